Background: an optimization exercise with open tools, aiming at small area, a short achievable clock period and few clock cycles per item. Do not read the settings as production practice.
Where RTL was checked, it was by simulation tests only, not by an equivalence proof against the original.
Order is by start time. A run may have started before the one above it ended, and the first run may already hold edits.
The series may have gaps, and a smaller design here may also do less where the tests do not look.
For runs 14, 23, 24, 28, 30 and 35, only the layout was checked, not whether the RTL still works.
Power and IR drop assume default switching activity.

[flow/config.mk]
export PLATFORM = sky130hd
export DESIGN_NAME = xtea_cores
export DESIGN_NICKNAME = xtea_cores
export VERILOG_FILES = /design/flow/design.v
export SDC_FILE = /design/flow/constraint.sdc
export NUM_CORES = 4
export LEC_CHECK = 0
export CAP_MARGIN = 20
export CORE_MARGIN = 2
export CORE_UTILIZATION = 40
export SLEW_MARGIN = 20
[flow/constraint.sdc]
create_clock -name core_clock -period 7.0 [get_ports {clk}]
set_input_delay 1.4000 -clock core_clock [delete_from_list [all_inputs] [get_ports {clk}]]
set_output_delay 1.4000 -clock core_clock [all_outputs]
set_load 0.01 [all_outputs]
[flow/design.v]
`default_nettype none
module xtea (
    input  wire         clk,         
    input  wire         rst_i,       
    input  wire         valid_i,     
    input  wire         en_i,        
    input  wire [ 63:0] data_i,      
    input  wire [127:0] key,         
    input  wire         decrypt_i,   
    output reg  [ 63:0] result_o,    
    output reg          valid_o,     
    output reg          busy_o       
);
  localparam reg [2:0] IDLE = 3'b000;
  localparam reg [2:0] ENC_Y = 3'b001;
  localparam reg [2:0] ENC_S = 3'b010;
  localparam reg [2:0] ENC_Z = 3'b011;
  localparam reg [2:0] DENC_Z = 3'b100;
  localparam reg [2:0] DENC_S = 3'b101;
  localparam reg [2:0] DENC_Y = 3'b110;
  localparam reg [2:0] DONE = 3'b111;
  reg [2:0] state;
  reg [31:0] k[4];
  reg [31:0] y, z, limit, sum;
  reg [31:0] delta;
  always @(posedge clk or posedge rst_i) begin : xtea
    if (rst_i) begin : reset_block
      state <= IDLE;
      valid_o <= 0;
      busy_o <= 0;
      result_o <= 0;
      delta <= 32'h9e3779b9;   
      sum <= 0;
    end else begin : xtea_core
      case (state)
        IDLE: begin
          busy_o  <= 0;
          valid_o <= 0;
          if (valid_i & en_i) begin
            k[0] <= key[127:96];   
            k[1] <= key[95:64];   
            k[2] <= key[63:32];   
            k[3] <= key[31:0];   
            y <= data_i[63:32];   
            z <= data_i[31:0];   
            busy_o <= 1;
            if (decrypt_i) begin : Encryption
              state <= DENC_Z;
              sum   <= 32'hc6ef3720;   
            end else begin : Decryption
              limit <= 32'hc6ef3720;   
              state <= ENC_Y;
              sum   <= 0;
            end
          end
        end
        ENC_Y: begin
          y <= y + ((((z << 4) ^ (z >> 5)) + z) ^ (sum + k[sum&3]));
          state <= ENC_S;
        end
        ENC_S: begin
          sum   <= sum + delta;
          state <= ENC_Z;
        end
        ENC_Z: begin
          z <= z + ((((y << 4) ^ (y >> 5)) + y) ^ (sum + k[(sum>>11)&3]));
          if (sum != limit) begin
            state <= ENC_Y;
          end else begin
            state <= DONE;
          end
        end
        DENC_Z: begin
          z <= z - ((((y << 4) ^ (y >> 5)) + y) ^ (sum + k[(sum>>11)&3]));
          state <= DENC_S;
        end
        DENC_S: begin
          sum   <= sum - delta;
          state <= DENC_Y;
        end
        DENC_Y: begin
          y <= y - ((((z << 4) ^ (z >> 5)) + z) ^ (sum + k[sum&3]));
          if (sum != 0) begin
            state <= DENC_Z;
          end else begin
            state <= DONE;
          end
        end
        DONE: begin
          valid_o <= 1;
          result_o <= {y, z};
          state <= IDLE;
        end
        default: begin
          state <= IDLE;
        end
      endcase
    end
  end
endmodule
`default_nettype none
module xtea_cores (
    input wire clk,
    input wire rst_i,
    input wire valid_i,
    input wire en_i,
    input wire [63:0] data_a_i,
    input wire [63:0] data_b_i,
    input wire [127:0] key,
    input wire decrypt_i,
    output reg [63:0] result_a_o,
    output reg [63:0] result_b_o,
    output reg valid_o,
    output reg busy_o
);
  wire [63:0] result_a_o_w, result_b_o_w;
  wire valid_o_a_w, valid_o_b_w;
  wire busy_o_a_w, busy_o_b_w;
  xtea core_1 (
      .clk(clk),
      .rst_i(rst_i),
      .valid_i(valid_i),
      .en_i(en_i),
      .data_i(data_a_i),
      .key(key),
      .decrypt_i(decrypt_i),
      .result_o(result_a_o_w),
      .valid_o(valid_o_a_w),
      .busy_o(busy_o_a_w)
  );
  xtea core_2 (
      .clk(clk),
      .rst_i(rst_i),
      .valid_i(valid_i),
      .en_i(en_i),
      .data_i(data_b_i),
      .key(key),
      .decrypt_i(decrypt_i),
      .result_o(result_b_o_w),
      .valid_o(valid_o_b_w),
      .busy_o(busy_o_b_w)
  );
  always @(busy_o_a_w or busy_o_b_w or valid_o_a_w or valid_o_b_w) begin
    valid_o <= valid_o_a_w & valid_o_b_w;
    busy_o  <= busy_o_a_w & busy_o_b_w;
  end
  always @(result_a_o_w or result_b_o_w) begin
    result_a_o <= result_a_o_w;
    result_b_o <= result_b_o_w;
  end
endmodule
[flow/run.sh]
#!/bin/bash
# synth_recipe.tcl (not shown) runs the flow's synth.tcl, then flattens the netlist and writes it again
# the make line also repeats each setting of config.mk as NAME=value (left out here)
make -C /OpenROAD-flow-scripts/flow DESIGN_CONFIG=/design/flow/config.mk WORK_HOME=/design/flow/orfs CLKGATE_MAP_FILE= SYNTH_SCRIPT=/design/flow/synth_recipe.tcl finish
==> run summary, run 1 <==
max-cap violations 0; GPL Wtd Cong 0.964; hold path startpoint core_1.result_o[0]$_DFFE_PP0P_; Worst Slack Setup Final 241 ps; Final min period 6760 ps; area grow syn2layout 21.7%; status complete, no violations; setup_tns 0 ps; number of antenna violations at the first check in global routing 8; Worst-path clk slew 60 ps; dpl ws -213 ps; unrepaired setup endpoints after global routing true; post-synthesis register bit count 586; CP max-delay cell or4_1; Die W 353 um; DRC errors left 0; vias in the first global route 39600; Final Slew Violations 0; Worst Setup SP core_1.sum[12]$_DFFE_PP0P_; DR WL/cell 24.1 um; GRT Total Usage 26.7%; H-tree levels 3; Yosys top cell by area edfxtp_1; startpoint types register; CTS tree done; CP top delay family compound AO/OA/AOI/OAI gates; WP data required 7350 ps; Routed Antenna Nets 0; Yosys warnings 3; synthesized instance count 4822; worst hold path type reg2reg; Final Routed Wirelength 171000 um; Die Area 125000 um^2; crit end category register; synth cell count leaders 452 x ha_1, 431 x a21oi_1, 417 x xnor2_1; Starting Density 40.5%; TritonCTS Sinks 586; CP max FO 6; hpwl dp 137000 um; Final Hold Vio Count 0; Worst R2R Setup Slack 240 ps; CP Class reg2reg; Top FF cell, synth edfxtp_1; Register Area 16600 um^2; CTS Buf Count 69; Overflow after GRT 0; hold depth 2; root cell of the clock tree clkbuf_16; Max Fclk 0.148 GHz; TritonRoute pass-1 iters 6; Least-Margin Pin Slew 1100 ps; Worst R2R Start core_1.sum[12]$_DFFE_PP0P_; Via density 5.85; Synth Net Count 5549; Hold Path Sink core_1.result_o[0]$_DFFE_PP0P_; sequential area share after synthesis 34.1%; most frequent cell after synthesis ha_1; top-level port count 391; worst reg2reg path depth 26; Clock Tree Buf Depth 3; synth top area cells edfxtp_1 24%, ha_1 12%, dfrtp_1 10%; layout cells sized above 1 14.7%; worst r2r dst core_1.z[31]$_DFFE_PP_; first-iteration detailed-routing DRC count 3985; Filler cells 11200; largest net degree at the start of global routing 129; Yosys top cell area share 23.7%; Post-synth ARST share 34.5%; Final setup viols 0; most used cell, CP buf_4; CP arrival 7110 ps; Die Y 353 um; Setup Skew 28.9 ps; first-pass GRT wire length 254000 um; Mapped Area 48700 um^2; I/O Buffers 390; # rows 127; Slowest Stage Delay on Critical Path 550 ps; Via Count 41700; Final Cycle Share 96.6%; clk latency of the worst-skew pair 640 ps; number of synthesized flops with an enable pin 384; area of the multi-input gates 31600 um^2; Inst Count DP 6970; Worst Path Buf+Inv 3; slew margin rel. 26.3%; Mean Syn Cell Area 10.1 um^2; fin util 49.2%; synth unique cells 110; Final nets 6179; Non-Filler Instances 7122; core area 120000 um^2
## layer usage
layer  wire (um)  share of wire [%]  up-vias  GRT usage [%]
met5           0                  0        -              0
met4        3210                1.9        0           5.46
met3       15100                8.8      157           4.54
met2       72100                 42     1674           39.2
met1       81100                 47    20400           40.8
li1            -                  -    19400              -
## worst max-delay path by stage
stage / end / slack, ps / depth (start not counted)
5_1_grt: core_2.y[31]$_DFFE_PP_ / -60 / 32
3_3_place_gp: core_2.y[31]$_DFFE_PP_ / -230 / 28
3_5_place_dp: core_2.y[31]$_DFFE_PP_ / -210 / 28
6_report: core_1.z[31]$_DFFE_PP_ / 240 / 26
4_1_cts: core_2.y[30]$_DFFE_PP_ / 4 / 30
2_1_floorplan: core_2.y[31]$_DFFE_PP_ / 70 / 28
## through the flow
step,hold slack [ps],area [um^2]
6_report,483,59200
4_1_cts,484,58700
5_1_grt,515,59200
2_1_floorplan,442,48700
3_3_place_gp,471,56400
3_5_place_dp,471,56400
## worst reg2reg max path: stages (launching register included)
cell       delay [ps]
dfrtp_4           480
buf_4             220
mux4_2            530
ha_1              430
nand3_1           120
a2bb2oi_2         170
a21oi_2           240
a31oi_4           120
buf_4             180
o41ai_4           460
and2_2            290
o22ai_1           150
nor4bb_1          180
or4_1             550
xor2_1            190
buf_4             190
a31oi_1           220
xnor2_1           120
ha_1              320
o21ai_0           100
nand2b_1          130
a21boi_0          340
a31oi_2           100
o21ai_0           290
xnor2_1           120
o311ai_1          120
o311ai_1          130
## final cells by class
class / instances / area share, %
multi-input combinational: 3989 / 53.4
sequential: 586 / 28.0
timing repair buffer: 690 / 10.6
tap: 1612 / 3.40
clock buffer: 95 / 3.22
inverter: 116 / 0.748
clock inverter: 32 / 0.547
antenna: 2 / 0.00845
## logic make-up (layout without fill, tap and decap cells)
group / count (synthesis) / count (layout) / share of synthesized area, %
multiplexers: 256 / 256 / 8.88
XOR/XNOR: 731 / 731 / 13.4
other: 0 / 2 / 0
adder cells (fa/ha/maj): 466 / 466 / 12.2
AND/OR/NAND/NOR: 1136 / 1136 / 11.3
AO/OA/AOI/OAI: 1400 / 1400 / 18.3
buffers and inverters: 247 / 933 / 1.91
flip-flops: 586 / 586 / 34.1
## what timing repair did
action / CTS / global route
buffers inserted: 2 / 20
setup endpoints to repair: 4 / 22
pin swaps: 1 / 16
gates resized for setup: 7 / 72
hold buffers: 0 / 0
## flip-flops by register name (all words and copies together) (netlist names)
register / flops
core_1.k: 128
core_2.k: 128
core_1.result_o: 64
core_2.result_o: 64
core_1.sum: 32
core_1.y: 32
core_1.z: 32
core_2.sum: 32
core_2.y: 32
core_2.z: 32
core_1.state: 3
core_2.state: 3
core_1.busy_o: 1
core_1.valid_o: 1
core_2.busy_o: 1
core_2.valid_o: 1
## cells in the final DEF, fill, tap and decap left out, drive strengths merged, types with 95 or more instances in the layout
master	n
ha	452
a21oi	437
xnor2	419
clkdlybuf4s50	390
edfxtp	384
nand2	357
o21ai	338
xor2	306
buf	300
nor2	273
dfrtp	202
a21o	187
mux4	128
mux2	126
inv	121
nand3	95
clkbuf	95
Testbench counts, summed over its fixed seeds: cycles 37,632, items 768.
Power of run 1 is left out: the tool's default activity adds up to more than one toggle a clock period on the data nets, which glitch-free logic cannot reach.
==> run 2, diff against run 1 <==
==> flow/design.v (replaced) <==
`default_nettype none
module xtea (
    input  wire [31:0] a,
    input  wire [31:0] b,
    input  wire [31:0] k,
    input  wire        g,
    input  wire        cin,
    output wire [31:0] y
);
  wire [31:0] bg = b & {32{g}};
  wire [31:0] f = ((bg << 4) ^ (bg >> 5)) + bg;
  wire [32:0] s = {a, cin} + {f ^ k, cin};
  assign y = s[32:1];
endmodule
`default_nettype none
module xtea_cores (
    input wire clk,
    input wire rst_i,
    input wire valid_i,
    input wire en_i,
    input wire [63:0] data_a_i,
    input wire [63:0] data_b_i,
    input wire [127:0] key,
    input wire decrypt_i,
    output wire [63:0] result_a_o,
    output wire [63:0] result_b_o,
    output reg valid_o,
    output reg busy_o
);
  localparam [31:0] DELTA = 32'h9e3779b9;
  localparam [31:0] SUM32 = 32'hc6ef3720;
  reg [6:0] cnt;
  reg dec;
  reg g;
  reg [31:0] k0, k1, k2, k3;
  reg [31:0] aa, ba, ab, bb;
  reg [31:0] kr, t;
  wire acc = (~busy_o | valid_o) & valid_i & en_i;
  wire last = dec ? (cnt == 7'd65) : (cnt == 7'd63);
  always @(posedge clk or posedge rst_i) begin
    if (rst_i) begin
      busy_o <= 1'b0;
      valid_o <= 1'b0;
      cnt <= 7'd0;
      dec <= 1'b0;
      g <= 1'b0;
    end else begin
      if (acc) begin
        busy_o <= 1'b1;
        valid_o <= 1'b0;
        cnt <= 7'd0;
        dec <= decrypt_i;
        g <= ~decrypt_i;
      end else begin
        if (valid_o) begin
          busy_o <= 1'b0;
          valid_o <= 1'b0;
        end else if (busy_o) begin
          valid_o <= last;
        end
        cnt <= cnt + 7'd1;
        g <= ~(dec & (cnt == 7'd64));
      end
    end
  end
  always @(posedge clk) begin
    if (acc) begin
      k0 <= key[127:96];
      k1 <= key[95:64];
      k2 <= key[63:32];
      k3 <= key[31:0];
    end
  end
  wire p = cnt[0] ^ dec;   
  wire [1:0] sel = cnt[0] ? t[1:0] : t[12:11];
  reg [31:0] ksel;
  always @(*) begin
    case (sel)
      2'd0: ksel = k0;
      2'd1: ksel = k1;
      2'd2: ksel = k2;
      default: ksel = k3;
    endcase
  end
  wire [31:0] sk = t + ksel;
  wire swap_next = dec & (cnt == 7'd64);
  always @(posedge clk) begin
    if (acc) begin
      kr <= decrypt_i ? 32'hffffffff : key[127:96];
      t  <= decrypt_i ? SUM32 : DELTA;
    end else begin
      kr <= swap_next ? 32'hffffffff : (sk ^ {32{dec}});
      if (p) t <= dec ? t - DELTA : t + DELTA;
    end
  end
  wire [31:0] na, nb;
  xtea step_a (.a(aa), .b(ba), .k(kr), .g(g), .cin(dec), .y(na));
  xtea step_b (.a(ab), .b(bb), .k(kr), .g(g), .cin(dec), .y(nb));
  always @(posedge clk) begin
    if (acc) begin
      aa <= data_a_i[63:32];
      ba <= data_a_i[31:0];
      ab <= data_b_i[63:32];
      bb <= data_b_i[31:0];
    end else begin
      aa <= ba;
      ba <= na;
      ab <= bb;
      bb <= nb;
    end
  end
  assign result_a_o = {aa, ba};
  assign result_b_o = {ab, bb};
endmodule
==> run 2 against run 1 <==
Via count is 54% lower. First-iteration DRC count is 71% lower. Clock-buffer cell count is 39 lower. Critical path type unchanged. Worst setup slack better by 850 ps. Core utilization is 2.3 points higher. Area after synthesis is 54% lower. Wire length is 58% lower. Cell area is 52% lower. Global-route usage is 2.4 points lower. Die area is 54% lower.
==> run summary, run 2 <==
Max Fclk 0.169 GHz (was 0.148 GHz); met3 routed WL 3550 um (was 15100 um); core area 55200 um^2 (was 120000 um^2); area grow syn2layout 27.1% (was 21.7%); Yosys warnings 1 (was 3); hpwl dp 55400 um (was 137000 um); commonest non-fill, non-tap cell in the layout clkdlybuf4s50_1 (was ha_1); H-tree levels 2 (was 3); Post-synth ARST share 3.32% (was 34.5%); met2 WL 33200 um (was 72100 um); most frequent cells in the layout 390 x clkdlybuf4s50_1, 331 x nand2_1, 224 x xnor2_1, 197 x a21oi_1, 195 x ha_1 (was 448 x ha_1, 419 x a21oi_1, 409 x xnor2_1, 390 x clkdlybuf4s50_1, 384 x edfxtp_1); max-cap violations 0 (unchanged); CTS tree done (unchanged); Die Y 241 um (was 353 um); Final Hold Vio Count 0 (unchanged); CP max-delay cell o41ai_1 (was or4_1); CP Class reg2reg (unchanged); Worst Path Buf+Inv 0 (was 3); post-synthesis register bit count 331 (was 586); CTS Buf Count 39 (was 69); Final Routed Wirelength 71300 um (was 171000 um); Yosys top cell area share 21.5% (was 23.7%); I/O Buffers 390 (unchanged); CP max FO 17 (was 6); cts hold-fix bufs 0 (unchanged); status complete, no violations (unchanged); Top FF cell, synth edfxtp_1 (unchanged); TritonCTS Sinks 331 (was 586); GPL Wtd Cong 0.906 (was 0.964); Die Area 57900 um^2 (was 125000 um^2); Overflow after GRT 0 (unchanged); most used cell, CP a21o_1 (was buf_4); Starting Density 40.5% (about the same); largest net degree at the start of global routing 120 (was 129); Final nets 3208 (was 6179); synth cell count leaders 332 x nand2_1, 224 x xnor2_1, 198 x a21oi_1 (was 452 x ha_1, 431 x a21oi_1, 417 x xnor2_1); Setup Skew 19.1 ps (was 28.9 ps); DRC errors left 0 (unchanged); CP top delay family compound AO/OA/AOI/OAI gates (unchanged); vias in the first global route 19100 (was 39600); worst hold path type reg2reg (unchanged); number of synthesized flops with an enable pin 160 (was 384); Least-Margin Pin Slew 901 ps (was 1100 ps); Clock Tree Buf Depth 3 (unchanged); Worst-path clk slew 70 ps (was 60 ps); slew margin rel. 39.7% (was 26.3%); root cell of the clock tree clkbuf_16 (unchanged); # rows 86 (was 127); Final Cycle Share 84.5% (was 96.6%); top-level port count 391 (unchanged); Via Count 19100 (was 41700); Design Area, Final 28400 um^2 (was 59200 um^2); Mean Syn Cell Area 9.39 um^2 (was 10.1 um^2); WP data required 7490 ps (was 7350 ps); Setup Buffers After CTS 0 (was 2); number of antenna violations at the first check in global routing 2 (was 8); Mapped Area 22400 um^2 (was 48700 um^2); Final min period 5910 ps (was 6760 ps); sequential area share after synthesis 37.0% (was 34.1%); Cell Chain, Critical Path and2_1 > ha_1 > ha_1 > a31o_2 > a21o_1 > a21oi_1 > o21ai_1 > a21oi_1 > o21ai_1 > a31o_2 > a21o_1 > a21oi_1 > xnor2_1 > ha_1 > a21o_1 > a21o_1 > a221o_1 > o41ai_1 > a31oi_1 > a21o_1 > a21oi_1 > xnor3_1 > o21ai_1; synth top area cells edfxtp_1 21%, dfxtp_1 14%, ha_1 11% (was edfxtp_1 24%, ha_1 12%, dfrtp_1 10%); synth unique cells 79 (was 110); Via density 5.41 (was 5.85); Final Slew Violations 0 (unchanged); DRT met1 WL 32300 um (was 81100 um); TritonRoute pass-1 iters 7 (was 6); post-CTS sizing 0 (was 7); first-iteration detailed-routing DRC count 1147 (was 3985); clk latency of the worst-skew pair 570 ps (was 640 ps); Die W 241 um (was 353 um); startpoint types register (unchanged); crit end category register (unchanged); Yosys top cell by area edfxtp_1 (unchanged); layout cells sized above 1 5.07% (was 14.7%); Worst R2R Setup Slack 1090 ps (was 240 ps); placed cell area 27100 um^2 (was 56400 um^2); Final setup viols 0 (unchanged); most frequent cell after synthesis nand2_1 (was ha_1); highest metal used met5 (was met4); Synth Net Count 2843 (was 5549); CP arrival 6410 ps (was 7110 ps); synthesized instance count 2383 (was 4822); GRT Total Usage 24.3% (was 26.7%); Slowest Stage Delay on Critical Path 510 ps (was 550 ps); first-pass GRT wire length 108000 um (was 254000 um); unrepaired setup endpoints after global routing false (was true); setup_tns 0 ps (unchanged); DR WL/cell 20.2 um (was 24.1 um); Routed Antenna Nets 0 (unchanged)
-- run 2: final cells by class --
cell class / instances / area [um^2]
multi-input cells: 1924 / 13600
clock buffers: 56 / 1120
well taps: 748 / 936
diodes: 1 / 2.50
flip-flops and latches: 331 / 8290
fillers: 5137 / 26800
repair buffers: 405 / 4060
clock inverters: 16 / 226
inverters: 47 / 184
-- run 2: through the flow --
stage	hold slack, ps	std cells	setup slack (ps)	utilization [%]
floorplan	497	2383	848	-
global placement	488	3454	1310	49.0
detailed placement	495	3454	1110	49.0
CTS	503	3526	1090	51.5
global route	533	3528	551	51.5
finish	500	3528	1090	51.5
-- run 2: per-layer routing --
metal | GRT usage, % | up-vias
met5 | 0 | -
li1 | - | 9288
met2 | 40.4 | 558
met1 | 33.0 | 9111
met4 | 7.57 | 2
met3 | 3.09 | 129
-- run 2: final timing paths --
kind | startpoint | to | cells past startpoint
setup / recovery | g$_DFF_PP0_ | ba[31]$_DFF_P_ | 23
hold reg to reg | ba[0]$_DFF_P_ | aa[0]$_DFF_P_ | 2
hold / removal | ba[0]$_DFF_P_ | aa[0]$_DFF_P_ | 2
setup reg to reg | g$_DFF_PP0_ | ba[31]$_DFF_P_ | 23
min in group asynchronous | rst_i | g$_DFF_PP0_ | 2
max in group asynchronous | rst_i | dec$_DFFE_PP0P_ | 2
-- run 2: logic make-up after synthesis --
group	count (synthesis)	synth area share, %
AO/OA/AOI/OAI	610	17.5
XOR/XNOR	328	13.2
adder cells (fa/ha/maj)	201	11.3
buffers and inverters	128	2.33
flip-flops	331	37.0
multiplexers	38	3.49
AND/OR/NAND/NOR	747	15.1
-- run 2: worst min-delay path, cell delays in order, from the launching register on --
cell	delay, ps
dfxtp_1	340
nand2_1	70
nand2_1	40
Testbench counts for the RTL of run 2, summed over its fixed seeds: cycles 25,346, items 768.
Power of run 2 is not shown: the default activity estimate is doubtful for this run.
==> run 3, diff against run 2 <==
--- a/flow/config.mk
+++ b/flow/config.mk
@@ -6,4 +6,5 @@
 export NUM_CORES = 4
 export LEC_CHECK = 0
+export ABC_CLOCK_PERIOD_IN_PS = 4000
 export CAP_MARGIN = 20
 export CORE_MARGIN = 2
==> run 3 against run 2 <==
Wire length unchanged. Area after synthesis unchanged. Clock skew unchanged. Worst setup slack unchanged. Die area unchanged. Synthesized cell count unchanged. Cell count unchanged. Non-clock buffer count unchanged.
==> run summary, run 3 <==
number of synthesized flops with an enable pin 160 (unchanged); most frequent cell after synthesis nand2_1 (unchanged); TritonCTS Sinks 331 (unchanged); synth unique cells 79 (unchanged); worst reg2reg path depth 23 (unchanged); Yosys top cell by area edfxtp_1 (unchanged); hold depth 2 (unchanged); area grow syn2layout 27.1% (unchanged); Setup Skew 19.1 ps (unchanged); # rows 86 (unchanged); worst hold path type reg2reg (unchanged); TritonRoute pass-1 iters 7 (unchanged); CP arrival 6410 ps (about the same); slew margin rel. 39.7% (unchanged); dpl ws 1110 ps (unchanged); cts hold-fix bufs 0 (unchanged); startpoint types register (unchanged); worst r2r dst ba[31]$_DFF_P_ (unchanged); commonest non-fill, non-tap cell in the layout clkdlybuf4s50_1 (unchanged); Final nets 3208 (unchanged); GRT Total Usage 24.3% (unchanged); Final Hold Vio Count 0 (unchanged); number of antenna violations at the first check in global routing 2 (unchanged); Yosys warnings 1 (unchanged); Setup Buffers After CTS 0 (unchanged); CP Class reg2reg (unchanged); Filler cells 5137 (unchanged); layout cells sized above 1 5.07% (unchanged); largest net degree at the start of global routing 120 (unchanged); most frequent cells in the layout 390 x clkdlybuf4s50_1, 331 x nand2_1, 224 x xnor2_1, 197 x a21oi_1, 195 x ha_1 (unchanged); CP max FO 17 (unchanged); most used cell, CP a21o_1 (unchanged); first-pass GRT wire length 108000 um (unchanged); Starting Density 40.5% (unchanged); Clock Tree Buf Depth 3 (unchanged); status complete, no violations (unchanged); DRC errors left 0 (unchanged); post-CTS sizing 0 (unchanged); H-tree levels 2 (unchanged); core area 55200 um^2 (unchanged); hold path startpoint ba[0]$_DFF_P_ (unchanged); Routed Antenna Nets 0 (unchanged); Top FF cell, synth edfxtp_1 (unchanged); Final Cycle Share 84.5% (unchanged); WP data required 7490 ps (about the same); top-level port count 391 (unchanged); CTS tree done (unchanged); Mean Syn Cell Area 9.39 um^2 (unchanged); Yosys top cell area share 21.5% (unchanged); CP max-delay cell o41ai_1 (unchanged); Final min period 5910 ps (unchanged); Die W 241 um (unchanged); Synth Net Count 2843 (unchanged); synthesized instance count 2383 (unchanged); Die Area 57900 um^2 (unchanged); GPL Wtd Cong 0.906 (unchanged); Mapped Area 22400 um^2 (unchanged); Worst-path clk slew 70 ps (about the same); Via Count 19100 (unchanged); Slowest Stage Delay on Critical Path 510 ps (about the same); I/O Buffers 390 (unchanged); sequential area share after synthesis 37.0% (unchanged); Final Routed Wirelength 71300 um (unchanged); Final Slew Violations 0 (unchanged); clk latency of the worst-skew pair 570 ps (about the same); post-synthesis register bit count 331 (unchanged); Worst R2R Start g$_DFF_PP0_ (unchanged); Cell Chain, Critical Path and2_1 > ha_1 > ha_1 > a31o_2 > a21o_1 > a21oi_1 > o21ai_1 > a21oi_1 > o21ai_1 > a31o_2 > a21o_1 > a21oi_1 > xnor2_1 > ha_1 > a21o_1 > a21o_1 > a221o_1 > o41ai_1 > a31oi_1 > a21o_1 > a21oi_1 > xnor3_1 > o21ai_1 (unchanged); Max Fclk 0.169 GHz (unchanged); setup_tns 0 ps (unchanged); Post-synth ARST share 3.32% (unchanged); CTS Buf Count 39 (unchanged); Via density 5.41 (unchanged); Hold Path Sink aa[0]$_DFF_P_ (unchanged); max-cap violations 0 (unchanged); Worst Slack Setup Final 1090 ps (unchanged); first-iteration detailed-routing DRC count 1147 (unchanged); synth cell count leaders 332 x nand2_1, 224 x xnor2_1, 198 x a21oi_1 (unchanged); crit end category register (unchanged); Inst Count DP 3454 (unchanged); synth top area cells edfxtp_1 21%, dfxtp_1 14%, ha_1 11% (unchanged); DR WL/cell 20.2 um (unchanged); unrepaired setup endpoints after global routing false (unchanged); Final setup viols 0 (unchanged); root cell of the clock tree clkbuf_16 (unchanged); Hold WS 500 ps (unchanged); Least-Margin Pin Slew 901 ps (unchanged); vias in the first global route 19100 (unchanged); Worst R2R Setup Slack 1090 ps (about the same); Overflow after GRT 0 (unchanged); Non-Filler Instances 3528 (unchanged); hpwl dp 55400 um (unchanged); Die Y 241 um (unchanged)
==> run 3: worst max-delay path, delay by kind of cell, from the launching register on <==
family / cells / cell delay, ps
AOI/OAI and AO/OA: 17 / 4000
xor gates and xnor gates: 2 / 370
adders and majority gates: 3 / 750
DFF: 1 / 500
and+or+nand+nor: 1 / 210
==> run 3: cell families (layout without fill, tap and decap cells) <==
family	count (synthesis)	after routing	synth area share, %
AOI/OAI and AO/OA	610	610	17.5
xor gates and xnor gates	328	328	13.2
adders and majority gates	201	201	11.3
buffers and inverters	128	524	2.33
DFF	331	331	37.0
muxes	38	38	3.49
other	0	1	0
and+or+nand+nor	747	747	15.1
==> run 3: cell type report <==
cell class | count | area [um^2] | area share, %
multi-input cells | 1924 | 13600 | 47.9
flip-flops and latches | 331 | 8290 | 29.1
repair buffers | 405 | 4060 | 14.3
clock buffers | 56 | 1120 | 3.94
well taps | 748 | 936 | 3.29
clock inverters | 16 | 226 | 0.796
inverters | 47 | 184 | 0.647
diodes | 1 | 2.50 | 0.00880
==> run 3: through the flow <==
stage | instance area [um^2] | utilization [%]
2_1_floorplan | 22400 | -
3_3_place_gp | 27100 | 49.0
3_5_place_dp | 27100 | 49.0
4_1_cts | 28400 | 51.5
5_1_grt | 28400 | 51.5
6_report | 28400 | 51.5
==> run 3: how the worst max path moves through the flow <==
stage	startpoint	to	slack [ps]
finish	g$_DFF_PP0_	ba[31]$_DFF_P_	1090
global route	g$_DFF_PP0_	bb[31]$_DFF_P_	550
CTS	g$_DFF_PP0_	bb[31]$_DFF_P_	1090
detailed placement	g$_DFF_PP0_	bb[31]$_DFF_P_	1110
global placement	g$_DFF_PP0_	ba[31]$_DFF_P_	1310
floorplan	en_i	k0[0]$_DFFE_PP_	850
==> run 3: layer usage <==
layer  up-vias  GRT usage (%)  share of wire (%)
met5         -              0              0.017
met4         2           7.57                3.0
met3       129           3.09                5.0
met2       558           40.4                 47
met1      9111           33.0                 45
li1       9288              -                  -
Power of run 3 is not shown: the default activity estimate is doubtful for this run.
==> run 4, diff against run 3 <==
--- a/flow/config.mk
+++ b/flow/config.mk
@@ -6,5 +6,5 @@
 export NUM_CORES = 4
 export LEC_CHECK = 0
-export ABC_CLOCK_PERIOD_IN_PS = 4000
+export ABC_CLOCK_PERIOD_IN_PS = 2500
 export CAP_MARGIN = 20
 export CORE_MARGIN = 2
==> run 4 against run 3 <==
Still clean. Die area unchanged. Sequential cell count stayed put. Critical path depth stayed put. Non-clock buffer count is the same. First-iteration DRC count unchanged. Cell area unchanged. Area after synthesis stayed put. Worst setup slack did not move. Synthesized cell count is the same. Clock-buffer cell count is the same. Largest cell class unchanged. Highest routed layer unchanged.
==> run summary, run 4 <==
synthesized instance count 2383 (unchanged); Starting Density 40.5% (unchanged); Top FF cell, synth edfxtp_1 (unchanged); GPL Wtd Cong 0.906 (unchanged); Filler cells 5137 (unchanged); post-CTS sizing 0 (unchanged); Post-synth ARST share 3.32% (unchanged); root cell of the clock tree clkbuf_16 (unchanged); hpwl dp 55400 um (unchanged); worst hold path type reg2reg (unchanged); Register Area 8290 um^2 (unchanged); Setup Skew 19.1 ps (unchanged); CTS tree done (unchanged); crit end category register (unchanged); CP max FO 17 (unchanged); startpoint types register (unchanged); synth cell count leaders 332 x nand2_1, 224 x xnor2_1, 198 x a21oi_1 (unchanged); post-synthesis register bit count 331 (unchanged); WP data required 7490 ps (about the same); Yosys top cell area share 21.5% (unchanged); core area 55200 um^2 (unchanged); Synth Net Count 2843 (unchanged); worst reg2reg path depth 23 (unchanged); Clock Tree Buf Depth 3 (unchanged); first-pass GRT wire length 108000 um (unchanged); synth top area cells edfxtp_1 21%, dfxtp_1 14%, ha_1 11% (unchanged); Final Hold Vio Count 0 (unchanged); Die W 241 um (unchanged); status complete, no violations (unchanged); TritonCTS Sinks 331 (unchanged); cts hold-fix bufs 0 (unchanged); Worst Slack Setup Final 1090 ps (unchanged); Via Count 19100 (unchanged); # rows 86 (unchanged); number of antenna violations at the first check in global routing 2 (unchanged); Die Area 57900 um^2 (unchanged); hold depth 2 (unchanged); first-iteration detailed-routing DRC count 1147 (unchanged); most frequent cell after synthesis nand2_1 (unchanged); Setup Buffers After CTS 0 (unchanged); I/O Buffers 390 (unchanged); CP Class reg2reg (unchanged); max-cap violations 0 (unchanged); clk latency of the worst-skew pair 570 ps (about the same); Mean Syn Cell Area 9.39 um^2 (unchanged); sequential area share after synthesis 37.0% (unchanged); CTS Buf Count 39 (unchanged); Worst-path clk slew 70 ps (about the same); Max Fclk 0.169 GHz (unchanged); Yosys warnings 1 (unchanged); Mapped Area 22400 um^2 (unchanged); Least-Margin Pin Slew 901 ps (unchanged); number of synthesized flops with an enable pin 160 (unchanged); DRC errors left 0 (unchanged); Die Y 241 um (unchanged); vias in the first global route 19100 (unchanged); fin util 51.5% (unchanged); DR WL/cell 20.2 um (unchanged); Design Area, Final 28400 um^2 (unchanged); unrepaired setup endpoints after global routing false (unchanged); GRT Total Usage 24.3% (unchanged); largest net degree at the start of global routing 120 (unchanged); CP arrival 6410 ps (about the same); Overflow after GRT 0 (unchanged); placed cell area 27100 um^2 (unchanged); Final nets 3208 (unchanged); Final Routed Wirelength 71300 um (unchanged); most frequent cells in the layout 390 x clkdlybuf4s50_1, 331 x nand2_1, 224 x xnor2_1, 197 x a21oi_1, 195 x ha_1 (unchanged); slew margin rel. 39.7% (unchanged); commonest non-fill, non-tap cell in the layout clkdlybuf4s50_1 (unchanged); area grow syn2layout 27.1% (unchanged); Yosys top cell by area edfxtp_1 (unchanged); top-level port count 391 (unchanged); Routed Antenna Nets 0 (unchanged); Final min period 5910 ps (unchanged); Final Cycle Share 84.5% (unchanged); Final Slew Violations 0 (unchanged); layout cells sized above 1 5.07% (unchanged); area of the multi-input gates 13600 um^2 (unchanged); H-tree levels 2 (unchanged); TritonRoute pass-1 iters 7 (unchanged); Via density 5.41 (unchanged); setup_tns 0 ps (unchanged); Final setup viols 0 (unchanged); synth unique cells 79 (unchanged); dpl ws 1110 ps (unchanged)
## run 4: cell counts in the layout (fill, tap and decap cells not counted)
No cell type changed its count.
## run 4: logic make-up after synthesis
logic type | Yosys count | share of synthesized area (%)
adders and majority gates | 201 | 11.3
buffers and inverters | 128 | 2.33
AOI/OAI and AO/OA | 610 | 17.5
and+or+nand+nor | 747 | 15.1
muxes | 38 | 3.49
DFF | 331 | 37.0
xor gates and xnor gates | 328 | 13.2
## run 4: per-stage QoR
stage	hold WS, ps	instances
2_1_floorplan	497	2383
3_3_place_gp	488	3454
3_5_place_dp	495	3454
4_1_cts	503	3526
5_1_grt	533	3528
6_report	500	3528
## run 4: layout make-up
class | count | share of cell area, %
inverters | 47 | 0.647
clock buffers | 56 | 3.94
repair buffers | 405 | 14.3
clock inverters | 16 | 0.796
flip-flops and latches | 331 | 29.1
multi-input cells | 1924 | 47.9
well taps | 748 | 3.29
diodes | 1 | 0.00880
## run 4: layer usage
layer  wire length, um  vias up  global-route usage (%)
met4              2130        2                    7.57
met2             33200      558                    40.4
met3              3550      129                    3.09
li1                  -     9288                       -
met1             32300     9111                    33.0
met5                12        -                       0
## run 4: final timing paths
kind	startpoint	end	slack [ps]
setup / recovery	g$_DFF_PP0_	ba[31]$_DFF_P_	1090
hold / removal	ba[0]$_DFF_P_	aa[0]$_DFF_P_	500
setup reg to reg	g$_DFF_PP0_	ba[31]$_DFF_P_	1090
hold reg to reg	ba[0]$_DFF_P_	aa[0]$_DFF_P_	500
max in group asynchronous	rst_i	dec$_DFFE_PP0P_	5340
min in group asynchronous	rst_i	g$_DFF_PP0_	1220
## run 4: critical path: stages (launching register included)
cell and delay (ps):
dfrtp_2 500, and2_1 210, ha_1 220, ha_1 200
a31o_2 230, a21o_1 180, a21oi_1 250, o21ai_1 190
a21oi_1 330, o21ai_1 210, a31o_2 300, a21o_1 170
a21oi_1 160, xnor2_1 140, ha_1 330, a21o_1 220
a21o_1 180, a221o_1 340, o41ai_1 510, a31oi_1 240
a21o_1 230, a21oi_1 150, xnor3_1 230, o21ai_1 110
Power of run 4 is not shown: the default activity estimate is doubtful for this run.
==> run 5, diff against run 4 <==
--- a/flow/config.mk
+++ b/flow/config.mk
@@ -6,7 +6,7 @@
 export NUM_CORES = 4
 export LEC_CHECK = 0
-export ABC_CLOCK_PERIOD_IN_PS = 2500
 export CAP_MARGIN = 20
 export CORE_MARGIN = 2
 export CORE_UTILIZATION = 40
+export SETUP_SLACK_MARGIN = 1.5
 export SLEW_MARGIN = 20
==> run 5 against run 4 <==
Still clean. Global-route usage about the same. Synthesized cell count did not move. Wire length up 1.1%. Worst hold slack improved by 5.3 ps. Cell count grew 0.40%. Fmax increased by 12%. Worst setup slack improved by 610 ps. Sequential cell count unchanged. Critical path type unchanged.
==> run summary, run 5 <==
status complete, no violations (unchanged); Final Hold Vio Count 0 (unchanged); Post-synth ARST share 3.32% (unchanged); Final min period 5300 ps (was 5910 ps); Final nets 3226 (was 3208); synth unique cells 79 (unchanged); Via Count 19100 (about the same); CP max-delay cell dfrtp_4 (was o41ai_1); sequential area share after synthesis 37.0% (unchanged); hpwl dp 56200 um (was 55400 um); number of synthesized flops with an enable pin 160 (unchanged); CP arrival 5730 ps (was 6410 ps); synth cell count leaders 332 x nand2_1, 224 x xnor2_1, 198 x a21oi_1 (unchanged); number of antenna violations at the first check in global routing 2 (unchanged); Crit path depth 22 (was 23); Final setup viols 0 (unchanged); top-level port count 391 (unchanged); Worst-path clk slew 60 ps (was 70 ps); first-pass GRT wire length 108000 um (about the same); vias in the first global route 19000 (was 19100); CP top delay family compound AO/OA/AOI/OAI gates (unchanged); Final Cycle Share 75.8% (was 84.5%); TritonRoute pass-1 iters 5 (was 7); Die Y 241 um (unchanged); most frequent cells in the layout 390 x clkdlybuf4s50_1, 331 x nand2_1, 224 x xnor2_1, 194 x ha_1, 190 x a21oi_1 (was 390 x clkdlybuf4s50_1, 331 x nand2_1, 224 x xnor2_1, 197 x a21oi_1, 195 x ha_1); Die Area 57900 um^2 (unchanged); Overflow after GRT 0 (unchanged); Setup crit end bb[24]$_DFF_P_ (was ba[31]$_DFF_P_); most frequent cell after synthesis nand2_1 (unchanged); I/O Buffers 390 (unchanged); Yosys top cell area share 21.5% (unchanged); Antenna Diode Count 0 (was 1); Slowest Stage Delay on Critical Path 530 ps (was 510 ps); most used cell, CP a21oi_1 (was a21o_1); unrepaired setup endpoints after global routing true (was false); CTS tree done (unchanged); CP Class reg2reg (unchanged); area grow syn2layout 27.4% (was 27.1%); synthesized instance count 2383 (unchanged); Mapped Area 22400 um^2 (unchanged); post-synthesis register bit count 331 (unchanged); crit end category register (unchanged); GPL Wtd Cong 0.913 (was 0.906); Die W 241 um (unchanged); worst reg2reg path depth 22 (was 23); WP data required 7430 ps (was 7490 ps); Worst Path Buf+Inv 2 (was 0); Final Slew Violations 0 (unchanged); GRT Total Usage 24.3% (about the same); Setup Skew 18.2 ps (was 19.1 ps); placed cell area 27100 um^2 (about the same); TritonCTS Sinks 331 (unchanged); Worst R2R Start g$_DFF_PP0_ (unchanged); Synth Net Count 2843 (unchanged); Via density 5.39 (was 5.41); core area 55200 um^2 (unchanged); Clock Tree Buf Depth 3 (unchanged); Yosys warnings 1 (unchanged); synth top area cells edfxtp_1 21%, dfxtp_1 14%, ha_1 11% (unchanged); Mean Syn Cell Area 9.39 um^2 (unchanged); setup_tns 0 ps (unchanged); commonest non-fill, non-tap cell in the layout clkdlybuf4s50_1 (unchanged); worst hold path type reg2reg (unchanged); H-tree levels 2 (unchanged); first-iteration detailed-routing DRC count 941 (was 1147); clk latency of the worst-skew pair 580 ps (was 570 ps); max-cap violations 0 (unchanged); # rows 86 (unchanged); DR WL/cell 20.3 um (was 20.2 um); Design Area, Final 28500 um^2 (was 28400 um^2); largest net degree at the start of global routing 94 (was 120); Final Routed Wirelength 72000 um (was 71300 um); DRC errors left 0 (unchanged); Top FF cell, synth edfxtp_1 (unchanged); CP max FO 40 (was 17); Least-Margin Pin Slew 963 ps (was 901 ps); Cell Chain, Critical Path buf_2 > buf_8 > and2_1 > ha_1 > or3_1 > o22ai_2 > o21ai_1 > a31oi_2 > o21bai_1 > a21oi_1 > xnor2_1 > ha_1 > nand2_1 > a211oi_1 > o311ai_0 > o21ba_2 > o211ai_1 > o211a_1 > o21ai_0 > a21oi_1 > xnor2_1 > a21oi_1 (was and2_1 > ha_1 > ha_1 > a31o_2 > a21o_1 > a21oi_1 > o21ai_1 > a21oi_1 > o21ai_1 > a31o_2 > a21o_1 > a21oi_1 > xnor2_1 > ha_1 > a21o_1 > a21o_1 > a221o_1 > o41ai_1 > a31oi_1 > a21o_1 > a21oi_1 > xnor3_1 > o21ai_1); Yosys top cell by area edfxtp_1 (unchanged); worst r2r dst bb[24]$_DFF_P_ (was ba[31]$_DFF_P_); CTS Buf Count 38 (was 39); Worst Setup SP g$_DFF_PP0_ (unchanged); Worst R2R Setup Slack 1700 ps (was 1090 ps); slew margin rel. 35.8% (was 39.7%); layout cells sized above 1 6.34% (was 5.07%); Starting Density 40.5% (unchanged); cts hold-fix bufs 0 (unchanged); startpoint types register (unchanged); Routed Antenna Nets 0 (unchanged); root cell of the clock tree clkbuf_16 (unchanged); Max Fclk 0.189 GHz (was 0.169 GHz)
==> run 5: timing repair <==
| action | in CTS | in global routing |
|---|---|---|
| setup endpoints to repair | 8 | 13 |
| resized for setup | 9 | 22 |
| buffers inserted | 4 | 13 |
| pin swaps | 3 | 12 |
| hold endpoints to repair | 0 | 0 |
==> run 5: area by class of cell <==
cell class              count  area, um^2
fillers                  5088       26700
multi-input cells        1924       13700
flip-flops and latches    331        8290
repair buffers            424        4180
clock buffers              50        1030
well taps                 748         936
inverters                  47         188
clock inverters            18         139
==> run 5: kinds of logic after synthesis <==
kind of cell	after synthesis	synth area share (%)
muxes	38	3.49
AOI/OAI and AO/OA	610	17.5
buffers and inverters	128	2.33
and+or+nand+nor	747	15.1
xor gates and xnor gates	328	13.2
adders and majority gates	201	11.3
DFF	331	37.0
==> run 5: worst min-delay path by stage <==
stage	cells after the start	from	endpoint	slack, ps
5_1_grt	2	ba[30]$_DFF_P_	aa[30]$_DFF_P_	530
4_1_cts	2	ba[3]$_DFF_P_	aa[3]$_DFF_P_	510
3_5_place_dp	2	ba[3]$_DFF_P_	aa[3]$_DFF_P_	510
3_3_place_gp	2	ba[30]$_DFF_P_	aa[30]$_DFF_P_	500
6_report	2	ba[3]$_DFF_P_	aa[3]$_DFF_P_	510
2_1_floorplan	2	ba[3]$_DFF_P_	aa[3]$_DFF_P_	500
==> run 5: stage by stage <==
step	hold slack (ps)	worst slack, ps	utilization, %	cells
floorplan	497	1540	-	2383
CTS	511	1500	51.3	3529
finish	506	1700	51.6	3542
detailed placement	509	1240	49.0	3457
global placement	502	1350	49.0	3457
global route	534	1400	51.6	3542
==> run 5: routing by layer <==
| layer | part of all wire, % | routed length, um | GRT usage [%] |
|---|---|---|---|
| met1 | 45 | 32700 | 32.4 |
| met5 | 0.018 | 13 | 0 |
| met4 | 2.1 | 1480 | 5.87 |
| met2 | 48 | 34300 | 41.9 |
| met3 | 5.0 | 3610 | 3.03 |
==> run 5: tightest hold or removal path: cells and delay by family (launching register included) <==
kind / cells / cell delay (ps)
DFF: 1 / 350
and+or+nand+nor: 2 / 110
Power of run 5 is not shown: the default activity estimate is doubtful for this run.
==> run 6, diff against run 5 <==
--- a/flow/config.mk
+++ b/flow/config.mk
@@ -9,4 +9,4 @@
 export CORE_MARGIN = 2
 export CORE_UTILIZATION = 40
-export SETUP_SLACK_MARGIN = 1.5
+export SETUP_SLACK_MARGIN = 3
 export SLEW_MARGIN = 20
==> run 6 against run 5 <==
Worst setup slack improved by 290 ps. Global-route usage increased by 0.47 points. Sequential cell count unchanged. Highest routed layer is now met4. Synthesized cell count unchanged. Area after synthesis unchanged. First-iteration DRC count increased by 14%.
==> run summary, run 6 <==
Die Area 57900 um^2 (unchanged); Final nets 3375 (was 3226); CP Class reg2reg (unchanged); Via Count 19800 (was 19100); synthesized instance count 2383 (unchanged); CP max-delay cell dfrtp_2 (was dfrtp_4); post-synthesis register bit count 331 (unchanged); commonest non-fill, non-tap cell in the layout clkdlybuf4s50_1 (unchanged); dpl ws 1370 ps (was 1240 ps); sequential area share after synthesis 37.0% (unchanged); Clock Tree Buf Depth 3 (unchanged); Worst R2R Setup Slack 1990 ps (was 1700 ps); number of synthesized flops with an enable pin 160 (unchanged); Final setup viols 0 (unchanged); CP max FO 5 (was 40); layout cells sized above 1 17.8% (was 6.34%); first-pass GRT wire length 111000 um (was 108000 um); area grow syn2layout 40.1% (was 27.4%); Antenna Diode Count 0 (unchanged); Slowest Stage Delay on Critical Path 460 ps (was 530 ps); DR WL/cell 20.3 um (about the same); setup_tns 0 ps (unchanged); Yosys top cell area share 21.5% (unchanged); Mean Syn Cell Area 9.39 um^2 (unchanged); GRT Total Usage 24.8% (was 24.3%); DRC errors left 0 (unchanged); Setup Skew 20.1 ps (was 18.2 ps); root cell of the clock tree clkbuf_16 (unchanged); placed cell area 27300 um^2 (was 27100 um^2); worst hold path type reg2reg (unchanged); Via density 5.37 (was 5.39); # rows 86 (unchanged); Final Routed Wirelength 74900 um (was 72000 um); WP data required 7510 ps (was 7430 ps); core area 55200 um^2 (unchanged); Mapped Area 22400 um^2 (unchanged); CTS tree done (unchanged); CTS Buf Count 40 (was 38); Overflow after GRT 0 (unchanged); synth cell count leaders 332 x nand2_1, 224 x xnor2_1, 198 x a21oi_1 (unchanged); vias in the first global route 19500 (was 19000); Synth Net Count 2843 (unchanged); max-cap violations 0 (unchanged); Die Y 241 um (unchanged); number of antenna violations at the first check in global routing 0 (was 2); Yosys warnings 1 (unchanged); Hold WS 510 ps (was 506 ps); CP arrival 5530 ps (was 5730 ps); most frequent cells in the layout 390 x clkdlybuf4s50_1, 326 x nand2_1, 206 x xnor2_1, 165 x ha_1, 162 x nor2_1 (was 390 x clkdlybuf4s50_1, 331 x nand2_1, 224 x xnor2_1, 194 x ha_1, 190 x a21oi_1); synth unique cells 79 (unchanged); top-level port count 391 (unchanged); I/O Buffers 390 (unchanged); most used cell, CP a21o_1 (was a21oi_1); synth top area cells edfxtp_1 21%, dfxtp_1 14%, ha_1 11% (unchanged); Design Area, Final 31400 um^2 (was 28500 um^2); Max Fclk 0.200 GHz (was 0.189 GHz); Routed Antenna Nets 0 (unchanged); Yosys top cell by area edfxtp_1 (unchanged); Least-Margin Pin Slew 930 ps (was 963 ps); Final min period 5010 ps (was 5300 ps); TritonCTS Sinks 331 (unchanged); status complete, no violations (unchanged); Top FF cell, synth edfxtp_1 (unchanged); most frequent cell after synthesis nand2_1 (unchanged); Filler cells 4817 (was 5088); GPL Wtd Cong 0.885 (was 0.913); slew margin rel. 37.8% (was 35.8%); CP top delay family compound AO/OA/AOI/OAI gates (unchanged); Final Slew Violations 0 (unchanged); startpoint types register (unchanged); Post-synth ARST share 3.32% (unchanged); unrepaired setup endpoints after global routing true (unchanged); Starting Density 40.5% (unchanged); first-iteration detailed-routing DRC count 1076 (was 941); Final Cycle Share 71.6% (was 75.8%); clk latency of the worst-skew pair 580 ps (about the same); Final Hold Vio Count 0 (unchanged); hpwl dp 55000 um (was 56200 um); Cell Chain, Critical Path buf_12 > and2_4 > ha_4 > ha_4 > a31o_4 > a21o_1 > a21oi_2 > o21ai_2 > a21oi_2 > o21ai_2 > a31o_2 > a21o_1 > a21oi_2 > xnor2_1 > ha_1 > a21o_1 > a21o_1 > a221o_1 > o41ai_4 > a31oi_2 > a21o_1 > a21oi_2 > xnor3_1 > o21ai_1 (was buf_2 > buf_8 > and2_1 > ha_1 > or3_1 > o22ai_2 > o21ai_1 > a31oi_2 > o21bai_1 > a21oi_1 > xnor2_1 > ha_1 > nand2_1 > a211oi_1 > o311ai_0 > o21ba_2 > o211ai_1 > o211a_1 > o21ai_0 > a21oi_1 > xnor2_1 > a21oi_1); H-tree levels 2 (unchanged); Worst Slack Setup Final 1990 ps (was 1700 ps); Worst-path clk slew 70 ps (was 60 ps); Worst Path Buf+Inv 1 (was 2); cts hold-fix bufs 0 (unchanged); TritonRoute pass-1 iters 6 (was 5); largest net degree at the start of global routing 109 (was 94); crit end category register (unchanged); Die W 241 um (unchanged)
run 6: path summary, 6_finish.rpt:
check                                   end     startpoint  cells past startpoint
max                          ba[31]$_DFF_P_    g$_DFF_PP0_                     24
min                           aa[0]$_DFF_P_  ba[0]$_DFF_P_                      2
max reg2reg                  ba[31]$_DFF_P_    g$_DFF_PP0_                     24
min reg2reg                   aa[0]$_DFF_P_  ba[0]$_DFF_P_                      2
max in group asynchronous   dec$_DFFE_PP0P_          rst_i                      2
min in group asynchronous  cnt[6]$_DFF_PP0_          rst_i                      2
run 6: per-layer routing:
metal	vias to the layer above	global-route usage, %	share of wire (%)
li1	9633	-	-
met4	0	6.15	2.1
met2	569	42.4	48
met1	9535	33.2	45
met3	92	3.08	5.0
met5	-	0	0
run 6: worst register-to-register path: cells and delay by family, from the launching register on:
family	cells	cell delay, ps
buf+inv	1	160
simple gates	1	170
fa+ha+maj	3	610
compound gates	17	3170
flops	1	460
xor+xnor	2	360
run 6: cell families after synthesis:
logic type / synth area share, %
buffers and inverters: 2.33
multiplexers: 3.49
AND/OR/NAND/NOR: 15.1
XOR/XNOR: 13.2
AO/OA/AOI/OAI: 17.5
flip-flops: 37.0
adder cells (fa/ha/maj): 11.3
run 6: layout make-up:
type	instances	area (um^2)	area share, %
clock buffer	57	1110	3.56
sequential	331	8290	26.4
inverter	47	191	0.610
multi-input combinational	1924	15100	48.1
clock inverter	16	230	0.734
timing repair inverter	3	17.5	0.0559
tap	748	936	2.98
timing repair buffer	568	5490	17.5
run 6: stage by stage:
stage	utilization (%)	instances
6_report	56.8	3694
5_1_grt	56.8	3694
4_1_cts	55.1	3649
2_1_floorplan	-	2383
3_3_place_gp	49.4	3455
3_5_place_dp	49.4	3455
run 6: repair_timing:
item,CTS,global route
pin swaps,117,97
cloned,6,2
setup buffers,115,43
resized for setup,158,125
endpoints found under the setup margin,85,61
Power of run 6 is not shown: the default activity estimate is doubtful for this run.
==> run 7, diff against run 6 <==
--- a/flow/design.v
+++ b/flow/design.v
@@ -4,10 +4,8 @@
     input  wire [31:0] b,
     input  wire [31:0] k,
-    input  wire        g,
     input  wire        cin,
     output wire [31:0] y
 );
-  wire [31:0] bg = b & {32{g}};
-  wire [31:0] f = ((bg << 4) ^ (bg >> 5)) + bg;
+  wire [31:0] f = ((b << 4) ^ (b >> 5)) + b;
   wire [32:0] s = {a, cin} + {f ^ k, cin};
   assign y = s[32:1];
@@ -32,5 +30,5 @@
   reg [6:0] cnt;
   reg dec;
-  reg g;
+  reg swp;
   reg [31:0] k0, k1, k2, k3;
   reg [31:0] aa, ba, ab, bb;
@@ -44,5 +42,5 @@
       cnt <= 7'd0;
       dec <= 1'b0;
-      g <= 1'b0;
+      swp <= 1'b0;
     end else begin
       if (acc) begin
@@ -51,5 +49,5 @@
         cnt <= 7'd0;
         dec <= decrypt_i;
-        g <= ~decrypt_i;
+        swp <= decrypt_i;
       end else begin
         if (valid_o) begin
@@ -60,5 +58,5 @@
         end
         cnt <= cnt + 7'd1;
-        g <= ~(dec & (cnt == 7'd64));
+        swp <= dec & (cnt == 7'd64);
       end
     end
@@ -84,17 +82,16 @@
   end
   wire [31:0] sk = t + ksel;
-  wire swap_next = dec & (cnt == 7'd64);
   always @(posedge clk) begin
     if (acc) begin
-      kr <= decrypt_i ? 32'hffffffff : key[127:96];
+      kr <= key[127:96];
       t  <= decrypt_i ? SUM32 : DELTA;
     end else begin
-      kr <= swap_next ? 32'hffffffff : (sk ^ {32{dec}});
+      kr <= sk ^ {32{dec}};
       if (p) t <= dec ? t - DELTA : t + DELTA;
     end
   end
   wire [31:0] na, nb;
-  xtea step_a (.a(aa), .b(ba), .k(kr), .g(g), .cin(dec), .y(na));
-  xtea step_b (.a(ab), .b(bb), .k(kr), .g(g), .cin(dec), .y(nb));
+  xtea step_a (.a(aa), .b(ba), .k(kr), .cin(dec), .y(na));
+  xtea step_b (.a(ab), .b(bb), .k(kr), .cin(dec), .y(nb));
   always @(posedge clk) begin
     if (acc) begin
@@ -105,7 +102,7 @@
     end else begin
       aa <= ba;
-      ba <= na;
+      ba <= swp ? aa : na;
       ab <= bb;
-      bb <= nb;
+      bb <= swp ? ab : nb;
     end
   end
==> run 7 against run 6 <==
Still clean on timing, DRC and antenna. Worst hold slack got worse by 0.72 ps. Clock skew rose by 9.4 ps. Non-clock buffer count down 39. Die area decreased by 0.96%. Core utilization decreased by 0.45 points. Wire length is 1.6% lower.
==> run summary, run 7 <==
status complete, no violations (unchanged); DRT met1 WL 32200 um (was 33500 um); root cell of the clock tree clkbuf_16 (unchanged); Worst R2R Start ba[17]$_DFF_P_ (was g$_DFF_PP0_); Final Hold Vio Count 0 (unchanged); Yosys warnings 1 (unchanged); setup_tns 0 ps (unchanged); Worst R2R Setup Slack 2320 ps (was 1990 ps); most frequent cells in the layout 390 x clkdlybuf4s50_1, 304 x nand2_1, 214 x a21oi_1, 191 x nor2_1, 163 x xnor2_1 (was 390 x clkdlybuf4s50_1, 326 x nand2_1, 206 x xnor2_1, 165 x ha_1, 162 x nor2_1); clk latency of the worst-skew pair 580 ps (about the same); WP data required 7490 ps (was 7510 ps); post-synthesis register bit count 331 (unchanged); Die W 239 um (was 241 um); Synth Net Count 2845 (was 2843); Hold Path Sink aa[0]$_DFF_P_ (unchanged); most frequent cell after synthesis nand2_1 (unchanged); DR WL/cell 20.2 um (was 20.3 um); Final Routed Wirelength 73700 um (was 74900 um); largest net degree at the start of global routing 135 (was 109); first-pass GRT wire length 109000 um (was 111000 um); top-level port count 391 (unchanged); Overflow after GRT 0 (unchanged); Least-Margin Pin Slew 878 ps (was 930 ps); highest metal used met5 (was met4); met2 WL 35800 um (was 36100 um); Final setup viols 0 (unchanged); Worst-path clk slew 60 ps (was 70 ps); worst reg2reg path depth 19 (was 24); Yosys top cell area share 21.7% (was 21.5%); startpoint types register (unchanged); core area 55000 um^2 (was 55200 um^2); met3 routed WL 3550 um (was 3770 um); Max Fclk 0.214 GHz (was 0.200 GHz); GPL Wtd Cong 0.943 (was 0.885); Final nets 3347 (was 3375); Clock Tree Buf Depth 3 (unchanged); first-iteration detailed-routing DRC count 1175 (was 1076); area grow syn2layout 39.8% (was 40.1%); Die Y 239 um (was 241 um); Yosys top cell by area edfxtp_1 (unchanged); worst r2r dst ba[31]$_DFF_P_ (unchanged); commonest non-fill, non-tap cell in the layout clkdlybuf4s50_1 (unchanged); synthesized instance count 2377 (was 2383); number of antenna violations at the first check in global routing 1 (was 0); mux share of post-synthesis cell area 4.09% (was 3.49%); CP arrival 5170 ps (was 5530 ps); Via Count 19700 (was 19800); Final min period 4680 ps (was 5010 ps); combinational family with the most area after synthesis compound AO/OA/AOI/OAI gates (unchanged); XOR/XNOR share of the synthesized area 12.3% (was 13.2%); hold depth 2 (unchanged); Routed Antenna Nets 0 (unchanged); GRT Total Usage 24.5% (was 24.8%); Setup Skew 29.5 ps (was 20.1 ps); area fraction in compound gates after synthesis 18.0% (was 17.5%); TritonRoute pass-1 iters 5 (was 6); Final Slew Violations 0 (unchanged); worst hold path type reg2reg (unchanged); slew margin rel. 41.3% (was 37.8%); hold path startpoint ba[0]$_DFF_P_ (unchanged); Final Cycle Share 66.9% (was 71.6%); CP max FO 6 (was 5); synth cell count leaders 309 x nand2_1, 265 x a21oi_1, 203 x nor2_1 (was 332 x nand2_1, 224 x xnor2_1, 198 x a21oi_1); Top FF cell, synth edfxtp_1 (unchanged); cts hold-fix bufs 0 (unchanged); Mean Syn Cell Area 9.32 um^2 (was 9.39 um^2); Post-Synth Adder-Cell Area 11.9% (was 11.3%); CTS tree done (unchanged); TritonCTS Sinks 331 (unchanged); Starting Density 40.3% (was 40.5%); max-cap violations 0 (unchanged); layout cells sized above 1 18.5% (was 17.8%); hpwl dp 54500 um (was 55000 um); Antenna Diode Count 0 (unchanged); Post-synth ARST share 3.32% (unchanged); Via density 5.39 (was 5.37); synth top area cells edfxtp_1 22%, dfxtp_1 14%, ha_1 11% (was edfxtp_1 21%, dfxtp_1 14%, ha_1 11%); unrepaired setup endpoints after global routing true (unchanged); vias in the first global route 19300 (was 19500); CTS Buf Count 40 (unchanged); Die Area 57300 um^2 (was 57900 um^2); # rows 86 (unchanged); H-tree levels 2 (unchanged); number of synthesized flops with an enable pin 160 (unchanged); CP Class reg2reg (unchanged); sequential area share after synthesis 37.4% (was 37.0%); Mapped Area 22200 um^2 (was 22400 um^2); DRC errors left 0 (unchanged); I/O Buffers 390 (unchanged); crit end category register (unchanged); Simple-Gate Fraction of Synth Area 14.4% (was 15.1%); synth unique cells 81 (was 79)
-- run 7: how the worst max path moves through the flow --
stage / cells past startpoint / startpoint / to / slack [ps]
after floorplan: 20 / ba[7]$_DFF_P_ / ba[31]$_DFF_P_ / 2500
after global placement: 15 / cnt[0]$_DFF_PP0_ / kr[31]$_DFF_P_ / 2090
after detailed placement: 15 / cnt[0]$_DFF_PP0_ / kr[31]$_DFF_P_ / 1980
after CTS: 20 / ba[7]$_DFF_P_ / ba[31]$_DFF_P_ / 2340
after global routing: 22 / bb[0]$_DFF_P_ / bb[31]$_DFF_P_ / 2160
final: 19 / ba[17]$_DFF_P_ / ba[31]$_DFF_P_ / 2320
-- run 7: kinds of logic (layout without fill, tap and decap cells) --
kind of cell	Yosys count	after routing
AO/OA/AOI/OAI	644	644
XOR/XNOR	311	311
adder cells (fa/ha/maj)	207	207
buffers and inverters	116	648
flip-flops	331	331
multiplexers	50	50
AND/OR/NAND/NOR	718	718
-- run 7: per-stage QoR --
| stage | cell area [um^2] | instances | worst slack (ps) | util, % | hold slack, ps |
|---|---|---|---|---|---|
| after detailed placement | 27100 | 3455 | 1980 | 49.3 | 490 |
| final | 31000 | 3657 | 2320 | 56.4 | 509 |
| after global routing | 31000 | 3657 | 2160 | 56.4 | 524 |
| after floorplan | 22500 | 2377 | 2500 | - | 476 |
| after global placement | 27100 | 3455 | 2090 | 49.3 | 484 |
| after CTS | 29800 | 3604 | 2340 | 54.1 | 498 |
-- run 7: routing by layer --
metal  vias to the layer above  global-route usage [%]
li1                       9545                       -
met1                      9501                    32.0
met2                       554                    42.5
met3                       124                    3.43
met4                         2                    6.59
met5                         -                       0
-- run 7: repair_timing --
action,4_1_cts,5_1_grt
pin swaps,123,133
buffers inserted,76,52
gates resized for setup,168,172
gates cloned,1,1
setup endpoints to repair,68,63
-- run 7: final cells by class --
class / count / area, um^2
fillers: 4808 / 24000
multi-input cells: 1930 / 15000
flip-flops and latches: 331 / 8390
repair buffers: 529 / 5100
clock buffers: 48 / 1070
well taps: 748 / 936
clock inverters: 24 / 313
inverters: 46 / 189
repair inverters: 1 / 7.51
-- run 7: critical path, stage by stage (launching register included) --
cell	delay (ps)
dfxtp_2	450
xor2_1	190
ha_2	340
a21o_1	170
a211o_1	320
a21oi_4	190
buf_6	140
xnor2_2	80
ha_1	320
a21o_1	170
a21oi_2	170
or2b_1	310
nor4b_4	420
o21ai_4	120
a21oi_4	210
nor2_2	60
a211oi_2	260
a21oi_2	60
or4_1	460
a31oi_1	160
Testbench counts for the RTL of run 7, summed over its fixed seeds: cycles 25,346, items 768.
Power of run 7 is left out: the tool's default activity adds up to more than one toggle a clock period on the data nets, which glitch-free logic cannot reach.
==> run 8, diff against run 7 <==
==> flow/flow/run.sh (new file) <==
#!/bin/bash
# Standard ORFS layout, but the port buffers are the smallest buffer cell.
set -euo pipefail
export BUFFER_PORTS_ARGS="-buffer_cell sky130_fd_sc_hd__buf_1"
bash standard.sh > standard_make.log 2>&1
==> flow/standard.sh (new file) <==
#!/bin/bash
# synth_recipe.tcl (not shown) runs the flow's synth.tcl, then flattens the netlist and writes it again
# the make line also repeats each setting of config.mk as NAME=value (left out here)
make -C /OpenROAD-flow-scripts/flow DESIGN_CONFIG=/design/flow/config.mk WORK_HOME=/design/flow/orfs CLKGATE_MAP_FILE= SYNTH_SCRIPT=/design/flow/synth_recipe.tcl "${@:-finish}"
--- a/flow/config.mk
+++ b/flow/config.mk
@@ -9,4 +9,4 @@
 export CORE_MARGIN = 2
 export CORE_UTILIZATION = 40
-export SETUP_SLACK_MARGIN = 3
+export SETUP_SLACK_MARGIN = 1.5
 export SLEW_MARGIN = 20
removed: flow/run.sh
==> run 8 against run 7 <==
Still clean on timing, DRC and antenna. Non-clock buffer count fell by 127. Register-to-register slack got worse by 590 ps. Via count fell by 2.9%. Worst setup slack got worse by 590 ps. Critical path depth rose by 2. Sequential cell count did not move. Synthesized cell count did not move. Worst hold slack got worse by 5.6 ps. Wire length fell by 7.1%. Global-route usage fell by 1.2 points. Area after synthesis did not move.
==> run summary, run 8 <==
Max Fclk 0.190 GHz (was 0.214 GHz); status complete, no violations (unchanged); most frequent cells in the layout 390 x buf_1, 308 x nand2_1, 262 x a21oi_1, 203 x nor2_1, 200 x ha_1 (was 390 x clkdlybuf4s50_1, 304 x nand2_1, 214 x a21oi_1, 191 x nor2_1, 163 x xnor2_1); Via density 5.43 (was 5.39); TritonRoute pass-1 iters 7 (was 5); max-cap violations 0 (unchanged); largest net degree at the start of global routing 134 (was 135); CTS Buf Count 40 (unchanged); met3 Resource Use GR 3.49% (was 3.43%); CTS tree done (unchanged); # rows 86 (unchanged); Mapped Area 22200 um^2 (unchanged); Final min period 5270 ps (was 4680 ps); commonest non-fill, non-tap cell in the layout buf_1 (was clkdlybuf4s50_1); root cell of the clock tree clkbuf_16 (unchanged); clk latency of the worst-skew pair 580 ps (about the same); first-iteration detailed-routing DRC count 1170 (was 1175); Final nets 3219 (was 3347); layout cells sized above 1 6.14% (was 18.5%); vias in the first global route 19000 (was 19300); Antenna Diode Count 0 (unchanged); CP max FO 6 (unchanged); Top FF cell, synth edfxtp_1 (unchanged); Routed Antenna Nets 0 (unchanged); I/O Buffers 390 (unchanged); post-synthesis register bit count 331 (unchanged); Die Area 57300 um^2 (unchanged); synth cell count leaders 309 x nand2_1, 265 x a21oi_1, 203 x nor2_1 (unchanged); Yosys warnings 1 (unchanged); synth unique cells 81 (unchanged); sequential area share after synthesis 37.4% (unchanged); Die Y 239 um (unchanged); Overflow after GRT 0 (unchanged); Least-Margin Pin Slew 915 ps (was 878 ps); slew margin rel. 39.0% (was 41.3%); Die W 239 um (unchanged); Final setup viols 0 (unchanged); Mean Syn Cell Area 9.32 um^2 (unchanged); DR WL/cell 19.4 um (was 20.2 um); DRC errors left 0 (unchanged); Yosys top cell area share 21.7% (unchanged); GPL Wtd Cong 0.955 (was 0.943); Final Cycle Share 75.2% (was 66.9%); Worst R2R Setup Slack 1730 ps (was 2320 ps); CP arrival 5760 ps (was 5170 ps); WP data required 7500 ps (was 7490 ps); hpwl dp 53100 um (was 54500 um); area grow syn2layout 17.1% (was 39.8%); worst hold path type reg2reg (unchanged); TritonCTS Sinks 331 (unchanged); startpoint types register (unchanged); first-pass GRT wire length 104000 um (was 109000 um); Worst-path clk slew 60 ps (about the same); met2 usage 39.9% (was 42.5%); Yosys top cell by area edfxtp_1 (unchanged); Clock Tree Buf Depth 3 (unchanged); Final Slew Violations 0 (unchanged); CP Class reg2reg (unchanged); crit end category register (unchanged); Synth Net Count 2845 (unchanged); Final Routed Wirelength 68500 um (was 73700 um); global routing usage on met1 29.6% (was 32.0%); Post-synth ARST share 3.32% (unchanged); Via Count 19200 (was 19700); Setup Skew 15.2 ps (was 29.5 ps); number of antenna violations at the first check in global routing 1 (unchanged); setup_tns 0 ps (unchanged); Register Area 8290 um^2 (was 8390 um^2); GRT Total Usage 23.3% (was 24.5%); top-level port count 391 (unchanged); Final Hold Vio Count 0 (unchanged); synthesized instance count 2377 (unchanged); unrepaired setup endpoints after global routing true (unchanged); area of the multi-input gates 13500 um^2 (was 15000 um^2); number of synthesized flops with an enable pin 160 (unchanged); gr busiest metal met2 (unchanged); H-tree levels 2 (unchanged); Filler cells 5218 (was 4808); Starting Density 40.3% (unchanged); synth top area cells edfxtp_1 22%, dfxtp_1 14%, ha_1 11% (unchanged); most frequent cell after synthesis nand2_1 (unchanged); core area 55000 um^2 (unchanged)
==> run 8: cell counts after synthesis <==
Identical to the previous run, type by type.
==> run 8: layout make-up <==
cell class	instances	share of cell area, %
clock buffers	48	4.17
multi-input cells	1930	52.1
inverters	46	0.694
well taps	748	3.61
clock inverters	26	1.45
repair buffers	402	6.00
flip-flops and latches	331	31.9
==> run 8: stage by stage <==
step           hold slack, ps  std cells  setup slack [ps]  cell area [um^2]  util (%)
6_report                  504       3531              1730             26000      47.2
5_1_grt                   519       3531              1360             26000      47.2
4_1_cts                   510       3531              1520             25900      47.1
3_5_place_dp              501       3457              1500             24400      44.4
3_3_place_gp              504       3457              1580             24400      44.4
2_1_floorplan             505       2377              2040             22200         -
==> run 8: worst max-delay path, cell delays in order, from the launching register on <==
cell	delay, ps
dfxtp_1	470
ha_1	270
fa_1	230
a21o_1	150
a21oi_2	80
o31ai_2	390
a21oi_2	160
o31ai_1	220
buf_4	170
a41oi_1	150
a211oi_1	360
a211o_1	220
xnor2_1	130
ha_1	310
a21o_1	180
a21o_1	180
or2_2	280
o311ai_0	360
a211oi_2	90
and3_2	230
or4_1	390
a31oi_1	160
==> run 8: repair_timing <==
| action | in CTS | in global routing |
|---|---|---|
| endpoints found under the setup margin | 1 | 13 |
| hold buffers | 0 | 0 |
| pin swaps | 0 | 1 |
| resized for setup | 1 | 18 |
| buffers inserted | 0 | 0 |
==> run 8: metal layers <==
layer,wire [um],vias to the layer above
met2,32600,666
met5,13,-
met4,2580,2
met3,3790,159
met1,29500,9028
li1,-,9303
==> run 8: path summary, 6_finish.rpt <==
check | endpoint | startpoint | cells after the start
min in group asynchronous | cnt[4]$_DFF_PP0_ | rst_i | 2
max in group asynchronous | swp$_DFF_PP0_ | rst_i | 2
max | ba[31]$_DFF_P_ | ba[5]$_DFF_P_ | 21
min | ba[31]$_DFF_P_ | aa[31]$_DFF_P_ | 2
max reg2reg | ba[31]$_DFF_P_ | ba[5]$_DFF_P_ | 21
min reg2reg | ba[31]$_DFF_P_ | aa[31]$_DFF_P_ | 2
==> run 8: kinds of logic (layout without fill, tap and decap cells) <==
| logic type | Yosys count | after routing | synth area share [%] |
|---|---|---|---|
| AND/OR/NAND/NOR | 718 | 718 | 14.4 |
| AO/OA/AOI/OAI | 644 | 644 | 18.0 |
| flip-flops | 331 | 331 | 37.4 |
| XOR/XNOR | 311 | 311 | 12.3 |
| adder cells (fa/ha/maj) | 207 | 207 | 11.9 |
| buffers and inverters | 116 | 522 | 1.97 |
| multiplexers | 50 | 50 | 4.09 |
Power of run 8 is left out for the same reason.
==> run 9, diff against run 8 <==
==> flow/flow/run.sh (replaced) <==
#!/bin/bash
# Standard ORFS layout, but the port buffers are the smallest buffer cell and
# CTS uses smaller buffers and no dummy loads.
set -euo pipefail
export BUFFER_PORTS_ARGS="-buffer_cell sky130_fd_sc_hd__buf_1"
export CTS_ARGS="-sink_clustering_enable -repair_clock_nets -dont_use_dummy_load -buf_list {sky130_fd_sc_hd__clkbuf_4 sky130_fd_sc_hd__clkbuf_8}"
export RECOVER_POWER=100
bash standard.sh > standard_make.log 2>&1
==> run 9 against run 8 <==
Sequential cell count stayed put. Via count up 0.13%. Core utilization down 1.3 points. Largest cell class unchanged. Now fails the layout checks on max-capacitance violations, max-slew violations. Clock-buffer cell count rose by 12. Worst setup slack worse by 860 ps. Non-clock buffer count unchanged. Global-route usage hardly changed.
==> run summary, run 9 <==
hpwl dp 53100 um (unchanged); vias in the first global route 19100 (was 19000); Max Fclk 0.163 GHz (was 0.190 GHz); Clock Tree Buf Depth 3 (unchanged); clk latency of the worst-skew pair 670 ps (was 580 ps); Synth Net Count 2845 (unchanged); slew margin rel. -48.4% (was 39.0%); TritonRoute pass-1 iters 5 (was 7); setup_tns 0 ps (unchanged); first-pass GRT wire length 104000 um (about the same); CP max FO 6 (unchanged); Die Y 239 um (unchanged); number of synthesized flops with an enable pin 160 (unchanged); area grow syn2layout 13.8% (was 17.1%); crit end category register (unchanged); worst hold path type reg2reg (unchanged); Starting Density 40.3% (unchanged); top-level port count 391 (unchanged); synth cell count leaders 309 x nand2_1, 265 x a21oi_1, 203 x nor2_1 (unchanged); Antenna Diode Count 0 (unchanged); Yosys warnings 1 (unchanged); Least-Margin Pin Slew 2220 ps (was 915 ps); post-synthesis register bit count 331 (unchanged); CTS Buf Count 60 (was 40); Final setup viols 0 (unchanged); Routed Antenna Nets 0 (unchanged); DRC errors left 0 (unchanged); # rows 86 (unchanged); synth top area cells edfxtp_1 22%, dfxtp_1 14%, ha_1 11% (unchanged); Setup Buffers After CTS 0 (unchanged); first-iteration detailed-routing DRC count 1070 (was 1170); largest net degree at the start of global routing 134 (unchanged); root cell of the clock tree clkbuf_8 (was clkbuf_16); Worst-path clk slew 60 ps (about the same); Post-synth ARST share 3.32% (unchanged); GRT Total Usage 23.3% (about the same); core area 55000 um^2 (unchanged); Top FF cell, synth edfxtp_1 (unchanged); Setup Skew 71.5 ps (was 15.2 ps); Via Count 19200 (about the same); H-tree levels 2 (unchanged); CTS tree done (unchanged); Mapped Area 22200 um^2 (unchanged); WP data required 7550 ps (was 7500 ps); commonest non-fill, non-tap cell in the layout buf_1 (unchanged); most frequent cells in the layout 388 x buf_1, 309 x nand2_1, 262 x a21oi_1, 203 x nor2_1, 200 x ha_1 (was 390 x buf_1, 308 x nand2_1, 262 x a21oi_1, 203 x nor2_1, 200 x ha_1); TritonCTS Sinks 331 (unchanged); Die W 239 um (unchanged); unrepaired setup endpoints after global routing true (unchanged); synthesized instance count 2377 (unchanged); sequential area share after synthesis 37.4% (unchanged); max-cap violations 5 (was 0); Final min period 6130 ps (was 5270 ps); CP arrival 6680 ps (was 5760 ps); Mean Syn Cell Area 9.32 um^2 (unchanged); Final Cycle Share 87.5% (was 75.2%); Filler cells 5290 (was 5218); CP Class reg2reg (unchanged); number of antenna violations at the first check in global routing 1 (unchanged); I/O Buffers 390 (unchanged); status finished with violations (was complete, no violations); Final nets 3239 (was 3219); Yosys top cell by area edfxtp_1 (unchanged); synth unique cells 81 (unchanged); Die Area 57300 um^2 (unchanged); startpoint types register (unchanged); Via density 5.45 (was 5.43); Yosys top cell area share 21.7% (unchanged); Final Hold Vio Count 0 (unchanged); Final Routed Wirelength 68500 um (about the same); most frequent cell after synthesis nand2_1 (unchanged); GPL Wtd Cong 0.955 (unchanged); Failing Checks max-capacitance violations, max-slew violations; layout cells sized above 1 5.16% (was 6.14%); DR WL/cell 19.5 um (was 19.4 um); Final Slew Violations 223 (was 0); Overflow after GRT 0 (unchanged)
run 9: cell counts after synthesis:
No cell type changed its count.
run 9: layout make-up:
type	count	area, um^2	share of cell area (%)
Sequential cell	331	8290	32.9
Inverter	46	180	0.714
Clock buffer	60	826	3.27
Timing Repair Buffer	402	1550	6.13
Multi-Input combinational cell	1930	13500	53.3
Tap cell	748	936	3.71
run 9: final timing paths:
| check | start | slack, ps | cells after the start | end |
|---|---|---|---|---|
| setup / recovery | ba[6]$_DFF_P_ | 870 | 20 | ba[31]$_DFF_P_ |
| hold / removal | aa[31]$_DFF_P_ | 500 | 2 | ba[31]$_DFF_P_ |
| setup reg to reg | ba[6]$_DFF_P_ | 870 | 20 | ba[31]$_DFF_P_ |
| hold reg to reg | aa[31]$_DFF_P_ | 500 | 2 | ba[31]$_DFF_P_ |
| max in group asynchronous | rst_i | 5940 | 2 | swp$_DFF_PP0_ |
| min in group asynchronous | rst_i | 720 | 2 | busy_o$_DFFE_PP0P_ |
run 9: repair_timing:
action | 4_1_cts | 5_1_grt
gates resized for setup | 0 | 18
hold buffers | 0 | 0
endpoints found under the setup margin | 0 | 12
run 9: kinds of logic after synthesis:
family	synth area share [%]
buf+inv	1.97
mux	4.09
fa+ha+maj	11.9
flops	37.4
compound gates	18.0
simple gates	14.4
xor+xnor	12.3
run 9: worst max-delay path, cell delays in order (launching register included):
cell and delay (ps):
dfxtp_1 490, ha_1 310, a211oi_1 210, o21bai_1 150, o41ai_1 630, nand2_1 220, a21o_1 230, a21oi_1 170
xnor2_1 120, ha_1 220, a21o_1 190, a21oi_1 320, or2b_1 270, nor4b_1 830, o21ai_0 440, a21oi_4 310
nor2_2 70, a211oi_2 170, a21oi_1 80, or4_1 460, a31oi_1 160
run 9: through the flow:
stage | worst slack (ps) | hold WS, ps | instances | instance area (um^2) | utilization (%)
floorplan | 2040 | 505 | 2377 | 22200 | -
global placement | 1580 | 504 | 3457 | 24400 | 44.4
detailed placement | 1500 | 501 | 3457 | 24400 | 44.4
CTS | 1510 | 499 | 3517 | 25300 | 45.9
global route | 702 | 514 | 3517 | 25200 | 45.9
finish | 873 | 496 | 3517 | 25200 | 45.9
run 9: layer usage:
layer | vias to the layer above | track usage (%) | routed length, um
met4 | 2 | 9.72 | 2660
li1 | 9297 | - | -
met1 | 9073 | 29.3 | 29400
met5 | - | 0 | 13
met2 | 648 | 39.8 | 32500
met3 | 163 | 3.54 | 3890
Power of run 9 is left out for the same reason.
==> run 10, diff against run 9 <==
--- a/flow/flow/run.sh
+++ b/flow/flow/run.sh
@@ -5,4 +5,3 @@
 export BUFFER_PORTS_ARGS="-buffer_cell sky130_fd_sc_hd__buf_1"
 export CTS_ARGS="-sink_clustering_enable -repair_clock_nets -dont_use_dummy_load -buf_list {sky130_fd_sc_hd__clkbuf_4 sky130_fd_sc_hd__clkbuf_8}"
-export RECOVER_POWER=100
 bash standard.sh > standard_make.log 2>&1
==> run 10 against run 9 <==
The run now finishes clean. Critical path depth up 2. Global-route usage unchanged. Sequential share of layout area decreased by 0.11 points. Via count grew 0.23%. Clock-buffer cell count stayed put. Synthesized cell count is the same.
==> run summary, run 10 <==
Overflow after GRT 0 (unchanged); XOR/XNOR share of the synthesized area 12.3% (unchanged); Mean Syn Cell Area 9.32 um^2 (unchanged); DR WL/cell 19.4 um (was 19.5 um); Final setup viols 0 (unchanged); CTS Buf Count 60 (unchanged); worst hold path type reg2reg (unchanged); clk latency of the worst-skew pair 670 ps (about the same); setup_tns 0 ps (unchanged); Worst-path clk slew 60 ps (about the same); CP max FO 6 (unchanged); combinational family with the most area after synthesis compound AO/OA/AOI/OAI gates (unchanged); layout cells sized above 1 5.81% (was 5.16%); post-synthesis register bit count 331 (unchanged); Synth Net Count 2845 (unchanged); Max Fclk 0.190 GHz (was 0.163 GHz); Hold WS 496 ps (about the same); core area 55000 um^2 (unchanged); vias in the first global route 19100 (unchanged); number of antenna violations at the first check in global routing 1 (unchanged); area fraction in compound gates after synthesis 18.0% (unchanged); DRC errors left 0 (unchanged); startpoint types register (unchanged); synth top area cells edfxtp_1 22%, dfxtp_1 14%, ha_1 11% (unchanged); global routing usage on met1 29.3% (unchanged); mux share of post-synthesis cell area 4.09% (unchanged); CP arrival 5820 ps (was 6680 ps); synth cell count leaders 309 x nand2_1, 265 x a21oi_1, 203 x nor2_1 (unchanged); Setup Skew 72.0 ps (was 71.5 ps); most frequent cell after synthesis nand2_1 (unchanged); unrepaired setup endpoints after global routing true (unchanged); TritonCTS Sinks 331 (unchanged); GPL Wtd Cong 0.955 (unchanged); Clock Tree Buf Depth 3 (unchanged); GRT Total Usage 23.3% (unchanged); Post-synth ARST share 3.32% (unchanged); top-level port count 391 (unchanged); sequential area share after synthesis 37.4% (unchanged); Final nets 3239 (unchanged); area grow syn2layout 14.3% (was 13.8%); Die Area 57300 um^2 (unchanged); I/O Buffers 390 (unchanged); Final Slew Violations 0 (was 223); Starting Density 40.3% (unchanged); met2 usage 39.8% (unchanged); met3 Resource Use GR 3.54% (unchanged); Yosys top cell by area edfxtp_1 (unchanged); most frequent cells in the layout 390 x buf_1, 308 x nand2_1, 262 x a21oi_1, 203 x nor2_1, 200 x ha_1 (was 388 x buf_1, 309 x nand2_1, 262 x a21oi_1, 203 x nor2_1, 200 x ha_1); Routed Antenna Nets 0 (unchanged); Via Count 19200 (about the same); Simple-Gate Fraction of Synth Area 14.4% (unchanged); Final Hold Vio Count 0 (unchanged); TritonRoute pass-1 iters 7 (was 5); # rows 86 (unchanged); Post-Synth Adder-Cell Area 11.9% (unchanged); gr busiest metal met2 (unchanged); WP data required 7550 ps (about the same); first-iteration detailed-routing DRC count 1071 (was 1070); Mapped Area 22200 um^2 (unchanged); Die Y 239 um (unchanged); root cell of the clock tree clkbuf_8 (unchanged); status complete, no violations (was finished with violations); Final min period 5270 ps (was 6130 ps); synthesized instance count 2377 (unchanged); Yosys warnings 1 (unchanged); fin util 46.1% (was 45.9%); Least-Margin Pin Slew 917 ps (was 2220 ps); Antenna Diode Count 0 (unchanged); crit end category register (unchanged); CP Class reg2reg (unchanged); cts hold-fix bufs 0 (unchanged); CTS tree done (unchanged); Yosys top cell area share 21.7% (unchanged); max-cap violations 0 (was 5); synth unique cells 81 (unchanged); number of synthesized flops with an enable pin 160 (unchanged); Via density 5.47 (was 5.45); commonest non-fill, non-tap cell in the layout buf_1 (unchanged); slew margin rel. 38.8% (was -48.4%); Final Routed Wirelength 68300 um (was 68500 um); H-tree levels 2 (unchanged); largest net degree at the start of global routing 134 (unchanged); Final Cycle Share 75.2% (was 87.5%); Die W 239 um (unchanged); Filler cells 5272 (was 5290); first-pass GRT wire length 104000 um (unchanged); hpwl dp 53100 um (unchanged); Top FF cell, synth edfxtp_1 (unchanged)
run 10: cells by family after synthesis:
logic type,count (synthesis)
compound gates,644
xor+xnor,311
fa+ha+maj,207
buf+inv,116
flops,331
mux,50
simple gates,718
run 10: layout make-up:
class / instances / area [um^2] / area share [%]
inverters: 46 / 180 / 0.711
repair buffers: 402 / 1560 / 6.15
clock buffers: 60 / 826 / 3.26
well taps: 748 / 936 / 3.70
multi-input cells: 1930 / 13500 / 53.4
flip-flops and latches: 331 / 8290 / 32.7
run 10: final timing paths:
check / start / to / slack [ps] / cells after the start
max in group asynchronous: rst_i / swp$_DFF_PP0_ / 5940 / 2
hold reg to reg: aa[31]$_DFF_P_ / ba[31]$_DFF_P_ / 500 / 2
setup / recovery: bb[5]$_DFF_P_ / bb[31]$_DFF_P_ / 1730 / 22
min in group asynchronous: rst_i / busy_o$_DFFE_PP0P_ / 720 / 2
hold / removal: aa[31]$_DFF_P_ / ba[31]$_DFF_P_ / 500 / 2
setup reg to reg: bb[5]$_DFF_P_ / bb[31]$_DFF_P_ / 1730 / 22
run 10: timing repair:
action	CTS	global route
buffers inserted	0	0
resized for setup	0	18
setup endpoints to repair	0	12
run 10: metrics by stage:
stage          setup WS [ps]  instance area (um^2)  instances
6_report                1730                 25300       3517
5_1_grt                 1380                 25300       3517
2_1_floorplan           2040                 22200       2377
3_5_place_dp            1500                 24400       3457
4_1_cts                 1510                 25300       3517
3_3_place_gp            1580                 24400       3457
run 10: worst max-delay path: stages, from the launching register on:
cell and delay, ps:
dfxtp_1 380, ha_1 250, fa_1 420, a21o_1 180
a21oi_1 270, o21ai_2 140, a221oi_2 370, o211a_1 240
nor2_1 90, a21o_1 180, a21oi_1 160, xnor2_1 100
ha_1 250, a2111oi_2 330, a211oi_1 150, a22o_1 220
a311o_1 390, and3_1 190, nor3_1 200, nor3_1 90
xnor2_1 130, or3_1 310, a31oi_1 160
run 10: metal layers:
metal | up-vias | part of all wire [%]
met4 | 2 | 4.0
met3 | 175 | 5.8
li1 | 9309 | -
met2 | 664 | 47
met5 | - | 0.019
met1 | 9078 | 43
Power of run 10 is left out for the same reason.
==> run 11, diff against run 10 <==
--- a/flow/config.mk
+++ b/flow/config.mk
@@ -9,4 +9,4 @@
 export CORE_MARGIN = 2
 export CORE_UTILIZATION = 40
-export SETUP_SLACK_MARGIN = 1.5
+export SETUP_SLACK_MARGIN = 2.6
 export SLEW_MARGIN = 20
==> run 11 against run 10 <==
Highest routed layer is now met4. Area after synthesis unchanged. Die area is the same. Critical endpoint unchanged. Cell area rose by 6.5%. Largest cell class unchanged. Still clean on timing, DRC and antenna. Non-clock buffer count increased by 91.
==> run summary, run 11 <==
status complete, no violations (unchanged); max-cap violations 0 (unchanged); post-synthesis register bit count 331 (unchanged); Synth Net Count 2845 (unchanged); crit end category register (unchanged); Top FF cell, synth edfxtp_1 (unchanged); Final Cycle Share 68.3% (was 75.2%); CTS tree done (unchanged); mux share of post-synthesis cell area 4.09% (unchanged); DR WL/cell 19.5 um (was 19.4 um); root cell of the clock tree clkbuf_8 (unchanged); CP Class reg2reg (unchanged); synth unique cells 81 (unchanged); Clock Tree Buf Depth 3 (unchanged); Mean Syn Cell Area 9.32 um^2 (unchanged); startpoint types register (unchanged); TritonRoute pass-1 iters 5 (was 7); Yosys top cell by area edfxtp_1 (unchanged); Cell Chain, Critical Path ha_4 > fa_2 > a21o_1 > a21oi_2 > o21ai_2 > a221oi_2 > o211a_1 > nor2_4 > and3_4 > nor2_4 > xnor2_2 > ha_1 > buf_4 > and2_1 > a22o_1 > a311o_1 > and3_4 > nor3_4 > nor3_2 > xnor2_1 > or3_1 > a31oi_1 (was ha_1 > fa_1 > a21o_1 > a21oi_1 > o21ai_2 > a221oi_2 > o211a_1 > nor2_1 > a21o_1 > a21oi_1 > xnor2_1 > ha_1 > a2111oi_2 > a211oi_1 > a22o_1 > a311o_1 > and3_1 > nor3_1 > nor3_1 > xnor2_1 > or3_1 > a31oi_1); first-iteration detailed-routing DRC count 1113 (was 1071); Mapped Area 22200 um^2 (unchanged); Final min period 4780 ps (was 5270 ps); Final Hold Vio Count 0 (unchanged); unrepaired setup endpoints after global routing true (unchanged); cts hold-fix bufs 0 (unchanged); DRC errors left 0 (unchanged); TritonCTS Sinks 331 (unchanged); GPL Wtd Cong 0.921 (was 0.955); Die Y 239 um (unchanged); Yosys warnings 1 (unchanged); GRT Total Usage 23.8% (was 23.3%); synthesized instance count 2377 (unchanged); # rows 86 (unchanged); Via Count 19600 (was 19200); Yosys top cell area share 21.7% (unchanged); Least-Margin Pin Slew 965 ps (was 917 ps); I/O Buffers 390 (unchanged); Max Fclk 0.209 GHz (was 0.190 GHz); area fraction in compound gates after synthesis 18.0% (unchanged); Filler cells 5144 (was 5272); slew margin rel. 35.6% (was 38.8%); layout cells sized above 1 14.5% (was 5.81%); WP data required 7540 ps (was 7550 ps); CTS Buf Count 60 (unchanged); Via density 5.43 (was 5.47); Post-synth ARST share 3.32% (unchanged); Final Slew Violations 0 (unchanged); Worst-path clk slew 60 ps (about the same); Final Routed Wirelength 70400 um (was 68300 um); top-level port count 391 (unchanged); H-tree levels 2 (unchanged); CP arrival 5320 ps (was 5820 ps); XOR/XNOR share of the synthesized area 12.3% (unchanged); area grow syn2layout 21.8% (was 14.3%); first-pass GRT wire length 106000 um (was 104000 um); Worst R2R Setup Slack 2220 ps (was 1730 ps); Post-Synth Adder-Cell Area 11.9% (unchanged); combinational family with the most area after synthesis compound AO/OA/AOI/OAI gates (unchanged); synth top area cells edfxtp_1 22%, dfxtp_1 14%, ha_1 11% (unchanged); Final setup viols 0 (unchanged); worst hold path type reg2reg (unchanged); hpwl dp 53200 um (was 53100 um); Final nets 3330 (was 3239); Overflow after GRT 0 (unchanged); Routed Antenna Nets 0 (unchanged); largest net degree at the start of global routing 91 (was 134); sequential area share after synthesis 37.4% (unchanged); most frequent cells in the layout 390 x buf_1, 304 x nand2_1, 234 x a21oi_1, 195 x nor2_1, 184 x ha_1 (was 390 x buf_1, 308 x nand2_1, 262 x a21oi_1, 203 x nor2_1, 200 x ha_1); clk latency of the worst-skew pair 660 ps (was 670 ps); setup_tns 0 ps (unchanged); synth cell count leaders 309 x nand2_1, 265 x a21oi_1, 203 x nor2_1 (unchanged); core area 55000 um^2 (unchanged); Die Area 57300 um^2 (unchanged); Slowest Stage Delay on Critical Path 380 ps (was 420 ps); Setup Skew 58.9 ps (was 72.0 ps); vias in the first global route 19300 (was 19100); commonest non-fill, non-tap cell in the layout buf_1 (unchanged); most frequent cell after synthesis nand2_1 (unchanged); number of synthesized flops with an enable pin 160 (unchanged); Starting Density 40.3% (unchanged); CP max FO 4 (was 6); number of antenna violations at the first check in global routing 1 (unchanged); CP max-delay cell fa_2 (was fa_1); Die W 239 um (unchanged); Simple-Gate Fraction of Synth Area 14.4% (unchanged)
[run 11: changes by cell type in the layout (fill, tap and decap cells not counted), moves of 10 or more]
cell     change
a21oi_1     -28
a21oi_2     +24
buf_4       +82
dfxtp_1     -36
dfxtp_2     +22
dfxtp_4     +14
ha_1        -16
ha_2        +10
o21ai_0     -16
o21ai_2     +10
[run 11: worst paths after layout]
path | from | to | depth (start not counted)
worst max-delay path | bb[0]$_DFF_P_ | bb[31]$_DFF_P_ | 22
worst min-delay path | ba[3]$_DFF_P_ | aa[3]$_DFF_P_ | 2
worst max register to register | bb[0]$_DFF_P_ | bb[31]$_DFF_P_ | 22
worst min register to register | ba[3]$_DFF_P_ | aa[3]$_DFF_P_ | 2
max in group asynchronous | rst_i | swp$_DFF_PP0_ | 2
min in group asynchronous | rst_i | busy_o$_DFFE_PP0P_ | 2
[run 11: logic make-up (layout without fill, tap and decap cells)]
group,count (synthesis),count (layout)
AND/OR/NAND/NOR,718,718
AO/OA/AOI/OAI,644,644
flip-flops,331,331
XOR/XNOR,311,311
adder cells (fa/ha/maj),207,207
buffers and inverters,116,599
multiplexers,50,50
other,0,1
[run 11: worst max-delay path, delay by kind of cell (launching register included)]
kind / cells / cell delay, ps
buf+inv: 1 / 160
simple gates: 8 / 1300
xor+xnor: 2 / 250
flops: 1 / 360
fa+ha+maj: 3 / 830
compound gates: 8 / 1760
[run 11: what timing repair did]
item                                   CTS  global route
gates resized for setup                138            89
endpoints found under the hold margin    0             0
setup buffers                           59            32
setup endpoints to repair               44            41
pin swaps                               78            88
[run 11: cell type report]
| type | instances | area, um^2 | area share [%] |
|---|---|---|---|
| Antenna cell | 1 | 2.50 | 0.00927 |
| Clock buffer | 60 | 826 | 3.06 |
| Inverter | 46 | 180 | 0.668 |
| Multi-Input combinational cell | 1930 | 14400 | 53.2 |
| Sequential cell | 331 | 8380 | 31.0 |
| Tap cell | 748 | 936 | 3.47 |
| Timing Repair Buffer | 493 | 2300 | 8.53 |
[run 11: stage by stage]
step	cells	area, um^2	hold WS, ps	utilization (%)	setup WS (ps)
2_1_floorplan	2377	22300	492	-	2500
6_report	3609	27000	499	49.1	2220
5_1_grt	3609	27000	508	49.1	2040
3_5_place_dp	3457	24600	493	44.7	1690
4_1_cts	3576	26400	498	48.0	2380
3_3_place_gp	3457	24600	496	44.7	1700
[run 11: routing by layer]
layer,vias up,part of all wire [%],global-route usage [%]
li1,9495,-,-
met1,9325,44,30.9
met2,612,48,40.5
met3,149,5.2,3.31
met4,0,3.5,8.37
met5,-,0,0
Power of run 11 is left out for the same reason.
==> run 12, diff against run 11 <==
--- a/flow/config.mk
+++ b/flow/config.mk
@@ -8,5 +8,6 @@
 export CAP_MARGIN = 20
 export CORE_MARGIN = 2
-export CORE_UTILIZATION = 40
-export SETUP_SLACK_MARGIN = 2.6
+export CORE_UTILIZATION = 55
+export PLACE_DENSITY = 0.72
+export SETUP_SLACK_MARGIN = 2.2
 export SLEW_MARGIN = 20
==> run 12 against run 11 <==
First-iteration DRC count is 25% higher. Wire length is 6.3% lower. Via count is 0.41% lower. Sequential share of layout area is 1.0 points higher. Still clean. Register-to-register slack hardly changed. Core utilization is 17 points higher. Sequential cell count stayed put. Cell count is 7.4% lower. Clock skew is 6.7 ps higher.
==> run summary, run 12 <==
status complete, no violations (unchanged); Setup Skew 65.6 ps (was 58.9 ps); unrepaired setup endpoints after global routing true (unchanged); met2 usage 50.7% (was 40.5%); Final Cycle Share 68.3% (about the same); worst hold path type reg2reg (unchanged); Via density 5.83 (was 5.43); layout cells sized above 1 12.1% (was 14.5%); global routing usage on met1 39.5% (was 30.9%); CP max FO 6 (was 4); Yosys top cell by area edfxtp_1 (unchanged); Final min period 4780 ps (about the same); Final Hold Vio Count 0 (unchanged); Final nets 3288 (was 3330); synthesized instance count 2377 (unchanged); hpwl dp 49900 um (was 53200 um); Mean Syn Cell Area 9.32 um^2 (unchanged); Synth Net Count 2845 (unchanged); synth cell count leaders 309 x nand2_1, 265 x a21oi_1, 203 x nor2_1 (unchanged); Routed Antenna Nets 0 (unchanged); WP data required 7520 ps (was 7540 ps); # rows 73 (was 86); number of antenna violations at the first check in global routing 0 (was 1); area grow syn2layout 18.0% (was 21.8%); largest net degree at the start of global routing 145 (was 91); sequential area share after synthesis 37.4% (unchanged); Least-Margin Pin Slew 934 ps (was 965 ps); CTS Buf Count 55 (was 60); Non-Filler Instances 3343 (was 3609); top-level port count 391 (unchanged); DRC errors left 0 (unchanged); Overflow after GRT 0 (unchanged); Worst Path Buf+Inv 0 (was 1); crit end category register (unchanged); Slowest Stage Delay on Critical Path 410 ps (was 380 ps); Inst Count DP 3231 (was 3457); Starting Density 55.8% (was 40.3%); CP max-delay cell or4_4 (was fa_2); most frequent cell after synthesis nand2_1 (unchanged); Die Y 205 um (was 239 um); core area 39700 um^2 (was 55000 um^2); Yosys top cell area share 21.7% (unchanged); Die Area 41900 um^2 (was 57300 um^2); H-tree levels 2 (unchanged); Design Area, Final 26100 um^2 (was 27000 um^2); DR WL/cell 19.7 um (was 19.5 um); CP arrival 5300 ps (was 5320 ps); met3 Resource Use GR 4.26% (was 3.31%); root cell of the clock tree clkbuf_8 (unchanged); Final setup viols 0 (unchanged); Final Routed Wirelength 66000 um (was 70400 um); Mapped Area 22200 um^2 (unchanged); vias in the first global route 18800 (was 19300); gr busiest metal met2 (unchanged); Post-synth ARST share 3.32% (unchanged); setup_tns 0 ps (unchanged); clk latency of the worst-skew pair 650 ps (was 660 ps); Clock Tree Buf Depth 3 (unchanged); fin util 65.8% (was 49.1%); CP top delay family compound AO/OA/AOI/OAI gates (unchanged); post-synthesis register bit count 331 (unchanged); Yosys warnings 1 (unchanged); Antenna Diode Count 0 (was 1); first-iteration detailed-routing DRC count 1388 (was 1113); first-pass GRT wire length 99500 um (was 106000 um); TritonRoute pass-1 iters 6 (was 5); slew margin rel. 37.7% (was 35.6%); Die W 205 um (was 239 um); Final Slew Violations 0 (unchanged); TritonCTS Sinks 331 (unchanged); CP Class reg2reg (unchanged); placed cell area 24200 um^2 (was 24600 um^2); GPL Wtd Cong 0.959 (was 0.921); Cell Chain, Critical Path xor2_4 > ha_4 > a21o_1 > a21o_1 > a211o_1 > a21oi_4 > o31ai_4 > a41oi_2 > a211oi_2 > a211o_1 > xnor2_2 > ha_1 > a21o_1 > a21o_1 > or2_4 > o311ai_4 > a211oi_2 > and3_4 > or4_4 > a31oi_1 (was ha_4 > fa_2 > a21o_1 > a21oi_2 > o21ai_2 > a221oi_2 > o211a_1 > nor2_4 > and3_4 > nor2_4 > xnor2_2 > ha_1 > buf_4 > and2_1 > a22o_1 > a311o_1 > and3_4 > nor3_4 > nor3_2 > xnor2_1 > or3_1 > a31oi_1); commonest non-fill, non-tap cell in the layout buf_1 (unchanged); Top FF cell, synth edfxtp_1 (unchanged); number of synthesized flops with an enable pin 160 (unchanged); most frequent cells in the layout 390 x buf_1, 305 x nand2_1, 241 x a21oi_1, 199 x nor2_1, 181 x ha_1 (was 390 x buf_1, 304 x nand2_1, 234 x a21oi_1, 195 x nor2_1, 184 x ha_1); Max Fclk 0.209 GHz (about the same); GRT Total Usage 30.3% (was 23.8%); synth unique cells 81 (unchanged); I/O Buffers 390 (unchanged); synth top area cells edfxtp_1 22%, dfxtp_1 14%, ha_1 11% (unchanged); most used cell, CP a21o_1; Via Count 19500 (was 19600); startpoint types register (unchanged); CTS tree done (unchanged); Worst-path clk slew 60 ps (about the same); max-cap violations 0 (unchanged)
==> run 12: changes by cell type in the layout (fill, tap and decap cells not counted), moves of 4 or more <==
cell      before  now
buf_4         93   64
o21ai_0       96  107
a21oi_2       27   19
o21ai_2       12    4
a21oi_1      234  241
buf_6          7    1
clkbuf_8      60   55
nor2_1       195  199
==> run 12: timing repair <==
item	CTS	global route
buffers inserted	15	42
hold endpoints to repair	0	0
endpoints found under the setup margin	29	29
hold buffers	0	0
resized for setup	68	130
pin swaps	24	89
==> run 12: path summary, 6_finish.rpt <==
check                          startpoint                end  slack (ps)  depth (start not counted)
max                         ba[7]$_DFF_P_     ba[31]$_DFF_P_        2220                         20
min                        aa[31]$_DFF_P_     ba[31]$_DFF_P_         500                          2
max reg2reg                 ba[7]$_DFF_P_     ba[31]$_DFF_P_        2220                         20
min reg2reg                aa[31]$_DFF_P_     ba[31]$_DFF_P_         500                          2
max in group asynchronous           rst_i      swp$_DFF_PP0_        5930                          2
min in group asynchronous           rst_i  valid_o$_DFF_PP0_         720                          2
==> run 12: worst reg2reg max path: stages, from the launching register on <==
cell      delay [ps]
dfxtp_4          380
xor2_4           200
ha_4             270
a21o_1           160
a21o_1           160
a211o_1          290
a21oi_4          180
o31ai_4          110
a41oi_2          280
a211oi_2         120
a211o_1          360
xnor2_2          150
ha_1             320
a21o_1           160
a21o_1           160
or2_4            260
o311ai_4         300
a211oi_2          80
and3_4           160
or4_4            410
a31oi_1          160
==> run 12: cell type report <==
| type | instances | area [um^2] |
|---|---|---|
| clock buffer | 55 | 757 |
| timing repair buffer | 456 | 1980 |
| tap | 525 | 657 |
| inverter | 46 | 180 |
| sequential | 331 | 8380 |
| fill | 3279 | 13600 |
| multi-input combinational | 1930 | 14200 |
==> run 12: kinds of logic after synthesis <==
kind of cell	count (synthesis)	share of synthesized area [%]
AND/OR/NAND/NOR	718	14.4
multiplexers	50	4.09
XOR/XNOR	311	12.3
adder cells (fa/ha/maj)	207	11.9
AO/OA/AOI/OAI	644	18.0
buffers and inverters	116	1.97
flip-flops	331	37.4
==> run 12: metrics by stage <==
stage / hold WS [ps] / setup WS (ps)
2_1_floorplan: 505 / 2210
3_3_place_gp: 490 / 1830
3_5_place_dp: 506 / 1710
4_1_cts: 493 / 2170
5_1_grt: 518 / 2050
6_report: 505 / 2220
==> run 12: metal layers <==
metal / vias up / wire (um)
li1: 9398 / -
met5: - / 0
met3: 150 / 4370
met4: 0 / 2590
met1: 9228 / 27800
met2: 725 / 31200
Power of run 12 is left out for the same reason.
==> run 13, diff against run 12 <==
--- a/flow/config.mk
+++ b/flow/config.mk
@@ -8,6 +8,5 @@
 export CAP_MARGIN = 20
 export CORE_MARGIN = 2
-export CORE_UTILIZATION = 55
-export PLACE_DENSITY = 0.72
+export CORE_UTILIZATION = 40
 export SETUP_SLACK_MARGIN = 2.2
 export SLEW_MARGIN = 20
==> run 13 against run 12 <==
Still clean. Sequential share of layout area shrank 0.48 points. Synthesized cell count is the same. Clock skew grew 27 ps. Worst setup slack gained 16 ps. First-iteration DRC count shrank 16%. Highest routed layer is now met5. Sequential cell count is the same. Largest cell class unchanged. Via count shrank 0.68%.
==> run summary, run 13 <==
worst hold path type reg2reg (unchanged); max-cap violations 0 (unchanged); number of antenna violations at the first check in global routing 2 (was 0); Final setup viols 0 (unchanged); Die Y 239 um (was 205 um); sequential area share after synthesis 37.4% (unchanged); synthesized instance count 2377 (unchanged); CP Class reg2reg (unchanged); Max Fclk 0.210 GHz (was 0.209 GHz); CP top delay family compound AO/OA/AOI/OAI gates (unchanged); Cell Chain, Critical Path ha_4 > fa_2 > a21o_1 > a21oi_2 > o21ai_2 > a221oi_2 > o211a_1 > nor2_2 > a21o_1 > a21oi_2 > xnor2_1 > ha_2 > nor2_4 > a211oi_2 > a22o_1 > a311o_1 > and3_4 > nor3_4 > nor3_2 > xnor2_1 > or3_1 > a31oi_1 (was xor2_4 > ha_4 > a21o_1 > a21o_1 > a211o_1 > a21oi_4 > o31ai_4 > a41oi_2 > a211oi_2 > a211o_1 > xnor2_2 > ha_1 > a21o_1 > a21o_1 > or2_4 > o311ai_4 > a211oi_2 > and3_4 > or4_4 > a31oi_1); Filler cells 5129 (was 3279); largest net degree at the start of global routing 146 (was 145); crit end category register (unchanged); area grow syn2layout 19.4% (was 18.0%); I/O Buffers 390 (unchanged); top-level port count 391 (unchanged); WP data required 7540 ps (was 7520 ps); vias in the first global route 18900 (was 18800); Mean Syn Cell Area 9.32 um^2 (unchanged); CP arrival 5300 ps (about the same); root cell of the clock tree clkbuf_8 (unchanged); core area 55000 um^2 (was 39700 um^2); slew margin rel. 36.3% (was 37.7%); post-synthesis register bit count 331 (unchanged); Final nets 3300 (was 3288); Clock Tree Buf Depth 3 (unchanged); most frequent cells in the layout 390 x buf_1, 306 x nand2_1, 245 x a21oi_1, 198 x nor2_1, 186 x ha_1 (was 390 x buf_1, 305 x nand2_1, 241 x a21oi_1, 199 x nor2_1, 181 x ha_1); synth cell count leaders 309 x nand2_1, 265 x a21oi_1, 203 x nor2_1 (unchanged); Mapped Area 22200 um^2 (unchanged); Design Area, Final 26500 um^2 (was 26100 um^2); CTS Buf Count 60 (was 55); Worst Path Buf+Inv 0 (unchanged); Die Area 57300 um^2 (was 41900 um^2); status complete, no violations (unchanged); layout cells sized above 1 11.8% (was 12.1%); Via density 5.41 (was 5.83); synth top area cells edfxtp_1 22%, dfxtp_1 14%, ha_1 11% (unchanged); Post-synth ARST share 3.32% (unchanged); Overflow after GRT 0 (unchanged); H-tree levels 2 (unchanged); number of synthesized flops with an enable pin 160 (unchanged); Worst Slack Setup Final 2230 ps (was 2220 ps); TritonCTS Sinks 331 (unchanged); Via Count 19400 (was 19500); Worst-path clk slew 60 ps (about the same); placed cell area 24500 um^2 (was 24200 um^2); Antenna Diode Count 0 (unchanged); Final Routed Wirelength 69300 um (was 66000 um); Non-Filler Instances 3578 (was 3343); clk latency of the worst-skew pair 690 ps (was 650 ps); Final Hold Vio Count 0 (unchanged); unrepaired setup endpoints after global routing true (unchanged); setup_tns 0 ps (unchanged); # rows 86 (was 73); hpwl dp 52900 um (was 49900 um); cts hold-fix bufs 0 (unchanged); Yosys warnings 1 (unchanged); Final Cycle Share 68.1% (was 68.3%); CP max FO 6 (unchanged); synth unique cells 81 (unchanged); Die W 239 um (was 205 um); GPL Wtd Cong 0.989 (was 0.959); commonest non-fill, non-tap cell in the layout buf_1 (unchanged); Routed Antenna Nets 0 (unchanged); first-pass GRT wire length 104000 um (was 99500 um); Slowest Stage Delay on Critical Path 400 ps (was 410 ps); Yosys top cell area share 21.7% (unchanged); dpl ws 1670 ps (was 1710 ps); GRT Total Usage 23.4% (was 30.3%); DRC errors left 0 (unchanged); TritonRoute pass-1 iters 5 (was 6); Least-Margin Pin Slew 955 ps (was 934 ps); Synth Net Count 2845 (unchanged); Starting Density 40.3% (was 55.8%); Yosys top cell by area edfxtp_1 (unchanged); Setup Skew 92.2 ps (was 65.6 ps); first-iteration detailed-routing DRC count 1162 (was 1388); Inst Count DP 3456 (was 3231); Top FF cell, synth edfxtp_1 (unchanged); Final min period 4770 ps (was 4780 ps); Final Slew Violations 0 (unchanged); CTS tree done (unchanged); startpoint types register (unchanged); DR WL/cell 19.4 um (was 19.7 um); most frequent cell after synthesis nand2_1 (unchanged); CP max-delay cell a311o_1 (was or4_4)
run 13: what timing repair did:
item / 4_1_cts / 5_1_grt
gates resized for setup: 74 / 105
gates cloned: 0 / 0
setup buffers: 17 / 45
endpoints found under the setup margin: 28 / 25
pin swaps: 27 / 69
run 13: layer usage:
layer | part of all wire (%) | GRT usage, % | vias to the layer above | routed length, um
met5 | 0.033 | 0 | - | 23
met4 | 3.5 | 8.48 | 4 | 2420
met3 | 5.4 | 3.18 | 157 | 3750
met2 | 48 | 40.2 | 619 | 33200
met1 | 43 | 30.0 | 9164 | 30000
li1 | - | - | 9425 | -
run 13: final cells by class:
| class | instances | area, um^2 | area share [%] |
|---|---|---|---|
| clock buffers | 60 | 826 | 3.12 |
| repair buffers | 463 | 2040 | 7.70 |
| multi-input cells | 1930 | 14100 | 53.4 |
| well taps | 748 | 936 | 3.54 |
| inverters | 46 | 180 | 0.681 |
| flip-flops and latches | 331 | 8360 | 31.6 |
run 13: stage by stage:
stage          hold WS (ps)  util [%]
2_1_floorplan           505         -
3_3_place_gp            494      44.5
3_5_place_dp            496      44.5
4_1_cts                 495      46.7
5_1_grt                 511      48.1
6_report                486      48.1
run 13: cells by family (layout without fill, tap and decap cells):
group	Yosys count	after routing	share of synthesized area [%]
DFF	331	331	37.4
xor gates and xnor gates	311	311	12.3
adders and majority gates	207	207	11.9
muxes	50	50	4.09
buffers and inverters	116	569	1.97
AOI/OAI and AO/OA	644	644	18.0
and+or+nand+nor	718	718	14.4
run 13: worst paths after layout:
kind | start | to | slack (ps) | cells past startpoint
min in group asynchronous | rst_i | cnt[5]$_DFF_PP0_ | 690 | 2
worst min register to register | ba[2]$_DFF_P_ | aa[2]$_DFF_P_ | 490 | 2
max in group asynchronous | rst_i | swp$_DFF_PP0_ | 5960 | 2
worst max-delay path | bb[0]$_DFF_P_ | bb[31]$_DFF_P_ | 2230 | 22
worst max register to register | bb[0]$_DFF_P_ | bb[31]$_DFF_P_ | 2230 | 22
worst min-delay path | ba[2]$_DFF_P_ | aa[2]$_DFF_P_ | 490 | 2
run 13: worst min-delay path, cell delays in order (launching register included):
cell and delay (ps):
dfxtp_2 340, nand2_1 60, nand2_1 40
Power of run 13 is left out for the same reason.
==> run 14, diff against run 13 <==
--- a/flow/design.v
+++ b/flow/design.v
@@ -7,7 +7,30 @@
     output wire [31:0] y
 );
-  wire [31:0] f = ((b << 4) ^ (b >> 5)) + b;
-  wire [32:0] s = {a, cin} + {f ^ k, cin};
-  assign y = s[32:1];
+  wire [31:0] s = (b << 4) ^ (b >> 5);
+  wire [31:0] c1;
+  xtea_prefix pf1 (.g(s & b), .p(s ^ b), .cin(1'b0), .c(c1));
+  wire [31:0] f = s ^ b ^ c1;
+  wire [31:0] gk = f ^ k;
+  wire [31:0] c2;
+  xtea_prefix pf2 (.g(a & gk), .p(a ^ gk), .cin(cin), .c(c2));
+  assign y = a ^ gk ^ c2;
+endmodule
+module xtea_prefix (
+    input  wire [31:0] g,
+    input  wire [31:0] p,
+    input  wire        cin,
+    output wire [31:0] c
+);
+  wire [31:0] g0 = {g[31:1], g[0] | (p[0] & cin)};
+  wire [31:0] g1 = g0 | (p & (g0 << 1));
+  wire [31:0] p1 = p & {p[30:0], 1'b1};
+  wire [31:0] g2 = g1 | (p1 & (g1 << 2));
+  wire [31:0] p2 = p1 & {p1[29:0], 2'b11};
+  wire [31:0] g3 = g2 | (p2 & (g2 << 4));
+  wire [31:0] p3 = p2 & {p2[27:0], 4'hf};
+  wire [31:0] g4 = g3 | (p3 & (g3 << 8));
+  wire [31:0] p4 = p3 & {p3[23:0], 8'hff};
+  wire [31:0] g5 = g4 | (p4 & (g4 << 16));
+  assign c = {g5[30:0], cin};
 endmodule
 `default_nettype none
==> run 14 against run 13 <==
Critical path type unchanged. Cell count rose by 0.67%. Global-route usage is 1.5 points higher. Cell area up 1.6%. Highest routed layer is now met4. Clock skew fell by 22 ps. Fmax shrank 6.9%. Sequential share of layout area decreased by 0.40 points. Sequential cell count unchanged. Die area rose by 1.3%. Clock-buffer cell count is 1 higher. Via count up 2.7%. Area after synthesis rose by 1.3%.
==> run summary, run 14 <==
Via density 5.52 (was 5.41); Final setup viols 0 (unchanged); Overflow after GRT 0 (unchanged); Synth Net Count 2874 (was 2845); synth cell count leaders 293 x nand2_1, 255 x a21oi_1, 199 x ha_1 (was 309 x nand2_1, 265 x a21oi_1, 203 x nor2_1); first-iteration detailed-routing DRC count 1192 (was 1162); worst hold path type reg2reg (unchanged); GPL Wtd Cong 0.939 (was 0.989); layout cells sized above 1 12.4% (was 11.8%); # rows 86 (unchanged); Non-Filler Instances 3602 (was 3578); DR WL/cell 20.6 um (was 19.4 um); crit end category register (unchanged); CTS tree done (unchanged); slew margin rel. 33.5% (was 36.3%); Worst-path clk slew 60 ps (about the same); Inst Count DP 3479 (was 3456); Antenna Diode Count 0 (unchanged); top-level port count 391 (unchanged); post-synthesis register bit count 331 (unchanged); CTS Buf Count 61 (was 60); DRC errors left 0 (unchanged); synth top area cells edfxtp_1 21%, dfxtp_1 14%, ha_1 11% (was edfxtp_1 22%, dfxtp_1 14%, ha_1 11%); root cell of the clock tree clkbuf_8 (unchanged); CP Class reg2reg (unchanged); Filler cells 5336 (was 5129); startpoint types register (unchanged); synth unique cells 72 (was 81); Setup Skew 70.6 ps (was 92.2 ps); CP arrival 5650 ps (was 5300 ps); Final Routed Wirelength 74200 um (was 69300 um); Die Y 241 um (was 239 um); Final Slew Violations 0 (unchanged); hpwl dp 57200 um (was 52900 um); Clock Tree Buf Depth 3 (unchanged); Least-Margin Pin Slew 998 ps (was 955 ps); status complete, no violations (unchanged); Worst Slack Setup Final 1880 ps (was 2230 ps); unrepaired setup endpoints after global routing true (unchanged); Die W 241 um (was 239 um); Final nets 3324 (was 3300); Starting Density 40.6% (was 40.3%); commonest non-fill, non-tap cell in the layout buf_1 (unchanged); Post-synth ARST share 3.32% (unchanged); dpl ws 1330 ps (was 1670 ps); Yosys top cell by area edfxtp_1 (unchanged); Final Hold Vio Count 0 (unchanged); area grow syn2layout 19.7% (was 19.4%); CP max FO 5 (was 6); most frequent cell after synthesis nand2_1 (unchanged); Top FF cell, synth edfxtp_1 (unchanged); cts hold-fix bufs 0 (unchanged); Yosys warnings 1 (unchanged); sequential area share after synthesis 36.9% (was 37.4%); WP data required 7530 ps (was 7540 ps); Via Count 19900 (was 19400); Routed Antenna Nets 0 (unchanged); most frequent cells in the layout 390 x buf_1, 287 x nand2_1, 234 x a21oi_1, 192 x nor2_1, 179 x ha_1 (was 390 x buf_1, 306 x nand2_1, 245 x a21oi_1, 198 x nor2_1, 186 x ha_1); fin util 48.6% (was 48.1%); number of synthesized flops with an enable pin 160 (unchanged); number of antenna violations at the first check in global routing 0 (was 2); I/O Buffers 390 (unchanged); clk latency of the worst-skew pair 690 ps (about the same); Die Area 58000 um^2 (was 57300 um^2); Max Fclk 0.195 GHz (was 0.210 GHz); first-pass GRT wire length 111000 um (was 104000 um); setup_tns 0 ps (unchanged); Mean Syn Cell Area 9.33 um^2 (was 9.32 um^2); vias in the first global route 19500 (was 18900); Yosys top cell area share 21.4% (was 21.7%); TritonRoute pass-1 iters 5 (unchanged); H-tree levels 2 (unchanged); GRT Total Usage 24.9% (was 23.4%); Final Cycle Share 73.1% (was 68.1%); core area 55300 um^2 (was 55000 um^2); Mapped Area 22500 um^2 (was 22200 um^2); TritonCTS Sinks 331 (unchanged); synthesized instance count 2406 (was 2377); max-cap violations 0 (unchanged); largest net degree at the start of global routing 99 (was 146); Final min period 5120 ps (was 4770 ps)
## run 14: cell types whose count changed in the layout (fill, tap and decap cells not counted), sizes merged, moves of 8 or more
| cell | change |
|---|---|
| a211oi | +10 |
| a21oi | -11 |
| nand2 | -16 |
| nor2 | -8 |
| o211ai | +8 |
| o21ai | -20 |
| xnor2 | +8 |
| xor2 | -18 |
## run 14: area by class of cell
| cell class | instances | area, um^2 | share of cell area, % |
|---|---|---|---|
| tap | 748 | 936 | 3.48 |
| sequential | 331 | 8380 | 31.2 |
| timing repair buffer | 466 | 2090 | 7.77 |
| inverter | 51 | 199 | 0.740 |
| clock buffer | 61 | 840 | 3.12 |
| multi-input combinational | 1945 | 14400 | 53.7 |
## run 14: path summary, 6_finish.rpt
check | startpoint | to | slack [ps] | depth (start not counted)
setup / recovery | bb[13]$_DFF_P_ | bb[31]$_DFF_P_ | 1880 | 22
min in group asynchronous | rst_i | valid_o$_DFF_PP0_ | 690 | 2
setup reg to reg | bb[13]$_DFF_P_ | bb[31]$_DFF_P_ | 1880 | 22
max in group asynchronous | rst_i | swp$_DFF_PP0_ | 5900 | 2
hold reg to reg | ba[29]$_DFF_P_ | aa[29]$_DFF_P_ | 490 | 2
hold / removal | ba[29]$_DFF_P_ | aa[29]$_DFF_P_ | 490 | 2
## run 14: what timing repair did
action	in CTS	in global routing
setup buffers	35	27
pin swaps	63	85
setup endpoints to repair	31	32
gates resized for setup	119	94
## run 14: cell families after synthesis
| group | synth area share [%] |
|---|---|
| compound gates | 19.2 |
| xor+xnor | 11.7 |
| fa+ha+maj | 11.8 |
| buf+inv | 2.18 |
| flops | 36.9 |
| mux | 4.02 |
| simple gates | 14.2 |
## run 14: metal layers
layer	track usage (%)	share of wire (%)
met5	0	0
met1	32.1	43
met4	9.11	3.4
met2	42.1	48
met3	3.89	5.8
## run 14: per-stage QoR
stage,area [um^2],hold WS (ps)
6_report,26900,487
5_1_grt,26900,486
4_1_cts,26300,455
3_5_place_dp,24700,503
3_3_place_gp,24700,490
2_1_floorplan,22500,484
## run 14: critical path, cell delays in order (launching register included)
cell,delay (ps)
dfxtp_4,370
xor2_1,180
ha_1,340
a211oi_2,210
o21ai_1,100
a221o_1,290
a31o_1,250
a41o_1,280
a211o_1,290
a21o_1,190
a21oi_2,160
xnor2_2,90
ha_1,320
nand2_2,90
nor4_4,370
nand2_2,130
o221ai_4,280
o41ai_4,110
nand4b_1,190
nand4_1,190
nor4b_1,330
a2111oi_2,80
o211a_1,140
Power of run 14 is left out for the same reason.
==> run 15, diff against run 14 <==
--- a/flow/design.v
+++ b/flow/design.v
@@ -7,30 +7,7 @@
     output wire [31:0] y
 );
-  wire [31:0] s = (b << 4) ^ (b >> 5);
-  wire [31:0] c1;
-  xtea_prefix pf1 (.g(s & b), .p(s ^ b), .cin(1'b0), .c(c1));
-  wire [31:0] f = s ^ b ^ c1;
-  wire [31:0] gk = f ^ k;
-  wire [31:0] c2;
-  xtea_prefix pf2 (.g(a & gk), .p(a ^ gk), .cin(cin), .c(c2));
-  assign y = a ^ gk ^ c2;
-endmodule
-module xtea_prefix (
-    input  wire [31:0] g,
-    input  wire [31:0] p,
-    input  wire        cin,
-    output wire [31:0] c
-);
-  wire [31:0] g0 = {g[31:1], g[0] | (p[0] & cin)};
-  wire [31:0] g1 = g0 | (p & (g0 << 1));
-  wire [31:0] p1 = p & {p[30:0], 1'b1};
-  wire [31:0] g2 = g1 | (p1 & (g1 << 2));
-  wire [31:0] p2 = p1 & {p1[29:0], 2'b11};
-  wire [31:0] g3 = g2 | (p2 & (g2 << 4));
-  wire [31:0] p3 = p2 & {p2[27:0], 4'hf};
-  wire [31:0] g4 = g3 | (p3 & (g3 << 8));
-  wire [31:0] p4 = p3 & {p3[23:0], 8'hff};
-  wire [31:0] g5 = g4 | (p4 & (g4 << 16));
-  assign c = {g5[30:0], cin};
+  wire [31:0] f = ((b << 4) ^ (b >> 5)) + b;
+  wire [32:0] s = {a, cin} + {f ^ k, cin};
+  assign y = s[32:1];
 endmodule
 `default_nettype none
==> flow/flow/run.sh (replaced) <==
#!/bin/bash
# Standard ORFS layout, but the port buffers are the smallest buffer cell and
# CTS uses smaller buffers and no dummy loads.
set -euo pipefail
export BUFFER_PORTS_ARGS="-buffer_cell sky130_fd_sc_hd__buf_1"
export CTS_ARGS="-sink_clustering_enable -repair_clock_nets -dont_use_dummy_load -buf_list {sky130_fd_sc_hd__clkbuf_4} -sink_clustering_size 16"
bash standard.sh > standard_make.log 2>&1
==> run 15 against run 14 <==
Clock-buffer cell count is 34 higher. Clock skew is 1.9 ps lower. Area after synthesis is 1.3% lower. Cell area is 1.9% lower. Register-to-register slack better by 320 ps. Largest cell class unchanged. Still clean. Synthesized cell count is 1.2% lower.
==> run summary, run 15 <==
status complete, no violations (unchanged); Die Area 57300 um^2 (was 58000 um^2); number of antenna violations at the first check in global routing 2 (was 0); Clock Tree Buf Depth 3 (unchanged); hpwl dp 52900 um (was 57200 um); Yosys warnings 1 (unchanged); most frequent cells in the layout 390 x buf_1, 306 x nand2_1, 245 x a21oi_1, 199 x nor2_1, 181 x ha_1 (was 390 x buf_1, 287 x nand2_1, 234 x a21oi_1, 192 x nor2_1, 179 x ha_1); root cell of the clock tree clkbuf_4 (was clkbuf_8); CTS Buf Count 95 (was 61); Yosys top cell area share 21.7% (was 21.4%); synth top area cells edfxtp_1 22%, dfxtp_1 14%, ha_1 11% (was edfxtp_1 21%, dfxtp_1 14%, ha_1 11%); GPL Wtd Cong 0.989 (was 0.939); slew margin rel. 36.8% (was 33.5%); Die Y 239 um (was 241 um); Yosys top cell by area edfxtp_1 (unchanged); Hold WS 491 ps (was 487 ps); commonest non-fill, non-tap cell in the layout buf_1 (unchanged); number of synthesized flops with an enable pin 160 (unchanged); most frequent cell after synthesis nand2_1 (unchanged); CTS tree done (unchanged); synthesized instance count 2377 (was 2406); Via density 5.44 (was 5.52); Final Cycle Share 68.6% (was 73.1%); Mean Syn Cell Area 9.32 um^2 (was 9.33 um^2); Worst-path clk slew 60 ps (about the same); worst hold path type reg2reg (unchanged); unrepaired setup endpoints after global routing true (unchanged); cts hold-fix bufs 0 (unchanged); WP data required 7740 ps (was 7530 ps); TritonRoute pass-1 iters 7 (was 5); Hold Path Sink aa[2]$_DFF_P_ (was aa[29]$_DFF_P_); area grow syn2layout 19.0% (was 19.7%); Max Fclk 0.208 GHz (was 0.195 GHz); Routed Antenna Nets 0 (unchanged); Final Slew Violations 0 (unchanged); CP Class reg2reg (unchanged); first-iteration detailed-routing DRC count 1241 (was 1192); Worst R2R Start ba[3]$_DFF_P_ (was bb[13]$_DFF_P_); H-tree levels 3 (was 2); max-cap violations 0 (unchanged); Final setup viols 0 (unchanged); worst r2r dst ba[31]$_DFF_P_ (was bb[31]$_DFF_P_); largest net degree at the start of global routing 146 (was 99); Final nets 3336 (was 3324); Filler cells 5170 (was 5336); Top FF cell, synth edfxtp_1 (unchanged); CP arrival 5540 ps (was 5650 ps); hold path startpoint ba[2]$_DFF_P_ (was ba[29]$_DFF_P_); I/O Buffers 390 (unchanged); top-level port count 391 (unchanged); TritonCTS Sinks 331 (unchanged); Overflow after GRT 0 (unchanged); Final Hold Vio Count 0 (unchanged); CP max FO 4 (was 5); Final min period 4800 ps (was 5120 ps); startpoint types register (unchanged); Synth Net Count 2845 (was 2874); Post-synth ARST share 3.32% (unchanged); Register Area 8380 um^2 (about the same); area of the multi-input gates 14100 um^2 (was 14400 um^2); hold depth 2 (unchanged); worst reg2reg path depth 21 (was 22); synth unique cells 81 (was 72); Worst R2R Setup Slack 2200 ps (was 1880 ps); crit end category register (unchanged); synth cell count leaders 309 x nand2_1, 265 x a21oi_1, 203 x nor2_1 (was 293 x nand2_1, 255 x a21oi_1, 199 x ha_1); Mapped Area 22200 um^2 (was 22500 um^2); first-pass GRT wire length 104000 um (was 111000 um); setup_tns 0 ps (unchanged); GRT Total Usage 23.6% (was 24.9%); Die W 239 um (was 241 um); Setup Skew 68.7 ps (was 70.6 ps); # rows 86 (unchanged); DRC errors left 0 (unchanged); Least-Margin Pin Slew 947 ps (was 998 ps); Starting Density 40.3% (was 40.6%); core area 55000 um^2 (was 55300 um^2); post-synthesis register bit count 331 (unchanged); layout cells sized above 1 13.1% (was 12.4%); clk latency of the worst-skew pair 840 ps (was 690 ps); Final Routed Wirelength 69700 um (was 74200 um); DR WL/cell 19.3 um (was 20.6 um); Via Count 19700 (was 19900); sequential area share after synthesis 37.4% (was 36.9%); vias in the first global route 19100 (was 19500)
==> run 15: worst max-delay path: stages, from the launching register on <==
cell      delay (ps)
dfxtp_2          360
xor2_2           160
ha_1             370
buf_4            130
nand4_1          120
a21oi_1          270
o41ai_4          150
nand2_2          120
nor2_1            50
a21oi_1          220
xnor2_1          180
ha_1             340
a21oi_4          180
or2b_1           280
nor4b_4          410
o21ai_2          150
a21oi_4          230
nor2_2            60
a211oi_2         260
a21oi_2           60
or4_1            470
a31oi_1          160
==> run 15: timing repair <==
| item | 4_1_cts | 5_1_grt |
|---|---|---|
| buffers inserted | 9 | 54 |
| endpoints found under the hold margin | 0 | 0 |
| pin swaps | 19 | 64 |
| gates resized for setup | 53 | 132 |
| setup endpoints to repair | 28 | 29 |
| gates cloned | 0 | 0 |
==> run 15: final cells by class <==
type | instances | area share (%)
clock buffers | 95 | 2.70
repair buffers | 464 | 7.77
well taps | 748 | 3.55
inverters | 46 | 0.683
multi-input cells | 1930 | 53.5
flip-flops and latches | 331 | 31.8
diodes | 1 | 0.00949
==> run 15: worst max-delay path by stage <==
stage                        from              to  slack [ps]  cells past startpoint
floorplan           ba[5]$_DFF_P_  ba[31]$_DFF_P_        2210                     20
global placement    bb[5]$_DFF_P_  bb[31]$_DFF_P_        1740                     22
detailed placement  ba[5]$_DFF_P_  ba[31]$_DFF_P_        1670                     20
CTS                 ba[5]$_DFF_P_  ba[31]$_DFF_P_        2110                     20
global route        ba[3]$_DFF_P_  ba[31]$_DFF_P_        1950                     21
finish              ba[3]$_DFF_P_  ba[31]$_DFF_P_        2200                     21
==> run 15: per-layer routing <==
layer  track usage (%)  vias up  wire length (um)
li1                  -     9540                 -
met1              29.9     9276             29900
met2              40.2      696             33500
met3              4.16      139              4230
met4              8.56        2              2120
met5                 0        -                10
==> run 15: through the flow <==
step	utilization [%]	instances	instance area [um^2]	setup WS, ps
3_5_place_dp	44.5	3456	24500	1670
6_report	48.0	3615	26400	2200
2_1_floorplan	-	2377	22200	2210
4_1_cts	46.2	3560	25400	2110
5_1_grt	48.0	3615	26400	1950
3_3_place_gp	44.5	3456	24500	1740
==> run 15: kinds of logic after synthesis <==
| logic type | share of synthesized area [%] |
|---|---|
| DFF | 37.4 |
| adders and majority gates | 11.9 |
| buffers and inverters | 1.97 |
| AOI/OAI and AO/OA | 18.0 |
| xor gates and xnor gates | 12.3 |
| and+or+nand+nor | 14.4 |
| muxes | 4.09 |
Testbench counts for the RTL of run 15, summed over its fixed seeds: cycles 25,346, items 768.
Power of run 15 is left out for the same reason.
==> run 16, diff against run 15 <==
==> flow/flow/run.sh (replaced) <==
#!/bin/bash
# Standard ORFS layout, but the port buffers are the smallest buffer cell and
# CTS uses smaller buffers and no dummy loads.
set -euo pipefail
export BUFFER_PORTS_ARGS="-buffer_cell sky130_fd_sc_hd__buf_1"
export CTS_ARGS="-sink_clustering_enable -repair_clock_nets -dont_use_dummy_load -buf_list {sky130_fd_sc_hd__clkbuf_4 sky130_fd_sc_hd__clkbuf_8}"
bash standard.sh > standard_make.log 2>&1
--- a/flow/config.mk
+++ b/flow/config.mk
@@ -6,4 +6,5 @@
 export NUM_CORES = 4
 export LEC_CHECK = 0
+export ABC_AREA = 1
 export CAP_MARGIN = 20
 export CORE_MARGIN = 2
==> run 16 against run 15 <==
Still clean on timing, DRC and antenna. Clock-buffer cell count shrank 37. First-iteration DRC count is 37% higher. Area after synthesis grew 11%. Critical path depth up 3. Cell count increased by 26%. Clock skew up 22 ps. Via count is 20% higher. Global-route usage up 2.8 points. Synthesized cell count rose by 43%. Critical endpoint is now bb[31]$_DFF_P_. Highest routed layer is now met4.
==> run summary, run 16 <==
Die Y 252 um (was 239 um); Setup Skew 90.8 ps (was 68.7 ps); hpwl dp 68900 um (was 52900 um); Yosys top cell area share 19.6% (was 21.7%); Least-Margin Pin Slew 1060 ps (was 947 ps); synth cell count leaders 973 x nand2_1, 342 x inv_1, 291 x nor2_1 (was 309 x nand2_1, 265 x a21oi_1, 203 x nor2_1); Worst R2R Start bb[10]$_DFF_P_ (was ba[3]$_DFF_P_); root cell of the clock tree clkbuf_8 (was clkbuf_4); GPL Wtd Cong 0.958 (was 0.989); top-level port count 391 (unchanged); Final Routed Wirelength 85500 um (was 69700 um); Yosys warnings 1 (unchanged); Final min period 4270 ps (was 4800 ps); slew margin rel. 29.3% (was 36.8%); post-synthesis register bit count 331 (unchanged); H-tree levels 2 (was 3); DR WL/cell 18.8 um (was 19.3 um); largest net degree at the start of global routing 149 (was 146); sequential area share after synthesis 33.8% (was 37.4%); Synth Net Count 3858 (was 2845); Starting Density 40.5% (was 40.3%); max-cap violations 0 (unchanged); Die Area 63300 um^2 (was 57300 um^2); Via density 5.18 (was 5.44); Final Cycle Share 61.0% (was 68.6%); number of antenna violations at the first check in global routing 0 (was 2); # rows 90 (was 86); most frequent cells in the layout 973 x nand2_1, 390 x buf_1, 341 x inv_1, 291 x nor2_1, 257 x a21oi_1 (was 390 x buf_1, 306 x nand2_1, 245 x a21oi_1, 199 x nor2_1, 181 x ha_1); Mean Syn Cell Area 7.23 um^2 (was 9.32 um^2); layout cells sized above 1 3.18% (was 13.1%); Final Slew Violations 0 (unchanged); first-pass GRT wire length 129000 um (was 104000 um); CP Class reg2reg (unchanged); Top FF cell, synth edfxtp_1 (unchanged); CTS Buf Count 58 (was 95); setup_tns 0 ps (unchanged); TritonRoute pass-1 iters 5 (was 7); Overflow after GRT 0 (unchanged); vias in the first global route 22800 (was 19100); first-iteration detailed-routing DRC count 1700 (was 1241); number of synthesized flops with an enable pin 160 (unchanged); Worst Setup SP bb[10]$_DFF_P_ (was ba[3]$_DFF_P_); worst hold path type reg2reg (unchanged); synth top area cells edfxtp_1 20%, nand2_1 15%, dfxtp_1 13% (was edfxtp_1 22%, dfxtp_1 14%, ha_1 11%); Final Hold Vio Count 0 (unchanged); WP data required 7490 ps (was 7740 ps); Post-synth ARST share 3.32% (unchanged); status complete, no violations (unchanged); Hold WS 491 ps (about the same); Mapped Area 24500 um^2 (was 22200 um^2); Worst R2R Setup Slack 2730 ps (was 2200 ps); area grow syn2layout 12.6% (was 19.0%); TritonCTS Sinks 331 (unchanged); Final nets 4245 (was 3336); commonest non-fill, non-tap cell in the layout nand2_1 (was buf_1); Antenna Diode Count 0 (was 1); clk latency of the worst-skew pair 680 ps (was 840 ps); Die W 252 um (was 239 um); synthesized instance count 3390 (was 2377); most frequent cell after synthesis nand2_1 (unchanged); startpoint types register (unchanged); worst reg2reg path depth 24 (was 21); worst r2r dst bb[31]$_DFF_P_ (was ba[31]$_DFF_P_); Via Count 23600 (was 19700); synth unique cells 51 (was 81); unrepaired setup endpoints after global routing false (was true); I/O Buffers 390 (unchanged); Worst-path clk slew 60 ps (about the same); Setup crit end bb[31]$_DFF_P_ (was ba[31]$_DFF_P_); Yosys top cell by area edfxtp_1 (unchanged); Routed Antenna Nets 0 (unchanged); CP max FO 5 (was 4); crit end category register (unchanged); cts hold-fix bufs 0 (unchanged); Final setup viols 0 (unchanged); GRT Total Usage 26.4% (was 23.6%); CTS tree done (unchanged); CP arrival 4770 ps (was 5540 ps); DRC errors left 0 (unchanged); core area 60500 um^2 (was 55000 um^2); Clock Tree Buf Depth 3 (unchanged); Max Fclk 0.234 GHz (was 0.208 GHz)
run 16: changes by cell type after synthesis, sizes merged, moves of 87 or more:
cell,before,now
nor2,204,291
nand3,37,154
inv,46,347
o21ai,117,269
xnor2,177,57
nand2,309,975
run 16: worst max-delay path, stage by stage, from the launching register on:
cell and delay, ps:
dfxtp_1 590, xor2_1 260, ha_1 280, nand2_1 90, inv_1 40, a21oi_1 120, nand2_1 160, a21oi_2 270
o21ai_2 110, a21oi_2 170, o21ai_1 90, nand2_1 60, inv_1 40, nor2_1 290, ha_1 340, nand2_1 140
inv_1 50, a21oi_1 200, nand2_1 150, a21oi_1 160, nand2_1 110, nand3_1 120, nand4_1 100, nand3_1 160
nand2_1 60
run 16: final cells by class:
cell class	count	area, um^2
clock buffer	58	798
tap	782	978
sequential	331	8280
inverter	348	1320
multi-input combinational	2638	14600
fill	6398	32900
timing repair buffer	400	1570
run 16: routing by layer:
layer  track usage (%)  vias to the layer above  routed length [um]
met4              8.88                        0                2760
met2              44.0                      674               39500
met5                 0                        -                   0
met1              35.3                    10800               38800
li1                  -                    12000                   -
met3              3.24                      137                4430
run 16: cells by family after synthesis:
family                     synth area share, %
and+or+nand+nor                           25.6
AOI/OAI and AO/OA                         14.8
xor gates and xnor gates                  8.54
buffers and inverters                     6.53
adders and majority gates                 10.7
DFF                                       33.8
run 16: timing repair:
item                                    CTS  global route
buffers inserted                          0             0
endpoints found under the setup margin    0             2
resized for setup                         0             1
run 16: how the worst min path moves through the flow:
stage	start	cells past startpoint	endpoint
2_1_floorplan	ba[28]$_DFF_P_	2	aa[28]$_DFF_P_
3_3_place_gp	ba[31]$_DFF_P_	2	aa[31]$_DFF_P_
3_5_place_dp	ba[31]$_DFF_P_	2	aa[31]$_DFF_P_
4_1_cts	bb[2]$_DFF_P_	2	ab[2]$_DFF_P_
5_1_grt	bb[2]$_DFF_P_	2	ab[2]$_DFF_P_
6_report	bb[2]$_DFF_P_	2	ab[2]$_DFF_P_
run 16: stage by stage:
stage	setup slack, ps	std cells	utilization (%)	area, um^2
6_report	2730	4557	45.6	27600
5_1_grt	2360	4557	45.6	27600
4_1_cts	2290	4556	45.6	27600
3_5_place_dp	2280	4498	44.3	26800
3_3_place_gp	2480	4498	44.3	26800
2_1_floorplan	2810	3390	-	24500
Power of run 16 is not shown: the default activity estimate is doubtful for this run.
==> run 17, diff against run 16 <==
--- a/flow/config.mk
+++ b/flow/config.mk
@@ -10,4 +10,4 @@
 export CORE_MARGIN = 2
 export CORE_UTILIZATION = 40
-export SETUP_SLACK_MARGIN = 2.2
+export SETUP_SLACK_MARGIN = 3.5
 export SLEW_MARGIN = 20
==> run 17 against run 16 <==
Still clean. Clock skew grew 18 ps. Sequential share of layout area shrank 4.0 points. Worst hold slack lost 61 ps. Critical path type unchanged. Largest cell class unchanged. Highest routed layer is now met5.
==> run summary, run 17 <==
crit end category register (unchanged); Via density 5.37 (was 5.18); Final nets 4399 (was 4245); synth unique cells 51 (unchanged); commonest non-fill, non-tap cell in the layout nand2_1 (unchanged); Least-Margin Pin Slew 985 ps (was 1060 ps); CP Class reg2reg (unchanged); Die Area 63300 um^2 (unchanged); post-synthesis register bit count 331 (unchanged); core area 60500 um^2 (unchanged); synth cell count leaders 973 x nand2_1, 342 x inv_1, 291 x nor2_1 (unchanged); Mean Syn Cell Area 7.23 um^2 (unchanged); top-level port count 391 (unchanged); Post-synth ARST share 3.32% (unchanged); Overflow after GRT 0 (unchanged); Final Slew Violations 0 (unchanged); Routed Antenna Nets 0 (unchanged); area grow syn2layout 32.7% (was 12.6%); XOR/XNOR share of the synthesized area 8.54% (unchanged); status complete, no violations (unchanged); sequential area share after synthesis 33.8% (unchanged); most frequent cells in the layout 846 x nand2_1, 390 x buf_1, 305 x inv_1, 231 x nor2_1, 160 x edfxtp_1 (was 973 x nand2_1, 390 x buf_1, 341 x inv_1, 291 x nor2_1, 257 x a21oi_1); TritonRoute pass-1 iters 5 (unchanged); DRC errors left 0 (unchanged); Final Cycle Share 53.5% (was 61.0%); area fraction in compound gates after synthesis 14.8% (unchanged); combinational family with the most area after synthesis simple AND/OR/NAND/NOR gates (unchanged); cts hold-fix bufs 0 (unchanged); Setup Skew 109 ps (was 90.8 ps); worst hold path type reg2reg (unchanged); Clock Tree Buf Depth 3 (unchanged); Starting Density 40.5% (unchanged); mux share of post-synthesis cell area 0% (unchanged); Top FF cell, synth edfxtp_1 (unchanged); setup_tns 0 ps (unchanged); most frequent cell after synthesis nand2_1 (unchanged); Synth Net Count 3858 (unchanged); Die W 252 um (unchanged); max-cap violations 0 (unchanged); Final min period 3740 ps (was 4270 ps); Mapped Area 24500 um^2 (unchanged); # rows 90 (unchanged); hpwl dp 68300 um (was 68900 um); startpoint types register (unchanged); slew margin rel. 34.3% (was 29.3%); synth top area cells edfxtp_1 20%, nand2_1 15%, dfxtp_1 13% (unchanged); Yosys top cell by area edfxtp_1 (unchanged); first-iteration detailed-routing DRC count 1980 (was 1700); GPL Wtd Cong 0.974 (was 0.958); GRT Total Usage 27.7% (was 26.4%); Final Routed Wirelength 93700 um (was 85500 um); CTS tree done (unchanged); H-tree levels 2 (unchanged); DR WL/cell 19.9 um (was 18.8 um); I/O Buffers 390 (unchanged); first-pass GRT wire length 136000 um (was 129000 um); Max Fclk 0.267 GHz (was 0.234 GHz); Yosys warnings 1 (unchanged); Simple-Gate Fraction of Synth Area 25.6% (unchanged); WP data required 7480 ps (was 7490 ps); Worst-path clk slew 50 ps (was 60 ps); number of antenna violations at the first check in global routing 2 (was 0); Die Y 252 um (unchanged); root cell of the clock tree clkbuf_8 (unchanged); CP arrival 4230 ps (was 4770 ps); unrepaired setup endpoints after global routing true (was false); clk latency of the worst-skew pair 700 ps (was 680 ps); number of synthesized flops with an enable pin 160 (unchanged); Final setup viols 0 (unchanged); Final Hold Vio Count 0 (unchanged); largest net degree at the start of global routing 120 (was 149); Post-Synth Adder-Cell Area 10.7% (unchanged); Via Count 25300 (was 23600); vias in the first global route 23900 (was 22800); layout cells sized above 1 22.8% (was 3.18%); Yosys top cell area share 19.6% (unchanged); CP max FO 5 (unchanged); synthesized instance count 3390 (unchanged); CTS Buf Count 58 (unchanged); TritonCTS Sinks 331 (unchanged)
## run 17: worst max-delay path, stage by stage, from the launching register on
cell and delay (ps):
dfxtp_2 480, xor2_1 180, ha_1 310, nand2_1 190, nor2_1 80, nor2_1 140
inv_1 100, o21ai_0 190, o211ai_1 140, xor2_1 330, inv_2 100, buf_6 130
ha_4 270, nand2_4 60, nor2_4 130, inv_2 70, nor3_4 140, nand4_1 210
nand3_1 130, nand3_1 100, nand2_1 110, nand2_1 40
## run 17: worst paths after layout
| path | startpoint | to | cells past startpoint | slack (ps) |
|---|---|---|---|---|
| setup / recovery | bb[12]$_DFF_P_ | bb[27]$_DFF_P_ | 21 | 3260 |
| hold / removal | bb[2]$_DFF_P_ | ab[2]$_DFF_P_ | 2 | 430 |
| setup reg to reg | bb[12]$_DFF_P_ | bb[27]$_DFF_P_ | 21 | 3260 |
| hold reg to reg | bb[2]$_DFF_P_ | ab[2]$_DFF_P_ | 2 | 430 |
| max in group asynchronous | rst_i | dec$_DFFE_PP0P_ | 2 | 5940 |
| min in group asynchronous | rst_i | cnt[1]$_DFF_PP0_ | 2 | 710 |
## run 17: logic make-up (layout without fill, tap and decap cells)
group	Yosys count	in the layout
compound gates	650	650
fa+ha+maj	207	207
buf+inv	421	960
simple gates	1542	1542
other cells	0	2
xor+xnor	239	239
flops	331	331
## run 17: routing by layer
layer / wire length, um / track usage, % / up-vias
met2: 44400 / 47.3 / 977
met5: 11 / 0 / -
li1: - / - / 12300
met1: 39400 / 36.0 / 11800
met4: 4000 / 10.0 / 2
met3: 5850 / 3.17 / 238
## run 17: repair_timing
item / in CTS / in global routing
setup endpoints to repair: 68 / 66
gates resized for setup: 370 / 561
buffers inserted: 63 / 84
gates cloned: 5 / 0
pin swaps: 87 / 246
hold endpoints to repair: 0 / 0
## run 17: layout make-up
class | instances | area (um^2)
clock buffer | 58 | 798
sequential | 331 | 8460
fill | 5709 | 27900
timing repair buffer | 553 | 2960
timing repair inverter | 1 | 8.76
inverter | 348 | 1340
tap | 782 | 978
multi-input combinational | 2638 | 18000
antenna | 2 | 5.00
## run 17: per-stage QoR
stage	std cells	hold slack [ps]	instance area, um^2	util (%)	worst slack, ps
6_report	4713	430	32500	53.8	3260
5_1_grt	4713	450	32500	53.8	3060
4_1_cts	4627	418	29600	48.9	3380
3_5_place_dp	4501	517	26800	44.3	2740
3_3_place_gp	4501	509	26800	44.3	2690
2_1_floorplan	3390	515	24500	-	3570
Power of run 17 is not shown: the default activity estimate is doubtful for this run.
==> run 18, diff against run 17 <==
--- a/flow/config.mk
+++ b/flow/config.mk
@@ -10,4 +10,4 @@
 export CORE_MARGIN = 2
 export CORE_UTILIZATION = 40
-export SETUP_SLACK_MARGIN = 3.5
+export SETUP_SLACK_MARGIN = 4
 export SLEW_MARGIN = 20
==> run 18 against run 17 <==
Still clean. Die area is the same. First-iteration DRC count is 5.6% higher. Global-route usage rose by 1.0 points. Core utilization rose by 3.0 points. Wire length grew 2.9%. Area after synthesis unchanged. Via count increased by 1.5%. Cell count rose by 2.1%. Sequential share of layout area decreased by 1.4 points. Non-clock buffer count up 95. Critical path type unchanged.
==> run summary, run 18 <==
I/O Buffers 390 (unchanged); # rows 90 (unchanged); layout cells sized above 1 28.3% (was 22.8%); most frequent cells in the layout 805 x nand2_1, 390 x buf_1, 277 x inv_1, 218 x nor2_1, 195 x buf_4 (was 846 x nand2_1, 390 x buf_1, 305 x inv_1, 231 x nor2_1, 160 x edfxtp_1); TritonCTS Sinks 331 (unchanged); slew margin rel. 33.7% (was 34.3%); synth cell count leaders 973 x nand2_1, 342 x inv_1, 291 x nor2_1 (unchanged); clk latency of the worst-skew pair 700 ps (about the same); Yosys top cell by area edfxtp_1 (unchanged); Crit path depth 23 (was 21); Setup crit end ba[24]$_DFF_P_ (was bb[27]$_DFF_P_); synthesized instance count 3390 (unchanged); DRC errors left 0 (unchanged); Final Hold Vio Count 0 (unchanged); most used cell, CP nand2_1 (unchanged); Worst Path Buf+Inv 3 (was 4); CP max-delay cell fa_2 (was dfxtp_2); TritonRoute pass-1 iters 7 (was 5); Worst R2R Setup Slack 3260 ps (about the same); Mean Syn Cell Area 7.23 um^2 (unchanged); CP arrival 4260 ps (was 4230 ps); Final nets 4496 (was 4399); Die W 252 um (unchanged); Via Count 25700 (was 25300); root cell of the clock tree clkbuf_8 (unchanged); first-iteration detailed-routing DRC count 2091 (was 1980); worst r2r dst ba[24]$_DFF_P_ (was bb[27]$_DFF_P_); sequential area share after synthesis 33.8% (unchanged); post-synthesis register bit count 331 (unchanged); Slowest Stage Delay on Critical Path 410 ps (was 480 ps); Synth Net Count 3858 (unchanged); largest net degree at the start of global routing 133 (was 120); Worst-path clk slew 60 ps (was 50 ps); synth top area cells edfxtp_1 20%, nand2_1 15%, dfxtp_1 13% (unchanged); Hold WS 477 ps (was 430 ps); Mapped Area 24500 um^2 (unchanged); Setup Skew 97.5 ps (was 109 ps); CP max FO 4 (was 5); crit end category register (unchanged); CP top delay family adder cells (was simple AND/OR/NAND/NOR gates); Final min period 3740 ps (about the same); Max Fclk 0.267 GHz (about the same); CTS tree done (unchanged); Overflow after GRT 0 (unchanged); Die Y 252 um (unchanged); number of antenna violations at the first check in global routing 1 (was 2); Final Cycle Share 53.4% (was 53.5%); first-pass GRT wire length 141000 um (was 136000 um); unrepaired setup endpoints after global routing true (unchanged); Yosys warnings 1 (unchanged); Worst Setup SP ba[5]$_DFF_P_ (was bb[12]$_DFF_P_); Final Routed Wirelength 96400 um (was 93700 um); core area 60500 um^2 (unchanged); Worst R2R Start ba[5]$_DFF_P_ (was bb[12]$_DFF_P_); status complete, no violations (unchanged); most frequent cell after synthesis nand2_1 (unchanged); cts hold-fix bufs 0 (unchanged); Final setup viols 0 (unchanged); WP data required 7520 ps (was 7480 ps); CP Class reg2reg (unchanged); Post-synth ARST share 3.32% (unchanged); Cell Chain, Critical Path ha_4 > fa_2 > nand3_2 > nand2_4 > a21oi_4 > buf_4 > o21bai_4 > a21oi_4 > buf_4 > o21ai_1 > xor2_1 > ha_4 > buf_12 > nand2_1 > o21ai_0 > a21oi_2 > nand3_2 > nand2_1 > nand2_2 > nand2_1 > nand2_1 > nor2_1 > o21ai_1 (was xor2_1 > ha_1 > nand2_1 > nor2_1 > nor2_1 > inv_1 > o21ai_0 > o211ai_1 > xor2_1 > inv_2 > buf_6 > ha_4 > nand2_4 > nor2_4 > inv_2 > nor3_4 > nand4_1 > nand3_1 > nand3_1 > nand2_1 > nand2_1); GRT Total Usage 28.7% (was 27.7%); area grow syn2layout 40.1% (was 32.7%); Via density 5.34 (was 5.37); hpwl dp 68800 um (was 68300 um); Top FF cell, synth edfxtp_1 (unchanged); Die Area 63300 um^2 (unchanged); GPL Wtd Cong 0.960 (was 0.974); worst reg2reg path depth 23 (was 21); Clock Tree Buf Depth 3 (unchanged); Starting Density 40.5% (unchanged); worst hold path type reg2reg (unchanged); Yosys top cell area share 19.6% (unchanged); Least-Margin Pin Slew 995 ps (was 985 ps); vias in the first global route 24700 (was 23900); setup_tns 0 ps (unchanged); CTS Buf Count 58 (unchanged); startpoint types register (unchanged); number of synthesized flops with an enable pin 160 (unchanged); Routed Antenna Nets 0 (unchanged); commonest non-fill, non-tap cell in the layout nand2_1 (unchanged); top-level port count 391 (unchanged); Final Slew Violations 0 (unchanged); synth unique cells 51 (unchanged); H-tree levels 2 (unchanged); max-cap violations 0 (unchanged); DR WL/cell 20.0 um (was 19.9 um)
-- run 18: cell counts after synthesis --
Identical to the previous run, type by type.
-- run 18: metal layers --
layer	GRT usage, %	wire (um)	up-vias
met2	48.8	46200	891
met1	37.6	41100	12100
met3	3.23	5320	214
met5	0	0	-
li1	-	-	12500
met4	10.5	3740	0
-- run 18: kinds of logic (layout without fill, tap and decap cells) --
kind of cell	Yosys count	count (layout)	synth area share (%)
simple gates	1542	1543	25.6
compound gates	650	650	14.8
buf+inv	421	1056	6.53
flops	331	331	33.8
xor+xnor	239	239	8.54
fa+ha+maj	207	207	10.7
other cells	0	2	0
-- run 18: worst min-delay path: cells and delay by family (launching register included) --
kind,cells,cell delay (ps)
flip-flops,1,350
AND/OR/NAND/NOR,2,110
-- run 18: final cells by class --
| class | instances | area (um^2) |
|---|---|---|
| diodes | 2 | 5.00 |
| clock buffers | 58 | 798 |
| fillers | 5597 | 26100 |
| inverters | 348 | 1370 |
| multi-input cells | 2639 | 18900 |
| flip-flops and latches | 331 | 8460 |
| well taps | 782 | 978 |
| repair buffers | 648 | 3850 |
| repair inverters | 2 | 16.3 |
-- run 18: how the worst min path moves through the flow --
stage | from | to | slack [ps] | cells after the start
global route | bb[4]$_DFF_P_ | ab[4]$_DFF_P_ | 490 | 2
floorplan | ba[2]$_DFF_P_ | aa[2]$_DFF_P_ | 490 | 2
CTS | bb[4]$_DFF_P_ | ab[4]$_DFF_P_ | 480 | 2
detailed placement | bb[3]$_DFF_P_ | ab[3]$_DFF_P_ | 500 | 2
finish | bb[4]$_DFF_P_ | ab[4]$_DFF_P_ | 480 | 2
global placement | bb[0]$_DFF_P_ | ab[0]$_DFF_P_ | 500 | 2
-- run 18: metrics by stage --
stage          area [um^2]  utilization, %  worst slack [ps]  instances
6_report             34300            56.8              3260       4810
5_1_grt              34300            56.8              3140       4810
4_1_cts              31900            52.8              3410       4716
3_5_place_dp         27100            44.8              1900       4499
3_3_place_gp         27100            44.8              2080       4498
2_1_floorplan        24900               -              3830       3390
-- run 18: repair_timing --
item,4_1_cts,5_1_grt
setup endpoints to repair,106,204
gates resized for setup,650,442
pin swaps,236,269
buffers inserted,152,91
gates cloned,7,1
Power of run 18 is not shown: the default activity estimate is doubtful for this run.
==> run 19, diff against run 18 <==
--- a/flow/flow/run.sh
+++ b/flow/flow/run.sh
@@ -4,4 +4,5 @@
 set -euo pipefail
 export BUFFER_PORTS_ARGS="-buffer_cell sky130_fd_sc_hd__buf_1"
+export ADDER_MAP_FILE=
 export CTS_ARGS="-sink_clustering_enable -repair_clock_nets -dont_use_dummy_load -buf_list {sky130_fd_sc_hd__clkbuf_4 sky130_fd_sc_hd__clkbuf_8}"
 bash standard.sh > standard_make.log 2>&1
--- a/flow/config.mk
+++ b/flow/config.mk
@@ -10,4 +10,4 @@
 export CORE_MARGIN = 2
 export CORE_UTILIZATION = 40
-export SETUP_SLACK_MARGIN = 4
+export SETUP_SLACK_MARGIN = 3.8
 export SLEW_MARGIN = 20
==> run 19 against run 18 <==
Critical path depth down 2. Sequential cell count unchanged. Highest routed layer unchanged. Wire length rose by 25%. Largest cell class unchanged. Cell count increased by 24%. Area after synthesis increased by 12%. Sequential share of layout area down 0.42 points.
==> run summary, run 19 <==
Max Fclk 0.318 GHz (was 0.267 GHz); CTS Buf Count 58 (unchanged); Yosys top cell by area nand2_1 (was edfxtp_1); setup_tns 0 ps (unchanged); number of antenna violations at the first check in global routing 3 (was 1); root cell of the clock tree clkbuf_8 (unchanged); CTS tree done (unchanged); number of synthesized flops with an enable pin 160 (unchanged); max-cap violations 0 (unchanged); Starting Density 40.3% (was 40.5%); Mean Syn Cell Area 6.06 um^2 (was 7.23 um^2); Via Count 31800 (was 25700); TritonRoute pass-1 iters 8 (was 7); Worst Setup SP dec$_DFFE_PP0P_ (was ba[5]$_DFF_P_); synth unique cells 58 (was 51); WP data required 7410 ps (was 7520 ps); met2 WL 55900 um (was 46200 um); DRT met1 WL 49200 um (was 41100 um); crit end category register (unchanged); most frequent cell after synthesis nand2_1 (unchanged); I/O Buffers 390 (unchanged); cts hold-fix bufs 0 (unchanged); clk latency of the worst-skew pair 710 ps (was 700 ps); Post-synth ARST share 3.32% (unchanged); Final Slew Violations 0 (unchanged); GRT Total Usage 32.0% (was 28.7%); post-synthesis register bit count 331 (unchanged); core area 68300 um^2 (was 60500 um^2); Mapped Area 27500 um^2 (was 24500 um^2); Final Hold Vio Count 0 (unchanged); Final Routed Wirelength 121000 um (was 96400 um); vias in the first global route 29200 (was 24700); TritonCTS Sinks 331 (unchanged); DRC errors left 0 (unchanged); Worst-path clk slew 60 ps (about the same); layout cells sized above 1 22.8% (was 28.3%); slew margin rel. 37.7% (was 33.7%); Clock Tree Buf Depth 3 (unchanged); status complete, no violations (unchanged); Via density 5.33 (was 5.34); CP arrival 3550 ps (was 4260 ps); Filler cells 7150 (was 5597); unrepaired setup endpoints after global routing true (unchanged); largest net degree at the start of global routing 185 (was 133); Final min period 3150 ps (was 3740 ps); Final nets 5349 (was 4496); Worst R2R Start dec$_DFFE_PP0P_ (was ba[5]$_DFF_P_); Setup Skew 68.0 ps (was 97.5 ps); area of the multi-input gates 19000 um^2 (was 18900 um^2); highest metal used met4 (unchanged); hold path startpoint bb[31]$_DFF_P_ (was bb[4]$_DFF_P_); synth cell count leaders 1719 x nand2_1, 529 x inv_1, 423 x nand3_1 (was 973 x nand2_1, 342 x inv_1, 291 x nor2_1); CP Class reg2reg (unchanged); GPL Wtd Cong 1.01 (was 0.960); worst hold path type reg2reg (unchanged); top-level port count 391 (unchanged); commonest non-fill, non-tap cell in the layout nand2_1 (unchanged); Top FF cell, synth edfxtp_1 (unchanged); sequential area share after synthesis 30.1% (was 33.8%); # rows 96 (was 90); synthesized instance count 4538 (was 3390); H-tree levels 2 (unchanged); Final setup viols 0 (unchanged); Overflow after GRT 0 (unchanged); hpwl dp 93000 um (was 68800 um); met3 routed WL 9080 um (was 5320 um); Synth Net Count 4799 (was 3858); DR WL/cell 20.2 um (was 20.0 um); Routed Antenna Nets 0 (unchanged); Final Cycle Share 45.0% (was 53.4%); CP max FO 7 (was 4); first-iteration detailed-routing DRC count 2828 (was 2091); Yosys top cell area share 23.4% (was 19.6%); Die Area 70900 um^2 (was 63300 um^2); most frequent cells in the layout 1487 x nand2_1, 496 x inv_1, 390 x buf_1, 340 x nand3_1, 271 x nand2_2 (was 805 x nand2_1, 390 x buf_1, 277 x inv_1, 218 x nor2_1, 195 x buf_4); first-pass GRT wire length 172000 um (was 141000 um); area grow syn2layout 27.4% (was 40.1%); Die Y 266 um (was 252 um); Least-Margin Pin Slew 935 ps (was 995 ps); Register Area 8490 um^2 (was 8460 um^2); Die W 266 um (was 252 um); startpoint types register (unchanged); Yosys warnings 1 (unchanged); synth top area cells nand2_1 23%, edfxtp_1 17%, dfxtp_1 12% (was edfxtp_1 20%, nand2_1 15%, dfxtp_1 13%)
run 19: final timing paths:
kind	depth (start not counted)	slack, ps	endpoint
worst max-delay path	21	3850	t[20]$_DFFE_PP_
worst min-delay path	2	520	ab[31]$_DFF_P_
worst max register to register	21	3850	t[20]$_DFFE_PP_
worst min register to register	2	520	ab[31]$_DFF_P_
max in group asynchronous	2	5890	dec$_DFFE_PP0P_
min in group asynchronous	2	700	dec$_DFFE_PP0P_
run 19: cell families (layout without fill, tap and decap cells):
group                  after synthesis  in the layout  share of synthesized area (%)
AO/OA/AOI/OAI                      543            543                           11.1
XOR/XNOR                           166            166                           5.28
buffers and inverters              695           1239                           9.86
flip-flops                         331            331                           30.1
other                                0              1                              0
AND/OR/NAND/NOR                   2803           2807                           43.6
run 19: final cells by class:
class                           count  area share, %
Timing Repair Buffer              565           9.07
Sequential cell                   331           24.2
Clock buffer                       58           2.28
Multi-Input combinational cell   3516           54.3
Tap cell                          882           3.15
Antenna cell                        1        0.00714
Inverter                          616           6.94
run 19: metal layers:
layer	track usage (%)	vias to the layer above
li1	-	15500
met1	40.7	14700
met2	53.5	1329
met3	5.07	312
met4	13.8	0
met5	0	-
run 19: what timing repair did:
item	in CTS	in global routing
resized for setup	182	691
setup endpoints to repair	94	78
gates cloned	6	6
buffers inserted	28	126
pin swaps	19	169
run 19: per-stage QoR:
stage | worst slack (ps) | utilization, % | hold WS [ps] | cell area (um^2) | instances
2_1_floorplan | 3950 | - | 519 | 27500 | 4538
3_3_place_gp | 2970 | 43.6 | 508 | 29800 | 5744
3_5_place_dp | 2930 | 43.6 | 507 | 29800 | 5744
4_1_cts | 3800 | 46.1 | 517 | 31500 | 5836
5_1_grt | 3680 | 51.3 | 556 | 35100 | 5969
6_report | 3850 | 51.3 | 519 | 35100 | 5969
run 19: worst max-delay path, stage by stage (launching register included):
cell and delay [ps]:
dfrtp_4 520, buf_12 160, clkinvlp_4 120, buf_12 170
buf_4 140, nor2_1 150, inv_1 100, nand3_1 90
and2_4 150, inv_2 40, nand2_1 60, nand2_2 70
nand3_2 60, nand2_2 70, a31oi_4 270, o21bai_1 130
nand2_1 90, nand2_2 70, buf_4 130, xor2_1 130
nand2_1 60, nand2_1 50
Power of run 19 is not shown: the default activity estimate is doubtful for this run.
==> run 20, diff against run 19 <==
--- a/flow/flow/run.sh
+++ b/flow/flow/run.sh
@@ -4,5 +4,4 @@
 set -euo pipefail
 export BUFFER_PORTS_ARGS="-buffer_cell sky130_fd_sc_hd__buf_1"
-export ADDER_MAP_FILE=
 export CTS_ARGS="-sink_clustering_enable -repair_clock_nets -dont_use_dummy_load -buf_list {sky130_fd_sc_hd__clkbuf_4 sky130_fd_sc_hd__clkbuf_8}"
 bash standard.sh > standard_make.log 2>&1
--- a/flow/config.mk
+++ b/flow/config.mk
@@ -10,4 +10,4 @@
 export CORE_MARGIN = 2
 export CORE_UTILIZATION = 40
-export SETUP_SLACK_MARGIN = 3.8
+export SETUP_SLACK_MARGIN = 3
 export SLEW_MARGIN = 20
==> run 20 against run 19 <==
Fmax fell by 17%. Via count down 25%. Cell area shrank 18%. Worst setup slack got worse by 630 ps. Clock skew grew 5.0 ps. Global-route usage decreased by 5.3 points. Critical endpoint is now bb[29]$_DFF_P_.
==> run summary, run 20 <==
most used cell, CP a21oi_1 (was nand2_1); Final Routed Wirelength 87600 um (was 121000 um); unrepaired setup endpoints after global routing true (unchanged); GRT Total Usage 26.7% (was 32.0%); CP max FO 6 (was 7); Worst-path clk slew 60 ps (about the same); Final setup viols 0 (unchanged); largest net degree at the start of global routing 100 (was 185); Die Area 63300 um^2 (was 70900 um^2); slew margin rel. 36.8% (was 37.7%); WP data required 7550 ps (was 7410 ps); layout cells sized above 1 8.61% (was 22.8%); CTS Buf Count 58 (unchanged); sequential area share after synthesis 33.8% (was 30.1%); Worst Path Buf+Inv 2 (was 7); synthesized instance count 3390 (was 4538); root cell of the clock tree clkbuf_8 (unchanged); area grow syn2layout 16.8% (was 27.4%); number of antenna violations at the first check in global routing 2 (was 3); post-synthesis register bit count 331 (unchanged); number of synthesized flops with an enable pin 160 (unchanged); Yosys warnings 1 (unchanged); clk latency of the worst-skew pair 690 ps (was 710 ps); DR WL/cell 19.1 um (was 20.2 um); # rows 90 (was 96); Synth Net Count 3858 (was 4799); Starting Density 40.5% (was 40.3%); GPL Wtd Cong 0.970 (was 1.01); DRC errors left 0 (unchanged); Slowest Stage Delay on Critical Path 440 ps (was 520 ps); synth unique cells 51 (was 58); top-level port count 391 (unchanged); TritonRoute pass-1 iters 6 (was 8); TritonCTS Sinks 331 (unchanged); synth cell count leaders 973 x nand2_1, 342 x inv_1, 291 x nor2_1 (was 1719 x nand2_1, 529 x inv_1, 423 x nand3_1); Post-synth ARST share 3.32% (unchanged); global routing usage on met1 36.0% (was 40.7%); CP arrival 4330 ps (was 3550 ps); H-tree levels 2 (unchanged); crit end category register (unchanged); most frequent cells in the layout 950 x nand2_1, 390 x buf_1, 340 x inv_1, 275 x nor2_1, 222 x a21oi_1 (was 1487 x nand2_1, 496 x inv_1, 390 x buf_1, 340 x nand3_1, 271 x nand2_2); Cell Chain, Critical Path xor2_1 > ha_1 > a21oi_1 > inv_1 > a31oi_2 > o21a_1 > nand3_1 > xor2_2 > inv_1 > ha_1 > a21oi_1 > a21boi_1 > o21ai_0 > a21oi_1 > nand2_1 > a21oi_1 > o21ai_0 > nand2_1 > nand2_1 (was buf_12 > clkinvlp_4 > buf_12 > buf_4 > nor2_1 > inv_1 > nand3_1 > and2_4 > inv_2 > nand2_1 > nand2_2 > nand3_2 > nand2_2 > a31oi_4 > o21bai_1 > nand2_1 > nand2_2 > buf_4 > xor2_1 > nand2_1 > nand2_1); most frequent cell after synthesis nand2_1 (unchanged); gr busiest metal met2 (unchanged); Mapped Area 24500 um^2 (was 27500 um^2); Overflow after GRT 0 (unchanged); startpoint types register (unchanged); CP top delay family compound AO/OA/AOI/OAI gates (was simple AND/OR/NAND/NOR gates); Die Y 252 um (was 266 um); core area 60500 um^2 (was 68300 um^2); status complete, no violations (unchanged); max-cap violations 0 (unchanged); I/O Buffers 390 (unchanged); vias in the first global route 22900 (was 29200); synth top area cells edfxtp_1 20%, nand2_1 15%, dfxtp_1 13% (was nand2_1 23%, edfxtp_1 17%, dfxtp_1 12%); Filler cells 6248 (was 7150); Final min period 3780 ps (was 3150 ps); Via density 5.22 (was 5.33); setup_tns 0 ps (unchanged); Max Fclk 0.264 GHz (was 0.318 GHz); met3 Resource Use GR 3.21% (was 5.07%); Final Slew Violations 0 (unchanged); Least-Margin Pin Slew 948 ps (was 935 ps); Via Count 23900 (was 31800); CP Class reg2reg (unchanged); met2 usage 45.2% (was 53.5%); Final Hold Vio Count 0 (unchanged); Clock Tree Buf Depth 3 (unchanged); first-iteration detailed-routing DRC count 1972 (was 2828); Mean Syn Cell Area 7.23 um^2 (was 6.06 um^2); Final nets 4267 (was 5349); Antenna Diode Count 0 (was 1); CP max-delay cell dfxtp_2 (was dfrtp_4); commonest non-fill, non-tap cell in the layout nand2_1 (unchanged); worst hold path type reg2reg (unchanged); Routed Antenna Nets 0 (unchanged); Top FF cell, synth edfxtp_1 (unchanged); Yosys top cell area share 19.6% (was 23.4%); hpwl dp 68900 um (was 93000 um); CTS tree done (unchanged); Setup Skew 72.9 ps (was 68.0 ps); Die W 252 um (was 266 um); Final Cycle Share 54.0% (was 45.0%); first-pass GRT wire length 131000 um (was 172000 um); Yosys top cell by area edfxtp_1 (was nand2_1)
[run 20: changes by cell type in the layout (fill, tap and decap cells not counted), moves of 47 or more]
cell / before / now
nand2_1: 1487 / 950
nand2_2: 271 / 22
nand3_1: 340 / 146
xor2_1: 123 / 172
inv_1: 496 / 340
inv_2: 83 / 3
ha_1: 0 / 177
nor2_2: 104 / 13
nor2_1: 228 / 275
buf_4: 143 / 26
a21oi_1: 135 / 222
nor2_4: 88 / 3
nand3_2: 97 / 7
[run 20: per-stage QoR]
| stage | worst slack, ps | cells | hold slack (ps) | cell area, um^2 | utilization, % |
|---|---|---|---|---|---|
| 3_5_place_dp | 2200 | 4501 | 521 | 26800 | 44.3 |
| 4_1_cts | 3000 | 4568 | 502 | 27800 | 45.9 |
| 5_1_grt | 2930 | 4579 | 485 | 28600 | 47.3 |
| 3_3_place_gp | 2280 | 4501 | 521 | 26800 | 44.3 |
| 6_report | 3220 | 4579 | 472 | 28600 | 47.3 |
| 2_1_floorplan | 3080 | 3390 | 515 | 24500 | - |
[run 20: area by class of cell]
| type | count | area (um^2) | share of cell area [%] |
|---|---|---|---|
| repair inverters | 2 | 16.3 | 0.0568 |
| repair buffers | 420 | 1730 | 6.03 |
| well taps | 782 | 978 | 3.42 |
| clock buffers | 58 | 798 | 2.79 |
| inverters | 348 | 1340 | 4.68 |
| multi-input cells | 2638 | 15400 | 53.7 |
| flip-flops and latches | 331 | 8400 | 29.3 |
[run 20: path summary, 6_finish.rpt]
path | from | end | slack [ps] | depth (start not counted)
min in group asynchronous | rst_i | busy_o$_DFFE_PP0P_ | 700 | 2
max in group asynchronous | rst_i | dec$_DFFE_PP0P_ | 5900 | 2
setup reg to reg | bb[19]$_DFF_P_ | bb[29]$_DFF_P_ | 3220 | 19
hold reg to reg | bb[2]$_DFF_P_ | ab[2]$_DFF_P_ | 470 | 2
hold / removal | bb[2]$_DFF_P_ | ab[2]$_DFF_P_ | 470 | 2
setup / recovery | bb[19]$_DFF_P_ | bb[29]$_DFF_P_ | 3220 | 19
[run 20: kinds of logic (layout without fill, tap and decap cells)]
logic type | Yosys count | after routing | synth area share [%]
AO/OA/AOI/OAI | 650 | 650 | 14.8
XOR/XNOR | 239 | 239 | 8.54
adder cells (fa/ha/maj) | 207 | 207 | 10.7
buffers and inverters | 421 | 828 | 6.53
flip-flops | 331 | 331 | 33.8
AND/OR/NAND/NOR | 1542 | 1542 | 25.6
[run 20: routing by layer]
metal / vias to the layer above / part of all wire, %
met5: - / 0
met3: 127 / 5.7
met4: 0 / 2.4
met2: 701 / 47
met1: 11100 / 45
li1: 12000 / -
[run 20: repair_timing]
action / CTS / global route
buffers inserted: 8 / 10
cloned: 1 / 1
endpoints found under the setup margin: 51 / 57
hold buffers: 0 / 0
resized for setup: 38 / 225
pin swaps: 3 / 22
[run 20: worst min-delay path, cell delays in order, from the launching register on]
cell	delay, ps
dfxtp_2	350
nand2_1	70
nand2_1	50
Power of run 20 is not shown: the default activity estimate is doubtful for this run.
==> run 21, diff against run 20 <==
--- a/flow/flow/run.sh
+++ b/flow/flow/run.sh
@@ -4,4 +4,5 @@
 set -euo pipefail
 export BUFFER_PORTS_ARGS="-buffer_cell sky130_fd_sc_hd__buf_1"
+export ADDER_MAP_FILE=
 export CTS_ARGS="-sink_clustering_enable -repair_clock_nets -dont_use_dummy_load -buf_list {sky130_fd_sc_hd__clkbuf_4 sky130_fd_sc_hd__clkbuf_8}"
 bash standard.sh > standard_make.log 2>&1
--- a/flow/config.mk
+++ b/flow/config.mk
@@ -10,4 +10,4 @@
 export CORE_MARGIN = 2
 export CORE_UTILIZATION = 40
-export SETUP_SLACK_MARGIN = 3
+export SETUP_SLACK_MARGIN = 3.0
 export SLEW_MARGIN = 20
==> run 21 against run 20 <==
Still clean on timing, DRC and antenna. Critical path depth rose by 2. Global-route usage rose by 4.4 points. Synthesized cell count rose by 34%. First-iteration DRC count rose by 31%. Die area rose by 12%. Sequential cell count did not move. Core utilization fell by 2.4 points. Worst hold slack improved by 93 ps. Worst setup slack got worse by 91 ps. Clock-buffer cell count rose by 3. Fmax fell by 2.3%. Sequential share of layout area fell by 2.3 points. Critical path type unchanged. Largest cell class unchanged.
==> run summary, run 21 <==
CP arrival 4430 ps (was 4330 ps); number of antenna violations at the first check in global routing 1 (was 2); most frequent cell after synthesis nand2_1 (unchanged); Register Area 8290 um^2 (was 8400 um^2); Yosys top cell area share 23.4% (was 19.6%); first-iteration detailed-routing DRC count 2582 (was 1972); sequential area share after synthesis 30.1% (was 33.8%); CTS Buf Count 61 (was 58); first-pass GRT wire length 167000 um (was 131000 um); Overflow after GRT 0 (unchanged); Max Fclk 0.258 GHz (was 0.264 GHz); CTS tree done (unchanged); Via Count 30500 (was 23900); unrepaired setup endpoints after global routing true (unchanged); DR WL/cell 19.7 um (was 19.1 um); number of synthesized flops with an enable pin 160 (unchanged); Die W 266 um (was 252 um); area grow syn2layout 11.6% (was 16.8%); crit end category register (unchanged); synth unique cells 58 (was 51); Die Y 266 um (was 252 um); slew margin rel. 33.9% (was 36.8%); Synth Net Count 4799 (was 3858); GPL Wtd Cong 1.03 (was 0.970); root cell of the clock tree clkbuf_8 (unchanged); Setup Skew 96.9 ps (was 72.9 ps); clk latency of the worst-skew pair 730 ps (was 690 ps); status complete, no violations (unchanged); H-tree levels 2 (unchanged); vias in the first global route 28400 (was 22900); synthesized instance count 4538 (was 3390); Die Area 70900 um^2 (was 63300 um^2); max-cap violations 0 (unchanged); GRT Total Usage 31.1% (was 26.7%); CP max FO 6 (unchanged); Post-synth ARST share 3.32% (unchanged); Routed Antenna Nets 0 (unchanged); Final Slew Violations 0 (unchanged); Mapped Area 27500 um^2 (was 24500 um^2); synth top area cells nand2_1 23%, edfxtp_1 17%, dfxtp_1 12% (was edfxtp_1 20%, nand2_1 15%, dfxtp_1 13%); Least-Margin Pin Slew 991 ps (was 948 ps); most frequent cells in the layout 1719 x nand2_1, 528 x inv_1, 422 x nand3_1, 390 x buf_1, 339 x nor2_1 (was 950 x nand2_1, 390 x buf_1, 340 x inv_1, 275 x nor2_1, 222 x a21oi_1); post-synthesis register bit count 331 (unchanged); dpl ws 2910 ps (was 2200 ps); Top FF cell, synth edfxtp_1 (unchanged); hpwl dp 92600 um (was 68900 um); TritonCTS Sinks 331 (unchanged); layout cells sized above 1 8.55% (was 8.61%); area of the multi-input gates 16600 um^2 (was 15400 um^2); setup_tns 0 ps (unchanged); Starting Density 40.3% (was 40.5%); WP data required 7550 ps (about the same); CP Class reg2reg (unchanged); top-level port count 391 (unchanged); synth cell count leaders 1719 x nand2_1, 529 x inv_1, 423 x nand3_1 (was 973 x nand2_1, 342 x inv_1, 291 x nor2_1); worst hold path type reg2reg (unchanged); Worst-path clk slew 70 ps (was 60 ps); Via density 5.25 (was 5.22); Mean Syn Cell Area 6.06 um^2 (was 7.23 um^2); core area 68300 um^2 (was 60500 um^2); startpoint types register (unchanged); Filler cells 7355 (was 6248); Final Routed Wirelength 114000 um (was 87600 um); I/O Buffers 390 (unchanged); Yosys warnings 1 (unchanged); Clock Tree Buf Depth 3 (unchanged); Final min period 3870 ps (was 3780 ps); DRC errors left 0 (unchanged); largest net degree at the start of global routing 151 (was 100); commonest non-fill, non-tap cell in the layout nand2_1 (unchanged); Final Cycle Share 55.3% (was 54.0%); # rows 96 (was 90); TritonRoute pass-1 iters 6 (unchanged); Final nets 5187 (was 4267); Final setup viols 0 (unchanged); Final Hold Vio Count 0 (unchanged); Yosys top cell by area nand2_1 (was edfxtp_1); Worst Slack Setup Final 3130 ps (was 3220 ps)
[run 21: cell count changes after synthesis, moves of 36 or more]
| cell | previous run | this run |
|---|---|---|
| nor2_1 | 291 | 339 |
| o21ai_1 | 23 | 59 |
| nor2_2 | 0 | 73 |
| a21oi_1 | 257 | 158 |
| inv_1 | 342 | 529 |
| nand3_1 | 152 | 423 |
| inv_2 | 5 | 82 |
| nand2_2 | 2 | 86 |
| xor2_1 | 182 | 123 |
| nand2_1 | 973 | 1719 |
| ha_1 | 201 | 0 |
[run 21: repair_timing]
| action | 4_1_cts | 5_1_grt |
|---|---|---|
| gates cloned | 0 | 2 |
| pin swaps | 0 | 2 |
| hold buffers | 0 | 0 |
| resized for setup | 1 | 11 |
| endpoints found under the setup margin | 17 | 36 |
| buffers inserted | 0 | 1 |
[run 21: cell type report]
type / count / area share (%)
Sequential cell: 331 / 27.0
Antenna cell: 1 / 0.00815
Tap cell: 882 / 3.59
Timing Repair Buffer: 402 / 5.16
Multi-Input combinational cell: 3514 / 53.9
Inverter: 616 / 7.58
Clock buffer: 61 / 2.73
[run 21: final timing paths]
path	start	to	slack [ps]	cells after the start
max in group asynchronous	rst_i	swp$_DFF_PP0_	5920	2
hold / removal	cnt[6]$_DFF_PP0_	cnt[6]$_DFF_PP0_	560	2
min in group asynchronous	rst_i	valid_o$_DFF_PP0_	670	2
setup reg to reg	ba[17]$_DFF_P_	ba[27]$_DFF_P_	3130	21
hold reg to reg	cnt[6]$_DFF_PP0_	cnt[6]$_DFF_PP0_	560	2
setup / recovery	ba[17]$_DFF_P_	ba[27]$_DFF_P_	3130	21
[run 21: kinds of logic (layout without fill, tap and decap cells)]
family | count (synthesis) | count (layout) | synth area share (%)
simple gates | 2803 | 2805 | 43.6
buf+inv | 695 | 1079 | 9.86
compound gates | 543 | 543 | 11.1
flops | 331 | 331 | 30.1
xor+xnor | 166 | 166 | 5.28
other cells | 0 | 1 | 0
[run 21: routing by layer]
metal / part of all wire [%] / track usage (%) / vias up / routed length (um)
met3: 7.7 / 5.08 / 255 / 8780
met4: 4.4 / 13.4 / 0 / 5040
li1: - / - / 15200 / -
met5: 0 / 0 / - / 0
met2: 47 / 52.3 / 1175 / 53100
met1: 41 / 39.2 / 13900 / 47200
[run 21: stage by stage]
stage | hold WS [ps] | util [%] | std cells | cell area, um^2
2_1_floorplan | 519 | - | 4538 | 27500
3_3_place_gp | 550 | 43.6 | 5742 | 29800
3_5_place_dp | 555 | 43.6 | 5742 | 29800
4_1_cts | 568 | 44.9 | 5803 | 30700
5_1_grt | 598 | 44.9 | 5807 | 30700
6_report | 564 | 44.9 | 5807 | 30700
[run 21: worst max-delay path, stage by stage (launching register included)]
cell and delay [ps]:
dfxtp_1 650, inv_2 190, nand2_1 130, nand2_1 60, nand2_1 100, nand2_1 140
nor2_1 200, nand2_1 160, nor2_1 210, nand3_1 160, nand4_1 180, nand2_1 70
nand2_1 110, nand2_2 110, nor2_2 200, nand2_1 150, nor2_1 200, o21ai_0 260
nand4_1 190, nand3_1 80, nand2_1 90, nand2_1 50
Power of run 21 is not shown: the default activity estimate is doubtful for this run.
==> run 22, diff against run 21 <==
--- a/flow/config.mk
+++ b/flow/config.mk
@@ -10,4 +10,4 @@
 export CORE_MARGIN = 2
 export CORE_UTILIZATION = 40
-export SETUP_SLACK_MARGIN = 3.0
+export SETUP_SLACK_MARGIN = 3.4
 export SLEW_MARGIN = 20
==> run 22 against run 21 <==
Cell count rose by 0.33%. Sequential cell count did not move. Synthesized cell count stayed put. Clock-buffer cell count is the same. Global-route usage up 0.17 points. First-iteration DRC count rose by 2.9%. Still clean. Core utilization up 0.74 points. Area after synthesis unchanged. Fmax up 12%. Register-to-register slack improved by 420 ps. Worst setup slack better by 420 ps.
==> run summary, run 22 <==
status complete, no violations (unchanged); Final Cycle Share 49.3% (was 55.3%); core area 68300 um^2 (unchanged); fin util 45.7% (was 44.9%); largest net degree at the start of global routing 151 (unchanged); GRT Total Usage 31.3% (was 31.1%); Mapped Area 27500 um^2 (unchanged); Least-Margin Pin Slew 981 ps (was 991 ps); commonest non-fill, non-tap cell in the layout nand2_1 (unchanged); CP max FO 37 (was 6); synth top area cells nand2_1 23%, edfxtp_1 17%, dfxtp_1 12% (unchanged); TritonCTS Sinks 331 (unchanged); synth cell count leaders 1719 x nand2_1, 529 x inv_1, 423 x nand3_1 (unchanged); top-level port count 391 (unchanged); # rows 96 (unchanged); Yosys top cell area share 23.4% (unchanged); first-iteration detailed-routing DRC count 2656 (was 2582); setup_tns 0 ps (unchanged); synth unique cells 58 (unchanged); GPL Wtd Cong 1.03 (unchanged); Routed Antenna Nets 0 (unchanged); H-tree levels 2 (unchanged); sequential area share after synthesis 30.1% (unchanged); synthesized instance count 4538 (unchanged); CTS Buf Count 61 (unchanged); Worst-path clk slew 60 ps (was 70 ps); Final Hold Vio Count 0 (unchanged); Yosys warnings 1 (unchanged); Setup Skew 101 ps (was 96.9 ps); TritonRoute pass-1 iters 6 (unchanged); Via Count 30700 (was 30500); number of antenna violations at the first check in global routing 2 (was 1); Die Y 266 um (unchanged); DR WL/cell 19.7 um (about the same); Final setup viols 0 (unchanged); hpwl dp 92600 um (unchanged); crit end category register (unchanged); number of synthesized flops with an enable pin 160 (unchanged); area of the multi-input gates 16700 um^2 (was 16600 um^2); Final nets 5205 (was 5187); worst hold path type reg2reg (unchanged); max-cap violations 0 (unchanged); Die W 266 um (unchanged); Starting Density 40.3% (unchanged); vias in the first global route 28500 (was 28400); Non-Filler Instances 5826 (was 5807); WP data required 7530 ps (was 7550 ps); Final Slew Violations 0 (unchanged); Mean Syn Cell Area 6.06 um^2 (unchanged); Inst Count DP 5742 (unchanged); layout cells sized above 1 10.6% (was 8.55%); Filler cells 7328 (was 7355); CP Class reg2reg (unchanged); slew margin rel. 34.6% (was 33.9%); Synth Net Count 4799 (unchanged); Top FF cell, synth edfxtp_1 (unchanged); most frequent cell after synthesis nand2_1 (unchanged); post-synthesis register bit count 331 (unchanged); Die Area 70900 um^2 (unchanged); startpoint types register (unchanged); most frequent cells in the layout 1710 x nand2_1, 525 x inv_1, 419 x nand3_1, 390 x buf_1, 324 x nor2_1 (was 1719 x nand2_1, 528 x inv_1, 422 x nand3_1, 390 x buf_1, 339 x nor2_1); Yosys top cell by area nand2_1 (unchanged); CP arrival 3980 ps (was 4430 ps); Max Fclk 0.290 GHz (was 0.258 GHz); Register Area 8380 um^2 (was 8290 um^2); unrepaired setup endpoints after global routing true (unchanged); clk latency of the worst-skew pair 730 ps (about the same); I/O Buffers 390 (unchanged); Clock Tree Buf Depth 3 (unchanged); area grow syn2layout 13.5% (was 11.6%); Overflow after GRT 0 (unchanged); first-pass GRT wire length 168000 um (was 167000 um); root cell of the clock tree clkbuf_8 (unchanged); Post-synth ARST share 3.32% (unchanged); Via density 5.27 (was 5.25); DRC errors left 0 (unchanged); Final min period 3450 ps (was 3870 ps); Final Routed Wirelength 115000 um (was 114000 um); CTS tree done (unchanged)
## run 22: cell counts after synthesis
No cell type changed its count.
## run 22: path summary, 6_finish.rpt
check | startpoint | to | slack [ps] | cells after the start
max | t[11]$_DFFE_PP_ | kr[23]$_DFF_P_ | 3550 | 22
min | cnt[6]$_DFF_PP0_ | cnt[6]$_DFF_PP0_ | 570 | 2
max reg2reg | t[11]$_DFFE_PP_ | kr[23]$_DFF_P_ | 3550 | 22
min reg2reg | cnt[6]$_DFF_PP0_ | cnt[6]$_DFF_PP0_ | 570 | 2
max in group asynchronous | rst_i | swp$_DFF_PP0_ | 5920 | 2
min in group asynchronous | rst_i | valid_o$_DFF_PP0_ | 670 | 2
## run 22: per-stage QoR
stage                     worst slack, ps  instance area, um^2  hold WS (ps)
after floorplan                      3590                27500           519
after global placement               2950                29800           550
after detailed placement             2910                29800           555
after CTS                            3400                30700           568
after global routing                 3370                31200           598
final                                3550                31200           566
## run 22: area by class of cell
cell class                 instances  area share (%)
tap                              882            3.53
multi-input combinational       3516            53.6
inverter                         616            7.52
timing repair buffer             418            5.79
antenna                            2          0.0160
clock buffer                      61            2.69
sequential                       331            26.8
## run 22: metal layers
metal,GRT usage [%],part of all wire [%],vias up
li1,-,-,15200
met1,39.4,41,13900
met2,52.6,46,1260
met3,4.97,8.0,284
met4,13.8,5.0,2
met5,0,0.010,-
## run 22: kinds of logic after synthesis
family	Yosys count	share of synthesized area (%)
compound gates	543	11.1
xor+xnor	166	5.28
buf+inv	695	9.86
flops	331	30.1
simple gates	2803	43.6
## run 22: worst max-delay path: stages (launching register included)
cell and delay (ps):
edfxtp_1 500, inv_2 120, o21ai_4 160, buf_12 240, nor2_4 70, buf_12 160
buf_4 150, nand2_1 50, nand3_1 260, o21ai_2 200, nor2_2 70, inv_1 50
nand2_1 70, nor2_2 120, inv_2 60, nor2_2 120, inv_2 70, nor2_1 220
nand3_1 170, nand2_1 120, nand2_1 60, nand3_1 80, nand2_1 60
## run 22: timing repair
action | CTS | global route
pin swaps | 2 | 11
buffers inserted | 2 | 13
resized for setup | 21 | 111
setup endpoints to repair | 47 | 68
hold buffers | 0 | 0
endpoints found under the hold margin | 0 | 0
cloned | 2 | 4
Power of run 22 is not shown: the default activity estimate is doubtful for this run.
==> run 23, diff against run 22 <==
--- a/flow/design.v
+++ b/flow/design.v
@@ -31,4 +31,5 @@
   reg dec;
   reg swp;
+  reg cin;   
   reg [31:0] k0, k1, k2, k3;
   reg [31:0] aa, ba, ab, bb;
@@ -43,4 +44,5 @@
       dec <= 1'b0;
       swp <= 1'b0;
+      cin <= 1'b0;
     end else begin
       if (acc) begin
@@ -50,4 +52,5 @@
         dec <= decrypt_i;
         swp <= decrypt_i;
+        cin <= decrypt_i;
       end else begin
         if (valid_o) begin
@@ -59,4 +62,5 @@
         cnt <= cnt + 7'd1;
         swp <= dec & (cnt == 7'd64);
+        cin <= cin & busy_o;
       end
     end
@@ -92,6 +96,6 @@
   end
   wire [31:0] na, nb;
-  xtea step_a (.a(aa), .b(ba), .k(kr), .cin(dec), .y(na));
-  xtea step_b (.a(ab), .b(bb), .k(kr), .cin(dec), .y(nb));
+  xtea step_a (.a(aa), .b(ba), .k(kr), .cin(cin), .y(na));
+  xtea step_b (.a(ab), .b(bb), .k(kr), .cin(cin), .y(nb));
   always @(posedge clk) begin
     if (acc) begin
==> run 23 against run 22 <==
Fmax up 0.89%. Worst hold slack worse by 21 ps. Critical path depth down 16. Synthesized cell count up 0.37%. Cell count up 0.12%. Largest cell class unchanged. Cell area down 0.34%. Critical endpoint is now t[28]$_DFFE_PP_.
==> run summary, run 23 <==
Die Area 70600 um^2 (was 70900 um^2); CP max FO 154 (was 37); Routed Antenna Nets 0 (unchanged); number of antenna violations at the first check in global routing 2 (unchanged); hold path startpoint cnt[6]$_DFF_PP0_ (unchanged); crit end category register (unchanged); max-cap violations 0 (unchanged); Final setup viols 0 (unchanged); root cell of the clock tree clkbuf_8 (unchanged); unrepaired setup endpoints after global routing true (unchanged); Via density 5.28 (was 5.27); Setup crit end t[28]$_DFFE_PP_ (was kr[23]$_DFF_P_); GRT Total Usage 30.9% (was 31.3%); global routing usage on met1 41.1% (was 39.4%); core area 67500 um^2 (was 68300 um^2); Mean Syn Cell Area 6.02 um^2 (was 6.06 um^2); Worst Slack Setup Final 3580 ps (was 3550 ps); power after layout 3.74 mW; sequential area share after synthesis 30.3% (was 30.1%); Final nets 5223 (was 5205); CTS Buf Count 60 (was 61); Yosys top cell area share 23.8% (was 23.4%); Setup Skew 87.1 ps (was 101 ps); Worst Setup SP en_i (was t[11]$_DFFE_PP_); Synth Net Count 4816 (was 4799); Starting Density 40.6% (was 40.3%); Via Count 30800 (was 30700); post-synthesis register bit count 332 (was 331); Final Cycle Share 48.9% (was 49.3%); Final Slew Violations 0 (unchanged); Worst R2R Setup Slack 3580 ps (was 3550 ps); worst r2r dst t[28]$_DFFE_PP_ (was kr[23]$_DFF_P_); P_leak 15.7 nW; cts hold-fix bufs 0 (unchanged); I/O Buffers 390 (unchanged); Overflow after GRT 0 (unchanged); area grow syn2layout 13.5% (about the same); worst hold path type reg2reg (unchanged); Least-Margin Pin Slew 1200 ps (was 981 ps); synth unique cells 60 (was 58); Worst R2R Start busy_o$_DFFE_PP0P_ (was t[11]$_DFFE_PP_); # rows 95 (was 96); maximum VDD drop 0.129 mV; DR WL/cell 19.5 um (was 19.7 um); Final Routed Wirelength 114000 um (was 115000 um); top-level port count 391 (unchanged); Yosys top cell by area nand2_1 (unchanged); setup_tns 0 ps (unchanged); Hold WS 545 ps (was 566 ps); met3 Resource Use GR 4.28% (was 4.97%); TritonRoute pass-1 iters 9 (was 6); startpoint types input port (was register); Max Fclk 0.292 GHz (was 0.290 GHz); CP arrival 3770 ps (was 3980 ps); most frequent cells in the layout 1728 x nand2_1, 508 x inv_1, 447 x nand3_1, 390 x buf_1, 324 x nor2_1 (was 1710 x nand2_1, 525 x inv_1, 419 x nand3_1, 390 x buf_1, 324 x nor2_1); Worst-path clk slew 50 ps (was 60 ps); GPL Wtd Cong 1.02 (was 1.03); CP Class in2reg (was reg2reg); Mapped Area 27400 um^2 (was 27500 um^2); vias in the first global route 28300 (was 28500); layout cells sized above 1 9.88% (was 10.6%); synth cell count leaders 1736 x nand2_1, 511 x inv_1, 456 x nand3_1 (was 1719 x nand2_1, 529 x inv_1, 423 x nand3_1); first-pass GRT wire length 166000 um (was 168000 um); Final min period 3420 ps (was 3450 ps); Top FF cell, synth edfxtp_1 (unchanged); gr busiest metal met2 (unchanged); status complete, no violations (unchanged); met2 usage 50.9% (was 52.6%); first-iteration detailed-routing DRC count 2957 (was 2656); DRC errors left 0 (unchanged); Die W 266 um (about the same); Yosys warnings 1 (unchanged); CTS tree done (unchanged); synthesized instance count 4555 (was 4538); pwr/cell area 120 nW/um^2; worst reg2reg path depth 8 (was 22); H-tree levels 2 (unchanged); Post-synth ARST share 3.61% (was 3.32%); Antenna Diode Count 0 (was 2); dpl ws 2870 ps (was 2910 ps); WP data required 7350 ps (was 7530 ps); Clock Tree Buf Depth 3 (unchanged); hpwl dp 91800 um (was 92600 um); commonest non-fill, non-tap cell in the layout nand2_1 (unchanged); Die Y 266 um (about the same); most frequent cell after synthesis nand2_1 (unchanged); slew margin rel. 19.9% (was 34.6%); largest net degree at the start of global routing 155 (was 151); number of synthesized flops with an enable pin 160 (unchanged); clk latency of the worst-skew pair 730 ps (about the same); Final Hold Vio Count 0 (unchanged); synth top area cells nand2_1 24%, edfxtp_1 18%, dfxtp_1 12% (was nand2_1 23%, edfxtp_1 17%, dfxtp_1 12%); TritonCTS Sinks 332 (was 331)
run 23: how the worst min path moves through the flow:
stage	cells past startpoint	slack, ps	endpoint
3_3_place_gp	2	520	cnt[6]$_DFF_PP0_
2_1_floorplan	2	500	cnt[6]$_DFF_PP0_
3_5_place_dp	2	530	cnt[6]$_DFF_PP0_
6_report	2	550	cnt[6]$_DFF_PP0_
4_1_cts	2	530	ab[1]$_DFF_P_
5_1_grt	2	570	ab[1]$_DFF_P_
run 23: what timing repair did:
item,CTS,global route
cloned,2,4
buffers inserted,0,15
gates resized for setup,16,134
pin swaps,2,12
endpoints found under the setup margin,38,64
run 23: metal layers:
metal / part of all wire (%) / vias to the layer above
li1: - / 15300
met1: 43 / 14000
met2: 45 / 1235
met3: 7.6 / 238
met4: 4.3 / 2
met5: 0.0070 / -
run 23: worst max-delay path: stages:
cell and delay, ps:
buf_1 90, nand3_2 70, buf_4 330, inv_8 750
buf_4 790, o21ai_0 210
run 23: through the flow:
stage               util (%)  area, um^2  std cells
finish                  46.1       31100       5833
global route            46.1       31100       5833
CTS                     45.3       30600       5814
detailed placement      44.0       29700       5752
global placement        44.0       29700       5752
floorplan                  -       27400       4555
run 23: layout make-up:
class / count / area (um^2)
inverters: 607 / 2310
repair buffers: 421 / 1830
multi-input cells: 3540 / 16600
fillers: 7490 / 36400
flip-flops and latches: 332 / 8410
well taps: 873 / 1090
clock buffers: 60 / 826
run 23: logic make-up after synthesis:
family / count (synthesis) / share of synthesized area [%]
simple gates: 2818 / 43.5
flops: 332 / 30.3
compound gates: 560 / 11.3
buf+inv: 685 / 9.76
xor+xnor: 160 / 5.14
run 23: power by group:
part | switching [mW] | internal [mW] | leakage [nW]
sequential | 0 | 2.05 | 3.04
combinational | 0.119 | 0.0601 | 12.2
clock | 0.772 | 0.744 | 0.431
total | 0.890 | 2.85 | 15.7
==> run 24, diff against run 23 <==
--- a/flow/config.mk
+++ b/flow/config.mk
@@ -10,4 +10,4 @@
 export CORE_MARGIN = 2
 export CORE_UTILIZATION = 40
-export SETUP_SLACK_MARGIN = 3.4
+export SETUP_SLACK_MARGIN = 3.7
 export SLEW_MARGIN = 20
==> run 24 against run 23 <==
First-iteration DRC count rose by 3.3%. Wire length rose by 6.1%. Non-clock buffer count rose by 53. Clock power is 7% higher. Power is 2.7% higher. Core utilization up 3.4 points. Sequential cell count is the same. Worst setup slack gained 220 ps. Largest power group unchanged. Combinational power is 2% higher. Synthesized cell count stayed put. Sequential power about the same. Fmax up 7.0%.
==> run summary, run 24 <==
status complete, no violations (unchanged); DRT met1 WL 50800 um (was 48700 um); Final Routed Wirelength 121000 um (was 114000 um); DR WL/cell 20.4 um (was 19.5 um); Worst Slack Setup Final 3800 ps (was 3580 ps); synth unique cells 60 (unchanged); P_leak 16.3 nW (was 15.7 nW); TritonCTS Sinks 332 (unchanged); Worst-path clk slew 50 ps (about the same); H-tree levels 3 (was 2); Yosys warnings 1 (unchanged); Final Slew Violations 0 (unchanged); Die Area 70600 um^2 (unchanged); Setup Skew 89.7 ps (was 87.1 ps); met2 WL 54800 um (was 51500 um); Synth Net Count 4816 (unchanged); core area 67500 um^2 (unchanged); CP Class reg2reg (was in2reg); top-level port count 391 (unchanged); setup_tns 0 ps (unchanged); sequential area share after synthesis 30.3% (unchanged); number of synthesized flops with an enable pin 160 (unchanged); post-synthesis register bit count 332 (unchanged); Yosys top cell by area nand2_1 (unchanged); DRC errors left 0 (unchanged); power after layout 3.84 mW (was 3.74 mW); root cell of the clock tree clkbuf_8 (unchanged); first-pass GRT wire length 174000 um (was 166000 um); Mapped Area 27400 um^2 (unchanged); max-cap violations 0 (unchanged); unrepaired setup endpoints after global routing true (unchanged); clk latency of the worst-skew pair 680 ps (was 730 ps); met3 routed WL 9140 um (was 8620 um); Max Fclk 0.313 GHz (was 0.292 GHz); Worst Path Buf+Inv 1 (was 4); Overflow after GRT 0 (unchanged); GRT Total Usage 32.5% (was 30.9%); Register Area 8520 um^2 (was 8410 um^2); cts hold-fix bufs 0 (unchanged); CP max-delay cell dfxtp_4 (was buf_4); area grow syn2layout 22.0% (was 13.5%); number of antenna violations at the first check in global routing 2 (unchanged); Post-synth ARST share 3.61% (unchanged); Final Cycle Share 45.7% (was 48.9%); synth top area cells nand2_1 24%, edfxtp_1 18%, dfxtp_1 12% (unchanged); Routed Antenna Nets 0 (unchanged); fin util 49.5% (was 46.1%); Mean Syn Cell Area 6.02 um^2 (unchanged); most frequent cells in the layout 1585 x nand2_1, 491 x inv_1, 402 x nand3_1, 390 x buf_1, 253 x nor2_1 (was 1728 x nand2_1, 508 x inv_1, 447 x nand3_1, 390 x buf_1, 324 x nor2_1); Slowest Stage Delay on Critical Path 430 ps (was 790 ps); vias in the first global route 29100 (was 28300); Cell Chain, Critical Path clkinvlp_4 > nand2_1 > nand2_1 > nand2_1 > nand2_2 > nor2_4 > nand2_1 > nor2_2 > nand3_2 > nand4_1 > nand2_1 > nand2_1 > nand2_2 > nor2_4 > nand2_2 > nor2_4 > nand3_2 > nand4_1 > nand3_1 > nand2_1 > nand2_1 (was buf_1 > nand3_2 > buf_4 > inv_8 > buf_4 > o21ai_0); CTS tree done (unchanged); Final setup viols 0 (unchanged); pwr/cell area 115 nW/um^2 (was 120 nW/um^2); commonest non-fill, non-tap cell in the layout nand2_1 (unchanged); # rows 95 (unchanged); TritonRoute pass-1 iters 8 (was 9); WP data required 7510 ps (was 7350 ps); Via Count 31900 (was 30800); Filler cells 7354 (was 7490); CP max FO 6 (was 154); Die Y 266 um (unchanged); Final nets 5285 (was 5223); Final min period 3200 ps (was 3420 ps); synthesized instance count 4555 (unchanged); most frequent cell after synthesis nand2_1 (unchanged); startpoint types register (was input port); layout cells sized above 1 17.7% (was 9.88%); first-iteration detailed-routing DRC count 3054 (was 2957); highest metal used met4 (was met5); most used cell, CP nand2_1 (was buf_4); hpwl dp 95200 um (was 91800 um); CTS Buf Count 66 (was 60); Die W 266 um (unchanged); crit end category register (unchanged); largest net degree at the start of global routing 220 (was 155); dpl ws 2580 ps (was 2870 ps); Top FF cell, synth edfxtp_1 (unchanged); Least-Margin Pin Slew 1180 ps (was 1200 ps); area of the multi-input gates 18100 um^2 (was 16600 um^2); Final Hold Vio Count 0 (unchanged); Yosys top cell area share 23.8% (unchanged); synth cell count leaders 1736 x nand2_1, 511 x inv_1, 456 x nand3_1 (unchanged); GPL Wtd Cong 0.995 (was 1.02); worst hold path type reg2reg (unchanged); CP top delay family simple AND/OR/NAND/NOR gates (was buffers and inverters); Via density 5.41 (was 5.28); I/O Buffers 390 (unchanged); CP arrival 3700 ps (was 3770 ps); maximum VDD drop 0.167 mV (was 0.129 mV); Clock Tree Buf Depth 3 (unchanged); slew margin rel. 21.6% (was 19.9%); Starting Density 40.6% (unchanged); Hold WS 550 ps (was 545 ps)
-- run 24: routing by layer --
layer  up-vias  track usage, %
met5         -               0
met4         0            13.9
met3       274            4.63
met2      1408            52.9
met1     14700            43.2
li1      15500               -
-- run 24: logic make-up after synthesis --
kind of cell              share of synthesized area (%)
and+or+nand+nor                                    43.5
DFF                                                30.3
buffers and inverters                              9.76
xor gates and xnor gates                           5.14
AOI/OAI and AO/OA                                  11.3
-- run 24: area by class of cell --
| cell class | instances | area share, % |
|---|---|---|
| antenna | 2 | 0.0150 |
| clock buffer | 66 | 2.72 |
| inverter | 607 | 7.14 |
| multi-input combinational | 3543 | 54.3 |
| sequential | 332 | 25.5 |
| tap | 873 | 3.27 |
| timing repair buffer | 474 | 7.06 |
-- run 24: final timing paths --
path	start	cells past startpoint	endpoint	slack (ps)
min in group asynchronous	rst_i	2	cnt[5]$_DFF_PP0_	920
max	ba[26]$_DFF_P_	21	ba[29]$_DFF_P_	3800
min reg2reg	cnt[2]$_DFF_PP0_	2	cnt[2]$_DFF_PP0_	550
max reg2reg	ba[26]$_DFF_P_	21	ba[29]$_DFF_P_	3800
min	cnt[2]$_DFF_PP0_	2	cnt[2]$_DFF_PP0_	550
max in group asynchronous	rst_i	2	swp$_DFF_PP0_	5690
-- run 24: worst reg2reg max path: stages (launching register included) --
cell	delay, ps
dfxtp_4	430
clkinvlp_4	180
nand2_1	110
nand2_1	60
nand2_1	110
nand2_2	120
nor2_4	140
nand2_1	130
nor2_2	190
nand3_2	160
nand4_1	150
nand2_1	60
nand2_1	100
nand2_2	130
nor2_4	170
nand2_2	140
nor2_4	170
nand3_2	160
nand4_1	130
nand3_1	90
nand2_1	100
nand2_1	50
-- run 24: report_power, final --
group	switching, mW	internal [mW]
clock network	0.804	0.826
logic	0.121	0.0615
registers	0	2.03
-- run 24: timing repair --
action,in CTS,in global routing
cloned,4,4
gates resized for setup,138,505
endpoints found under the setup margin,81,86
buffers inserted,21,50
pin swaps,10,67
hold endpoints to repair,0,0
-- run 24: through the flow --
step	area [um^2]	std cells
finish	33400	5897
detailed placement	29700	5750
global placement	29700	5750
floorplan	27400	4555
global route	33400	5896
CTS	31200	5841
==> run 25, diff against run 24 <==
--- a/flow/design.v
+++ b/flow/design.v
@@ -35,5 +35,6 @@
   reg [31:0] aa, ba, ab, bb;
   reg [31:0] kr, t;
-  wire acc = (~busy_o | valid_o) & valid_i & en_i;
+  wire rdy = ~busy_o | valid_o;
+  wire acc = rdy & valid_i & en_i;
   wire last = dec ? (cnt == 7'd65) : (cnt == 7'd63);
   always @(posedge clk or posedge rst_i) begin
@@ -41,31 +42,33 @@
       busy_o <= 1'b0;
       valid_o <= 1'b0;
+    end else if (acc) begin
+      busy_o <= 1'b1;
+      valid_o <= 1'b0;
+    end else if (valid_o) begin
+      busy_o <= 1'b0;
+      valid_o <= 1'b0;
+    end else if (busy_o) begin
+      valid_o <= last;
+    end
+  end
+  always @(posedge clk or posedge rst_i) begin
+    if (rst_i) begin
       cnt <= 7'd0;
       dec <= 1'b0;
       swp <= 1'b0;
       cin <= 1'b0;
+    end else if (rdy) begin
+      cnt <= 7'd0;
+      dec <= decrypt_i;
+      swp <= decrypt_i;
+      cin <= decrypt_i;
     end else begin
-      if (acc) begin
-        busy_o <= 1'b1;
-        valid_o <= 1'b0;
-        cnt <= 7'd0;
-        dec <= decrypt_i;
-        swp <= decrypt_i;
-        cin <= decrypt_i;
-      end else begin
-        if (valid_o) begin
-          busy_o <= 1'b0;
-          valid_o <= 1'b0;
-        end else if (busy_o) begin
-          valid_o <= last;
-        end
-        cnt <= cnt + 7'd1;
-        swp <= dec & (cnt == 7'd64);
-        cin <= cin & busy_o;
-      end
+      cnt <= cnt + 7'd1;
+      swp <= dec & (cnt == 7'd64);
+      cin <= cin & busy_o;
     end
   end
   always @(posedge clk) begin
-    if (acc) begin
+    if (rdy) begin
       k0 <= key[127:96];
       k1 <= key[95:64];
@@ -87,5 +90,5 @@
   wire [31:0] sk = t + ksel;
   always @(posedge clk) begin
-    if (acc) begin
+    if (rdy) begin
       kr <= key[127:96];
       t  <= decrypt_i ? SUM32 : DELTA;
@@ -99,5 +102,5 @@
   xtea step_b (.a(ab), .b(bb), .k(kr), .cin(cin), .y(nb));
   always @(posedge clk) begin
-    if (acc) begin
+    if (rdy) begin
       aa <= data_a_i[63:32];
       ba <= data_a_i[31:0];
--- a/flow/config.mk
+++ b/flow/config.mk
@@ -10,4 +10,4 @@
 export CORE_MARGIN = 2
 export CORE_UTILIZATION = 40
-export SETUP_SLACK_MARGIN = 3.7
+export SETUP_SLACK_MARGIN = 3.4
 export SLEW_MARGIN = 20
==> run 25 against run 24 <==
Still clean. Cell area decreased by 6.0%. Clock-buffer cell count decreased by 6. Cell count decreased by 0.61%. Sequential share of layout area increased by 1.3 points. Worst hold slack improved by 31 ps. Highest routed layer unchanged.
==> run summary, run 25 <==
Yosys warnings 1 (unchanged); setup_tns 0 ps (unchanged); GPL Wtd Cong 1.07 (was 0.995); Mapped Area 27200 um^2 (was 27400 um^2); Die Y 265 um (was 266 um); first-iteration detailed-routing DRC count 2707 (was 3054); first-pass GRT wire length 174000 um (about the same); max-cap violations 0 (unchanged); Routed Antenna Nets 0 (unchanged); TritonCTS Sinks 332 (unchanged); layout cells sized above 1 9.39% (was 17.7%); number of synthesized flops with an enable pin 160 (unchanged); # rows 95 (unchanged); Final nets 5249 (was 5285); CP Class reg2reg (unchanged); Starting Density 40.4% (was 40.6%); clk latency of the worst-skew pair 720 ps (was 680 ps); Final setup viols 0 (unchanged); CP max-delay cell dfxtp_4 (unchanged); most used cell, CP nand2_1 (unchanged); TritonRoute pass-1 iters 6 (was 8); Yosys top cell area share 24.1% (was 23.8%); Least-Margin Pin Slew 1020 ps (was 1180 ps); post-synthesis register bit count 332 (unchanged); Slowest Stage Delay on Critical Path 440 ps (was 430 ps); GRT Total Usage 32.9% (was 32.5%); slew margin rel. 32.1% (was 21.6%); largest net degree at the start of global routing 195 (was 220); Overflow after GRT 0 (unchanged); Final min period 3440 ps (was 3200 ps); commonest non-fill, non-tap cell in the layout nand2_1 (unchanged); Non-Filler Instances 5861 (was 5897); most frequent cell after synthesis nand2_1 (unchanged); H-tree levels 2 (was 3); Max Fclk 0.290 GHz (was 0.313 GHz); synthesized instance count 4561 (was 4555); startpoint types register (unchanged); area grow syn2layout 15.5% (was 22.0%); Mean Syn Cell Area 5.96 um^2 (was 6.02 um^2); Via density 5.29 (was 5.41); Final Routed Wirelength 119000 um (was 121000 um); I/O Buffers 390 (unchanged); synth unique cells 56 (was 60); Inst Count DP 5755 (was 5750); Via Count 31000 (was 31900); top-level port count 391 (unchanged); number of antenna violations at the first check in global routing 2 (unchanged); Worst-path clk slew 60 ps (was 50 ps); unrepaired setup endpoints after global routing true (unchanged); Setup Skew 82.2 ps (was 89.7 ps); Clock Tree Buf Depth 3 (unchanged); crit end category register (unchanged); CP arrival 3980 ps (was 3700 ps); synth cell count leaders 1749 x nand2_1, 589 x inv_1, 453 x nand3_1 (was 1736 x nand2_1, 511 x inv_1, 456 x nand3_1); Final Slew Violations 0 (unchanged); Die W 265 um (was 266 um); DR WL/cell 20.3 um (was 20.4 um); status complete, no violations (unchanged); most frequent cells in the layout 1717 x nand2_1, 572 x inv_1, 442 x nand3_1, 390 x buf_1, 341 x nor2_1 (was 1585 x nand2_1, 491 x inv_1, 402 x nand3_1, 390 x buf_1, 253 x nor2_1); CP max FO 7 (was 6); Final Cycle Share 49.2% (was 45.7%); hpwl dp 95700 um (was 95200 um); Synth Net Count 4822 (was 4816); root cell of the clock tree clkbuf_8 (unchanged); Post-synth ARST share 3.61% (unchanged); CTS Buf Count 60 (was 66); Die Area 70100 um^2 (was 70600 um^2); CTS tree done (unchanged); Cell Chain, Critical Path clkinvlp_4 > buf_12 > nand3_1 > nand2_2 > nor2_1 > nand2_1 > nor2_1 > inv_1 > nor2_1 > nand2_1 > nand3_1 > nand2_1 > nand3_1 > nand2_2 > nor2_2 > nand2_1 > nor2_1 > nand2_1 > nand4_1 > nand3_1 > nand2_1 > nand2_1 (was clkinvlp_4 > nand2_1 > nand2_1 > nand2_1 > nand2_2 > nor2_4 > nand2_1 > nor2_2 > nand3_2 > nand4_1 > nand2_1 > nand2_1 > nand2_2 > nor2_4 > nand2_2 > nor2_4 > nand3_2 > nand4_1 > nand3_1 > nand2_1 > nand2_1); Final Hold Vio Count 0 (unchanged); worst hold path type reg2reg (unchanged); synth top area cells nand2_1 24%, edfxtp_1 18%, dfxtp_1 12% (unchanged); DRC errors left 0 (unchanged); sequential area share after synthesis 30.5% (was 30.3%); Yosys top cell by area nand2_1 (unchanged); core area 67300 um^2 (was 67500 um^2); WP data required 7540 ps (was 7510 ps); vias in the first global route 29400 (was 29100); Top FF cell, synth edfxtp_1 (unchanged)
run 25: changes by cell type in the layout (fill, tap and decap cells not counted), sizes merged, moves of 8 or more:
| cell | change |
|---|---|
| a21oi | -9 |
| buf | -34 |
| inv | +23 |
| nand2 | -18 |
| nor2 | +17 |
| o211ai | +8 |
run 25: worst max-delay path: cells and delay by family (launching register included):
kind	cells	cell delay [ps]
DFF	1	440
buffers and inverters	3	410
and+or+nand+nor	19	2430
run 25: stage by stage:
stage / setup WS, ps / util, % / hold slack, ps / cell area (um^2)
final: 3560 / 46.7 / 581 / 31400
after global routing: 3370 / 46.7 / 607 / 31400
after CTS: 3400 / 45.5 / 576 / 30600
after detailed placement: 2660 / 43.8 / 573 / 29500
after global placement: 2670 / 43.8 / 574 / 29500
after floorplan: 3650 / - / 535 / 27200
run 25: timing repair:
item,in CTS,in global routing
hold buffers,0,0
buffers inserted,16,23
setup endpoints to repair,54,63
resized for setup,51,201
pin swaps,5,11
cloned,3,2
run 25: cell type report:
type	instances	area, um^2
multi-input cells	3523	16700
repair buffers	439	1970
inverters	631	2430
fillers	7408	35800
flip-flops and latches	332	8430
clock buffers	60	826
well taps	873	1090
repair inverters	1	5.00
diodes	2	5.00
run 25: kinds of logic (layout without fill, tap and decap cells):
| family | Yosys count | in the layout | share of synthesized area, % |
|---|---|---|---|
| simple gates | 2810 | 2811 | 43.0 |
| buf+inv | 709 | 1131 | 10.1 |
| compound gates | 550 | 552 | 11.2 |
| flops | 332 | 332 | 30.5 |
| xor+xnor | 160 | 160 | 5.15 |
| other cells | 0 | 2 | 0 |
run 25: path summary, 6_finish.rpt:
check / startpoint / to / slack (ps) / depth (start not counted)
hold / removal: cnt[6]$_DFF_PP0_ / cnt[6]$_DFF_PP0_ / 580 / 2
max in group asynchronous: rst_i / cnt[0]$_DFF_PP0_ / 5700 / 2
min in group asynchronous: rst_i / swp$_DFF_PP0_ / 780 / 2
setup reg to reg: ba[16]$_DFF_P_ / ba[30]$_DFF_P_ / 3560 / 22
setup / recovery: ba[16]$_DFF_P_ / ba[30]$_DFF_P_ / 3560 / 22
hold reg to reg: cnt[6]$_DFF_PP0_ / cnt[6]$_DFF_PP0_ / 580 / 2
run 25: layer usage:
| layer | up-vias | GRT usage [%] | share of wire [%] |
|---|---|---|---|
| met3 | 248 | 5.35 | 7.8 |
| met2 | 1243 | 54.9 | 46 |
| li1 | 15300 | - | - |
| met5 | - | 0 | 0 |
| met4 | 0 | 13.9 | 4.7 |
| met1 | 14200 | 42.1 | 41 |
Testbench counts for the RTL of run 25, summed over its fixed seeds: cycles 25,346, items 768.
Power of run 25 is not shown: the default activity estimate is doubtful for this run.
==> run 26, diff against run 25 <==
--- a/flow/config.mk
+++ b/flow/config.mk
@@ -9,5 +9,7 @@
 export CAP_MARGIN = 20
 export CORE_MARGIN = 2
-export CORE_UTILIZATION = 40
-export SETUP_SLACK_MARGIN = 3.4
+export CORE_UTILIZATION = 60
+export GPL_ROUTABILITY_DRIVEN = 0
+export PLACE_DENSITY = 0.75
+export SETUP_SLACK_MARGIN = 3.5
 export SLEW_MARGIN = 20
==> run 26 against run 25 <==
Still clean. Worst setup slack got worse by 28 ps. Non-clock buffer count fell by 13. Fmax decreased by 0.80%. Clock skew fell by 1.8 ps. Global-route usage rose by 9.0 points. Cell count down 4.9%. Via count is 1.8% higher. Synthesized cell count did not move. Sequential cell count did not move. Area after synthesis unchanged. Clock-buffer cell count fell by 4. Critical endpoint is now kr[31]$_DFF_P_. Largest cell class unchanged. Highest routed layer is now met5.
==> run summary, run 26 <==
worst hold path type reg2reg (unchanged); sequential area share after synthesis 30.5% (unchanged); Starting Density 60.3% (was 40.4%); Slowest Stage Delay on Critical Path 550 ps (was 440 ps); Top FF cell, synth edfxtp_1 (unchanged); max-cap violations 0 (unchanged); CTS Buf Count 56 (was 60); Final nets 5236 (was 5249); Non-Filler Instances 5573 (was 5861); WP data required 7600 ps (was 7540 ps); CP arrival 4080 ps (was 3980 ps); number of antenna violations at the first check in global routing 1 (was 2); Inst Count DP 5484 (was 5755); top-level port count 391 (unchanged); largest net degree at the start of global routing 183 (was 195); Die Y 217 um (was 265 um); cts hold-fix bufs 0 (unchanged); Yosys warnings 1 (unchanged); synth unique cells 56 (unchanged); setup_tns 0 ps (unchanged); DRC errors left 0 (unchanged); DR WL/cell 18.4 um (was 20.3 um); CP Class reg2reg (unchanged); status complete, no violations (unchanged); commonest non-fill, non-tap cell in the layout nand2_1 (unchanged); root cell of the clock tree clkbuf_8 (unchanged); hpwl dp 79800 um (was 95700 um); Least-Margin Pin Slew 903 ps (was 1020 ps); layout cells sized above 1 8.53% (was 9.39%); Filler cells 4371 (was 7408); Overflow after GRT 0 (unchanged); core area 45100 um^2 (was 67300 um^2); TritonRoute pass-1 iters 6 (unchanged); synthesized instance count 4561 (unchanged); slew margin rel. 39.8% (was 32.1%); clk latency of the worst-skew pair 690 ps (was 720 ps); # rows 78 (was 95); CP max FO 16 (was 7); Final Slew Violations 0 (unchanged); Worst-path clk slew 60 ps (about the same); Yosys top cell by area nand2_1 (unchanged); first-pass GRT wire length 152000 um (was 174000 um); Final setup viols 0 (unchanged); Setup Skew 80.4 ps (was 82.2 ps); Via Count 31600 (was 31000); Post-synth ARST share 3.61% (unchanged); Register Area 8420 um^2 (was 8430 um^2); synth top area cells nand2_1 24%, edfxtp_1 18%, dfxtp_1 12% (unchanged); most used cell, CP nand2_1 (unchanged); CP max-delay cell dfrtp_4 (was dfxtp_4); Yosys top cell area share 24.1% (unchanged); area of the multi-input gates 16500 um^2 (was 16700 um^2); vias in the first global route 28300 (was 29400); GRT Total Usage 41.8% (was 32.9%); CTS tree done (unchanged); Final Routed Wirelength 102000 um (was 119000 um); first-iteration detailed-routing DRC count 4140 (was 2707); area grow syn2layout 12.9% (was 15.5%); Mapped Area 27200 um^2 (unchanged); most frequent cells in the layout 1727 x nand2_1, 572 x inv_1, 446 x nand3_1, 390 x buf_1, 353 x nor2_1 (was 1717 x nand2_1, 572 x inv_1, 442 x nand3_1, 390 x buf_1, 341 x nor2_1); unrepaired setup endpoints after global routing true (unchanged); Max Fclk 0.288 GHz (was 0.290 GHz); TritonCTS Sinks 332 (unchanged); H-tree levels 2 (unchanged); Synth Net Count 4822 (unchanged); I/O Buffers 390 (unchanged); synth cell count leaders 1749 x nand2_1, 589 x inv_1, 453 x nand3_1 (unchanged); Routed Antenna Nets 0 (unchanged); Clock Tree Buf Depth 3 (unchanged); startpoint types register (unchanged); Mean Syn Cell Area 5.96 um^2 (unchanged); crit end category register (unchanged); Final Cycle Share 49.6% (was 49.2%); Via density 5.67 (was 5.29); post-synthesis register bit count 332 (unchanged); Die W 217 um (was 265 um); Die Area 47100 um^2 (was 70100 um^2); Cell Chain, Critical Path o21ai_4 > buf_4 > nand2_4 > o21ai_0 > inv_1 > or2_2 > a21boi_0 > o221ai_1 > a21oi_1 > nand2_1 > nand2_1 > nand3_1 > nand2_1 (was clkinvlp_4 > buf_12 > nand3_1 > nand2_2 > nor2_1 > nand2_1 > nor2_1 > inv_1 > nor2_1 > nand2_1 > nand3_1 > nand2_1 > nand3_1 > nand2_2 > nor2_2 > nand2_1 > nor2_1 > nand2_1 > nand4_1 > nand3_1 > nand2_1 > nand2_1); Final Hold Vio Count 0 (unchanged); Final min period 3470 ps (was 3440 ps); Antenna Diode Count 0 (was 2); number of synthesized flops with an enable pin 160 (unchanged); most frequent cell after synthesis nand2_1 (unchanged)
run 26: cell counts after synthesis:
Identical to the previous run, type by type.
run 26: critical path: cells and delay by family, from the launching register on:
kind | cells | cell delay [ps]
buffers and inverters | 2 | 310
AOI/OAI and AO/OA | 5 | 1700
DFF | 1 | 550
and+or+nand+nor | 6 | 810
run 26: repair_timing:
item | 4_1_cts | 5_1_grt
pin swaps | 3 | 13
cloned | 5 | 4
endpoints found under the setup margin | 40 | 72
endpoints found under the hold margin | 0 | 0
gates resized for setup | 19 | 182
buffers inserted | 5 | 19
run 26: per-layer routing:
layer	global-route usage, %	routed length (um)	vias to the layer above
met5	0	12	-
met4	25.9	7820	2
met3	8.93	12500	470
met2	65.8	44100	1924
met1	52.6	38100	13900
li1	-	-	15300
run 26: final cells by class:
cell class / instances / share of cell area (%)
Timing Repair Buffer: 426 / 5.93
Sequential cell: 332 / 27.4
Clock buffer: 56 / 2.51
Timing Repair inverter: 1 / 0.0163
Tap cell: 600 / 2.45
Multi-Input combinational cell: 3527 / 53.8
Inverter: 631 / 7.87
run 26: logic make-up (layout without fill, tap and decap cells):
group                  Yosys count  in the layout  synth area share (%)
buffers and inverters          709           1114                  10.1
AO/OA/AOI/OAI                  550            553                  11.2
flip-flops                     332            332                  30.5
XOR/XNOR                       160            160                  5.15
AND/OR/NAND/NOR               2810           2814                  43.0
run 26: final timing paths:
| check | startpoint | end | slack [ps] | cells after the start |
|---|---|---|---|---|
| hold / removal | ba[31]$_DFF_P_ | aa[31]$_DFF_P_ | 550 | 2 |
| setup reg to reg | cnt[0]$_DFF_PP0_ | kr[31]$_DFF_P_ | 3530 | 13 |
| min in group asynchronous | rst_i | cnt[0]$_DFF_PP0_ | 760 | 2 |
| hold reg to reg | ba[31]$_DFF_P_ | aa[31]$_DFF_P_ | 550 | 2 |
| setup / recovery | cnt[0]$_DFF_PP0_ | kr[31]$_DFF_P_ | 3530 | 13 |
| max in group asynchronous | rst_i | cnt[0]$_DFF_PP0_ | 5790 | 2 |
run 26: stage by stage:
step / setup WS, ps / util [%] / hold WS [ps] / area (um^2)
after detailed placement: 3200 / 64.7 / 538 / 29200
after global routing: 3430 / 68.1 / 611 / 30700
after global placement: 3300 / 64.7 / 546 / 29200
after CTS: 3440 / 66.7 / 552 / 30100
after floorplan: 3650 / - / 535 / 27200
final: 3530 / 68.1 / 551 / 30700
Power of run 26 is not shown: the default activity estimate is doubtful for this run.
==> run 27, diff against run 26 <==
--- a/flow/config.mk
+++ b/flow/config.mk
@@ -10,5 +10,4 @@
 export CORE_MARGIN = 2
 export CORE_UTILIZATION = 60
-export GPL_ROUTABILITY_DRIVEN = 0
 export PLACE_DENSITY = 0.75
 export SETUP_SLACK_MARGIN = 3.5
==> run 27 against run 26 <==
Sequential cell count did not move. Wire length is 5.7% higher. Cell area increased by 1.9%. Still clean on timing, DRC and antenna.
==> run summary, run 27 <==
status complete, no violations (unchanged); DR WL/cell 19.4 um (was 18.4 um); Yosys top cell area share 24.1% (unchanged); CTS tree done (unchanged); synth unique cells 56 (unchanged); synthesized instance count 4561 (unchanged); Via density 5.75 (was 5.67); setup_tns 0 ps (unchanged); number of antenna violations at the first check in global routing 2 (was 1); CP arrival 3810 ps (was 4080 ps); Die Area 47100 um^2 (unchanged); Setup Skew 70.5 ps (was 80.4 ps); post-synthesis register bit count 332 (unchanged); Least-Margin Pin Slew 1050 ps (was 903 ps); H-tree levels 2 (unchanged); Max Fclk 0.291 GHz (was 0.288 GHz); number of synthesized flops with an enable pin 160 (unchanged); slew margin rel. 30.3% (was 39.8%); Yosys top cell by area nand2_1 (unchanged); Top FF cell, synth edfxtp_1 (unchanged); crit end category register (unchanged); hpwl dp 82100 um (was 79800 um); most frequent cells in the layout 1717 x nand2_1, 573 x inv_1, 439 x nand3_1, 390 x buf_1, 325 x nor2_1 (was 1727 x nand2_1, 572 x inv_1, 446 x nand3_1, 390 x buf_1, 353 x nor2_1); Yosys warnings 1 (unchanged); startpoint types register (unchanged); max-cap violations 0 (unchanged); most frequent cell after synthesis nand2_1 (unchanged); worst reg2reg path depth 21 (was 13); worst hold path type reg2reg (unchanged); largest net degree at the start of global routing 183 (unchanged); vias in the first global route 28800 (was 28300); Final Hold Vio Count 0 (unchanged); layout cells sized above 1 10.2% (was 8.53%); Die Y 217 um (unchanged); Mapped Area 27200 um^2 (unchanged); Final nets 5259 (was 5236); Final Cycle Share 49.1% (was 49.6%); CTS Buf Count 55 (was 56); commonest non-fill, non-tap cell in the layout nand2_1 (unchanged); synth top area cells nand2_1 24%, edfxtp_1 18%, dfxtp_1 12% (unchanged); TritonRoute pass-1 iters 6 (unchanged); Synth Net Count 4822 (unchanged); Starting Density 60.3% (unchanged); TritonCTS Sinks 332 (unchanged); area grow syn2layout 15.0% (was 12.9%); Final Slew Violations 0 (unchanged); Final min period 3440 ps (was 3470 ps); DRC errors left 0 (unchanged); Mean Syn Cell Area 5.96 um^2 (unchanged); CP max FO 27 (was 16); GRT Total Usage 43.5% (was 41.8%); core area 45100 um^2 (unchanged); sequential area share after synthesis 30.5% (unchanged); WP data required 7380 ps (was 7600 ps); Final setup viols 0 (unchanged); clk latency of the worst-skew pair 690 ps (about the same); hold depth 4 (was 2); top-level port count 391 (unchanged); Final Routed Wirelength 108000 um (was 102000 um); Routed Antenna Nets 0 (unchanged); Worst-path clk slew 60 ps (about the same); first-iteration detailed-routing DRC count 4024 (was 4140); GPL Wtd Cong 1.11; root cell of the clock tree clkbuf_8 (unchanged); Design Area, Final 31300 um^2 (was 30700 um^2); first-pass GRT wire length 157000 um (was 152000 um); placed cell area 29100 um^2 (was 29200 um^2); Via Count 32200 (was 31600); # rows 78 (unchanged); synth cell count leaders 1749 x nand2_1, 589 x inv_1, 453 x nand3_1 (unchanged); CP Class reg2reg (unchanged); I/O Buffers 390 (unchanged); unrepaired setup endpoints after global routing true (unchanged); Post-synth ARST share 3.61% (unchanged); Overflow after GRT 0 (unchanged); Clock Tree Buf Depth 3 (unchanged); Die W 217 um (unchanged)
==> run 27: cell counts after synthesis <==
Identical to the previous run, type by type.
==> run 27: cell families (layout without fill, tap and decap cells) <==
kind of cell | count (synthesis) | count (layout) | synth area share, %
DFF | 332 | 332 | 30.5
buffers and inverters | 709 | 1138 | 10.1
other | 0 | 2 | 0
xor gates and xnor gates | 160 | 160 | 5.15
and+or+nand+nor | 2810 | 2813 | 43.0
AOI/OAI and AO/OA | 550 | 553 | 11.2
==> run 27: final timing paths <==
path	start	to	slack, ps
hold / removal	aa[8]$_DFF_P_	ba[8]$_DFF_P_	530
max in group asynchronous	rst_i	cnt[0]$_DFF_PP0_	5720
hold reg to reg	aa[8]$_DFF_P_	ba[8]$_DFF_P_	530
setup / recovery	dec$_DFFE_PP0N_	t[31]$_SDFFCE_PN1P_	3560
setup reg to reg	dec$_DFFE_PP0N_	t[31]$_SDFFCE_PN1P_	3560
min in group asynchronous	rst_i	cnt[1]$_DFF_PP0_	780
==> run 27: area by class of cell <==
cell class	count	area, um^2
well taps	600	751
fillers	4147	13800
multi-input cells	3526	16800
flip-flops and latches	332	8420
inverters	631	2410
repair inverters	1	5.00
diodes	2	5.00
clock buffers	55	757
repair buffers	451	2120
==> run 27: repair_timing <==
item / in CTS / in global routing
resized for setup: 25 / 266
cloned: 6 / 3
buffers inserted: 15 / 36
pin swaps: 5 / 27
endpoints found under the setup margin: 46 / 68
hold buffers: 0 / 0
==> run 27: critical path, cell delays in order, from the launching register on <==
cell	delay [ps]
dfrtp_2	490
buf_12	210
nand2_1	100
inv_1	50
nor2_1	180
nand2_1	130
o21ai_2	180
nand3_1	100
nand2_1	140
nand2_1	70
nand2_1	120
a21oi_1	140
o21ai_2	190
nand2_1	110
nand2_1	120
a21oi_1	140
o21bai_2	220
nand2_1	70
nand2_1	110
nand2_1	80
nand3_1	80
nand3_1	80
==> run 27: layer usage <==
layer	global-route usage, %	wire length (um)
met5	0	0
met4	29.6	8470
met1	54.9	40400
met3	7.49	12500
met2	68.2	47000
==> run 27: per-stage QoR <==
| step | hold slack, ps | util (%) | cells | worst slack [ps] |
|---|---|---|---|---|
| 2_1_floorplan | 535 | - | 4561 | 3650 |
| 3_3_place_gp | 558 | 64.6 | 5481 | 2850 |
| 3_5_place_dp | 557 | 64.6 | 5481 | 2790 |
| 4_1_cts | 539 | 66.9 | 5557 | 3470 |
| 5_1_grt | 601 | 69.4 | 5597 | 3360 |
| 6_report | 530 | 69.4 | 5598 | 3560 |
Power of run 27 is not shown: the default activity estimate is doubtful for this run.
==> run 28, diff against run 27 <==
--- a/flow/design.v
+++ b/flow/design.v
@@ -8,6 +8,30 @@
 );
   wire [31:0] f = ((b << 4) ^ (b >> 5)) + b;
-  wire [32:0] s = {a, cin} + {f ^ k, cin};
-  assign y = s[32:1];
+  wire [31:0] gk = f ^ k;
+  wire [31:0] p = a ^ gk;
+  wire [31:0] g = a & gk;
+  wire [31:0] g0 = {g[31:1], g[0] | (p[0] & cin)};
+  genvar l, m;
+  generate
+    for (l = 0; l < 5; l = l + 1) begin : lev
+      wire [31:0] gi, pi, gs, ps, go, po;
+      if (l == 0) begin : first
+        assign gi = g0;
+        assign pi = p;
+      end else begin : next
+        assign gi = lev[l-1].go;
+        assign pi = lev[l-1].po;
+      end
+      for (m = 0; m < 32; m = m + (2 << l)) begin : blk
+        assign gs[m+(1<<l)-1:m] = {(1 << l) {1'b0}};
+        assign ps[m+(1<<l)-1:m] = {(1 << l) {1'b1}};
+        assign gs[m+(2<<l)-1:m+(1<<l)] = {(1 << l) {gi[m+(1<<l)-1]}};
+        assign ps[m+(2<<l)-1:m+(1<<l)] = {(1 << l) {pi[m+(1<<l)-1]}};
+      end
+      assign go = gi | (pi & gs);
+      assign po = pi & ps;
+    end
+  endgenerate
+  assign y = p ^ {lev[4].go[30:0], cin};
 endmodule
 `default_nettype none
==> run 28 against run 27 <==
Cell area down 6.6%. Synthesized cell count down 8.1%. Cell count down 7.6%. Highest routed layer unchanged. Critical path depth up 3. Non-clock buffer count down 35.
==> run summary, run 28 <==
status complete, no violations (unchanged); Cell Chain, Critical Path inv_2 > nand2_1 > nand2_1 > nand2_2 > nand2_2 > nor2_2 > nand2_1 > nor2_2 > nand2_2 > nand4_1 > nand3_1 > nand2_2 > clkinv_1 > nand2_2 > nor2_1 > nor2_4 > nand3_4 > buf_4 > nand3_2 > nand3_1 > nand2_1 > nand3_1 > nand2_1 > nand2_1 (was buf_12 > nand2_1 > inv_1 > nor2_1 > nand2_1 > o21ai_2 > nand3_1 > nand2_1 > nand2_1 > nand2_1 > a21oi_1 > o21ai_2 > nand2_1 > nand2_1 > a21oi_1 > o21bai_2 > nand2_1 > nand2_1 > nand2_1 > nand3_1 > nand3_1); Worst-path clk slew 50 ps (was 60 ps); Slowest Stage Delay on Critical Path 590 ps (was 490 ps); Least-Margin Pin Slew 966 ps (was 1050 ps); Final min period 3320 ps (was 3440 ps); CTS Buf Count 56 (was 55); Register Area 8380 um^2 (was 8420 um^2); Max Fclk 0.301 GHz (was 0.291 GHz); max-cap violations 0 (unchanged); CP Class reg2reg (unchanged); startpoint types register (unchanged); first-pass GRT wire length 144000 um (was 157000 um); vias in the first global route 26900 (was 28800); crit end category register (unchanged); Mapped Area 26200 um^2 (was 27200 um^2); largest net degree at the start of global routing 182 (was 183); area grow syn2layout 11.6% (was 15.0%); # rows 76 (was 78); Filler cells 4055 (was 4147); Design Area, Final 29200 um^2 (was 31300 um^2); clk latency of the worst-skew pair 700 ps (was 690 ps); I/O Buffers 390 (unchanged); core area 43100 um^2 (was 45100 um^2); H-tree levels 2 (unchanged); CTS tree done (unchanged); slew margin rel. 35.6% (was 30.3%); setup_tns 0 ps (unchanged); most frequent cells in the layout 1525 x nand2_1, 496 x inv_1, 407 x nand3_1, 390 x buf_1, 261 x nor2_1 (was 1717 x nand2_1, 573 x inv_1, 439 x nand3_1, 390 x buf_1, 325 x nor2_1); Routed Antenna Nets 0 (unchanged); GRT Total Usage 41.5% (was 43.5%); Die W 213 um (was 217 um); Antenna Diode Count 0 (was 2); layout cells sized above 1 9.09% (was 10.2%); number of synthesized flops with an enable pin 160 (unchanged); Top FF cell, synth edfxtp_1 (unchanged); most frequent cell after synthesis nand2_1 (unchanged); root cell of the clock tree clkbuf_8 (unchanged); Final Cycle Share 47.4% (was 49.1%); synth top area cells nand2_1 22%, edfxtp_1 18%, dfxtp_1 12% (was nand2_1 24%, edfxtp_1 18%, dfxtp_1 12%); Worst Path Buf+Inv 3 (was 2); Synth Net Count 4454 (was 4822); top-level port count 391 (unchanged); TritonCTS Sinks 332 (unchanged); Via Count 29300 (was 32200); Final Hold Vio Count 0 (unchanged); placed cell area 28100 um^2 (was 29100 um^2); first-iteration detailed-routing DRC count 3064 (was 4024); sequential area share after synthesis 31.7% (was 30.5%); Yosys top cell by area nand2_1 (unchanged); most used cell, CP nand2_1 (unchanged); Post-synth ARST share 3.61% (unchanged); Mean Syn Cell Area 6.25 um^2 (was 5.96 um^2); DR WL/cell 18.6 um (was 19.4 um); Die Y 213 um (was 217 um); area of the multi-input gates 15500 um^2 (was 16800 um^2); Final Slew Violations 0 (unchanged); GPL Wtd Cong 1.03 (was 1.11); CP max-delay cell dfxtp_1 (was dfrtp_2); post-synthesis register bit count 332 (unchanged); DRC errors left 0 (unchanged); Yosys top cell area share 21.9% (was 24.1%); number of antenna violations at the first check in global routing 0 (was 2); commonest non-fill, non-tap cell in the layout nand2_1 (unchanged); Starting Density 60.8% (was 60.3%); Final nets 4852 (was 5259); Yosys warnings 1 (unchanged); CP arrival 3830 ps (was 3810 ps); synth unique cells 61 (was 56); worst hold path type reg2reg (unchanged); Setup Skew 95.1 ps (was 70.5 ps); unrepaired setup endpoints after global routing true (unchanged); Die Area 45300 um^2 (was 47100 um^2); synth cell count leaders 1526 x nand2_1, 498 x inv_1, 407 x nand3_1 (was 1749 x nand2_1, 589 x inv_1, 453 x nand3_1); Final setup viols 0 (unchanged); Clock Tree Buf Depth 3 (unchanged); TritonRoute pass-1 iters 6 (unchanged); Overflow after GRT 0 (unchanged); synthesized instance count 4193 (was 4561); Final Routed Wirelength 96200 um (was 108000 um); CP max FO 16 (was 27); WP data required 7520 ps (was 7380 ps); Via density 5.67 (was 5.75); hpwl dp 75900 um (was 82100 um); CP top delay family simple AND/OR/NAND/NOR gates (unchanged)
## run 28: cell count changes in the layout (fill, tap and decap cells not counted), sizes merged, moves of 7 or more
cell / change
inv: -58
clkinvlp: -8
nor2: -120
buf: -33
nand2: -177
xor2: +7
nand3: -21
nor3: -7
## run 28: per-layer routing
metal	global-route usage (%)	up-vias	part of all wire, %
met4	28.9	0	7.8
li1	-	14200	-
met3	6.60	422	9.2
met5	0	-	0
met2	67.3	1579	45
met1	50.8	13100	38
## run 28: tightest hold or removal path, stage by stage (launching register included)
cell      delay, ps
dfxtp_1         380
o211ai_1        100
nand2_1          50
## run 28: worst paths after layout
path | cells after the start | to | slack [ps] | startpoint
worst max register to register | 24 | bb[26]$_DFF_P_ | 3680 | bb[18]$_DFF_P_
max in group asynchronous | 2 | cin$_DFF_PP0_ | 5730 | rst_i
worst max-delay path | 24 | bb[26]$_DFF_P_ | 3680 | bb[18]$_DFF_P_
worst min register to register | 2 | bb[13]$_DFF_P_ | 550 | ab[13]$_DFF_P_
min in group asynchronous | 2 | valid_o$_DFF_PP0_ | 770 | rst_i
worst min-delay path | 2 | bb[13]$_DFF_P_ | 550 | ab[13]$_DFF_P_
## run 28: what timing repair did
item,in CTS,in global routing
setup buffers,2,13
resized for setup,6,81
pin swaps,2,6
hold buffers,0,0
setup endpoints to repair,27,66
cloned,2,0
## run 28: logic make-up (layout without fill, tap and decap cells)
family / count (synthesis) / in the layout / synth area share (%)
and+or+nand+nor: 2483 / 2485 / 41.2
buffers and inverters: 648 / 1042 / 9.58
AOI/OAI and AO/OA: 566 / 566 / 11.8
DFF: 332 / 332 / 31.7
xor gates and xnor gates: 164 / 164 / 5.65
## run 28: through the flow
step           utilization, %  hold WS, ps  std cells  setup slack (ps)
6_report                 67.9          553       5174              3680
2_1_floorplan               -          534       4193              3620
5_1_grt                  67.9          608       5174              3450
4_1_cts                  67.2          551       5161              3510
3_3_place_gp             65.3          534       5101              3330
3_5_place_dp             65.3          545       5101              3170
## run 28: area by class of cell
type | count | area share (%)
Clock buffer | 56 | 2.64
Inverter | 570 | 7.34
Multi-Input combinational cell | 3215 | 52.9
Sequential cell | 332 | 28.7
Tap cell | 585 | 2.50
Timing Repair Buffer | 416 | 5.96
Power of run 28 is not shown: the default activity estimate is doubtful for this run.
==> run 29, diff against run 28 <==
--- a/flow/design.v
+++ b/flow/design.v
@@ -7,8 +7,19 @@
     output wire [31:0] y
 );
-  wire [31:0] f = ((b << 4) ^ (b >> 5)) + b;
+  wire [31:0] s = (b << 4) ^ (b >> 5);
+  wire [31:0] c1;
+  xtea_sk pf1 (.g(s & b), .p(s ^ b), .cin(1'b0), .c(c1));
+  wire [31:0] f = s ^ b ^ c1;
   wire [31:0] gk = f ^ k;
-  wire [31:0] p = a ^ gk;
-  wire [31:0] g = a & gk;
+  wire [31:0] c2;
+  xtea_sk pf2 (.g(a & gk), .p(a ^ gk), .cin(cin), .c(c2));
+  assign y = a ^ gk ^ c2;
+endmodule
+module xtea_sk (
+    input  wire [31:0] g,
+    input  wire [31:0] p,
+    input  wire        cin,
+    output wire [31:0] c
+);
   wire [31:0] g0 = {g[31:1], g[0] | (p[0] & cin)};
   genvar l, m;
@@ -33,5 +44,5 @@
     end
   endgenerate
-  assign y = p ^ {lev[4].go[30:0], cin};
+  assign c = {lev[4].go[30:0], cin};
 endmodule
 `default_nettype none
==> run 29 against run 28 <==
Area after synthesis decreased by 8.3%. Critical path type unchanged. Still clean. Highest routed layer unchanged. Cell area decreased by 7.4%. Largest cell class unchanged. Synthesized cell count decreased by 11%.
==> run summary, run 29 <==
CTS tree done (unchanged); first-iteration detailed-routing DRC count 2188 (was 3064); Final Slew Violations 0 (unchanged); Clock Tree Buf Depth 3 (unchanged); synthesized instance count 3742 (was 4193); worst reg2reg path depth 24 (unchanged); number of synthesized flops with an enable pin 160 (unchanged); Worst Slack Setup Final 3720 ps (was 3680 ps); number of antenna violations at the first check in global routing 0 (unchanged); Least-Margin Pin Slew 1030 ps (was 966 ps); synth top area cells nand2_1 21%, edfxtp_1 20%, dfxtp_1 13% (was nand2_1 22%, edfxtp_1 18%, dfxtp_1 12%); Via Count 25000 (was 29300); Antenna Diode Count 0 (unchanged); vias in the first global route 22500 (was 26900); setup_tns 0 ps (unchanged); post-synthesis register bit count 332 (unchanged); Worst R2R Setup Slack 3720 ps (was 3680 ps); Mean Syn Cell Area 6.42 um^2 (was 6.25 um^2); Final min period 3280 ps (was 3320 ps); slew margin rel. 31.1% (was 35.6%); Via density 5.35 (was 5.67); fin util 68.3% (was 67.9%); Top FF cell, synth edfxtp_1 (unchanged); TritonCTS Sinks 332 (unchanged); Final setup viols 0 (unchanged); status complete, no violations (unchanged); unrepaired setup endpoints after global routing true (unchanged); Final Cycle Share 46.9% (was 47.4%); Post-synth ARST share 3.61% (unchanged); Yosys warnings 1 (unchanged); clk latency of the worst-skew pair 650 ps (was 700 ps); worst hold path type reg2reg (unchanged); root cell of the clock tree clkbuf_8 (unchanged); worst r2r dst kr[24]$_DFF_P_ (was bb[26]$_DFF_P_); CTS Buf Count 54 (was 56); WP data required 7510 ps (was 7520 ps); area of the multi-input gates 13600 um^2 (was 15500 um^2); sequential area share after synthesis 34.6% (was 31.7%); crit end category register (unchanged); GPL Wtd Cong 0.982 (was 1.03); cts hold-fix bufs 0 (unchanged); Final Routed Wirelength 74900 um (was 96200 um); hpwl dp 56100 um (was 75900 um); Die W 204 um (was 213 um); TritonRoute pass-1 iters 6 (unchanged); Synth Net Count 4003 (was 4454); Register Area 8400 um^2 (was 8380 um^2); dpl ws 2640 ps (was 3170 ps); Hold Path Sink cnt[5]$_DFF_PP0_ (was bb[13]$_DFF_P_); most frequent cells in the layout 1336 x nand2_1, 448 x inv_1, 390 x buf_1, 323 x nand3_1, 259 x nor2_1 (was 1525 x nand2_1, 496 x inv_1, 407 x nand3_1, 390 x buf_1, 261 x nor2_1); Max Fclk 0.305 GHz (was 0.301 GHz); Die Area 41600 um^2 (was 45300 um^2); hold depth 1 (was 2); GRT Total Usage 35.3% (was 41.5%); Setup Skew 44.8 ps (was 95.1 ps); Yosys top cell area share 21.0% (was 21.9%); max-cap violations 0 (unchanged); H-tree levels 2 (unchanged); # rows 73 (was 76); most frequent cell after synthesis nand2_1 (unchanged); Overflow after GRT 0 (unchanged); Die Y 204 um (was 213 um); startpoint types register (unchanged); Worst-path clk slew 60 ps (was 50 ps); largest net degree at the start of global routing 203 (was 182); DRC errors left 0 (unchanged); Worst R2R Start cnt[0]$_DFF_PP0_ (was bb[18]$_DFF_P_); core area 39600 um^2 (was 43100 um^2); Routed Antenna Nets 0 (unchanged); Yosys top cell by area nand2_1 (unchanged); placed cell area 25800 um^2 (was 28100 um^2); top-level port count 391 (unchanged); layout cells sized above 1 8.43% (was 9.09%); Final nets 4401 (was 4852); hold path startpoint cnt[5]$_DFF_PP0_ (was ab[13]$_DFF_P_); Filler cells 3767 (was 4055); CP Class reg2reg (unchanged); CP arrival 3790 ps (was 3830 ps); I/O Buffers 390 (unchanged); synth cell count leaders 1344 x nand2_1, 451 x inv_1, 324 x nand3_1 (was 1526 x nand2_1, 498 x inv_1, 407 x nand3_1); first-pass GRT wire length 115000 um (was 144000 um); Final Hold Vio Count 0 (unchanged); DR WL/cell 16.1 um (was 18.6 um); Mapped Area 24000 um^2 (was 26200 um^2); synth unique cells 58 (was 61); Design Area, Final 27100 um^2 (was 29200 um^2); commonest non-fill, non-tap cell in the layout nand2_1 (unchanged); CP max FO 36 (was 16); Starting Density 60.6% (was 60.8%); area grow syn2layout 12.7% (was 11.6%)
run 29: metal layers:
layer | vias to the layer above | global-route usage, % | part of all wire (%)
met5 | - | 0 | 0
met4 | 0 | 18.0 | 5.1
met3 | 203 | 6.66 | 9.0
met2 | 1074 | 55.6 | 44
met1 | 11000 | 46.3 | 42
li1 | 12700 | - | -
run 29: how the worst max path moves through the flow:
stage,startpoint,end,slack [ps],depth (start not counted)
floorplan,dec$_DFFE_PP0N_,t[0]$_DFFE_PP_,3710,6
global placement,dec$_DFFE_PP0N_,t[31]$_SDFFCE_PN1P_,2730,19
detailed placement,dec$_DFFE_PP0N_,t[31]$_SDFFCE_PN1P_,2640,19
CTS,cnt[0]$_DFF_PP0_,kr[18]$_DFF_P_,3550,20
finish,cnt[0]$_DFF_PP0_,kr[24]$_DFF_P_,3720,24
global route,bb[28]$_DFF_P_,bb[31]$_DFF_P_,3480,25
run 29: area by class of cell:
class | instances | area share [%]
multi-input cells | 2821 | 50.1
flip-flops and latches | 332 | 31.0
inverters | 511 | 7.16
repair buffers | 419 | 6.55
clock buffers | 54 | 2.75
well taps | 525 | 2.43
repair inverters | 1 | 0.0185
run 29: repair_timing:
item                       CTS  global route
pin swaps                    3             4
setup endpoints to repair   44            59
gates cloned                 5             0
setup buffers               13             9
resized for setup           11           102
run 29: per-stage QoR:
stage,hold slack [ps],instances
final,504,4663
after global routing,531,4663
after CTS,502,4654
after detailed placement,490,4582
after global placement,489,4582
after floorplan,457,3742
run 29: logic make-up (layout without fill, tap and decap cells):
group                     count (synthesis)  after routing  share of synthesized area [%]
xor gates and xnor gates                155            155                           5.66
DFF                                     332            332                           34.6
and+or+nand+nor                        2123           2125                           37.5
AOI/OAI and AO/OA                       539            541                           12.5
buffers and inverters                   593            985                           9.79
run 29: critical path, stage by stage, from the launching register on:
cell	delay (ps)
dfrtp_4	550
nand2_1	180
o21ai_4	80
buf_8	190
nor2_4	130
buf_12	150
nand2_1	60
nand3_1	70
o21ai_1	70
or2_1	280
nand3_2	90
nand2_2	80
inv_2	60
o21ai_2	60
nand2_1	90
nand2_2	90
nand2_1	70
nand2_1	90
nand3_1	90
nand2_1	110
nand2_1	90
nand2_1	60
or2_1	210
nand3_1	70
nand2_1	60
Testbench counts for the RTL of run 29, summed over its fixed seeds: cycles 25,346, items 768.
Power of run 29 is not shown: the default activity estimate is doubtful for this run.
==> run 30, diff against run 29 <==
--- a/flow/design.v
+++ b/flow/design.v
@@ -123,5 +123,7 @@
     endcase
   end
-  wire [31:0] sk = t + ksel;
+  wire [31:0] skc;
+  xtea_sk skadd (.g(t & ksel), .p(t ^ ksel), .cin(1'b0), .c(skc));
+  wire [31:0] sk = t ^ ksel ^ skc;
   always @(posedge clk) begin
     if (rdy) begin
==> run 30 against run 29 <==
Register-to-register slack lost 90 ps. Sequential share of layout area increased by 0.36 points. Cell count fell by 2.1%. Sequential cell count is the same. Synthesized cell count decreased by 2.5%. Core utilization increased by 0.63 points. First-iteration DRC count up 13%. Wire length rose by 3.1%. Cell area shrank 1.4%. Clock-buffer cell count grew 2. Non-clock buffer count is 5 higher. Critical endpoint is now bb[14]$_DFF_P_. Highest routed layer unchanged.
==> run summary, run 30 <==
first-pass GRT wire length 119000 um (was 115000 um); Inst Count DP 4483 (was 4582); fin util 68.9% (was 68.3%); vias in the first global route 23800 (was 22500); DR WL/cell 16.9 um (was 16.1 um); unrepaired setup endpoints after global routing true (unchanged); Routed Antenna Nets 0 (unchanged); Die Area 40900 um^2 (was 41600 um^2); Non-Filler Instances 4567 (was 4663); XOR/XNOR share of the synthesized area 5.22% (was 5.66%); Post-synth ARST share 3.61% (unchanged); first-iteration detailed-routing DRC count 2475 (was 2188); area grow syn2layout 13.2% (was 12.7%); Final nets 4310 (was 4401); DRC errors left 0 (unchanged); CTS Buf Count 56 (was 54); top-level port count 391 (unchanged); area fraction in compound gates after synthesis 11.8% (was 12.5%); hold path startpoint cnt[5]$_DFF_PP0_ (unchanged); Starting Density 60.9% (was 60.6%); TritonCTS Sinks 332 (unchanged); H-tree levels 2 (unchanged); clk latency of the worst-skew pair 680 ps (was 650 ps); Final Cycle Share 48.2% (was 46.9%); layout cells sized above 1 8.03% (was 8.43%); combinational family with the most area after synthesis simple AND/OR/NAND/NOR gates (unchanged); root cell of the clock tree clkbuf_8 (unchanged); number of antenna violations at the first check in global routing 2 (was 0); post-synthesis register bit count 332 (unchanged); synthesized instance count 3649 (was 3742); slew margin rel. 26.3% (was 31.1%); most frequent cells in the layout 1369 x nand2_1, 412 x inv_1, 390 x buf_1, 348 x nand3_1, 220 x nor2_1 (was 1336 x nand2_1, 448 x inv_1, 390 x buf_1, 323 x nand3_1, 259 x nor2_1); Max Fclk 0.296 GHz (was 0.305 GHz); Final setup viols 0 (unchanged); most frequent cell after synthesis nand2_1 (unchanged); synth top area cells nand2_1 22%, edfxtp_1 20%, dfxtp_1 14% (was nand2_1 21%, edfxtp_1 20%, dfxtp_1 13%); Final Slew Violations 0 (unchanged); Overflow after GRT 0 (unchanged); CP Class reg2reg (unchanged); Die Y 202 um (was 204 um); Worst-path clk slew 50 ps (was 60 ps); setup_tns 0 ps (unchanged); Clock Tree Buf Depth 3 (unchanged); # rows 72 (was 73); mux share of post-synthesis cell area 0% (unchanged); Yosys top cell area share 21.9% (was 21.0%); core area 38700 um^2 (was 39600 um^2); synth unique cells 62 (was 58); Simple-Gate Fraction of Synth Area 38.7% (was 37.5%); synth cell count leaders 1378 x nand2_1, 418 x inv_1, 349 x nand3_1 (was 1344 x nand2_1, 451 x inv_1, 324 x nand3_1); Yosys top cell by area nand2_1 (unchanged); GPL Wtd Cong 1.02 (was 0.982); Via density 5.60 (was 5.35); Filler cells 3314 (was 3767); CTS tree done (unchanged); CP max-delay cell clkinv_1 (was dfrtp_4); commonest non-fill, non-tap cell in the layout nand2_1 (unchanged); TritonRoute pass-1 iters 8 (was 6); Slowest Stage Delay on Critical Path 1090 ps (was 550 ps); WP data required 7490 ps (was 7510 ps); worst hold path type reg2reg (unchanged); Die W 202 um (was 204 um); Worst R2R Start swp$_DFF_PP0_ (was cnt[0]$_DFF_PP0_); sequential area share after synthesis 35.2% (was 34.6%); max-cap violations 0 (unchanged); Via Count 25600 (was 25000); Final Hold Vio Count 0 (unchanged); startpoint types register (unchanged); most used cell, CP buf_4 (was nand2_1); Cell Chain, Critical Path buf_4 > clkinv_1 > buf_4 > o211ai_1 > nand2_1 (was nand2_1 > o21ai_4 > buf_8 > nor2_4 > buf_12 > nand2_1 > nand3_1 > o21ai_1 > or2_1 > nand3_2 > nand2_2 > inv_2 > o21ai_2 > nand2_1 > nand2_2 > nand2_1 > nand2_1 > nand3_1 > nand2_1 > nand2_1 > nand2_1 > or2_1 > nand3_1 > nand2_1); Final Routed Wirelength 77200 um (was 74900 um); CP arrival 3860 ps (was 3790 ps); Setup Skew 70.2 ps (was 44.8 ps); crit end category register (unchanged); CP max FO 85 (was 36); Mean Syn Cell Area 6.46 um^2 (was 6.42 um^2); I/O Buffers 390 (unchanged); number of synthesized flops with an enable pin 160 (unchanged); Top FF cell, synth edfxtp_1 (unchanged); GRT Total Usage 36.4% (was 35.3%); Synth Net Count 3910 (was 4003); status complete, no violations (unchanged); Mapped Area 23600 um^2 (was 24000 um^2); Least-Margin Pin Slew 1100 ps (was 1030 ps); Yosys warnings 1 (unchanged); Worst Setup SP swp$_DFF_PP0_ (was cnt[0]$_DFF_PP0_); hpwl dp 57300 um (was 56100 um); largest net degree at the start of global routing 225 (was 203); Post-Synth Adder-Cell Area 0% (unchanged); Final min period 3370 ps (was 3280 ps)
[run 30: critical path: cells and delay by family (launching register included)]
kind            cells  cell delay, ps
buf+inv             3            2440
compound gates      1             290
flops               1             330
simple gates        1              70
[run 30: cell families after synthesis]
kind of cell / after synthesis
AND/OR/NAND/NOR: 2151
buffers and inverters: 539
AO/OA/AOI/OAI: 488
flip-flops: 332
XOR/XNOR: 139
[run 30: path summary, 6_finish.rpt]
path | end | slack, ps | cells after the start
worst max-delay path | bb[14]$_DFF_P_ | 3630 | 5
worst min-delay path | cnt[5]$_DFF_PP0_ | 510 | 1
worst max register to register | bb[14]$_DFF_P_ | 3630 | 5
worst min register to register | cnt[5]$_DFF_PP0_ | 510 | 1
max in group asynchronous | dec$_DFFE_PP0N_ | 5860 | 2
min in group asynchronous | cin$_DFF_PP0_ | 740 | 2
[run 30: through the flow]
| step | hold WS, ps | area [um^2] | setup slack [ps] |
|---|---|---|---|
| 5_1_grt | 523 | 26700 | 3430 |
| 2_1_floorplan | 457 | 23600 | 3890 |
| 6_report | 513 | 26700 | 3630 |
| 3_3_place_gp | 481 | 25400 | 3130 |
| 4_1_cts | 501 | 26300 | 3510 |
| 3_5_place_dp | 492 | 25400 | 2830 |
[run 30: routing by layer]
layer  global-route usage (%)  up-vias  wire [um]
met5                        0        -          0
met1                     46.1    11500      30500
met4                     21.0        0       4170
met2                     59.9     1357      35400
li1                         -    12500          -
met3                     5.00      273       7160
[run 30: cell type report]
cell class | instances | area (um^2) | area share [%]
Multi-Input combinational cell | 2780 | 13300 | 50.0
Sequential cell | 332 | 8380 | 31.4
Timing Repair Buffer | 424 | 1830 | 6.85
Inverter | 455 | 1720 | 6.46
Clock buffer | 56 | 771 | 2.89
Tap cell | 518 | 648 | 2.43
Antenna cell | 2 | 5.00 | 0.0187
[run 30: timing repair]
action,4_1_cts,5_1_grt
setup endpoints to repair,45,66
hold buffers,0,0
gates resized for setup,12,103
setup buffers,10,13
pin swaps,3,6
gates cloned,2,1
Power of run 30 is left out: the tool's default activity adds up to more than one toggle a clock period on the data nets, which glitch-free logic cannot reach.
==> run 31, diff against run 30 <==
--- a/flow/design.v
+++ b/flow/design.v
@@ -123,7 +123,5 @@
     endcase
   end
-  wire [31:0] skc;
-  xtea_sk skadd (.g(t & ksel), .p(t ^ ksel), .cin(1'b0), .c(skc));
-  wire [31:0] sk = t ^ ksel ^ skc;
+  wire [31:0] sk = t + ksel;
   always @(posedge clk) begin
     if (rdy) begin
--- a/flow/config.mk
+++ b/flow/config.mk
@@ -11,4 +11,4 @@
 export CORE_UTILIZATION = 60
 export PLACE_DENSITY = 0.75
-export SETUP_SLACK_MARGIN = 3.5
+export SETUP_SLACK_MARGIN = 3.2
 export SLEW_MARGIN = 20
==> run 31 against run 30 <==
Still clean on timing, DRC and antenna. Core utilization down 1.5 points. Die area up 1.7%. Fmax down 6.7%. Sequential cell count unchanged. Sequential share of layout area down 0.26 points. Global-route usage down 1.3 points. Cell count up 1.9%. First-iteration DRC count down 23%. Area after synthesis up 1.8%. Largest cell class unchanged. Highest routed layer unchanged.
==> run summary, run 31 <==
status complete, no violations (unchanged); Yosys top cell area share 21.0% (was 21.9%); WP data required 7460 ps (was 7490 ps); slew margin rel. 31.5% (was 26.3%); DR WL/cell 15.9 um (was 16.9 um); Mapped Area 24000 um^2 (was 23600 um^2); Yosys top cell by area nand2_1 (unchanged); Final nets 4391 (was 4310); CTS Buf Count 54 (was 56); I/O Buffers 390 (unchanged); worst reg2reg path depth 21 (was 5); Via density 5.34 (was 5.60); Final Cycle Share 51.7% (was 48.2%); CTS tree done (unchanged); Final Hold Vio Count 0 (unchanged); Inst Count DP 4582 (was 4483); Routed Antenna Nets 0 (unchanged); CP Class reg2reg (unchanged); layout cells sized above 1 6.42% (was 8.03%); TritonCTS Sinks 332 (unchanged); clk latency of the worst-skew pair 650 ps (was 680 ps); Setup Skew 51.6 ps (was 70.2 ps); Final min period 3620 ps (was 3370 ps); first-pass GRT wire length 115000 um (was 119000 um); synth unique cells 58 (was 62); Top FF cell, synth edfxtp_1 (unchanged); Via Count 24900 (was 25600); worst r2r dst kr[19]$_DFF_P_ (was bb[14]$_DFF_P_); Die Area 41600 um^2 (was 40900 um^2); sequential area share after synthesis 34.6% (was 35.2%); Worst-path clk slew 60 ps (was 50 ps); core area 39600 um^2 (was 38700 um^2); largest net degree at the start of global routing 203 (was 225); number of antenna violations at the first check in global routing 0 (was 2); hold depth 1 (unchanged); worst hold path type reg2reg (unchanged); synthesized instance count 3742 (was 3649); area of the multi-input gates 13400 um^2 (was 13300 um^2); crit end category register (unchanged); Worst Setup SP cnt[0]$_DFF_PP0_ (was swp$_DFF_PP0_); synth top area cells nand2_1 21%, edfxtp_1 20%, dfxtp_1 13% (was nand2_1 22%, edfxtp_1 20%, dfxtp_1 14%); # rows 73 (was 72); first-iteration detailed-routing DRC count 1902 (was 2475); Die W 204 um (was 202 um); Synth Net Count 4003 (was 3910); root cell of the clock tree clkbuf_8 (unchanged); H-tree levels 2 (unchanged); Worst R2R Setup Slack 3380 ps (was 3630 ps); most frequent cell after synthesis nand2_1 (unchanged); fin util 67.4% (was 68.9%); GRT Total Usage 35.2% (was 36.4%); GPL Wtd Cong 0.982 (was 1.02); CP max FO 14 (was 85); max-cap violations 0 (unchanged); commonest non-fill, non-tap cell in the layout nand2_1 (unchanged); Final Slew Violations 0 (unchanged); DRC errors left 0 (unchanged); setup_tns 0 ps (unchanged); post-synthesis register bit count 332 (unchanged); Setup crit end kr[19]$_DFF_P_ (was bb[14]$_DFF_P_); Overflow after GRT 0 (unchanged); unrepaired setup endpoints after global routing false (was true); area grow syn2layout 11.4% (was 13.2%); Starting Density 60.6% (was 60.9%); Least-Margin Pin Slew 1030 ps (was 1100 ps); Post-synth ARST share 3.61% (unchanged); number of synthesized flops with an enable pin 160 (unchanged); Final Routed Wirelength 74200 um (was 77200 um); top-level port count 391 (unchanged); Final setup viols 0 (unchanged); startpoint types register (unchanged); Worst R2R Start cnt[0]$_DFF_PP0_ (was swp$_DFF_PP0_); Die Y 204 um (was 202 um); Clock Tree Buf Depth 3 (unchanged); vias in the first global route 22400 (was 23800); most frequent cells in the layout 1344 x nand2_1, 450 x inv_1, 390 x buf_1, 324 x nand3_1, 265 x nor2_1 (was 1369 x nand2_1, 412 x inv_1, 390 x buf_1, 348 x nand3_1, 220 x nor2_1); Non-Filler Instances 4653 (was 4567); Register Area 8320 um^2 (was 8380 um^2); CP arrival 4080 ps (was 3860 ps); synth cell count leaders 1344 x nand2_1, 451 x inv_1, 324 x nand3_1 (was 1378 x nand2_1, 418 x inv_1, 349 x nand3_1); Yosys warnings 1 (unchanged); Mean Syn Cell Area 6.42 um^2 (was 6.46 um^2); TritonRoute pass-1 iters 6 (was 8); Max Fclk 0.276 GHz (was 0.296 GHz); Hold WS 496 ps (was 513 ps); hpwl dp 56100 um (was 57300 um); Antenna Diode Count 0 (was 2); Filler cells 3852 (was 3314)
run 31: worst min path at each step:
stage	from	end	slack [ps]
2_1_floorplan	cnt[5]$_DFF_PP0_	cnt[5]$_DFF_PP0_	460
3_3_place_gp	cnt[5]$_DFF_PP0_	cnt[5]$_DFF_PP0_	490
3_5_place_dp	cnt[5]$_DFF_PP0_	cnt[5]$_DFF_PP0_	490
4_1_cts	cnt[5]$_DFF_PP0_	cnt[5]$_DFF_PP0_	500
5_1_grt	cnt[5]$_DFF_PP0_	cnt[5]$_DFF_PP0_	530
6_report	cnt[5]$_DFF_PP0_	cnt[5]$_DFF_PP0_	500
run 31: layout make-up:
cell class | count | area share (%)
sequential | 332 | 31.1
timing repair buffer | 409 | 6.24
multi-input combinational | 2821 | 50.2
inverter | 511 | 7.22
timing repair inverter | 1 | 0.0187
clock buffer | 54 | 2.78
tap | 525 | 2.46
run 31: per-layer routing:
layer  GRT usage, %  up-vias  wire length, um
li1               -    12700                -
met1           46.3    10900            31500
met2           55.8     1075            32300
met3           6.60      189             6840
met4           17.1        0             3530
met5              0        -                0
run 31: repair_timing:
action                                  4_1_cts  5_1_grt
endpoints found under the setup margin       33       33
hold buffers                                  0        0
pin swaps                                     3        3
buffers inserted                              5        7
gates resized for setup                       3        9
gates cloned                                  5        0
run 31: logic make-up after synthesis:
| family | Yosys count | synth area share [%] |
|---|---|---|
| buf+inv | 593 | 9.79 |
| simple gates | 2123 | 37.5 |
| compound gates | 539 | 12.5 |
| xor+xnor | 155 | 5.66 |
| flops | 332 | 34.6 |
run 31: worst max-delay path, cell delays in order (launching register included):
cell	delay, ps
dfrtp_4	580
nand2_2	230
o21ai_4	190
buf_4	220
nor2_4	50
buf_12	150
buf_4	150
nand2_1	50
nand3_1	50
o21ai_1	210
nor2_1	130
inv_1	70
nand2_1	80
nor2_1	150
inv_2	50
o21ai_0	380
a21oi_1	140
nand2_2	150
nand2_1	70
nand2_1	80
xnor2_1	120
o21ai_1	80
run 31: through the flow:
stage,area [um^2],worst slack (ps)
2_1_floorplan,24000,3710
3_3_place_gp,25800,2730
3_5_place_dp,25800,2640
4_1_cts,26600,3200
5_1_grt,26700,3200
6_report,26700,3380
Testbench counts for the RTL of run 31, summed over its fixed seeds: cycles 25,346, items 768.
Power of run 31 is not shown: the default activity estimate is doubtful for this run.
==> run 32, diff against run 31 <==
--- a/flow/config.mk
+++ b/flow/config.mk
@@ -11,4 +11,4 @@
 export CORE_UTILIZATION = 60
 export PLACE_DENSITY = 0.75
-export SETUP_SLACK_MARGIN = 3.2
+export SETUP_SLACK_MARGIN = 3.8
 export SLEW_MARGIN = 20
==> run 32 against run 31 <==
Still clean. Worst setup slack improved by 380 ps. Clock skew up 24 ps. Fmax increased by 12%. Worst hold slack better by 7.3 ps. First-iteration DRC count up 32%. Core utilization rose by 6.5 points. Synthesized cell count unchanged. Wire length increased by 8.6%. Sequential cell count is the same. Non-clock buffer count grew 103. Via count grew 5.9%. Critical endpoint is now kr[25]$_DFF_P_.
==> run summary, run 32 <==
status complete, no violations (unchanged); most frequent cell after synthesis nand2_1 (unchanged); Filler cells 3409 (was 3852); hpwl dp 56300 um (was 56100 um); cts hold-fix bufs 0 (unchanged); Overflow after GRT 0 (unchanged); largest net degree at the start of global routing 220 (was 203); Max Fclk 0.309 GHz (was 0.276 GHz); synth cell count leaders 1344 x nand2_1, 451 x inv_1, 324 x nand3_1 (unchanged); clk latency of the worst-skew pair 670 ps (was 650 ps); Simple-Gate Fraction of Synth Area 37.5% (unchanged); Final min period 3240 ps (was 3620 ps); Final Hold Vio Count 0 (unchanged); met2 usage 58.2% (was 55.8%); GPL Wtd Cong 1.02 (was 0.982); commonest non-fill, non-tap cell in the layout nand2_1 (unchanged); dpl ws 2660 ps (was 2640 ps); number of antenna violations at the first check in global routing 1 (was 0); Worst-path clk slew 60 ps (about the same); synthesized instance count 3742 (unchanged); Yosys top cell by area nand2_1 (unchanged); Die W 204 um (unchanged); Worst Slack Setup Final 3760 ps (was 3380 ps); most frequent cells in the layout 1235 x nand2_1, 431 x inv_1, 390 x buf_1, 284 x nand3_1, 221 x o21ai_0 (was 1344 x nand2_1, 450 x inv_1, 390 x buf_1, 324 x nand3_1, 265 x nor2_1); met3 Resource Use GR 5.98% (was 6.60%); Final Routed Wirelength 80600 um (was 74200 um); mux share of post-synthesis cell area 0% (unchanged); first-pass GRT wire length 117000 um (was 115000 um); number of synthesized flops with an enable pin 160 (unchanged); Yosys warnings 1 (unchanged); Yosys top cell area share 21.0% (unchanged); unrepaired setup endpoints after global routing true (was false); Final nets 4502 (was 4391); I/O Buffers 390 (unchanged); synth unique cells 58 (unchanged); Post-Synth Adder-Cell Area 0% (unchanged); vias in the first global route 22600 (was 22400); Setup Skew 75.7 ps (was 51.6 ps); Mapped Area 24000 um^2 (unchanged); Die Area 41600 um^2 (unchanged); CP Class reg2reg (unchanged); CTS Buf Count 57 (was 54); CTS tree done (unchanged); Final setup viols 0 (unchanged); CP arrival 3790 ps (was 4080 ps); TritonRoute pass-1 iters 6 (unchanged); DRC errors left 0 (unchanged); setup_tns 0 ps (unchanged); core area 39600 um^2 (unchanged); startpoint types register (unchanged); Synth Net Count 4003 (unchanged); Via density 5.53 (was 5.34); CP max FO 9 (was 14); post-synthesis register bit count 332 (unchanged); top-level port count 391 (unchanged); XOR/XNOR share of the synthesized area 5.66% (unchanged); Clock Tree Buf Depth 3 (unchanged); H-tree levels 2 (unchanged); crit end category register (unchanged); slew margin rel. 32.1% (was 31.5%); area grow syn2layout 22.1% (was 11.4%); Starting Density 60.6% (unchanged); GRT Total Usage 35.8% (was 35.2%); global routing usage on met1 47.4% (was 46.3%); Mean Syn Cell Area 6.42 um^2 (unchanged); sequential area share after synthesis 34.6% (unchanged); Least-Margin Pin Slew 1020 ps (was 1030 ps); Final Slew Violations 0 (unchanged); TritonCTS Sinks 332 (unchanged); area fraction in compound gates after synthesis 12.5% (unchanged); first-iteration detailed-routing DRC count 2516 (was 1902); layout cells sized above 1 17.2% (was 6.42%); synth top area cells nand2_1 21%, edfxtp_1 20%, dfxtp_1 13% (unchanged); max-cap violations 0 (unchanged); fin util 73.9% (was 67.4%); Hold WS 504 ps (was 496 ps); root cell of the clock tree clkbuf_8 (unchanged); gr busiest metal met2 (unchanged); worst hold path type reg2reg (unchanged); Final Cycle Share 46.3% (was 51.7%); DR WL/cell 16.9 um (was 15.9 um); Post-synth ARST share 3.61% (unchanged); # rows 73 (unchanged); Top FF cell, synth edfxtp_1 (unchanged); Via Count 26300 (was 24900); Routed Antenna Nets 0 (unchanged); Die Y 204 um (unchanged); combinational family with the most area after synthesis simple AND/OR/NAND/NOR gates (unchanged); WP data required 7550 ps (was 7460 ps)
-- run 32: cells by family (layout without fill, tap and decap cells) --
kind of cell              Yosys count  in the layout
DFF                               332            332
other                               0              1
and+or+nand+nor                  2123           2129
AOI/OAI and AO/OA                 539            542
xor gates and xnor gates          155            155
buffers and inverters             593           1081
-- run 32: critical path, stage by stage (launching register included) --
cell     delay [ps]
dfrtp_4         560
buf_12          160
o21ai_4         140
buf_12          180
buf_12          120
nor2_4           30
buf_4           160
buf_12          130
nand2_1          50
nand3_1          80
o21ai_2         110
or2_4           170
nand2_2          70
nor2_4          130
inv_2            80
nor4_4          340
a21oi_2         100
or2_1           260
nand2_1          60
nand2_1          40
nand3_1          70
nand2_1          70
-- run 32: path summary, 6_finish.rpt --
check                                  from                 end  slack [ps]  depth (start not counted)
setup / recovery           cnt[0]$_DFF_PP0_      kr[25]$_DFF_P_        3760                         21
hold / removal             cnt[5]$_DFF_PP0_    cnt[5]$_DFF_PP0_         500                          1
setup reg to reg           cnt[0]$_DFF_PP0_      kr[25]$_DFF_P_        3760                         21
hold reg to reg            cnt[5]$_DFF_PP0_    cnt[5]$_DFF_PP0_         500                          1
max in group asynchronous             rst_i     dec$_DFFE_PP0N_        5910                          2
min in group asynchronous             rst_i  busy_o$_DFFE_PP0P_         720                          2
-- run 32: routing by layer --
metal / vias to the layer above / wire [um]
met4: 0 / 3670
met1: 11700 / 32100
li1: 13000 / -
met3: 267 / 7880
met5: - / 0
met2: 1360 / 37000
-- run 32: per-stage QoR --
step | cells | cell area (um^2)
2_1_floorplan | 3742 | 24000
6_report | 4765 | 29300
3_3_place_gp | 4582 | 25800
3_5_place_dp | 4582 | 25800
5_1_grt | 4765 | 29300
4_1_cts | 4682 | 27200
-- run 32: what timing repair did --
item | 4_1_cts | 5_1_grt
endpoints found under the setup margin | 78 | 72
gates cloned | 7 | 4
pin swaps | 11 | 110
endpoints found under the hold margin | 0 | 0
buffers inserted | 36 | 78
gates resized for setup | 74 | 454
-- run 32: cell type report --
cell class	instances	area (um^2)	area share, %
tap	525	657	2.24
antenna	1	2.50	0.00854
timing repair inverter	1	5.00	0.0171
clock buffer	57	785	2.68
sequential	332	8500	29.0
multi-input combinational	2826	14700	50.2
timing repair buffer	512	2650	9.04
inverter	511	1990	6.78
Power of run 32 is not shown: the default activity estimate is doubtful for this run.
==> run 33, diff against run 32 <==
--- a/flow/config.mk
+++ b/flow/config.mk
@@ -11,4 +11,4 @@
 export CORE_UTILIZATION = 60
 export PLACE_DENSITY = 0.75
-export SETUP_SLACK_MARGIN = 3.8
+export SETUP_SLACK_MARGIN = 3.6
 export SLEW_MARGIN = 20
==> run 33 against run 32 <==
Still clean on timing, DRC and antenna. Cell area shrank 6.5%. Fmax shrank 1.3%. Cell count shrank 1.8%. Core utilization shrank 4.8 points. Worst setup slack lost 42 ps. Wire length shrank 5.8%. Register-to-register slack lost 40 ps. Area after synthesis is the same. Highest routed layer unchanged.
==> run summary, run 33 <==
status complete, no violations (unchanged); Final min period 3280 ps (was 3240 ps); Yosys warnings 1 (unchanged); Final setup viols 0 (unchanged); most used cell, CP nand2_1; CP Class reg2reg (unchanged); Slowest Stage Delay on Critical Path 550 ps (was 560 ps); root cell of the clock tree clkbuf_8 (unchanged); number of antenna violations at the first check in global routing 0 (was 1); worst hold path type reg2reg (unchanged); Overflow after GRT 0 (unchanged); Worst-path clk slew 60 ps (about the same); met3 routed WL 7150 um (was 7880 um); crit end category register (unchanged); Mapped Area 24000 um^2 (unchanged); DR WL/cell 16.2 um (was 16.9 um); worst r2r dst kr[18]$_DFF_P_ (was kr[25]$_DFF_P_); Max Fclk 0.305 GHz (was 0.309 GHz); Final Routed Wirelength 75900 um (was 80600 um); CTS Buf Count 54 (was 57); core area 39600 um^2 (unchanged); Worst Path Buf+Inv 3 (was 6); Clock Tree Buf Depth 3 (unchanged); hpwl dp 56100 um (was 56300 um); Least-Margin Pin Slew 1030 ps (was 1020 ps); sequential area share after synthesis 34.6% (unchanged); Mean Syn Cell Area 6.42 um^2 (unchanged); slew margin rel. 31.5% (was 32.1%); synth cell count leaders 1344 x nand2_1, 451 x inv_1, 324 x nand3_1 (unchanged); CP max-delay cell dfrtp_4 (unchanged); dpl ws 2640 ps (was 2660 ps); number of synthesized flops with an enable pin 160 (unchanged); vias in the first global route 22400 (was 22600); Via density 5.39 (was 5.53); Via Count 25200 (was 26300); largest net degree at the start of global routing 203 (was 220); top-level port count 391 (unchanged); clk latency of the worst-skew pair 660 ps (was 670 ps); cts hold-fix bufs 0 (unchanged); Final nets 4419 (was 4502); startpoint types register (unchanged); synth unique cells 58 (unchanged); Die Y 204 um (unchanged); CP arrival 3780 ps (was 3790 ps); Cell Chain, Critical Path clkbuf_2 > o21a_4 > nor2_4 > buf_4 > nand2_1 > nand3_1 > o21ai_1 > nor2_2 > nand3_2 > nand2_4 > inv_2 > o21ai_2 > nand2_1 > nand2_2 > nand3_2 > nand2_2 > nand2_1 > nand2_2 > nand2_1 > a21o_1 > nand3_1 > nand2_1 (was buf_12 > o21ai_4 > buf_12 > buf_12 > nor2_4 > buf_4 > buf_12 > nand2_1 > nand3_1 > o21ai_2 > or2_4 > nand2_2 > nor2_4 > inv_2 > nor4_4 > a21oi_2 > or2_1 > nand2_1 > nand2_1 > nand3_1 > nand2_1); TritonCTS Sinks 332 (unchanged); GPL Wtd Cong 0.982 (was 1.02); CP top delay family simple AND/OR/NAND/NOR gates (unchanged); Final Slew Violations 0 (unchanged); max-cap violations 0 (unchanged); # rows 73 (unchanged); Starting Density 60.6% (unchanged); Worst R2R Setup Slack 3720 ps (was 3760 ps); met2 WL 33400 um (was 37000 um); Design Area, Final 27400 um^2 (was 29300 um^2); hold path startpoint cnt[5]$_DFF_PP0_ (unchanged); Hold WS 499 ps (was 504 ps); Final Hold Vio Count 0 (unchanged); Final Cycle Share 46.9% (was 46.3%); Yosys top cell area share 21.0% (unchanged); Top FF cell, synth edfxtp_1 (unchanged); I/O Buffers 390 (unchanged); Synth Net Count 4003 (unchanged); GRT Total Usage 35.3% (was 35.8%); placed cell area 25800 um^2 (unchanged); hold depth 1 (unchanged); DRT met1 WL 31600 um (was 32100 um); Die Area 41600 um^2 (unchanged); commonest non-fill, non-tap cell in the layout nand2_1 (unchanged); CP max FO 6 (was 9); Worst Slack Setup Final 3720 ps (was 3760 ps); Hold Path Sink cnt[5]$_DFF_PP0_ (unchanged); Antenna Diode Count 0 (was 1); highest metal used met4 (unchanged); worst reg2reg path depth 22 (was 21); Die W 204 um (unchanged); unrepaired setup endpoints after global routing true (unchanged); most frequent cell after synthesis nand2_1 (unchanged); layout cells sized above 1 9.77% (was 17.2%); H-tree levels 2 (unchanged); Yosys top cell by area nand2_1 (unchanged); setup_tns 0 ps (unchanged); TritonRoute pass-1 iters 6 (unchanged); first-iteration detailed-routing DRC count 2217 (was 2516); CTS tree done (unchanged); synthesized instance count 3742 (unchanged); Routed Antenna Nets 0 (unchanged); Worst R2R Start cnt[0]$_DFF_PP0_ (unchanged); WP data required 7500 ps (was 7550 ps); synth top area cells nand2_1 21%, edfxtp_1 20%, dfxtp_1 13% (unchanged); area grow syn2layout 14.2% (was 22.1%); DRC errors left 0 (unchanged); post-synthesis register bit count 332 (unchanged); Setup Skew 45.7 ps (was 75.7 ps); most frequent cells in the layout 1330 x nand2_1, 444 x inv_1, 390 x buf_1, 319 x nand3_1, 252 x nor2_1 (was 1235 x nand2_1, 431 x inv_1, 390 x buf_1, 284 x nand3_1, 221 x o21ai_0); first-pass GRT wire length 115000 um (was 117000 um); Post-synth ARST share 3.61% (unchanged)
## run 33: cell counts after synthesis
Identical to the previous run, type by type.
## run 33: logic make-up after synthesis
kind of cell,share of synthesized area [%]
flops,34.6
buf+inv,9.79
simple gates,37.5
xor+xnor,5.66
compound gates,12.5
## run 33: layout make-up
type,instances,area [um^2]
Multi-Input combinational cell,2822,13700
Inverter,511,1940
Sequential cell,332,8420
Clock buffer,54,743
Timing Repair inverter,1,5.00
Fill cell,3700,12200
Timing Repair Buffer,436,1930
Tap cell,525,657
## run 33: worst max path at each step
stage	startpoint	end	slack (ps)	cells after the start
2_1_floorplan	dec$_DFFE_PP0N_	t[0]$_DFFE_PP_	3710	6
3_3_place_gp	dec$_DFFE_PP0N_	t[31]$_SDFFCE_PN1P_	2730	19
3_5_place_dp	dec$_DFFE_PP0N_	t[31]$_SDFFCE_PN1P_	2640	19
4_1_cts	dec$_DFFE_PP0N_	t[31]$_SDFFCE_PN1P_	3590	19
5_1_grt	cnt[0]$_DFF_PP0_	kr[18]$_DFF_P_	3500	22
6_report	cnt[0]$_DFF_PP0_	kr[18]$_DFF_P_	3720	22
## run 33: worst register-to-register path, stage by stage, from the launching register on
cell      delay (ps)
dfrtp_4          550
clkbuf_2         180
o21a_4           270
nor2_4           130
buf_4            160
nand2_1           60
nand3_1           60
o21ai_1          110
nor2_2           170
nand3_2          120
nand2_4          110
inv_2             40
o21ai_2          150
nand2_1          130
nand2_2          140
nand3_2           90
nand2_2          120
nand2_1           70
nand2_2          120
nand2_1           80
a21o_1           160
nand3_1           60
nand2_1           60
## run 33: per-stage QoR
stage               cells  util [%]
finish               4681      69.1
global route         4681      69.1
CTS                  4655      67.5
detailed placement   4582      65.0
global placement     4582      65.0
floorplan            3742         -
## run 33: layer usage
metal	vias up	GRT usage (%)
met4	0	17.6
met2	1145	55.8
li1	12800	-
met5	-	0
met3	210	6.46
met1	11100	46.5
## run 33: what timing repair did
action                                  CTS  global route
gates cloned                              5             1
endpoints found under the setup margin   47            63
resized for setup                        13           156
setup buffers                            14            25
pin swaps                                 3            15
Power of run 33 is not shown: the default activity estimate is doubtful for this run.
==> run 34, diff against run 33 <==
--- a/flow/config.mk
+++ b/flow/config.mk
@@ -11,4 +11,4 @@
 export CORE_UTILIZATION = 60
 export PLACE_DENSITY = 0.75
-export SETUP_SLACK_MARGIN = 3.6
+export SETUP_SLACK_MARGIN = 3.4
 export SLEW_MARGIN = 20
==> run 34 against run 33 <==
Critical path depth is 2 lower. Cell area is 1.8% lower. Synthesized cell count stayed put. Sequential share of layout area is 0.30 points higher. Clock skew is 2.8 ps higher. Cell count is 0.43% lower. Core utilization is 1.2 points lower. Global-route usage is 0.054 points lower. Highest routed layer unchanged.
==> run summary, run 34 <==
Yosys top cell area share 21.0% (unchanged); Final setup viols 0 (unchanged); startpoint types register (unchanged); XOR/XNOR share of the synthesized area 5.66% (unchanged); Final Slew Violations 0 (unchanged); Yosys top cell by area nand2_1 (unchanged); Post-Synth Adder-Cell Area 0% (unchanged); # rows 73 (unchanged); area grow syn2layout 12.1% (was 14.2%); number of synthesized flops with an enable pin 160 (unchanged); DRC errors left 0 (unchanged); Die Y 204 um (unchanged); Final min period 3420 ps (was 3280 ps); fin util 67.9% (was 69.1%); Mapped Area 24000 um^2 (unchanged); mux share of post-synthesis cell area 0% (unchanged); Via density 5.35 (was 5.39); setup_tns 0 ps (unchanged); CP Class reg2reg (unchanged); Post-synth ARST share 3.61% (unchanged); Die Area 41600 um^2 (unchanged); clk latency of the worst-skew pair 650 ps (was 660 ps); top-level port count 391 (unchanged); most frequent cell after synthesis nand2_1 (unchanged); Final nets 4399 (was 4419); Filler cells 3811 (was 3700); WP data required 7460 ps (was 7500 ps); max-cap violations 0 (unchanged); cts hold-fix bufs 0 (unchanged); Inst Count DP 4582 (unchanged); worst hold path type reg2reg (unchanged); post-synthesis register bit count 332 (unchanged); Setup Skew 48.4 ps (was 45.7 ps); Synth Net Count 4003 (unchanged); Max Fclk 0.293 GHz (was 0.305 GHz); Final Cycle Share 48.8% (was 46.9%); Mean Syn Cell Area 6.42 um^2 (unchanged); CTS tree done (unchanged); vias in the first global route 22400 (about the same); first-iteration detailed-routing DRC count 2027 (was 2217); Die W 204 um (unchanged); most frequent cells in the layout 1341 x nand2_1, 448 x inv_1, 390 x buf_1, 324 x nand3_1, 262 x nor2_1 (was 1330 x nand2_1, 444 x inv_1, 390 x buf_1, 319 x nand3_1, 252 x nor2_1); Via Count 24900 (was 25200); TritonRoute pass-1 iters 6 (unchanged); first-pass GRT wire length 115000 um (about the same); synth unique cells 58 (unchanged); synth top area cells nand2_1 21%, edfxtp_1 20%, dfxtp_1 13% (unchanged); layout cells sized above 1 7.54% (was 9.77%); CP arrival 3880 ps (was 3780 ps); Antenna Diode Count 0 (unchanged); GPL Wtd Cong 0.982 (unchanged); slew margin rel. 31.6% (was 31.5%); number of antenna violations at the first check in global routing 0 (unchanged); crit end category register (unchanged); Routed Antenna Nets 0 (unchanged); Yosys warnings 1 (unchanged); synth cell count leaders 1344 x nand2_1, 451 x inv_1, 324 x nand3_1 (unchanged); TritonCTS Sinks 332 (unchanged); DR WL/cell 16.0 um (was 16.2 um); Least-Margin Pin Slew 1030 ps (about the same); Simple-Gate Fraction of Synth Area 37.5% (unchanged); Starting Density 60.6% (unchanged); status complete, no violations (unchanged); core area 39600 um^2 (unchanged); CTS Buf Count 54 (unchanged); largest net degree at the start of global routing 203 (unchanged); Clock Tree Buf Depth 3 (unchanged); unrepaired setup endpoints after global routing true (unchanged); synthesized instance count 3742 (unchanged); Overflow after GRT 0 (unchanged); sequential area share after synthesis 34.6% (unchanged); Non-Filler Instances 4661 (was 4681); GRT Total Usage 35.2% (was 35.3%); Final Routed Wirelength 74500 um (was 75900 um); Worst-path clk slew 60 ps (about the same); combinational family with the most area after synthesis simple AND/OR/NAND/NOR gates (unchanged); CP max FO 11 (was 6); hpwl dp 56100 um (unchanged); I/O Buffers 390 (unchanged); Final Hold Vio Count 0 (unchanged); H-tree levels 2 (unchanged); root cell of the clock tree clkbuf_8 (unchanged); area fraction in compound gates after synthesis 12.5% (unchanged); Top FF cell, synth edfxtp_1 (unchanged); commonest non-fill, non-tap cell in the layout nand2_1 (unchanged)
[run 34: cell types whose count changed in the layout (fill, tap and decap cells not counted), sizes merged]
| cell | before | now |
|---|---|---|
| clkbuf | 55 | 54 |
| buf | 435 | 417 |
| nand2 | 1393 | 1392 |
[run 34: timing repair]
item	CTS	global route
setup buffers	8	12
cloned	5	0
resized for setup	9	51
setup endpoints to repair	41	50
pin swaps	3	3
[run 34: worst max-delay path, stage by stage (launching register included)]
cell and delay (ps):
edfxtp_1 440, clkinvlp_4 180, o21ai_4 320, buf_4 220
nor2_4 40, buf_4 190, nand2_1 70, nand3_1 50
o21ai_1 200, nor2_1 130, inv_1 70, nand2_1 80
nor2_1 150, inv_2 50, o21ai_0 380, a21oi_1 140
nand2_2 150, nand2_1 70, nand2_1 80, xnor2_1 120
o21ai_1 80
[run 34: cell families after synthesis]
kind of cell           count (synthesis)
buffers and inverters                593
AO/OA/AOI/OAI                        539
XOR/XNOR                             155
flip-flops                           332
AND/OR/NAND/NOR                     2123
[run 34: area by class of cell]
type                       count  area (um^2)  area share, %
multi-input combinational   2821        13500           50.0
sequential                   332         8360           31.0
inverter                     511         1930           7.19
timing repair buffer         417         1750           6.51
clock buffer                  54          743           2.76
tap                          525          657           2.44
timing repair inverter         1         5.00         0.0186
[run 34: final timing paths]
| kind | start | endpoint | slack (ps) | cells after the start |
|---|---|---|---|---|
| worst max-delay path | t[12]$_SDFFCE_PN1P_ | kr[19]$_DFF_P_ | 3580 | 20 |
| worst min-delay path | cnt[5]$_DFF_PP0_ | cnt[5]$_DFF_PP0_ | 500 | 1 |
| worst max register to register | t[12]$_SDFFCE_PN1P_ | kr[19]$_DFF_P_ | 3580 | 20 |
| worst min register to register | cnt[5]$_DFF_PP0_ | cnt[5]$_DFF_PP0_ | 500 | 1 |
| max in group asynchronous | rst_i | cnt[0]$_DFF_PP0_ | 5880 | 2 |
| min in group asynchronous | rst_i | cnt[4]$_DFF_PP0_ | 740 | 2 |
[run 34: routing by layer]
| layer | track usage, % | part of all wire [%] | vias up |
|---|---|---|---|
| met2 | 55.7 | 44 | 1047 |
| met5 | 0 | 0 | - |
| met4 | 17.4 | 4.8 | 0 |
| li1 | - | - | 12700 |
| met1 | 46.4 | 42 | 11000 |
| met3 | 6.57 | 9.2 | 186 |
[run 34: per-stage QoR]
step                      instance area (um^2)  hold slack, ps  setup slack (ps)
after floorplan                          24000             457              3710
after detailed placement                 25800             490              2640
after CTS                                26700             502              3390
after global placement                   25800             489              2730
after global routing                     26900             531              3380
final                                    26900             504              3580
Power of run 34 is not shown: the default activity estimate is doubtful for this run.
==> run 35, diff against run 34 <==
--- a/flow/design.v
+++ b/flow/design.v
@@ -113,5 +113,5 @@
   end
   wire p = cnt[0] ^ dec;   
-  wire [1:0] sel = cnt[0] ? t[1:0] : t[12:11];
+  reg [1:0] sel;
   reg [31:0] ksel;
   always @(*) begin
@@ -123,12 +123,17 @@
     endcase
   end
-  wire [31:0] sk = t + ksel;
+  wire [31:0] skc;
+  xtea_sk skadd (.g(t & ksel), .p(t ^ ksel), .cin(1'b0), .c(skc));
+  wire [31:0] sk = t ^ ksel ^ skc;
+  wire [31:0] tn = p ? (dec ? t - DELTA : t + DELTA) : t;
   always @(posedge clk) begin
     if (rdy) begin
-      kr <= key[127:96];
-      t  <= decrypt_i ? SUM32 : DELTA;
+      kr  <= key[127:96];
+      t   <= decrypt_i ? SUM32 : DELTA;
+      sel <= decrypt_i ? SUM32[12:11] : DELTA[12:11];
     end else begin
-      kr <= sk ^ {32{dec}};
-      if (p) t <= dec ? t - DELTA : t + DELTA;
+      kr  <= sk ^ {32{dec}};
+      t   <= tn;
+      sel <= cnt[0] ? tn[12:11] : tn[1:0];
     end
   end
--- a/flow/config.mk
+++ b/flow/config.mk
@@ -11,4 +11,4 @@
 export CORE_UTILIZATION = 60
 export PLACE_DENSITY = 0.75
-export SETUP_SLACK_MARGIN = 3.4
+export SETUP_SLACK_MARGIN = 3.5
 export SLEW_MARGIN = 20
==> run 35 against run 34 <==
Still clean. First-iteration DRC count is 19% higher. Clock-buffer cell count increased by 1. Wire length up 5.1%. Cell count decreased by 2.0%. Register-to-register slack better by 30 ps. Via count increased by 2.9%. Fmax rose by 0.89%.
==> run summary, run 35 <==
GPL Wtd Cong 1.03 (was 0.982); vias in the first global route 23900 (was 22400); DR WL/cell 17.1 um (was 16.0 um); slew margin rel. 31.0% (was 31.6%); GRT Total Usage 37.0% (was 35.2%); Top FF cell, synth dfxtp_1 (was edfxtp_1); placed cell area 25400 um^2 (was 25800 um^2); Worst-path clk slew 60 ps (about the same); Synth Net Count 3928 (was 4003); Final min period 3390 ps (was 3420 ps); synth unique cells 63 (was 58); sequential area share after synthesis 35.2% (was 34.6%); first-iteration detailed-routing DRC count 2419 (was 2027); TritonRoute pass-1 iters 9 (was 6); root cell of the clock tree clkbuf_8 (unchanged); Final Cycle Share 48.4% (was 48.8%); TritonCTS Sinks 334 (was 332); most frequent cell after synthesis nand2_1 (unchanged); Via Count 25700 (was 24900); Final Routed Wirelength 78200 um (was 74500 um); global routing usage on met1 47.6% (was 46.4%); Max Fclk 0.295 GHz (was 0.293 GHz); CP Class reg2reg (unchanged); Least-Margin Pin Slew 1030 ps (about the same); Die Area 40900 um^2 (was 41600 um^2); largest net degree at the start of global routing 118 (was 203); core area 38700 um^2 (was 39600 um^2); synthesized instance count 3667 (was 3742); Final nets 4313 (was 4399); hold depth 1 (unchanged); startpoint types register (unchanged); Worst R2R Setup Slack 3610 ps (was 3580 ps); CTS Buf Count 55 (was 54); synth cell count leaders 1346 x nand2_1, 405 x inv_1, 342 x nand3_1 (was 1344 x nand2_1, 451 x inv_1, 324 x nand3_1); number of synthesized flops with an enable pin 156 (was 160); setup_tns 0 ps (unchanged); # rows 72 (was 73); crit end category register (unchanged); gr busiest metal met2 (unchanged); most frequent cells in the layout 1339 x nand2_1, 399 x inv_1, 390 x buf_1, 339 x nand3_1 (was 1341 x nand2_1, 448 x inv_1, 390 x buf_1, 324 x nand3_1, 262 x nor2_1); Yosys top cell area share 21.4% (was 21.0%); Starting Density 60.9% (was 60.6%); unrepaired setup endpoints after global routing false (was true); CP max FO 117 (was 11); Final Slew Violations 0 (unchanged); Via density 5.62 (was 5.35); met2 usage 61.2% (was 55.7%); status complete, no violations (unchanged); CTS tree done (unchanged); layout cells sized above 1 8.57% (was 7.54%); H-tree levels 2 (unchanged); Die Y 202 um (was 204 um); Mapped Area 23600 um^2 (was 24000 um^2); Die W 202 um (was 204 um); WP data required 7560 ps (was 7460 ps); hpwl dp 59300 um (was 56100 um); commonest non-fill, non-tap cell in the layout nand2_1 (unchanged); Yosys top cell by area nand2_1 (unchanged); synth top area cells nand2_1 21%, edfxtp_1 20%, dfxtp_1 14% (was nand2_1 21%, edfxtp_1 20%, dfxtp_1 13%); number of antenna violations at the first check in global routing 0 (unchanged); worst hold path type reg2reg (unchanged); DRC errors left 0 (unchanged); Setup Skew 86.1 ps (was 48.4 ps); met3 Resource Use GR 6.09% (was 6.57%); CP arrival 3950 ps (was 3880 ps); Overflow after GRT 0 (unchanged); Final Hold Vio Count 0 (unchanged); Routed Antenna Nets 0 (unchanged); dpl ws 2750 ps (was 2640 ps); top-level port count 391 (unchanged); Post-synth ARST share 3.59% (was 3.61%); worst reg2reg path depth 6 (was 20); Mean Syn Cell Area 6.44 um^2 (was 6.42 um^2); Antenna Diode Count 0 (unchanged); Final setup viols 0 (unchanged); clk latency of the worst-skew pair 700 ps (was 650 ps); Design Area, Final 26600 um^2 (was 26900 um^2); Yosys warnings 1 (unchanged); area grow syn2layout 12.7% (was 12.1%); I/O Buffers 390 (unchanged); Worst Slack Setup Final 3610 ps (was 3580 ps); max-cap violations 0 (unchanged); Clock Tree Buf Depth 3 (unchanged); first-pass GRT wire length 121000 um (was 115000 um); post-synthesis register bit count 334 (was 332)
[run 35: repair_timing]
action	in CTS	in global routing
endpoints found under the setup margin	115	81
pin swaps	1	6
hold endpoints to repair	0	0
cloned	0	1
gates resized for setup	14	107
setup buffers	2	8
hold buffers	0	0
[run 35: routing by layer]
metal | wire [um] | vias up | part of all wire, %
met5 | 0 | - | 0
met4 | 3480 | 0 | 4.4
met3 | 7380 | 254 | 9.4
met2 | 35700 | 1316 | 46
met1 | 31600 | 11600 | 40
li1 | - | 12500 | -
[run 35: path summary, 6_finish.rpt]
path / endpoint / from
max: kr[4]$_DFF_P_ / valid_o$_DFF_PP0_
min: cnt[5]$_DFF_PP0_ / cnt[5]$_DFF_PP0_
max reg2reg: kr[4]$_DFF_P_ / valid_o$_DFF_PP0_
min reg2reg: cnt[5]$_DFF_PP0_ / cnt[5]$_DFF_PP0_
max in group asynchronous: swp$_DFF_PP0_ / rst_i
min in group asynchronous: busy_o$_DFFE_PP0P_ / rst_i
[run 35: logic make-up after synthesis]
family / Yosys count / share of synthesized area, %
xor gates and xnor gates: 140 / 5.25
AOI/OAI and AO/OA: 515 / 12.0
and+or+nand+nor: 2134 / 38.6
buffers and inverters: 544 / 9.01
DFF: 334 / 35.2
[run 35: final cells by class]
type,count,area (um^2)
Clock buffer,55,757
Fill cell,3488,12100
Inverter,457,1740
Multi-Input combinational cell,2789,13300
Sequential cell,334,8400
Tap cell,518,648
Timing Repair Buffer,415,1750
[run 35: stage by stage]
step	instances	utilization, %	hold WS (ps)
after CTS	4559	67.8	518
after detailed placement	4502	65.6	511
after global routing	4568	68.7	546
final	4568	68.7	520
after global placement	4502	65.6	480
after floorplan	3667	-	457
[run 35: worst max-delay path: stages (launching register included)]
cell and delay (ps):
dfrtp_1 400, nor2_4 100, buf_4 600, inv_8 400
nor2_1 670, clkinv_1 610, o211ai_1 450
Power of run 35 is not shown: default switching activity piles up to over one toggle a cycle in this logic, so the estimate is an artifact.
==> run 36, diff against run 35 <==
--- a/flow/design.v
+++ b/flow/design.v
@@ -70,5 +70,6 @@
   reg [31:0] aa, ba, ab, bb;
   reg [31:0] kr, t;
-  wire rdy = ~busy_o | valid_o;
+  reg nrdy;
+  wire rdy = ~nrdy;
   wire acc = rdy & valid_i & en_i;
   wire last = dec ? (cnt == 7'd65) : (cnt == 7'd63);
@@ -77,12 +78,16 @@
       busy_o <= 1'b0;
       valid_o <= 1'b0;
+      nrdy <= 1'b0;
     end else if (acc) begin
       busy_o <= 1'b1;
       valid_o <= 1'b0;
+      nrdy <= 1'b1;
     end else if (valid_o) begin
       busy_o <= 1'b0;
       valid_o <= 1'b0;
+      nrdy <= 1'b0;
     end else if (busy_o) begin
       valid_o <= last;
+      nrdy <= ~last;
     end
   end
--- a/flow/config.mk
+++ b/flow/config.mk
@@ -11,4 +11,4 @@
 export CORE_UTILIZATION = 60
 export PLACE_DENSITY = 0.75
-export SETUP_SLACK_MARGIN = 3.5
+export SETUP_SLACK_MARGIN = 3.6
 export SLEW_MARGIN = 20
==> run 36 against run 35 <==
Critical path depth rose by 5. Cell area rose by 1.6%. Largest cell class unchanged. Sequential share of layout area fell by 0.32 points. Critical endpoint is now t[29]$_SDFFCE_PN0P_. First-iteration DRC count rose by 17%. Highest routed layer is now met5. Global-route usage rose by 0.54 points.
==> run summary, run 36 <==
Die W 202 um (about the same); Yosys top cell by area nand2_1 (unchanged); Clock Tree Buf Depth 3 (unchanged); Die Area 40900 um^2 (about the same); DRC errors left 0 (unchanged); GRT Total Usage 37.6% (was 37.0%); clk latency of the worst-skew pair 670 ps (was 700 ps); status complete, no violations (unchanged); Final nets 4336 (was 4313); Yosys warnings 1 (unchanged); first-iteration detailed-routing DRC count 2821 (was 2419); TritonCTS Sinks 335 (was 334); post-synthesis register bit count 335 (was 334); I/O Buffers 390 (unchanged); fin util 69.8% (was 68.7%); synth cell count leaders 1310 x nand2_1, 409 x inv_1, 336 x nand3_1 (was 1346 x nand2_1, 405 x inv_1, 342 x nand3_1); top-level port count 391 (unchanged); Final setup viols 0 (unchanged); worst hold path type reg2reg (unchanged); Die Y 202 um (about the same); Final Routed Wirelength 80000 um (was 78200 um); CP arrival 3670 ps (was 3950 ps); global routing usage on met1 48.2% (was 47.6%); CP max FO 14 (was 117); vias in the first global route 23900 (about the same); H-tree levels 2 (unchanged); area grow syn2layout 14.7% (was 12.7%); slew margin rel. 32.8% (was 31.0%); Via Count 25900 (was 25700); Final Hold Vio Count 0 (unchanged); Final Slew Violations 0 (unchanged); Filler cells 3442 (was 3488); met3 Resource Use GR 6.39% (was 6.09%); Worst-path clk slew 60 ps (about the same); gr busiest metal met2 (unchanged); Final min period 3260 ps (was 3390 ps); max-cap violations 0 (unchanged); number of antenna violations at the first check in global routing 1 (was 0); number of synthesized flops with an enable pin 156 (unchanged); CTS Buf Count 54 (was 55); Yosys top cell area share 20.9% (was 21.4%); sequential area share after synthesis 35.4% (was 35.2%); hpwl dp 59700 um (was 59300 um); Top FF cell, synth dfxtp_1 (unchanged); most frequent cells in the layout 1287 x nand2_1, 407 x inv_1, 390 x buf_1, 332 x nand3_1, 252 x o21ai_0 (was 1339 x nand2_1, 399 x inv_1, 390 x buf_1, 339 x nand3_1); Final Cycle Share 46.6% (was 48.4%); first-pass GRT wire length 122000 um (was 121000 um); Overflow after GRT 0 (unchanged); Routed Antenna Nets 0 (unchanged); setup_tns 0 ps (unchanged); Antenna Diode Count 0 (unchanged); largest net degree at the start of global routing 173 (was 118); layout cells sized above 1 9.58% (was 8.57%); synth top area cells nand2_1 21%, edfxtp_1 20%, dfxtp_1 14% (unchanged); unrepaired setup endpoints after global routing true (was false); Setup Skew 90.9 ps (was 86.1 ps); CP Class reg2reg (unchanged); Starting Density 60.8% (was 60.9%); crit end category register (unchanged); commonest non-fill, non-tap cell in the layout nand2_1 (unchanged); met2 usage 61.5% (was 61.2%); DR WL/cell 17.4 um (was 17.1 um); synthesized instance count 3666 (was 3667); core area 38700 um^2 (unchanged); Post-synth ARST share 3.88% (was 3.59%); Mapped Area 23600 um^2 (about the same); WP data required 7410 ps (was 7560 ps); TritonRoute pass-1 iters 7 (was 9); Max Fclk 0.306 GHz (was 0.295 GHz); Via density 5.65 (was 5.62); root cell of the clock tree clkbuf_8 (unchanged); Worst Slack Setup Final 3740 ps (was 3610 ps); startpoint types register (unchanged); Mean Syn Cell Area 6.43 um^2 (was 6.44 um^2); CTS tree done (unchanged); synth unique cells 58 (was 63); dpl ws 2940 ps (was 2750 ps); Synth Net Count 3927 (was 3928); most frequent cell after synthesis nand2_1 (unchanged); GPL Wtd Cong 1.03 (about the same); Least-Margin Pin Slew 1010 ps (was 1030 ps); # rows 72 (unchanged)
[run 36: kinds of logic (layout without fill, tap and decap cells)]
family                    Yosys count  after routing  synth area share [%]
muxes                               2              2                0.0850
AOI/OAI and AO/OA                 545            545                  12.5
xor gates and xnor gates          145            145                  5.42
buffers and inverters             547            952                  9.04
DFF                               335            335                  35.4
and+or+nand+nor                  2092           2094                  37.6
[run 36: per-stage QoR]
step / instances / cell area, um^2 / hold slack [ps]
floorplan: 3666 / 23600 / 478
global placement: 4503 / 25400 / 504
detailed placement: 4503 / 25400 / 533
CTS: 4563 / 26300 / 503
global route: 4591 / 27000 / 521
finish: 4591 / 27000 / 514
[run 36: worst max-delay path: stages, from the launching register on]
cell and delay, ps:
dfrtp_2 420, buf_12 170, xnor2_1 580, nor2_1 260, nand2_1 160, nor2_1 60, a211o_1 230, a221oi_1 310
o21ai_0 320, a31oi_1 270, xor2_1 170, nor2_1 50
[run 36: final timing paths]
| kind | startpoint | cells past startpoint | slack (ps) | to |
|---|---|---|---|---|
| setup / recovery | dec$_DFFE_PP0N_ | 11 | 3740 | t[29]$_SDFFCE_PN0P_ |
| hold / removal | ba[30]$_DFF_P_ | 2 | 510 | aa[30]$_DFF_P_ |
| setup reg to reg | dec$_DFFE_PP0N_ | 11 | 3740 | t[29]$_SDFFCE_PN0P_ |
| hold reg to reg | ba[30]$_DFF_P_ | 2 | 510 | aa[30]$_DFF_P_ |
| max in group asynchronous | rst_i | 2 | 5810 | swp$_DFF_PP0_ |
| min in group asynchronous | rst_i | 2 | 750 | valid_o$_DFF_PP0_ |
[run 36: area by class of cell]
class	instances	area (um^2)	share of cell area, %
multi-input combinational	2786	13500	49.8
sequential	335	8440	31.2
clock buffer	54	743	2.75
inverter	461	1770	6.53
tap	518	648	2.40
timing repair buffer	437	1970	7.29
[run 36: what timing repair did]
action                     CTS  global route
hold buffers                 0             0
pin swaps                    3            18
resized for setup           29           158
cloned                       1             4
setup endpoints to repair   67            71
buffers inserted             5            24
[run 36: per-layer routing]
metal / wire [um] / vias to the layer above / part of all wire (%)
met5: 7 / - / 0.0087
met4: 4250 / 2 / 5.3
met3: 7980 / 288 / 10
met2: 36500 / 1423 / 46
met1: 31300 / 11600 / 39
li1: - / 12600 / -
Testbench counts for the RTL of run 36, summed over its fixed seeds: cycles 25,346, items 768.
Power of run 36 is not shown: the default activity estimate is doubtful for this run.
==> run 37, diff against run 36 <==
--- a/flow/config.mk
+++ b/flow/config.mk
@@ -11,4 +11,4 @@
 export CORE_UTILIZATION = 60
 export PLACE_DENSITY = 0.75
-export SETUP_SLACK_MARGIN = 3.6
+export SETUP_SLACK_MARGIN = 3.5
 export SLEW_MARGIN = 20
==> run 37 against run 36 <==
Still clean on timing, DRC and antenna. Fmax shrank 2.0%. Wire length shrank 0.27%. Cell area shrank 0.83%. Critical path type unchanged. Largest cell class unchanged. Highest routed layer unchanged.
==> run summary, run 37 <==
first-pass GRT wire length 122000 um (about the same); Cell Chain, Critical Path buf_12 > xnor2_1 > nor2_1 > nand2_1 > nor2_1 > a211o_1 > a221oi_1 > o21ai_0 > a31oi_1 > xor2_1 > nor2_1 (unchanged); H-tree levels 2 (unchanged); slew margin rel. 30.4% (was 32.8%); Clock Tree Buf Depth 3 (unchanged); worst hold path type reg2reg (unchanged); Non-Filler Instances 4582 (was 4591); core area 38700 um^2 (unchanged); Design Area, Final 26800 um^2 (was 27000 um^2); Yosys top cell by area nand2_1 (unchanged); Final Hold Vio Count 0 (unchanged); DR WL/cell 17.4 um (about the same); Setup Skew 93.7 ps (was 90.9 ps); largest net degree at the start of global routing 173 (unchanged); CTS tree done (unchanged); Die W 202 um (unchanged); Synth Net Count 3927 (unchanged); vias in the first global route 23900 (about the same); top-level port count 391 (unchanged); most frequent cell after synthesis nand2_1 (unchanged); Least-Margin Pin Slew 1040 ps (was 1010 ps); status complete, no violations (unchanged); number of synthesized flops with an enable pin 156 (unchanged); CP top delay family compound AO/OA/AOI/OAI gates (unchanged); Worst Path Buf+Inv 1 (unchanged); crit end category register (unchanged); synth unique cells 58 (unchanged); GRT Total Usage 37.5% (was 37.6%); Filler cells 3450 (was 3442); startpoint types register (unchanged); GPL Wtd Cong 1.03 (unchanged); Final Routed Wirelength 79800 um (was 80000 um); area of the multi-input gates 13300 um^2 (was 13500 um^2); setup_tns 0 ps (unchanged); Routed Antenna Nets 0 (unchanged); CTS Buf Count 54 (unchanged); Final setup viols 0 (unchanged); sequential area share after synthesis 35.4% (unchanged); Yosys top cell area share 20.9% (unchanged); # rows 72 (unchanged); max-cap violations 0 (unchanged); Post-synth ARST share 3.88% (unchanged); Hold WS 516 ps (was 514 ps); Die Area 40900 um^2 (unchanged); synth top area cells nand2_1 21%, edfxtp_1 20%, dfxtp_1 14% (unchanged); Antenna Diode Count 0 (unchanged); TritonRoute pass-1 iters 8 (was 7); Via density 5.64 (was 5.65); Via Count 25900 (about the same); unrepaired setup endpoints after global routing false (was true); Inst Count DP 4503 (unchanged); Starting Density 60.8% (unchanged); Slowest Stage Delay on Critical Path 580 ps (about the same); number of antenna violations at the first check in global routing 1 (unchanged); Top FF cell, synth dfxtp_1 (unchanged); layout cells sized above 1 8.61% (was 9.58%); TritonCTS Sinks 335 (unchanged); CP max FO 14 (unchanged); Register Area 8420 um^2 (was 8440 um^2); Final min period 3330 ps (was 3260 ps); most used cell, CP nor2_1 (unchanged); CP max-delay cell xnor2_1 (unchanged); placed cell area 25400 um^2 (unchanged); Mapped Area 23600 um^2 (unchanged); Mean Syn Cell Area 6.43 um^2 (unchanged); Final Cycle Share 47.6% (was 46.6%); clk latency of the worst-skew pair 680 ps (was 670 ps); Overflow after GRT 0 (unchanged); I/O Buffers 390 (unchanged); DRC errors left 0 (unchanged); WP data required 7410 ps (about the same); synthesized instance count 3666 (unchanged); synth cell count leaders 1310 x nand2_1, 409 x inv_1, 336 x nand3_1 (unchanged); first-iteration detailed-routing DRC count 2675 (was 2821); commonest non-fill, non-tap cell in the layout nand2_1 (unchanged); post-synthesis register bit count 335 (unchanged); CP Class reg2reg (unchanged); Max Fclk 0.300 GHz (was 0.306 GHz); hpwl dp 59700 um (unchanged); CP arrival 3750 ps (was 3670 ps); Die Y 202 um (unchanged); area grow syn2layout 13.7% (was 14.7%); Final Slew Violations 0 (unchanged); Final nets 4327 (was 4336); most frequent cells in the layout 1298 x nand2_1, 408 x inv_1, 390 x buf_1, 335 x nand3_1, 258 x nor2_1 (was 1287 x nand2_1, 407 x inv_1, 390 x buf_1, 332 x nand3_1, 252 x o21ai_0); Yosys warnings 1 (unchanged); root cell of the clock tree clkbuf_8 (unchanged); Worst-path clk slew 60 ps (about the same)
-- run 37: cells by family after synthesis --
kind of cell | Yosys count | synth area share, %
DFF | 335 | 35.4
muxes | 2 | 0.0850
xor gates and xnor gates | 145 | 5.42
AOI/OAI and AO/OA | 545 | 12.5
and+or+nand+nor | 2092 | 37.6
buffers and inverters | 547 | 9.04
-- run 37: through the flow --
stage                     utilization, %  worst slack (ps)
after floorplan                        -              3660
after global placement              65.6              3120
after detailed placement            65.6              2940
after CTS                           67.8              3500
after global routing                69.2              3470
final                               69.2              3670
-- run 37: routing by layer --
layer	part of all wire [%]	vias to the layer above	track usage, %	wire length (um)
li1	-	12600	-	-
met4	5.5	2	18.6	4370
met3	10	289	6.43	8040
met5	0.010	-	0.714	8
met1	39	11600	48.2	31200
met2	45	1391	61.3	36100
-- run 37: final cells by class --
type | count | share of cell area [%]
clock buffers | 54 | 2.77
inverters | 461 | 6.55
multi-input cells | 2787 | 49.8
flip-flops and latches | 335 | 31.4
well taps | 518 | 2.42
repair buffers | 427 | 7.02
-- run 37: path summary, 6_finish.rpt --
check	start	to	slack (ps)	cells past startpoint
min in group asynchronous	rst_i	cin$_DFF_PP0_	740	2
worst max register to register	dec$_DFFE_PP0N_	t[29]$_SDFFCE_PN0P_	3670	11
worst max-delay path	dec$_DFFE_PP0N_	t[29]$_SDFFCE_PN0P_	3670	11
worst min register to register	ba[30]$_DFF_P_	aa[30]$_DFF_P_	520	2
worst min-delay path	ba[30]$_DFF_P_	aa[30]$_DFF_P_	520	2
max in group asynchronous	rst_i	swp$_DFF_PP0_	5820	2
-- run 37: worst register-to-register path, delay by kind of cell (launching register included) --
family	cells	cell delay, ps
AND/OR/NAND/NOR	4	530
XOR/XNOR	2	760
buffers and inverters	1	190
AO/OA/AOI/OAI	4	1130
flip-flops	1	480
-- run 37: timing repair --
item                                    CTS  global route
hold buffers                              0             0
pin swaps                                 2            17
gates cloned                              1             5
gates resized for setup                  15           123
endpoints found under the setup margin   48            69
setup buffers                             5            14
Power of run 37 is not shown: the default activity estimate is doubtful for this run.

what the ideal ports hide:
No port has a modelled driver above. Below, the same layouts with a new extraction and two added sets of constraints. Step 1 (the two cells are an assumption about what drives the block):
set clk [get_ports {clk}]
set_driving_cell -lib_cell sky130_fd_sc_hd__clkbuf_16 $clk
set_driving_cell -lib_cell sky130_fd_sc_hd__buf_2 [delete_from_list [all_inputs] $clk]
Step 2 moves the port delays by t, midway between the first and last clock arrival at a register: inputs arrive t later, outputs are due t later. That takes back most of the time a late clock gives input paths. Three values: no drivers, after step 1, after step 2; two values: the first two.
run	shift t [ns]	slack for setup (ns)	hold WS [ns]	latest minus earliest clock arrival (ns)	pins driven straight from the clock port
run 1	0.706	0.241 / 0.241 / 0.241	0.483 / 0.483 / 0.483	0.029 / 0.029	1
run 2	0.617	1.087 / 1.087 / 1.087	0.500 / 0.500 / 0.500	0.019 / 0.019	1
run 3	0.617	1.087 / 1.087 / 1.087	0.500 / 0.500 / 0.500	0.019 / 0.019	1
run 4	0.617	1.087 / 1.087 / 1.087	0.500 / 0.500 / 0.500	0.019 / 0.019	1
run 5	0.631	1.697 / 1.697 / 1.697	0.506 / 0.506 / 0.506	0.018 / 0.019	1
run 6	0.629	1.988 / 1.988 / 1.988	0.510 / 0.510 / 0.510	0.020 / 0.021	1
run 7	0.623	2.320 / 2.320 / 2.320	0.509 / 0.509 / 0.509	0.030 / 0.030	1
run 8	0.627	1.735 / 1.735 / 1.735	0.504 / 0.504 / 0.504	0.015 / 0.016	1
run 9	0.683	0.873 / 0.873 / 0.685	0.496 / 0.496 / 0.496	0.077 / 0.077	1
run 10	0.684	1.733 / 1.733 / 1.733	0.496 / 0.496 / 0.496	0.077 / 0.077	1
run 11	0.680	2.219 / 2.219 / 2.219	0.499 / 0.499 / 0.499	0.063 / 0.064	1
run 12	0.671	2.217 / 2.217 / 2.217	0.505 / 0.505 / 0.505	0.066 / 0.066	1
run 13	0.689	2.234 / 2.234 / 2.234	0.486 / 0.486 / 0.486	0.094 / 0.094	1
run 14	0.700	1.882 / 1.882 / 1.882	0.487 / 0.487 / 0.487	0.071 / 0.071	1
run 15	0.861	2.200 / 2.200 / 2.200	0.491 / 0.491 / 0.491	0.075 / 0.075	1
run 16	0.688	2.728 / 2.728 / 2.728	0.491 / 0.491 / 0.491	0.090 / 0.091	1
run 17	0.700	3.257 / 3.257 / 3.257	0.430 / 0.430 / 0.430	0.114 / 0.114	1
run 18	0.712	3.260 / 3.260 / 3.260	0.477 / 0.477 / 0.477	0.098 / 0.097	1
run 19	0.741	3.853 / 3.853 / 3.324	0.519 / 0.519 / 0.519	0.070 / 0.070	1
run 20	0.709	3.219 / 3.219 / 3.219	0.472 / 0.472 / 0.472	0.073 / 0.073	1
run 21	0.748	3.128 / 3.128 / 3.128	0.564 / 0.564 / 0.564	0.097 / 0.097	1
run 22	0.744	3.547 / 3.547 / 3.161	0.566 / 0.566 / 0.566	0.101 / 0.101	1
run 23	0.740	3.578 / 3.581 / 2.871	0.545 / 0.545 / 0.545	0.089 / 0.088	1
run 24	0.697	3.802 / 3.802 / 3.281	0.550 / 0.550 / 0.550	0.096 / 0.096	1
run 25	0.745	3.555 / 3.555 / 3.555	0.581 / 0.581 / 0.581	0.084 / 0.084	1
run 26	0.710	3.527 / 3.527 / 3.527	0.551 / 0.551 / 0.551	0.082 / 0.082	1
run 27	0.717	3.564 / 3.564 / 3.564	0.530 / 0.530 / 0.530	0.071 / 0.071	1
run 28	0.710	3.682 / 3.682 / 3.682	0.553 / 0.553 / 0.553	0.095 / 0.095	1
run 29	0.684	3.716 / 3.716 / 3.716	0.504 / 0.504 / 0.504	0.045 / 0.045	1
run 30	0.692	3.627 / 3.627 / 3.627	0.513 / 0.513 / 0.513	0.070 / 0.070	1
run 31	0.681	3.382 / 3.382 / 3.382	0.496 / 0.496 / 0.496	0.052 / 0.052	1
run 32	0.692	3.762 / 3.762 / 3.762	0.504 / 0.504 / 0.504	0.077 / 0.077	1
run 33	0.689	3.720 / 3.720 / 3.720	0.499 / 0.499 / 0.499	0.046 / 0.046	1
run 34	0.682	3.583 / 3.583 / 3.583	0.504 / 0.504 / 0.504	0.049 / 0.050	1
run 35	0.709	3.613 / 3.613 / 3.613	0.520 / 0.520 / 0.520	0.087 / 0.087	1
run 36	0.682	3.737 / 3.737 / 3.737	0.514 / 0.514 / 0.514	0.092 / 0.092	1
run 37	0.684	3.670 / 3.670 / 3.670	0.516 / 0.516 / 0.516	0.096 / 0.097	1
For run 23, which loses most, drivers alone change the setup slack by +0.003 ns; drivers and shift together by -0.707 ns.
